Source: an optimization exercise on an open RTL-to-GDS flow (aim: small area and few clock cycles per item). Production flows keep margins and buffers that such runs may drop. The RTL was checked by simulation tests, not by an equivalence proof against the original design. Runs are listed by start time; runs that overlapped did not see each other's results, and the first one shown may already differ from the original design. The series may have gaps, and a smaller design here may also do less where the tests do not look.

$ cat design/flow/design.v
module pipeline_division #(
  parameter int DIVINDED_WIDTH = 32,
  parameter int DIVISOR_WIDTH  = 32
)(
  input                           clk_i,
  input                           rst_i,
  input  [DIVINDED_WIDTH - 1 : 0] divinded_i,
  input  [DIVISOR_WIDTH - 1 : 0]  divisor_i,
  input                           valid_i,
  output                          ready_o,
  output [DIVINDED_WIDTH - 1 : 0] quotient_o,
  output [DIVISOR_WIDTH - 1 : 0]  reminder_o,
  output                          valid_o,
  input                           ready_i
);
localparam int STAGES_AMOUNT   = DIVINDED_WIDTH + 2;
localparam int SHIFT_REG_WIDTH = DIVINDED_WIDTH * 2;
logic       [STAGES_AMOUNT - 1 : 0][DIVINDED_WIDTH - 1 : 0] division_stages_rh;
logic       [STAGES_AMOUNT - 1 : 0][DIVINDED_WIDTH - 1 : 0] division_stages_rl;
logic       [STAGES_AMOUNT - 1 : 0][DIVINDED_WIDTH - 1 : 0] rh_comb;
logic       [STAGES_AMOUNT - 1 : 0]                         q;
logic       [STAGES_AMOUNT - 1 : 0][DIVISOR_WIDTH - 1 : 0]  divisor_lock;
logic       [STAGES_AMOUNT - 1 : 0]                         valid_d;
always_ff @( posedge clk_i, posedge rst_i )
  if( rst_i )
    valid_d <= STAGES_AMOUNT'( 0 );
  else
    if( ready_o )
      begin
        valid_d[0] <= valid_i;
        for( int i = 1; i < STAGES_AMOUNT; i++ )
          valid_d[i] <= valid_d[i - 1];
      end
always_comb
  for( int i = 0; i < STAGES_AMOUNT; i++ )
    begin
      q[i] = division_stages_rh[i] >= divisor_lock[i];
      rh_comb[i] = division_stages_rh[i];
      if( q[i] )
        rh_comb[i] = division_stages_rh[i] - divisor_lock[i];
    end
always_ff @( posedge clk_i, posedge rst_i )
  if( rst_i )
    divisor_lock <= ( STAGES_AMOUNT * DIVISOR_WIDTH )'( 0 );
  else
    if( ready_o )
      for( int i = 0; i < STAGES_AMOUNT; i++ )
        if( i == 0 )
          divisor_lock[i] <= divisor_i;
        else
          divisor_lock[i] <= divisor_lock[i - 1];
always_ff @( posedge clk_i, posedge rst_i )
  if( rst_i )
    begin
      division_stages_rh <= ( STAGES_AMOUNT * DIVINDED_WIDTH )'( 0 );
      division_stages_rl <= ( STAGES_AMOUNT * DIVINDED_WIDTH )'( 0 );
    end
  else
    if( ready_o )
      for( int i = 0; i < STAGES_AMOUNT; i++ )
        if( i == 0 )
          begin
            division_stages_rh[i] <= DIVINDED_WIDTH'( 0 );
            division_stages_rl[i] <= divinded_i;
          end
        else
          if( i == ( STAGES_AMOUNT - 1 ) )
            begin
              division_stages_rh[i] <= rh_comb[i - 1];
              division_stages_rl[i] <= { division_stages_rl[i - 1][DIVINDED_WIDTH - 2 : 0], q[i - 1] };
            end
          else
            begin
              division_stages_rh[i] <= { rh_comb[i - 1], division_stages_rl[i - 1][DIVINDED_WIDTH - 1] };
              division_stages_rl[i] <= { division_stages_rl[i - 1][DIVINDED_WIDTH - 2 : 0], q[i - 1] };
            end
assign quotient_o = division_stages_rl[STAGES_AMOUNT - 1];
assign reminder_o = division_stages_rh[STAGES_AMOUNT - 1];
assign ready_o    = !valid_d[STAGES_AMOUNT - 1] || ready_i;
assign valid_o    = valid_d[STAGES_AMOUNT - 1];
endmodule
$ cat design/flow/run.sh
#!/bin/bash
# synth_recipe.tcl (not shown) runs the flow's synth.tcl, then flattens the netlist and writes it again
# the make line also repeats each setting of config.mk as NAME=value (left out here)
make -C /OpenROAD-flow-scripts/flow DESIGN_CONFIG=/design/flow/config.mk WORK_HOME=/design/flow/orfs CLKGATE_MAP_FILE= SYNTH_SCRIPT=/design/flow/synth_recipe.tcl finish
$ cat design/flow/config.mk
export PLATFORM = sky130hd
export DESIGN_NAME = pipeline_division
export DESIGN_NICKNAME = pipeline_division
export VERILOG_FILES = /design/flow/design.v
export SDC_FILE = /design/flow/constraint.sdc
export NUM_CORES = 4
export LEC_CHECK = 0
export CAP_MARGIN = 20
export CORE_MARGIN = 2
export CORE_UTILIZATION = 45
export PLACE_DENSITY = 0.6
export SLEW_MARGIN = 20
$ cat design/flow/constraint.sdc
create_clock -name core_clock -period 5.0 [get_ports {clk_i}]
set_input_delay 1.0000 -clock core_clock [delete_from_list [all_inputs] [get_ports {clk_i}]]
set_output_delay 1.0000 -clock core_clock [all_outputs]
set_load 0.01 [all_outputs]
==> reports/metrics.csv, run 1 <==
stage,metric,value,unit
yosys,Syn. warnings,1,
final_layout,nets,21980,
route,metal1 wirelength,226700,µm
die,Chip Width,631.9,µm
die,I/O pin cnt,134,
route,first drt pass iteration count,8,
route,via count,140100,
clock_network,CTS Buf Count,366,
yosys,post-synthesis sequential element count,3202,
timing,# setup viols final,0,
final_layout,Filler Cells Inserted,38000,
yosys,Post-synth EDFFs,0,
route,DR WL/cell,17.31,µm
die,FP Rows,230,
place,RePlAce Congestion,0.8968,
clock_network,CTS tree,built,
die,full die area,399300,µm²
critical_path,critical path's most frequent cell,a211oi_1,
timing,relative max-transition margin,26.44,%
clock_network,H-tree levels,5,
global_routing,largest net degree at the start of global routing,204,
timing,max frequency,0.2357,GHz
clock_network,CTS sink count,3202,
final_layout,share of cells above drive strength 1,4.871,%
critical_path,"CP delay by family, top",compound AO/OA/AOI/OAI gates,
route,Met2 Wirelength,197000,µm
global_routing,first-pass GRT wire length,744000,µm
yosys,Synth Flop Type,dfrtp_1,
global_routing,All-Layer GR Usage,22.62,%
route,WL final,456400,µm
final_layout,most frequent cells in the layout,"nand2_1 (5484), dfrtp_1 (3202), o21ai_0 (1789), a21oi_1 (1567), nor2_1 (1472)",
clock_network,clock transition at the registers of the reported paths,0.06,ns
final_layout,sequential cell area,80130,µm²
die,Die H,631.9,µm
timing,Setup TNS Final,0,ns
worst_hold_path,Tightest Hold Check Type,reg -> reg,
route,metal3 WL,19900,µm
route,max layer used,met4,
yosys,Mapped Area,177400,µm²
timing,"Slew Viols, Final",0,
timing,RSZ-0062 raised after global routing,false,
clock_network,Root Driver,clkbuf_16,
run_status,status,finished clean,
clock_network,Hold Buf Count CTS,0,
clock_network,post_cts resized,0,
route,DRC viols,0,
critical_path,CP endpoint kind,flop,
global_routing,initial antenna violation count,7,
yosys,synthesized area per cell,8.402,µm²
critical_path,"Buf+Inv Stages, Crit Path",2,
critical_path,Setup CP Type,reg -> reg,
yosys,share of the synthesized area in the top cell type,45.17,%
clock_network,Post-CTS Setup Bufs,0,
critical_path,crit-path max cell delay,0.82,ns
yosys,post-synth cell types,96,
final_layout,multi-input logic area,88420,µm²
yosys,Mapped Cells,21110,
route,detail-routed via count per cell,5.313,
yosys,syn nets,22240,
yosys,Synth async-reset ratio,100.0,%
timing,Worst-Margin Slew,1.093,ns
place,HPWL after DPL,333700,µm
critical_path,Critical Path RT,5.85,ns
critical_path,critical path cell sequence,"inv_1, ha_1, fa_1, nor2b_1, o21ai_1, a21oi_1, o21a_1, a211oi_1, o21ai_1, a211oi_1, a211oi_1, o22ai_4, buf_4, mux2_2, o21ai_0",
die,initial core utilization,45.19,%
global_routing,vias in the first global route,134300,
global_routing,grt ovf,0,
clock_network,Max clock buf depth,4,
yosys,"area leader, netlist",dfrtp_1,
critical_path,Setup crit start kind,flop,
yosys,sequential share of the synthesized area,45.17,%
critical_path,critical path peak fanout,23,
timing,post-layout minimum cycle time,4.242,ns
route,antenna-violating nets left,0,
place,IO Port Bufs,133,
die,core area,392500,µm²
final_layout,area grow syn2layout,11.06,%
job,max_cap viols,0,
yosys,synth top area cells,"dfrtp_1 (45%), nand2_1 (12%), ha_1 (7.2%)",
critical_path,CP arrival,5.09,ns
clock_network,Clock Latency Late Sink,0.97,ns
timing,Final Skew,0.04121,ns
route,starting DRC count in detailed routing,9946,
timing,part of the cycle the worst path needs,84.84,%
final_layout,"most common cell after layout, fill and taps aside",nand2_1,
timing,final hold viol count,0,
critical_path,CP max stage cell,o22ai_4,
state kept, by name, indices dropped and copies added, names as in the netlist:
register and cells:
valid_d 34, division_stages_rl 1056, division_stages_rh 1056, divisor_lock 1056
worst register-to-register path, cell delays in order (launching register included):
cell      delay (ns)
dfrtp_1         0.35
inv_1           0.09
ha_1            0.19
fa_1            0.23
nor2b_1         0.06
o21ai_1         0.15
a21oi_1         0.13
o21a_1          0.26
a211oi_1        0.29
o21ai_1         0.23
a211oi_1        0.34
a211oi_1        0.14
o22ai_4         0.82
buf_4           0.38
mux2_2          0.36
o21ai_0         0.13
cell usage after synthesis (61+ instances only):
master    count
or3_1        61
a21o_1      562
nand3_1     197
o21bai_1    127
dfrtp_1    3202
o21ai_0    1789
clkbuf_1    815
buf_2        69
xor2_1      291
nor2_1     1474
a21oi_1    1569
mux2i_1     350
and3_1      107
o21a_1      173
a31oi_1     270
a211oi_1    103
nand2_1    5484
buf_1        66
nor3_1      233
nor2b_1     148
buf_4        71
inv_1      1312
nand4_1     157
xnor2_1     450
ha_1       1025
nand2b_1    116
o211ai_1     61
logic make-up after synthesis:
group	synth area share (%)
and+or+nand+nor	19.07
AOI/OAI and AO/OA	17.13
DFF	45.17
buffers and inverters	5.144
adders and majority gates	7.591
xor gates and xnor gates	3.658
muxes	2.235
per-stage QoR:
step | cell area (µm²) | instances | setup WS, ns | util [%] | hold slack, ns
final | 197000 | 26370 | 0.7580 | 50.19 | 0.4527
after global placement | 184500 | 25710 | 0.8089 | 46.99 | 0.4427
after global routing | 197000 | 26370 | 0.4509 | 50.19 | 0.4679
after floorplan | 177400 | 21110 | -40.58 | - | 0.4300
after CTS | 197000 | 26360 | 0.7734 | 50.19 | 0.4527
after detailed placement | 184500 | 25710 | 0.8060 | 46.99 | 0.4472
area by class of cell:
type                            count  area share, %
Sequential cell                  3202          40.67
Antenna cell                        5       0.006351
Multi-Input combinational cell  15580          44.88
Clock inverter                    142         0.9564
Inverter                         1313          2.507
Tap cell                         5220          3.315
Clock buffer                      516          5.416
Timing Repair Buffer              395          2.252
routing by layer:
| layer | GRT usage [%] | vias up |
|---|---|---|
| met5 | 0 | - |
| met4 | 6.201 | 0 |
| met3 | 2.427 | 650 |
| met2 | 34.44 | 2608 |
| met1 | 34.04 | 66260 |
| li1 | - | 70580 |
worst paths after layout:
kind	slack, ns	depth (start not counted)	end	start
setup / recovery	0.76	15	division_stages_rh[897]	division_stages_rh[864]
hold / removal	0.45	2	division_stages_rl[231]	division_stages_rl[198]
setup reg to reg	0.76	15	division_stages_rh[897]	division_stages_rh[864]
hold reg to reg	0.45	2	division_stages_rl[231]	division_stages_rl[198]
max in group asynchronous	2.94	5	divisor_lock[67]	rst_i
min in group asynchronous	0.61	2	division_stages_rl[1030]	rst_i
Testbench counts, summed over its fixed seeds: cycles 4,136, items 4,000.
Power of run 1 is not shown: the default activity estimate is doubtful for this run.
==> run 2: changes to the inputs <==
==> design/flow/design.v (replaced) <==
module pipeline_division #(
  parameter int DIVINDED_WIDTH = 32,
  parameter int DIVISOR_WIDTH  = 32
)(
  input                           clk_i,
  input                           rst_i,
  input  [DIVINDED_WIDTH - 1 : 0] divinded_i,
  input  [DIVISOR_WIDTH - 1 : 0]  divisor_i,
  input                           valid_i,
  output                          ready_o,
  output [DIVINDED_WIDTH - 1 : 0] quotient_o,
  output [DIVISOR_WIDTH - 1 : 0]  reminder_o,
  output                          valid_o,
  input                           ready_i
);
logic [2:0] rem_0;
logic [31:0] sh_0;
logic [31:0] dv_0;
logic [4:0] rem_1;
logic [31:0] sh_1;
logic [31:0] dv_1;
logic [6:0] rem_2;
logic [31:0] sh_2;
logic [31:0] dv_2;
logic [8:0] rem_3;
logic [31:0] sh_3;
logic [31:0] dv_3;
logic [10:0] rem_4;
logic [31:0] sh_4;
logic [31:0] dv_4;
logic [12:0] rem_5;
logic [31:0] sh_5;
logic [31:0] dv_5;
logic [14:0] rem_6;
logic [31:0] sh_6;
logic [31:0] dv_6;
logic [16:0] rem_7;
logic [31:0] sh_7;
logic [31:0] dv_7;
logic [18:0] rem_8;
logic [31:0] sh_8;
logic [31:0] dv_8;
logic [20:0] rem_9;
logic [31:0] sh_9;
logic [31:0] dv_9;
logic [22:0] rem_10;
logic [31:0] sh_10;
logic [31:0] dv_10;
logic [24:0] rem_11;
logic [31:0] sh_11;
logic [31:0] dv_11;
logic [26:0] rem_12;
logic [31:0] sh_12;
logic [31:0] dv_12;
logic [28:0] rem_13;
logic [31:0] sh_13;
logic [31:0] dv_13;
logic [30:0] rem_14;
logic [31:0] sh_14;
logic [31:0] dv_14;
logic [14:0] vld;
assign ready_o = !vld[14] || ready_i;
assign valid_o = vld[14];
always_ff @( posedge clk_i, posedge rst_i )
  if( rst_i )
    vld <= 15'( 0 );
  else
    if( ready_o )
      vld <= { vld[13:0], valid_i };
logic [0:0] x_s0_1;
assign x_s0_1 = divinded_i[31];
logic [1:0] d_s0_1;
assign d_s0_1 = { 1'b0, x_s0_1 } - { 1'b0, divisor_i[0:0] };
logic q_s0_1;
assign q_s0_1 = ( x_s0_1 >= divisor_i[0:0] ) && ( divisor_i[31:1] == 31'( 0 ) );
logic [0:0] r_s0_1;
assign r_s0_1 = q_s0_1 ? d_s0_1[0:0] : x_s0_1;
logic [31:0] s_s0_1;
assign s_s0_1 = { divinded_i[30:0], q_s0_1 };
logic [1:0] x_s0_2;
assign x_s0_2 = { r_s0_1, s_s0_1[31] };
logic [2:0] d_s0_2;
assign d_s0_2 = { 1'b0, x_s0_2 } - { 1'b0, divisor_i[1:0] };
logic q_s0_2;
assign q_s0_2 = ( x_s0_2 >= divisor_i[1:0] ) && ( divisor_i[31:2] == 30'( 0 ) );
logic [1:0] r_s0_2;
assign r_s0_2 = q_s0_2 ? d_s0_2[1:0] : x_s0_2;
logic [31:0] s_s0_2;
assign s_s0_2 = { s_s0_1[30:0], q_s0_2 };
logic [2:0] x_s0_3;
assign x_s0_3 = { r_s0_2, s_s0_2[31] };
logic [3:0] d_s0_3;
assign d_s0_3 = { 1'b0, x_s0_3 } - { 1'b0, divisor_i[2:0] };
logic q_s0_3;
assign q_s0_3 = ( x_s0_3 >= divisor_i[2:0] ) && ( divisor_i[31:3] == 29'( 0 ) );
logic [2:0] r_s0_3;
assign r_s0_3 = q_s0_3 ? d_s0_3[2:0] : x_s0_3;
logic [31:0] s_s0_3;
assign s_s0_3 = { s_s0_2[30:0], q_s0_3 };
always_ff @( posedge clk_i )
  if( ready_o )
    begin
      rem_0 <= r_s0_3;
      sh_0  <= s_s0_3;
      dv_0  <= divisor_i;
    end
logic [3:0] x_s1_4;
assign x_s1_4 = { rem_0, sh_0[31] };
logic [4:0] d_s1_4;
assign d_s1_4 = { 1'b0, x_s1_4 } - { 1'b0, dv_0[3:0] };
logic q_s1_4;
assign q_s1_4 = ( x_s1_4 >= dv_0[3:0] ) && ( dv_0[31:4] == 28'( 0 ) );
logic [3:0] r_s1_4;
assign r_s1_4 = q_s1_4 ? d_s1_4[3:0] : x_s1_4;
logic [31:0] s_s1_4;
assign s_s1_4 = { sh_0[30:0], q_s1_4 };
logic [4:0] x_s1_5;
assign x_s1_5 = { r_s1_4, s_s1_4[31] };
logic [5:0] d_s1_5;
assign d_s1_5 = { 1'b0, x_s1_5 } - { 1'b0, dv_0[4:0] };
logic q_s1_5;
assign q_s1_5 = ( x_s1_5 >= dv_0[4:0] ) && ( dv_0[31:5] == 27'( 0 ) );
logic [4:0] r_s1_5;
assign r_s1_5 = q_s1_5 ? d_s1_5[4:0] : x_s1_5;
logic [31:0] s_s1_5;
assign s_s1_5 = { s_s1_4[30:0], q_s1_5 };
always_ff @( posedge clk_i )
  if( ready_o )
    begin
      rem_1 <= r_s1_5;
      sh_1  <= s_s1_5;
      dv_1  <= dv_0;
    end
logic [5:0] x_s2_6;
assign x_s2_6 = { rem_1, sh_1[31] };
logic [6:0] d_s2_6;
assign d_s2_6 = { 1'b0, x_s2_6 } - { 1'b0, dv_1[5:0] };
logic q_s2_6;
assign q_s2_6 = ( x_s2_6 >= dv_1[5:0] ) && ( dv_1[31:6] == 26'( 0 ) );
logic [5:0] r_s2_6;
assign r_s2_6 = q_s2_6 ? d_s2_6[5:0] : x_s2_6;
logic [31:0] s_s2_6;
assign s_s2_6 = { sh_1[30:0], q_s2_6 };
logic [6:0] x_s2_7;
assign x_s2_7 = { r_s2_6, s_s2_6[31] };
logic [7:0] d_s2_7;
assign d_s2_7 = { 1'b0, x_s2_7 } - { 1'b0, dv_1[6:0] };
logic q_s2_7;
assign q_s2_7 = ( x_s2_7 >= dv_1[6:0] ) && ( dv_1[31:7] == 25'( 0 ) );
logic [6:0] r_s2_7;
assign r_s2_7 = q_s2_7 ? d_s2_7[6:0] : x_s2_7;
logic [31:0] s_s2_7;
assign s_s2_7 = { s_s2_6[30:0], q_s2_7 };
always_ff @( posedge clk_i )
  if( ready_o )
    begin
      rem_2 <= r_s2_7;
      sh_2  <= s_s2_7;
      dv_2  <= dv_1;
    end
logic [7:0] x_s3_8;
assign x_s3_8 = { rem_2, sh_2[31] };
logic [8:0] d_s3_8;
assign d_s3_8 = { 1'b0, x_s3_8 } - { 1'b0, dv_2[7:0] };
logic q_s3_8;
assign q_s3_8 = ( x_s3_8 >= dv_2[7:0] ) && ( dv_2[31:8] == 24'( 0 ) );
logic [7:0] r_s3_8;
assign r_s3_8 = q_s3_8 ? d_s3_8[7:0] : x_s3_8;
logic [31:0] s_s3_8;
assign s_s3_8 = { sh_2[30:0], q_s3_8 };
logic [8:0] x_s3_9;
assign x_s3_9 = { r_s3_8, s_s3_8[31] };
logic [9:0] d_s3_9;
assign d_s3_9 = { 1'b0, x_s3_9 } - { 1'b0, dv_2[8:0] };
logic q_s3_9;
assign q_s3_9 = ( x_s3_9 >= dv_2[8:0] ) && ( dv_2[31:9] == 23'( 0 ) );
logic [8:0] r_s3_9;
assign r_s3_9 = q_s3_9 ? d_s3_9[8:0] : x_s3_9;
logic [31:0] s_s3_9;
assign s_s3_9 = { s_s3_8[30:0], q_s3_9 };
always_ff @( posedge clk_i )
  if( ready_o )
    begin
      rem_3 <= r_s3_9;
      sh_3  <= s_s3_9;
      dv_3  <= dv_2;
    end
logic [9:0] x_s4_10;
assign x_s4_10 = { rem_3, sh_3[31] };
logic [10:0] d_s4_10;
assign d_s4_10 = { 1'b0, x_s4_10 } - { 1'b0, dv_3[9:0] };
logic q_s4_10;
assign q_s4_10 = ( x_s4_10 >= dv_3[9:0] ) && ( dv_3[31:10] == 22'( 0 ) );
logic [9:0] r_s4_10;
assign r_s4_10 = q_s4_10 ? d_s4_10[9:0] : x_s4_10;
logic [31:0] s_s4_10;
assign s_s4_10 = { sh_3[30:0], q_s4_10 };
logic [10:0] x_s4_11;
assign x_s4_11 = { r_s4_10, s_s4_10[31] };
logic [11:0] d_s4_11;
assign d_s4_11 = { 1'b0, x_s4_11 } - { 1'b0, dv_3[10:0] };
logic q_s4_11;
assign q_s4_11 = ( x_s4_11 >= dv_3[10:0] ) && ( dv_3[31:11] == 21'( 0 ) );
logic [10:0] r_s4_11;
assign r_s4_11 = q_s4_11 ? d_s4_11[10:0] : x_s4_11;
logic [31:0] s_s4_11;
assign s_s4_11 = { s_s4_10[30:0], q_s4_11 };
always_ff @( posedge clk_i )
  if( ready_o )
    begin
      rem_4 <= r_s4_11;
      sh_4  <= s_s4_11;
      dv_4  <= dv_3;
    end
logic [11:0] x_s5_12;
assign x_s5_12 = { rem_4, sh_4[31] };
logic [12:0] d_s5_12;
assign d_s5_12 = { 1'b0, x_s5_12 } - { 1'b0, dv_4[11:0] };
logic q_s5_12;
assign q_s5_12 = ( x_s5_12 >= dv_4[11:0] ) && ( dv_4[31:12] == 20'( 0 ) );
logic [11:0] r_s5_12;
assign r_s5_12 = q_s5_12 ? d_s5_12[11:0] : x_s5_12;
logic [31:0] s_s5_12;
assign s_s5_12 = { sh_4[30:0], q_s5_12 };
logic [12:0] x_s5_13;
assign x_s5_13 = { r_s5_12, s_s5_12[31] };
logic [13:0] d_s5_13;
assign d_s5_13 = { 1'b0, x_s5_13 } - { 1'b0, dv_4[12:0] };
logic q_s5_13;
assign q_s5_13 = ( x_s5_13 >= dv_4[12:0] ) && ( dv_4[31:13] == 19'( 0 ) );
logic [12:0] r_s5_13;
assign r_s5_13 = q_s5_13 ? d_s5_13[12:0] : x_s5_13;
logic [31:0] s_s5_13;
assign s_s5_13 = { s_s5_12[30:0], q_s5_13 };
always_ff @( posedge clk_i )
  if( ready_o )
    begin
      rem_5 <= r_s5_13;
      sh_5  <= s_s5_13;
      dv_5  <= dv_4;
    end
logic [13:0] x_s6_14;
assign x_s6_14 = { rem_5, sh_5[31] };
logic [14:0] d_s6_14;
assign d_s6_14 = { 1'b0, x_s6_14 } - { 1'b0, dv_5[13:0] };
logic q_s6_14;
assign q_s6_14 = ( x_s6_14 >= dv_5[13:0] ) && ( dv_5[31:14] == 18'( 0 ) );
logic [13:0] r_s6_14;
assign r_s6_14 = q_s6_14 ? d_s6_14[13:0] : x_s6_14;
logic [31:0] s_s6_14;
assign s_s6_14 = { sh_5[30:0], q_s6_14 };
logic [14:0] x_s6_15;
assign x_s6_15 = { r_s6_14, s_s6_14[31] };
logic [15:0] d_s6_15;
assign d_s6_15 = { 1'b0, x_s6_15 } - { 1'b0, dv_5[14:0] };
logic q_s6_15;
assign q_s6_15 = ( x_s6_15 >= dv_5[14:0] ) && ( dv_5[31:15] == 17'( 0 ) );
logic [14:0] r_s6_15;
assign r_s6_15 = q_s6_15 ? d_s6_15[14:0] : x_s6_15;
logic [31:0] s_s6_15;
assign s_s6_15 = { s_s6_14[30:0], q_s6_15 };
always_ff @( posedge clk_i )
  if( ready_o )
    begin
      rem_6 <= r_s6_15;
      sh_6  <= s_s6_15;
      dv_6  <= dv_5;
    end
logic [15:0] x_s7_16;
assign x_s7_16 = { rem_6, sh_6[31] };
logic [16:0] d_s7_16;
assign d_s7_16 = { 1'b0, x_s7_16 } - { 1'b0, dv_6[15:0] };
logic q_s7_16;
assign q_s7_16 = ( x_s7_16 >= dv_6[15:0] ) && ( dv_6[31:16] == 16'( 0 ) );
logic [15:0] r_s7_16;
assign r_s7_16 = q_s7_16 ? d_s7_16[15:0] : x_s7_16;
logic [31:0] s_s7_16;
assign s_s7_16 = { sh_6[30:0], q_s7_16 };
logic [16:0] x_s7_17;
assign x_s7_17 = { r_s7_16, s_s7_16[31] };
logic [17:0] d_s7_17;
assign d_s7_17 = { 1'b0, x_s7_17 } - { 1'b0, dv_6[16:0] };
logic q_s7_17;
assign q_s7_17 = ( x_s7_17 >= dv_6[16:0] ) && ( dv_6[31:17] == 15'( 0 ) );
logic [16:0] r_s7_17;
assign r_s7_17 = q_s7_17 ? d_s7_17[16:0] : x_s7_17;
logic [31:0] s_s7_17;
assign s_s7_17 = { s_s7_16[30:0], q_s7_17 };
always_ff @( posedge clk_i )
  if( ready_o )
    begin
      rem_7 <= r_s7_17;
      sh_7  <= s_s7_17;
      dv_7  <= dv_6;
    end
logic [17:0] x_s8_18;
assign x_s8_18 = { rem_7, sh_7[31] };
logic [18:0] d_s8_18;
assign d_s8_18 = { 1'b0, x_s8_18 } - { 1'b0, dv_7[17:0] };
logic q_s8_18;
assign q_s8_18 = ( x_s8_18 >= dv_7[17:0] ) && ( dv_7[31:18] == 14'( 0 ) );
logic [17:0] r_s8_18;
assign r_s8_18 = q_s8_18 ? d_s8_18[17:0] : x_s8_18;
logic [31:0] s_s8_18;
assign s_s8_18 = { sh_7[30:0], q_s8_18 };
logic [18:0] x_s8_19;
assign x_s8_19 = { r_s8_18, s_s8_18[31] };
logic [19:0] d_s8_19;
assign d_s8_19 = { 1'b0, x_s8_19 } - { 1'b0, dv_7[18:0] };
logic q_s8_19;
assign q_s8_19 = ( x_s8_19 >= dv_7[18:0] ) && ( dv_7[31:19] == 13'( 0 ) );
logic [18:0] r_s8_19;
assign r_s8_19 = q_s8_19 ? d_s8_19[18:0] : x_s8_19;
logic [31:0] s_s8_19;
assign s_s8_19 = { s_s8_18[30:0], q_s8_19 };
always_ff @( posedge clk_i )
  if( ready_o )
    begin
      rem_8 <= r_s8_19;
      sh_8  <= s_s8_19;
      dv_8  <= dv_7;
    end
logic [19:0] x_s9_20;
assign x_s9_20 = { rem_8, sh_8[31] };
logic [20:0] d_s9_20;
assign d_s9_20 = { 1'b0, x_s9_20 } - { 1'b0, dv_8[19:0] };
logic q_s9_20;
assign q_s9_20 = ( x_s9_20 >= dv_8[19:0] ) && ( dv_8[31:20] == 12'( 0 ) );
logic [19:0] r_s9_20;
assign r_s9_20 = q_s9_20 ? d_s9_20[19:0] : x_s9_20;
logic [31:0] s_s9_20;
assign s_s9_20 = { sh_8[30:0], q_s9_20 };
logic [20:0] x_s9_21;
assign x_s9_21 = { r_s9_20, s_s9_20[31] };
logic [21:0] d_s9_21;
assign d_s9_21 = { 1'b0, x_s9_21 } - { 1'b0, dv_8[20:0] };
logic q_s9_21;
assign q_s9_21 = ( x_s9_21 >= dv_8[20:0] ) && ( dv_8[31:21] == 11'( 0 ) );
logic [20:0] r_s9_21;
assign r_s9_21 = q_s9_21 ? d_s9_21[20:0] : x_s9_21;
logic [31:0] s_s9_21;
assign s_s9_21 = { s_s9_20[30:0], q_s9_21 };
always_ff @( posedge clk_i )
  if( ready_o )
    begin
      rem_9 <= r_s9_21;
      sh_9  <= s_s9_21;
      dv_9  <= dv_8;
    end
logic [21:0] x_s10_22;
assign x_s10_22 = { rem_9, sh_9[31] };
logic [22:0] d_s10_22;
assign d_s10_22 = { 1'b0, x_s10_22 } - { 1'b0, dv_9[21:0] };
logic q_s10_22;
assign q_s10_22 = ( x_s10_22 >= dv_9[21:0] ) && ( dv_9[31:22] == 10'( 0 ) );
logic [21:0] r_s10_22;
assign r_s10_22 = q_s10_22 ? d_s10_22[21:0] : x_s10_22;
logic [31:0] s_s10_22;
assign s_s10_22 = { sh_9[30:0], q_s10_22 };
logic [22:0] x_s10_23;
assign x_s10_23 = { r_s10_22, s_s10_22[31] };
logic [23:0] d_s10_23;
assign d_s10_23 = { 1'b0, x_s10_23 } - { 1'b0, dv_9[22:0] };
logic q_s10_23;
assign q_s10_23 = ( x_s10_23 >= dv_9[22:0] ) && ( dv_9[31:23] == 9'( 0 ) );
logic [22:0] r_s10_23;
assign r_s10_23 = q_s10_23 ? d_s10_23[22:0] : x_s10_23;
logic [31:0] s_s10_23;
assign s_s10_23 = { s_s10_22[30:0], q_s10_23 };
always_ff @( posedge clk_i )
  if( ready_o )
    begin
      rem_10 <= r_s10_23;
      sh_10  <= s_s10_23;
      dv_10  <= dv_9;
    end
logic [23:0] x_s11_24;
assign x_s11_24 = { rem_10, sh_10[31] };
logic [24:0] d_s11_24;
assign d_s11_24 = { 1'b0, x_s11_24 } - { 1'b0, dv_10[23:0] };
logic q_s11_24;
assign q_s11_24 = ( x_s11_24 >= dv_10[23:0] ) && ( dv_10[31:24] == 8'( 0 ) );
logic [23:0] r_s11_24;
assign r_s11_24 = q_s11_24 ? d_s11_24[23:0] : x_s11_24;
logic [31:0] s_s11_24;
assign s_s11_24 = { sh_10[30:0], q_s11_24 };
logic [24:0] x_s11_25;
assign x_s11_25 = { r_s11_24, s_s11_24[31] };
logic [25:0] d_s11_25;
assign d_s11_25 = { 1'b0, x_s11_25 } - { 1'b0, dv_10[24:0] };
logic q_s11_25;
assign q_s11_25 = ( x_s11_25 >= dv_10[24:0] ) && ( dv_10[31:25] == 7'( 0 ) );
logic [24:0] r_s11_25;
assign r_s11_25 = q_s11_25 ? d_s11_25[24:0] : x_s11_25;
logic [31:0] s_s11_25;
assign s_s11_25 = { s_s11_24[30:0], q_s11_25 };
always_ff @( posedge clk_i )
  if( ready_o )
    begin
      rem_11 <= r_s11_25;
      sh_11  <= s_s11_25;
      dv_11  <= dv_10;
    end
logic [25:0] x_s12_26;
assign x_s12_26 = { rem_11, sh_11[31] };
logic [26:0] d_s12_26;
assign d_s12_26 = { 1'b0, x_s12_26 } - { 1'b0, dv_11[25:0] };
logic q_s12_26;
assign q_s12_26 = ( x_s12_26 >= dv_11[25:0] ) && ( dv_11[31:26] == 6'( 0 ) );
logic [25:0] r_s12_26;
assign r_s12_26 = q_s12_26 ? d_s12_26[25:0] : x_s12_26;
logic [31:0] s_s12_26;
assign s_s12_26 = { sh_11[30:0], q_s12_26 };
logic [26:0] x_s12_27;
assign x_s12_27 = { r_s12_26, s_s12_26[31] };
logic [27:0] d_s12_27;
assign d_s12_27 = { 1'b0, x_s12_27 } - { 1'b0, dv_11[26:0] };
logic q_s12_27;
assign q_s12_27 = ( x_s12_27 >= dv_11[26:0] ) && ( dv_11[31:27] == 5'( 0 ) );
logic [26:0] r_s12_27;
assign r_s12_27 = q_s12_27 ? d_s12_27[26:0] : x_s12_27;
logic [31:0] s_s12_27;
assign s_s12_27 = { s_s12_26[30:0], q_s12_27 };
always_ff @( posedge clk_i )
  if( ready_o )
    begin
      rem_12 <= r_s12_27;
      sh_12  <= s_s12_27;
      dv_12  <= dv_11;
    end
logic [27:0] x_s13_28;
assign x_s13_28 = { rem_12, sh_12[31] };
logic [28:0] d_s13_28;
assign d_s13_28 = { 1'b0, x_s13_28 } - { 1'b0, dv_12[27:0] };
logic q_s13_28;
assign q_s13_28 = ( x_s13_28 >= dv_12[27:0] ) && ( dv_12[31:28] == 4'( 0 ) );
logic [27:0] r_s13_28;
assign r_s13_28 = q_s13_28 ? d_s13_28[27:0] : x_s13_28;
logic [31:0] s_s13_28;
assign s_s13_28 = { sh_12[30:0], q_s13_28 };
logic [28:0] x_s13_29;
assign x_s13_29 = { r_s13_28, s_s13_28[31] };
logic [29:0] d_s13_29;
assign d_s13_29 = { 1'b0, x_s13_29 } - { 1'b0, dv_12[28:0] };
logic q_s13_29;
assign q_s13_29 = ( x_s13_29 >= dv_12[28:0] ) && ( dv_12[31:29] == 3'( 0 ) );
logic [28:0] r_s13_29;
assign r_s13_29 = q_s13_29 ? d_s13_29[28:0] : x_s13_29;
logic [31:0] s_s13_29;
assign s_s13_29 = { s_s13_28[30:0], q_s13_29 };
always_ff @( posedge clk_i )
  if( ready_o )
    begin
      rem_13 <= r_s13_29;
      sh_13  <= s_s13_29;
      dv_13  <= dv_12;
    end
logic [29:0] x_s14_30;
assign x_s14_30 = { rem_13, sh_13[31] };
logic [30:0] d_s14_30;
assign d_s14_30 = { 1'b0, x_s14_30 } - { 1'b0, dv_13[29:0] };
logic q_s14_30;
assign q_s14_30 = ( x_s14_30 >= dv_13[29:0] ) && ( dv_13[31:30] == 2'( 0 ) );
logic [29:0] r_s14_30;
assign r_s14_30 = q_s14_30 ? d_s14_30[29:0] : x_s14_30;
logic [31:0] s_s14_30;
assign s_s14_30 = { sh_13[30:0], q_s14_30 };
logic [30:0] x_s14_31;
assign x_s14_31 = { r_s14_30, s_s14_30[31] };
logic [31:0] d_s14_31;
assign d_s14_31 = { 1'b0, x_s14_31 } - { 1'b0, dv_13[30:0] };
logic q_s14_31;
assign q_s14_31 = ( x_s14_31 >= dv_13[30:0] ) && ( dv_13[31:31] == 1'( 0 ) );
logic [30:0] r_s14_31;
assign r_s14_31 = q_s14_31 ? d_s14_31[30:0] : x_s14_31;
logic [31:0] s_s14_31;
assign s_s14_31 = { s_s14_30[30:0], q_s14_31 };
always_ff @( posedge clk_i )
  if( ready_o )
    begin
      rem_14 <= r_s14_31;
      sh_14  <= s_s14_31;
      dv_14  <= dv_13;
    end
logic [31:0] x_so_32;
assign x_so_32 = { rem_14, sh_14[31] };
logic [32:0] d_so_32;
assign d_so_32 = { 1'b0, x_so_32 } - { 1'b0, dv_14[31:0] };
logic q_so_32;
assign q_so_32 = ( x_so_32 >= dv_14[31:0] );
logic [31:0] r_so_32;
assign r_so_32 = q_so_32 ? d_so_32[31:0] : x_so_32;
logic [31:0] s_so_32;
assign s_so_32 = { sh_14[30:0], q_so_32 };
assign quotient_o = s_so_32;
assign reminder_o = r_so_32;
endmodule
--- a/design/flow/config.mk
+++ b/design/flow/config.mk
@@ -7,2 +7,3 @@
 export LEC_CHECK = 0
+export ABC_AREA = 1
 export CAP_MARGIN = 20
==> run 2 against run 1 <==
Compared with the run above:
- still clean
- register-to-register slack worse by 0.51 ns
- synthesized area shrank 56%
- fmax decreased by 11%
- via count decreased by 55%
- sequential share of layout area is 0.064 points higher
- setup slack worse by 0.55 ns
- core utilization up 2.5 points
==> reports/metrics.csv, run 2 <==
stage,metric,value,unit
critical_path,CP max stage cell,clkdlybuf4s50_1,
yosys,Mapped Cells,9111,
place,IO Port Bufs,133,
die,Die H,419.8,µm
route,detail-routed via count per cell,5.172,
global_routing,largest net degree at the start of global routing,182,
global_routing,first-pass GRT wire length,366300,µm
yosys,Synth async-reset ratio,1.220,%
route,starting DRC count in detailed routing,4896,
global_routing,All-Layer GR Usage,27.61,%
critical_path,Setup CP Type,reg -> out,
yosys,Synth Flop Type,edfxtp_1,
yosys,post-synthesis sequential element count,1230,
die,I/O pin cnt,134,
die,FP Rows,152,
final_layout,most frequent cells in the layout,"nand2_1 (2656), inv_1 (1262), edfxtp_1 (1215), nand3_1 (674), nor2_1 (600)",
final_layout,Filler Cells Inserted,16390,
die,initial core utilization,45.30,%
clock_network,CTS tree,built,
final_layout,nets,10440,
final_layout,share of cells above drive strength 1,8.916,%
timing,Final Skew,0.03994,ns
clock_network,H-tree levels,4,
global_routing,vias in the first global route,61820,
yosys,sequential share of the synthesized area,47.38,%
timing,final hold viol count,0,
critical_path,Critical Path RT,4.00,ns
final_layout,"most common cell after layout, fill and taps aside",nand2_1,
yosys,synthesized area per cell,8.539,µm²
yosys,synth cell count leaders,"nand2_1 (2661), inv_1 (1265), edfxtp_1 (1215), nand3_1 (674), nor2_1 (603)",
yosys,Post-synth EDFFs,1215,
die,core area,171700,µm²
route,WL final,244900,µm
place,HPWL after DPL,202900,µm
yosys,most common cell in the netlist,nand2_1,
clock_network,Root Driver,clkbuf_16,
clock_network,Hold Buf Count CTS,0,
timing,part of the cycle the worst path needs,95.79,%
critical_path,CP endpoint kind,output pin,
yosys,synth top area cells,"edfxtp_1 (47%), nand2_1 (13%), ha_1 (8.5%)",
timing,relative max-transition margin,31.55,%
timing,# setup viols final,0,
timing,Setup TNS Final,0,ns
die,Chip Width,419.8,µm
critical_path,CP arrival,3.79,ns
clock_network,Clock Latency Late Sink,0.81,ns
yosys,share of the synthesized area in the top cell type,46.90,%
timing,Worst-Margin Slew,1.027,ns
critical_path,critical path cell sequence,"inv_1, ha_1, a21oi_2, o21ai_0, a21oi_1, o21ai_0, nor2_1, nand2_4, clkinv_8, nand2_1, nand2_1, clkdlybuf4s50_1",
critical_path,crit-path max cell delay,0.64,ns
place,DP Area,85730,µm²
critical_path,critical path peak fanout,48,
yosys,Mapped Area,77800,µm²
critical_path,"CP delay by family, top",buffers and inverters,
critical_path,Setup crit start kind,flop,
clock_network,Max clock buf depth,3,
final_layout,area grow syn2layout,16.31,%
die,full die area,176200,µm²
place,RePlAce Congestion,0.9986,
run_status,status,finished clean,
route,first drt pass iteration count,6,
yosys,"area leader, netlist",edfxtp_1,
global_routing,initial antenna violation count,7,
worst_hold_path,Tightest Hold Check Type,reg -> reg,
yosys,Syn. warnings,1,
job,max_cap viols,0,
yosys,syn nets,9738,
clock_network,CTS sink count,1230,
route,via count,63320,
route,antenna-violating nets left,0,
critical_path,"Buf+Inv Stages, Crit Path",3,
route,DRC viols,0,
clock_network,clock transition at the registers of the reported paths,0.07,ns
timing,"Slew Viols, Final",0,
yosys,post-synth cell types,55,
final_layout,final core occ,52.69,%
clock_network,CTS Buf Count,136,
timing,post-layout minimum cycle time,4.790,ns
final_layout,final instance area,90490,µm²
route,DR WL/cell,20.00,µm
timing,max frequency,0.2088,GHz
global_routing,grt ovf,0,
==> run 2: logic make-up (layout without fill, tap and decap cells) <==
kind of cell / after synthesis / after routing / synth area share, %
xor+xnor: 315 / 315 / 3.546
simple gates: 4616 / 4616 / 25.68
buf+inv: 1405 / 2220 / 7.197
fa+ha+maj: 559 / 559 / 9.289
other cells: 0 / 7 / 0
compound gates: 975 / 975 / 6.753
mux: 11 / 11 / 0.1592
flops: 1230 / 1230 / 47.38
==> run 2: worst reg2reg max path, cell delays in order (launching register included) <==
cell,delay (ns)
edfxtp_1,0.60
inv_1,0.20
ha_1,0.34
nand2_1,0.07
buf_4,0.14
nor3_1,0.29
nand3_1,0.20
inv_1,0.09
nor2_1,0.06
nor2_4,0.13
buf_12,0.13
nand2_1,0.08
and2_1,0.16
ha_1,0.34
a21oi_1,0.28
o21ai_0,0.19
nand2_1,0.09
nand3_1,0.09
nor2_1,0.14
nand3_1,0.10
nand2_1,0.15
inv_2,0.06
buf_12,0.15
buf_4,0.15
nand2_1,0.07
nand2_2,0.16
==> run 2: final cells by class <==
cell class | count | area (µm²) | area share (%)
inverter | 1284 | 4845 | 5.354
clock inverter | 91 | 929.6 | 1.027
tap | 2310 | 2890 | 3.194
sequential | 1230 | 36860 | 40.73
multi-input combinational | 6476 | 35500 | 39.23
timing repair buffer | 685 | 5894 | 6.514
clock buffer | 160 | 3557 | 3.931
antenna | 7 | 17.52 | 0.01936
==> run 2: path summary, 6_finish.rpt <==
kind                       startpoint              to  slack (ns)  cells after the start
max in group asynchronous       rst_i          vld[5]        4.09                      2
max                         dv_14[25]  reminder_o[19]        0.21                     12
min in group asynchronous       rst_i          vld[0]        0.55                      2
min                          sh_7[23]        sh_8[25]        0.41                      0
min reg2reg                  sh_7[23]        sh_8[25]        0.41                      0
max reg2reg                 dv_11[25]      rem_12[24]        0.25                     25
==> run 2: routing by layer <==
metal / vias up / share of wire (%) / routed length [µm] / global-route usage [%]
met5: - / 0.0053 / 13 / 0
met1: 29690 / 44 / 108700 / 36.88
met3: 331 / 5.1 / 12560 / 3.482
met2: 1537 / 47 / 114100 / 45.97
met4: 2 / 3.9 / 9557 / 10.05
li1: 31760 / - / - / -
==> run 2: metrics by stage <==
stage | setup WS (ns) | cells | hold slack (ns)
finish | 0.2103 | 12240 | 0.4059
global route | -0.0002522 | 12240 | 0.4142
CTS | 0.006549 | 12220 | 0.4107
detailed placement | -0.03296 | 11970 | 0.4045
global placement | -0.1237 | 11970 | 0.4001
floorplan | -0.05792 | 9111 | 0.4003
==> run 2: what timing repair did <==
item,in CTS,in global routing
setup buffers,0,14
setup endpoints to repair,31,90
pin swaps,0,1
resized for setup,6,34
gates cloned,0,0
Testbench counts for the RTL of run 2, summed over its fixed seeds: cycles 4,060, items 4,000.
Power of run 2 is not shown: the default activity estimate is doubtful for this run.
==> run 3: too many edits to list; what changed since run 2 <==
design/flow/design.v: 497 -> 2511 lines; modules unchanged: 0
  pipeline_division: edited, 497 -> 2511 lines, shown in part
==> module pipeline_division, changes in run 3, first 77 of 2845 lines <==
@@ -15,3 +15,3 @@
 );
-logic [2:0] rem_0;
+logic [1:0] rem_0;
 logic [31:0] sh_0;
@@ -21,58 +21,49 @@
 logic [31:0] dv_1;
-logic [6:0] rem_2;
+logic [7:0] rem_2;
 logic [31:0] sh_2;
 logic [31:0] dv_2;
-logic [8:0] rem_3;
+logic [10:0] rem_3;
 logic [31:0] sh_3;
 logic [31:0] dv_3;
-logic [10:0] rem_4;
+logic [13:0] rem_4;
 logic [31:0] sh_4;
 logic [31:0] dv_4;
-logic [12:0] rem_5;
+logic [16:0] rem_5;
 logic [31:0] sh_5;
 logic [31:0] dv_5;
-logic [14:0] rem_6;
+logic [19:0] rem_6;
 logic [31:0] sh_6;
 logic [31:0] dv_6;
-logic [16:0] rem_7;
+logic [22:0] rem_7;
 logic [31:0] sh_7;
 logic [31:0] dv_7;
-logic [18:0] rem_8;
+logic [25:0] rem_8;
 logic [31:0] sh_8;
 logic [31:0] dv_8;
-logic [20:0] rem_9;
+logic [28:0] rem_9;
 logic [31:0] sh_9;
 logic [31:0] dv_9;
-logic [22:0] rem_10;
+logic [31:0] rem_10;
 logic [31:0] sh_10;
 logic [31:0] dv_10;
-logic [24:0] rem_11;
-logic [31:0] sh_11;
-logic [31:0] dv_11;
-logic [26:0] rem_12;
-logic [31:0] sh_12;
-logic [31:0] dv_12;
-logic [28:0] rem_13;
-logic [31:0] sh_13;
-logic [31:0] dv_13;
-logic [30:0] rem_14;
-logic [31:0] sh_14;
-logic [31:0] dv_14;
-logic [14:0] vld;
-assign ready_o = !vld[14] || ready_i;
-assign valid_o = vld[14];
+logic [10:0] vld;
+assign ready_o = !vld[10] || ready_i;
+assign valid_o = vld[10];
 always_ff @( posedge clk_i, posedge rst_i )
   if( rst_i )
-    vld <= 15'( 0 );
+    vld <= 11'( 0 );
   else
     if( ready_o )
-      vld <= { vld[13:0], valid_i };
+      vld <= { vld[9:0], valid_i };
 logic [0:0] x_s0_1;
 assign x_s0_1 = divinded_i[31];
-logic [1:0] d_s0_1;
-assign d_s0_1 = { 1'b0, x_s0_1 } - { 1'b0, divisor_i[0:0] };
+logic [0:0] g0_s0_1, e0_s0_1;
+assign g0_s0_1 = ~x_s0_1 & divisor_i[0:0];
+assign e0_s0_1 = ~x_s0_1 | divisor_i[0:0];
 logic q_s0_1;
==> run 3 against run 2 <==
Compared with the run above:
- critical endpoint is now rem_9[10]
- clock-buffer cell count down 43
- hold slack worse by 0.0042 ns
- setup slack worse by 0.25 ns
- fmax down 5.0%
- cell count down 3.1%
- now fails the layout checks on setup timing
- sequential share of layout area down 8.9 points
- largest cell class is now multi-input gates
- core utilization up 8.7 points
==> reports/metrics.csv, run 3 <==
stage,metric,value,unit
yosys,Syn. warnings,1,
yosys,post-synthesis sequential element count,870,
die,I/O pin cnt,134,
clock_network,Root Driver,clkbuf_16,
route,first drt pass iteration count,7,
critical_path,CP max stage cell,edfxtp_1,
clock_network,clock transition at the registers of the reported paths,0.06,ns
job,max_cap viols,0,
final_layout,nets,10080,
clock_network,Hold Buf Count CTS,0,
clock_network,CTS Buf Count,99,
critical_path,critical path startpoint,dv_8[17],
final_layout,Final Instance Count excl. Fillers,11860,
place,dpl cells,11410,
final_layout,share of cells above drive strength 1,25.03,%
critical_path,critical path's most frequent cell,nand2_2,
timing,worst setup margin,-0.04344,ns
clock_network,CTS sink count,870,
yosys,synthesized area per cell,7.157,µm²
global_routing,vias in the first global route,55320,
final_layout,most frequent cells in the layout,"nand2_1 (2849), buf_4 (1285), inv_1 (1011), nand3_1 (973), edfxtp_1 (859)",
timing,final hold slack,0.4017,ns
final_layout,sequential cell area,26070,µm²
yosys,share of the synthesized area in the top cell type,42.62,%
clock_network,H-tree levels,3,
final_layout,final core occ,61.35,%
place,HPWL after DPL,121500,µm
timing,relative max-transition margin,34.61,%
die,initial core utilization,45.35,%
final_layout,n_diodes,0,
timing,# setup viols final,14,
final_layout,Filler Cells Inserted,11710,
die,core area,133500,µm²
timing,post-layout minimum cycle time,5.043,ns
global_routing,grt ovf,0,
place,RePlAce Congestion,0.8894,
yosys,post-synth cell types,59,
timing,max frequency,0.1983,GHz
critical_path,r2r startpoint,dv_8[17],
timing,final hold viol count,0,
global_routing,initial antenna violation count,0,
global_routing,first-pass GRT wire length,251100,µm
timing,part of the cycle the worst path needs,100.9,%
route,antenna-violating nets left,0,
timing,"Slew Viols, Final",0,
critical_path,critical path peak fanout,8,
yosys,sequential share of the synthesized area,43.07,%
critical_path,flop-to-flop setup slack,-0.04,ns
run_status,layout check faults,setup timing,
critical_path,Critical Path RT,5.57,ns
critical_path,Setup CP Type,reg -> reg,
yosys,Post-synth EDFFs,859,
route,starting DRC count in detailed routing,2883,
yosys,syn nets,8525,
route,DRC viols,0,
worst_hold_path,Tightest Hold Check Type,reg -> reg,
critical_path,CP arrival,5.61,ns
run_status,status,finished with violations,
global_routing,largest net degree at the start of global routing,170,
die,full die area,137400,µm²
yosys,Mapped Area,60520,µm²
route,WL final,167000,µm
final_layout,area grow syn2layout,35.28,%
die,Die H,370.7,µm
timing,Final Skew,0.05859,ns
route,DR WL/cell,14.08,µm
critical_path,RR Endpoint,rem_9[10],
route,detail-routed via count per cell,5.026,
critical_path,Setup crit start kind,flop,
yosys,most common cell in the netlist,nand2_1,
timing,Worst-Margin Slew,0.9809,ns
timing,Setup TNS Final,-0.3292,ns
clock_network,Clock Latency Late Sink,0.74,ns
yosys,synth top area cells,"edfxtp_1 (43%), nand2_1 (20%), nand3_1 (9.0%)",
route,via count,59600,
final_layout,multi-input logic area,32340,µm²
timing,RSZ-0062 raised after global routing,true,
yosys,Synth async-reset ratio,1.264,%
place,IO Port Bufs,133,
critical_path,crit-path max cell delay,0.44,ns
clock_network,Max clock buf depth,3,
clock_network,CTS tree,built,
yosys,synth cell count leaders,"nand2_1 (3152), nand3_1 (1083), inv_1 (1039), edfxtp_1 (859), nor2_1 (647)",
yosys,Synth Flop Type,edfxtp_1,
yosys,"area leader, netlist",edfxtp_1,
critical_path,R2R depth,43,
yosys,Mapped Cells,8457,
global_routing,All-Layer GR Usage,21.91,%
final_layout,"most common cell after layout, fill and taps aside",nand2_1,
die,Chip Width,370.7,µm
critical_path,crit path to,rem_9[10],
critical_path,CP endpoint kind,flop,
die,FP Rows,134,
-- run 3: cell types whose count changed after synthesis, moves of 70 or more --
cell      before   now
a21oi_1      516   185
and2_1       220    16
edfxtp_1    1215   859
ha_1         528     0
inv_1       1265  1039
inv_2         14    84
nand2_1     2661  3152
nand3_1      674  1083
nand4_1      147   279
xnor2_1      159    20
-- run 3: layout make-up --
type | instances | area share, %
Sequential cell | 870 | 31.84
Timing Repair Buffer | 1559 | 16.63
Tap cell | 1768 | 2.702
Clock inverter | 61 | 0.9337
Multi-Input combinational cell | 6338 | 39.49
Clock buffer | 117 | 3.108
Inverter | 1146 | 5.291
-- run 3: how the worst min path moves through the flow --
| stage | slack (ns) | to | cells after the start | startpoint |
|---|---|---|---|---|
| after floorplan | 0.40 | sh_10[10] | 0 | sh_9[7] |
| after CTS | 0.40 | sh_1[30] | 0 | sh_0[27] |
| after detailed placement | 0.40 | sh_10[14] | 0 | sh_9[11] |
| final | 0.40 | sh_4[23] | 0 | sh_3[20] |
| after global placement | 0.40 | sh_3[11] | 0 | sh_2[8] |
| after global routing | 0.40 | sh_6[18] | 0 | sh_5[15] |
-- run 3: logic make-up (layout without fill, tap and decap cells) --
family	after synthesis	in the layout	share of synthesized area, %
and+or+nand+nor	5453	5467	38.85
buffers and inverters	1263	2883	8.563
DFF	870	870	43.07
AOI/OAI and AO/OA	655	655	6.353
xor gates and xnor gates	208	208	3.010
muxes	7	7	0.1302
adders and majority gates	1	1	0.01654
-- run 3: metal layers --
metal  up-vias  wire length (µm)  track usage [%]
li1      30930                 -                -
met1     27270             60210            22.39
met2       957             91570            43.71
met3       450              4377            2.465
met4         0             10830            10.28
met5         -                 0                0
-- run 3: timing repair --
| item | CTS | global route |
|---|---|---|
| endpoints found under the hold margin | 0 | 0 |
| cloned | 0 | 54 |
| setup buffers | 0 | 214 |
| gates resized for setup | 15 | 899 |
| setup endpoints to repair | 83 | 195 |
| pin swaps | 0 | 274 |
-- run 3: through the flow --
step	instance area, µm²	setup WS (ns)
floorplan	60540	0.6154
global placement	72600	-0.1397
detailed placement	72600	-0.1833
CTS	75970	0.0002442
global route	81870	-0.3049
finish	81870	-0.04344
-- run 3: worst max-delay path: cells and delay by family (launching register included) --
family	cells	cell delay [ns]
AO/OA/AOI/OAI	4	0.70
buffers and inverters	11	1.45
flip-flops	1	0.44
AND/OR/NAND/NOR	28	2.26
Testbench counts for the RTL of run 3, summed over its fixed seeds: cycles 4,044, items 4,000.
Power of run 3 is not shown: the default activity estimate is doubtful for this run.
==> run 4: too many edits to list; what changed since run 3 <==
design/flow/design.v: 2511 -> 2501 lines; modules unchanged: 0
  pipeline_division: edited, 2511 -> 2501 lines, shown in part
==> module pipeline_division, changes in run 4, first 71 of 3578 lines <==
@@ -15,44 +15,41 @@
 );
-logic [1:0] rem_0;
+logic [3:0] rem_0;
 logic [31:0] sh_0;
 logic [31:0] dv_0;
-logic [4:0] rem_1;
+logic [6:0] rem_1;
 logic [31:0] sh_1;
 logic [31:0] dv_1;
-logic [7:0] rem_2;
+logic [9:0] rem_2;
 logic [31:0] sh_2;
 logic [31:0] dv_2;
-logic [10:0] rem_3;
+logic [12:0] rem_3;
 logic [31:0] sh_3;
 logic [31:0] dv_3;
-logic [13:0] rem_4;
+logic [15:0] rem_4;
 logic [31:0] sh_4;
 logic [31:0] dv_4;
-logic [16:0] rem_5;
+logic [18:0] rem_5;
 logic [31:0] sh_5;
 logic [31:0] dv_5;
-logic [19:0] rem_6;
+logic [21:0] rem_6;
 logic [31:0] sh_6;
 logic [31:0] dv_6;
-logic [22:0] rem_7;
+logic [24:0] rem_7;
 logic [31:0] sh_7;
 logic [31:0] dv_7;
-logic [25:0] rem_8;
+logic [27:0] rem_8;
 logic [31:0] sh_8;
 logic [31:0] dv_8;
-logic [28:0] rem_9;
+logic [30:0] rem_9;
 logic [31:0] sh_9;
 logic [31:0] dv_9;
-logic [31:0] rem_10;
-logic [31:0] sh_10;
-logic [31:0] dv_10;
-logic [10:0] vld;
-assign ready_o = !vld[10] || ready_i;
-assign valid_o = vld[10];
+logic [9:0] vld;
+assign ready_o = !vld[9] || ready_i;
+assign valid_o = vld[9];
 always_ff @( posedge clk_i, posedge rst_i )
   if( rst_i )
-    vld <= 11'( 0 );
+    vld <= 10'( 0 );
   else
     if( ready_o )
-      vld <= { vld[9:0], valid_i };
+      vld <= { vld[8:0], valid_i };
 logic [0:0] x_s0_1;
@@ -84,2 +81,37 @@
 assign s_s0_2 = { s_s0_1[30:0], q_s0_2 };
+logic [2:0] x_s0_3;
+assign x_s0_3 = { r_s0_2, s_s0_2[31] };
+logic [2:0] g0_s0_3, e0_s0_3;
+assign g0_s0_3 = ~x_s0_3 & divisor_i[2:0];
+assign e0_s0_3 = ~x_s0_3 | divisor_i[2:0];
+logic g1_s0_3_1; assign g1_s0_3_1 = g0_s0_3[1] | ( e0_s0_3[1] & g0_s0_3[0] );
+logic e1_s0_3_1; assign e1_s0_3_1 = e0_s0_3[1] & e0_s0_3[0];
+logic g2_s0_3_2; assign g2_s0_3_2 = g0_s0_3[2] | ( e0_s0_3[2] & g1_s0_3_1 );
+logic q_s0_3;
==> run 4 against run 3 <==
Compared with the run above:
- still fails the layout checks on setup timing
- cell count down 1.2%
- clock skew down 0.024 ns
- register-to-register slack worse by 0.06 ns
- critical path type is now reg -> out
- largest cell class unchanged
- synthesized cell count down 1.5%
==> reports/metrics.csv, run 4 <==
stage,metric,value,unit
route,Met2 Wirelength,89850,µm
final_layout,share of cells above drive strength 1,27.37,%
yosys,Synth Area in Compound Gates,6.397,%
yosys,post-synthesis simple-gate area fraction,39.17,%
place,HPWL after DPL,118100,µm
global_routing,largest net degree at the start of global routing,147,
critical_path,CP max stage cell,edfxtp_1,
yosys,Synth async-reset ratio,1.212,%
critical_path,crit-path max cell delay,0.38,ns
route,DRC viols,0,
yosys,synthesized area per cell,7.115,µm²
yosys,Post-synth EDFFs,815,
route,antenna-violating nets left,0,
yosys,combinational family with the most area after synthesis,simple AND/OR/NAND/NOR gates,
critical_path,CP arrival,4.56,ns
yosys,sequential share of the synthesized area,41.71,%
global_routing,initial antenna violation count,0,
route,metal1 wirelength,58510,µm
final_layout,most frequent cells in the layout,"nand2_1 (2708), buf_4 (1293), inv_1 (1020), nand3_1 (928), edfxtp_1 (815)",
critical_path,Setup CP Type,reg -> out,
yosys,adder-cell share of the synthesized area,0,%
critical_path,Critical Path RT,4.00,ns
timing,final hold viol count,0,
clock_network,Max clock buf depth,3,
worst_hold_path,Tightest Hold Check Type,reg -> reg,
route,via count,58730,
critical_path,Setup crit start kind,flop,
critical_path,critical path peak fanout,8,
yosys,Synth Flop Type,edfxtp_1,
yosys,post-synth cell types,69,
clock_network,Hold Buf Count CTS,0,
yosys,syn nets,8400,
global_routing,vias in the first global route,54510,
yosys,Mapped Area,59280,µm²
route,metal3 WL,4250,µm
timing,RSZ-0062 raised after global routing,true,
clock_network,CTS tree,built,
critical_path,r2r startpoint,dv_8[0],
final_layout,area grow syn2layout,36.62,%
job,max_cap viols,0,
clock_network,Root Driver,clkbuf_16,
clock_network,clock transition at the registers of the reported paths,0.06,ns
run_status,layout check faults,setup timing,
clock_network,CTS Buf Count,95,
worst_hold_path,worst hold endpoint,sh_6[10],
yosys,synth top area cells,"edfxtp_1 (41%), nand2_1 (19%), nand3_1 (9.0%)",
critical_path,flop-to-flop setup slack,-0.10,ns
route,WL final,165100,µm
route,first drt pass iteration count,7,
yosys,share of the synthesized area in the top cell type,41.28,%
critical_path,CP endpoint kind,output pin,
place,IO Port Bufs,133,
route,starting DRC count in detailed routing,2333,
timing,max frequency,0.1799,GHz
critical_path,"CP delay by family, top",simple AND/OR/NAND/NOR gates,
timing,Final Skew,0.03500,ns
route,max layer used,met4,
yosys,Mapped Cells,8332,
yosys,Syn. warnings,1,
final_layout,nets,9952,
timing,post-layout minimum cycle time,5.560,ns
clock_network,Clock Latency Late Sink,0.73,ns
yosys,multiplexer area fraction after synthesis,0.1140,%
timing,Setup TNS Final,-15.92,ns
die,Chip Width,367.0,µm
critical_path,R2R depth,41,
timing,# setup viols final,57,
die,core area,131100,µm²
critical_path,RR Endpoint,rem_9[2],
critical_path,"Buf+Inv Stages, Crit Path",7,
route,DR WL/cell,14.09,µm
timing,"Slew Viols, Final",0,
worst_hold_path,hold_sp,sh_5[7],
yosys,post-synthesis sequential element count,825,
yosys,synth cell count leaders,"nand2_1 (3053), nand3_1 (1062), inv_1 (1060), edfxtp_1 (815), nor2_1 (612)",
die,I/O pin cnt,134,
clock_network,CTS sink count,825,
clock_network,H-tree levels,3,
final_layout,n_diodes,0,
yosys,Synth Area in XOR/XNOR,3.233,%
die,Die H,367.0,µm
global_routing,first-pass GRT wire length,247600,µm
timing,relative max-transition margin,39.53,%
final_layout,final core occ,61.76,%
route,detail-routed via count per cell,5.011,
yosys,"area leader, netlist",edfxtp_1,
timing,part of the cycle the worst path needs,111.2,%
die,FP Rows,133,
die,full die area,134700,µm²
final_layout,"most common cell after layout, fill and taps aside",nand2_1,
global_routing,grt ovf,0,
worst_hold_path,WHS Path Cells,0,
die,initial core utilization,45.21,%
yosys,most common cell in the netlist,nand2_1,
global_routing,All-Layer GR Usage,21.97,%
place,RePlAce Congestion,0.8828,
timing,worst setup margin,-0.5596,ns
run_status,status,finished with violations,
timing,Worst-Margin Slew,0.9070,ns
run 4: changes by cell type in the layout (fill, tap and decap cells not counted), moves of 22 or more:
cell             delta
nand3_1            -45
clkdlybuf4s50_1    -33
buf_2              +31
o21ai_0            -28
nand2_1           -141
edfxtp_1           -44
nand3_2            +28
inv_2              +22
nor2_1             -44
run 4: worst max path at each step:
| stage | start | end | slack [ns] | cells after the start |
|---|---|---|---|---|
| floorplan | dv_9[0] | reminder_o[13] | 0.07 | 27 |
| global placement | dv_9[0] | reminder_o[19] | -0.92 | 30 |
| detailed placement | dv_9[0] | reminder_o[19] | -1.05 | 30 |
| CTS | dv_9[0] | reminder_o[7] | -0.83 | 31 |
| global route | dv_9[0] | reminder_o[17] | -0.81 | 29 |
| finish | dv_9[0] | reminder_o[17] | -0.56 | 29 |
run 4: layout make-up:
class	instances	area (µm²)
clock buffers	110	2434
clock inverters	68	858.3
fillers	11550	50140
inverters	1180	4444
multi-input cells	6195	32510
flip-flops and latches	825	24720
well taps	1755	2196
repair buffers	1587	13820
run 4: metal layers:
layer	global-route usage [%]	vias up
met4	12.38	0
li1	-	30400
met5	0	-
met2	43.96	939
met3	2.253	475
met1	21.64	26910
run 4: metrics by stage:
step / hold WS (ns) / area (µm²) / setup slack, ns / instances
final: 0.4130 / 80990 / -0.5596 / 11720
after global routing: 0.4152 / 80990 / -0.8060 / 11720
after CTS: 0.4052 / 74710 / -0.8255 / 11440
after detailed placement: 0.4045 / 70970 / -1.049 / 11230
after global placement: 0.4002 / 70970 / -0.9153 / 11230
after floorplan: 0.4003 / 59300 / 0.07447 / 8332
run 4: logic make-up after synthesis:
kind of cell,after synthesis
AOI/OAI and AO/OA,638
muxes,6
DFF,825
buffers and inverters,1323
and+or+nand+nor,5322
xor gates and xnor gates,218
run 4: what timing repair did:
action | in CTS | in global routing
pin swaps | 17 | 395
gates cloned | 5 | 49
setup endpoints to repair | 120 | 210
resized for setup | 196 | 957
buffers inserted | 33 | 233
Testbench counts for the RTL of run 4, summed over its fixed seeds: cycles 4,040, items 4,000.
Power of run 4 is not shown: the default activity estimate is doubtful for this run.
## Run 5: large edit since run 4, in outline
design/flow/design.v: 2501 -> 2551 lines; modules unchanged: 0
  pipeline_division: edited, 2501 -> 2551 lines, shown in part
==> module pipeline_division, changes in run 5, first 79 of 4528 lines <==
@@ -15,41 +15,56 @@
 );
-logic [3:0] rem_0;
+logic [2:0] rem_0;
 logic [31:0] sh_0;
 logic [31:0] dv_0;
-logic [6:0] rem_1;
+logic [4:0] rem_1;
 logic [31:0] sh_1;
 logic [31:0] dv_1;
-logic [9:0] rem_2;
+logic [6:0] rem_2;
 logic [31:0] sh_2;
 logic [31:0] dv_2;
-logic [12:0] rem_3;
+logic [8:0] rem_3;
 logic [31:0] sh_3;
 logic [31:0] dv_3;
-logic [15:0] rem_4;
+logic [10:0] rem_4;
 logic [31:0] sh_4;
 logic [31:0] dv_4;
-logic [18:0] rem_5;
+logic [12:0] rem_5;
 logic [31:0] sh_5;
 logic [31:0] dv_5;
-logic [21:0] rem_6;
+logic [14:0] rem_6;
 logic [31:0] sh_6;
 logic [31:0] dv_6;
-logic [24:0] rem_7;
+logic [16:0] rem_7;
 logic [31:0] sh_7;
 logic [31:0] dv_7;
-logic [27:0] rem_8;
+logic [18:0] rem_8;
 logic [31:0] sh_8;
 logic [31:0] dv_8;
-logic [30:0] rem_9;
+logic [20:0] rem_9;
 logic [31:0] sh_9;
 logic [31:0] dv_9;
-logic [9:0] vld;
-assign ready_o = !vld[9] || ready_i;
-assign valid_o = vld[9];
+logic [22:0] rem_10;
+logic [31:0] sh_10;
+logic [31:0] dv_10;
+logic [24:0] rem_11;
+logic [31:0] sh_11;
+logic [31:0] dv_11;
+logic [26:0] rem_12;
+logic [31:0] sh_12;
+logic [31:0] dv_12;
+logic [28:0] rem_13;
+logic [31:0] sh_13;
+logic [31:0] dv_13;
+logic [30:0] rem_14;
+logic [31:0] sh_14;
+logic [31:0] dv_14;
+logic [14:0] vld;
+assign ready_o = !vld[14] || ready_i;
+assign valid_o = vld[14];
 always_ff @( posedge clk_i, posedge rst_i )
   if( rst_i )
-    vld <= 10'( 0 );
+    vld <= 15'( 0 );
   else
     if( ready_o )
-      vld <= { vld[8:0], valid_i };
+      vld <= { vld[13:0], valid_i };
 logic [0:0] x_s0_1;
@@ -97,21 +112,2 @@
 assign s_s0_3 = { s_s0_2[30:0], q_s0_3 };
-logic [3:0] x_s0_4;
-assign x_s0_4 = { r_s0_3, s_s0_3[31] };
-logic [3:0] g0_s0_4, e0_s0_4;
-assign g0_s0_4 = ~x_s0_4 & divisor_i[3:0];
-assign e0_s0_4 = ~x_s0_4 | divisor_i[3:0];
==> run 5 against run 4 <==
Compared with the run above:
- the run now finishes clean
- clock-buffer cell count is 55 higher
- via count is 6.8% lower
- critical path depth is 8 lower
- sequential share of layout area is 16 points higher
- first-iteration DRC count is 2.8% higher
- routed wire length is 8.0% lower
- synthesized area is 19% higher
- clock skew is 0.010 ns higher
- die area is 19% higher
==> reports/metrics.csv, run 5 <==
stage,metric,value,unit
route,starting DRC count in detailed routing,2399,
final_layout,"most common cell after layout, fill and taps aside",nand2_1,
critical_path,CP endpoint kind,output pin,
clock_network,H-tree levels,4,
yosys,sequential share of the synthesized area,52.12,%
route,DR WL/cell,14.02,µm
timing,max frequency,0.2053,GHz
place,IO Port Bufs,133,
yosys,Synth async-reset ratio,1.220,%
global_routing,largest net degree at the start of global routing,150,
final_layout,Filler Cells Inserted,14330,
route,DRC viols,0,
route,detail-routed via count per cell,5.050,
critical_path,Setup CP Type,reg -> out,
global_routing,initial antenna violation count,1,
route,antenna-violating nets left,0,
yosys,syn nets,8478,
clock_network,CTS Buf Count,140,
clock_network,Root Driver,clkbuf_16,
timing,relative max-transition margin,36.20,%
global_routing,GR peak layer,met2,
route,via count,54720,
yosys,Syn. warnings,1,
global_routing,vias in the first global route,53180,
timing,worst setup margin,0.1292,ns
die,FP Rows,145,
timing,Final Skew,0.04525,ns
final_layout,share of cells above drive strength 1,9.411,%
timing,"Slew Viols, Final",0,
global_routing,met1 Use GR,17.57,%
worst_hold_path,Tightest Hold Check Type,reg -> reg,
place,dpl ws,0.2708,ns
final_layout,nets,8736,
route,WL final,151900,µm
timing,RSZ-0062 raised after global routing,true,
die,I/O pin cnt,134,
critical_path,Critical Path RT,4.00,ns
clock_network,clock transition at the registers of the reported paths,0.06,ns
clock_network,Max clock buf depth,3,
clock_network,Clock Latency Late Sink,0.79,ns
job,max_cap viols,0,
yosys,share of the synthesized area in the top cell type,51.59,%
die,full die area,160300,µm²
yosys,"area leader, netlist",edfxtp_1,
global_routing,GRT met2 Usage,38.10,%
yosys,post-synthesis sequential element count,1230,
timing,Worst-Margin Slew,0.9570,ns
yosys,synth cell count leaders,"nand2_1 (2789), edfxtp_1 (1215), inv_1 (997), nand3_1 (799), nor2_1 (658)",
die,core area,156200,µm²
run_status,status,finished clean,
die,initial core utilization,45.27,%
critical_path,Setup crit start kind,flop,
route,first drt pass iteration count,6,
yosys,Synth Flop Type,edfxtp_1,
die,Die H,400.4,µm
global_routing,GR Util met3,2.552,%
yosys,Post-synth EDFFs,1215,
clock_network,CTS tree,built,
clock_network,CTS sink count,1230,
global_routing,All-Layer GR Usage,18.83,%
place,HPWL after DPL,116900,µm
timing,post-layout minimum cycle time,4.871,ns
die,Chip Width,400.4,µm
critical_path,CP arrival,3.87,ns
yosys,synth top area cells,"edfxtp_1 (52%), nand2_1 (15%), nand3_1 (5.7%)",
yosys,synthesized area per cell,8.409,µm²
yosys,Mapped Area,70720,µm²
timing,# setup viols final,0,
timing,final hold viol count,0,
yosys,Mapped Cells,8410,
yosys,most common cell in the netlist,nand2_1,
critical_path,critical path peak fanout,26,
place,RePlAce Congestion,0.8822,
global_routing,first-pass GRT wire length,248400,µm
final_layout,area grow syn2layout,12.38,%
timing,part of the cycle the worst path needs,97.42,%
yosys,post-synth cell types,64,
final_layout,most frequent cells in the layout,"nand2_1 (2784), edfxtp_1 (1215), inv_1 (995), nand3_1 (799), nor2_1 (657)",
clock_network,Hold Buf Count CTS,0,
global_routing,grt ovf,0,
==> run 5: cell type report <==
class / instances / area, µm² / area share, %
diodes: 1 / 2.502 / 0.003148
clock buffers: 165 / 3661 / 4.606
clock inverters: 86 / 1154 / 1.451
inverters: 1137 / 4300 / 5.411
multi-input cells: 5935 / 28700 / 36.11
flip-flops and latches: 1230 / 36860 / 46.38
well taps: 2058 / 2575 / 3.240
repair buffers: 224 / 2230 / 2.805
==> run 5: final timing paths <==
check	start	endpoint	slack, ns	depth (start not counted)
max	sh_14[31]	reminder_o[4]	0.13	21
min	sh_9[21]	sh_10[23]	0.39	0
max reg2reg	dv_11[13]	rem_12[8]	0.61	25
min reg2reg	sh_9[21]	sh_10[23]	0.39	0
max in group asynchronous	rst_i	vld[5]	4.06	2
min in group asynchronous	rst_i	vld[0]	0.58	2
==> run 5: worst max-delay path, cell delays in order (launching register included) <==
cell and delay [ns]:
edfxtp_1 0.39, inv_1 0.08, nand2_2 0.07, nor2_2 0.12
a21oi_2 0.06, nand2_1 0.06, o21ai_1 0.09, o21ai_1 0.13
nand2_1 0.10, o21ai_2 0.16, inv_1 0.09, o21ai_2 0.19
a21oi_2 0.10, inv_2 0.08, nand2_1 0.08, nand2_4 0.13
nand3_1 0.13, nand2_4 0.13, inv_8 0.09, o21ai_0 0.10
xor2_1 0.16, clkdlybuf4s50_1 0.54
==> run 5: metal layers <==
metal	part of all wire (%)	vias to the layer above	wire length, µm
met2	55	885	84150
li1	-	28360	-
met4	5.8	0	8850
met5	0	-	0
met3	2.8	393	4219
met1	36	25080	54710
==> run 5: cells by family after synthesis <==
kind of cell	after synthesis	share of synthesized area, %
buffers and inverters	1245	7.397
muxes	11	0.1752
xor gates and xnor gates	285	3.646
AOI/OAI and AO/OA	746	6.052
DFF	1230	52.12
adders and majority gates	2	0.02831
and+or+nand+nor	4891	30.58
==> run 5: per-stage QoR <==
step	util [%]	hold slack, ns	area, µm²	TNS (ns)	std cells
final	50.88	0.3905	79480	0	10840
after detailed placement	47.70	0.4045	74510	0	10580
after CTS	50.82	0.3888	79380	0	10830
after global placement	47.70	0.4006	74510	0	10580
after floorplan	-	0.4003	70770	-0.05792	8410
after global routing	50.88	0.3933	79480	-0.3574	10840
==> run 5: repair_timing <==
action / CTS / global route
resized for setup: 21 / 33
endpoints found under the setup margin: 33 / 40
pin swaps: 2 / 1
buffers inserted: 3 / 2
Testbench counts for the RTL of run 5, summed over its fixed seeds: cycles 4,060, items 4,000.
Power of run 5 is not shown: the default activity estimate is doubtful for this run.
## Run 6: large edit since run 5, in outline
design/flow/design.v: 2551 -> 2501 lines; modules unchanged: 0
  pipeline_division: edited, 2551 -> 2501 lines, shown in part
==> module pipeline_division, changes in run 6, first 79 of 4866 lines <==
@@ -15,56 +15,41 @@
 );
-logic [2:0] rem_0;
+logic [4:0] rem_0;
 logic [31:0] sh_0;
 logic [31:0] dv_0;
-logic [4:0] rem_1;
+logic [7:0] rem_1;
 logic [31:0] sh_1;
 logic [31:0] dv_1;
-logic [6:0] rem_2;
+logic [10:0] rem_2;
 logic [31:0] sh_2;
 logic [31:0] dv_2;
-logic [8:0] rem_3;
+logic [13:0] rem_3;
 logic [31:0] sh_3;
 logic [31:0] dv_3;
-logic [10:0] rem_4;
+logic [16:0] rem_4;
 logic [31:0] sh_4;
 logic [31:0] dv_4;
-logic [12:0] rem_5;
+logic [19:0] rem_5;
 logic [31:0] sh_5;
 logic [31:0] dv_5;
-logic [14:0] rem_6;
+logic [22:0] rem_6;
 logic [31:0] sh_6;
 logic [31:0] dv_6;
-logic [16:0] rem_7;
+logic [25:0] rem_7;
 logic [31:0] sh_7;
 logic [31:0] dv_7;
-logic [18:0] rem_8;
+logic [28:0] rem_8;
 logic [31:0] sh_8;
 logic [31:0] dv_8;
-logic [20:0] rem_9;
+logic [31:0] rem_9;
 logic [31:0] sh_9;
 logic [31:0] dv_9;
-logic [22:0] rem_10;
-logic [31:0] sh_10;
-logic [31:0] dv_10;
-logic [24:0] rem_11;
-logic [31:0] sh_11;
-logic [31:0] dv_11;
-logic [26:0] rem_12;
-logic [31:0] sh_12;
-logic [31:0] dv_12;
-logic [28:0] rem_13;
-logic [31:0] sh_13;
-logic [31:0] dv_13;
-logic [30:0] rem_14;
-logic [31:0] sh_14;
-logic [31:0] dv_14;
-logic [14:0] vld;
-assign ready_o = !vld[14] || ready_i;
-assign valid_o = vld[14];
+logic [9:0] vld;
+assign ready_o = !vld[9] || ready_i;
+assign valid_o = vld[9];
 always_ff @( posedge clk_i, posedge rst_i )
   if( rst_i )
-    vld <= 15'( 0 );
+    vld <= 10'( 0 );
   else
     if( ready_o )
-      vld <= { vld[13:0], valid_i };
+      vld <= { vld[8:0], valid_i };
 logic [0:0] x_s0_1;
@@ -112,2 +97,43 @@
 assign s_s0_3 = { s_s0_2[30:0], q_s0_3 };
+logic [3:0] x_s0_4;
+assign x_s0_4 = { r_s0_3, s_s0_3[31] };
+logic [3:0] g0_s0_4, e0_s0_4;
+assign g0_s0_4 = ~x_s0_4 & divisor_i[3:0];
+assign e0_s0_4 = ~x_s0_4 | divisor_i[3:0];
--- a/design/flow/config.mk
+++ b/design/flow/config.mk
@@ -10,4 +10,4 @@
 export CORE_MARGIN = 2
-export CORE_UTILIZATION = 45
-export PLACE_DENSITY = 0.6
+export CORE_UTILIZATION = 65
+export PLACE_DENSITY = 0.75
 export SLEW_MARGIN = 20
==> run 6 against run 5 <==
Compared with the run above:
- global-route usage increased by 14 points
- critical endpoint is now rem_7[14]
- now fails the layout checks on setup timing
- highest routed layer is now met5
- critical path type is now reg -> reg
- largest cell class is now multi-input gates
- critical path depth increased by 16
- sequential share of layout area decreased by 16 points
==> reports/metrics.csv, run 6 <==
stage,metric,value,unit
critical_path,CP endpoint kind,flop,
final_layout,final instance area,78830,µm²
yosys,synth cell count leaders,"nand2_1 (3177), nand3_1 (1124), inv_1 (1019), edfxtp_1 (793), nor2_1 (604)",
die,Chip Width,304.5,µm
route,DR WL/cell,18.79,µm
critical_path,critical path's most frequent cell,nand2_4,
clock_network,Root Driver,clkbuf_16,
yosys,syn nets,8467,
global_routing,All-Layer GR Usage,33.18,%
timing,"Slew Viols, Final",0,
clock_network,H-tree levels,3,
route,via count,67200,
yosys,Mapped Area,58680,µm²
critical_path,CP arrival,6.66,ns
route,WL final,208300,µm
global_routing,initial antenna violation count,3,
critical_path,CP max stage cell,edfxtp_1,
timing,part of the cycle the worst path needs,123.9,%
route,antenna-violating nets left,0,
die,I/O pin cnt,134,
place,DP Area,68710,µm²
critical_path,critical path peak fanout,7,
timing,post-layout minimum cycle time,6.195,ns
route,first drt pass iteration count,14,
worst_hold_path,Tightest Hold Check Type,reg -> reg,
yosys,post-synth cell types,65,
critical_path,Setup crit start kind,flop,
yosys,Syn. warnings,1,
critical_path,"Buf+Inv Stages, Crit Path",5,
yosys,synthesized area per cell,6.987,µm²
route,starting DRC count in detailed routing,7804,
place,HPWL after DPL,118800,µm
die,FP Rows,110,
timing,RSZ-0062 raised after global routing,true,
yosys,Synth async-reset ratio,1.245,%
run_status,status,finished with violations,
timing,# setup viols final,129,
clock_network,Max clock buf depth,3,
yosys,Mapped Cells,8399,
yosys,sequential share of the synthesized area,41.01,%
yosys,"area leader, netlist",edfxtp_1,
timing,worst setup margin,-1.195,ns
die,Die H,304.5,µm
global_routing,vias in the first global route,57380,
final_layout,area grow syn2layout,34.34,%
global_routing,largest net degree at the start of global routing,133,
yosys,share of the synthesized area in the top cell type,40.58,%
timing,relative max-transition margin,39.33,%
run_status,layout check faults,setup timing,
place,RePlAce Congestion,0.9169,
yosys,Post-synth EDFFs,793,
timing,final hold viol count,0,
final_layout,Filler Cells Inserted,4474,
job,max_cap viols,0,
clock_network,Hold Buf Count CTS,0,
yosys,synth top area cells,"edfxtp_1 (41%), nand2_1 (20%), nand3_1 (9.6%)",
die,full die area,92700,µm²
final_layout,share of cells above drive strength 1,26.19,%
clock_network,CTS Buf Count,86,
critical_path,Setup CP Type,reg -> reg,
clock_network,CTS sink count,803,
yosys,most common cell in the netlist,nand2_1,
global_routing,first-pass GRT wire length,257400,µm
place,IO Port Bufs,133,
route,DRC viols,0,
die,initial core utilization,65.39,%
final_layout,"most common cell after layout, fill and taps aside",nand2_1,
timing,max frequency,0.1614,GHz
final_layout,most frequent cells in the layout,"nand2_1 (2818), buf_4 (1171), inv_1 (982), nand3_1 (972), edfxtp_1 (793)",
timing,Final Skew,0.06618,ns
critical_path,Critical Path RT,5.46,ns
clock_network,clock transition at the registers of the reported paths,0.08,ns
clock_network,CTS tree,built,
clock_network,Clock Latency Late Sink,0.74,ns
timing,Worst-Margin Slew,0.9100,ns
route,detail-routed via count per cell,6.062,
yosys,post-synthesis sequential element count,803,
die,core area,89740,µm²
global_routing,grt ovf,0,
final_layout,nets,9906,
critical_path,"CP delay by family, top",simple AND/OR/NAND/NOR gates,
yosys,Synth Flop Type,edfxtp_1,
final_layout,n_diodes,0,
critical_path,crit-path max cell delay,0.56,ns
[run 6: cell types whose count changed after synthesis, moves of 22 or more]
cell,delta
a21oi_1,-25
edfxtp_1,-422
inv_1,+22
inv_2,-26
nand2_1,+388
nand2_2,-27
nand3_1,+325
nand4_1,+92
nor2_1,-54
o21ai_0,-68
xor2_1,-61
[run 6: area by class of cell]
| class | instances | area (µm²) | share of cell area, % |
|---|---|---|---|
| Clock buffer | 102 | 2222 | 2.819 |
| Clock inverter | 57 | 625.6 | 0.7936 |
| Inverter | 1151 | 4384 | 5.561 |
| Multi-Input combinational cell | 6340 | 33280 | 42.21 |
| Sequential cell | 803 | 24060 | 30.52 |
| Tap cell | 1176 | 1471 | 1.867 |
| Timing Repair Buffer | 1454 | 12770 | 16.20 |
| Timing Repair inverter | 2 | 17.52 | 0.02222 |
[run 6: cell families (layout without fill, tap and decap cells)]
kind of cell,Yosys count,count (layout),synth area share (%)
buf+inv,1266,2766,8.838
compound gates,624,624,6.215
xor+xnor,213,213,3.179
fa+ha+maj,1,1,0.01706
mux,6,6,0.1151
simple gates,5486,5496,40.63
flops,803,803,41.01
[run 6: path summary, 6_finish.rpt]
check                      startpoint   endpoint  slack [ns]  cells after the start
max                          dv_6[30]  rem_7[14]       -1.19                     37
min                          sh_5[19]   sh_6[22]        0.41                      0
max reg2reg                  dv_6[30]  rem_7[14]       -1.19                     37
min reg2reg                  sh_5[19]   sh_6[22]        0.41                      0
max in group asynchronous       rst_i     vld[8]        4.14                      2
min in group asynchronous       rst_i     vld[0]        0.57                      2
[run 6: through the flow]
| step | setup TNS, ns | setup WS (ns) | hold WS, ns | cells | util [%] |
|---|---|---|---|---|---|
| after global placement | -2.478 | -0.4623 | 0.4007 | 10600 | 76.56 |
| final | -71.62 | -1.195 | 0.4059 | 11090 | 87.85 |
| after floorplan | 0 | 0.6774 | 0.4003 | 8399 | - |
| after global routing | -109.33 | -1.653 | 0.4046 | 11090 | 87.85 |
| after CTS | 0 | 0.0007949 | 0.4132 | 10770 | 80.06 |
| after detailed placement | -5.622 | -0.5342 | 0.4045 | 10600 | 76.56 |
[run 6: what timing repair did]
action	4_1_cts	5_1_grt
endpoints found under the setup margin	144	194
buffers inserted	10	263
gates resized for setup	45	1084
pin swaps	10	401
cloned	1	52
[run 6: routing by layer]
metal	part of all wire [%]	track usage [%]
met3	9.0	4.214
met1	31	32.97
met4	11	20.95
met2	49	64.60
met5	0.032	0
[run 6: worst register-to-register path: cells and delay by family (launching register included)]
family / cells / cell delay [ns]
DFF: 1 / 0.56
and+or+nand+nor: 31 / 4.30
buffers and inverters: 5 / 0.86
AOI/OAI and AO/OA: 1 / 0.25
Testbench counts for the RTL of run 6, summed over its fixed seeds: cycles 4,040, items 4,000.
Power of run 6 is not shown: the default activity estimate is doubtful for this run.
==> run 7: changes to the inputs <==
==> design/flow/design.v: back to that of run 5 <==
--- a/design/flow/config.mk
+++ b/design/flow/config.mk
@@ -11,2 +11,4 @@
 export CORE_UTILIZATION = 65
+export CTS_BUF_LIST = sky130_fd_sc_hd__clkbuf_8
+export CTS_CLUSTER_SIZE = 20
 export PLACE_DENSITY = 0.75
==> run 7 against run 6 <==
Compared with the run above:
- now clean on timing, DRC and antenna
- cell count fell by 7.3%
- fmax rose by 27%
- design area shrank 1.4%
- first-iteration DRC count down 57%
- global-route usage decreased by 6.1 points
- synthesized area increased by 21%
- register-to-register slack improved by 1.7 ns
- flip-flop and latch count rose by 427
- sequential share of layout area rose by 17 points
- core utilization down 16 points
- clock-buffer cell count up 96
- critical path type is now reg -> out
- largest cell class is now registers
- highest routed layer is now met4
==> reports/metrics.csv, run 7 <==
stage,metric,value,unit
global_routing,first-pass GRT wire length,246900,µm
timing,Final Skew,0.05953,ns
die,FP Rows,121,
clock_network,CTS sink count,1230,
timing,worst setup margin,0.1242,ns
global_routing,largest net degree at the start of global routing,163,
timing,post-layout minimum cycle time,4.876,ns
yosys,Post-synth EDFFs,1215,
critical_path,CP max stage cell,clkdlybuf4s50_1,
final_layout,"most common cell after layout, fill and taps aside",nand2_1,
yosys,post-synth cell types,64,
route,starting DRC count in detailed routing,3345,
place,RePlAce Congestion,0.9314,
timing,relative max-transition margin,32.25,%
final_layout,share of cells above drive strength 1,9.716,%
yosys,multiplexer area fraction after synthesis,0.1751,%
yosys,combinational family with the most area after synthesis,simple AND/OR/NAND/NOR gates,
critical_path,r2r startpoint,dv_11[7],
critical_path,"CP delay by family, top",buffers and inverters,
yosys,Mapped Cells,8410,
clock_network,Clock Latency Late Sink,0.91,ns
yosys,Mapped Area,70720,µm²
critical_path,critical path peak fanout,26,
critical_path,CP endpoint kind,output pin,
worst_hold_path,WHS Path Cells,0,
clock_network,clock transition at the registers of the reported paths,0.06,ns
timing,Worst-Margin Slew,1.016,ns
yosys,Synth Area in Compound Gates,6.052,%
critical_path,Setup crit start kind,flop,
die,full die area,111500,µm²
yosys,Synth Area in XOR/XNOR,3.646,%
final_layout,nets,8774,
route,antenna-violating nets left,0,
timing,"Slew Viols, Final",0,
critical_path,critical path's most frequent cell,nand2_2,
final_layout,final core occ,71.71,%
final_layout,most frequent cells in the layout,"nand2_1 (2782), edfxtp_1 (1215), inv_1 (1045), nand3_1 (799), nor2_1 (657)",
yosys,sequential share of the synthesized area,52.12,%
yosys,Synth Flop Type,edfxtp_1,
timing,RSZ-0062 raised after global routing,true,
yosys,syn nets,8478,
yosys,Synth async-reset ratio,1.220,%
run_status,status,finished clean,
yosys,synth top area cells,"edfxtp_1 (52%), nand2_1 (15%), nand3_1 (5.7%)",
final_layout,Filler Cells Inserted,8041,
timing,max frequency,0.2051,GHz
global_routing,grt ovf,0,
critical_path,Critical Path RT,4.00,ns
critical_path,CP arrival,3.88,ns
route,DR WL/cell,14.60,µm
final_layout,area grow syn2layout,9.922,%
timing,# setup viols final,0,
timing,final hold viol count,0,
timing,Setup TNS Final,0,ns
global_routing,All-Layer GR Usage,27.12,%
clock_network,CTS tree,built,
die,Die H,333.9,µm
worst_hold_path,Tightest Hold Check Type,reg -> reg,
worst_hold_path,hold_sp,sh_8[19],
global_routing,initial antenna violation count,5,
critical_path,RR Endpoint,rem_12[8],
die,I/O pin cnt,134,
route,WL final,150100,µm
place,HPWL after DPL,115400,µm
clock_network,H-tree levels,4,
timing,part of the cycle the worst path needs,97.52,%
clock_network,Root Driver,clkbuf_8,
die,Chip Width,333.9,µm
route,DRC viols,0,
place,IO Port Bufs,133,
yosys,synthesized area per cell,8.409,µm²
yosys,synth cell count leaders,"nand2_1 (2789), edfxtp_1 (1215), inv_1 (997), nand3_1 (799), nor2_1 (658)",
job,max_cap viols,0,
clock_network,CTS Buf Count,194,
yosys,Syn. warnings,1,
critical_path,crit-path max cell delay,0.54,ns
yosys,adder-cell share of the synthesized area,0.02831,%
critical_path,R2R depth,25,
yosys,share of the synthesized area in the top cell type,51.59,%
yosys,most common cell in the netlist,nand2_1,
place,dpl ws,0.1280,ns
critical_path,"Buf+Inv Stages, Crit Path",5,
critical_path,flop-to-flop setup slack,0.53,ns
critical_path,Setup CP Type,reg -> out,
yosys,post-synthesis sequential element count,1230,
yosys,"area leader, netlist",edfxtp_1,
worst_hold_path,worst hold endpoint,sh_9[21],
die,initial core utilization,65.24,%
final_layout,multi-input logic area,28740,µm²
route,first drt pass iteration count,7,
final_layout,sequential cell area,36860,µm²
critical_path,critical path cell sequence,"inv_1, nand2_2, nand2_1, a21oi_2, nand2_1, o21ai_2, o21ai_2, nand2_2, o21ai_4, inv_2, o21ai_4, a21oi_2, inv_2, nand2_4, nand2_8, nand3_1, nand2_2, inv_8, nand3_1, xor2_1, clkdlybuf4s50_1",
route,via count,56040,
clock_network,Max clock buf depth,3,
die,core area,108400,µm²
route,detail-routed via count per cell,5.453,
yosys,post-synthesis simple-gate area fraction,30.58,%
global_routing,vias in the first global route,54330,
## run 7: through the flow
| step | cell area [µm²] | cells | hold slack [ns] |
|---|---|---|---|
| floorplan | 70770 | 8410 | 0.4003 |
| global placement | 73580 | 9916 | 0.4000 |
| detailed placement | 73600 | 9917 | 0.4045 |
| CTS | 77620 | 10270 | 0.3589 |
| global route | 77740 | 10280 | 0.3774 |
| finish | 77740 | 10280 | 0.3673 |
## run 7: how the worst max path moves through the flow
stage,start,end,depth (start not counted)
after floorplan,ready_i,ready_o,3
after global placement,sh_14[31],reminder_o[24],21
after detailed placement,sh_14[31],reminder_o[24],21
after CTS,sh_14[31],reminder_o[24],21
after global routing,dv_14[0],reminder_o[5],20
final,sh_14[31],reminder_o[5],21
## run 7: final cells by class
type,count,share of cell area [%]
Inverter,1137,5.532
Tap cell,1414,2.276
Clock buffer,198,3.505
Multi-Input combinational cell,5935,36.97
Clock inverter,154,1.611
Sequential cell,1230,47.42
Timing Repair Buffer,208,2.685
Antenna cell,1,0.003219
## run 7: metal layers
layer	GRT usage, %	routed length [µm]	vias up
met3	3.334	4808	457
met2	53.35	82490	1264
li1	-	-	28490
met5	0	0	-
met4	17.89	9633	0
met1	26.16	53160	25830
## run 7: kinds of logic after synthesis
kind of cell / after synthesis
adders and majority gates: 2
buffers and inverters: 1245
xor gates and xnor gates: 285
and+or+nand+nor: 4891
DFF: 1230
AOI/OAI and AO/OA: 746
muxes: 11
## run 7: worst reg2reg max path: cells and delay by family, from the launching register on
family	cells	cell delay, ns
flops	1	0.47
compound gates	1	0.10
buf+inv	3	0.66
xor+xnor	1	0.15
simple gates	20	2.83
## run 7: repair_timing
item                                    CTS  global route
buffers inserted                          2             4
hold buffers                              0             0
pin swaps                                 2             4
gates cloned                              0             1
endpoints found under the setup margin   33            48
resized for setup                        48            26
Testbench counts for the RTL of run 7, summed over its fixed seeds: cycles 4,060, items 4,000.
Power of run 7 is not shown: the default activity estimate is doubtful for this run.
## Run 8: large edit since run 7, in outline
design/flow/design.v: 2551 -> 2273 lines; modules unchanged: 0
  pipeline_division: edited, 2551 -> 2273 lines, shown in part
==> module pipeline_division, changes in run 8, first 72 of 3820 lines <==
@@ -15,45 +15,45 @@
 );
-logic [2:0] rem_0;
+logic [3:0] rem_0;
 logic [31:0] sh_0;
 logic [31:0] dv_0;
-logic [4:0] rem_1;
+logic [5:0] rem_1;
 logic [31:0] sh_1;
 logic [31:0] dv_1;
-logic [6:0] rem_2;
+logic [7:0] rem_2;
 logic [31:0] sh_2;
 logic [31:0] dv_2;
-logic [8:0] rem_3;
+logic [9:0] rem_3;
 logic [31:0] sh_3;
 logic [31:0] dv_3;
-logic [10:0] rem_4;
+logic [11:0] rem_4;
 logic [31:0] sh_4;
 logic [31:0] dv_4;
-logic [12:0] rem_5;
+logic [13:0] rem_5;
 logic [31:0] sh_5;
 logic [31:0] dv_5;
-logic [14:0] rem_6;
+logic [15:0] rem_6;
 logic [31:0] sh_6;
 logic [31:0] dv_6;
-logic [16:0] rem_7;
+logic [17:0] rem_7;
 logic [31:0] sh_7;
 logic [31:0] dv_7;
-logic [18:0] rem_8;
+logic [19:0] rem_8;
 logic [31:0] sh_8;
 logic [31:0] dv_8;
-logic [20:0] rem_9;
+logic [21:0] rem_9;
 logic [31:0] sh_9;
 logic [31:0] dv_9;
-logic [22:0] rem_10;
+logic [23:0] rem_10;
 logic [31:0] sh_10;
 logic [31:0] dv_10;
-logic [24:0] rem_11;
+logic [25:0] rem_11;
 logic [31:0] sh_11;
 logic [31:0] dv_11;
-logic [26:0] rem_12;
+logic [27:0] rem_12;
 logic [31:0] sh_12;
 logic [31:0] dv_12;
-logic [28:0] rem_13;
+logic [29:0] rem_13;
 logic [31:0] sh_13;
 logic [31:0] dv_13;
-logic [30:0] rem_14;
+logic [31:0] rem_14;
 logic [31:0] sh_14;
@@ -88,2 +88,3 @@
 logic g1_s0_2_1; assign g1_s0_2_1 = g0_s0_2[1] | ( e0_s0_2[1] & g0_s0_2[0] );
+logic e1_s0_2_1; assign e1_s0_2_1 = e0_s0_2[1] & e0_s0_2[0];
 logic q_s0_2;
@@ -103,5 +104,6 @@
 logic e1_s0_3_1; assign e1_s0_3_1 = e0_s0_3[1] & e0_s0_3[0];
-logic g2_s0_3_2; assign g2_s0_3_2 = g0_s0_3[2] | ( e0_s0_3[2] & g1_s0_3_1 );
+logic g4_s0_3_2; assign g4_s0_3_2 = g0_s0_3[2] | ( e0_s0_3[2] & g1_s0_3_1 );
+logic e4_s0_3_2; assign e4_s0_3_2 = e0_s0_3[2] & e1_s0_3_1;
 logic q_s0_3;
-assign q_s0_3 = !g2_s0_3_2 && ( divisor_i[31:3] == 29'( 0 ) );
--- a/design/flow/config.mk
+++ b/design/flow/config.mk
@@ -10,6 +10,4 @@
 export CORE_MARGIN = 2
-export CORE_UTILIZATION = 65
-export CTS_BUF_LIST = sky130_fd_sc_hd__clkbuf_8
-export CTS_CLUSTER_SIZE = 20
-export PLACE_DENSITY = 0.75
+export CORE_UTILIZATION = 45
+export PLACE_DENSITY = 0.6
 export SLEW_MARGIN = 20
==> run 8 against run 7 <==
Compared with the run above:
- still clean on timing, DRC and antenna
- synthesized cell count fell by 13%
- clock skew fell by 0.012 ns
- setup slack improved by 0.35 ns
- clock-buffer cell count fell by 32
- via count fell by 15%
- non-clock buffer count rose by 40
- cell count fell by 6.3%
- register-to-register slack got worse by 0.06 ns
- design area fell by 4.5%
- core utilization fell by 20 points
- die area rose by 33%
- critical endpoint is now rem_5[6]
==> reports/metrics.csv, run 8 <==
stage,metric,value,unit
yosys,Synth async-reset ratio,1.237,%
clock_network,Root Driver,clkbuf_16,
timing,"Slew Viols, Final",0,
route,starting DRC count in detailed routing,2276,
timing,relative max-transition margin,47.39,%
place,IO Port Bufs,133,
yosys,synth cell count leaders,"nand2_1 (2253), edfxtp_1 (1198), inv_1 (957), nand3_1 (660), nor2_1 (575)",
critical_path,CP arrival,5.06,ns
critical_path,Setup crit start kind,flop,
yosys,share of the synthesized area in the top cell type,55.07,%
timing,Final Skew,0.04750,ns
critical_path,Setup CP Type,reg -> reg,
worst_hold_path,Tightest Hold Check Type,reg -> reg,
yosys,most common cell in the netlist,nand2_1,
global_routing,vias in the first global route,46280,
final_layout,"most common cell after layout, fill and taps aside",nand2_1,
critical_path,critical path startpoint,dv_4[0],
final_layout,area grow syn2layout,13.65,%
critical_path,Critical Path RT,5.53,ns
clock_network,H-tree levels,4,
route,via count,47580,
clock_network,CTS sink count,1213,
timing,RSZ-0062 raised after global routing,true,
global_routing,GR Util met3,2.542,%
place,RePlAce Congestion,0.8920,
yosys,post-synthesis sequential element count,1213,
critical_path,critical path peak fanout,11,
route,first drt pass iteration count,8,
yosys,Synth Flop Type,edfxtp_1,
die,Chip Width,385.0,µm
timing,final hold viol count,0,
route,DRC viols,0,
yosys,synthesized area per cell,8.960,µm²
timing,post-layout minimum cycle time,4.527,ns
route,DR WL/cell,13.34,µm
yosys,Mapped Cells,7291,
place,HPWL after DPL,97640,µm
timing,max frequency,0.2209,GHz
route,WL final,128400,µm
clock_network,Max clock buf depth,3,
timing,part of the cycle the worst path needs,90.54,%
global_routing,largest net degree at the start of global routing,133,
route,detail-routed via count per cell,4.941,
global_routing,GR peak layer,met2,
critical_path,r2r startpoint,dv_4[0],
yosys,sequential share of the synthesized area,55.64,%
clock_network,CTS tree,built,
final_layout,share of cells above drive strength 1,7.146,%
die,Die H,385.0,µm
global_routing,GRT met2 Usage,34.40,%
die,core area,143800,µm²
critical_path,CP endpoint kind,flop,
yosys,syn nets,7359,
final_layout,final core occ,51.62,%
die,I/O pin cnt,134,
global_routing,first-pass GRT wire length,214300,µm
yosys,"area leader, netlist",edfxtp_1,
global_routing,initial antenna violation count,0,
job,max_cap viols,0,
final_layout,nets,7678,
global_routing,All-Layer GR Usage,17.52,%
worst_hold_path,hold_sp,sh_6[0],
yosys,synth top area cells,"edfxtp_1 (55%), nand2_1 (13%), xor2_1 (5.7%)",
die,FP Rows,139,
yosys,Syn. warnings,1,
die,full die area,148200,µm²
yosys,Mapped Area,65330,µm²
run_status,status,finished clean,
timing,Worst-Margin Slew,0.7892,ns
clock_network,clock transition at the registers of the reported paths,0.06,ns
global_routing,grt ovf,0,
clock_network,Clock Latency Late Sink,0.78,ns
global_routing,met1 Use GR,18.03,%
route,antenna-violating nets left,0,
timing,# setup viols final,0,
yosys,Post-synth EDFFs,1198,
final_layout,most frequent cells in the layout,"nand2_1 (2252), edfxtp_1 (1198), inv_1 (956), nand3_1 (660), nor2_1 (574)",
clock_network,Post-CTS Setup Bufs,0,
clock_network,CTS Buf Count,140,
yosys,post-synth cell types,66,
die,initial core utilization,45.42,%
run 8: cell types whose count changed after synthesis, sizes merged, moves of 39 or more:
cell and change:
nand2 -613, o21ai -60, a21oi -67, nor2 -134, nand4 -47, inv -146
nand3 -157, xor2 +169, buf -39
run 8: final cells by class:
cell class / instances / area [µm²]
tap: 1903 / 2381
sequential: 1213 / 36350
multi-input combinational: 5014 / 24710
inverter: 993 / 3742
clock inverter: 91 / 1057
antenna: 1 / 2.502
clock buffer: 166 / 3601
fill: 12880 / 69590
timing repair buffer: 248 / 2395
run 8: per-layer routing:
layer  wire length [µm]  share of wire, %  vias to the layer above
met5                  0                 0                        -
met4               5556               4.3                        0
met3               3510               2.7                      288
met2              69340                54                      643
met1              50020                39                    21850
li1                   -                 -                    24800
run 8: path summary, 6_finish.rpt:
| check | cells after the start | endpoint | slack [ns] |
|---|---|---|---|
| worst max-delay path | 27 | rem_5[6] | 0.47 |
| worst min-delay path | 0 | sh_7[2] | 0.40 |
| worst max register to register | 27 | rem_5[6] | 0.47 |
| worst min register to register | 0 | sh_7[2] | 0.40 |
| max in group asynchronous | 2 | vld[2] | 4.07 |
| min in group asynchronous | 2 | vld[0] | 0.56 |
run 8: worst max-delay path, cell delays in order, from the launching register on:
cell and delay, ns:
edfxtp_1 0.48, nand2_2 0.13, nand2_1 0.08, a21oi_2 0.17
a21oi_1 0.12, maj3_2 0.35, nand2_1 0.07, nand2_1 0.09
nand2_1 0.09, nand2_2 0.08, nand2_1 0.07, nand2_1 0.12
o21ai_1 0.22, nand2_1 0.11, nor2_2 0.29, nand2_1 0.09
nand2_1 0.13, nand2_1 0.08, nand3_1 0.11, nand2_1 0.12
nand3_1 0.10, nand2_1 0.15, nand2_1 0.09, nand2_1 0.10
nand3_1 0.09, nand3_1 0.35, o21ai_0 0.31, nand2_1 0.07
run 8: cell families after synthesis:
kind of cell	count (synthesis)	share of synthesized area [%]
compound gates	564	4.852
xor+xnor	486	6.573
fa+ha+maj	6	0.09768
buf+inv	1064	6.579
flops	1213	55.64
mux	11	0.1896
simple gates	3947	26.06
run 8: per-stage QoR:
stage | hold slack, ns | setup TNS, ns | setup slack [ns] | cell area, µm² | instances
6_report | 0.3961 | 0 | 0.4729 | 74240 | 9629
5_1_grt | 0.4025 | 0 | 0.00006972 | 74240 | 9628
4_1_cts | 0.3921 | 0 | 0.3665 | 74240 | 9628
3_5_place_dp | 0.4045 | 0 | 0.04677 | 69580 | 9371
3_3_place_gp | 0.4004 | -0.03624 | -0.03624 | 69580 | 9371
2_1_floorplan | 0.4003 | -0.01860 | -0.01860 | 65380 | 7291
run 8: what timing repair did:
item | in CTS | in global routing
endpoints found under the setup margin | 0 | 18
resized for setup | 0 | 3
hold buffers | 0 | 0
Testbench counts for the RTL of run 8, summed over its fixed seeds: cycles 4,060, items 4,000.
Power of run 8 is not shown: the default activity estimate is doubtful for this run.
==> run 9: changes to the inputs <==
--- a/design/flow/config.mk
+++ b/design/flow/config.mk
@@ -10,4 +10,6 @@
 export CORE_MARGIN = 2
-export CORE_UTILIZATION = 45
-export PLACE_DENSITY = 0.6
+export CORE_UTILIZATION = 65
+export CTS_BUF_LIST = sky130_fd_sc_hd__clkbuf_8
+export CTS_CLUSTER_SIZE = 20
+export PLACE_DENSITY = 0.75
 export SLEW_MARGIN = 20
==> run 9 against run 8 <==
Compared with the run above:
- fmax is essentially flat
- cell count is 5.7% lower
- clock skew decreased by 0.011 ns
- routed wire length is 1.6% lower
- via count is 1.5% higher
- non-clock buffer count shrank 41
- synthesized area stayed put
- synthesized cell count unchanged
- still clean
- highest routed layer unchanged
==> reports/metrics.csv, run 9 <==
stage,metric,value,unit
timing,part of the cycle the worst path needs,90.50,%
route,DRC viols,0,
yosys,Post-synth EDFFs,1198,
yosys,Synth Area in Compound Gates,4.852,%
critical_path,CP max stage cell,edfxtp_1,
worst_hold_path,WHS Path Cells,0,
yosys,synth cell count leaders,"nand2_1 (2253), edfxtp_1 (1198), inv_1 (957), nand3_1 (660), nor2_1 (575)",
route,DR WL/cell,13.93,µm
clock_network,CTS tree,built,
final_layout,"most common cell after layout, fill and taps aside",nand2_1,
die,core area,99860,µm²
yosys,multiplexer area fraction after synthesis,0.1896,%
final_layout,sequential cell area,36350,µm²
clock_network,CTS sink count,1213,
place,IO Port Bufs,133,
critical_path,Critical Path RT,5.63,ns
timing,relative max-transition margin,25.90,%
yosys,post-synthesis sequential element count,1213,
die,I/O pin cnt,134,
global_routing,grt ovf,0,
timing,"Slew Viols, Final",0,
final_layout,most frequent cells in the layout,"nand2_1 (2252), edfxtp_1 (1198), inv_1 (1020), nand3_1 (660), nor2_1 (574)",
route,antenna-violating nets left,0,
yosys,synth top area cells,"edfxtp_1 (55%), nand2_1 (13%), xor2_1 (5.7%)",
worst_hold_path,hold_sp,sh_12[3],
yosys,most common cell in the netlist,nand2_1,
die,initial core utilization,65.42,%
yosys,Syn. warnings,1,
route,detail-routed via count per cell,5.320,
timing,post-layout minimum cycle time,4.525,ns
critical_path,CP arrival,5.15,ns
route,starting DRC count in detailed routing,2601,
clock_network,H-tree levels,4,
yosys,Synth Area in XOR/XNOR,6.573,%
clock_network,Max clock buf depth,3,
clock_network,Post-CTS Setup Bufs,0,
critical_path,critical path startpoint,dv_4[0],
global_routing,All-Layer GR Usage,24.85,%
critical_path,crit-path max cell delay,0.49,ns
yosys,synthesized area per cell,8.960,µm²
timing,Final Skew,0.03622,ns
global_routing,first-pass GRT wire length,209300,µm
yosys,combinational family with the most area after synthesis,simple AND/OR/NAND/NOR gates,
clock_network,Root Driver,clkbuf_8,
clock_network,Clock Latency Late Sink,0.88,ns
timing,max frequency,0.2210,GHz
final_layout,multi-input logic area,24720,µm²
place,HPWL after DPL,94560,µm
critical_path,Setup CP Type,reg -> reg,
critical_path,R2R depth,27,
final_layout,Filler Cells Inserted,7244,
critical_path,flop-to-flop setup slack,0.48,ns
yosys,adder-cell share of the synthesized area,0.09768,%
yosys,Mapped Area,65330,µm²
worst_hold_path,Tightest Hold Check Type,reg -> reg,
critical_path,critical path peak fanout,11,
global_routing,initial antenna violation count,1,
job,max_cap viols,0,
run_status,status,finished clean,
route,first drt pass iteration count,6,
critical_path,RR Endpoint,rem_5[6],
timing,final hold slack,0.3928,ns
critical_path,critical path's most frequent cell,nand2_1,
final_layout,final core occ,72.37,%
die,full die area,103100,µm²
timing,Worst-Margin Slew,1.112,ns
critical_path,r2r startpoint,dv_4[0],
route,WL final,126400,µm
timing,final hold viol count,0,
yosys,sequential share of the synthesized area,55.64,%
place,RePlAce Congestion,0.8954,
final_layout,area grow syn2layout,10.62,%
yosys,Mapped Cells,7291,
final_layout,share of cells above drive strength 1,7.185,%
timing,# setup viols final,0,
clock_network,CTS Buf Count,193,
yosys,Synth async-reset ratio,1.237,%
yosys,"area leader, netlist",edfxtp_1,
global_routing,largest net degree at the start of global routing,178,
worst_hold_path,worst hold endpoint,sh_13[5],
yosys,syn nets,7359,
timing,RSZ-0062 raised after global routing,false,
die,Die H,321.0,µm
critical_path,Setup crit start kind,flop,
yosys,share of the synthesized area in the top cell type,55.07,%
yosys,Synth Flop Type,edfxtp_1,
clock_network,clock transition at the registers of the reported paths,0.06,ns
final_layout,nets,7690,
global_routing,vias in the first global route,46320,
timing,Setup TNS Final,0,ns
route,via count,48300,
yosys,post-synth cell types,66,
die,Chip Width,321.0,µm
yosys,post-synthesis simple-gate area fraction,26.06,%
die,FP Rows,116,
critical_path,CP endpoint kind,flop,
## run 9: cell counts after synthesis
No cell type changed its count.
## run 9: per-stage QoR
step	area [µm²]	worst slack, ns	std cells
final	72270	0.4751	9079
after global routing	72270	0.01452	9079
after CTS	72250	0.3405	9078
after detailed placement	68480	-0.1813	8725
after global placement	68480	-0.1618	8725
after floorplan	65380	-0.01860	7291
## run 9: worst max-delay path: cells and delay by family (launching register included)
family	cells	cell delay (ns)
adder cells (fa/ha/maj)	1	0.35
AND/OR/NAND/NOR	22	2.56
flip-flops	1	0.49
AO/OA/AOI/OAI	4	0.84
## run 9: kinds of logic after synthesis
group,count (synthesis)
adders and majority gates,6
xor gates and xnor gates,486
muxes,11
buffers and inverters,1064
DFF,1213
AOI/OAI and AO/OA,564
and+or+nand+nor,3947
## run 9: routing by layer
layer	global-route usage (%)	wire length (µm)	up-vias
met5	0	0	-
met4	14.15	6778	0
met3	3.960	4284	334
met2	47.70	67720	936
met1	25.34	47650	22170
li1	-	-	24860
## run 9: how the worst max path moves through the flow
stage	to	slack, ns	depth (start not counted)
after global routing	rem_14[30]	0.01	35
final	rem_5[6]	0.48	27
after floorplan	ready_o	-0.02	3
after CTS	rem_7[10]	0.34	30
after global placement	rem_0[0]	-0.16	25
after detailed placement	rem_0[0]	-0.18	25
## run 9: area by class of cell
class,instances,share of cell area [%]
Tap cell,1298,2.247
Clock buffer,199,3.790
Clock inverter,154,1.435
Multi-Input combinational cell,5014,34.21
Sequential cell,1213,50.30
Timing Repair Buffer,207,2.836
Inverter,993,5.179
Antenna cell,1,0.003463
## run 9: timing repair
item	in CTS	in global routing
setup endpoints to repair	0	17
hold buffers	0	0
resized for setup	0	7
hold endpoints to repair	0	0
Power of run 9 is not shown: the default activity estimate is doubtful for this run.
==> run 10: too many edits to list; what changed since run 9 <==
design/flow/design.v: 2273 -> 2299 lines; modules unchanged: 0
  pipeline_division: edited, 2273 -> 2174 lines, shown in part
  pipeline_division_steps_1_6: new, 125 lines
==> module pipeline_division, changes in run 10, first 76 of 4330 lines <==
@@ -15,122 +15,54 @@
 );
-logic [3:0] rem_0;
-logic [31:0] sh_0;
+logic [5:0] rem_0, rem_0_d;
+logic [31:0] sh_0, sh_0_d;
 logic [31:0] dv_0;
-logic [5:0] rem_1;
-logic [31:0] sh_1;
+logic [7:0] rem_1, rem_1_d;
+logic [31:0] sh_1, sh_1_d;
 logic [31:0] dv_1;
-logic [7:0] rem_2;
-logic [31:0] sh_2;
+logic [9:0] rem_2, rem_2_d;
+logic [31:0] sh_2, sh_2_d;
 logic [31:0] dv_2;
-logic [9:0] rem_3;
-logic [31:0] sh_3;
+logic [11:0] rem_3, rem_3_d;
+logic [31:0] sh_3, sh_3_d;
 logic [31:0] dv_3;
-logic [11:0] rem_4;
-logic [31:0] sh_4;
+logic [13:0] rem_4, rem_4_d;
+logic [31:0] sh_4, sh_4_d;
 logic [31:0] dv_4;
-logic [13:0] rem_5;
-logic [31:0] sh_5;
+logic [15:0] rem_5, rem_5_d;
+logic [31:0] sh_5, sh_5_d;
 logic [31:0] dv_5;
-logic [15:0] rem_6;
-logic [31:0] sh_6;
+logic [17:0] rem_6, rem_6_d;
+logic [31:0] sh_6, sh_6_d;
 logic [31:0] dv_6;
-logic [17:0] rem_7;
-logic [31:0] sh_7;
+logic [19:0] rem_7, rem_7_d;
+logic [31:0] sh_7, sh_7_d;
 logic [31:0] dv_7;
-logic [19:0] rem_8;
-logic [31:0] sh_8;
+logic [21:0] rem_8, rem_8_d;
+logic [31:0] sh_8, sh_8_d;
 logic [31:0] dv_8;
-logic [21:0] rem_9;
-logic [31:0] sh_9;
+logic [23:0] rem_9, rem_9_d;
+logic [31:0] sh_9, sh_9_d;
 logic [31:0] dv_9;
-logic [23:0] rem_10;
-logic [31:0] sh_10;
+logic [25:0] rem_10, rem_10_d;
+logic [31:0] sh_10, sh_10_d;
 logic [31:0] dv_10;
-logic [25:0] rem_11;
-logic [31:0] sh_11;
+logic [27:0] rem_11, rem_11_d;
+logic [31:0] sh_11, sh_11_d;
 logic [31:0] dv_11;
-logic [27:0] rem_12;
-logic [31:0] sh_12;
+logic [29:0] rem_12, rem_12_d;
+logic [31:0] sh_12, sh_12_d;
 logic [31:0] dv_12;
-logic [29:0] rem_13;
-logic [31:0] sh_13;
+logic [31:0] rem_13, rem_13_d;
+logic [31:0] sh_13, sh_13_d;
 logic [31:0] dv_13;
-logic [31:0] rem_14;
-logic [31:0] sh_14;
-logic [31:0] dv_14;
-logic [14:0] vld;
==> module pipeline_division_steps_1_6 as of run 10 <==
module pipeline_division_steps_1_6 (
  input  [31:0] sh_i,
  input  [31:0] dv_i,
  output [5:0] rem_o,
  output [31:0] sh_o
);
  logic [0:0] x_1;
  assign x_1 = sh_i[31];
  logic [0:0] g0_1, e0_1;
  assign g0_1 = ~x_1 & dv_i[0:0];
  assign e0_1 = ~x_1 | dv_i[0:0];
  logic q_1;
  assign q_1 = !g0_1[0] && ( dv_i[31:1] == 31'( 0 ) );
  logic [0:0] bw_1;
  assign bw_1 = { 1'b0 };
  logic [0:0] r_1;
  assign r_1 = x_1 ^ ( { 1{ q_1 } } & ( dv_i[0:0] ^ bw_1 ) );
  logic [31:0] s_1;
  assign s_1 = { sh_i[30:0], q_1 };
  logic [1:0] x_2;
  assign x_2 = { r_1, s_1[31] };
  logic [1:0] g0_2, e0_2;
  assign g0_2 = ~x_2 & dv_i[1:0];
  assign e0_2 = ~x_2 | dv_i[1:0];
  logic g1_2_1; assign g1_2_1 = g0_2[1] | ( e0_2[1] & g0_2[0] );
  logic e1_2_1; assign e1_2_1 = e0_2[1] & e0_2[0];
  logic q_2;
  assign q_2 = !g1_2_1 && ( dv_i[31:2] == 30'( 0 ) );
  logic [1:0] bw_2;
  assign bw_2 = { g0_2[0], 1'b0 };
  logic [1:0] r_2;
  assign r_2 = x_2 ^ ( { 2{ q_2 } } & ( dv_i[1:0] ^ bw_2 ) );
  logic [31:0] s_2;
  assign s_2 = { s_1[30:0], q_2 };
  logic [2:0] x_3;
  assign x_3 = { r_2, s_2[31] };
  logic [2:0] g0_3, e0_3;
  assign g0_3 = ~x_3 & dv_i[2:0];
  assign e0_3 = ~x_3 | dv_i[2:0];
  logic g1_3_1; assign g1_3_1 = g0_3[1] | ( e0_3[1] & g0_3[0] );
  logic e1_3_1; assign e1_3_1 = e0_3[1] & e0_3[0];
  logic g4_3_2; assign g4_3_2 = g0_3[2] | ( e0_3[2] & g1_3_1 );
  logic e4_3_2; assign e4_3_2 = e0_3[2] & e1_3_1;
  logic q_3;
  assign q_3 = !g4_3_2 && ( dv_i[31:3] == 29'( 0 ) );
  logic [2:0] bw_3;
  assign bw_3 = { g1_3_1, g0_3[0], 1'b0 };
  logic [2:0] r_3;
  assign r_3 = x_3 ^ ( { 3{ q_3 } } & ( dv_i[2:0] ^ bw_3 ) );
  logic [31:0] s_3;
  assign s_3 = { s_2[30:0], q_3 };
  logic [3:0] x_4;
  assign x_4 = { r_3, s_3[31] };
  logic [3:0] g0_4, e0_4;
  assign g0_4 = ~x_4 & dv_i[3:0];
  assign e0_4 = ~x_4 | dv_i[3:0];
  logic g1_4_1; assign g1_4_1 = g0_4[1] | ( e0_4[1] & g0_4[0] );
  logic e1_4_1; assign e1_4_1 = e0_4[1] & e0_4[0];
  logic g1_4_3; assign g1_4_3 = g0_4[3] | ( e0_4[3] & g0_4[2] );
  logic e1_4_3; assign e1_4_3 = e0_4[3] & e0_4[2];
  logic g2_4_3; assign g2_4_3 = g1_4_3 | ( e1_4_3 & g1_4_1 );
  logic e2_4_3; assign e2_4_3 = e1_4_3 & e1_4_1;
  logic g4_4_2; assign g4_4_2 = g0_4[2] | ( e0_4[2] & g1_4_1 );
  logic e4_4_2; assign e4_4_2 = e0_4[2] & e1_4_1;
  logic q_4;
  assign q_4 = !g2_4_3 && ( dv_i[31:4] == 28'( 0 ) );
  logic [3:0] bw_4;
  assign bw_4 = { g4_4_2, g1_4_1, g0_4[0], 1'b0 };
  logic [3:0] r_4;
  assign r_4 = x_4 ^ ( { 4{ q_4 } } & ( dv_i[3:0] ^ bw_4 ) );
  logic [31:0] s_4;
  assign s_4 = { s_3[30:0], q_4 };
  logic [4:0] x_5;
  assign x_5 = { r_4, s_4[31] };
  logic [4:0] g0_5, e0_5;
  assign g0_5 = ~x_5 & dv_i[4:0];
  assign e0_5 = ~x_5 | dv_i[4:0];
  logic g1_5_1; assign g1_5_1 = g0_5[1] | ( e0_5[1] & g0_5[0] );
  logic e1_5_1; assign e1_5_1 = e0_5[1] & e0_5[0];
  logic g1_5_3; assign g1_5_3 = g0_5[3] | ( e0_5[3] & g0_5[2] );
  logic e1_5_3; assign e1_5_3 = e0_5[3] & e0_5[2];
  logic g2_5_3; assign g2_5_3 = g1_5_3 | ( e1_5_3 & g1_5_1 );
  logic e2_5_3; assign e2_5_3 = e1_5_3 & e1_5_1;
  logic g6_5_2; assign g6_5_2 = g0_5[2] | ( e0_5[2] & g1_5_1 );
  logic e6_5_2; assign e6_5_2 = e0_5[2] & e1_5_1;
  logic g6_5_4; assign g6_5_4 = g0_5[4] | ( e0_5[4] & g2_5_3 );
  logic e6_5_4; assign e6_5_4 = e0_5[4] & e2_5_3;
  logic q_5;
  assign q_5 = !g6_5_4 && ( dv_i[31:5] == 27'( 0 ) );
  logic [4:0] bw_5;
  assign bw_5 = { g2_5_3, g6_5_2, g1_5_1, g0_5[0], 1'b0 };
  logic [4:0] r_5;
  assign r_5 = x_5 ^ ( { 5{ q_5 } } & ( dv_i[4:0] ^ bw_5 ) );
  logic [31:0] s_5;
  assign s_5 = { s_4[30:0], q_5 };
  logic [5:0] x_6;
  assign x_6 = { r_5, s_5[31] };
  logic [5:0] g0_6, e0_6;
  assign g0_6 = ~x_6 & dv_i[5:0];
  assign e0_6 = ~x_6 | dv_i[5:0];
  logic g1_6_1; assign g1_6_1 = g0_6[1] | ( e0_6[1] & g0_6[0] );
  logic e1_6_1; assign e1_6_1 = e0_6[1] & e0_6[0];
  logic g1_6_3; assign g1_6_3 = g0_6[3] | ( e0_6[3] & g0_6[2] );
  logic e1_6_3; assign e1_6_3 = e0_6[3] & e0_6[2];
  logic g1_6_5; assign g1_6_5 = g0_6[5] | ( e0_6[5] & g0_6[4] );
  logic e1_6_5; assign e1_6_5 = e0_6[5] & e0_6[4];
  logic g2_6_3; assign g2_6_3 = g1_6_3 | ( e1_6_3 & g1_6_1 );
  logic e2_6_3; assign e2_6_3 = e1_6_3 & e1_6_1;
  logic g5_6_5; assign g5_6_5 = g1_6_5 | ( e1_6_5 & g2_6_3 );
  logic e5_6_5; assign e5_6_5 = e1_6_5 & e2_6_3;
  logic g6_6_2; assign g6_6_2 = g0_6[2] | ( e0_6[2] & g1_6_1 );
  logic e6_6_2; assign e6_6_2 = e0_6[2] & e1_6_1;
  logic g6_6_4; assign g6_6_4 = g0_6[4] | ( e0_6[4] & g2_6_3 );
  logic e6_6_4; assign e6_6_4 = e0_6[4] & e2_6_3;
  logic q_6;
  assign q_6 = !g5_6_5 && ( dv_i[31:6] == 26'( 0 ) );
  logic [5:0] bw_6;
  assign bw_6 = { g6_6_4, g2_6_3, g6_6_2, g1_6_1, g0_6[0], 1'b0 };
  logic [5:0] r_6;
  assign r_6 = x_6 ^ ( { 6{ q_6 } } & ( dv_i[5:0] ^ bw_6 ) );
  logic [31:0] s_6;
  assign s_6 = { s_5[30:0], q_6 };
  assign rem_o = r_6;
  assign sh_o  = s_6;
endmodule
--- a/design/flow/config.mk
+++ b/design/flow/config.mk
@@ -15 +15,2 @@
 export SLEW_MARGIN = 20
+export SYNTH_HIERARCHICAL = 1
==> run 10 against run 9 <==
Compared with the run above:
- register-to-register slack worse by 0.097 ns
- die area down 1.6%
- design area fell by 2.3%
- hold slack better by 0.0081 ns
- synthesized cell count hardly changed
- global-route usage shrank 0.38 points
- clock-buffer cell count is 12 lower
- first-iteration DRC count shrank 4.1%
- flip-flop and latch count fell by 69
- core utilization decreased by 0.41 points
- non-clock buffer count grew 15
- sequential share of layout area decreased by 1.8 points
==> reports/metrics.csv, run 10 <==
stage,metric,value,unit
critical_path,CP endpoint kind,flop,
place,dpl ws,-0.2117,ns
yosys,Synth async-reset ratio,1.224,%
clock_network,Max clock buf depth,3,
die,initial core utilization,65.46,%
yosys,Syn. warnings,7,
global_routing,largest net degree at the start of global routing,189,
critical_path,CP max stage cell,edfxtp_1,
final_layout,Filler Cells Inserted,7255,
route,WL final,123500,µm
global_routing,All-Layer GR Usage,24.47,%
yosys,Mapped Area,64240,µm²
yosys,"area leader, netlist",edfxtp_1,
route,detail-routed via count per cell,5.316,
final_layout,final instance area,70610,µm²
worst_hold_path,hold_sp,sh_11[25],
timing,Worst-Margin Slew,1.027,ns
final_layout,share of cells above drive strength 1,9.177,%
die,I/O pin cnt,134,
critical_path,CP arrival,5.22,ns
yosys,post-synth cell types,74,
clock_network,Hold Buf Count CTS,0,
die,Die H,318.4,µm
clock_network,Post-CTS Setup Bufs,0,
critical_path,RR Endpoint,rem_13[29],
timing,final hold viol count,0,
worst_hold_path,WHS Path Cells,0,
yosys,sequential share of the synthesized area,53.37,%
clock_network,Clock Latency Late Sink,0.88,ns
final_layout,nets,7657,
route,starting DRC count in detailed routing,2495,
final_layout,final core occ,71.96,%
timing,# setup viols final,0,
critical_path,Critical Path RT,5.59,ns
worst_hold_path,Tightest Hold Check Type,reg -> reg,
clock_network,Root Driver,clkbuf_8,
timing,part of the cycle the worst path needs,92.44,%
timing,RSZ-0062 raised after global routing,false,
yosys,Synth Flop Type,edfxtp_1,
critical_path,critical path peak fanout,32,
yosys,Post-synth EDFFs,1130,
timing,"Slew Viols, Final",0,
die,Chip Width,318.4,µm
route,antenna-violating nets left,0,
yosys,most common cell in the netlist,nand2_1,
place,HPWL after DPL,93580,µm
place,DP Area,67110,µm²
final_layout,area grow syn2layout,9.919,%
place,IO Port Bufs,133,
job,max_cap viols,0,
critical_path,Setup crit start kind,flop,
timing,relative max-transition margin,31.55,%
timing,max frequency,0.2164,GHz
clock_network,CTS tree,built,
die,full die area,101400,µm²
final_layout,most frequent cells in the layout,"nand2_1 (2240), edfxtp_1 (1130), inv_1 (980), nand3_1 (682), nor2_1 (524)",
route,DRC viols,0,
critical_path,R2R depth,34,
yosys,post-synthesis sequential element count,1144,
yosys,synth cell count leaders,"nand2_1 (2241), edfxtp_1 (1130), inv_1 (919), nand3_1 (682), nor2_1 (524)",
global_routing,initial antenna violation count,1,
clock_network,H-tree levels,4,
route,first drt pass iteration count,6,
yosys,syn nets,7354,
run_status,status,finished clean,
final_layout,"most common cell after layout, fill and taps aside",nand2_1,
critical_path,r2r startpoint,dv_12[3],
yosys,synth top area cells,"edfxtp_1 (53%), nand2_1 (13%), xor2_1 (5.6%)",
die,FP Rows,115,
global_routing,vias in the first global route,46700,
critical_path,flop-to-flop setup slack,0.38,ns
route,DR WL/cell,13.68,µm
global_routing,first-pass GRT wire length,206000,µm
timing,Final Skew,0.04691,ns
yosys,Mapped Cells,7286,
timing,worst setup margin,0.3780,ns
route,via count,47980,
yosys,share of the synthesized area in the top cell type,52.82,%
critical_path,critical path's most frequent cell,nand2_1,
critical_path,crit-path max cell delay,0.46,ns
clock_network,clock transition at the registers of the reported paths,0.06,ns
worst_hold_path,worst hold endpoint,sh_12[27],
clock_network,CTS sink count,1144,
place,RePlAce Congestion,0.8533,
timing,post-layout minimum cycle time,4.622,ns
yosys,synthesized area per cell,8.817,µm²
clock_network,post_cts resized,0,
clock_network,CTS Buf Count,185,
die,core area,98130,µm²
global_routing,grt ovf,0,
critical_path,Setup CP Type,reg -> reg,
[run 10: worst max-delay path by stage]
stage	startpoint	to	slack, ns	cells past startpoint
after floorplan	ready_i	ready_o	0.02	3
after global placement	divisor_i[27]	rem_0[1]	-0.1	37
after detailed placement	divisor_i[30]	rem_0[3]	-0.21	35
after CTS	dv_12[2]	rem_13[4]	0.32	31
after global routing	dv_12[2]	rem_13[30]	0.01	34
final	dv_12[3]	rem_13[29]	0.38	34
[run 10: cell families (layout without fill, tap and decap cells)]
kind of cell               count (synthesis)  in the layout  synth area share (%)
xor gates and xnor gates                 469            469                 6.453
other                                      0              1                     0
and+or+nand+nor                         3996           3996                 27.52
AOI/OAI and AO/OA                        562            563                 5.169
muxes                                     10             10                0.1753
buffers and inverters                   1098           1548                 7.200
DFF                                     1144           1144                 53.37
adders and majority gates                  7              7                0.1207
[run 10: through the flow]
step                TNS [ns]  cells  hold slack, ns
CTS                        0   9023          0.3989
finish                     0   9025          0.4009
detailed placement    -1.256   8688          0.4045
global route               0   9025          0.4014
floorplan                  0   7286          0.4003
global placement     -0.5109   8688          0.4003
[run 10: cell type report]
type                    instances  area, µm²  share of cell area (%)
clock buffers                 187       2574                   3.645
diodes                          1      2.502                0.003544
inverters                     991       3739                   5.294
flip-flops and latches       1144      34280                   48.55
multi-input cells            5045      25380                   35.95
repair buffers                222       2112                   2.991
clock inverters               148      910.9                   1.290
well taps                    1287       1610                   2.280
[run 10: metal layers]
layer	part of all wire (%)	up-vias	global-route usage [%]
li1	-	24740	-
met1	37	22040	24.45
met2	54	881	47.72
met3	3.0	321	3.383
met4	5.8	0	14.41
met5	0	-	0
[run 10: worst max-delay path: cells and delay by family (launching register included)]
family	cells	cell delay, ns
buf+inv	2	0.18
compound gates	2	0.30
flops	1	0.46
simple gates	30	3.38
[run 10: Yosys stat by module, one instance, submodules excluded]
| module | flip-flops and latches | area (µm²) | times used |
|---|---|---|---|
| pipeline_division | 1144 | 62560 | 1 |
| pipeline_division_steps_1_6 | 0 | 1683 | 1 |
Testbench counts for the RTL of run 10, summed over its fixed seeds: cycles 4,056, items 4,000.
Power of run 10 is not shown: the default activity estimate is doubtful for this run.
==> run 11: changes to the inputs <==
==> design/flow/design.v: back to that of run 8 <==
--- a/design/flow/config.mk
+++ b/design/flow/config.mk
@@ -11,6 +11,5 @@
 export CORE_UTILIZATION = 65
-export CTS_BUF_LIST = sky130_fd_sc_hd__clkbuf_8
-export CTS_CLUSTER_SIZE = 20
+export CTS_BUF_LIST = sky130_fd_sc_hd__clkbuf_4
+export CTS_CLUSTER_SIZE = 16
 export PLACE_DENSITY = 0.75
 export SLEW_MARGIN = 20
-export SYNTH_HIERARCHICAL = 1
==> run 11 against run 10 <==
Compared with the run above:
- core utilization up 0.57 points
- first-iteration DRC count up 15%
- clock-buffer cell count up 259
- register-to-register slack hardly changed
- synthesized area rose by 1.7%
- flip-flop and latch count rose by 69
- synthesized cell count about the same
- via count up 2.0%
- sequential share of layout area up 1.6 points
- critical path depth shrank 5
- critical path type unchanged
- critical endpoint is now rem_9[13]
==> reports/metrics.csv, run 11 <==
stage,metric,value,unit
clock_network,CTS Buf Count,322,
critical_path,crit-path max cell delay,0.46,ns
die,Die H,321.0,µm
die,Chip Width,321.0,µm
global_routing,vias in the first global route,47270,
yosys,Mapped Area,65330,µm²
die,I/O pin cnt,134,
final_layout,share of cells above drive strength 1,9.802,%
critical_path,Setup crit start kind,flop,
timing,max frequency,0.2158,GHz
timing,# setup viols final,0,
run_status,status,finished clean,
worst_hold_path,Tightest Hold Check Type,in -> async,
route,first drt pass iteration count,6,
global_routing,largest net degree at the start of global routing,178,
clock_network,CTS sink count,1213,
final_layout,nets,7819,
critical_path,Setup CP Type,reg -> reg,
route,DR WL/cell,13.75,µm
yosys,sequential share of the synthesized area,55.64,%
critical_path,CP arrival,5.49,ns
critical_path,CP endpoint kind,flop,
final_layout,Final Instance Count excl. Fillers,9281,
clock_network,Clock Latency Late Sink,1.19,ns
die,full die area,103100,µm²
critical_path,critical path peak fanout,19,
route,metal3 WL,4103,µm
critical_path,Critical Path RT,5.86,ns
timing,part of the cycle the worst path needs,92.67,%
clock_network,H-tree levels,5,
critical_path,critical path's most frequent cell,nand2_1,
die,FP Rows,116,
place,IO Port Bufs,133,
route,Met2 Wirelength,68530,µm
route,via count,48920,
route,max layer used,met4,
place,DP Area,68480,µm²
clock_network,Post-CTS Setup Bufs,0,
global_routing,initial antenna violation count,2,
yosys,syn nets,7359,
yosys,synth top area cells,"edfxtp_1 (55%), nand2_1 (13%), xor2_1 (5.7%)",
yosys,synthesized area per cell,8.960,µm²
place,HPWL after DPL,94560,µm
timing,relative max-transition margin,28.55,%
final_layout,"most common cell after layout, fill and taps aside",nand2_1,
final_layout,most frequent cells in the layout,"nand2_1 (2252), edfxtp_1 (1198), inv_1 (956), nand3_1 (660), nor2_1 (574)",
final_layout,area grow syn2layout,10.87,%
route,antenna-violating nets left,0,
critical_path,CP max stage cell,edfxtp_1,
yosys,post-synthesis sequential element count,1213,
route,metal1 wirelength,47630,µm
place,dpl cells,8725,
route,detail-routed via count per cell,5.271,
route,DRC viols,0,
timing,post-layout minimum cycle time,4.633,ns
job,max_cap viols,0,
yosys,Synth async-reset ratio,1.237,%
yosys,Synth Flop Type,edfxtp_1,
final_layout,Filler Cells Inserted,7326,
yosys,post-synth cell types,66,
timing,RSZ-0062 raised after global routing,true,
route,WL final,127600,µm
timing,final hold viol count,0,
die,core area,99860,µm²
clock_network,clock transition at the registers of the reported paths,0.06,ns
global_routing,first-pass GRT wire length,211100,µm
final_layout,final instance area,72430,µm²
yosys,synth cell count leaders,"nand2_1 (2253), edfxtp_1 (1198), inv_1 (957), nand3_1 (660), nor2_1 (575)",
yosys,Mapped Cells,7291,
global_routing,All-Layer GR Usage,25.05,%
yosys,"area leader, netlist",edfxtp_1,
yosys,share of the synthesized area in the top cell type,55.07,%
timing,Final Skew,0.1005,ns
yosys,Syn. warnings,1,
die,initial core utilization,65.42,%
yosys,Post-synth EDFFs,1198,
timing,Worst-Margin Slew,1.072,ns
yosys,most common cell in the netlist,nand2_1,
clock_network,Max clock buf depth,4,
timing,"Slew Viols, Final",0,
place,RePlAce Congestion,0.8954,
clock_network,CTS tree,built,
global_routing,grt ovf,0,
route,starting DRC count in detailed routing,2865,
clock_network,Root Driver,clkbuf_4,
## run 11: cell families after synthesis
kind of cell	count (synthesis)	synth area share, %
and+or+nand+nor	3947	26.06
DFF	1213	55.64
buffers and inverters	1064	6.579
AOI/OAI and AO/OA	564	4.852
xor gates and xnor gates	486	6.573
muxes	11	0.1896
adders and majority gates	6	0.09768
## run 11: final timing paths
| check | from | to | slack (ns) | cells past startpoint |
|---|---|---|---|---|
| min in group core_clock | divinded_i[27] | sh_0[31] | 0.37 | 1 |
| worst max register to register | dv_8[3] | rem_9[13] | 0.37 | 29 |
| worst min register to register | sh_0[29] | sh_1[31] | 0.37 | 0 |
| worst max-delay path | dv_8[3] | rem_9[13] | 0.37 | 29 |
| worst min-delay path | rst_i | vld[6] | 0.16 | 2 |
| max in group asynchronous | rst_i | vld[11] | 4.41 | 2 |
## run 11: area by class of cell
| type | instances | area, µm² | area share, % |
|---|---|---|---|
| timing repair buffer | 207 | 2049 | 2.830 |
| inverter | 993 | 3742 | 5.167 |
| antenna | 5 | 12.51 | 0.01728 |
| sequential | 1213 | 36350 | 50.19 |
| clock inverter | 105 | 583.1 | 0.8050 |
| multi-input combinational | 5014 | 24720 | 34.13 |
| clock buffer | 446 | 3348 | 4.623 |
| tap | 1298 | 1624 | 2.242 |
## run 11: critical path: cells and delay by family, from the launching register on
| family | cells | cell delay [ns] |
|---|---|---|
| and+or+nand+nor | 18 | 1.92 |
| buffers and inverters | 4 | 0.52 |
| DFF | 1 | 0.46 |
| AOI/OAI and AO/OA | 7 | 1.38 |
## run 11: what timing repair did
action	in CTS	in global routing
hold buffers	0	0
endpoints found under the setup margin	0	14
resized for setup	0	5
## run 11: through the flow
stage | setup WS, ns | utilization [%] | hold WS [ns] | TNS, ns
after global placement | -0.1618 | 68.57 | 0.4003 | -0.5119
after floorplan | -0.01860 | - | 0.4003 | -0.01860
after global routing | -0.005805 | 72.52 | 0.1499 | -0.005805
after CTS | 0.3253 | 72.51 | 0.05575 | 0
after detailed placement | -0.1813 | 68.57 | 0.4045 | -0.5558
final | 0.3666 | 72.53 | 0.1621 | 0
## run 11: metal layers
| layer | track usage [%] | up-vias |
|---|---|---|
| met5 | 0 | - |
| met4 | 16.37 | 0 |
| met3 | 3.652 | 353 |
| met2 | 47.88 | 960 |
| met1 | 25.08 | 22320 |
| li1 | - | 25280 |
Testbench counts for the RTL of run 11, summed over its fixed seeds: cycles 4,060, items 4,000.
Power of run 11 is not shown: the default activity estimate is doubtful for this run.
--- run 12: outline of the changes from run 11 ---
design/flow/design.v: 2273 -> 2302 lines; modules unchanged: 0
  pipeline_division: edited, 2273 -> 1685 lines, shown in part
  pipeline_division_steps_1_6: new, 125 lines
  pipeline_division_steps_7_10: new, 152 lines, not shown
  pipeline_division_steps_11_13: new, 153 lines, not shown
  pipeline_division_steps_14_16: new, 187 lines, not shown
==> module pipeline_division, changes in run 12, first 76 of 3853 lines <==
@@ -15,122 +15,48 @@
 );
-logic [3:0] rem_0;
-logic [31:0] sh_0;
+logic [5:0] rem_0, rem_0_d;
+logic [31:0] sh_0, sh_0_d;
 logic [31:0] dv_0;
-logic [5:0] rem_1;
-logic [31:0] sh_1;
+logic [9:0] rem_1, rem_1_d;
+logic [31:0] sh_1, sh_1_d;
 logic [31:0] dv_1;
-logic [7:0] rem_2;
-logic [31:0] sh_2;
+logic [12:0] rem_2, rem_2_d;
+logic [31:0] sh_2, sh_2_d;
 logic [31:0] dv_2;
-logic [9:0] rem_3;
-logic [31:0] sh_3;
+logic [15:0] rem_3, rem_3_d;
+logic [31:0] sh_3, sh_3_d;
 logic [31:0] dv_3;
-logic [11:0] rem_4;
-logic [31:0] sh_4;
+logic [17:0] rem_4, rem_4_d;
+logic [31:0] sh_4, sh_4_d;
 logic [31:0] dv_4;
-logic [13:0] rem_5;
-logic [31:0] sh_5;
+logic [19:0] rem_5, rem_5_d;
+logic [31:0] sh_5, sh_5_d;
 logic [31:0] dv_5;
-logic [15:0] rem_6;
-logic [31:0] sh_6;
+logic [21:0] rem_6, rem_6_d;
+logic [31:0] sh_6, sh_6_d;
 logic [31:0] dv_6;
-logic [17:0] rem_7;
-logic [31:0] sh_7;
+logic [23:0] rem_7, rem_7_d;
+logic [31:0] sh_7, sh_7_d;
 logic [31:0] dv_7;
-logic [19:0] rem_8;
-logic [31:0] sh_8;
+logic [25:0] rem_8, rem_8_d;
+logic [31:0] sh_8, sh_8_d;
 logic [31:0] dv_8;
-logic [21:0] rem_9;
-logic [31:0] sh_9;
+logic [27:0] rem_9, rem_9_d;
+logic [31:0] sh_9, sh_9_d;
 logic [31:0] dv_9;
-logic [23:0] rem_10;
-logic [31:0] sh_10;
+logic [29:0] rem_10, rem_10_d;
+logic [31:0] sh_10, sh_10_d;
 logic [31:0] dv_10;
-logic [25:0] rem_11;
-logic [31:0] sh_11;
+logic [31:0] rem_11, rem_11_d;
+logic [31:0] sh_11, sh_11_d;
 logic [31:0] dv_11;
-logic [27:0] rem_12;
-logic [31:0] sh_12;
-logic [31:0] dv_12;
-logic [29:0] rem_13;
-logic [31:0] sh_13;
-logic [31:0] dv_13;
-logic [31:0] rem_14;
-logic [31:0] sh_14;
-logic [31:0] dv_14;
-logic [14:0] vld;
-assign ready_o = !vld[14] || ready_i;
-assign valid_o = vld[14];
+logic [11:0] vld;
+assign ready_o = !vld[11] || ready_i;
==> module pipeline_division_steps_1_6 as of run 12 <==
module pipeline_division_steps_1_6 (
  input  [31:0] sh_i,
  input  [31:0] dv_i,
  output [5:0] rem_o,
  output [31:0] sh_o
);
  logic [0:0] x_1;
  assign x_1 = sh_i[31];
  logic [0:0] g0_1, e0_1;
  assign g0_1 = ~x_1 & dv_i[0:0];
  assign e0_1 = ~x_1 | dv_i[0:0];
  logic q_1;
  assign q_1 = !g0_1[0] && ( dv_i[31:1] == 31'( 0 ) );
  logic [0:0] bw_1;
  assign bw_1 = { 1'b0 };
  logic [0:0] r_1;
  assign r_1 = x_1 ^ ( { 1{ q_1 } } & ( dv_i[0:0] ^ bw_1 ) );
  logic [31:0] s_1;
  assign s_1 = { sh_i[30:0], q_1 };
  logic [1:0] x_2;
  assign x_2 = { r_1, s_1[31] };
  logic [1:0] g0_2, e0_2;
  assign g0_2 = ~x_2 & dv_i[1:0];
  assign e0_2 = ~x_2 | dv_i[1:0];
  logic g1_2_1; assign g1_2_1 = g0_2[1] | ( e0_2[1] & g0_2[0] );
  logic e1_2_1; assign e1_2_1 = e0_2[1] & e0_2[0];
  logic q_2;
  assign q_2 = !g1_2_1 && ( dv_i[31:2] == 30'( 0 ) );
  logic [1:0] bw_2;
  assign bw_2 = { g0_2[0], 1'b0 };
  logic [1:0] r_2;
  assign r_2 = x_2 ^ ( { 2{ q_2 } } & ( dv_i[1:0] ^ bw_2 ) );
  logic [31:0] s_2;
  assign s_2 = { s_1[30:0], q_2 };
  logic [2:0] x_3;
  assign x_3 = { r_2, s_2[31] };
  logic [2:0] g0_3, e0_3;
  assign g0_3 = ~x_3 & dv_i[2:0];
  assign e0_3 = ~x_3 | dv_i[2:0];
  logic g1_3_1; assign g1_3_1 = g0_3[1] | ( e0_3[1] & g0_3[0] );
  logic e1_3_1; assign e1_3_1 = e0_3[1] & e0_3[0];
  logic g4_3_2; assign g4_3_2 = g0_3[2] | ( e0_3[2] & g1_3_1 );
  logic e4_3_2; assign e4_3_2 = e0_3[2] & e1_3_1;
  logic q_3;
  assign q_3 = !g4_3_2 && ( dv_i[31:3] == 29'( 0 ) );
  logic [2:0] bw_3;
  assign bw_3 = { g1_3_1, g0_3[0], 1'b0 };
  logic [2:0] r_3;
  assign r_3 = x_3 ^ ( { 3{ q_3 } } & ( dv_i[2:0] ^ bw_3 ) );
  logic [31:0] s_3;
  assign s_3 = { s_2[30:0], q_3 };
  logic [3:0] x_4;
  assign x_4 = { r_3, s_3[31] };
  logic [3:0] g0_4, e0_4;
  assign g0_4 = ~x_4 & dv_i[3:0];
  assign e0_4 = ~x_4 | dv_i[3:0];
  logic g1_4_1; assign g1_4_1 = g0_4[1] | ( e0_4[1] & g0_4[0] );
  logic e1_4_1; assign e1_4_1 = e0_4[1] & e0_4[0];
  logic g1_4_3; assign g1_4_3 = g0_4[3] | ( e0_4[3] & g0_4[2] );
  logic e1_4_3; assign e1_4_3 = e0_4[3] & e0_4[2];
  logic g2_4_3; assign g2_4_3 = g1_4_3 | ( e1_4_3 & g1_4_1 );
  logic e2_4_3; assign e2_4_3 = e1_4_3 & e1_4_1;
  logic g4_4_2; assign g4_4_2 = g0_4[2] | ( e0_4[2] & g1_4_1 );
  logic e4_4_2; assign e4_4_2 = e0_4[2] & e1_4_1;
  logic q_4;
  assign q_4 = !g2_4_3 && ( dv_i[31:4] == 28'( 0 ) );
  logic [3:0] bw_4;
  assign bw_4 = { g4_4_2, g1_4_1, g0_4[0], 1'b0 };
  logic [3:0] r_4;
  assign r_4 = x_4 ^ ( { 4{ q_4 } } & ( dv_i[3:0] ^ bw_4 ) );
  logic [31:0] s_4;
  assign s_4 = { s_3[30:0], q_4 };
  logic [4:0] x_5;
  assign x_5 = { r_4, s_4[31] };
  logic [4:0] g0_5, e0_5;
  assign g0_5 = ~x_5 & dv_i[4:0];
  assign e0_5 = ~x_5 | dv_i[4:0];
  logic g1_5_1; assign g1_5_1 = g0_5[1] | ( e0_5[1] & g0_5[0] );
  logic e1_5_1; assign e1_5_1 = e0_5[1] & e0_5[0];
  logic g1_5_3; assign g1_5_3 = g0_5[3] | ( e0_5[3] & g0_5[2] );
  logic e1_5_3; assign e1_5_3 = e0_5[3] & e0_5[2];
  logic g2_5_3; assign g2_5_3 = g1_5_3 | ( e1_5_3 & g1_5_1 );
  logic e2_5_3; assign e2_5_3 = e1_5_3 & e1_5_1;
  logic g6_5_2; assign g6_5_2 = g0_5[2] | ( e0_5[2] & g1_5_1 );
  logic e6_5_2; assign e6_5_2 = e0_5[2] & e1_5_1;
  logic g6_5_4; assign g6_5_4 = g0_5[4] | ( e0_5[4] & g2_5_3 );
  logic e6_5_4; assign e6_5_4 = e0_5[4] & e2_5_3;
  logic q_5;
  assign q_5 = !g6_5_4 && ( dv_i[31:5] == 27'( 0 ) );
  logic [4:0] bw_5;
  assign bw_5 = { g2_5_3, g6_5_2, g1_5_1, g0_5[0], 1'b0 };
  logic [4:0] r_5;
  assign r_5 = x_5 ^ ( { 5{ q_5 } } & ( dv_i[4:0] ^ bw_5 ) );
  logic [31:0] s_5;
  assign s_5 = { s_4[30:0], q_5 };
  logic [5:0] x_6;
  assign x_6 = { r_5, s_5[31] };
  logic [5:0] g0_6, e0_6;
  assign g0_6 = ~x_6 & dv_i[5:0];
  assign e0_6 = ~x_6 | dv_i[5:0];
  logic g1_6_1; assign g1_6_1 = g0_6[1] | ( e0_6[1] & g0_6[0] );
  logic e1_6_1; assign e1_6_1 = e0_6[1] & e0_6[0];
  logic g1_6_3; assign g1_6_3 = g0_6[3] | ( e0_6[3] & g0_6[2] );
  logic e1_6_3; assign e1_6_3 = e0_6[3] & e0_6[2];
  logic g1_6_5; assign g1_6_5 = g0_6[5] | ( e0_6[5] & g0_6[4] );
  logic e1_6_5; assign e1_6_5 = e0_6[5] & e0_6[4];
  logic g2_6_3; assign g2_6_3 = g1_6_3 | ( e1_6_3 & g1_6_1 );
  logic e2_6_3; assign e2_6_3 = e1_6_3 & e1_6_1;
  logic g5_6_5; assign g5_6_5 = g1_6_5 | ( e1_6_5 & g2_6_3 );
  logic e5_6_5; assign e5_6_5 = e1_6_5 & e2_6_3;
  logic g6_6_2; assign g6_6_2 = g0_6[2] | ( e0_6[2] & g1_6_1 );
  logic e6_6_2; assign e6_6_2 = e0_6[2] & e1_6_1;
  logic g6_6_4; assign g6_6_4 = g0_6[4] | ( e0_6[4] & g2_6_3 );
  logic e6_6_4; assign e6_6_4 = e0_6[4] & e2_6_3;
  logic q_6;
  assign q_6 = !g5_6_5 && ( dv_i[31:6] == 26'( 0 ) );
  logic [5:0] bw_6;
  assign bw_6 = { g6_6_4, g2_6_3, g6_6_2, g1_6_1, g0_6[0], 1'b0 };
  logic [5:0] r_6;
  assign r_6 = x_6 ^ ( { 6{ q_6 } } & ( dv_i[5:0] ^ bw_6 ) );
  logic [31:0] s_6;
  assign s_6 = { s_5[30:0], q_6 };
  assign rem_o = r_6;
  assign sh_o  = s_6;
endmodule
--- a/design/flow/config.mk
+++ b/design/flow/config.mk
@@ -11,5 +11,6 @@
 export CORE_UTILIZATION = 65
-export CTS_BUF_LIST = sky130_fd_sc_hd__clkbuf_4
-export CTS_CLUSTER_SIZE = 16
+export CTS_BUF_LIST = sky130_fd_sc_hd__clkbuf_8
+export CTS_CLUSTER_SIZE = 20
 export PLACE_DENSITY = 0.75
 export SLEW_MARGIN = 20
+export SYNTH_HIERARCHICAL = 1
==> run 12 against run 11 <==
Compared with the run above:
- still clean on timing, DRC and antenna
- synthesized cell count rose by 2.5%
- synthesized area fell by 5.4%
- hold slack improved by 0.24 ns
- flip-flop and latch count fell by 220
- non-clock buffer count rose by 81
- via count fell by 0.57%
==> reports/metrics.csv, run 12 <==
stage,metric,value,unit
route,detail-routed via count per cell,5.339,
timing,part of the cycle the worst path needs,92.94,%
route,DRC viols,0,
die,I/O pin cnt,134,
yosys,post-synth cell types,75,
critical_path,critical path peak fanout,17,
route,antenna-violating nets left,0,
route,via count,48640,
final_layout,area grow syn2layout,9.654,%
die,Die H,312.4,µm
final_layout,Final Instance Count excl. Fillers,9110,
critical_path,flop-to-flop setup slack,0.35,ns
timing,final hold slack,0.4070,ns
timing,post-layout minimum cycle time,4.647,ns
place,HPWL after DPL,98670,µm
yosys,Mapped Area,61820,µm²
final_layout,share of cells above drive strength 1,10.79,%
yosys,sequential share of the synthesized area,48.14,%
clock_network,Root Driver,clkbuf_8,
timing,final hold viol count,0,
final_layout,Filler Cells Inserted,7162,
clock_network,CTS Buf Count,162,
die,initial core utilization,65.36,%
final_layout,final instance area,67790,µm²
critical_path,Setup crit start kind,flop,
clock_network,Max clock buf depth,3,
final_layout,most frequent cells in the layout,"nand2_1 (2264), edfxtp_1 (981), inv_1 (980), nand3_1 (757), nor2_1 (535)",
die,core area,94590,µm²
critical_path,critical path's most frequent cell,nand2_1,
yosys,synthesized area per cell,8.272,µm²
global_routing,largest net degree at the start of global routing,154,
yosys,Post-synth EDFFs,981,
run_status,status,finished clean,
timing,Final Skew,0.02637,ns
timing,Worst-Margin Slew,0.8840,ns
place,RePlAce Congestion,0.9015,
timing,relative max-transition margin,41.07,%
worst_hold_path,Tightest Hold Check Type,reg -> reg,
critical_path,crit-path max cell delay,0.53,ns
critical_path,CP max stage cell,edfxtp_1,
final_layout,sequential cell area,29760,µm²
yosys,most common cell in the netlist,nand2_1,
final_layout,"most common cell after layout, fill and taps aside",nand2_1,
route,DR WL/cell,14.17,µm
clock_network,Hold Buf Count CTS,0,
yosys,"area leader, netlist",edfxtp_1,
final_layout,nets,7780,
global_routing,first-pass GRT wire length,212900,µm
place,IO Port Bufs,133,
route,WL final,129100,µm
yosys,Synth Flop Type,edfxtp_1,
global_routing,initial antenna violation count,1,
critical_path,"CP delay by family, top",simple AND/OR/NAND/NOR gates,
global_routing,vias in the first global route,45600,
clock_network,CTS tree,built,
die,full die area,97590,µm²
global_routing,All-Layer GR Usage,26.55,%
die,Chip Width,312.4,µm
timing,# setup viols final,0,
place,dpl cells,8783,
clock_network,Clock Latency Late Sink,0.86,ns
yosys,synth cell count leaders,"nand2_1 (2268), edfxtp_1 (981), inv_1 (950), nand3_1 (759), nor2_1 (542)",
global_routing,grt ovf,0,
yosys,syn nets,7542,
critical_path,CP endpoint kind,flop,
yosys,Syn. warnings,7,
critical_path,CP arrival,5.24,ns
job,max_cap viols,0,
timing,max frequency,0.2152,GHz
die,FP Rows,113,
clock_network,clock transition at the registers of the reported paths,0.06,ns
clock_network,H-tree levels,4,
route,first drt pass iteration count,6,
route,starting DRC count in detailed routing,3141,
final_layout,multi-input logic area,26600,µm²
clock_network,CTS sink count,993,
critical_path,Critical Path RT,5.60,ns
yosys,Synth async-reset ratio,1.208,%
place,DP Area,64230,µm²
yosys,share of the synthesized area in the top cell type,47.65,%
critical_path,"Buf+Inv Stages, Crit Path",3,
critical_path,Setup CP Type,reg -> reg,
yosys,Mapped Cells,7474,
yosys,post-synthesis sequential element count,993,
yosys,synth top area cells,"edfxtp_1 (48%), nand2_1 (14%), nand3_1 (6.1%)",
timing,"Slew Viols, Final",0,
## run 12: cell count changes in the layout (fill, tap and decap cells not counted), sizes merged, moves of 32 or more
| cell | previous run | this run |
|---|---|---|
| clkbuf | 446 | 167 |
| edfxtp | 1198 | 981 |
| nand4 | 176 | 236 |
| inv | 994 | 1074 |
| nor4 | 45 | 13 |
| nand2 | 2337 | 2432 |
| o21ai | 324 | 292 |
| nand3 | 672 | 813 |
| buf | 74 | 155 |
## run 12: worst paths after layout
check,startpoint,to,depth (start not counted)
worst max-delay path,dv_1[1],rem_2[1],34
worst min register to register,sh_2[27],sh_3[30],0
worst max register to register,dv_1[1],rem_2[1],34
min in group asynchronous,rst_i,vld[0],2
max in group asynchronous,rst_i,vld[3],2
worst min-delay path,sh_2[27],sh_3[30],0
## run 12: final cells by class
cell class | instances | area share [%]
Sequential cell | 993 | 43.90
Tap cell | 1265 | 2.335
Clock inverter | 129 | 1.353
Clock buffer | 167 | 3.391
Timing Repair Buffer | 288 | 3.981
Multi-Input combinational cell | 5224 | 39.23
Inverter | 1043 | 5.805
Antenna cell | 1 | 0.003691
## run 12: through the flow
step | TNS [ns] | setup WS [ns] | utilization [%]
floorplan | 0 | 0.3073 | -
global placement | 0 | 0.02246 | 67.91
detailed placement | -0.3412 | -0.07823 | 67.91
CTS | 0 | 0.1017 | 71.31
global route | -0.2585 | -0.03742 | 71.67
finish | 0 | 0.3531 | 71.67
## run 12: kinds of logic (layout without fill, tap and decap cells)
group	count (synthesis)	count (layout)	synth area share, %
and+or+nand+nor	4196	4199	30.70
buffers and inverters	1260	1627	9.095
DFF	993	993	48.14
AOI/OAI and AO/OA	557	557	5.333
xor gates and xnor gates	459	459	6.576
muxes	8	8	0.1457
adders and majority gates	1	1	0.01821
other	0	1	0
## run 12: modules after synthesis, one instance, submodules excluded
| module | cells | flops+latches | area [µm²] |
|---|---|---|---|
| pipeline_division_steps_7_10 | 505 | 0 | 2571 |
| pipeline_division_steps_11_13 | 495 | 0 | 2564 |
| pipeline_division_steps_14_16 | 588 | 0 | 3129 |
| pipeline_division_steps_1_6 | 319 | 0 | 1683 |
| pipeline_division | 5567 | 993 | 51870 |
## run 12: worst reg2reg max path, delay by kind of cell, from the launching register on
kind	cells	cell delay [ns]
buf+inv	3	0.57
flops	1	0.53
compound gates	1	0.29
xor+xnor	1	0.18
simple gates	29	2.84
## run 12: repair_timing
action,in CTS,in global routing
setup endpoints to repair,0,40
setup buffers,0,27
gates resized for setup,0,29
## run 12: layer usage
| layer | wire length, µm | share of wire (%) | global-route usage [%] |
|---|---|---|---|
| met5 | 0 | 0 | 0 |
| met4 | 5059 | 3.9 | 11.36 |
| met3 | 4941 | 3.8 | 3.869 |
| met2 | 66960 | 52 | 49.06 |
| met1 | 52120 | 40 | 30.55 |
Testbench counts for the RTL of run 12, summed over its fixed seeds: cycles 4,048, items 4,000.
Power of run 12 is not shown: the default activity estimate is doubtful for this run.
==> run 13: changes to the inputs <==
--- a/design/flow/config.mk
+++ b/design/flow/config.mk
@@ -10,6 +10,6 @@
 export CORE_MARGIN = 2
-export CORE_UTILIZATION = 65
+export CORE_UTILIZATION = 75
 export CTS_BUF_LIST = sky130_fd_sc_hd__clkbuf_8
 export CTS_CLUSTER_SIZE = 20
-export PLACE_DENSITY = 0.75
+export PLACE_DENSITY = 0.85
 export SLEW_MARGIN = 20
==> run 13 against run 12 <==
Compared with the run above:
- still clean on timing, DRC and antenna
- clock skew increased by 0.031 ns
- design area fell by 0.95%
- fmax decreased by 2.8%
- critical path type unchanged
- critical endpoint is now rem_3[14]
- largest cell class unchanged
==> reports/metrics.csv, run 13 <==
stage,metric,value,unit
die,FP Rows,105,
critical_path,CP arrival,5.36,ns
timing,post-layout minimum cycle time,4.783,ns
global_routing,largest net degree at the start of global routing,161,
route,detail-routed via count per cell,5.689,
die,I/O pin cnt,134,
global_routing,vias in the first global route,48650,
timing,Final Skew,0.05710,ns
yosys,Synth Area in XOR/XNOR,6.576,%
yosys,Synth Area in Compound Gates,5.333,%
clock_network,CTS tree,built,
timing,Setup TNS Final,0,ns
worst_hold_path,Tightest Hold Check Type,reg -> reg,
yosys,Syn. warnings,7,
route,DRC viols,0,
yosys,combinational family with the most area after synthesis,simple AND/OR/NAND/NOR gates,
place,dpl ws,-0.1238,ns
critical_path,R2R depth,40,
yosys,post-synth cell types,75,
timing,final hold viol count,0,
route,first drt pass iteration count,6,
timing,Worst-Margin Slew,0.8238,ns
final_layout,share of cells above drive strength 1,10.22,%
clock_network,H-tree levels,4,
yosys,Mapped Cells,7474,
route,starting DRC count in detailed routing,3688,
yosys,"area leader, netlist",edfxtp_1,
critical_path,Setup CP Type,reg -> reg,
timing,part of the cycle the worst path needs,95.66,%
final_layout,area grow syn2layout,8.610,%
timing,# setup viols final,0,
clock_network,Hold Buf Count CTS,0,
timing,worst setup margin,0.2171,ns
place,IO Port Bufs,133,
yosys,sequential share of the synthesized area,48.14,%
die,full die area,84740,µm²
die,initial core utilization,75.53,%
final_layout,final instance area,67140,µm²
timing,max frequency,0.2091,GHz
yosys,synth top area cells,"edfxtp_1 (48%), nand2_1 (14%), nand3_1 (6.1%)",
critical_path,crit-path max cell delay,0.52,ns
yosys,Post-synth EDFFs,981,
timing,relative max-transition margin,45.08,%
clock_network,Max clock buf depth,3,
yosys,syn nets,7542,
timing,"Slew Viols, Final",0,
critical_path,critical path peak fanout,18,
critical_path,CP max stage cell,edfxtp_1,
clock_network,CTS sink count,993,
job,max_cap viols,0,
worst_hold_path,WHS Path Cells,0,
final_layout,"most common cell after layout, fill and taps aside",nand2_1,
die,core area,81850,µm²
clock_network,CTS Buf Count,161,
critical_path,Critical Path RT,5.58,ns
global_routing,first-pass GRT wire length,223300,µm
yosys,post-synthesis simple-gate area fraction,30.70,%
yosys,most common cell in the netlist,nand2_1,
clock_network,Root Driver,clkbuf_8,
route,antenna-violating nets left,0,
final_layout,most frequent cells in the layout,"nand2_1 (2265), inv_1 (993), edfxtp_1 (981), nand3_1 (759), nor2_1 (538)",
place,HPWL after DPL,102500,µm
route,WL final,139100,µm
clock_network,Clock Latency Late Sink,0.88,ns
place,RePlAce Congestion,0.9276,
yosys,synth cell count leaders,"nand2_1 (2268), edfxtp_1 (981), inv_1 (950), nand3_1 (759), nor2_1 (542)",
global_routing,All-Layer GR Usage,32.24,%
critical_path,critical path's most frequent cell,nand2_1,
critical_path,CP endpoint kind,flop,
global_routing,initial antenna violation count,4,
place,DP Area,63710,µm²
yosys,synthesized area per cell,8.272,µm²
critical_path,flop-to-flop setup slack,0.22,ns
final_layout,nets,7753,
route,via count,50540,
die,Chip Width,291.1,µm
yosys,post-synthesis sequential element count,993,
route,DR WL/cell,15.65,µm
yosys,adder-cell share of the synthesized area,0.01821,%
yosys,share of the synthesized area in the top cell type,47.65,%
clock_network,clock transition at the registers of the reported paths,0.13,ns
yosys,Synth Flop Type,edfxtp_1,
yosys,Synth async-reset ratio,1.208,%
yosys,Mapped Area,61820,µm²
yosys,multiplexer area fraction after synthesis,0.1457,%
critical_path,Setup crit start kind,flop,
run_status,status,finished clean,
global_routing,grt ovf,0,
die,Die H,291.1,µm
## run 13: metal layers
metal	vias up	wire length [µm]	track usage [%]
met5	-	43	0
met2	1748	71790	59.69
met1	23350	51300	34.49
li1	24920	-	-
met4	6	8625	19.40
met3	521	7289	5.055
## run 13: layout make-up
type | instances | area [µm²]
clock inverter | 128 | 857.1
timing repair buffer | 263 | 2470
multi-input combinational | 5223 | 26550
clock buffer | 162 | 2230
inverter | 1043 | 3939
sequential | 993 | 29760
tap | 1070 | 1339
fill | 5173 | 14700
antenna | 2 | 5.005
## run 13: per-stage QoR
step	hold slack [ns]	util, %	cells
floorplan	0.4003	-	7474
global placement	0.4003	77.84	8558
detailed placement	0.4045	77.84	8558
CTS	0.3992	81.62	8848
global route	0.3793	82.03	8883
finish	0.3629	82.04	8884
## run 13: critical path: cells and delay by family, from the launching register on
| kind | cells | cell delay (ns) |
|---|---|---|
| simple gates | 34 | 3.40 |
| buf+inv | 5 | 0.41 |
| compound gates | 1 | 0.16 |
| flops | 1 | 0.52 |
## run 13: what timing repair did
item,in CTS,in global routing
resized for setup,0,18
endpoints found under the setup margin,0,45
setup buffers,0,32
## run 13: logic make-up (layout without fill, tap and decap cells)
kind of cell,count (synthesis),in the layout
other,0,2
DFF,993,993
buffers and inverters,1260,1596
xor gates and xnor gates,459,459
AOI/OAI and AO/OA,557,558
muxes,8,8
adders and majority gates,1,1
and+or+nand+nor,4196,4197
## run 13: path summary, 6_finish.rpt
check	endpoint	from
worst max-delay path	rem_3[14]	dv_2[2]
worst min-delay path	sh_1[26]	sh_0[22]
worst max register to register	rem_3[14]	dv_2[2]
worst min register to register	sh_1[26]	sh_0[22]
max in group asynchronous	vld[10]	rst_i
min in group asynchronous	vld[7]	rst_i
## run 13: modules after synthesis, one instance, submodules excluded
module	cell area (µm²)	flops+latches
pipeline_division_steps_11_13	2564	0
pipeline_division_steps_1_6	1683	0
pipeline_division	51870	993
pipeline_division_steps_14_16	3129	0
pipeline_division_steps_7_10	2571	0
Power of run 13 is not shown: the default activity estimate is doubtful for this run.
==> run 14: changes to the inputs <==
--- a/design/flow/config.mk
+++ b/design/flow/config.mk
@@ -10,6 +10,7 @@
 export CORE_MARGIN = 2
-export CORE_UTILIZATION = 75
+export CORE_UTILIZATION = 65
 export CTS_BUF_LIST = sky130_fd_sc_hd__clkbuf_8
 export CTS_CLUSTER_SIZE = 20
-export PLACE_DENSITY = 0.85
+export GPL_TIMING_DRIVEN = 0
+export PLACE_DENSITY = 0.75
 export SLEW_MARGIN = 20
==> run 14 against run 13 <==
Compared with the run above:
- still clean on timing, DRC and antenna
- first-iteration DRC count decreased by 18%
- die area up 15%
- via count fell by 2.2%
- flip-flop and latch count did not move
- setup slack worse by 0.023 ns
- cell count grew 3.6%
- core utilization decreased by 9.6 points
- register-to-register slack better by 0.02 ns
- critical endpoint is now ready_o
==> reports/metrics.csv, run 14 <==
stage,metric,value,unit
job,max_cap viols,0,
final_layout,nets,7874,
timing,Final Skew,0.04838,ns
yosys,"area leader, netlist",edfxtp_1,
critical_path,critical path peak fanout,90,
yosys,Synth Flop Type,edfxtp_1,
global_routing,first-pass GRT wire length,219600,µm
yosys,synth cell count leaders,"nand2_1 (2268), edfxtp_1 (981), inv_1 (950), nand3_1 (759), nor2_1 (542)",
die,initial core utilization,65.36,%
worst_hold_path,Tightest Hold Check Type,in -> reg,
global_routing,GR peak layer,met2,
clock_network,CTS sink count,993,
clock_network,Hold Buf Count CTS,0,
clock_network,Root Driver,clkbuf_8,
timing,"Slew Viols, Final",0,
timing,final hold viol count,0,
timing,Setup TNS Final,0,ns
route,DR WL/cell,14.75,µm
die,FP Rows,113,
clock_network,Clock Latency Late Sink,0.86,ns
clock_network,CTS Buf Count,164,
timing,Worst-Margin Slew,0.9290,ns
global_routing,largest net degree at the start of global routing,157,
yosys,Post-synth EDFFs,981,
timing,post-layout minimum cycle time,4.805,ns
global_routing,vias in the first global route,47100,
final_layout,Filler Cells Inserted,7223,
critical_path,Setup CP Type,in -> out,
critical_path,CP endpoint kind,output pin,
yosys,Mapped Cells,7474,
clock_network,clock transition at the registers of the reported paths,0.05,ns
clock_network,CTS tree,built,
global_routing,All-Layer GR Usage,27.62,%
global_routing,met1 Use GR,29.56,%
yosys,sequential share of the synthesized area,48.14,%
yosys,Syn. warnings,7,
run_status,status,finished clean,
final_layout,final core occ,72.47,%
yosys,synth top area cells,"edfxtp_1 (48%), nand2_1 (14%), nand3_1 (6.1%)",
timing,part of the cycle the worst path needs,96.11,%
die,Chip Width,312.4,µm
yosys,Mapped Area,61820,µm²
timing,# setup viols final,0,
route,starting DRC count in detailed routing,3012,
critical_path,Critical Path RT,4.00,ns
yosys,post-synth cell types,75,
route,WL final,135700,µm
die,core area,94590,µm²
route,first drt pass iteration count,6,
place,RePlAce Congestion,0.9101,
critical_path,Setup crit start kind,input pin,
final_layout,area grow syn2layout,10.88,%
global_routing,grt ovf,0,
yosys,syn nets,7542,
place,HPWL after DPL,104000,µm
route,via count,49440,
route,DRC viols,0,
yosys,post-synthesis sequential element count,993,
critical_path,CP arrival,3.81,ns
global_routing,GRT met2 Usage,51.34,%
global_routing,initial antenna violation count,1,
place,IO Port Bufs,107,
final_layout,most frequent cells in the layout,"nand2_1 (2255), inv_1 (995), edfxtp_1 (981), nand3_1 (745), nor2_1 (541)",
die,full die area,97590,µm²
final_layout,"most common cell after layout, fill and taps aside",nand2_1,
yosys,most common cell in the netlist,nand2_1,
die,Die H,312.4,µm
timing,relative max-transition margin,38.07,%
timing,max frequency,0.2081,GHz
timing,RSZ-0062 raised after global routing,true,
global_routing,GR Util met3,3.796,%
die,I/O pin cnt,134,
route,detail-routed via count per cell,5.371,
yosys,Synth async-reset ratio,1.208,%
route,antenna-violating nets left,0,
yosys,share of the synthesized area in the top cell type,47.65,%
timing,final hold slack,0.3216,ns
clock_network,Max clock buf depth,3,
final_layout,share of cells above drive strength 1,12.13,%
clock_network,H-tree levels,4,
yosys,synthesized area per cell,8.272,µm²
==> run 14: cell counts after synthesis <==
No cell type changed its count.
==> run 14: Yosys stat by module, one instance, submodules excluded <==
module,cells inside,times used,flops+latches
pipeline_division,5567,1,993
pipeline_division_steps_14_16,588,1,0
pipeline_division_steps_7_10,505,1,0
pipeline_division_steps_11_13,495,1,0
pipeline_division_steps_1_6,319,1,0
==> run 14: path summary, 6_finish.rpt <==
check | start | endpoint | slack (ns) | depth (start not counted)
min reg2reg | sh_9[17] | sh_10[19] | 0.40 | 0
max reg2reg | dv_0[6] | rem_1[1] | 0.24 | 37
max | ready_i | ready_o | 0.19 | 7
min in group asynchronous | rst_i | vld[7] | 0.46 | 2
min | divinded_i[19] | sh_0[25] | 0.32 | 1
max in group asynchronous | rst_i | vld[5] | 4.25 | 2
==> run 14: stage by stage <==
step / setup WS [ns] / cell area [µm²] / cells
6_report: 0.1946 / 68550 / 9204
5_1_grt: -0.09979 / 68550 / 9203
4_1_cts: 0.01744 / 67800 / 9152
3_5_place_dp: -0.3194 / 64700 / 8854
3_3_place_gp: -2.132 / 64500 / 8846
2_1_floorplan: 0.3073 / 61840 / 7474
==> run 14: cells by family after synthesis <==
logic type,count (synthesis),share of synthesized area [%]
simple gates,4196,30.70
buf+inv,1260,9.095
flops,993,48.14
compound gates,557,5.333
xor+xnor,459,6.576
mux,8,0.1457
fa+ha+maj,1,0.01821
==> run 14: critical path, stage by stage <==
cell	delay (ns)
clkdlybuf4s50_1	0.45
inv_1	0.04
nand2_1	0.32
clkbuf_16	0.38
buf_16	0.34
buf_16	0.38
clkdlybuf4s50_1	0.63
==> run 14: repair_timing <==
item / CTS / global route
gates resized for setup: 1 / 80
cloned: 1 / 6
pin swaps: 0 / 26
setup buffers: 0 / 44
setup endpoints to repair: 2 / 109
==> run 14: area by class of cell <==
type	count	area (µm²)	share of cell area, %
Timing Repair Buffer	165	1729	2.523
Tap cell	1265	1583	2.309
Inverter	1043	3955	5.770
Clock inverter	133	799.5	1.166
Sequential cell	993	29760	43.41
Buffer	217	1723	2.513
Multi-Input combinational cell	5222	26740	39.01
Clock buffer	164	2257	3.293
Antenna cell	2	5.005	0.007301
==> run 14: routing by layer <==
layer  routed length (µm)  vias to the layer above
met1                52200                    22680
met3                 5445                      416
li1                     -                    25150
met5                    0                        -
met4                 8240                        0
met2                69840                     1188
Power of run 14 is not shown: the default activity estimate is doubtful for this run.
==> run 15: changes to the inputs <==
--- a/design/flow/design.v
+++ b/design/flow/design.v
@@ -27,35 +27,32 @@
 logic [31:0] dv_3;
-logic [17:0] rem_4, rem_4_d;
+logic [18:0] rem_4, rem_4_d;
 logic [31:0] sh_4, sh_4_d;
 logic [31:0] dv_4;
-logic [19:0] rem_5, rem_5_d;
+logic [21:0] rem_5, rem_5_d;
 logic [31:0] sh_5, sh_5_d;
 logic [31:0] dv_5;
-logic [21:0] rem_6, rem_6_d;
+logic [23:0] rem_6, rem_6_d;
 logic [31:0] sh_6, sh_6_d;
 logic [31:0] dv_6;
-logic [23:0] rem_7, rem_7_d;
+logic [25:0] rem_7, rem_7_d;
 logic [31:0] sh_7, sh_7_d;
 logic [31:0] dv_7;
-logic [25:0] rem_8, rem_8_d;
+logic [27:0] rem_8, rem_8_d;
 logic [31:0] sh_8, sh_8_d;
 logic [31:0] dv_8;
-logic [27:0] rem_9, rem_9_d;
+logic [29:0] rem_9, rem_9_d;
 logic [31:0] sh_9, sh_9_d;
 logic [31:0] dv_9;
-logic [29:0] rem_10, rem_10_d;
+logic [31:0] rem_10, rem_10_d;
 logic [31:0] sh_10, sh_10_d;
 logic [31:0] dv_10;
-logic [31:0] rem_11, rem_11_d;
-logic [31:0] sh_11, sh_11_d;
-logic [31:0] dv_11;
-logic [11:0] vld;
-assign ready_o = !vld[11] || ready_i;
-assign valid_o = vld[11];
+logic [10:0] vld;
+assign ready_o = !vld[10] || ready_i;
+assign valid_o = vld[10];
 always_ff @( posedge clk_i, posedge rst_i )
   if( rst_i )
-    vld <= 12'( 0 );
+    vld <= 11'( 0 );
   else
     if( ready_o )
-      vld <= { vld[10:0], valid_i };
+      vld <= { vld[9:0], valid_i };
 pipeline_division_steps_1_6 u_steps_0 ( .sh_i( divinded_i ), .dv_i( divisor_i ), .rem_o( rem_0_d ), .sh_o( sh_0_d ) );
@@ -92,142 +89,3 @@
     end
-logic [16:0] x_17;
-assign x_17 = { rem_3, sh_3[31] };
-logic [16:0] g0_17, e0_17;
-assign g0_17 = ~x_17 & dv_3[16:0];
-assign e0_17 = ~x_17 | dv_3[16:0];
-logic g1_17_1; assign g1_17_1 = g0_17[1] | ( e0_17[1] & g0_17[0] );
-logic e1_17_1; assign e1_17_1 = e0_17[1] & e0_17[0];
-logic g1_17_3; assign g1_17_3 = g0_17[3] | ( e0_17[3] & g0_17[2] );
-logic e1_17_3; assign e1_17_3 = e0_17[3] & e0_17[2];
-logic g1_17_5; assign g1_17_5 = g0_17[5] | ( e0_17[5] & g0_17[4] );
-logic e1_17_5; assign e1_17_5 = e0_17[5] & e0_17[4];
-logic g1_17_7; assign g1_17_7 = g0_17[7] | ( e0_17[7] & g0_17[6] );
-logic e1_17_7; assign e1_17_7 = e0_17[7] & e0_17[6];
-logic g1_17_9; assign g1_17_9 = g0_17[9] | ( e0_17[9] & g0_17[8] );
-logic e1_17_9; assign e1_17_9 = e0_17[9] & e0_17[8];
-logic g1_17_11; assign g1_17_11 = g0_17[11] | ( e0_17[11] & g0_17[10] );
-logic e1_17_11; assign e1_17_11 = e0_17[11] & e0_17[10];
-logic g1_17_13; assign g1_17_13 = g0_17[13] | ( e0_17[13] & g0_17[12] );
-logic e1_17_13; assign e1_17_13 = e0_17[13] & e0_17[12];
-logic g1_17_15; assign g1_17_15 = g0_17[15] | ( e0_17[15] & g0_17[14] );
-logic e1_17_15; assign e1_17_15 = e0_17[15] & e0_17[14];
-logic g2_17_3; assign g2_17_3 = g1_17_3 | ( e1_17_3 & g1_17_1 );
-logic e2_17_3; assign e2_17_3 = e1_17_3 & e1_17_1;
-logic g2_17_7; assign g2_17_7 = g1_17_7 | ( e1_17_7 & g1_17_5 );
-logic e2_17_7; assign e2_17_7 = e1_17_7 & e1_17_5;
-logic g2_17_11; assign g2_17_11 = g1_17_11 | ( e1_17_11 & g1_17_9 );
-logic e2_17_11; assign e2_17_11 = e1_17_11 & e1_17_9;
-logic g2_17_15; assign g2_17_15 = g1_17_15 | ( e1_17_15 & g1_17_13 );
-logic e2_17_15; assign e2_17_15 = e1_17_15 & e1_17_13;
-logic g3_17_7; assign g3_17_7 = g2_17_7 | ( e2_17_7 & g2_17_3 );
-logic e3_17_7; assign e3_17_7 = e2_17_7 & e2_17_3;
-logic g3_17_15; assign g3_17_15 = g2_17_15 | ( e2_17_15 & g2_17_11 );
-logic e3_17_15; assign e3_17_15 = e2_17_15 & e2_17_11;
-logic g4_17_15; assign g4_17_15 = g3_17_15 | ( e3_17_15 & g3_17_7 );
-logic e4_17_15; assign e4_17_15 = e3_17_15 & e3_17_7;
-logic g8_17_11; assign g8_17_11 = g2_17_11 | ( e2_17_11 & g3_17_7 );
-logic e8_17_11; assign e8_17_11 = e2_17_11 & e3_17_7;
-logic g9_17_5; assign g9_17_5 = g1_17_5 | ( e1_17_5 & g2_17_3 );
-logic e9_17_5; assign e9_17_5 = e1_17_5 & e2_17_3;
-logic g9_17_9; assign g9_17_9 = g1_17_9 | ( e1_17_9 & g3_17_7 );
-logic e9_17_9; assign e9_17_9 = e1_17_9 & e3_17_7;
-logic g9_17_13; assign g9_17_13 = g1_17_13 | ( e1_17_13 & g8_17_11 );
-logic e9_17_13; assign e9_17_13 = e1_17_13 & e8_17_11;
-logic g10_17_2; assign g10_17_2 = g0_17[2] | ( e0_17[2] & g1_17_1 );
-logic e10_17_2; assign e10_17_2 = e0_17[2] & e1_17_1;
-logic g10_17_4; assign g10_17_4 = g0_17[4] | ( e0_17[4] & g2_17_3 );
-logic e10_17_4; assign e10_17_4 = e0_17[4] & e2_17_3;
-logic g10_17_6; assign g10_17_6 = g0_17[6] | ( e0_17[6] & g9_17_5 );
-logic e10_17_6; assign e10_17_6 = e0_17[6] & e9_17_5;
-logic g10_17_8; assign g10_17_8 = g0_17[8] | ( e0_17[8] & g3_17_7 );
-logic e10_17_8; assign e10_17_8 = e0_17[8] & e3_17_7;
-logic g10_17_10; assign g10_17_10 = g0_17[10] | ( e0_17[10] & g9_17_9 );
-logic e10_17_10; assign e10_17_10 = e0_17[10] & e9_17_9;
-logic g10_17_12; assign g10_17_12 = g0_17[12] | ( e0_17[12] & g8_17_11 );
-logic e10_17_12; assign e10_17_12 = e0_17[12] & e8_17_11;
-logic g10_17_14; assign g10_17_14 = g0_17[14] | ( e0_17[14] & g9_17_13 );
-logic e10_17_14; assign e10_17_14 = e0_17[14] & e9_17_13;
-logic g10_17_16; assign g10_17_16 = g0_17[16] | ( e0_17[16] & g4_17_15 );
-logic e10_17_16; assign e10_17_16 = e0_17[16] & e4_17_15;
-logic q_17;
-assign q_17 = !g10_17_16 && ( dv_3[31:17] == 15'( 0 ) );
-logic [16:0] bw_17;
-assign bw_17 = { g4_17_15, g10_17_14, g9_17_13, g10_17_12, g8_17_11, g10_17_10, g9_17_9, g10_17_8, g3_17_7, g10_17_6, g9_17_5, g10_17_4, g2_17_3, g10_17_2, g1_17_1, g0_17[0], 1'b0 };
-logic [16:0] r_17;
-assign r_17 = x_17 ^ ( { 17{ q_17 } } & ( dv_3[16:0] ^ bw_17 ) );
-logic [31:0] s_17;
-assign s_17 = { sh_3[30:0], q_17 };
-logic [17:0] x_18;
-assign x_18 = { r_17, s_17[31] };
-logic [17:0] g0_18, e0_18;
-assign g0_18 = ~x_18 & dv_3[17:0];
-assign e0_18 = ~x_18 | dv_3[17:0];
-logic g1_18_1; assign g1_18_1 = g0_18[1] | ( e0_18[1] & g0_18[0] );
-logic e1_18_1; assign e1_18_1 = e0_18[1] & e0_18[0];
-logic g1_18_3; assign g1_18_3 = g0_18[3] | ( e0_18[3] & g0_18[2] );
-logic e1_18_3; assign e1_18_3 = e0_18[3] & e0_18[2];
-logic g1_18_5; assign g1_18_5 = g0_18[5] | ( e0_18[5] & g0_18[4] );
-logic e1_18_5; assign e1_18_5 = e0_18[5] & e0_18[4];
-logic g1_18_7; assign g1_18_7 = g0_18[7] | ( e0_18[7] & g0_18[6] );
-logic e1_18_7; assign e1_18_7 = e0_18[7] & e0_18[6];
-logic g1_18_9; assign g1_18_9 = g0_18[9] | ( e0_18[9] & g0_18[8] );
-logic e1_18_9; assign e1_18_9 = e0_18[9] & e0_18[8];
-logic g1_18_11; assign g1_18_11 = g0_18[11] | ( e0_18[11] & g0_18[10] );
-logic e1_18_11; assign e1_18_11 = e0_18[11] & e0_18[10];
-logic g1_18_13; assign g1_18_13 = g0_18[13] | ( e0_18[13] & g0_18[12] );
-logic e1_18_13; assign e1_18_13 = e0_18[13] & e0_18[12];
-logic g1_18_15; assign g1_18_15 = g0_18[15] | ( e0_18[15] & g0_18[14] );
-logic e1_18_15; assign e1_18_15 = e0_18[15] & e0_18[14];
-logic g1_18_17; assign g1_18_17 = g0_18[17] | ( e0_18[17] & g0_18[16] );
-logic e1_18_17; assign e1_18_17 = e0_18[17] & e0_18[16];
-logic g2_18_3; assign g2_18_3 = g1_18_3 | ( e1_18_3 & g1_18_1 );
-logic e2_18_3; assign e2_18_3 = e1_18_3 & e1_18_1;
-logic g2_18_7; assign g2_18_7 = g1_18_7 | ( e1_18_7 & g1_18_5 );
-logic e2_18_7; assign e2_18_7 = e1_18_7 & e1_18_5;
-logic g2_18_11; assign g2_18_11 = g1_18_11 | ( e1_18_11 & g1_18_9 );
-logic e2_18_11; assign e2_18_11 = e1_18_11 & e1_18_9;
-logic g2_18_15; assign g2_18_15 = g1_18_15 | ( e1_18_15 & g1_18_13 );
-logic e2_18_15; assign e2_18_15 = e1_18_15 & e1_18_13;
-logic g3_18_7; assign g3_18_7 = g2_18_7 | ( e2_18_7 & g2_18_3 );
-logic e3_18_7; assign e3_18_7 = e2_18_7 & e2_18_3;
-logic g3_18_15; assign g3_18_15 = g2_18_15 | ( e2_18_15 & g2_18_11 );
-logic e3_18_15; assign e3_18_15 = e2_18_15 & e2_18_11;
-logic g4_18_15; assign g4_18_15 = g3_18_15 | ( e3_18_15 & g3_18_7 );
-logic e4_18_15; assign e4_18_15 = e3_18_15 & e3_18_7;
-logic g8_18_11; assign g8_18_11 = g2_18_11 | ( e2_18_11 & g3_18_7 );
-logic e8_18_11; assign e8_18_11 = e2_18_11 & e3_18_7;
-logic g9_18_5; assign g9_18_5 = g1_18_5 | ( e1_18_5 & g2_18_3 );
-logic e9_18_5; assign e9_18_5 = e1_18_5 & e2_18_3;
-logic g9_18_9; assign g9_18_9 = g1_18_9 | ( e1_18_9 & g3_18_7 );
-logic e9_18_9; assign e9_18_9 = e1_18_9 & e3_18_7;
-logic g9_18_13; assign g9_18_13 = g1_18_13 | ( e1_18_13 & g8_18_11 );
-logic e9_18_13; assign e9_18_13 = e1_18_13 & e8_18_11;
-logic g9_18_17; assign g9_18_17 = g1_18_17 | ( e1_18_17 & g4_18_15 );
-logic e9_18_17; assign e9_18_17 = e1_18_17 & e4_18_15;
-logic g10_18_2; assign g10_18_2 = g0_18[2] | ( e0_18[2] & g1_18_1 );
-logic e10_18_2; assign e10_18_2 = e0_18[2] & e1_18_1;
-logic g10_18_4; assign g10_18_4 = g0_18[4] | ( e0_18[4] & g2_18_3 );
-logic e10_18_4; assign e10_18_4 = e0_18[4] & e2_18_3;
-logic g10_18_6; assign g10_18_6 = g0_18[6] | ( e0_18[6] & g9_18_5 );
-logic e10_18_6; assign e10_18_6 = e0_18[6] & e9_18_5;
-logic g10_18_8; assign g10_18_8 = g0_18[8] | ( e0_18[8] & g3_18_7 );
-logic e10_18_8; assign e10_18_8 = e0_18[8] & e3_18_7;
-logic g10_18_10; assign g10_18_10 = g0_18[10] | ( e0_18[10] & g9_18_9 );
-logic e10_18_10; assign e10_18_10 = e0_18[10] & e9_18_9;
-logic g10_18_12; assign g10_18_12 = g0_18[12] | ( e0_18[12] & g8_18_11 );
-logic e10_18_12; assign e10_18_12 = e0_18[12] & e8_18_11;
-logic g10_18_14; assign g10_18_14 = g0_18[14] | ( e0_18[14] & g9_18_13 );
-logic e10_18_14; assign e10_18_14 = e0_18[14] & e9_18_13;
-logic g10_18_16; assign g10_18_16 = g0_18[16] | ( e0_18[16] & g4_18_15 );
-logic e10_18_16; assign e10_18_16 = e0_18[16] & e4_18_15;
-logic q_18;
-assign q_18 = !g9_18_17 && ( dv_3[31:18] == 14'( 0 ) );
-logic [17:0] bw_18;
-assign bw_18 = { g10_18_16, g4_18_15, g10_18_14, g9_18_13, g10_18_12, g8_18_11, g10_18_10, g9_18_9, g10_18_8, g3_18_7, g10_18_6, g9_18_5, g10_18_4, g2_18_3, g10_18_2, g1_18_1, g0_18[0], 1'b0 };
-logic [17:0] r_18;
-assign r_18 = x_18 ^ ( { 18{ q_18 } } & ( dv_3[17:0] ^ bw_18 ) );
-logic [31:0] s_18;
-assign s_18 = { s_17[30:0], q_18 };
-assign rem_4_d = r_18;
-assign sh_4_d = s_18;
+pipeline_division_steps_17_19 u_steps_4 ( .rem_i( rem_3 ), .sh_i( sh_3 ), .dv_i( dv_3 ), .rem_o( rem_4_d ), .sh_o( sh_4_d ) );
 always_ff @( posedge clk_i )
@@ -239,156 +97,3 @@
     end
-logic [18:0] x_19;
-assign x_19 = { rem_4, sh_4[31] };
-logic [18:0] g0_19, e0_19;
-assign g0_19 = ~x_19 & dv_4[18:0];
-assign e0_19 = ~x_19 | dv_4[18:0];
-logic g1_19_1; assign g1_19_1 = g0_19[1] | ( e0_19[1] & g0_19[0] );
-logic e1_19_1; assign e1_19_1 = e0_19[1] & e0_19[0];
-logic g1_19_3; assign g1_19_3 = g0_19[3] | ( e0_19[3] & g0_19[2] );
-logic e1_19_3; assign e1_19_3 = e0_19[3] & e0_19[2];
-logic g1_19_5; assign g1_19_5 = g0_19[5] | ( e0_19[5] & g0_19[4] );
-logic e1_19_5; assign e1_19_5 = e0_19[5] & e0_19[4];
-logic g1_19_7; assign g1_19_7 = g0_19[7] | ( e0_19[7] & g0_19[6] );
-logic e1_19_7; assign e1_19_7 = e0_19[7] & e0_19[6];
-logic g1_19_9; assign g1_19_9 = g0_19[9] | ( e0_19[9] & g0_19[8] );
-logic e1_19_9; assign e1_19_9 = e0_19[9] & e0_19[8];
-logic g1_19_11; assign g1_19_11 = g0_19[11] | ( e0_19[11] & g0_19[10] );
-logic e1_19_11; assign e1_19_11 = e0_19[11] & e0_19[10];
-logic g1_19_13; assign g1_19_13 = g0_19[13] | ( e0_19[13] & g0_19[12] );
-logic e1_19_13; assign e1_19_13 = e0_19[13] & e0_19[12];
-logic g1_19_15; assign g1_19_15 = g0_19[15] | ( e0_19[15] & g0_19[14] );
-logic e1_19_15; assign e1_19_15 = e0_19[15] & e0_19[14];
-logic g1_19_17; assign g1_19_17 = g0_19[17] | ( e0_19[17] & g0_19[16] );
-logic e1_19_17; assign e1_19_17 = e0_19[17] & e0_19[16];
-logic g2_19_3; assign g2_19_3 = g1_19_3 | ( e1_19_3 & g1_19_1 );
-logic e2_19_3; assign e2_19_3 = e1_19_3 & e1_19_1;
-logic g2_19_7; assign g2_19_7 = g1_19_7 | ( e1_19_7 & g1_19_5 );
-logic e2_19_7; assign e2_19_7 = e1_19_7 & e1_19_5;
-logic g2_19_11; assign g2_19_11 = g1_19_11 | ( e1_19_11 & g1_19_9 );
-logic e2_19_11; assign e2_19_11 = e1_19_11 & e1_19_9;
-logic g2_19_15; assign g2_19_15 = g1_19_15 | ( e1_19_15 & g1_19_13 );
-logic e2_19_15; assign e2_19_15 = e1_19_15 & e1_19_13;
-logic g3_19_7; assign g3_19_7 = g2_19_7 | ( e2_19_7 & g2_19_3 );
-logic e3_19_7; assign e3_19_7 = e2_19_7 & e2_19_3;
-logic g3_19_15; assign g3_19_15 = g2_19_15 | ( e2_19_15 & g2_19_11 );
-logic e3_19_15; assign e3_19_15 = e2_19_15 & e2_19_11;
-logic g4_19_15; assign g4_19_15 = g3_19_15 | ( e3_19_15 & g3_19_7 );
-logic e4_19_15; assign e4_19_15 = e3_19_15 & e3_19_7;
-logic g8_19_11; assign g8_19_11 = g2_19_11 | ( e2_19_11 & g3_19_7 );
-logic e8_19_11; assign e8_19_11 = e2_19_11 & e3_19_7;
-logic g9_19_5; assign g9_19_5 = g1_19_5 | ( e1_19_5 & g2_19_3 );
-logic e9_19_5; assign e9_19_5 = e1_19_5 & e2_19_3;
-logic g9_19_9; assign g9_19_9 = g1_19_9 | ( e1_19_9 & g3_19_7 );
-logic e9_19_9; assign e9_19_9 = e1_19_9 & e3_19_7;
-logic g9_19_13; assign g9_19_13 = g1_19_13 | ( e1_19_13 & g8_19_11 );
-logic e9_19_13; assign e9_19_13 = e1_19_13 & e8_19_11;
-logic g9_19_17; assign g9_19_17 = g1_19_17 | ( e1_19_17 & g4_19_15 );
-logic e9_19_17; assign e9_19_17 = e1_19_17 & e4_19_15;
-logic g10_19_2; assign g10_19_2 = g0_19[2] | ( e0_19[2] & g1_19_1 );
-logic e10_19_2; assign e10_19_2 = e0_19[2] & e1_19_1;
-logic g10_19_4; assign g10_19_4 = g0_19[4] | ( e0_19[4] & g2_19_3 );
-logic e10_19_4; assign e10_19_4 = e0_19[4] & e2_19_3;
-logic g10_19_6; assign g10_19_6 = g0_19[6] | ( e0_19[6] & g9_19_5 );
-logic e10_19_6; assign e10_19_6 = e0_19[6] & e9_19_5;
-logic g10_19_8; assign g10_19_8 = g0_19[8] | ( e0_19[8] & g3_19_7 );
-logic e10_19_8; assign e10_19_8 = e0_19[8] & e3_19_7;
-logic g10_19_10; assign g10_19_10 = g0_19[10] | ( e0_19[10] & g9_19_9 );
-logic e10_19_10; assign e10_19_10 = e0_19[10] & e9_19_9;
-logic g10_19_12; assign g10_19_12 = g0_19[12] | ( e0_19[12] & g8_19_11 );
-logic e10_19_12; assign e10_19_12 = e0_19[12] & e8_19_11;
-logic g10_19_14; assign g10_19_14 = g0_19[14] | ( e0_19[14] & g9_19_13 );
-logic e10_19_14; assign e10_19_14 = e0_19[14] & e9_19_13;
-logic g10_19_16; assign g10_19_16 = g0_19[16] | ( e0_19[16] & g4_19_15 );
-logic e10_19_16; assign e10_19_16 = e0_19[16] & e4_19_15;
-logic g10_19_18; assign g10_19_18 = g0_19[18] | ( e0_19[18] & g9_19_17 );
-logic e10_19_18; assign e10_19_18 = e0_19[18] & e9_19_17;
-logic q_19;
-assign q_19 = !g10_19_18 && ( dv_4[31:19] == 13'( 0 ) );
-logic [18:0] bw_19;
-assign bw_19 = { g9_19_17, g10_19_16, g4_19_15, g10_19_14, g9_19_13, g10_19_12, g8_19_11, g10_19_10, g9_19_9, g10_19_8, g3_19_7, g10_19_6, g9_19_5, g10_19_4, g2_19_3, g10_19_2, g1_19_1, g0_19[0], 1'b0 };
-logic [18:0] r_19;
-assign r_19 = x_19 ^ ( { 19{ q_19 } } & ( dv_4[18:0] ^ bw_19 ) );
-logic [31:0] s_19;
-assign s_19 = { sh_4[30:0], q_19 };
-logic [19:0] x_20;
-assign x_20 = { r_19, s_19[31] };
-logic [19:0] g0_20, e0_20;
-assign g0_20 = ~x_20 & dv_4[19:0];
-assign e0_20 = ~x_20 | dv_4[19:0];
-logic g1_20_1; assign g1_20_1 = g0_20[1] | ( e0_20[1] & g0_20[0] );
-logic e1_20_1; assign e1_20_1 = e0_20[1] & e0_20[0];
-logic g1_20_3; assign g1_20_3 = g0_20[3] | ( e0_20[3] & g0_20[2] );
-logic e1_20_3; assign e1_20_3 = e0_20[3] & e0_20[2];
-logic g1_20_5; assign g1_20_5 = g0_20[5] | ( e0_20[5] & g0_20[4] );
-logic e1_20_5; assign e1_20_5 = e0_20[5] & e0_20[4];
-logic g1_20_7; assign g1_20_7 = g0_20[7] | ( e0_20[7] & g0_20[6] );
-logic e1_20_7; assign e1_20_7 = e0_20[7] & e0_20[6];
-logic g1_20_9; assign g1_20_9 = g0_20[9] | ( e0_20[9] & g0_20[8] );
-logic e1_20_9; assign e1_20_9 = e0_20[9] & e0_20[8];
-logic g1_20_11; assign g1_20_11 = g0_20[11] | ( e0_20[11] & g0_20[10] );
-logic e1_20_11; assign e1_20_11 = e0_20[11] & e0_20[10];
-logic g1_20_13; assign g1_20_13 = g0_20[13] | ( e0_20[13] & g0_20[12] );
-logic e1_20_13; assign e1_20_13 = e0_20[13] & e0_20[12];
-logic g1_20_15; assign g1_20_15 = g0_20[15] | ( e0_20[15] & g0_20[14] );
-logic e1_20_15; assign e1_20_15 = e0_20[15] & e0_20[14];
-logic g1_20_17; assign g1_20_17 = g0_20[17] | ( e0_20[17] & g0_20[16] );
-logic e1_20_17; assign e1_20_17 = e0_20[17] & e0_20[16];
-logic g1_20_19; assign g1_20_19 = g0_20[19] | ( e0_20[19] & g0_20[18] );
-logic e1_20_19; assign e1_20_19 = e0_20[19] & e0_20[18];
-logic g2_20_3; assign g2_20_3 = g1_20_3 | ( e1_20_3 & g1_20_1 );
-logic e2_20_3; assign e2_20_3 = e1_20_3 & e1_20_1;
-logic g2_20_7; assign g2_20_7 = g1_20_7 | ( e1_20_7 & g1_20_5 );
-logic e2_20_7; assign e2_20_7 = e1_20_7 & e1_20_5;
-logic g2_20_11; assign g2_20_11 = g1_20_11 | ( e1_20_11 & g1_20_9 );
-logic e2_20_11; assign e2_20_11 = e1_20_11 & e1_20_9;
-logic g2_20_15; assign g2_20_15 = g1_20_15 | ( e1_20_15 & g1_20_13 );
-logic e2_20_15; assign e2_20_15 = e1_20_15 & e1_20_13;
-logic g2_20_19; assign g2_20_19 = g1_20_19 | ( e1_20_19 & g1_20_17 );
-logic e2_20_19; assign e2_20_19 = e1_20_19 & e1_20_17;
-logic g3_20_7; assign g3_20_7 = g2_20_7 | ( e2_20_7 & g2_20_3 );
-logic e3_20_7; assign e3_20_7 = e2_20_7 & e2_20_3;
-logic g3_20_15; assign g3_20_15 = g2_20_15 | ( e2_20_15 & g2_20_11 );
-logic e3_20_15; assign e3_20_15 = e2_20_15 & e2_20_11;
-logic g4_20_15; assign g4_20_15 = g3_20_15 | ( e3_20_15 & g3_20_7 );
-logic e4_20_15; assign e4_20_15 = e3_20_15 & e3_20_7;
-logic g8_20_11; assign g8_20_11 = g2_20_11 | ( e2_20_11 & g3_20_7 );
-logic e8_20_11; assign e8_20_11 = e2_20_11 & e3_20_7;
-logic g8_20_19; assign g8_20_19 = g2_20_19 | ( e2_20_19 & g4_20_15 );
-logic e8_20_19; assign e8_20_19 = e2_20_19 & e4_20_15;
-logic g9_20_5; assign g9_20_5 = g1_20_5 | ( e1_20_5 & g2_20_3 );
-logic e9_20_5; assign e9_20_5 = e1_20_5 & e2_20_3;
-logic g9_20_9; assign g9_20_9 = g1_20_9 | ( e1_20_9 & g3_20_7 );
-logic e9_20_9; assign e9_20_9 = e1_20_9 & e3_20_7;
-logic g9_20_13; assign g9_20_13 = g1_20_13 | ( e1_20_13 & g8_20_11 );
-logic e9_20_13; assign e9_20_13 = e1_20_13 & e8_20_11;
-logic g9_20_17; assign g9_20_17 = g1_20_17 | ( e1_20_17 & g4_20_15 );
-logic e9_20_17; assign e9_20_17 = e1_20_17 & e4_20_15;
-logic g10_20_2; assign g10_20_2 = g0_20[2] | ( e0_20[2] & g1_20_1 );
-logic e10_20_2; assign e10_20_2 = e0_20[2] & e1_20_1;
-logic g10_20_4; assign g10_20_4 = g0_20[4] | ( e0_20[4] & g2_20_3 );
-logic e10_20_4; assign e10_20_4 = e0_20[4] & e2_20_3;
-logic g10_20_6; assign g10_20_6 = g0_20[6] | ( e0_20[6] & g9_20_5 );
-logic e10_20_6; assign e10_20_6 = e0_20[6] & e9_20_5;
-logic g10_20_8; assign g10_20_8 = g0_20[8] | ( e0_20[8] & g3_20_7 );
-logic e10_20_8; assign e10_20_8 = e0_20[8] & e3_20_7;
-logic g10_20_10; assign g10_20_10 = g0_20[10] | ( e0_20[10] & g9_20_9 );
-logic e10_20_10; assign e10_20_10 = e0_20[10] & e9_20_9;
-logic g10_20_12; assign g10_20_12 = g0_20[12] | ( e0_20[12] & g8_20_11 );
-logic e10_20_12; assign e10_20_12 = e0_20[12] & e8_20_11;
-logic g10_20_14; assign g10_20_14 = g0_20[14] | ( e0_20[14] & g9_20_13 );
-logic e10_20_14; assign e10_20_14 = e0_20[14] & e9_20_13;
-logic g10_20_16; assign g10_20_16 = g0_20[16] | ( e0_20[16] & g4_20_15 );
-logic e10_20_16; assign e10_20_16 = e0_20[16] & e4_20_15;
-logic g10_20_18; assign g10_20_18 = g0_20[18] | ( e0_20[18] & g9_20_17 );
-logic e10_20_18; assign e10_20_18 = e0_20[18] & e9_20_17;
-logic q_20;
-assign q_20 = !g8_20_19 && ( dv_4[31:20] == 12'( 0 ) );
-logic [19:0] bw_20;
-assign bw_20 = { g10_20_18, g9_20_17, g10_20_16, g4_20_15, g10_20_14, g9_20_13, g10_20_12, g8_20_11, g10_20_10, g9_20_9, g10_20_8, g3_20_7, g10_20_6, g9_20_5, g10_20_4, g2_20_3, g10_20_2, g1_20_1, g0_20[0], 1'b0 };
-logic [19:0] r_20;
-assign r_20 = x_20 ^ ( { 20{ q_20 } } & ( dv_4[19:0] ^ bw_20 ) );
-logic [31:0] s_20;
-assign s_20 = { s_19[30:0], q_20 };
-assign rem_5_d = r_20;
-assign sh_5_d = s_20;
+pipeline_division_steps_20_22 u_steps_5 ( .rem_i( rem_4 ), .sh_i( sh_4 ), .dv_i( dv_4 ), .rem_o( rem_5_d ), .sh_o( sh_5_d ) );
 always_ff @( posedge clk_i )
@@ -400,182 +105,7 @@
     end
-logic [20:0] x_21;
-assign x_21 = { rem_5, sh_5[31] };
-logic [20:0] g0_21, e0_21;
-assign g0_21 = ~x_21 & dv_5[20:0];
-assign e0_21 = ~x_21 | dv_5[20:0];
-logic g1_21_1; assign g1_21_1 = g0_21[1] | ( e0_21[1] & g0_21[0] );
-logic e1_21_1; assign e1_21_1 = e0_21[1] & e0_21[0];
-logic g1_21_3; assign g1_21_3 = g0_21[3] | ( e0_21[3] & g0_21[2] );
-logic e1_21_3; assign e1_21_3 = e0_21[3] & e0_21[2];
-logic g1_21_5; assign g1_21_5 = g0_21[5] | ( e0_21[5] & g0_21[4] );
-logic e1_21_5; assign e1_21_5 = e0_21[5] & e0_21[4];
-logic g1_21_7; assign g1_21_7 = g0_21[7] | ( e0_21[7] & g0_21[6] );
-logic e1_21_7; assign e1_21_7 = e0_21[7] & e0_21[6];
-logic g1_21_9; assign g1_21_9 = g0_21[9] | ( e0_21[9] & g0_21[8] );
-logic e1_21_9; assign e1_21_9 = e0_21[9] & e0_21[8];
-logic g1_21_11; assign g1_21_11 = g0_21[11] | ( e0_21[11] & g0_21[10] );
-logic e1_21_11; assign e1_21_11 = e0_21[11] & e0_21[10];
-logic g1_21_13; assign g1_21_13 = g0_21[13] | ( e0_21[13] & g0_21[12] );
-logic e1_21_13; assign e1_21_13 = e0_21[13] & e0_21[12];
-logic g1_21_15; assign g1_21_15 = g0_21[15] | ( e0_21[15] & g0_21[14] );
-logic e1_21_15; assign e1_21_15 = e0_21[15] & e0_21[14];
-logic g1_21_17; assign g1_21_17 = g0_21[17] | ( e0_21[17] & g0_21[16] );
-logic e1_21_17; assign e1_21_17 = e0_21[17] & e0_21[16];
-logic g1_21_19; assign g1_21_19 = g0_21[19] | ( e0_21[19] & g0_21[18] );
-logic e1_21_19; assign e1_21_19 = e0_21[19] & e0_21[18];
-logic g2_21_3; assign g2_21_3 = g1_21_3 | ( e1_21_3 & g1_21_1 );
-logic e2_21_3; assign e2_21_3 = e1_21_3 & e1_21_1;
-logic g2_21_7; assign g2_21_7 = g1_21_7 | ( e1_21_7 & g1_21_5 );
-logic e2_21_7; assign e2_21_7 = e1_21_7 & e1_21_5;
-logic g2_21_11; assign g2_21_11 = g1_21_11 | ( e1_21_11 & g1_21_9 );
-logic e2_21_11; assign e2_21_11 = e1_21_11 & e1_21_9;
-logic g2_21_15; assign g2_21_15 = g1_21_15 | ( e1_21_15 & g1_21_13 );
-logic e2_21_15; assign e2_21_15 = e1_21_15 & e1_21_13;
-logic g2_21_19; assign g2_21_19 = g1_21_19 | ( e1_21_19 & g1_21_17 );
-logic e2_21_19; assign e2_21_19 = e1_21_19 & e1_21_17;
-logic g3_21_7; assign g3_21_7 = g2_21_7 | ( e2_21_7 & g2_21_3 );
-logic e3_21_7; assign e3_21_7 = e2_21_7 & e2_21_3;
-logic g3_21_15; assign g3_21_15 = g2_21_15 | ( e2_21_15 & g2_21_11 );
-logic e3_21_15; assign e3_21_15 = e2_21_15 & e2_21_11;
-logic g4_21_15; assign g4_21_15 = g3_21_15 | ( e3_21_15 & g3_21_7 );
-logic e4_21_15; assign e4_21_15 = e3_21_15 & e3_21_7;
-logic g8_21_11; assign g8_21_11 = g2_21_11 | ( e2_21_11 & g3_21_7 );
-logic e8_21_11; assign e8_21_11 = e2_21_11 & e3_21_7;
-logic g8_21_19; assign g8_21_19 = g2_21_19 | ( e2_21_19 & g4_21_15 );
-logic e8_21_19; assign e8_21_19 = e2_21_19 & e4_21_15;
-logic g9_21_5; assign g9_21_5 = g1_21_5 | ( e1_21_5 & g2_21_3 );
-logic e9_21_5; assign e9_21_5 = e1_21_5 & e2_21_3;
-logic g9_21_9; assign g9_21_9 = g1_21_9 | ( e1_21_9 & g3_21_7 );
-logic e9_21_9; assign e9_21_9 = e1_21_9 & e3_21_7;
-logic g9_21_13; assign g9_21_13 = g1_21_13 | ( e1_21_13 & g8_21_11 );
-logic e9_21_13; assign e9_21_13 = e1_21_13 & e8_21_11;
-logic g9_21_17; assign g9_21_17 = g1_21_17 | ( e1_21_17 & g4_21_15 );
-logic e9_21_17; assign e9_21_17 = e1_21_17 & e4_21_15;
-logic g10_21_2; assign g10_21_2 = g0_21[2] | ( e0_21[2] & g1_21_1 );
-logic e10_21_2; assign e10_21_2 = e0_21[2] & e1_21_1;
-logic g10_21_4; assign g10_21_4 = g0_21[4] | ( e0_21[4] & g2_21_3 );
-logic e10_21_4; assign e10_21_4 = e0_21[4] & e2_21_3;
-logic g10_21_6; assign g10_21_6 = g0_21[6] | ( e0_21[6] & g9_21_5 );
-logic e10_21_6; assign e10_21_6 = e0_21[6] & e9_21_5;
-logic g10_21_8; assign g10_21_8 = g0_21[8] | ( e0_21[8] & g3_21_7 );
-logic e10_21_8; assign e10_21_8 = e0_21[8] & e3_21_7;
-logic g10_21_10; assign g10_21_10 = g0_21[10] | ( e0_21[10] & g9_21_9 );
-logic e10_21_10; assign e10_21_10 = e0_21[10] & e9_21_9;
-logic g10_21_12; assign g10_21_12 = g0_21[12] | ( e0_21[12] & g8_21_11 );
-logic e10_21_12; assign e10_21_12 = e0_21[12] & e8_21_11;
-logic g10_21_14; assign g10_21_14 = g0_21[14] | ( e0_21[14] & g9_21_13 );
-logic e10_21_14; assign e10_21_14 = e0_21[14] & e9_21_13;
-logic g10_21_16; assign g10_21_16 = g0_21[16] | ( e0_21[16] & g4_21_15 );
-logic e10_21_16; assign e10_21_16 = e0_21[16] & e4_21_15;
-logic g10_21_18; assign g10_21_18 = g0_21[18] | ( e0_21[18] & g9_21_17 );
-logic e10_21_18; assign e10_21_18 = e0_21[18] & e9_21_17;
-logic g10_21_20; assign g10_21_20 = g0_21[20] | ( e0_21[20] & g8_21_19 );
-logic e10_21_20; assign e10_21_20 = e0_21[20] & e8_21_19;
-logic q_21;
-assign q_21 = !g10_21_20 && ( dv_5[31:21] == 11'( 0 ) );
-logic [20:0] bw_21;
-assign bw_21 = { g8_21_19, g10_21_18, g9_21_17, g10_21_16, g4_21_15, g10_21_14, g9_21_13, g10_21_12, g8_21_11, g10_21_10, g9_21_9, g10_21_8, g3_21_7, g10_21_6, g9_21_5, g10_21_4, g2_21_3, g10_21_2, g1_21_1, g0_21[0], 1'b0 };
-logic [20:0] r_21;
-assign r_21 = x_21 ^ ( { 21{ q_21 } } & ( dv_5[20:0] ^ bw_21 ) );
-logic [31:0] s_21;
-assign s_21 = { sh_5[30:0], q_21 };
-logic [21:0] x_22;
-assign x_22 = { r_21, s_21[31] };
-logic [21:0] g0_22, e0_22;
-assign g0_22 = ~x_22 & dv_5[21:0];
-assign e0_22 = ~x_22 | dv_5[21:0];
-logic g1_22_1; assign g1_22_1 = g0_22[1] | ( e0_22[1] & g0_22[0] );
-logic e1_22_1; assign e1_22_1 = e0_22[1] & e0_22[0];
-logic g1_22_3; assign g1_22_3 = g0_22[3] | ( e0_22[3] & g0_22[2] );
-logic e1_22_3; assign e1_22_3 = e0_22[3] & e0_22[2];
-logic g1_22_5; assign g1_22_5 = g0_22[5] | ( e0_22[5] & g0_22[4] );
-logic e1_22_5; assign e1_22_5 = e0_22[5] & e0_22[4];
-logic g1_22_7; assign g1_22_7 = g0_22[7] | ( e0_22[7] & g0_22[6] );
-logic e1_22_7; assign e1_22_7 = e0_22[7] & e0_22[6];
-logic g1_22_9; assign g1_22_9 = g0_22[9] | ( e0_22[9] & g0_22[8] );
-logic e1_22_9; assign e1_22_9 = e0_22[9] & e0_22[8];
-logic g1_22_11; assign g1_22_11 = g0_22[11] | ( e0_22[11] & g0_22[10] );
-logic e1_22_11; assign e1_22_11 = e0_22[11] & e0_22[10];
-logic g1_22_13; assign g1_22_13 = g0_22[13] | ( e0_22[13] & g0_22[12] );
-logic e1_22_13; assign e1_22_13 = e0_22[13] & e0_22[12];
-logic g1_22_15; assign g1_22_15 = g0_22[15] | ( e0_22[15] & g0_22[14] );
-logic e1_22_15; assign e1_22_15 = e0_22[15] & e0_22[14];
-logic g1_22_17; assign g1_22_17 = g0_22[17] | ( e0_22[17] & g0_22[16] );
-logic e1_22_17; assign e1_22_17 = e0_22[17] & e0_22[16];
-logic g1_22_19; assign g1_22_19 = g0_22[19] | ( e0_22[19] & g0_22[18] );
-logic e1_22_19; assign e1_22_19 = e0_22[19] & e0_22[18];
-logic g1_22_21; assign g1_22_21 = g0_22[21] | ( e0_22[21] & g0_22[20] );
-logic e1_22_21; assign e1_22_21 = e0_22[21] & e0_22[20];
-logic g2_22_3; assign g2_22_3 = g1_22_3 | ( e1_22_3 & g1_22_1 );
-logic e2_22_3; assign e2_22_3 = e1_22_3 & e1_22_1;
-logic g2_22_7; assign g2_22_7 = g1_22_7 | ( e1_22_7 & g1_22_5 );
-logic e2_22_7; assign e2_22_7 = e1_22_7 & e1_22_5;
-logic g2_22_11; assign g2_22_11 = g1_22_11 | ( e1_22_11 & g1_22_9 );
-logic e2_22_11; assign e2_22_11 = e1_22_11 & e1_22_9;
-logic g2_22_15; assign g2_22_15 = g1_22_15 | ( e1_22_15 & g1_22_13 );
-logic e2_22_15; assign e2_22_15 = e1_22_15 & e1_22_13;
-logic g2_22_19; assign g2_22_19 = g1_22_19 | ( e1_22_19 & g1_22_17 );
-logic e2_22_19; assign e2_22_19 = e1_22_19 & e1_22_17;
-logic g3_22_7; assign g3_22_7 = g2_22_7 | ( e2_22_7 & g2_22_3 );
-logic e3_22_7; assign e3_22_7 = e2_22_7 & e2_22_3;
-logic g3_22_15; assign g3_22_15 = g2_22_15 | ( e2_22_15 & g2_22_11 );
-logic e3_22_15; assign e3_22_15 = e2_22_15 & e2_22_11;
-logic g4_22_15; assign g4_22_15 = g3_22_15 | ( e3_22_15 & g3_22_7 );
-logic e4_22_15; assign e4_22_15 = e3_22_15 & e3_22_7;
-logic g8_22_11; assign g8_22_11 = g2_22_11 | ( e2_22_11 & g3_22_7 );
-logic e8_22_11; assign e8_22_11 = e2_22_11 & e3_22_7;
-logic g8_22_19; assign g8_22_19 = g2_22_19 | ( e2_22_19 & g4_22_15 );
-logic e8_22_19; assign e8_22_19 = e2_22_19 & e4_22_15;
-logic g9_22_5; assign g9_22_5 = g1_22_5 | ( e1_22_5 & g2_22_3 );
-logic e9_22_5; assign e9_22_5 = e1_22_5 & e2_22_3;
-logic g9_22_9; assign g9_22_9 = g1_22_9 | ( e1_22_9 & g3_22_7 );
-logic e9_22_9; assign e9_22_9 = e1_22_9 & e3_22_7;
-logic g9_22_13; assign g9_22_13 = g1_22_13 | ( e1_22_13 & g8_22_11 );
-logic e9_22_13; assign e9_22_13 = e1_22_13 & e8_22_11;
-logic g9_22_17; assign g9_22_17 = g1_22_17 | ( e1_22_17 & g4_22_15 );
-logic e9_22_17; assign e9_22_17 = e1_22_17 & e4_22_15;
-logic g9_22_21; assign g9_22_21 = g1_22_21 | ( e1_22_21 & g8_22_19 );
-logic e9_22_21; assign e9_22_21 = e1_22_21 & e8_22_19;
-logic g10_22_2; assign g10_22_2 = g0_22[2] | ( e0_22[2] & g1_22_1 );
-logic e10_22_2; assign e10_22_2 = e0_22[2] & e1_22_1;
-logic g10_22_4; assign g10_22_4 = g0_22[4] | ( e0_22[4] & g2_22_3 );
-logic e10_22_4; assign e10_22_4 = e0_22[4] & e2_22_3;
-logic g10_22_6; assign g10_22_6 = g0_22[6] | ( e0_22[6] & g9_22_5 );
-logic e10_22_6; assign e10_22_6 = e0_22[6] & e9_22_5;
-logic g10_22_8; assign g10_22_8 = g0_22[8] | ( e0_22[8] & g3_22_7 );
-logic e10_22_8; assign e10_22_8 = e0_22[8] & e3_22_7;
-logic g10_22_10; assign g10_22_10 = g0_22[10] | ( e0_22[10] & g9_22_9 );
-logic e10_22_10; assign e10_22_10 = e0_22[10] & e9_22_9;
-logic g10_22_12; assign g10_22_12 = g0_22[12] | ( e0_22[12] & g8_22_11 );
-logic e10_22_12; assign e10_22_12 = e0_22[12] & e8_22_11;
-logic g10_22_14; assign g10_22_14 = g0_22[14] | ( e0_22[14] & g9_22_13 );
-logic e10_22_14; assign e10_22_14 = e0_22[14] & e9_22_13;
-logic g10_22_16; assign g10_22_16 = g0_22[16] | ( e0_22[16] & g4_22_15 );
-logic e10_22_16; assign e10_22_16 = e0_22[16] & e4_22_15;
-logic g10_22_18; assign g10_22_18 = g0_22[18] | ( e0_22[18] & g9_22_17 );
-logic e10_22_18; assign e10_22_18 = e0_22[18] & e9_22_17;
-logic g10_22_20; assign g10_22_20 = g0_22[20] | ( e0_22[20] & g8_22_19 );
-logic e10_22_20; assign e10_22_20 = e0_22[20] & e8_22_19;
-logic q_22;
-assign q_22 = !g9_22_21 && ( dv_5[31:22] == 10'( 0 ) );
-logic [21:0] bw_22;
-assign bw_22 = { g10_22_20, g8_22_19, g10_22_18, g9_22_17, g10_22_16, g4_22_15, g10_22_14, g9_22_13, g10_22_12, g8_22_11, g10_22_10, g9_22_9, g10_22_8, g3_22_7, g10_22_6, g9_22_5, g10_22_4, g2_22_3, g10_22_2, g1_22_1, g0_22[0], 1'b0 };
-logic [21:0] r_22;
-assign r_22 = x_22 ^ ( { 22{ q_22 } } & ( dv_5[21:0] ^ bw_22 ) );
-logic [31:0] s_22;
-assign s_22 = { s_21[30:0], q_22 };
-assign rem_6_d = r_22;
-assign sh_6_d = s_22;
-always_ff @( posedge clk_i )
-  if( ready_o )
-    begin
-      rem_6 <= rem_6_d;
-      sh_6  <= sh_6_d;
-      dv_6  <= dv_5;
-    end
 logic [22:0] x_23;
-assign x_23 = { rem_6, sh_6[31] };
+assign x_23 = { rem_5, sh_5[31] };
 logic [22:0] g0_23, e0_23;
-assign g0_23 = ~x_23 & dv_6[22:0];
-assign e0_23 = ~x_23 | dv_6[22:0];
+assign g0_23 = ~x_23 & dv_5[22:0];
+assign e0_23 = ~x_23 | dv_5[22:0];
 logic g1_23_1; assign g1_23_1 = g0_23[1] | ( e0_23[1] & g0_23[0] );
@@ -655,3 +185,3 @@
 logic q_23;
-assign q_23 = !g10_23_22 && ( dv_6[31:23] == 9'( 0 ) );
+assign q_23 = !g10_23_22 && ( dv_5[31:23] == 9'( 0 ) );
 logic [22:0] bw_23;
@@ -659,5 +189,5 @@
 logic [22:0] r_23;
-assign r_23 = x_23 ^ ( { 23{ q_23 } } & ( dv_6[22:0] ^ bw_23 ) );
+assign r_23 = x_23 ^ ( { 23{ q_23 } } & ( dv_5[22:0] ^ bw_23 ) );
 logic [31:0] s_23;
-assign s_23 = { sh_6[30:0], q_23 };
+assign s_23 = { sh_5[30:0], q_23 };
 logic [23:0] x_24;
@@ -665,4 +195,4 @@
 logic [23:0] g0_24, e0_24;
-assign g0_24 = ~x_24 & dv_6[23:0];
-assign e0_24 = ~x_24 | dv_6[23:0];
+assign g0_24 = ~x_24 & dv_5[23:0];
+assign e0_24 = ~x_24 | dv_5[23:0];
 logic g1_24_1; assign g1_24_1 = g0_24[1] | ( e0_24[1] & g0_24[0] );
@@ -750,3 +280,3 @@
 logic q_24;
-assign q_24 = !g7_24_23 && ( dv_6[31:24] == 8'( 0 ) );
+assign q_24 = !g7_24_23 && ( dv_5[31:24] == 8'( 0 ) );
 logic [23:0] bw_24;
@@ -754,7 +284,7 @@
 logic [23:0] r_24;
-assign r_24 = x_24 ^ ( { 24{ q_24 } } & ( dv_6[23:0] ^ bw_24 ) );
+assign r_24 = x_24 ^ ( { 24{ q_24 } } & ( dv_5[23:0] ^ bw_24 ) );
 logic [31:0] s_24;
 assign s_24 = { s_23[30:0], q_24 };
-assign rem_7_d = r_24;
-assign sh_7_d = s_24;
+assign rem_6_d = r_24;
+assign sh_6_d = s_24;
 always_ff @( posedge clk_i )
@@ -762,11 +292,11 @@
     begin
-      rem_7 <= rem_7_d;
-      sh_7  <= sh_7_d;
-      dv_7  <= dv_6;
+      rem_6 <= rem_6_d;
+      sh_6  <= sh_6_d;
+      dv_6  <= dv_5;
     end
 logic [24:0] x_25;
-assign x_25 = { rem_7, sh_7[31] };
+assign x_25 = { rem_6, sh_6[31] };
 logic [24:0] g0_25, e0_25;
-assign g0_25 = ~x_25 & dv_7[24:0];
-assign e0_25 = ~x_25 | dv_7[24:0];
+assign g0_25 = ~x_25 & dv_6[24:0];
+assign e0_25 = ~x_25 | dv_6[24:0];
 logic g1_25_1; assign g1_25_1 = g0_25[1] | ( e0_25[1] & g0_25[0] );
@@ -856,3 +386,3 @@
 logic q_25;
-assign q_25 = !g10_25_24 && ( dv_7[31:25] == 7'( 0 ) );
+assign q_25 = !g10_25_24 && ( dv_6[31:25] == 7'( 0 ) );
 logic [24:0] bw_25;
@@ -860,5 +390,5 @@
 logic [24:0] r_25;
-assign r_25 = x_25 ^ ( { 25{ q_25 } } & ( dv_7[24:0] ^ bw_25 ) );
+assign r_25 = x_25 ^ ( { 25{ q_25 } } & ( dv_6[24:0] ^ bw_25 ) );
 logic [31:0] s_25;
-assign s_25 = { sh_7[30:0], q_25 };
+assign s_25 = { sh_6[30:0], q_25 };
 logic [25:0] x_26;
@@ -866,4 +396,4 @@
 logic [25:0] g0_26, e0_26;
-assign g0_26 = ~x_26 & dv_7[25:0];
-assign e0_26 = ~x_26 | dv_7[25:0];
+assign g0_26 = ~x_26 & dv_6[25:0];
+assign e0_26 = ~x_26 | dv_6[25:0];
 logic g1_26_1; assign g1_26_1 = g0_26[1] | ( e0_26[1] & g0_26[0] );
@@ -957,3 +487,3 @@
 logic q_26;
-assign q_26 = !g9_26_25 && ( dv_7[31:26] == 6'( 0 ) );
+assign q_26 = !g9_26_25 && ( dv_6[31:26] == 6'( 0 ) );
 logic [25:0] bw_26;
@@ -961,7 +491,7 @@
 logic [25:0] r_26;
-assign r_26 = x_26 ^ ( { 26{ q_26 } } & ( dv_7[25:0] ^ bw_26 ) );
+assign r_26 = x_26 ^ ( { 26{ q_26 } } & ( dv_6[25:0] ^ bw_26 ) );
 logic [31:0] s_26;
 assign s_26 = { s_25[30:0], q_26 };
-assign rem_8_d = r_26;
-assign sh_8_d = s_26;
+assign rem_7_d = r_26;
+assign sh_7_d = s_26;
 always_ff @( posedge clk_i )
@@ -969,11 +499,11 @@
     begin
-      rem_8 <= rem_8_d;
-      sh_8  <= sh_8_d;
-      dv_8  <= dv_7;
+      rem_7 <= rem_7_d;
+      sh_7  <= sh_7_d;
+      dv_7  <= dv_6;
     end
 logic [26:0] x_27;
-assign x_27 = { rem_8, sh_8[31] };
+assign x_27 = { rem_7, sh_7[31] };
 logic [26:0] g0_27, e0_27;
-assign g0_27 = ~x_27 & dv_8[26:0];
-assign e0_27 = ~x_27 | dv_8[26:0];
+assign g0_27 = ~x_27 & dv_7[26:0];
+assign e0_27 = ~x_27 | dv_7[26:0];
 logic g1_27_1; assign g1_27_1 = g0_27[1] | ( e0_27[1] & g0_27[0] );
@@ -1069,3 +599,3 @@
 logic q_27;
-assign q_27 = !g10_27_26 && ( dv_8[31:27] == 5'( 0 ) );
+assign q_27 = !g10_27_26 && ( dv_7[31:27] == 5'( 0 ) );
 logic [26:0] bw_27;
@@ -1073,5 +603,5 @@
 logic [26:0] r_27;
-assign r_27 = x_27 ^ ( { 27{ q_27 } } & ( dv_8[26:0] ^ bw_27 ) );
+assign r_27 = x_27 ^ ( { 27{ q_27 } } & ( dv_7[26:0] ^ bw_27 ) );
 logic [31:0] s_27;
-assign s_27 = { sh_8[30:0], q_27 };
+assign s_27 = { sh_7[30:0], q_27 };
 logic [27:0] x_28;
@@ -1079,4 +609,4 @@
 logic [27:0] g0_28, e0_28;
-assign g0_28 = ~x_28 & dv_8[27:0];
-assign e0_28 = ~x_28 | dv_8[27:0];
+assign g0_28 = ~x_28 & dv_7[27:0];
+assign e0_28 = ~x_28 | dv_7[27:0];
 logic g1_28_1; assign g1_28_1 = g0_28[1] | ( e0_28[1] & g0_28[0] );
@@ -1178,3 +708,3 @@
 logic q_28;
-assign q_28 = !g8_28_27 && ( dv_8[31:28] == 4'( 0 ) );
+assign q_28 = !g8_28_27 && ( dv_7[31:28] == 4'( 0 ) );
 logic [27:0] bw_28;
@@ -1182,7 +712,7 @@
 logic [27:0] r_28;
-assign r_28 = x_28 ^ ( { 28{ q_28 } } & ( dv_8[27:0] ^ bw_28 ) );
+assign r_28 = x_28 ^ ( { 28{ q_28 } } & ( dv_7[27:0] ^ bw_28 ) );
 logic [31:0] s_28;
 assign s_28 = { s_27[30:0], q_28 };
-assign rem_9_d = r_28;
-assign sh_9_d = s_28;
+assign rem_8_d = r_28;
+assign sh_8_d = s_28;
 always_ff @( posedge clk_i )
@@ -1190,11 +720,11 @@
     begin
-      rem_9 <= rem_9_d;
-      sh_9  <= sh_9_d;
-      dv_9  <= dv_8;
+      rem_8 <= rem_8_d;
+      sh_8  <= sh_8_d;
+      dv_8  <= dv_7;
     end
 logic [28:0] x_29;
-assign x_29 = { rem_9, sh_9[31] };
+assign x_29 = { rem_8, sh_8[31] };
 logic [28:0] g0_29, e0_29;
-assign g0_29 = ~x_29 & dv_9[28:0];
-assign e0_29 = ~x_29 | dv_9[28:0];
+assign g0_29 = ~x_29 & dv_8[28:0];
+assign e0_29 = ~x_29 | dv_8[28:0];
 logic g1_29_1; assign g1_29_1 = g0_29[1] | ( e0_29[1] & g0_29[0] );
@@ -1298,3 +828,3 @@
 logic q_29;
-assign q_29 = !g10_29_28 && ( dv_9[31:29] == 3'( 0 ) );
+assign q_29 = !g10_29_28 && ( dv_8[31:29] == 3'( 0 ) );
 logic [28:0] bw_29;
@@ -1302,5 +832,5 @@
 logic [28:0] r_29;
-assign r_29 = x_29 ^ ( { 29{ q_29 } } & ( dv_9[28:0] ^ bw_29 ) );
+assign r_29 = x_29 ^ ( { 29{ q_29 } } & ( dv_8[28:0] ^ bw_29 ) );
 logic [31:0] s_29;
-assign s_29 = { sh_9[30:0], q_29 };
+assign s_29 = { sh_8[30:0], q_29 };
 logic [29:0] x_30;
@@ -1308,4 +838,4 @@
 logic [29:0] g0_30, e0_30;
-assign g0_30 = ~x_30 & dv_9[29:0];
-assign e0_30 = ~x_30 | dv_9[29:0];
+assign g0_30 = ~x_30 & dv_8[29:0];
+assign e0_30 = ~x_30 | dv_8[29:0];
 logic g1_30_1; assign g1_30_1 = g0_30[1] | ( e0_30[1] & g0_30[0] );
@@ -1413,3 +943,3 @@
 logic q_30;
-assign q_30 = !g9_30_29 && ( dv_9[31:30] == 2'( 0 ) );
+assign q_30 = !g9_30_29 && ( dv_8[31:30] == 2'( 0 ) );
 logic [29:0] bw_30;
@@ -1417,7 +947,7 @@
 logic [29:0] r_30;
-assign r_30 = x_30 ^ ( { 30{ q_30 } } & ( dv_9[29:0] ^ bw_30 ) );
+assign r_30 = x_30 ^ ( { 30{ q_30 } } & ( dv_8[29:0] ^ bw_30 ) );
 logic [31:0] s_30;
 assign s_30 = { s_29[30:0], q_30 };
-assign rem_10_d = r_30;
-assign sh_10_d = s_30;
+assign rem_9_d = r_30;
+assign sh_9_d = s_30;
 always_ff @( posedge clk_i )
@@ -1425,11 +955,11 @@
     begin
-      rem_10 <= rem_10_d;
-      sh_10  <= sh_10_d;
-      dv_10  <= dv_9;
+      rem_9 <= rem_9_d;
+      sh_9  <= sh_9_d;
+      dv_9  <= dv_8;
     end
 logic [30:0] x_31;
-assign x_31 = { rem_10, sh_10[31] };
+assign x_31 = { rem_9, sh_9[31] };
 logic [30:0] g0_31, e0_31;
-assign g0_31 = ~x_31 & dv_10[30:0];
-assign e0_31 = ~x_31 | dv_10[30:0];
+assign g0_31 = ~x_31 & dv_9[30:0];
+assign e0_31 = ~x_31 | dv_9[30:0];
 logic g1_31_1; assign g1_31_1 = g0_31[1] | ( e0_31[1] & g0_31[0] );
@@ -1539,3 +1069,3 @@
 logic q_31;
-assign q_31 = !g10_31_30 && ( dv_10[31:31] == 1'( 0 ) );
+assign q_31 = !g10_31_30 && ( dv_9[31:31] == 1'( 0 ) );
 logic [30:0] bw_31;
@@ -1543,5 +1073,5 @@
 logic [30:0] r_31;
-assign r_31 = x_31 ^ ( { 31{ q_31 } } & ( dv_10[30:0] ^ bw_31 ) );
+assign r_31 = x_31 ^ ( { 31{ q_31 } } & ( dv_9[30:0] ^ bw_31 ) );
 logic [31:0] s_31;
-assign s_31 = { sh_10[30:0], q_31 };
+assign s_31 = { sh_9[30:0], q_31 };
 logic [31:0] x_32;
@@ -1549,4 +1079,4 @@
 logic [31:0] g0_32, e0_32;
-assign g0_32 = ~x_32 & dv_10[31:0];
-assign e0_32 = ~x_32 | dv_10[31:0];
+assign g0_32 = ~x_32 & dv_9[31:0];
+assign e0_32 = ~x_32 | dv_9[31:0];
 logic g1_32_1; assign g1_32_1 = g0_32[1] | ( e0_32[1] & g0_32[0] );
@@ -1670,7 +1200,7 @@
 logic [31:0] r_32;
-assign r_32 = x_32 ^ ( { 32{ q_32 } } & ( dv_10[31:0] ^ bw_32 ) );
+assign r_32 = x_32 ^ ( { 32{ q_32 } } & ( dv_9[31:0] ^ bw_32 ) );
 logic [31:0] s_32;
 assign s_32 = { s_31[30:0], q_32 };
-assign rem_11_d = r_32;
-assign sh_11_d = s_32;
+assign rem_10_d = r_32;
+assign sh_10_d = s_32;
 always_ff @( posedge clk_i )
@@ -1678,8 +1208,8 @@
     begin
-      rem_11 <= rem_11_d;
-      sh_11  <= sh_11_d;
-      dv_11  <= dv_10;
+      rem_10 <= rem_10_d;
+      sh_10  <= sh_10_d;
+      dv_10  <= dv_9;
     end
-assign quotient_o = sh_11;
-assign reminder_o = rem_11;
+assign quotient_o = sh_10;
+assign reminder_o = rem_10;
 endmodule
@@ -2302 +1832,477 @@
 endmodule
+module pipeline_division_steps_17_19 (
+  input  [15:0] rem_i,
+  input  [31:0] sh_i,
+  input  [31:0] dv_i,
+  output [18:0] rem_o,
+  output [31:0] sh_o
+);
+  logic [16:0] x_17;
+  assign x_17 = { rem_i, sh_i[31] };
+  logic [16:0] g0_17, e0_17;
+  assign g0_17 = ~x_17 & dv_i[16:0];
+  assign e0_17 = ~x_17 | dv_i[16:0];
+  logic g1_17_1; assign g1_17_1 = g0_17[1] | ( e0_17[1] & g0_17[0] );
+  logic e1_17_1; assign e1_17_1 = e0_17[1] & e0_17[0];
+  logic g1_17_3; assign g1_17_3 = g0_17[3] | ( e0_17[3] & g0_17[2] );
+  logic e1_17_3; assign e1_17_3 = e0_17[3] & e0_17[2];
+  logic g1_17_5; assign g1_17_5 = g0_17[5] | ( e0_17[5] & g0_17[4] );
+  logic e1_17_5; assign e1_17_5 = e0_17[5] & e0_17[4];
+  logic g1_17_7; assign g1_17_7 = g0_17[7] | ( e0_17[7] & g0_17[6] );
+  logic e1_17_7; assign e1_17_7 = e0_17[7] & e0_17[6];
+  logic g1_17_9; assign g1_17_9 = g0_17[9] | ( e0_17[9] & g0_17[8] );
+  logic e1_17_9; assign e1_17_9 = e0_17[9] & e0_17[8];
+  logic g1_17_11; assign g1_17_11 = g0_17[11] | ( e0_17[11] & g0_17[10] );
+  logic e1_17_11; assign e1_17_11 = e0_17[11] & e0_17[10];
+  logic g1_17_13; assign g1_17_13 = g0_17[13] | ( e0_17[13] & g0_17[12] );
+  logic e1_17_13; assign e1_17_13 = e0_17[13] & e0_17[12];
+  logic g1_17_15; assign g1_17_15 = g0_17[15] | ( e0_17[15] & g0_17[14] );
+  logic e1_17_15; assign e1_17_15 = e0_17[15] & e0_17[14];
+  logic g2_17_3; assign g2_17_3 = g1_17_3 | ( e1_17_3 & g1_17_1 );
+  logic e2_17_3; assign e2_17_3 = e1_17_3 & e1_17_1;
+  logic g2_17_7; assign g2_17_7 = g1_17_7 | ( e1_17_7 & g1_17_5 );
+  logic e2_17_7; assign e2_17_7 = e1_17_7 & e1_17_5;
+  logic g2_17_11; assign g2_17_11 = g1_17_11 | ( e1_17_11 & g1_17_9 );
+  logic e2_17_11; assign e2_17_11 = e1_17_11 & e1_17_9;
+  logic g2_17_15; assign g2_17_15 = g1_17_15 | ( e1_17_15 & g1_17_13 );
+  logic e2_17_15; assign e2_17_15 = e1_17_15 & e1_17_13;
+  logic g3_17_7; assign g3_17_7 = g2_17_7 | ( e2_17_7 & g2_17_3 );
+  logic e3_17_7; assign e3_17_7 = e2_17_7 & e2_17_3;
+  logic g3_17_15; assign g3_17_15 = g2_17_15 | ( e2_17_15 & g2_17_11 );
+  logic e3_17_15; assign e3_17_15 = e2_17_15 & e2_17_11;
+  logic g4_17_15; assign g4_17_15 = g3_17_15 | ( e3_17_15 & g3_17_7 );
+  logic e4_17_15; assign e4_17_15 = e3_17_15 & e3_17_7;
+  logic g8_17_11; assign g8_17_11 = g2_17_11 | ( e2_17_11 & g3_17_7 );
+  logic e8_17_11; assign e8_17_11 = e2_17_11 & e3_17_7;
+  logic g9_17_5; assign g9_17_5 = g1_17_5 | ( e1_17_5 & g2_17_3 );
+  logic e9_17_5; assign e9_17_5 = e1_17_5 & e2_17_3;
+  logic g9_17_9; assign g9_17_9 = g1_17_9 | ( e1_17_9 & g3_17_7 );
+  logic e9_17_9; assign e9_17_9 = e1_17_9 & e3_17_7;
+  logic g9_17_13; assign g9_17_13 = g1_17_13 | ( e1_17_13 & g8_17_11 );
+  logic e9_17_13; assign e9_17_13 = e1_17_13 & e8_17_11;
+  logic g10_17_2; assign g10_17_2 = g0_17[2] | ( e0_17[2] & g1_17_1 );
+  logic e10_17_2; assign e10_17_2 = e0_17[2] & e1_17_1;
+  logic g10_17_4; assign g10_17_4 = g0_17[4] | ( e0_17[4] & g2_17_3 );
+  logic e10_17_4; assign e10_17_4 = e0_17[4] & e2_17_3;
+  logic g10_17_6; assign g10_17_6 = g0_17[6] | ( e0_17[6] & g9_17_5 );
+  logic e10_17_6; assign e10_17_6 = e0_17[6] & e9_17_5;
+  logic g10_17_8; assign g10_17_8 = g0_17[8] | ( e0_17[8] & g3_17_7 );
+  logic e10_17_8; assign e10_17_8 = e0_17[8] & e3_17_7;
+  logic g10_17_10; assign g10_17_10 = g0_17[10] | ( e0_17[10] & g9_17_9 );
+  logic e10_17_10; assign e10_17_10 = e0_17[10] & e9_17_9;
+  logic g10_17_12; assign g10_17_12 = g0_17[12] | ( e0_17[12] & g8_17_11 );
+  logic e10_17_12; assign e10_17_12 = e0_17[12] & e8_17_11;
+  logic g10_17_14; assign g10_17_14 = g0_17[14] | ( e0_17[14] & g9_17_13 );
+  logic e10_17_14; assign e10_17_14 = e0_17[14] & e9_17_13;
+  logic g10_17_16; assign g10_17_16 = g0_17[16] | ( e0_17[16] & g4_17_15 );
+  logic e10_17_16; assign e10_17_16 = e0_17[16] & e4_17_15;
+  logic q_17;
+  assign q_17 = !g10_17_16 && ( dv_i[31:17] == 15'( 0 ) );
+  logic [16:0] bw_17;
+  assign bw_17 = { g4_17_15, g10_17_14, g9_17_13, g10_17_12, g8_17_11, g10_17_10, g9_17_9, g10_17_8, g3_17_7, g10_17_6, g9_17_5, g10_17_4, g2_17_3, g10_17_2, g1_17_1, g0_17[0], 1'b0 };
+  logic [16:0] r_17;
+  assign r_17 = x_17 ^ ( { 17{ q_17 } } & ( dv_i[16:0] ^ bw_17 ) );
+  logic [31:0] s_17;
+  assign s_17 = { sh_i[30:0], q_17 };
+  logic [17:0] x_18;
+  assign x_18 = { r_17, s_17[31] };
+  logic [17:0] g0_18, e0_18;
+  assign g0_18 = ~x_18 & dv_i[17:0];
+  assign e0_18 = ~x_18 | dv_i[17:0];
+  logic g1_18_1; assign g1_18_1 = g0_18[1] | ( e0_18[1] & g0_18[0] );
+  logic e1_18_1; assign e1_18_1 = e0_18[1] & e0_18[0];
+  logic g1_18_3; assign g1_18_3 = g0_18[3] | ( e0_18[3] & g0_18[2] );
+  logic e1_18_3; assign e1_18_3 = e0_18[3] & e0_18[2];
+  logic g1_18_5; assign g1_18_5 = g0_18[5] | ( e0_18[5] & g0_18[4] );
+  logic e1_18_5; assign e1_18_5 = e0_18[5] & e0_18[4];
+  logic g1_18_7; assign g1_18_7 = g0_18[7] | ( e0_18[7] & g0_18[6] );
+  logic e1_18_7; assign e1_18_7 = e0_18[7] & e0_18[6];
+  logic g1_18_9; assign g1_18_9 = g0_18[9] | ( e0_18[9] & g0_18[8] );
+  logic e1_18_9; assign e1_18_9 = e0_18[9] & e0_18[8];
+  logic g1_18_11; assign g1_18_11 = g0_18[11] | ( e0_18[11] & g0_18[10] );
+  logic e1_18_11; assign e1_18_11 = e0_18[11] & e0_18[10];
+  logic g1_18_13; assign g1_18_13 = g0_18[13] | ( e0_18[13] & g0_18[12] );
+  logic e1_18_13; assign e1_18_13 = e0_18[13] & e0_18[12];
+  logic g1_18_15; assign g1_18_15 = g0_18[15] | ( e0_18[15] & g0_18[14] );
+  logic e1_18_15; assign e1_18_15 = e0_18[15] & e0_18[14];
+  logic g1_18_17; assign g1_18_17 = g0_18[17] | ( e0_18[17] & g0_18[16] );
+  logic e1_18_17; assign e1_18_17 = e0_18[17] & e0_18[16];
+  logic g2_18_3; assign g2_18_3 = g1_18_3 | ( e1_18_3 & g1_18_1 );
+  logic e2_18_3; assign e2_18_3 = e1_18_3 & e1_18_1;
+  logic g2_18_7; assign g2_18_7 = g1_18_7 | ( e1_18_7 & g1_18_5 );
+  logic e2_18_7; assign e2_18_7 = e1_18_7 & e1_18_5;
+  logic g2_18_11; assign g2_18_11 = g1_18_11 | ( e1_18_11 & g1_18_9 );
+  logic e2_18_11; assign e2_18_11 = e1_18_11 & e1_18_9;
+  logic g2_18_15; assign g2_18_15 = g1_18_15 | ( e1_18_15 & g1_18_13 );
+  logic e2_18_15; assign e2_18_15 = e1_18_15 & e1_18_13;
+  logic g3_18_7; assign g3_18_7 = g2_18_7 | ( e2_18_7 & g2_18_3 );
+  logic e3_18_7; assign e3_18_7 = e2_18_7 & e2_18_3;
+  logic g3_18_15; assign g3_18_15 = g2_18_15 | ( e2_18_15 & g2_18_11 );
+  logic e3_18_15; assign e3_18_15 = e2_18_15 & e2_18_11;
+  logic g4_18_15; assign g4_18_15 = g3_18_15 | ( e3_18_15 & g3_18_7 );
+  logic e4_18_15; assign e4_18_15 = e3_18_15 & e3_18_7;
+  logic g8_18_11; assign g8_18_11 = g2_18_11 | ( e2_18_11 & g3_18_7 );
+  logic e8_18_11; assign e8_18_11 = e2_18_11 & e3_18_7;
+  logic g9_18_5; assign g9_18_5 = g1_18_5 | ( e1_18_5 & g2_18_3 );
+  logic e9_18_5; assign e9_18_5 = e1_18_5 & e2_18_3;
+  logic g9_18_9; assign g9_18_9 = g1_18_9 | ( e1_18_9 & g3_18_7 );
+  logic e9_18_9; assign e9_18_9 = e1_18_9 & e3_18_7;
+  logic g9_18_13; assign g9_18_13 = g1_18_13 | ( e1_18_13 & g8_18_11 );
+  logic e9_18_13; assign e9_18_13 = e1_18_13 & e8_18_11;
+  logic g9_18_17; assign g9_18_17 = g1_18_17 | ( e1_18_17 & g4_18_15 );
+  logic e9_18_17; assign e9_18_17 = e1_18_17 & e4_18_15;
+  logic g10_18_2; assign g10_18_2 = g0_18[2] | ( e0_18[2] & g1_18_1 );
+  logic e10_18_2; assign e10_18_2 = e0_18[2] & e1_18_1;
+  logic g10_18_4; assign g10_18_4 = g0_18[4] | ( e0_18[4] & g2_18_3 );
+  logic e10_18_4; assign e10_18_4 = e0_18[4] & e2_18_3;
+  logic g10_18_6; assign g10_18_6 = g0_18[6] | ( e0_18[6] & g9_18_5 );
+  logic e10_18_6; assign e10_18_6 = e0_18[6] & e9_18_5;
+  logic g10_18_8; assign g10_18_8 = g0_18[8] | ( e0_18[8] & g3_18_7 );
+  logic e10_18_8; assign e10_18_8 = e0_18[8] & e3_18_7;
+  logic g10_18_10; assign g10_18_10 = g0_18[10] | ( e0_18[10] & g9_18_9 );
+  logic e10_18_10; assign e10_18_10 = e0_18[10] & e9_18_9;
+  logic g10_18_12; assign g10_18_12 = g0_18[12] | ( e0_18[12] & g8_18_11 );
+  logic e10_18_12; assign e10_18_12 = e0_18[12] & e8_18_11;
+  logic g10_18_14; assign g10_18_14 = g0_18[14] | ( e0_18[14] & g9_18_13 );
+  logic e10_18_14; assign e10_18_14 = e0_18[14] & e9_18_13;
+  logic g10_18_16; assign g10_18_16 = g0_18[16] | ( e0_18[16] & g4_18_15 );
+  logic e10_18_16; assign e10_18_16 = e0_18[16] & e4_18_15;
+  logic q_18;
+  assign q_18 = !g9_18_17 && ( dv_i[31:18] == 14'( 0 ) );
+  logic [17:0] bw_18;
+  assign bw_18 = { g10_18_16, g4_18_15, g10_18_14, g9_18_13, g10_18_12, g8_18_11, g10_18_10, g9_18_9, g10_18_8, g3_18_7, g10_18_6, g9_18_5, g10_18_4, g2_18_3, g10_18_2, g1_18_1, g0_18[0], 1'b0 };
+  logic [17:0] r_18;
+  assign r_18 = x_18 ^ ( { 18{ q_18 } } & ( dv_i[17:0] ^ bw_18 ) );
+  logic [31:0] s_18;
+  assign s_18 = { s_17[30:0], q_18 };
+  logic [18:0] x_19;
+  assign x_19 = { r_18, s_18[31] };
+  logic [18:0] g0_19, e0_19;
+  assign g0_19 = ~x_19 & dv_i[18:0];
+  assign e0_19 = ~x_19 | dv_i[18:0];
+  logic g1_19_1; assign g1_19_1 = g0_19[1] | ( e0_19[1] & g0_19[0] );
+  logic e1_19_1; assign e1_19_1 = e0_19[1] & e0_19[0];
+  logic g1_19_3; assign g1_19_3 = g0_19[3] | ( e0_19[3] & g0_19[2] );
+  logic e1_19_3; assign e1_19_3 = e0_19[3] & e0_19[2];
+  logic g1_19_5; assign g1_19_5 = g0_19[5] | ( e0_19[5] & g0_19[4] );
+  logic e1_19_5; assign e1_19_5 = e0_19[5] & e0_19[4];
+  logic g1_19_7; assign g1_19_7 = g0_19[7] | ( e0_19[7] & g0_19[6] );
+  logic e1_19_7; assign e1_19_7 = e0_19[7] & e0_19[6];
+  logic g1_19_9; assign g1_19_9 = g0_19[9] | ( e0_19[9] & g0_19[8] );
+  logic e1_19_9; assign e1_19_9 = e0_19[9] & e0_19[8];
+  logic g1_19_11; assign g1_19_11 = g0_19[11] | ( e0_19[11] & g0_19[10] );
+  logic e1_19_11; assign e1_19_11 = e0_19[11] & e0_19[10];
+  logic g1_19_13; assign g1_19_13 = g0_19[13] | ( e0_19[13] & g0_19[12] );
+  logic e1_19_13; assign e1_19_13 = e0_19[13] & e0_19[12];
+  logic g1_19_15; assign g1_19_15 = g0_19[15] | ( e0_19[15] & g0_19[14] );
+  logic e1_19_15; assign e1_19_15 = e0_19[15] & e0_19[14];
+  logic g1_19_17; assign g1_19_17 = g0_19[17] | ( e0_19[17] & g0_19[16] );
+  logic e1_19_17; assign e1_19_17 = e0_19[17] & e0_19[16];
+  logic g2_19_3; assign g2_19_3 = g1_19_3 | ( e1_19_3 & g1_19_1 );
+  logic e2_19_3; assign e2_19_3 = e1_19_3 & e1_19_1;
+  logic g2_19_7; assign g2_19_7 = g1_19_7 | ( e1_19_7 & g1_19_5 );
+  logic e2_19_7; assign e2_19_7 = e1_19_7 & e1_19_5;
+  logic g2_19_11; assign g2_19_11 = g1_19_11 | ( e1_19_11 & g1_19_9 );
+  logic e2_19_11; assign e2_19_11 = e1_19_11 & e1_19_9;
+  logic g2_19_15; assign g2_19_15 = g1_19_15 | ( e1_19_15 & g1_19_13 );
+  logic e2_19_15; assign e2_19_15 = e1_19_15 & e1_19_13;
+  logic g3_19_7; assign g3_19_7 = g2_19_7 | ( e2_19_7 & g2_19_3 );
+  logic e3_19_7; assign e3_19_7 = e2_19_7 & e2_19_3;
+  logic g3_19_15; assign g3_19_15 = g2_19_15 | ( e2_19_15 & g2_19_11 );
+  logic e3_19_15; assign e3_19_15 = e2_19_15 & e2_19_11;
+  logic g4_19_15; assign g4_19_15 = g3_19_15 | ( e3_19_15 & g3_19_7 );
+  logic e4_19_15; assign e4_19_15 = e3_19_15 & e3_19_7;
+  logic g8_19_11; assign g8_19_11 = g2_19_11 | ( e2_19_11 & g3_19_7 );
+  logic e8_19_11; assign e8_19_11 = e2_19_11 & e3_19_7;
+  logic g9_19_5; assign g9_19_5 = g1_19_5 | ( e1_19_5 & g2_19_3 );
+  logic e9_19_5; assign e9_19_5 = e1_19_5 & e2_19_3;
+  logic g9_19_9; assign g9_19_9 = g1_19_9 | ( e1_19_9 & g3_19_7 );
+  logic e9_19_9; assign e9_19_9 = e1_19_9 & e3_19_7;
+  logic g9_19_13; assign g9_19_13 = g1_19_13 | ( e1_19_13 & g8_19_11 );
+  logic e9_19_13; assign e9_19_13 = e1_19_13 & e8_19_11;
+  logic g9_19_17; assign g9_19_17 = g1_19_17 | ( e1_19_17 & g4_19_15 );
+  logic e9_19_17; assign e9_19_17 = e1_19_17 & e4_19_15;
+  logic g10_19_2; assign g10_19_2 = g0_19[2] | ( e0_19[2] & g1_19_1 );
+  logic e10_19_2; assign e10_19_2 = e0_19[2] & e1_19_1;
+  logic g10_19_4; assign g10_19_4 = g0_19[4] | ( e0_19[4] & g2_19_3 );
+  logic e10_19_4; assign e10_19_4 = e0_19[4] & e2_19_3;
+  logic g10_19_6; assign g10_19_6 = g0_19[6] | ( e0_19[6] & g9_19_5 );
+  logic e10_19_6; assign e10_19_6 = e0_19[6] & e9_19_5;
+  logic g10_19_8; assign g10_19_8 = g0_19[8] | ( e0_19[8] & g3_19_7 );
+  logic e10_19_8; assign e10_19_8 = e0_19[8] & e3_19_7;
+  logic g10_19_10; assign g10_19_10 = g0_19[10] | ( e0_19[10] & g9_19_9 );
+  logic e10_19_10; assign e10_19_10 = e0_19[10] & e9_19_9;
+  logic g10_19_12; assign g10_19_12 = g0_19[12] | ( e0_19[12] & g8_19_11 );
+  logic e10_19_12; assign e10_19_12 = e0_19[12] & e8_19_11;
+  logic g10_19_14; assign g10_19_14 = g0_19[14] | ( e0_19[14] & g9_19_13 );
+  logic e10_19_14; assign e10_19_14 = e0_19[14] & e9_19_13;
+  logic g10_19_16; assign g10_19_16 = g0_19[16] | ( e0_19[16] & g4_19_15 );
+  logic e10_19_16; assign e10_19_16 = e0_19[16] & e4_19_15;
+  logic g10_19_18; assign g10_19_18 = g0_19[18] | ( e0_19[18] & g9_19_17 );
+  logic e10_19_18; assign e10_19_18 = e0_19[18] & e9_19_17;
+  logic q_19;
+  assign q_19 = !g10_19_18 && ( dv_i[31:19] == 13'( 0 ) );
+  logic [18:0] bw_19;
+  assign bw_19 = { g9_19_17, g10_19_16, g4_19_15, g10_19_14, g9_19_13, g10_19_12, g8_19_11, g10_19_10, g9_19_9, g10_19_8, g3_19_7, g10_19_6, g9_19_5, g10_19_4, g2_19_3, g10_19_2, g1_19_1, g0_19[0], 1'b0 };
+  logic [18:0] r_19;
+  assign r_19 = x_19 ^ ( { 19{ q_19 } } & ( dv_i[18:0] ^ bw_19 ) );
+  logic [31:0] s_19;
+  assign s_19 = { s_18[30:0], q_19 };
+  assign rem_o = r_19;
+  assign sh_o  = s_19;
+endmodule
+module pipeline_division_steps_20_22 (
+  input  [18:0] rem_i,
+  input  [31:0] sh_i,
+  input  [31:0] dv_i,
+  output [21:0] rem_o,
+  output [31:0] sh_o
+);
+  logic [19:0] x_20;
+  assign x_20 = { rem_i, sh_i[31] };
+  logic [19:0] g0_20, e0_20;
+  assign g0_20 = ~x_20 & dv_i[19:0];
+  assign e0_20 = ~x_20 | dv_i[19:0];
+  logic g1_20_1; assign g1_20_1 = g0_20[1] | ( e0_20[1] & g0_20[0] );
+  logic e1_20_1; assign e1_20_1 = e0_20[1] & e0_20[0];
+  logic g1_20_3; assign g1_20_3 = g0_20[3] | ( e0_20[3] & g0_20[2] );
+  logic e1_20_3; assign e1_20_3 = e0_20[3] & e0_20[2];
+  logic g1_20_5; assign g1_20_5 = g0_20[5] | ( e0_20[5] & g0_20[4] );
+  logic e1_20_5; assign e1_20_5 = e0_20[5] & e0_20[4];
+  logic g1_20_7; assign g1_20_7 = g0_20[7] | ( e0_20[7] & g0_20[6] );
+  logic e1_20_7; assign e1_20_7 = e0_20[7] & e0_20[6];
+  logic g1_20_9; assign g1_20_9 = g0_20[9] | ( e0_20[9] & g0_20[8] );
+  logic e1_20_9; assign e1_20_9 = e0_20[9] & e0_20[8];
+  logic g1_20_11; assign g1_20_11 = g0_20[11] | ( e0_20[11] & g0_20[10] );
+  logic e1_20_11; assign e1_20_11 = e0_20[11] & e0_20[10];
+  logic g1_20_13; assign g1_20_13 = g0_20[13] | ( e0_20[13] & g0_20[12] );
+  logic e1_20_13; assign e1_20_13 = e0_20[13] & e0_20[12];
+  logic g1_20_15; assign g1_20_15 = g0_20[15] | ( e0_20[15] & g0_20[14] );
+  logic e1_20_15; assign e1_20_15 = e0_20[15] & e0_20[14];
+  logic g1_20_17; assign g1_20_17 = g0_20[17] | ( e0_20[17] & g0_20[16] );
+  logic e1_20_17; assign e1_20_17 = e0_20[17] & e0_20[16];
+  logic g1_20_19; assign g1_20_19 = g0_20[19] | ( e0_20[19] & g0_20[18] );
+  logic e1_20_19; assign e1_20_19 = e0_20[19] & e0_20[18];
+  logic g2_20_3; assign g2_20_3 = g1_20_3 | ( e1_20_3 & g1_20_1 );
+  logic e2_20_3; assign e2_20_3 = e1_20_3 & e1_20_1;
+  logic g2_20_7; assign g2_20_7 = g1_20_7 | ( e1_20_7 & g1_20_5 );
+  logic e2_20_7; assign e2_20_7 = e1_20_7 & e1_20_5;
+  logic g2_20_11; assign g2_20_11 = g1_20_11 | ( e1_20_11 & g1_20_9 );
+  logic e2_20_11; assign e2_20_11 = e1_20_11 & e1_20_9;
+  logic g2_20_15; assign g2_20_15 = g1_20_15 | ( e1_20_15 & g1_20_13 );
+  logic e2_20_15; assign e2_20_15 = e1_20_15 & e1_20_13;
+  logic g2_20_19; assign g2_20_19 = g1_20_19 | ( e1_20_19 & g1_20_17 );
+  logic e2_20_19; assign e2_20_19 = e1_20_19 & e1_20_17;
+  logic g3_20_7; assign g3_20_7 = g2_20_7 | ( e2_20_7 & g2_20_3 );
+  logic e3_20_7; assign e3_20_7 = e2_20_7 & e2_20_3;
+  logic g3_20_15; assign g3_20_15 = g2_20_15 | ( e2_20_15 & g2_20_11 );
+  logic e3_20_15; assign e3_20_15 = e2_20_15 & e2_20_11;
+  logic g4_20_15; assign g4_20_15 = g3_20_15 | ( e3_20_15 & g3_20_7 );
+  logic e4_20_15; assign e4_20_15 = e3_20_15 & e3_20_7;
+  logic g8_20_11; assign g8_20_11 = g2_20_11 | ( e2_20_11 & g3_20_7 );
+  logic e8_20_11; assign e8_20_11 = e2_20_11 & e3_20_7;
+  logic g8_20_19; assign g8_20_19 = g2_20_19 | ( e2_20_19 & g4_20_15 );
+  logic e8_20_19; assign e8_20_19 = e2_20_19 & e4_20_15;
+  logic g9_20_5; assign g9_20_5 = g1_20_5 | ( e1_20_5 & g2_20_3 );
+  logic e9_20_5; assign e9_20_5 = e1_20_5 & e2_20_3;
+  logic g9_20_9; assign g9_20_9 = g1_20_9 | ( e1_20_9 & g3_20_7 );
+  logic e9_20_9; assign e9_20_9 = e1_20_9 & e3_20_7;
+  logic g9_20_13; assign g9_20_13 = g1_20_13 | ( e1_20_13 & g8_20_11 );
+  logic e9_20_13; assign e9_20_13 = e1_20_13 & e8_20_11;
+  logic g9_20_17; assign g9_20_17 = g1_20_17 | ( e1_20_17 & g4_20_15 );
+  logic e9_20_17; assign e9_20_17 = e1_20_17 & e4_20_15;
+  logic g10_20_2; assign g10_20_2 = g0_20[2] | ( e0_20[2] & g1_20_1 );
+  logic e10_20_2; assign e10_20_2 = e0_20[2] & e1_20_1;
+  logic g10_20_4; assign g10_20_4 = g0_20[4] | ( e0_20[4] & g2_20_3 );
+  logic e10_20_4; assign e10_20_4 = e0_20[4] & e2_20_3;
+  logic g10_20_6; assign g10_20_6 = g0_20[6] | ( e0_20[6] & g9_20_5 );
+  logic e10_20_6; assign e10_20_6 = e0_20[6] & e9_20_5;
+  logic g10_20_8; assign g10_20_8 = g0_20[8] | ( e0_20[8] & g3_20_7 );
+  logic e10_20_8; assign e10_20_8 = e0_20[8] & e3_20_7;
+  logic g10_20_10; assign g10_20_10 = g0_20[10] | ( e0_20[10] & g9_20_9 );
+  logic e10_20_10; assign e10_20_10 = e0_20[10] & e9_20_9;
+  logic g10_20_12; assign g10_20_12 = g0_20[12] | ( e0_20[12] & g8_20_11 );
+  logic e10_20_12; assign e10_20_12 = e0_20[12] & e8_20_11;
+  logic g10_20_14; assign g10_20_14 = g0_20[14] | ( e0_20[14] & g9_20_13 );
+  logic e10_20_14; assign e10_20_14 = e0_20[14] & e9_20_13;
+  logic g10_20_16; assign g10_20_16 = g0_20[16] | ( e0_20[16] & g4_20_15 );
+  logic e10_20_16; assign e10_20_16 = e0_20[16] & e4_20_15;
+  logic g10_20_18; assign g10_20_18 = g0_20[18] | ( e0_20[18] & g9_20_17 );
+  logic e10_20_18; assign e10_20_18 = e0_20[18] & e9_20_17;
+  logic q_20;
+  assign q_20 = !g8_20_19 && ( dv_i[31:20] == 12'( 0 ) );
+  logic [19:0] bw_20;
+  assign bw_20 = { g10_20_18, g9_20_17, g10_20_16, g4_20_15, g10_20_14, g9_20_13, g10_20_12, g8_20_11, g10_20_10, g9_20_9, g10_20_8, g3_20_7, g10_20_6, g9_20_5, g10_20_4, g2_20_3, g10_20_2, g1_20_1, g0_20[0], 1'b0 };
+  logic [19:0] r_20;
+  assign r_20 = x_20 ^ ( { 20{ q_20 } } & ( dv_i[19:0] ^ bw_20 ) );
+  logic [31:0] s_20;
+  assign s_20 = { sh_i[30:0], q_20 };
+  logic [20:0] x_21;
+  assign x_21 = { r_20, s_20[31] };
+  logic [20:0] g0_21, e0_21;
+  assign g0_21 = ~x_21 & dv_i[20:0];
+  assign e0_21 = ~x_21 | dv_i[20:0];
+  logic g1_21_1; assign g1_21_1 = g0_21[1] | ( e0_21[1] & g0_21[0] );
+  logic e1_21_1; assign e1_21_1 = e0_21[1] & e0_21[0];
+  logic g1_21_3; assign g1_21_3 = g0_21[3] | ( e0_21[3] & g0_21[2] );
+  logic e1_21_3; assign e1_21_3 = e0_21[3] & e0_21[2];
+  logic g1_21_5; assign g1_21_5 = g0_21[5] | ( e0_21[5] & g0_21[4] );
+  logic e1_21_5; assign e1_21_5 = e0_21[5] & e0_21[4];
+  logic g1_21_7; assign g1_21_7 = g0_21[7] | ( e0_21[7] & g0_21[6] );
+  logic e1_21_7; assign e1_21_7 = e0_21[7] & e0_21[6];
+  logic g1_21_9; assign g1_21_9 = g0_21[9] | ( e0_21[9] & g0_21[8] );
+  logic e1_21_9; assign e1_21_9 = e0_21[9] & e0_21[8];
+  logic g1_21_11; assign g1_21_11 = g0_21[11] | ( e0_21[11] & g0_21[10] );
+  logic e1_21_11; assign e1_21_11 = e0_21[11] & e0_21[10];
+  logic g1_21_13; assign g1_21_13 = g0_21[13] | ( e0_21[13] & g0_21[12] );
+  logic e1_21_13; assign e1_21_13 = e0_21[13] & e0_21[12];
+  logic g1_21_15; assign g1_21_15 = g0_21[15] | ( e0_21[15] & g0_21[14] );
+  logic e1_21_15; assign e1_21_15 = e0_21[15] & e0_21[14];
+  logic g1_21_17; assign g1_21_17 = g0_21[17] | ( e0_21[17] & g0_21[16] );
+  logic e1_21_17; assign e1_21_17 = e0_21[17] & e0_21[16];
+  logic g1_21_19; assign g1_21_19 = g0_21[19] | ( e0_21[19] & g0_21[18] );
+  logic e1_21_19; assign e1_21_19 = e0_21[19] & e0_21[18];
+  logic g2_21_3; assign g2_21_3 = g1_21_3 | ( e1_21_3 & g1_21_1 );
+  logic e2_21_3; assign e2_21_3 = e1_21_3 & e1_21_1;
+  logic g2_21_7; assign g2_21_7 = g1_21_7 | ( e1_21_7 & g1_21_5 );
+  logic e2_21_7; assign e2_21_7 = e1_21_7 & e1_21_5;
+  logic g2_21_11; assign g2_21_11 = g1_21_11 | ( e1_21_11 & g1_21_9 );
+  logic e2_21_11; assign e2_21_11 = e1_21_11 & e1_21_9;
+  logic g2_21_15; assign g2_21_15 = g1_21_15 | ( e1_21_15 & g1_21_13 );
+  logic e2_21_15; assign e2_21_15 = e1_21_15 & e1_21_13;
+  logic g2_21_19; assign g2_21_19 = g1_21_19 | ( e1_21_19 & g1_21_17 );
+  logic e2_21_19; assign e2_21_19 = e1_21_19 & e1_21_17;
+  logic g3_21_7; assign g3_21_7 = g2_21_7 | ( e2_21_7 & g2_21_3 );
+  logic e3_21_7; assign e3_21_7 = e2_21_7 & e2_21_3;
+  logic g3_21_15; assign g3_21_15 = g2_21_15 | ( e2_21_15 & g2_21_11 );
+  logic e3_21_15; assign e3_21_15 = e2_21_15 & e2_21_11;
+  logic g4_21_15; assign g4_21_15 = g3_21_15 | ( e3_21_15 & g3_21_7 );
+  logic e4_21_15; assign e4_21_15 = e3_21_15 & e3_21_7;
+  logic g8_21_11; assign g8_21_11 = g2_21_11 | ( e2_21_11 & g3_21_7 );
+  logic e8_21_11; assign e8_21_11 = e2_21_11 & e3_21_7;
+  logic g8_21_19; assign g8_21_19 = g2_21_19 | ( e2_21_19 & g4_21_15 );
+  logic e8_21_19; assign e8_21_19 = e2_21_19 & e4_21_15;
+  logic g9_21_5; assign g9_21_5 = g1_21_5 | ( e1_21_5 & g2_21_3 );
+  logic e9_21_5; assign e9_21_5 = e1_21_5 & e2_21_3;
+  logic g9_21_9; assign g9_21_9 = g1_21_9 | ( e1_21_9 & g3_21_7 );
+  logic e9_21_9; assign e9_21_9 = e1_21_9 & e3_21_7;
+  logic g9_21_13; assign g9_21_13 = g1_21_13 | ( e1_21_13 & g8_21_11 );
+  logic e9_21_13; assign e9_21_13 = e1_21_13 & e8_21_11;
+  logic g9_21_17; assign g9_21_17 = g1_21_17 | ( e1_21_17 & g4_21_15 );
+  logic e9_21_17; assign e9_21_17 = e1_21_17 & e4_21_15;
+  logic g10_21_2; assign g10_21_2 = g0_21[2] | ( e0_21[2] & g1_21_1 );
+  logic e10_21_2; assign e10_21_2 = e0_21[2] & e1_21_1;
+  logic g10_21_4; assign g10_21_4 = g0_21[4] | ( e0_21[4] & g2_21_3 );
+  logic e10_21_4; assign e10_21_4 = e0_21[4] & e2_21_3;
+  logic g10_21_6; assign g10_21_6 = g0_21[6] | ( e0_21[6] & g9_21_5 );
+  logic e10_21_6; assign e10_21_6 = e0_21[6] & e9_21_5;
+  logic g10_21_8; assign g10_21_8 = g0_21[8] | ( e0_21[8] & g3_21_7 );
+  logic e10_21_8; assign e10_21_8 = e0_21[8] & e3_21_7;
+  logic g10_21_10; assign g10_21_10 = g0_21[10] | ( e0_21[10] & g9_21_9 );
+  logic e10_21_10; assign e10_21_10 = e0_21[10] & e9_21_9;
+  logic g10_21_12; assign g10_21_12 = g0_21[12] | ( e0_21[12] & g8_21_11 );
+  logic e10_21_12; assign e10_21_12 = e0_21[12] & e8_21_11;
+  logic g10_21_14; assign g10_21_14 = g0_21[14] | ( e0_21[14] & g9_21_13 );
+  logic e10_21_14; assign e10_21_14 = e0_21[14] & e9_21_13;
+  logic g10_21_16; assign g10_21_16 = g0_21[16] | ( e0_21[16] & g4_21_15 );
+  logic e10_21_16; assign e10_21_16 = e0_21[16] & e4_21_15;
+  logic g10_21_18; assign g10_21_18 = g0_21[18] | ( e0_21[18] & g9_21_17 );
+  logic e10_21_18; assign e10_21_18 = e0_21[18] & e9_21_17;
+  logic g10_21_20; assign g10_21_20 = g0_21[20] | ( e0_21[20] & g8_21_19 );
+  logic e10_21_20; assign e10_21_20 = e0_21[20] & e8_21_19;
+  logic q_21;
+  assign q_21 = !g10_21_20 && ( dv_i[31:21] == 11'( 0 ) );
+  logic [20:0] bw_21;
+  assign bw_21 = { g8_21_19, g10_21_18, g9_21_17, g10_21_16, g4_21_15, g10_21_14, g9_21_13, g10_21_12, g8_21_11, g10_21_10, g9_21_9, g10_21_8, g3_21_7, g10_21_6, g9_21_5, g10_21_4, g2_21_3, g10_21_2, g1_21_1, g0_21[0], 1'b0 };
+  logic [20:0] r_21;
+  assign r_21 = x_21 ^ ( { 21{ q_21 } } & ( dv_i[20:0] ^ bw_21 ) );
+  logic [31:0] s_21;
+  assign s_21 = { s_20[30:0], q_21 };
+  logic [21:0] x_22;
+  assign x_22 = { r_21, s_21[31] };
+  logic [21:0] g0_22, e0_22;
+  assign g0_22 = ~x_22 & dv_i[21:0];
+  assign e0_22 = ~x_22 | dv_i[21:0];
+  logic g1_22_1; assign g1_22_1 = g0_22[1] | ( e0_22[1] & g0_22[0] );
+  logic e1_22_1; assign e1_22_1 = e0_22[1] & e0_22[0];
+  logic g1_22_3; assign g1_22_3 = g0_22[3] | ( e0_22[3] & g0_22[2] );
+  logic e1_22_3; assign e1_22_3 = e0_22[3] & e0_22[2];
+  logic g1_22_5; assign g1_22_5 = g0_22[5] | ( e0_22[5] & g0_22[4] );
+  logic e1_22_5; assign e1_22_5 = e0_22[5] & e0_22[4];
+  logic g1_22_7; assign g1_22_7 = g0_22[7] | ( e0_22[7] & g0_22[6] );
+  logic e1_22_7; assign e1_22_7 = e0_22[7] & e0_22[6];
+  logic g1_22_9; assign g1_22_9 = g0_22[9] | ( e0_22[9] & g0_22[8] );
+  logic e1_22_9; assign e1_22_9 = e0_22[9] & e0_22[8];
+  logic g1_22_11; assign g1_22_11 = g0_22[11] | ( e0_22[11] & g0_22[10] );
+  logic e1_22_11; assign e1_22_11 = e0_22[11] & e0_22[10];
+  logic g1_22_13; assign g1_22_13 = g0_22[13] | ( e0_22[13] & g0_22[12] );
+  logic e1_22_13; assign e1_22_13 = e0_22[13] & e0_22[12];
+  logic g1_22_15; assign g1_22_15 = g0_22[15] | ( e0_22[15] & g0_22[14] );
+  logic e1_22_15; assign e1_22_15 = e0_22[15] & e0_22[14];
+  logic g1_22_17; assign g1_22_17 = g0_22[17] | ( e0_22[17] & g0_22[16] );
+  logic e1_22_17; assign e1_22_17 = e0_22[17] & e0_22[16];
+  logic g1_22_19; assign g1_22_19 = g0_22[19] | ( e0_22[19] & g0_22[18] );
+  logic e1_22_19; assign e1_22_19 = e0_22[19] & e0_22[18];
+  logic g1_22_21; assign g1_22_21 = g0_22[21] | ( e0_22[21] & g0_22[20] );
+  logic e1_22_21; assign e1_22_21 = e0_22[21] & e0_22[20];
+  logic g2_22_3; assign g2_22_3 = g1_22_3 | ( e1_22_3 & g1_22_1 );
+  logic e2_22_3; assign e2_22_3 = e1_22_3 & e1_22_1;
+  logic g2_22_7; assign g2_22_7 = g1_22_7 | ( e1_22_7 & g1_22_5 );
+  logic e2_22_7; assign e2_22_7 = e1_22_7 & e1_22_5;
+  logic g2_22_11; assign g2_22_11 = g1_22_11 | ( e1_22_11 & g1_22_9 );
+  logic e2_22_11; assign e2_22_11 = e1_22_11 & e1_22_9;
+  logic g2_22_15; assign g2_22_15 = g1_22_15 | ( e1_22_15 & g1_22_13 );
+  logic e2_22_15; assign e2_22_15 = e1_22_15 & e1_22_13;
+  logic g2_22_19; assign g2_22_19 = g1_22_19 | ( e1_22_19 & g1_22_17 );
+  logic e2_22_19; assign e2_22_19 = e1_22_19 & e1_22_17;
+  logic g3_22_7; assign g3_22_7 = g2_22_7 | ( e2_22_7 & g2_22_3 );
+  logic e3_22_7; assign e3_22_7 = e2_22_7 & e2_22_3;
+  logic g3_22_15; assign g3_22_15 = g2_22_15 | ( e2_22_15 & g2_22_11 );
+  logic e3_22_15; assign e3_22_15 = e2_22_15 & e2_22_11;
+  logic g4_22_15; assign g4_22_15 = g3_22_15 | ( e3_22_15 & g3_22_7 );
+  logic e4_22_15; assign e4_22_15 = e3_22_15 & e3_22_7;
+  logic g8_22_11; assign g8_22_11 = g2_22_11 | ( e2_22_11 & g3_22_7 );
+  logic e8_22_11; assign e8_22_11 = e2_22_11 & e3_22_7;
+  logic g8_22_19; assign g8_22_19 = g2_22_19 | ( e2_22_19 & g4_22_15 );
+  logic e8_22_19; assign e8_22_19 = e2_22_19 & e4_22_15;
+  logic g9_22_5; assign g9_22_5 = g1_22_5 | ( e1_22_5 & g2_22_3 );
+  logic e9_22_5; assign e9_22_5 = e1_22_5 & e2_22_3;
+  logic g9_22_9; assign g9_22_9 = g1_22_9 | ( e1_22_9 & g3_22_7 );
+  logic e9_22_9; assign e9_22_9 = e1_22_9 & e3_22_7;
+  logic g9_22_13; assign g9_22_13 = g1_22_13 | ( e1_22_13 & g8_22_11 );
+  logic e9_22_13; assign e9_22_13 = e1_22_13 & e8_22_11;
+  logic g9_22_17; assign g9_22_17 = g1_22_17 | ( e1_22_17 & g4_22_15 );
+  logic e9_22_17; assign e9_22_17 = e1_22_17 & e4_22_15;
+  logic g9_22_21; assign g9_22_21 = g1_22_21 | ( e1_22_21 & g8_22_19 );
+  logic e9_22_21; assign e9_22_21 = e1_22_21 & e8_22_19;
+  logic g10_22_2; assign g10_22_2 = g0_22[2] | ( e0_22[2] & g1_22_1 );
+  logic e10_22_2; assign e10_22_2 = e0_22[2] & e1_22_1;
+  logic g10_22_4; assign g10_22_4 = g0_22[4] | ( e0_22[4] & g2_22_3 );
+  logic e10_22_4; assign e10_22_4 = e0_22[4] & e2_22_3;
+  logic g10_22_6; assign g10_22_6 = g0_22[6] | ( e0_22[6] & g9_22_5 );
+  logic e10_22_6; assign e10_22_6 = e0_22[6] & e9_22_5;
+  logic g10_22_8; assign g10_22_8 = g0_22[8] | ( e0_22[8] & g3_22_7 );
+  logic e10_22_8; assign e10_22_8 = e0_22[8] & e3_22_7;
+  logic g10_22_10; assign g10_22_10 = g0_22[10] | ( e0_22[10] & g9_22_9 );
+  logic e10_22_10; assign e10_22_10 = e0_22[10] & e9_22_9;
+  logic g10_22_12; assign g10_22_12 = g0_22[12] | ( e0_22[12] & g8_22_11 );
+  logic e10_22_12; assign e10_22_12 = e0_22[12] & e8_22_11;
+  logic g10_22_14; assign g10_22_14 = g0_22[14] | ( e0_22[14] & g9_22_13 );
+  logic e10_22_14; assign e10_22_14 = e0_22[14] & e9_22_13;
+  logic g10_22_16; assign g10_22_16 = g0_22[16] | ( e0_22[16] & g4_22_15 );
+  logic e10_22_16; assign e10_22_16 = e0_22[16] & e4_22_15;
+  logic g10_22_18; assign g10_22_18 = g0_22[18] | ( e0_22[18] & g9_22_17 );
+  logic e10_22_18; assign e10_22_18 = e0_22[18] & e9_22_17;
+  logic g10_22_20; assign g10_22_20 = g0_22[20] | ( e0_22[20] & g8_22_19 );
+  logic e10_22_20; assign e10_22_20 = e0_22[20] & e8_22_19;
+  logic q_22;
+  assign q_22 = !g9_22_21 && ( dv_i[31:22] == 10'( 0 ) );
+  logic [21:0] bw_22;
+  assign bw_22 = { g10_22_20, g8_22_19, g10_22_18, g9_22_17, g10_22_16, g4_22_15, g10_22_14, g9_22_13, g10_22_12, g8_22_11, g10_22_10, g9_22_9, g10_22_8, g3_22_7, g10_22_6, g9_22_5, g10_22_4, g2_22_3, g10_22_2, g1_22_1, g0_22[0], 1'b0 };
+  logic [21:0] r_22;
+  assign r_22 = x_22 ^ ( { 22{ q_22 } } & ( dv_i[21:0] ^ bw_22 ) );
+  logic [31:0] s_22;
+  assign s_22 = { s_21[30:0], q_22 };
+  assign rem_o = r_22;
+  assign sh_o  = s_22;
+endmodule
--- a/design/flow/config.mk
+++ b/design/flow/config.mk
@@ -13,3 +13,2 @@
 export CTS_CLUSTER_SIZE = 20
-export GPL_TIMING_DRIVEN = 0
 export PLACE_DENSITY = 0.75
==> run 15 against run 14 <==
Compared with the run above:
- the layout now fails its checks (setup timing)
- hold slack improved by 0.078 ns
- synthesized cell count increased by 2.8%
- critical path depth increased by 28
- synthesized area decreased by 1.7%
- design area increased by 0.14%
- critical endpoint is now rem_5[8]
- register-to-register slack got worse by 0.30 ns
- core utilization increased by 1.3 points
- global-route usage decreased by 0.37 points
- flip-flop and latch count decreased by 84
- routed wire length decreased by 0.38%
- sequential share of layout area decreased by 3.7 points
==> reports/metrics.csv, run 15 <==
stage,metric,value,unit
clock_network,CTS sink count,909,
timing,"Slew Viols, Final",0,
die,core area,93050,µm²
route,DRC viols,0,
critical_path,CP max stage cell,edfxtp_1,
place,HPWL after DPL,100600,µm
die,Chip Width,309.8,µm
clock_network,clock transition at the registers of the reported paths,0.06,ns
global_routing,grt ovf,0,
route,detail-routed via count per cell,5.362,
place,RePlAce Congestion,0.9004,
route,first drt pass iteration count,8,
timing,# setup viols final,9,
run_status,status,finished with violations,
die,initial core utilization,65.33,%
yosys,synthesized area per cell,7.915,µm²
clock_network,Clock Latency Late Sink,0.85,ns
yosys,Synth Flop Type,edfxtp_1,
timing,final hold viol count,0,
timing,Final Skew,0.03929,ns
yosys,Synth async-reset ratio,1.210,%
place,dpl cells,9072,
timing,relative max-transition margin,41.43,%
final_layout,"most common cell after layout, fill and taps aside",nand2_1,
critical_path,Critical Path RT,5.60,ns
yosys,Post-synth EDFFs,898,
route,starting DRC count in detailed routing,3314,
job,max_cap viols,0,
yosys,"area leader, netlist",edfxtp_1,
global_routing,largest net degree at the start of global routing,157,
worst_hold_path,Tightest Hold Check Type,reg -> reg,
timing,Setup TNS Final,-0.2761,ns
critical_path,critical path peak fanout,8,
global_routing,All-Layer GR Usage,27.25,%
final_layout,final core occ,73.78,%
global_routing,vias in the first global route,46890,
route,WL final,135200,µm
yosys,most common cell in the netlist,nand2_1,
clock_network,Max clock buf depth,3,
final_layout,most frequent cells in the layout,"nand2_1 (2425), inv_1 (936), edfxtp_1 (898), nand3_1 (816), nor2_1 (468)",
die,FP Rows,112,
yosys,synth top area cells,"edfxtp_1 (44%), nand2_1 (15%), nand3_1 (7.0%)",
critical_path,CP endpoint kind,flop,
critical_path,"CP delay by family, top",simple AND/OR/NAND/NOR gates,
die,Die H,309.8,µm
clock_network,Root Driver,clkbuf_8,
final_layout,nets,8123,
timing,max frequency,0.1974,GHz
critical_path,CP arrival,5.66,ns
place,IO Port Bufs,133,
yosys,sequential share of the synthesized area,44.81,%
yosys,Syn. warnings,7,
die,full die area,95980,µm²
timing,part of the cycle the worst path needs,101.3,%
final_layout,Final Instance Count excl. Fillers,9435,
critical_path,crit-path max cell delay,0.39,ns
place,dpl ws,-0.04865,ns
critical_path,critical path's most frequent cell,nand2_2,
yosys,Mapped Area,60790,µm²
yosys,post-synthesis sequential element count,909,
clock_network,CTS tree,built,
clock_network,CTS Buf Count,151,
global_routing,first-pass GRT wire length,214700,µm
clock_network,Hold Buf Count CTS,0,
final_layout,area grow syn2layout,12.93,%
yosys,syn nets,7748,
timing,Worst-Margin Slew,0.8775,ns
clock_network,H-tree levels,4,
yosys,synth cell count leaders,"nand2_1 (2486), inv_1 (903), edfxtp_1 (898), nand3_1 (856), nor2_1 (486)",
critical_path,Setup CP Type,reg -> reg,
yosys,share of the synthesized area in the top cell type,44.36,%
critical_path,"Buf+Inv Stages, Crit Path",6,
run_status,layout check faults,setup timing,
route,via count,50590,
timing,post-layout minimum cycle time,5.065,ns
yosys,post-synth cell types,73,
die,I/O pin cnt,134,
global_routing,initial antenna violation count,3,
critical_path,Setup crit start kind,flop,
yosys,Mapped Cells,7680,
route,DR WL/cell,14.33,µm
timing,worst setup margin,-0.06485,ns
final_layout,Filler Cells Inserted,7091,
route,antenna-violating nets left,0,
final_layout,share of cells above drive strength 1,15.68,%
timing,RSZ-0062 raised after global routing,true,
run 15: cell count changes in the layout (fill, tap and decap cells not counted), moves of 39 or more:
| cell | before | now |
|---|---|---|
| inv_1 | 995 | 936 |
| buf_4 | 183 | 330 |
| xor2_1 | 411 | 355 |
| edfxtp_1 | 981 | 898 |
| buf_6 | 44 | 3 |
| nand2_1 | 2255 | 2425 |
| nand3_1 | 745 | 816 |
| nand2_2 | 130 | 187 |
| o21ai_0 | 223 | 184 |
| nor2_1 | 541 | 468 |
| inv_2 | 71 | 122 |
run 15: worst paths after layout:
| path | start | slack [ns] | depth (start not counted) | to |
|---|---|---|---|---|
| max | dv_4[24] | -0.06 | 35 | rem_5[8] |
| min | sh_1[28] | 0.40 | 0 | sh_2[31] |
| max reg2reg | dv_4[24] | -0.06 | 35 | rem_5[8] |
| min reg2reg | sh_1[28] | 0.40 | 0 | sh_2[31] |
| max in group asynchronous | rst_i | 4.27 | 2 | vld[7] |
| min in group asynchronous | rst_i | 0.44 | 2 | vld[5] |
run 15: modules after synthesis, one instance, submodules excluded:
| module | cells inside | flip-flops and latches | copies in the design | cell area, µm² |
|---|---|---|---|---|
| pipeline_division_steps_20_22 | 875 | 0 | 1 | 4229 |
| pipeline_division_steps_14_16 | 588 | 0 | 1 | 3129 |
| pipeline_division_steps_7_10 | 505 | 0 | 1 | 2571 |
| pipeline_division_steps_1_6 | 319 | 0 | 1 | 1683 |
| pipeline_division_steps_11_13 | 495 | 0 | 1 | 2564 |
| pipeline_division | 4151 | 909 | 1 | 42820 |
| pipeline_division_steps_17_19 | 747 | 0 | 1 | 3786 |
run 15: cells by family (layout without fill, tap and decap cells):
logic type	count (synthesis)	after routing	share of synthesized area, %
AOI/OAI and AO/OA	491	492	4.790
xor gates and xnor gates	410	410	6.019
buffers and inverters	1338	1820	10.24
DFF	909	909	44.81
muxes	7	7	0.1297
other	0	5	0
and+or+nand+nor	4525	4538	34.00
run 15: area by class of cell:
class / count / area, µm² / area share (%)
Antenna cell: 5 / 12.51 / 0.01823
Clock inverter: 121 / 903.4 / 1.316
Timing Repair Buffer: 501 / 4558 / 6.640
Clock buffer: 153 / 2106 / 3.068
Inverter: 1045 / 3959 / 5.767
Sequential cell: 909 / 27240 / 39.68
Tap cell: 1254 / 1569 / 2.286
Multi-Input combinational cell: 5447 / 28300 / 41.22
run 15: layer usage:
layer	up-vias	routed length, µm	track usage (%)
met4	4	6624	13.43
met2	1181	69920	50.57
met5	-	25	0
met3	376	5480	4.105
met1	23230	53170	30.32
li1	25800	-	-
run 15: metrics by stage:
stage          area (µm²)  hold slack [ns]
5_1_grt             68650           0.4149
4_1_cts             67050           0.3705
6_report            68650           0.3996
3_5_place_dp        64030           0.4045
2_1_floorplan       60810           0.4003
3_3_place_gp        64030           0.4007
run 15: repair_timing:
| item | 4_1_cts | 5_1_grt |
|---|---|---|
| resized for setup | 1 | 207 |
| pin swaps | 0 | 73 |
| cloned | 0 | 18 |
| setup buffers | 0 | 66 |
| setup endpoints to repair | 11 | 90 |
run 15: worst reg2reg max path, delay by kind of cell (launching register included):
| family | cells | cell delay [ns] |
|---|---|---|
| AO/OA/AOI/OAI | 3 | 0.44 |
| XOR/XNOR | 1 | 0.16 |
| buffers and inverters | 6 | 0.88 |
| flip-flops | 1 | 0.39 |
| AND/OR/NAND/NOR | 25 | 2.95 |
Testbench counts for the RTL of run 15, summed over its fixed seeds: cycles 4,044, items 4,000.
Power of run 15 is not shown: the default activity estimate is doubtful for this run.
==> run 16: changes to the inputs <==
==> design/flow/design.v: back to that of run 12 <==
--- a/design/flow/config.mk
+++ b/design/flow/config.mk
@@ -12,3 +12,4 @@
 export CTS_BUF_LIST = sky130_fd_sc_hd__clkbuf_8
-export CTS_CLUSTER_SIZE = 20
+export CTS_CLUSTER_DIAMETER = 80
+export CTS_CLUSTER_SIZE = 16
 export PLACE_DENSITY = 0.75
==> run 16 against run 15 <==
Compared with the run above:
- the run now finishes clean
- clock skew is 0.0074 ns higher
- setup slack better by 0.36 ns
- routed wire length down 5.6%
- via count shrank 5.2%
- non-clock buffer count is 208 lower
- fmax rose by 7.7%
- flip-flop and latch count up 84
- global-route usage is 1.1 points lower
- core utilization down 4.1 points
- highest routed layer is now met4
==> reports/metrics.csv, run 16 <==
stage,metric,value,unit
place,dpl ws,-0.07823,ns
critical_path,critical path peak fanout,17,
yosys,synth top area cells,"edfxtp_1 (48%), nand2_1 (14%), nand3_1 (6.1%)",
critical_path,Setup CP Type,reg -> reg,
timing,max frequency,0.2126,GHz
worst_hold_path,worst hold endpoint,sh_8[6],
clock_network,clock transition at the registers of the reported paths,0.10,ns
job,max_cap viols,0,
yosys,post-synthesis sequential element count,993,
final_layout,share of cells above drive strength 1,9.434,%
place,dpl cells,8783,
critical_path,R2R depth,32,
clock_network,CTS tree,built,
route,via count,47970,
global_routing,initial antenna violation count,1,
yosys,share of the synthesized area in the top cell type,47.65,%
final_layout,area grow syn2layout,6.529,%
timing,part of the cycle the worst path needs,94.07,%
timing,final hold slack,0.3939,ns
global_routing,first-pass GRT wire length,210400,µm
critical_path,critical path's most frequent cell,nand2_1,
yosys,sequential share of the synthesized area,48.14,%
clock_network,CTS sink count,993,
critical_path,Critical Path RT,5.50,ns
timing,Setup TNS Final,0,ns
global_routing,All-Layer GR Usage,26.16,%
global_routing,grt ovf,0,
yosys,Mapped Cells,7474,
critical_path,CP max stage cell,edfxtp_1,
yosys,"area leader, netlist",edfxtp_1,
global_routing,vias in the first global route,44800,
critical_path,crit-path max cell delay,0.52,ns
clock_network,Max clock buf depth,3,
die,full die area,97590,µm²
route,antenna-violating nets left,0,
critical_path,CP arrival,5.21,ns
final_layout,nets,7698,
yosys,synthesized area per cell,8.272,µm²
clock_network,CTS Buf Count,74,
timing,post-layout minimum cycle time,4.703,ns
place,IO Port Bufs,133,
timing,worst setup margin,0.2966,ns
timing,"Slew Viols, Final",0,
die,FP Rows,113,
timing,# setup viols final,0,
route,DRC viols,0,
worst_hold_path,Tightest Hold Check Type,reg -> reg,
route,first drt pass iteration count,6,
route,starting DRC count in detailed routing,3041,
route,WL final,127600,µm
critical_path,r2r startpoint,dv_1[6],
timing,final hold viol count,0,
yosys,syn nets,7542,
global_routing,largest net degree at the start of global routing,154,
worst_hold_path,hold_sp,sh_7[4],
timing,Final Skew,0.04671,ns
yosys,post-synth cell types,75,
critical_path,Setup crit start kind,flop,
yosys,Synth async-reset ratio,1.208,%
timing,relative max-transition margin,41.67,%
timing,Worst-Margin Slew,0.8749,ns
clock_network,Root Driver,clkbuf_8,
yosys,Mapped Area,61820,µm²
yosys,Syn. warnings,7,
critical_path,CP endpoint kind,flop,
die,core area,94590,µm²
worst_hold_path,WHS Path Cells,0,
clock_network,H-tree levels,3,
yosys,synth cell count leaders,"nand2_1 (2268), edfxtp_1 (981), inv_1 (950), nand3_1 (759), nor2_1 (542)",
die,I/O pin cnt,134,
die,Chip Width,312.4,µm
place,RePlAce Congestion,0.9015,
place,HPWL after DPL,98670,µm
die,initial core utilization,65.36,%
critical_path,RR Endpoint,rem_2[1],
yosys,Synth Flop Type,edfxtp_1,
final_layout,Final Instance Count excl. Fillers,8920,
timing,RSZ-0062 raised after global routing,true,
clock_network,Clock Latency Late Sink,0.78,ns
yosys,most common cell in the netlist,nand2_1,
route,DR WL/cell,14.31,µm
run_status,status,finished clean,
critical_path,flop-to-flop setup slack,0.30,ns
route,detail-routed via count per cell,5.377,
yosys,Post-synth EDFFs,981,
final_layout,Filler Cells Inserted,7320,
final_layout,"most common cell after layout, fill and taps aside",nand2_1,
final_layout,most frequent cells in the layout,"nand2_1 (2264), edfxtp_1 (981), inv_1 (957), nand3_1 (757), nor2_1 (538)",
die,Die H,312.4,µm
==> run 16: changes by cell type after synthesis, sizes merged, moves of 6 or more <==
cell | previous run | this run
nand2 | 2684 | 2430
nand3 | 908 | 812
edfxtp | 898 | 981
buf | 283 | 205
xor2 | 365 | 419
nor2 | 532 | 579
nand4 | 272 | 236
o21ai | 264 | 292
a21oi | 147 | 161
o21bai | 24 | 31
clkinv | 17 | 11
or2 | 34 | 40
==> run 16: final cells by class <==
type                    count  area, µm²  share of cell area, %
flip-flops and latches    993      29760                  45.19
multi-input cells        5225      26610                  40.40
inverters                1043       3935                  5.975
repair buffers            293       2745                  4.168
well taps                1265       1583                  2.403
clock buffers              77       1060                  1.609
clock inverters            22      162.7                 0.2470
diodes                      2      5.005               0.007599
==> run 16: how the worst max path moves through the flow <==
stage	from	to	slack, ns
2_1_floorplan	ready_i	ready_o	0.31
3_3_place_gp	divisor_i[10]	rem_0[4]	0.02
3_5_place_dp	divisor_i[10]	rem_0[1]	-0.08
4_1_cts	dv_0[14]	rem_1[7]	0.12
5_1_grt	dv_1[6]	rem_2[1]	-0.04
6_report	dv_1[6]	rem_2[1]	0.30
==> run 16: critical path, delay by kind of cell, from the launching register on <==
kind / cells / cell delay (ns)
xor gates and xnor gates: 1 / 0.18
buffers and inverters: 3 / 0.58
and+or+nand+nor: 26 / 2.74
AOI/OAI and AO/OA: 2 / 0.41
DFF: 1 / 0.52
==> run 16: through the flow <==
step	area [µm²]	util, %
after detailed placement	64230	67.91
final	65860	69.63
after CTS	65460	69.20
after global placement	64230	67.91
after global routing	65860	69.62
after floorplan	61840	-
==> run 16: cell families after synthesis <==
family | synth area share, %
and+or+nand+nor | 30.70
buffers and inverters | 9.095
DFF | 48.14
AOI/OAI and AO/OA | 5.333
xor gates and xnor gates | 6.576
muxes | 0.1457
adders and majority gates | 0.01821
==> run 16: per-module statistics from Yosys, one instance, submodules excluded <==
module / copies in the design / flops+latches
pipeline_division_steps_11_13: 1 / 0
pipeline_division_steps_1_6: 1 / 0
pipeline_division: 1 / 993
pipeline_division_steps_7_10: 1 / 0
pipeline_division_steps_14_16: 1 / 0
==> run 16: what timing repair did <==
item                                    4_1_cts  5_1_grt
setup buffers                                 0       32
endpoints found under the setup margin        0       41
gates resized for setup                       0       27
hold buffers                                  0        0
==> run 16: layer usage <==
metal,up-vias,track usage [%],wire length [µm]
li1,24700,-,-
met1,22080,30.75,52240
met2,918,48.75,66050
met3,267,2.541,4529
met4,0,10.85,4824
met5,-,0,0
Testbench counts for the RTL of run 16, summed over its fixed seeds: cycles 4,048, items 4,000.
Power of run 16 is not shown: the default activity estimate is doubtful for this run.
==> run 17: changes to the inputs <==
--- a/design/flow/design.v
+++ b/design/flow/design.v
@@ -76,3 +76,147 @@
     end
-pipeline_division_steps_11_13 u_steps_2 ( .rem_i( rem_1 ), .sh_i( sh_1 ), .dv_i( dv_1 ), .rem_o( rem_2_d ), .sh_o( sh_2_d ) );
+logic [10:0] x_11;
+assign x_11 = { rem_1, sh_1[31] };
+logic [10:0] g0_11, e0_11;
+assign g0_11 = ~x_11 & dv_1[10:0];
+assign e0_11 = ~x_11 | dv_1[10:0];
+logic g1_11_1; assign g1_11_1 = g0_11[1] | ( e0_11[1] & g0_11[0] );
+logic e1_11_1; assign e1_11_1 = e0_11[1] & e0_11[0];
+logic g1_11_3; assign g1_11_3 = g0_11[3] | ( e0_11[3] & g0_11[2] );
+logic e1_11_3; assign e1_11_3 = e0_11[3] & e0_11[2];
+logic g1_11_5; assign g1_11_5 = g0_11[5] | ( e0_11[5] & g0_11[4] );
+logic e1_11_5; assign e1_11_5 = e0_11[5] & e0_11[4];
+logic g1_11_7; assign g1_11_7 = g0_11[7] | ( e0_11[7] & g0_11[6] );
+logic e1_11_7; assign e1_11_7 = e0_11[7] & e0_11[6];
+logic g1_11_9; assign g1_11_9 = g0_11[9] | ( e0_11[9] & g0_11[8] );
+logic e1_11_9; assign e1_11_9 = e0_11[9] & e0_11[8];
+logic g2_11_3; assign g2_11_3 = g1_11_3 | ( e1_11_3 & g1_11_1 );
+logic e2_11_3; assign e2_11_3 = e1_11_3 & e1_11_1;
+logic g2_11_7; assign g2_11_7 = g1_11_7 | ( e1_11_7 & g1_11_5 );
+logic e2_11_7; assign e2_11_7 = e1_11_7 & e1_11_5;
+logic g3_11_7; assign g3_11_7 = g2_11_7 | ( e2_11_7 & g2_11_3 );
+logic e3_11_7; assign e3_11_7 = e2_11_7 & e2_11_3;
+logic g7_11_5; assign g7_11_5 = g1_11_5 | ( e1_11_5 & g2_11_3 );
+logic e7_11_5; assign e7_11_5 = e1_11_5 & e2_11_3;
+logic g7_11_9; assign g7_11_9 = g1_11_9 | ( e1_11_9 & g3_11_7 );
+logic e7_11_9; assign e7_11_9 = e1_11_9 & e3_11_7;
+logic g8_11_2; assign g8_11_2 = g0_11[2] | ( e0_11[2] & g1_11_1 );
+logic e8_11_2; assign e8_11_2 = e0_11[2] & e1_11_1;
+logic g8_11_4; assign g8_11_4 = g0_11[4] | ( e0_11[4] & g2_11_3 );
+logic e8_11_4; assign e8_11_4 = e0_11[4] & e2_11_3;
+logic g8_11_6; assign g8_11_6 = g0_11[6] | ( e0_11[6] & g7_11_5 );
+logic e8_11_6; assign e8_11_6 = e0_11[6] & e7_11_5;
+logic g8_11_8; assign g8_11_8 = g0_11[8] | ( e0_11[8] & g3_11_7 );
+logic e8_11_8; assign e8_11_8 = e0_11[8] & e3_11_7;
+logic g8_11_10; assign g8_11_10 = g0_11[10] | ( e0_11[10] & g7_11_9 );
+logic e8_11_10; assign e8_11_10 = e0_11[10] & e7_11_9;
+logic q_11;
+assign q_11 = !g8_11_10 && ( dv_1[31:11] == 21'( 0 ) );
+logic [10:0] bw_11;
+assign bw_11 = { g7_11_9, g8_11_8, g3_11_7, g8_11_6, g7_11_5, g8_11_4, g2_11_3, g8_11_2, g1_11_1, g0_11[0], 1'b0 };
+logic [10:0] r_11;
+assign r_11 = x_11 ^ ( { 11{ q_11 } } & ( dv_1[10:0] ^ bw_11 ) );
+logic [31:0] s_11;
+assign s_11 = { sh_1[30:0], q_11 };
+logic [11:0] x_12;
+assign x_12 = { r_11, s_11[31] };
+logic [11:0] g0_12, e0_12;
+assign g0_12 = ~x_12 & dv_1[11:0];
+assign e0_12 = ~x_12 | dv_1[11:0];
+logic g1_12_1; assign g1_12_1 = g0_12[1] | ( e0_12[1] & g0_12[0] );
+logic e1_12_1; assign e1_12_1 = e0_12[1] & e0_12[0];
+logic g1_12_3; assign g1_12_3 = g0_12[3] | ( e0_12[3] & g0_12[2] );
+logic e1_12_3; assign e1_12_3 = e0_12[3] & e0_12[2];
+logic g1_12_5; assign g1_12_5 = g0_12[5] | ( e0_12[5] & g0_12[4] );
+logic e1_12_5; assign e1_12_5 = e0_12[5] & e0_12[4];
+logic g1_12_7; assign g1_12_7 = g0_12[7] | ( e0_12[7] & g0_12[6] );
+logic e1_12_7; assign e1_12_7 = e0_12[7] & e0_12[6];
+logic g1_12_9; assign g1_12_9 = g0_12[9] | ( e0_12[9] & g0_12[8] );
+logic e1_12_9; assign e1_12_9 = e0_12[9] & e0_12[8];
+logic g1_12_11; assign g1_12_11 = g0_12[11] | ( e0_12[11] & g0_12[10] );
+logic e1_12_11; assign e1_12_11 = e0_12[11] & e0_12[10];
+logic g2_12_3; assign g2_12_3 = g1_12_3 | ( e1_12_3 & g1_12_1 );
+logic e2_12_3; assign e2_12_3 = e1_12_3 & e1_12_1;
+logic g2_12_7; assign g2_12_7 = g1_12_7 | ( e1_12_7 & g1_12_5 );
+logic e2_12_7; assign e2_12_7 = e1_12_7 & e1_12_5;
+logic g2_12_11; assign g2_12_11 = g1_12_11 | ( e1_12_11 & g1_12_9 );
+logic e2_12_11; assign e2_12_11 = e1_12_11 & e1_12_9;
+logic g3_12_7; assign g3_12_7 = g2_12_7 | ( e2_12_7 & g2_12_3 );
+logic e3_12_7; assign e3_12_7 = e2_12_7 & e2_12_3;
+logic g6_12_11; assign g6_12_11 = g2_12_11 | ( e2_12_11 & g3_12_7 );
+logic e6_12_11; assign e6_12_11 = e2_12_11 & e3_12_7;
+logic g7_12_5; assign g7_12_5 = g1_12_5 | ( e1_12_5 & g2_12_3 );
+logic e7_12_5; assign e7_12_5 = e1_12_5 & e2_12_3;
+logic g7_12_9; assign g7_12_9 = g1_12_9 | ( e1_12_9 & g3_12_7 );
+logic e7_12_9; assign e7_12_9 = e1_12_9 & e3_12_7;
+logic g8_12_2; assign g8_12_2 = g0_12[2] | ( e0_12[2] & g1_12_1 );
+logic e8_12_2; assign e8_12_2 = e0_12[2] & e1_12_1;
+logic g8_12_4; assign g8_12_4 = g0_12[4] | ( e0_12[4] & g2_12_3 );
+logic e8_12_4; assign e8_12_4 = e0_12[4] & e2_12_3;
+logic g8_12_6; assign g8_12_6 = g0_12[6] | ( e0_12[6] & g7_12_5 );
+logic e8_12_6; assign e8_12_6 = e0_12[6] & e7_12_5;
+logic g8_12_8; assign g8_12_8 = g0_12[8] | ( e0_12[8] & g3_12_7 );
+logic e8_12_8; assign e8_12_8 = e0_12[8] & e3_12_7;
+logic g8_12_10; assign g8_12_10 = g0_12[10] | ( e0_12[10] & g7_12_9 );
+logic e8_12_10; assign e8_12_10 = e0_12[10] & e7_12_9;
+logic q_12;
+assign q_12 = !g6_12_11 && ( dv_1[31:12] == 20'( 0 ) );
+logic [11:0] bw_12;
+assign bw_12 = { g8_12_10, g7_12_9, g8_12_8, g3_12_7, g8_12_6, g7_12_5, g8_12_4, g2_12_3, g8_12_2, g1_12_1, g0_12[0], 1'b0 };
+logic [11:0] r_12;
+assign r_12 = x_12 ^ ( { 12{ q_12 } } & ( dv_1[11:0] ^ bw_12 ) );
+logic [31:0] s_12;
+assign s_12 = { s_11[30:0], q_12 };
+logic [12:0] x_13;
+assign x_13 = { r_12, s_12[31] };
+logic [12:0] g0_13, e0_13;
+assign g0_13 = ~x_13 & dv_1[12:0];
+assign e0_13 = ~x_13 | dv_1[12:0];
+logic g1_13_1; assign g1_13_1 = g0_13[1] | ( e0_13[1] & g0_13[0] );
+logic e1_13_1; assign e1_13_1 = e0_13[1] & e0_13[0];
+logic g1_13_3; assign g1_13_3 = g0_13[3] | ( e0_13[3] & g0_13[2] );
+logic e1_13_3; assign e1_13_3 = e0_13[3] & e0_13[2];
+logic g1_13_5; assign g1_13_5 = g0_13[5] | ( e0_13[5] & g0_13[4] );
+logic e1_13_5; assign e1_13_5 = e0_13[5] & e0_13[4];
+logic g1_13_7; assign g1_13_7 = g0_13[7] | ( e0_13[7] & g0_13[6] );
+logic e1_13_7; assign e1_13_7 = e0_13[7] & e0_13[6];
+logic g1_13_9; assign g1_13_9 = g0_13[9] | ( e0_13[9] & g0_13[8] );
+logic e1_13_9; assign e1_13_9 = e0_13[9] & e0_13[8];
+logic g1_13_11; assign g1_13_11 = g0_13[11] | ( e0_13[11] & g0_13[10] );
+logic e1_13_11; assign e1_13_11 = e0_13[11] & e0_13[10];
+logic g2_13_3; assign g2_13_3 = g1_13_3 | ( e1_13_3 & g1_13_1 );
+logic e2_13_3; assign e2_13_3 = e1_13_3 & e1_13_1;
+logic g2_13_7; assign g2_13_7 = g1_13_7 | ( e1_13_7 & g1_13_5 );
+logic e2_13_7; assign e2_13_7 = e1_13_7 & e1_13_5;
+logic g2_13_11; assign g2_13_11 = g1_13_11 | ( e1_13_11 & g1_13_9 );
+logic e2_13_11; assign e2_13_11 = e1_13_11 & e1_13_9;
+logic g3_13_7; assign g3_13_7 = g2_13_7 | ( e2_13_7 & g2_13_3 );
+logic e3_13_7; assign e3_13_7 = e2_13_7 & e2_13_3;
+logic g6_13_11; assign g6_13_11 = g2_13_11 | ( e2_13_11 & g3_13_7 );
+logic e6_13_11; assign e6_13_11 = e2_13_11 & e3_13_7;
+logic g7_13_5; assign g7_13_5 = g1_13_5 | ( e1_13_5 & g2_13_3 );
+logic e7_13_5; assign e7_13_5 = e1_13_5 & e2_13_3;
+logic g7_13_9; assign g7_13_9 = g1_13_9 | ( e1_13_9 & g3_13_7 );
+logic e7_13_9; assign e7_13_9 = e1_13_9 & e3_13_7;
+logic g8_13_2; assign g8_13_2 = g0_13[2] | ( e0_13[2] & g1_13_1 );
+logic e8_13_2; assign e8_13_2 = e0_13[2] & e1_13_1;
+logic g8_13_4; assign g8_13_4 = g0_13[4] | ( e0_13[4] & g2_13_3 );
+logic e8_13_4; assign e8_13_4 = e0_13[4] & e2_13_3;
+logic g8_13_6; assign g8_13_6 = g0_13[6] | ( e0_13[6] & g7_13_5 );
+logic e8_13_6; assign e8_13_6 = e0_13[6] & e7_13_5;
+logic g8_13_8; assign g8_13_8 = g0_13[8] | ( e0_13[8] & g3_13_7 );
+logic e8_13_8; assign e8_13_8 = e0_13[8] & e3_13_7;
+logic g8_13_10; assign g8_13_10 = g0_13[10] | ( e0_13[10] & g7_13_9 );
+logic e8_13_10; assign e8_13_10 = e0_13[10] & e7_13_9;
+logic g8_13_12; assign g8_13_12 = g0_13[12] | ( e0_13[12] & g6_13_11 );
+logic e8_13_12; assign e8_13_12 = e0_13[12] & e6_13_11;
+logic q_13;
+assign q_13 = !g8_13_12 && ( dv_1[31:13] == 19'( 0 ) );
+logic [12:0] bw_13;
+assign bw_13 = { g6_13_11, g8_13_10, g7_13_9, g8_13_8, g3_13_7, g8_13_6, g7_13_5, g8_13_4, g2_13_3, g8_13_2, g1_13_1, g0_13[0], 1'b0 };
+logic [12:0] r_13;
+assign r_13 = x_13 ^ ( { 13{ q_13 } } & ( dv_1[12:0] ^ bw_13 ) );
+logic [31:0] s_13;
+assign s_13 = { s_12[30:0], q_13 };
+assign rem_2_d = r_13;
+assign sh_2_d = s_13;
 always_ff @( posedge clk_i )
@@ -84,3 +228,181 @@
     end
-pipeline_division_steps_14_16 u_steps_3 ( .rem_i( rem_2 ), .sh_i( sh_2 ), .dv_i( dv_2 ), .rem_o( rem_3_d ), .sh_o( sh_3_d ) );
+logic [13:0] x_14;
+assign x_14 = { rem_2, sh_2[31] };
+logic [13:0] g0_14, e0_14;
+assign g0_14 = ~x_14 & dv_2[13:0];
+assign e0_14 = ~x_14 | dv_2[13:0];
+logic g1_14_1; assign g1_14_1 = g0_14[1] | ( e0_14[1] & g0_14[0] );
+logic e1_14_1; assign e1_14_1 = e0_14[1] & e0_14[0];
+logic g1_14_3; assign g1_14_3 = g0_14[3] | ( e0_14[3] & g0_14[2] );
+logic e1_14_3; assign e1_14_3 = e0_14[3] & e0_14[2];
+logic g1_14_5; assign g1_14_5 = g0_14[5] | ( e0_14[5] & g0_14[4] );
+logic e1_14_5; assign e1_14_5 = e0_14[5] & e0_14[4];
+logic g1_14_7; assign g1_14_7 = g0_14[7] | ( e0_14[7] & g0_14[6] );
+logic e1_14_7; assign e1_14_7 = e0_14[7] & e0_14[6];
+logic g1_14_9; assign g1_14_9 = g0_14[9] | ( e0_14[9] & g0_14[8] );
+logic e1_14_9; assign e1_14_9 = e0_14[9] & e0_14[8];
+logic g1_14_11; assign g1_14_11 = g0_14[11] | ( e0_14[11] & g0_14[10] );
+logic e1_14_11; assign e1_14_11 = e0_14[11] & e0_14[10];
+logic g1_14_13; assign g1_14_13 = g0_14[13] | ( e0_14[13] & g0_14[12] );
+logic e1_14_13; assign e1_14_13 = e0_14[13] & e0_14[12];
+logic g2_14_3; assign g2_14_3 = g1_14_3 | ( e1_14_3 & g1_14_1 );
+logic e2_14_3; assign e2_14_3 = e1_14_3 & e1_14_1;
+logic g2_14_7; assign g2_14_7 = g1_14_7 | ( e1_14_7 & g1_14_5 );
+logic e2_14_7; assign e2_14_7 = e1_14_7 & e1_14_5;
+logic g2_14_11; assign g2_14_11 = g1_14_11 | ( e1_14_11 & g1_14_9 );
+logic e2_14_11; assign e2_14_11 = e1_14_11 & e1_14_9;
+logic g3_14_7; assign g3_14_7 = g2_14_7 | ( e2_14_7 & g2_14_3 );
+logic e3_14_7; assign e3_14_7 = e2_14_7 & e2_14_3;
+logic g6_14_11; assign g6_14_11 = g2_14_11 | ( e2_14_11 & g3_14_7 );
+logic e6_14_11; assign e6_14_11 = e2_14_11 & e3_14_7;
+logic g7_14_5; assign g7_14_5 = g1_14_5 | ( e1_14_5 & g2_14_3 );
+logic e7_14_5; assign e7_14_5 = e1_14_5 & e2_14_3;
+logic g7_14_9; assign g7_14_9 = g1_14_9 | ( e1_14_9 & g3_14_7 );
+logic e7_14_9; assign e7_14_9 = e1_14_9 & e3_14_7;
+logic g7_14_13; assign g7_14_13 = g1_14_13 | ( e1_14_13 & g6_14_11 );
+logic e7_14_13; assign e7_14_13 = e1_14_13 & e6_14_11;
+logic g8_14_2; assign g8_14_2 = g0_14[2] | ( e0_14[2] & g1_14_1 );
+logic e8_14_2; assign e8_14_2 = e0_14[2] & e1_14_1;
+logic g8_14_4; assign g8_14_4 = g0_14[4] | ( e0_14[4] & g2_14_3 );
+logic e8_14_4; assign e8_14_4 = e0_14[4] & e2_14_3;
+logic g8_14_6; assign g8_14_6 = g0_14[6] | ( e0_14[6] & g7_14_5 );
+logic e8_14_6; assign e8_14_6 = e0_14[6] & e7_14_5;
+logic g8_14_8; assign g8_14_8 = g0_14[8] | ( e0_14[8] & g3_14_7 );
+logic e8_14_8; assign e8_14_8 = e0_14[8] & e3_14_7;
+logic g8_14_10; assign g8_14_10 = g0_14[10] | ( e0_14[10] & g7_14_9 );
+logic e8_14_10; assign e8_14_10 = e0_14[10] & e7_14_9;
+logic g8_14_12; assign g8_14_12 = g0_14[12] | ( e0_14[12] & g6_14_11 );
+logic e8_14_12; assign e8_14_12 = e0_14[12] & e6_14_11;
+logic q_14;
+assign q_14 = !g7_14_13 && ( dv_2[31:14] == 18'( 0 ) );
+logic [13:0] bw_14;
+assign bw_14 = { g8_14_12, g6_14_11, g8_14_10, g7_14_9, g8_14_8, g3_14_7, g8_14_6, g7_14_5, g8_14_4, g2_14_3, g8_14_2, g1_14_1, g0_14[0], 1'b0 };
+logic [13:0] r_14;
+assign r_14 = x_14 ^ ( { 14{ q_14 } } & ( dv_2[13:0] ^ bw_14 ) );
+logic [31:0] s_14;
+assign s_14 = { sh_2[30:0], q_14 };
+logic [14:0] x_15;
+assign x_15 = { r_14, s_14[31] };
+logic [14:0] g0_15, e0_15;
+assign g0_15 = ~x_15 & dv_2[14:0];
+assign e0_15 = ~x_15 | dv_2[14:0];
+logic g1_15_1; assign g1_15_1 = g0_15[1] | ( e0_15[1] & g0_15[0] );
+logic e1_15_1; assign e1_15_1 = e0_15[1] & e0_15[0];
+logic g1_15_3; assign g1_15_3 = g0_15[3] | ( e0_15[3] & g0_15[2] );
+logic e1_15_3; assign e1_15_3 = e0_15[3] & e0_15[2];
+logic g1_15_5; assign g1_15_5 = g0_15[5] | ( e0_15[5] & g0_15[4] );
+logic e1_15_5; assign e1_15_5 = e0_15[5] & e0_15[4];
+logic g1_15_7; assign g1_15_7 = g0_15[7] | ( e0_15[7] & g0_15[6] );
+logic e1_15_7; assign e1_15_7 = e0_15[7] & e0_15[6];
+logic g1_15_9; assign g1_15_9 = g0_15[9] | ( e0_15[9] & g0_15[8] );
+logic e1_15_9; assign e1_15_9 = e0_15[9] & e0_15[8];
+logic g1_15_11; assign g1_15_11 = g0_15[11] | ( e0_15[11] & g0_15[10] );
+logic e1_15_11; assign e1_15_11 = e0_15[11] & e0_15[10];
+logic g1_15_13; assign g1_15_13 = g0_15[13] | ( e0_15[13] & g0_15[12] );
+logic e1_15_13; assign e1_15_13 = e0_15[13] & e0_15[12];
+logic g2_15_3; assign g2_15_3 = g1_15_3 | ( e1_15_3 & g1_15_1 );
+logic e2_15_3; assign e2_15_3 = e1_15_3 & e1_15_1;
+logic g2_15_7; assign g2_15_7 = g1_15_7 | ( e1_15_7 & g1_15_5 );
+logic e2_15_7; assign e2_15_7 = e1_15_7 & e1_15_5;
+logic g2_15_11; assign g2_15_11 = g1_15_11 | ( e1_15_11 & g1_15_9 );
+logic e2_15_11; assign e2_15_11 = e1_15_11 & e1_15_9;
+logic g3_15_7; assign g3_15_7 = g2_15_7 | ( e2_15_7 & g2_15_3 );
+logic e3_15_7; assign e3_15_7 = e2_15_7 & e2_15_3;
+logic g6_15_11; assign g6_15_11 = g2_15_11 | ( e2_15_11 & g3_15_7 );
+logic e6_15_11; assign e6_15_11 = e2_15_11 & e3_15_7;
+logic g7_15_5; assign g7_15_5 = g1_15_5 | ( e1_15_5 & g2_15_3 );
+logic e7_15_5; assign e7_15_5 = e1_15_5 & e2_15_3;
+logic g7_15_9; assign g7_15_9 = g1_15_9 | ( e1_15_9 & g3_15_7 );
+logic e7_15_9; assign e7_15_9 = e1_15_9 & e3_15_7;
+logic g7_15_13; assign g7_15_13 = g1_15_13 | ( e1_15_13 & g6_15_11 );
+logic e7_15_13; assign e7_15_13 = e1_15_13 & e6_15_11;
+logic g8_15_2; assign g8_15_2 = g0_15[2] | ( e0_15[2] & g1_15_1 );
+logic e8_15_2; assign e8_15_2 = e0_15[2] & e1_15_1;
+logic g8_15_4; assign g8_15_4 = g0_15[4] | ( e0_15[4] & g2_15_3 );
+logic e8_15_4; assign e8_15_4 = e0_15[4] & e2_15_3;
+logic g8_15_6; assign g8_15_6 = g0_15[6] | ( e0_15[6] & g7_15_5 );
+logic e8_15_6; assign e8_15_6 = e0_15[6] & e7_15_5;
+logic g8_15_8; assign g8_15_8 = g0_15[8] | ( e0_15[8] & g3_15_7 );
+logic e8_15_8; assign e8_15_8 = e0_15[8] & e3_15_7;
+logic g8_15_10; assign g8_15_10 = g0_15[10] | ( e0_15[10] & g7_15_9 );
+logic e8_15_10; assign e8_15_10 = e0_15[10] & e7_15_9;
+logic g8_15_12; assign g8_15_12 = g0_15[12] | ( e0_15[12] & g6_15_11 );
+logic e8_15_12; assign e8_15_12 = e0_15[12] & e6_15_11;
+logic g8_15_14; assign g8_15_14 = g0_15[14] | ( e0_15[14] & g7_15_13 );
+logic e8_15_14; assign e8_15_14 = e0_15[14] & e7_15_13;
+logic q_15;
+assign q_15 = !g8_15_14 && ( dv_2[31:15] == 17'( 0 ) );
+logic [14:0] bw_15;
+assign bw_15 = { g7_15_13, g8_15_12, g6_15_11, g8_15_10, g7_15_9, g8_15_8, g3_15_7, g8_15_6, g7_15_5, g8_15_4, g2_15_3, g8_15_2, g1_15_1, g0_15[0], 1'b0 };
+logic [14:0] r_15;
+assign r_15 = x_15 ^ ( { 15{ q_15 } } & ( dv_2[14:0] ^ bw_15 ) );
+logic [31:0] s_15;
+assign s_15 = { s_14[30:0], q_15 };
+logic [15:0] x_16;
+assign x_16 = { r_15, s_15[31] };
+logic [15:0] g0_16, e0_16;
+assign g0_16 = ~x_16 & dv_2[15:0];
+assign e0_16 = ~x_16 | dv_2[15:0];
+logic g1_16_1; assign g1_16_1 = g0_16[1] | ( e0_16[1] & g0_16[0] );
+logic e1_16_1; assign e1_16_1 = e0_16[1] & e0_16[0];
+logic g1_16_3; assign g1_16_3 = g0_16[3] | ( e0_16[3] & g0_16[2] );
+logic e1_16_3; assign e1_16_3 = e0_16[3] & e0_16[2];
+logic g1_16_5; assign g1_16_5 = g0_16[5] | ( e0_16[5] & g0_16[4] );
+logic e1_16_5; assign e1_16_5 = e0_16[5] & e0_16[4];
+logic g1_16_7; assign g1_16_7 = g0_16[7] | ( e0_16[7] & g0_16[6] );
+logic e1_16_7; assign e1_16_7 = e0_16[7] & e0_16[6];
+logic g1_16_9; assign g1_16_9 = g0_16[9] | ( e0_16[9] & g0_16[8] );
+logic e1_16_9; assign e1_16_9 = e0_16[9] & e0_16[8];
+logic g1_16_11; assign g1_16_11 = g0_16[11] | ( e0_16[11] & g0_16[10] );
+logic e1_16_11; assign e1_16_11 = e0_16[11] & e0_16[10];
+logic g1_16_13; assign g1_16_13 = g0_16[13] | ( e0_16[13] & g0_16[12] );
+logic e1_16_13; assign e1_16_13 = e0_16[13] & e0_16[12];
+logic g1_16_15; assign g1_16_15 = g0_16[15] | ( e0_16[15] & g0_16[14] );
+logic e1_16_15; assign e1_16_15 = e0_16[15] & e0_16[14];
+logic g2_16_3; assign g2_16_3 = g1_16_3 | ( e1_16_3 & g1_16_1 );
+logic e2_16_3; assign e2_16_3 = e1_16_3 & e1_16_1;
+logic g2_16_7; assign g2_16_7 = g1_16_7 | ( e1_16_7 & g1_16_5 );
+logic e2_16_7; assign e2_16_7 = e1_16_7 & e1_16_5;
+logic g2_16_11; assign g2_16_11 = g1_16_11 | ( e1_16_11 & g1_16_9 );
+logic e2_16_11; assign e2_16_11 = e1_16_11 & e1_16_9;
+logic g2_16_15; assign g2_16_15 = g1_16_15 | ( e1_16_15 & g1_16_13 );
+logic e2_16_15; assign e2_16_15 = e1_16_15 & e1_16_13;
+logic g3_16_7; assign g3_16_7 = g2_16_7 | ( e2_16_7 & g2_16_3 );
+logic e3_16_7; assign e3_16_7 = e2_16_7 & e2_16_3;
+logic g3_16_15; assign g3_16_15 = g2_16_15 | ( e2_16_15 & g2_16_11 );
+logic e3_16_15; assign e3_16_15 = e2_16_15 & e2_16_11;
+logic g4_16_15; assign g4_16_15 = g3_16_15 | ( e3_16_15 & g3_16_7 );
+logic e4_16_15; assign e4_16_15 = e3_16_15 & e3_16_7;
+logic g6_16_11; assign g6_16_11 = g2_16_11 | ( e2_16_11 & g3_16_7 );
+logic e6_16_11; assign e6_16_11 = e2_16_11 & e3_16_7;
+logic g7_16_5; assign g7_16_5 = g1_16_5 | ( e1_16_5 & g2_16_3 );
+logic e7_16_5; assign e7_16_5 = e1_16_5 & e2_16_3;
+logic g7_16_9; assign g7_16_9 = g1_16_9 | ( e1_16_9 & g3_16_7 );
+logic e7_16_9; assign e7_16_9 = e1_16_9 & e3_16_7;
+logic g7_16_13; assign g7_16_13 = g1_16_13 | ( e1_16_13 & g6_16_11 );
+logic e7_16_13; assign e7_16_13 = e1_16_13 & e6_16_11;
+logic g8_16_2; assign g8_16_2 = g0_16[2] | ( e0_16[2] & g1_16_1 );
+logic e8_16_2; assign e8_16_2 = e0_16[2] & e1_16_1;
+logic g8_16_4; assign g8_16_4 = g0_16[4] | ( e0_16[4] & g2_16_3 );
+logic e8_16_4; assign e8_16_4 = e0_16[4] & e2_16_3;
+logic g8_16_6; assign g8_16_6 = g0_16[6] | ( e0_16[6] & g7_16_5 );
+logic e8_16_6; assign e8_16_6 = e0_16[6] & e7_16_5;
+logic g8_16_8; assign g8_16_8 = g0_16[8] | ( e0_16[8] & g3_16_7 );
+logic e8_16_8; assign e8_16_8 = e0_16[8] & e3_16_7;
+logic g8_16_10; assign g8_16_10 = g0_16[10] | ( e0_16[10] & g7_16_9 );
+logic e8_16_10; assign e8_16_10 = e0_16[10] & e7_16_9;
+logic g8_16_12; assign g8_16_12 = g0_16[12] | ( e0_16[12] & g6_16_11 );
+logic e8_16_12; assign e8_16_12 = e0_16[12] & e6_16_11;
+logic g8_16_14; assign g8_16_14 = g0_16[14] | ( e0_16[14] & g7_16_13 );
+logic e8_16_14; assign e8_16_14 = e0_16[14] & e7_16_13;
+logic q_16;
+assign q_16 = !g4_16_15 && ( dv_2[31:16] == 16'( 0 ) );
+logic [15:0] bw_16;
+assign bw_16 = { g8_16_14, g7_16_13, g8_16_12, g6_16_11, g8_16_10, g7_16_9, g8_16_8, g3_16_7, g8_16_6, g7_16_5, g8_16_4, g2_16_3, g8_16_2, g1_16_1, g0_16[0], 1'b0 };
+logic [15:0] r_16;
+assign r_16 = x_16 ^ ( { 16{ q_16 } } & ( dv_2[15:0] ^ bw_16 ) );
+logic [31:0] s_16;
+assign s_16 = { s_15[30:0], q_16 };
+assign rem_3_d = r_16;
+assign sh_3_d = s_16;
 always_ff @( posedge clk_i )
@@ -1962,341 +2284 @@
 endmodule
-module pipeline_division_steps_11_13 (
-  input  [9:0] rem_i,
-  input  [31:0] sh_i,
-  input  [31:0] dv_i,
-  output [12:0] rem_o,
-  output [31:0] sh_o
-);
-  logic [10:0] x_11;
-  assign x_11 = { rem_i, sh_i[31] };
-  logic [10:0] g0_11, e0_11;
-  assign g0_11 = ~x_11 & dv_i[10:0];
-  assign e0_11 = ~x_11 | dv_i[10:0];
-  logic g1_11_1; assign g1_11_1 = g0_11[1] | ( e0_11[1] & g0_11[0] );
-  logic e1_11_1; assign e1_11_1 = e0_11[1] & e0_11[0];
-  logic g1_11_3; assign g1_11_3 = g0_11[3] | ( e0_11[3] & g0_11[2] );
-  logic e1_11_3; assign e1_11_3 = e0_11[3] & e0_11[2];
-  logic g1_11_5; assign g1_11_5 = g0_11[5] | ( e0_11[5] & g0_11[4] );
-  logic e1_11_5; assign e1_11_5 = e0_11[5] & e0_11[4];
-  logic g1_11_7; assign g1_11_7 = g0_11[7] | ( e0_11[7] & g0_11[6] );
-  logic e1_11_7; assign e1_11_7 = e0_11[7] & e0_11[6];
-  logic g1_11_9; assign g1_11_9 = g0_11[9] | ( e0_11[9] & g0_11[8] );
-  logic e1_11_9; assign e1_11_9 = e0_11[9] & e0_11[8];
-  logic g2_11_3; assign g2_11_3 = g1_11_3 | ( e1_11_3 & g1_11_1 );
-  logic e2_11_3; assign e2_11_3 = e1_11_3 & e1_11_1;
-  logic g2_11_7; assign g2_11_7 = g1_11_7 | ( e1_11_7 & g1_11_5 );
-  logic e2_11_7; assign e2_11_7 = e1_11_7 & e1_11_5;
-  logic g3_11_7; assign g3_11_7 = g2_11_7 | ( e2_11_7 & g2_11_3 );
-  logic e3_11_7; assign e3_11_7 = e2_11_7 & e2_11_3;
-  logic g7_11_5; assign g7_11_5 = g1_11_5 | ( e1_11_5 & g2_11_3 );
-  logic e7_11_5; assign e7_11_5 = e1_11_5 & e2_11_3;
-  logic g7_11_9; assign g7_11_9 = g1_11_9 | ( e1_11_9 & g3_11_7 );
-  logic e7_11_9; assign e7_11_9 = e1_11_9 & e3_11_7;
-  logic g8_11_2; assign g8_11_2 = g0_11[2] | ( e0_11[2] & g1_11_1 );
-  logic e8_11_2; assign e8_11_2 = e0_11[2] & e1_11_1;
-  logic g8_11_4; assign g8_11_4 = g0_11[4] | ( e0_11[4] & g2_11_3 );
-  logic e8_11_4; assign e8_11_4 = e0_11[4] & e2_11_3;
-  logic g8_11_6; assign g8_11_6 = g0_11[6] | ( e0_11[6] & g7_11_5 );
-  logic e8_11_6; assign e8_11_6 = e0_11[6] & e7_11_5;
-  logic g8_11_8; assign g8_11_8 = g0_11[8] | ( e0_11[8] & g3_11_7 );
-  logic e8_11_8; assign e8_11_8 = e0_11[8] & e3_11_7;
-  logic g8_11_10; assign g8_11_10 = g0_11[10] | ( e0_11[10] & g7_11_9 );
-  logic e8_11_10; assign e8_11_10 = e0_11[10] & e7_11_9;
-  logic q_11;
-  assign q_11 = !g8_11_10 && ( dv_i[31:11] == 21'( 0 ) );
-  logic [10:0] bw_11;
-  assign bw_11 = { g7_11_9, g8_11_8, g3_11_7, g8_11_6, g7_11_5, g8_11_4, g2_11_3, g8_11_2, g1_11_1, g0_11[0], 1'b0 };
-  logic [10:0] r_11;
-  assign r_11 = x_11 ^ ( { 11{ q_11 } } & ( dv_i[10:0] ^ bw_11 ) );
-  logic [31:0] s_11;
-  assign s_11 = { sh_i[30:0], q_11 };
-  logic [11:0] x_12;
-  assign x_12 = { r_11, s_11[31] };
-  logic [11:0] g0_12, e0_12;
-  assign g0_12 = ~x_12 & dv_i[11:0];
-  assign e0_12 = ~x_12 | dv_i[11:0];
-  logic g1_12_1; assign g1_12_1 = g0_12[1] | ( e0_12[1] & g0_12[0] );
-  logic e1_12_1; assign e1_12_1 = e0_12[1] & e0_12[0];
-  logic g1_12_3; assign g1_12_3 = g0_12[3] | ( e0_12[3] & g0_12[2] );
-  logic e1_12_3; assign e1_12_3 = e0_12[3] & e0_12[2];
-  logic g1_12_5; assign g1_12_5 = g0_12[5] | ( e0_12[5] & g0_12[4] );
-  logic e1_12_5; assign e1_12_5 = e0_12[5] & e0_12[4];
-  logic g1_12_7; assign g1_12_7 = g0_12[7] | ( e0_12[7] & g0_12[6] );
-  logic e1_12_7; assign e1_12_7 = e0_12[7] & e0_12[6];
-  logic g1_12_9; assign g1_12_9 = g0_12[9] | ( e0_12[9] & g0_12[8] );
-  logic e1_12_9; assign e1_12_9 = e0_12[9] & e0_12[8];
-  logic g1_12_11; assign g1_12_11 = g0_12[11] | ( e0_12[11] & g0_12[10] );
-  logic e1_12_11; assign e1_12_11 = e0_12[11] & e0_12[10];
-  logic g2_12_3; assign g2_12_3 = g1_12_3 | ( e1_12_3 & g1_12_1 );
-  logic e2_12_3; assign e2_12_3 = e1_12_3 & e1_12_1;
-  logic g2_12_7; assign g2_12_7 = g1_12_7 | ( e1_12_7 & g1_12_5 );
-  logic e2_12_7; assign e2_12_7 = e1_12_7 & e1_12_5;
-  logic g2_12_11; assign g2_12_11 = g1_12_11 | ( e1_12_11 & g1_12_9 );
-  logic e2_12_11; assign e2_12_11 = e1_12_11 & e1_12_9;
-  logic g3_12_7; assign g3_12_7 = g2_12_7 | ( e2_12_7 & g2_12_3 );
-  logic e3_12_7; assign e3_12_7 = e2_12_7 & e2_12_3;
-  logic g6_12_11; assign g6_12_11 = g2_12_11 | ( e2_12_11 & g3_12_7 );
-  logic e6_12_11; assign e6_12_11 = e2_12_11 & e3_12_7;
-  logic g7_12_5; assign g7_12_5 = g1_12_5 | ( e1_12_5 & g2_12_3 );
-  logic e7_12_5; assign e7_12_5 = e1_12_5 & e2_12_3;
-  logic g7_12_9; assign g7_12_9 = g1_12_9 | ( e1_12_9 & g3_12_7 );
-  logic e7_12_9; assign e7_12_9 = e1_12_9 & e3_12_7;
-  logic g8_12_2; assign g8_12_2 = g0_12[2] | ( e0_12[2] & g1_12_1 );
-  logic e8_12_2; assign e8_12_2 = e0_12[2] & e1_12_1;
-  logic g8_12_4; assign g8_12_4 = g0_12[4] | ( e0_12[4] & g2_12_3 );
-  logic e8_12_4; assign e8_12_4 = e0_12[4] & e2_12_3;
-  logic g8_12_6; assign g8_12_6 = g0_12[6] | ( e0_12[6] & g7_12_5 );
-  logic e8_12_6; assign e8_12_6 = e0_12[6] & e7_12_5;
-  logic g8_12_8; assign g8_12_8 = g0_12[8] | ( e0_12[8] & g3_12_7 );
-  logic e8_12_8; assign e8_12_8 = e0_12[8] & e3_12_7;
-  logic g8_12_10; assign g8_12_10 = g0_12[10] | ( e0_12[10] & g7_12_9 );
-  logic e8_12_10; assign e8_12_10 = e0_12[10] & e7_12_9;
-  logic q_12;
-  assign q_12 = !g6_12_11 && ( dv_i[31:12] == 20'( 0 ) );
-  logic [11:0] bw_12;
-  assign bw_12 = { g8_12_10, g7_12_9, g8_12_8, g3_12_7, g8_12_6, g7_12_5, g8_12_4, g2_12_3, g8_12_2, g1_12_1, g0_12[0], 1'b0 };
-  logic [11:0] r_12;
-  assign r_12 = x_12 ^ ( { 12{ q_12 } } & ( dv_i[11:0] ^ bw_12 ) );
-  logic [31:0] s_12;
-  assign s_12 = { s_11[30:0], q_12 };
-  logic [12:0] x_13;
-  assign x_13 = { r_12, s_12[31] };
-  logic [12:0] g0_13, e0_13;
-  assign g0_13 = ~x_13 & dv_i[12:0];
-  assign e0_13 = ~x_13 | dv_i[12:0];
-  logic g1_13_1; assign g1_13_1 = g0_13[1] | ( e0_13[1] & g0_13[0] );
-  logic e1_13_1; assign e1_13_1 = e0_13[1] & e0_13[0];
-  logic g1_13_3; assign g1_13_3 = g0_13[3] | ( e0_13[3] & g0_13[2] );
-  logic e1_13_3; assign e1_13_3 = e0_13[3] & e0_13[2];
-  logic g1_13_5; assign g1_13_5 = g0_13[5] | ( e0_13[5] & g0_13[4] );
-  logic e1_13_5; assign e1_13_5 = e0_13[5] & e0_13[4];
-  logic g1_13_7; assign g1_13_7 = g0_13[7] | ( e0_13[7] & g0_13[6] );
-  logic e1_13_7; assign e1_13_7 = e0_13[7] & e0_13[6];
-  logic g1_13_9; assign g1_13_9 = g0_13[9] | ( e0_13[9] & g0_13[8] );
-  logic e1_13_9; assign e1_13_9 = e0_13[9] & e0_13[8];
-  logic g1_13_11; assign g1_13_11 = g0_13[11] | ( e0_13[11] & g0_13[10] );
-  logic e1_13_11; assign e1_13_11 = e0_13[11] & e0_13[10];
-  logic g2_13_3; assign g2_13_3 = g1_13_3 | ( e1_13_3 & g1_13_1 );
-  logic e2_13_3; assign e2_13_3 = e1_13_3 & e1_13_1;
-  logic g2_13_7; assign g2_13_7 = g1_13_7 | ( e1_13_7 & g1_13_5 );
-  logic e2_13_7; assign e2_13_7 = e1_13_7 & e1_13_5;
-  logic g2_13_11; assign g2_13_11 = g1_13_11 | ( e1_13_11 & g1_13_9 );
-  logic e2_13_11; assign e2_13_11 = e1_13_11 & e1_13_9;
-  logic g3_13_7; assign g3_13_7 = g2_13_7 | ( e2_13_7 & g2_13_3 );
-  logic e3_13_7; assign e3_13_7 = e2_13_7 & e2_13_3;
-  logic g6_13_11; assign g6_13_11 = g2_13_11 | ( e2_13_11 & g3_13_7 );
-  logic e6_13_11; assign e6_13_11 = e2_13_11 & e3_13_7;
-  logic g7_13_5; assign g7_13_5 = g1_13_5 | ( e1_13_5 & g2_13_3 );
-  logic e7_13_5; assign e7_13_5 = e1_13_5 & e2_13_3;
-  logic g7_13_9; assign g7_13_9 = g1_13_9 | ( e1_13_9 & g3_13_7 );
-  logic e7_13_9; assign e7_13_9 = e1_13_9 & e3_13_7;
-  logic g8_13_2; assign g8_13_2 = g0_13[2] | ( e0_13[2] & g1_13_1 );
-  logic e8_13_2; assign e8_13_2 = e0_13[2] & e1_13_1;
-  logic g8_13_4; assign g8_13_4 = g0_13[4] | ( e0_13[4] & g2_13_3 );
-  logic e8_13_4; assign e8_13_4 = e0_13[4] & e2_13_3;
-  logic g8_13_6; assign g8_13_6 = g0_13[6] | ( e0_13[6] & g7_13_5 );
-  logic e8_13_6; assign e8_13_6 = e0_13[6] & e7_13_5;
-  logic g8_13_8; assign g8_13_8 = g0_13[8] | ( e0_13[8] & g3_13_7 );
-  logic e8_13_8; assign e8_13_8 = e0_13[8] & e3_13_7;
-  logic g8_13_10; assign g8_13_10 = g0_13[10] | ( e0_13[10] & g7_13_9 );
-  logic e8_13_10; assign e8_13_10 = e0_13[10] & e7_13_9;
-  logic g8_13_12; assign g8_13_12 = g0_13[12] | ( e0_13[12] & g6_13_11 );
-  logic e8_13_12; assign e8_13_12 = e0_13[12] & e6_13_11;
-  logic q_13;
-  assign q_13 = !g8_13_12 && ( dv_i[31:13] == 19'( 0 ) );
-  logic [12:0] bw_13;
-  assign bw_13 = { g6_13_11, g8_13_10, g7_13_9, g8_13_8, g3_13_7, g8_13_6, g7_13_5, g8_13_4, g2_13_3, g8_13_2, g1_13_1, g0_13[0], 1'b0 };
-  logic [12:0] r_13;
-  assign r_13 = x_13 ^ ( { 13{ q_13 } } & ( dv_i[12:0] ^ bw_13 ) );
-  logic [31:0] s_13;
-  assign s_13 = { s_12[30:0], q_13 };
-  assign rem_o = r_13;
-  assign sh_o  = s_13;
-endmodule
-module pipeline_division_steps_14_16 (
-  input  [12:0] rem_i,
-  input  [31:0] sh_i,
-  input  [31:0] dv_i,
-  output [15:0] rem_o,
-  output [31:0] sh_o
-);
-  logic [13:0] x_14;
-  assign x_14 = { rem_i, sh_i[31] };
-  logic [13:0] g0_14, e0_14;
-  assign g0_14 = ~x_14 & dv_i[13:0];
-  assign e0_14 = ~x_14 | dv_i[13:0];
-  logic g1_14_1; assign g1_14_1 = g0_14[1] | ( e0_14[1] & g0_14[0] );
-  logic e1_14_1; assign e1_14_1 = e0_14[1] & e0_14[0];
-  logic g1_14_3; assign g1_14_3 = g0_14[3] | ( e0_14[3] & g0_14[2] );
-  logic e1_14_3; assign e1_14_3 = e0_14[3] & e0_14[2];
-  logic g1_14_5; assign g1_14_5 = g0_14[5] | ( e0_14[5] & g0_14[4] );
-  logic e1_14_5; assign e1_14_5 = e0_14[5] & e0_14[4];
-  logic g1_14_7; assign g1_14_7 = g0_14[7] | ( e0_14[7] & g0_14[6] );
-  logic e1_14_7; assign e1_14_7 = e0_14[7] & e0_14[6];
-  logic g1_14_9; assign g1_14_9 = g0_14[9] | ( e0_14[9] & g0_14[8] );
-  logic e1_14_9; assign e1_14_9 = e0_14[9] & e0_14[8];
-  logic g1_14_11; assign g1_14_11 = g0_14[11] | ( e0_14[11] & g0_14[10] );
-  logic e1_14_11; assign e1_14_11 = e0_14[11] & e0_14[10];
-  logic g1_14_13; assign g1_14_13 = g0_14[13] | ( e0_14[13] & g0_14[12] );
-  logic e1_14_13; assign e1_14_13 = e0_14[13] & e0_14[12];
-  logic g2_14_3; assign g2_14_3 = g1_14_3 | ( e1_14_3 & g1_14_1 );
-  logic e2_14_3; assign e2_14_3 = e1_14_3 & e1_14_1;
-  logic g2_14_7; assign g2_14_7 = g1_14_7 | ( e1_14_7 & g1_14_5 );
-  logic e2_14_7; assign e2_14_7 = e1_14_7 & e1_14_5;
-  logic g2_14_11; assign g2_14_11 = g1_14_11 | ( e1_14_11 & g1_14_9 );
-  logic e2_14_11; assign e2_14_11 = e1_14_11 & e1_14_9;
-  logic g3_14_7; assign g3_14_7 = g2_14_7 | ( e2_14_7 & g2_14_3 );
-  logic e3_14_7; assign e3_14_7 = e2_14_7 & e2_14_3;
-  logic g6_14_11; assign g6_14_11 = g2_14_11 | ( e2_14_11 & g3_14_7 );
-  logic e6_14_11; assign e6_14_11 = e2_14_11 & e3_14_7;
-  logic g7_14_5; assign g7_14_5 = g1_14_5 | ( e1_14_5 & g2_14_3 );
-  logic e7_14_5; assign e7_14_5 = e1_14_5 & e2_14_3;
-  logic g7_14_9; assign g7_14_9 = g1_14_9 | ( e1_14_9 & g3_14_7 );
-  logic e7_14_9; assign e7_14_9 = e1_14_9 & e3_14_7;
-  logic g7_14_13; assign g7_14_13 = g1_14_13 | ( e1_14_13 & g6_14_11 );
-  logic e7_14_13; assign e7_14_13 = e1_14_13 & e6_14_11;
-  logic g8_14_2; assign g8_14_2 = g0_14[2] | ( e0_14[2] & g1_14_1 );
-  logic e8_14_2; assign e8_14_2 = e0_14[2] & e1_14_1;
-  logic g8_14_4; assign g8_14_4 = g0_14[4] | ( e0_14[4] & g2_14_3 );
-  logic e8_14_4; assign e8_14_4 = e0_14[4] & e2_14_3;
-  logic g8_14_6; assign g8_14_6 = g0_14[6] | ( e0_14[6] & g7_14_5 );
-  logic e8_14_6; assign e8_14_6 = e0_14[6] & e7_14_5;
-  logic g8_14_8; assign g8_14_8 = g0_14[8] | ( e0_14[8] & g3_14_7 );
-  logic e8_14_8; assign e8_14_8 = e0_14[8] & e3_14_7;
-  logic g8_14_10; assign g8_14_10 = g0_14[10] | ( e0_14[10] & g7_14_9 );
-  logic e8_14_10; assign e8_14_10 = e0_14[10] & e7_14_9;
-  logic g8_14_12; assign g8_14_12 = g0_14[12] | ( e0_14[12] & g6_14_11 );
-  logic e8_14_12; assign e8_14_12 = e0_14[12] & e6_14_11;
-  logic q_14;
-  assign q_14 = !g7_14_13 && ( dv_i[31:14] == 18'( 0 ) );
-  logic [13:0] bw_14;
-  assign bw_14 = { g8_14_12, g6_14_11, g8_14_10, g7_14_9, g8_14_8, g3_14_7, g8_14_6, g7_14_5, g8_14_4, g2_14_3, g8_14_2, g1_14_1, g0_14[0], 1'b0 };
-  logic [13:0] r_14;
-  assign r_14 = x_14 ^ ( { 14{ q_14 } } & ( dv_i[13:0] ^ bw_14 ) );
-  logic [31:0] s_14;
-  assign s_14 = { sh_i[30:0], q_14 };
-  logic [14:0] x_15;
-  assign x_15 = { r_14, s_14[31] };
-  logic [14:0] g0_15, e0_15;
-  assign g0_15 = ~x_15 & dv_i[14:0];
-  assign e0_15 = ~x_15 | dv_i[14:0];
-  logic g1_15_1; assign g1_15_1 = g0_15[1] | ( e0_15[1] & g0_15[0] );
-  logic e1_15_1; assign e1_15_1 = e0_15[1] & e0_15[0];
-  logic g1_15_3; assign g1_15_3 = g0_15[3] | ( e0_15[3] & g0_15[2] );
-  logic e1_15_3; assign e1_15_3 = e0_15[3] & e0_15[2];
-  logic g1_15_5; assign g1_15_5 = g0_15[5] | ( e0_15[5] & g0_15[4] );
-  logic e1_15_5; assign e1_15_5 = e0_15[5] & e0_15[4];
-  logic g1_15_7; assign g1_15_7 = g0_15[7] | ( e0_15[7] & g0_15[6] );
-  logic e1_15_7; assign e1_15_7 = e0_15[7] & e0_15[6];
-  logic g1_15_9; assign g1_15_9 = g0_15[9] | ( e0_15[9] & g0_15[8] );
-  logic e1_15_9; assign e1_15_9 = e0_15[9] & e0_15[8];
-  logic g1_15_11; assign g1_15_11 = g0_15[11] | ( e0_15[11] & g0_15[10] );
-  logic e1_15_11; assign e1_15_11 = e0_15[11] & e0_15[10];
-  logic g1_15_13; assign g1_15_13 = g0_15[13] | ( e0_15[13] & g0_15[12] );
-  logic e1_15_13; assign e1_15_13 = e0_15[13] & e0_15[12];
-  logic g2_15_3; assign g2_15_3 = g1_15_3 | ( e1_15_3 & g1_15_1 );
-  logic e2_15_3; assign e2_15_3 = e1_15_3 & e1_15_1;
-  logic g2_15_7; assign g2_15_7 = g1_15_7 | ( e1_15_7 & g1_15_5 );
-  logic e2_15_7; assign e2_15_7 = e1_15_7 & e1_15_5;
-  logic g2_15_11; assign g2_15_11 = g1_15_11 | ( e1_15_11 & g1_15_9 );
-  logic e2_15_11; assign e2_15_11 = e1_15_11 & e1_15_9;
-  logic g3_15_7; assign g3_15_7 = g2_15_7 | ( e2_15_7 & g2_15_3 );
-  logic e3_15_7; assign e3_15_7 = e2_15_7 & e2_15_3;
-  logic g6_15_11; assign g6_15_11 = g2_15_11 | ( e2_15_11 & g3_15_7 );
-  logic e6_15_11; assign e6_15_11 = e2_15_11 & e3_15_7;
-  logic g7_15_5; assign g7_15_5 = g1_15_5 | ( e1_15_5 & g2_15_3 );
-  logic e7_15_5; assign e7_15_5 = e1_15_5 & e2_15_3;
-  logic g7_15_9; assign g7_15_9 = g1_15_9 | ( e1_15_9 & g3_15_7 );
-  logic e7_15_9; assign e7_15_9 = e1_15_9 & e3_15_7;
-  logic g7_15_13; assign g7_15_13 = g1_15_13 | ( e1_15_13 & g6_15_11 );
-  logic e7_15_13; assign e7_15_13 = e1_15_13 & e6_15_11;
-  logic g8_15_2; assign g8_15_2 = g0_15[2] | ( e0_15[2] & g1_15_1 );
-  logic e8_15_2; assign e8_15_2 = e0_15[2] & e1_15_1;
-  logic g8_15_4; assign g8_15_4 = g0_15[4] | ( e0_15[4] & g2_15_3 );
-  logic e8_15_4; assign e8_15_4 = e0_15[4] & e2_15_3;
-  logic g8_15_6; assign g8_15_6 = g0_15[6] | ( e0_15[6] & g7_15_5 );
-  logic e8_15_6; assign e8_15_6 = e0_15[6] & e7_15_5;
-  logic g8_15_8; assign g8_15_8 = g0_15[8] | ( e0_15[8] & g3_15_7 );
-  logic e8_15_8; assign e8_15_8 = e0_15[8] & e3_15_7;
-  logic g8_15_10; assign g8_15_10 = g0_15[10] | ( e0_15[10] & g7_15_9 );
-  logic e8_15_10; assign e8_15_10 = e0_15[10] & e7_15_9;
-  logic g8_15_12; assign g8_15_12 = g0_15[12] | ( e0_15[12] & g6_15_11 );
-  logic e8_15_12; assign e8_15_12 = e0_15[12] & e6_15_11;
-  logic g8_15_14; assign g8_15_14 = g0_15[14] | ( e0_15[14] & g7_15_13 );
-  logic e8_15_14; assign e8_15_14 = e0_15[14] & e7_15_13;
-  logic q_15;
-  assign q_15 = !g8_15_14 && ( dv_i[31:15] == 17'( 0 ) );
-  logic [14:0] bw_15;
-  assign bw_15 = { g7_15_13, g8_15_12, g6_15_11, g8_15_10, g7_15_9, g8_15_8, g3_15_7, g8_15_6, g7_15_5, g8_15_4, g2_15_3, g8_15_2, g1_15_1, g0_15[0], 1'b0 };
-  logic [14:0] r_15;
-  assign r_15 = x_15 ^ ( { 15{ q_15 } } & ( dv_i[14:0] ^ bw_15 ) );
-  logic [31:0] s_15;
-  assign s_15 = { s_14[30:0], q_15 };
-  logic [15:0] x_16;
-  assign x_16 = { r_15, s_15[31] };
-  logic [15:0] g0_16, e0_16;
-  assign g0_16 = ~x_16 & dv_i[15:0];
-  assign e0_16 = ~x_16 | dv_i[15:0];
-  logic g1_16_1; assign g1_16_1 = g0_16[1] | ( e0_16[1] & g0_16[0] );
-  logic e1_16_1; assign e1_16_1 = e0_16[1] & e0_16[0];
-  logic g1_16_3; assign g1_16_3 = g0_16[3] | ( e0_16[3] & g0_16[2] );
-  logic e1_16_3; assign e1_16_3 = e0_16[3] & e0_16[2];
-  logic g1_16_5; assign g1_16_5 = g0_16[5] | ( e0_16[5] & g0_16[4] );
-  logic e1_16_5; assign e1_16_5 = e0_16[5] & e0_16[4];
-  logic g1_16_7; assign g1_16_7 = g0_16[7] | ( e0_16[7] & g0_16[6] );
-  logic e1_16_7; assign e1_16_7 = e0_16[7] & e0_16[6];
-  logic g1_16_9; assign g1_16_9 = g0_16[9] | ( e0_16[9] & g0_16[8] );
-  logic e1_16_9; assign e1_16_9 = e0_16[9] & e0_16[8];
-  logic g1_16_11; assign g1_16_11 = g0_16[11] | ( e0_16[11] & g0_16[10] );
-  logic e1_16_11; assign e1_16_11 = e0_16[11] & e0_16[10];
-  logic g1_16_13; assign g1_16_13 = g0_16[13] | ( e0_16[13] & g0_16[12] );
-  logic e1_16_13; assign e1_16_13 = e0_16[13] & e0_16[12];
-  logic g1_16_15; assign g1_16_15 = g0_16[15] | ( e0_16[15] & g0_16[14] );
-  logic e1_16_15; assign e1_16_15 = e0_16[15] & e0_16[14];
-  logic g2_16_3; assign g2_16_3 = g1_16_3 | ( e1_16_3 & g1_16_1 );
-  logic e2_16_3; assign e2_16_3 = e1_16_3 & e1_16_1;
-  logic g2_16_7; assign g2_16_7 = g1_16_7 | ( e1_16_7 & g1_16_5 );
-  logic e2_16_7; assign e2_16_7 = e1_16_7 & e1_16_5;
-  logic g2_16_11; assign g2_16_11 = g1_16_11 | ( e1_16_11 & g1_16_9 );
-  logic e2_16_11; assign e2_16_11 = e1_16_11 & e1_16_9;
-  logic g2_16_15; assign g2_16_15 = g1_16_15 | ( e1_16_15 & g1_16_13 );
-  logic e2_16_15; assign e2_16_15 = e1_16_15 & e1_16_13;
-  logic g3_16_7; assign g3_16_7 = g2_16_7 | ( e2_16_7 & g2_16_3 );
-  logic e3_16_7; assign e3_16_7 = e2_16_7 & e2_16_3;
-  logic g3_16_15; assign g3_16_15 = g2_16_15 | ( e2_16_15 & g2_16_11 );
-  logic e3_16_15; assign e3_16_15 = e2_16_15 & e2_16_11;
-  logic g4_16_15; assign g4_16_15 = g3_16_15 | ( e3_16_15 & g3_16_7 );
-  logic e4_16_15; assign e4_16_15 = e3_16_15 & e3_16_7;
-  logic g6_16_11; assign g6_16_11 = g2_16_11 | ( e2_16_11 & g3_16_7 );
-  logic e6_16_11; assign e6_16_11 = e2_16_11 & e3_16_7;
-  logic g7_16_5; assign g7_16_5 = g1_16_5 | ( e1_16_5 & g2_16_3 );
-  logic e7_16_5; assign e7_16_5 = e1_16_5 & e2_16_3;
-  logic g7_16_9; assign g7_16_9 = g1_16_9 | ( e1_16_9 & g3_16_7 );
-  logic e7_16_9; assign e7_16_9 = e1_16_9 & e3_16_7;
-  logic g7_16_13; assign g7_16_13 = g1_16_13 | ( e1_16_13 & g6_16_11 );
-  logic e7_16_13; assign e7_16_13 = e1_16_13 & e6_16_11;
-  logic g8_16_2; assign g8_16_2 = g0_16[2] | ( e0_16[2] & g1_16_1 );
-  logic e8_16_2; assign e8_16_2 = e0_16[2] & e1_16_1;
-  logic g8_16_4; assign g8_16_4 = g0_16[4] | ( e0_16[4] & g2_16_3 );
-  logic e8_16_4; assign e8_16_4 = e0_16[4] & e2_16_3;
-  logic g8_16_6; assign g8_16_6 = g0_16[6] | ( e0_16[6] & g7_16_5 );
-  logic e8_16_6; assign e8_16_6 = e0_16[6] & e7_16_5;
-  logic g8_16_8; assign g8_16_8 = g0_16[8] | ( e0_16[8] & g3_16_7 );
-  logic e8_16_8; assign e8_16_8 = e0_16[8] & e3_16_7;
-  logic g8_16_10; assign g8_16_10 = g0_16[10] | ( e0_16[10] & g7_16_9 );
-  logic e8_16_10; assign e8_16_10 = e0_16[10] & e7_16_9;
-  logic g8_16_12; assign g8_16_12 = g0_16[12] | ( e0_16[12] & g6_16_11 );
-  logic e8_16_12; assign e8_16_12 = e0_16[12] & e6_16_11;
-  logic g8_16_14; assign g8_16_14 = g0_16[14] | ( e0_16[14] & g7_16_13 );
-  logic e8_16_14; assign e8_16_14 = e0_16[14] & e7_16_13;
-  logic q_16;
-  assign q_16 = !g4_16_15 && ( dv_i[31:16] == 16'( 0 ) );
-  logic [15:0] bw_16;
-  assign bw_16 = { g8_16_14, g7_16_13, g8_16_12, g6_16_11, g8_16_10, g7_16_9, g8_16_8, g3_16_7, g8_16_6, g7_16_5, g8_16_4, g2_16_3, g8_16_2, g1_16_1, g0_16[0], 1'b0 };
-  logic [15:0] r_16;
-  assign r_16 = x_16 ^ ( { 16{ q_16 } } & ( dv_i[15:0] ^ bw_16 ) );
-  logic [31:0] s_16;
-  assign s_16 = { s_15[30:0], q_16 };
-  assign rem_o = r_16;
-  assign sh_o  = s_16;
-endmodule
--- a/design/flow/config.mk
+++ b/design/flow/config.mk
@@ -12,4 +12,3 @@
 export CTS_BUF_LIST = sky130_fd_sc_hd__clkbuf_8
-export CTS_CLUSTER_DIAMETER = 80
-export CTS_CLUSTER_SIZE = 16
+export CTS_CLUSTER_SIZE = 20
 export PLACE_DENSITY = 0.75
==> run 17 against run 16 <==
Compared with the run above:
- design area is 3.0% higher
- highest routed layer unchanged
- hold slack worse by 0.0069 ns
- synthesized area is 2.2% lower
- register-to-register slack worse by 0.12 ns
- fmax is 2.6% lower
- global-route usage is 0.38 points higher
- routed wire length is 0.29% higher
- largest cell class unchanged
- cell count is 1.2% higher
- sequential share of layout area is 1.3 points lower
- core utilization is 4.1 points higher
- die area is 2.1% lower
- synthesized cell count is 2.5% lower
==> reports/metrics.csv, run 17 <==
stage,metric,value,unit
timing,Setup TNS Final,0,ns
worst_hold_path,hold_sp,sh_6[25],
die,FP Rows,111,
timing,Worst-Margin Slew,0.9251,ns
route,DR WL/cell,14.18,µm
final_layout,final core occ,73.76,%
die,full die area,95520,µm²
clock_network,clock transition at the registers of the reported paths,0.06,ns
clock_network,Max clock buf depth,3,
timing,relative max-transition margin,38.32,%
yosys,most common cell in the netlist,nand2_1,
worst_hold_path,worst hold endpoint,sh_7[27],
global_routing,initial antenna violation count,1,
final_layout,Final Instance Count excl. Fillers,9028,
global_routing,vias in the first global route,45310,
yosys,synthesized area per cell,8.302,µm²
route,starting DRC count in detailed routing,2954,
critical_path,CP arrival,5.40,ns
critical_path,critical path peak fanout,9,
final_layout,area grow syn2layout,12.11,%
place,dpl cells,8693,
yosys,synth cell count leaders,"nand2_1 (2260), edfxtp_1 (981), inv_1 (940), nand3_1 (764), nor2_1 (546)",
timing,RSZ-0062 raised after global routing,true,
clock_network,CTS tree,built,
yosys,post-synthesis sequential element count,993,
final_layout,nets,7722,
die,I/O pin cnt,134,
critical_path,r2r startpoint,sh_9[31],
timing,part of the cycle the worst path needs,96.55,%
final_layout,share of cells above drive strength 1,11.53,%
yosys,synth top area cells,"edfxtp_1 (49%), nand2_1 (14%), nand3_1 (6.3%)",
critical_path,crit-path max cell delay,0.48,ns
die,core area,91940,µm²
timing,max frequency,0.2071,GHz
place,HPWL after DPL,97010,µm
yosys,Mapped Area,60490,µm²
place,dpl ws,-0.1642,ns
route,DRC viols,0,
yosys,syn nets,7354,
clock_network,H-tree levels,4,
timing,Final Skew,0.05085,ns
job,max_cap viols,0,
yosys,Post-synth EDFFs,981,
die,Die H,309.1,µm
route,antenna-violating nets left,0,
die,Chip Width,309.1,µm
yosys,Synth async-reset ratio,1.208,%
critical_path,Setup crit start kind,flop,
clock_network,Root Driver,clkbuf_8,
critical_path,RR Endpoint,rem_10[4],
route,WL final,128000,µm
route,detail-routed via count per cell,5.312,
route,first drt pass iteration count,8,
timing,worst setup margin,0.1724,ns
clock_network,Clock Latency Late Sink,0.85,ns
critical_path,R2R depth,35,
yosys,Mapped Cells,7286,
critical_path,CP max stage cell,edfxtp_1,
yosys,Syn. warnings,7,
worst_hold_path,WHS Path Cells,0,
final_layout,most frequent cells in the layout,"nand2_1 (2245), edfxtp_1 (981), inv_1 (979), nand3_1 (760), nor2_1 (539)",
timing,"Slew Viols, Final",0,
timing,post-layout minimum cycle time,4.828,ns
global_routing,All-Layer GR Usage,26.54,%
critical_path,Setup CP Type,reg -> reg,
yosys,"area leader, netlist",edfxtp_1,
yosys,share of the synthesized area in the top cell type,48.70,%
critical_path,flop-to-flop setup slack,0.17,ns
yosys,Synth Flop Type,edfxtp_1,
critical_path,critical path's most frequent cell,nand2_1,
die,initial core utilization,65.79,%
final_layout,Filler Cells Inserted,6747,
place,IO Port Bufs,133,
global_routing,grt ovf,0,
timing,# setup viols final,0,
route,via count,47960,
run_status,status,finished clean,
global_routing,first-pass GRT wire length,207100,µm
worst_hold_path,Tightest Hold Check Type,reg -> reg,
yosys,post-synth cell types,75,
yosys,sequential share of the synthesized area,49.20,%
final_layout,"most common cell after layout, fill and taps aside",nand2_1,
clock_network,Hold Buf Count CTS,0,
timing,final hold viol count,0,
clock_network,CTS sink count,993,
critical_path,CP endpoint kind,flop,
global_routing,largest net degree at the start of global routing,171,
clock_network,CTS Buf Count,161,
critical_path,Critical Path RT,5.57,ns
place,RePlAce Congestion,0.8886,
## run 17: modules after synthesis, one instance, submodules excluded
| module | cells inside | times used | flops+latches | area, µm² |
|---|---|---|---|---|
| pipeline_division_steps_7_10 | 505 | 1 | 0 | 2571 |
| pipeline_division | 6462 | 1 | 993 | 56240 |
| pipeline_division_steps_1_6 | 319 | 1 | 0 | 1683 |
## run 17: area by class of cell
type | count | area (µm²) | share of cell area [%]
antenna | 2 | 5.005 | 0.007380
clock buffer | 168 | 2312 | 3.410
clock inverter | 124 | 824.5 | 1.216
inverter | 1012 | 3826 | 5.642
multi-input combinational | 5133 | 26120 | 38.51
sequential | 993 | 29760 | 43.88
tap | 1243 | 1555 | 2.293
timing repair buffer | 353 | 3416 | 5.037
## run 17: layer usage
layer	up-vias	wire length, µm	global-route usage, %
met1	21900	48240	27.91
met3	382	4608	3.672
met4	0	7510	14.47
met2	1023	67660	50.71
met5	-	0	0
li1	24660	-	-
## run 17: metrics by stage
step / area [µm²] / hold WS [ns]
6_report: 67820 / 0.3870
5_1_grt: 67810 / 0.3961
4_1_cts: 67000 / 0.3908
3_5_place_dp: 63870 / 0.4045
3_3_place_gp: 63870 / 0.4003
2_1_floorplan: 60510 / 0.4003
## run 17: repair_timing
action / 4_1_cts / 5_1_grt
setup buffers: 0 / 34
endpoints found under the setup margin: 0 / 169
resized for setup: 0 / 80
## run 17: cell families after synthesis
group | after synthesis | share of synthesized area [%]
AO/OA/AOI/OAI | 512 | 5.014
XOR/XNOR | 478 | 6.958
adder cells (fa/ha/maj) | 7 | 0.1282
buffers and inverters | 1162 | 8.226
flip-flops | 993 | 49.20
multiplexers | 8 | 0.1489
AND/OR/NAND/NOR | 4126 | 30.33
## run 17: how the worst max path moves through the flow
stage,from,to,depth (start not counted),slack (ns)
2_1_floorplan,ready_i,ready_o,3,0.31
3_3_place_gp,divisor_i[9],rem_0[2],38,-0.07
3_5_place_dp,divisor_i[9],rem_0[2],40,-0.16
4_1_cts,dv_0[9],rem_1[2],36,0.07
5_1_grt,sh_9[31],rem_10[24],35,-0.09
6_report,sh_9[31],rem_10[4],35,0.17
## run 17: critical path, delay by kind of cell, from the launching register on
kind	cells	cell delay (ns)
flip-flops	1	0.48
buffers and inverters	5	0.67
AO/OA/AOI/OAI	5	0.86
AND/OR/NAND/NOR	23	1.98
XOR/XNOR	1	0.17
adder cells (fa/ha/maj)	1	0.36
Testbench counts for the RTL of run 17, summed over its fixed seeds: cycles 4,048, items 4,000.
Power of run 17 is not shown: the default activity estimate is doubtful for this run.
==> run 18: changes to the inputs <==
--- a/design/flow/config.mk
+++ b/design/flow/config.mk
@@ -12,3 +12,4 @@
 export CTS_BUF_LIST = sky130_fd_sc_hd__clkbuf_8
-export CTS_CLUSTER_SIZE = 20
+export CTS_CLUSTER_DIAMETER = 80
+export CTS_CLUSTER_SIZE = 16
 export PLACE_DENSITY = 0.75
==> run 18 against run 17 <==
Compared with the run above:
- still clean on timing, DRC and antenna
- routed wire length decreased by 1.8%
- sequential share of layout area increased by 1.2 points
- clock-buffer cell count decreased by 93
- synthesized area unchanged
- non-clock buffer count increased by 7
- cell count decreased by 2.0%
- fmax decreased by 0.51%
- first-iteration DRC count decreased by 5.8%
- synthesized cell count unchanged
- setup slack got worse by 0.025 ns
- clock skew about the same
- core utilization decreased by 2.0 points
- critical path type unchanged
- critical endpoint unchanged
==> reports/metrics.csv, run 18 <==
stage,metric,value,unit
run_status,status,finished clean,
timing,relative max-transition margin,41.09,%
clock_network,Root Driver,clkbuf_8,
global_routing,GR peak layer,met2,
yosys,Synth Flop Type,edfxtp_1,
route,DRC viols,0,
die,Die H,309.1,µm
final_layout,Filler Cells Inserted,6977,
yosys,Post-synth EDFFs,981,
timing,Setup TNS Final,0,ns
global_routing,largest net degree at the start of global routing,171,
yosys,Synth async-reset ratio,1.208,%
die,FP Rows,111,
critical_path,Setup crit start kind,flop,
clock_network,Clock Latency Late Sink,0.76,ns
final_layout,area grow syn2layout,9.112,%
final_layout,nets,7644,
place,HPWL after DPL,97010,µm
clock_network,Max clock buf depth,3,
timing,part of the cycle the worst path needs,97.04,%
clock_network,CTS Buf Count,75,
worst_hold_path,Tightest Hold Check Type,reg -> reg,
global_routing,met1 Use GR,28.01,%
critical_path,CP arrival,5.36,ns
route,DR WL/cell,14.21,µm
timing,"Slew Viols, Final",0,
yosys,most common cell in the netlist,nand2_1,
yosys,post-synthesis sequential element count,993,
die,Chip Width,309.1,µm
job,max_cap viols,0,
final_layout,share of cells above drive strength 1,10.27,%
route,starting DRC count in detailed routing,2782,
yosys,syn nets,7354,
clock_network,H-tree levels,3,
timing,Worst-Margin Slew,0.8763,ns
die,initial core utilization,65.79,%
die,I/O pin cnt,134,
yosys,share of the synthesized area in the top cell type,48.70,%
final_layout,final core occ,71.79,%
timing,final hold viol count,0,
timing,post-layout minimum cycle time,4.852,ns
global_routing,GRT met2 Usage,50.55,%
yosys,synth top area cells,"edfxtp_1 (49%), nand2_1 (14%), nand3_1 (6.3%)",
final_layout,most frequent cells in the layout,"nand2_1 (2243), edfxtp_1 (981), inv_1 (944), nand3_1 (762), nor2_1 (541)",
critical_path,critical path's most frequent cell,nand2_2,
die,core area,91940,µm²
global_routing,vias in the first global route,44410,
place,RePlAce Congestion,0.8886,
yosys,Mapped Cells,7286,
route,WL final,125700,µm
critical_path,Critical Path RT,5.51,ns
critical_path,CP endpoint kind,flop,
route,detail-routed via count per cell,5.330,
final_layout,Final Instance Count excl. Fillers,8848,
global_routing,grt ovf,0,
clock_network,CTS tree,built,
critical_path,critical path peak fanout,9,
yosys,Syn. warnings,7,
yosys,post-synth cell types,75,
route,first drt pass iteration count,8,
yosys,sequential share of the synthesized area,49.20,%
clock_network,CTS sink count,993,
place,IO Port Bufs,133,
route,antenna-violating nets left,0,
critical_path,CP max stage cell,edfxtp_1,
yosys,"area leader, netlist",edfxtp_1,
timing,Final Skew,0.05084,ns
route,via count,47160,
global_routing,GR Util met3,2.699,%
yosys,Mapped Area,60490,µm²
global_routing,initial antenna violation count,2,
timing,max frequency,0.2061,GHz
timing,# setup viols final,0,
yosys,synth cell count leaders,"nand2_1 (2260), edfxtp_1 (981), inv_1 (940), nand3_1 (764), nor2_1 (546)",
global_routing,All-Layer GR Usage,26.01,%
global_routing,first-pass GRT wire length,203900,µm
place,dpl cells,8693,
final_layout,"most common cell after layout, fill and taps aside",nand2_1,
die,full die area,95520,µm²
critical_path,crit-path max cell delay,0.50,ns
clock_network,clock transition at the registers of the reported paths,0.10,ns
critical_path,Setup CP Type,reg -> reg,
yosys,synthesized area per cell,8.302,µm²
[run 18: cell counts after synthesis]
No cell type changed its count.
[run 18: per-module statistics from Yosys (local to each module, per instance)]
| module | cell area (µm²) | flops+latches |
|---|---|---|
| pipeline_division_steps_7_10 | 2571 | 0 |
| pipeline_division_steps_1_6 | 1683 | 0 |
| pipeline_division | 56240 | 993 |
[run 18: routing by layer]
metal	up-vias	wire, µm	share of wire, %
met5	-	0	0
met4	0	6665	5.3
met3	299	3557	2.8
met2	813	67040	53
met1	21660	48460	39
li1	24400	-	-
[run 18: critical path, delay by kind of cell, from the launching register on]
family          cells  cell delay, ns
fa+ha+maj           1            0.36
buf+inv             6            0.86
xor+xnor            2            0.38
flops               1            0.50
compound gates      5            0.84
simple gates       19            1.63
[run 18: path summary, 6_finish.rpt]
path / from / endpoint / slack [ns] / cells after the start
worst min-delay path: sh_10[5] / sh_11[7] / 0.40 / 0
worst max-delay path: sh_9[31] / rem_10[4] / 0.15 / 33
worst min register to register: sh_10[5] / sh_11[7] / 0.40 / 0
min in group asynchronous: rst_i / vld[9] / 0.55 / 2
max in group asynchronous: rst_i / vld[8] / 4.13 / 2
worst max register to register: sh_9[31] / rem_10[4] / 0.15 / 33
[run 18: final cells by class]
cell class	count	area [µm²]	share of cell area (%)
Sequential cell	993	29760	45.09
Multi-Input combinational cell	5134	26120	39.57
Inverter	1012	3825	5.795
Timing Repair Buffer	360	3455	5.234
Tap cell	1243	1555	2.356
Clock buffer	75	1032	1.564
Clock inverter	27	250.2	0.3791
Antenna cell	4	10.01	0.01517
[run 18: timing repair]
action,in CTS,in global routing
hold buffers,0,0
resized for setup,0,81
buffers inserted,0,41
endpoints found under the setup margin,0,168
[run 18: stage by stage]
step | hold slack (ns) | area [µm²] | worst slack (ns)
final | 0.4009 | 66000 | 0.1478
after global routing | 0.4102 | 66000 | -0.08314
after CTS | 0.3941 | 65150 | 0.09174
after detailed placement | 0.4045 | 63870 | -0.1642
after global placement | 0.4003 | 63870 | -0.07498
after floorplan | 0.4003 | 60510 | 0.3073
[run 18: kinds of logic (layout without fill, tap and decap cells)]
family | Yosys count | in the layout | share of synthesized area (%)
simple gates | 4126 | 4129 | 30.33
compound gates | 512 | 512 | 5.014
fa+ha+maj | 7 | 7 | 0.1282
buf+inv | 1162 | 1474 | 8.226
flops | 993 | 993 | 49.20
xor+xnor | 478 | 478 | 6.958
other cells | 0 | 4 | 0
mux | 8 | 8 | 0.1489
Power of run 18 is not shown: the default activity estimate is doubtful for this run.
==> run 19: changes to the inputs <==
==> design/flow/design.v: back to that of run 12 <==
--- a/design/flow/config.mk
+++ b/design/flow/config.mk
@@ -10,3 +10,3 @@
 export CORE_MARGIN = 2
-export CORE_UTILIZATION = 65
+export CORE_UTILIZATION = 70
 export CTS_BUF_LIST = sky130_fd_sc_hd__clkbuf_8
@@ -14,3 +14,3 @@
 export CTS_CLUSTER_SIZE = 16
-export PLACE_DENSITY = 0.75
+export PLACE_DENSITY = 0.8
 export SLEW_MARGIN = 20
==> run 19 against run 18 <==
Compared with the run above:
- highest routed layer unchanged
- fmax increased by 4.0%
- critical endpoint is now rem_3[11]
- cell count decreased by 0.50%
- flip-flop and latch count unchanged
- synthesized area increased by 2.2%
- sequential share of layout area increased by 0.20 points
- still clean on timing, DRC and antenna
==> reports/metrics.csv, run 19 <==
stage,metric,value,unit
yosys,synthesized area per cell,8.272,µm²
critical_path,Setup crit start kind,flop,
yosys,Mapped Area,61820,µm²
worst_hold_path,Tightest Hold Check Type,reg -> reg,
die,FP Rows,108,
die,full die area,90710,µm²
yosys,synth top area cells,"edfxtp_1 (48%), nand2_1 (14%), nand3_1 (6.1%)",
critical_path,r2r startpoint,dv_2[28],
yosys,Synth Flop Type,edfxtp_1,
clock_network,Max clock buf depth,3,
place,HPWL after DPL,102900,µm
yosys,most common cell in the netlist,nand2_1,
place,DP Area,64030,µm²
global_routing,All-Layer GR Usage,29.48,%
worst_hold_path,hold_sp,sh_6[22],
run_status,status,finished clean,
route,WL final,133600,µm
global_routing,initial antenna violation count,2,
die,initial core utilization,70.93,%
yosys,synth cell count leaders,"nand2_1 (2268), edfxtp_1 (981), inv_1 (950), nand3_1 (759), nor2_1 (542)",
global_routing,grt ovf,0,
clock_network,CTS sink count,993,
timing,"Slew Viols, Final",0,
critical_path,"Buf+Inv Stages, Crit Path",3,
final_layout,area grow syn2layout,6.290,%
yosys,share of the synthesized area in the top cell type,47.65,%
final_layout,final instance area,65710,µm²
timing,Worst-Margin Slew,0.9583,ns
timing,Final Skew,0.05925,ns
critical_path,Setup CP Type,reg -> reg,
timing,max frequency,0.2142,GHz
final_layout,"most common cell after layout, fill and taps aside",nand2_1,
route,detail-routed via count per cell,5.564,
route,antenna-violating nets left,0,
route,via count,48980,
clock_network,Clock Latency Late Sink,0.79,ns
global_routing,largest net degree at the start of global routing,178,
yosys,sequential share of the synthesized area,48.14,%
route,DR WL/cell,15.18,µm
place,IO Port Bufs,133,
timing,part of the cycle the worst path needs,93.36,%
critical_path,CP max stage cell,nor4_2,
clock_network,CTS tree,built,
timing,post-layout minimum cycle time,4.668,ns
timing,final hold slack,0.4047,ns
yosys,post-synthesis sequential element count,993,
route,DRC viols,0,
die,I/O pin cnt,134,
route,starting DRC count in detailed routing,3425,
yosys,Post-synth EDFFs,981,
critical_path,critical path peak fanout,18,
timing,final hold viol count,0,
die,Chip Width,301.2,µm
critical_path,critical path startpoint,dv_2[28],
yosys,Mapped Cells,7474,
final_layout,share of cells above drive strength 1,9.375,%
place,RePlAce Congestion,0.9200,
clock_network,Root Driver,clkbuf_8,
critical_path,CP arrival,5.18,ns
final_layout,nets,7694,
global_routing,vias in the first global route,46180,
yosys,Syn. warnings,7,
yosys,Synth async-reset ratio,1.208,%
timing,# setup viols final,0,
job,max_cap viols,0,
yosys,"area leader, netlist",edfxtp_1,
final_layout,most frequent cells in the layout,"nand2_1 (2264), edfxtp_1 (981), inv_1 (959), nand3_1 (756), nor2_1 (539)",
yosys,post-synth cell types,75,
clock_network,CTS Buf Count,73,
critical_path,Critical Path RT,5.51,ns
global_routing,first-pass GRT wire length,218200,µm
critical_path,crit-path max cell delay,0.47,ns
final_layout,Filler Cells Inserted,6417,
die,core area,87160,µm²
clock_network,clock transition at the registers of the reported paths,0.10,ns
yosys,syn nets,7542,
clock_network,H-tree levels,3,
route,first drt pass iteration count,10,
critical_path,critical path's most frequent cell,nand2_1,
die,Die H,301.2,µm
critical_path,CP endpoint kind,flop,
critical_path,"CP delay by family, top",simple AND/OR/NAND/NOR gates,
timing,relative max-transition margin,36.11,%
run 19: layout make-up:
type | instances | area [µm²] | area share, %
clock buffers | 75 | 1032 | 1.571
clock inverters | 22 | 195.2 | 0.2970
well taps | 1155 | 1445 | 2.199
multi-input cells | 5225 | 26620 | 40.51
inverters | 1043 | 3939 | 5.994
repair buffers | 290 | 2716 | 4.134
diodes | 1 | 2.502 | 0.003808
flip-flops and latches | 993 | 29760 | 45.29
run 19: routing by layer:
layer | vias to the layer above | share of wire [%] | GRT usage [%]
li1 | 24670 | - | -
met1 | 22710 | 40 | 35.09
met2 | 1277 | 51 | 53.30
met3 | 326 | 4.7 | 3.242
met4 | 0 | 4.6 | 13.98
met5 | - | 0 | 0
run 19: kinds of logic after synthesis:
| family | synth area share, % |
|---|---|
| AND/OR/NAND/NOR | 30.70 |
| XOR/XNOR | 6.576 |
| multiplexers | 0.1457 |
| AO/OA/AOI/OAI | 5.333 |
| buffers and inverters | 9.095 |
| adder cells (fa/ha/maj) | 0.01821 |
| flip-flops | 48.14 |
run 19: Yosys stat by module (local to each module, per instance):
module                         cells  cell area, µm²  flops+latches
pipeline_division_steps_14_16    588            3129              0
pipeline_division_steps_11_13    495            2564              0
pipeline_division_steps_7_10     505            2571              0
pipeline_division               5567           51870            993
pipeline_division_steps_1_6      319            1683              0
run 19: final timing paths:
check / to / slack [ns] / cells past startpoint
setup / recovery: rem_3[11] / 0.33 / 31
hold / removal: sh_7[24] / 0.40 / 0
setup reg to reg: rem_3[11] / 0.33 / 31
hold reg to reg: sh_7[24] / 0.40 / 0
max in group asynchronous: vld[6] / 4.13 / 2
min in group asynchronous: vld[9] / 0.56 / 2
run 19: repair_timing:
action / in CTS / in global routing
setup buffers: 0 / 33
endpoints found under the setup margin: 0 / 81
resized for setup: 0 / 37
hold buffers: 0 / 0
run 19: through the flow:
stage          util (%)  instances  setup slack [ns]  setup TNS, ns
2_1_floorplan         -       7474            0.3073              0
3_3_place_gp      73.47       8668          -0.07765        -0.4242
3_5_place_dp      73.47       8668           -0.1535        -0.8446
4_1_cts           74.88       8765           0.06112              0
5_1_grt           75.39       8804          -0.02961        -0.1466
6_report          75.39       8804            0.3322              0
Testbench counts for the RTL of run 19, summed over its fixed seeds: cycles 4,048, items 4,000.
Power of run 19 is not shown: the default activity estimate is doubtful for this run.
==> run 20: changes to the inputs <==
==> design/flow/design.v: back to that of run 8 <==
--- a/design/flow/config.mk
+++ b/design/flow/config.mk
@@ -10,3 +10,3 @@
 export CORE_MARGIN = 2
-export CORE_UTILIZATION = 70
+export CORE_UTILIZATION = 65
 export CTS_BUF_LIST = sky130_fd_sc_hd__clkbuf_8
@@ -14,4 +14,3 @@
 export CTS_CLUSTER_SIZE = 16
-export PLACE_DENSITY = 0.8
+export PLACE_DENSITY = 0.75
 export SLEW_MARGIN = 20
-export SYNTH_HIERARCHICAL = 1
==> run 20 against run 19 <==
Compared with the run above:
- die area increased by 14%
- clock-buffer cell count is 13 higher
- cell count increased by 0.56%
- synthesized cell count is 2.4% lower
- sequential share of layout area is 6.6 points higher
- flip-flop and latch count up 220
- fmax grew 2.9%
- still clean
- global-route usage down 5.3 points
- clock skew fell by 0.0014 ns
- synthesized area up 5.7%
- hold slack lost 0.015 ns
- first-iteration DRC count fell by 21%
==> reports/metrics.csv, run 20 <==
stage,metric,value,unit
yosys,Syn. warnings,1,
clock_network,Post-CTS Setup Bufs,0,
critical_path,CP max stage cell,edfxtp_1,
route,first drt pass iteration count,5,
yosys,synth cell count leaders,"nand2_1 (2253), edfxtp_1 (1198), inv_1 (957), nand3_1 (660), nor2_1 (575)",
global_routing,initial antenna violation count,1,
timing,# setup viols final,0,
global_routing,first-pass GRT wire length,204600,µm
clock_network,CTS sink count,1213,
clock_network,H-tree levels,3,
timing,relative max-transition margin,32.23,%
die,Die H,321.0,µm
clock_network,CTS tree,built,
die,I/O pin cnt,134,
yosys,share of the synthesized area in the top cell type,55.07,%
critical_path,Setup CP Type,reg -> reg,
die,Chip Width,321.0,µm
final_layout,nets,7585,
critical_path,crit-path max cell delay,0.50,ns
place,HPWL after DPL,94560,µm
critical_path,critical path cell sequence,"nand2_1, nand2_1, a21oi_1, a21oi_1, maj3_2, a21oi_2, o21ai_2, nand3_1, nand2_1, a21boi_2, buf_4, nand4_1, nand2_1, nand2_1, nand2_1, inv_1, nand2_1, nand3_1, nand2_1, nand2_1, nand3_1, clkinv_1, nand4_1, nand2_1",
global_routing,grt ovf,0,
route,DRC viols,0,
clock_network,Root Driver,clkbuf_8,
timing,Worst-Margin Slew,1.017,ns
timing,post-layout minimum cycle time,4.535,ns
final_layout,share of cells above drive strength 1,5.494,%
clock_network,clock transition at the registers of the reported paths,0.09,ns
global_routing,vias in the first global route,44860,
run_status,status,finished clean,
route,via count,47340,
final_layout,"most common cell after layout, fill and taps aside",nand2_1,
yosys,synth top area cells,"edfxtp_1 (55%), nand2_1 (13%), xor2_1 (5.7%)",
timing,final hold viol count,0,
final_layout,final instance area,70010,µm²
critical_path,Critical Path RT,5.54,ns
yosys,Synth Flop Type,edfxtp_1,
critical_path,"CP delay by family, top",simple AND/OR/NAND/NOR gates,
global_routing,largest net degree at the start of global routing,178,
route,detail-routed via count per cell,5.347,
route,WL final,123600,µm
critical_path,critical path's most frequent cell,nand2_1,
place,RePlAce Congestion,0.8954,
critical_path,"Buf+Inv Stages, Crit Path",3,
clock_network,CTS Buf Count,88,
place,IO Port Bufs,133,
timing,part of the cycle the worst path needs,90.71,%
yosys,post-synth cell types,66,
die,full die area,103100,µm²
critical_path,Setup crit start kind,flop,
yosys,synthesized area per cell,8.960,µm²
route,antenna-violating nets left,0,
yosys,syn nets,7359,
timing,max frequency,0.2205,GHz
global_routing,All-Layer GR Usage,24.19,%
worst_hold_path,Tightest Hold Check Type,reg -> reg,
timing,"Slew Viols, Final",0,
timing,RSZ-0062 raised after global routing,false,
timing,Final Skew,0.05788,ns
critical_path,flop-to-flop setup slack,0.46,ns
yosys,post-synthesis sequential element count,1213,
clock_network,Clock Latency Late Sink,0.82,ns
yosys,sequential share of the synthesized area,55.64,%
yosys,"area leader, netlist",edfxtp_1,
route,DR WL/cell,13.97,µm
critical_path,CP arrival,5.07,ns
job,max_cap viols,0,
clock_network,Max clock buf depth,3,
yosys,most common cell in the netlist,nand2_1,
die,FP Rows,116,
yosys,Synth async-reset ratio,1.237,%
yosys,Post-synth EDFFs,1198,
final_layout,area grow syn2layout,7.173,%
die,initial core utilization,65.42,%
critical_path,critical path peak fanout,13,
route,starting DRC count in detailed routing,2712,
die,core area,99860,µm²
critical_path,CP endpoint kind,flop,
place,DP Area,68480,µm²
final_layout,most frequent cells in the layout,"nand2_1 (2252), edfxtp_1 (1198), inv_1 (977), nand3_1 (660), nor2_1 (574)",
yosys,Mapped Cells,7291,
yosys,Mapped Area,65330,µm²
## run 20: metal layers
| metal | GRT usage (%) | vias up | routed length [µm] |
|---|---|---|---|
| met1 | 25.20 | 21690 | 46910 |
| met3 | 2.840 | 313 | 3597 |
| met5 | 0 | - | 0 |
| met4 | 13.74 | 0 | 7401 |
| met2 | 46.65 | 822 | 65740 |
| li1 | - | 24520 | - |
## run 20: cell type report
type / count / area, µm²
diodes: 1 / 2.502
inverters: 993 / 3742
multi-input cells: 5014 / 24720
repair buffers: 207 / 2053
fillers: 7481 / 29840
clock buffers: 88 / 1211
well taps: 1298 / 1624
clock inverters: 39 / 306.5
flip-flops and latches: 1213 / 36350
## run 20: per-stage QoR
step           cells  util, %  setup TNS [ns]  worst slack [ns]  hold slack (ns)
6_report        8853    70.11               0            0.4647           0.3896
4_1_cts         8852    70.09               0            0.3350           0.3911
3_3_place_gp    8725    68.57         -0.5119           -0.1618           0.4003
2_1_floorplan   7291        -        -0.01860          -0.01860           0.4003
5_1_grt         8853    70.11               0           0.04258           0.4077
3_5_place_dp    8725    68.57         -0.5558           -0.1813           0.4045
## run 20: cells by family (layout without fill, tap and decap cells)
family,count (synthesis),in the layout,synth area share (%)
buffers and inverters,1064,1327,6.579
and+or+nand+nor,3947,3947,26.06
muxes,11,11,0.1896
AOI/OAI and AO/OA,564,564,4.852
DFF,1213,1213,55.64
adders and majority gates,6,6,0.09768
xor gates and xnor gates,486,486,6.573
other,0,1,0
## run 20: worst paths after layout
kind,from,endpoint,cells past startpoint
setup / recovery,dv_3[0],rem_4[7],24
hold / removal,sh_3[5],sh_4[7],0
setup reg to reg,dv_3[0],rem_4[7],24
hold reg to reg,sh_3[5],sh_4[7],0
max in group asynchronous,rst_i,vld[12],2
min in group asynchronous,rst_i,vld[2],2
## run 20: timing repair
item,4_1_cts,5_1_grt
endpoints found under the setup margin,0,22
hold buffers,0,0
gates resized for setup,0,8
hold endpoints to repair,0,0
Testbench counts for the RTL of run 20, summed over its fixed seeds: cycles 4,060, items 4,000.
Power of run 20 is not shown: the default activity estimate is doubtful for this run.
## Run 21: large edit since run 20, in outline
design/flow/design.v: 2273 -> 2383 lines; modules unchanged: 0
  pipeline_division: edited, 2273 -> 1382 lines, not shown
  pipeline_division_steps_1_7: new, 158 lines
  pipeline_division_steps_8_11: new, 246 lines, not shown
  pipeline_division_steps_12_14: new, 165 lines, not shown
  pipeline_division_steps_15_17: new, 199 lines, not shown
  pipeline_division_steps_18_20: new, 233 lines, not shown
==> module pipeline_division_steps_1_7 as of run 21 <==
module pipeline_division_steps_1_7 (
  input  [31:0] sh_i,
  input  [31:0] dv_i,
  output [6:0] rem_o,
  output [31:0] sh_o
);
  logic big;
  assign big = dv_i[31:7] != 25'( 0 );
  logic [31:0] dvl;
  assign dvl = { 25'( 0 ), dv_i[6:0] };
  logic [0:0] x_1;
  assign x_1 = sh_i[31];
  logic [0:0] g0_1, e0_1;
  assign g0_1 = ~x_1 & dvl[0:0];
  assign e0_1 = ~x_1 | dvl[0:0];
  logic q_1;
  assign q_1 = !g0_1[0] && ( dvl[31:1] == 31'( 0 ) );
  logic [0:0] bw_1;
  assign bw_1 = { 1'b0 };
  logic [0:0] r_1;
  assign r_1 = x_1 ^ ( { 1{ q_1 } } & ( dvl[0:0] ^ bw_1 ) );
  logic [31:0] s_1;
  assign s_1 = { sh_i[30:0], q_1 };
  logic [1:0] x_2;
  assign x_2 = { r_1, s_1[31] };
  logic [1:0] g0_2, e0_2;
  assign g0_2 = ~x_2 & dvl[1:0];
  assign e0_2 = ~x_2 | dvl[1:0];
  logic g1_2_1; assign g1_2_1 = g0_2[1] | ( e0_2[1] & g0_2[0] );
  logic e1_2_1; assign e1_2_1 = e0_2[1] & e0_2[0];
  logic q_2;
  assign q_2 = !g1_2_1 && ( dvl[31:2] == 30'( 0 ) );
  logic [1:0] bw_2;
  assign bw_2 = { g0_2[0], 1'b0 };
  logic [1:0] r_2;
  assign r_2 = x_2 ^ ( { 2{ q_2 } } & ( dvl[1:0] ^ bw_2 ) );
  logic [31:0] s_2;
  assign s_2 = { s_1[30:0], q_2 };
  logic [2:0] x_3;
  assign x_3 = { r_2, s_2[31] };
  logic [2:0] g0_3, e0_3;
  assign g0_3 = ~x_3 & dvl[2:0];
  assign e0_3 = ~x_3 | dvl[2:0];
  logic g1_3_1; assign g1_3_1 = g0_3[1] | ( e0_3[1] & g0_3[0] );
  logic e1_3_1; assign e1_3_1 = e0_3[1] & e0_3[0];
  logic g4_3_2; assign g4_3_2 = g0_3[2] | ( e0_3[2] & g1_3_1 );
  logic e4_3_2; assign e4_3_2 = e0_3[2] & e1_3_1;
  logic q_3;
  assign q_3 = !g4_3_2 && ( dvl[31:3] == 29'( 0 ) );
  logic [2:0] bw_3;
  assign bw_3 = { g1_3_1, g0_3[0], 1'b0 };
  logic [2:0] r_3;
  assign r_3 = x_3 ^ ( { 3{ q_3 } } & ( dvl[2:0] ^ bw_3 ) );
  logic [31:0] s_3;
  assign s_3 = { s_2[30:0], q_3 };
  logic [3:0] x_4;
  assign x_4 = { r_3, s_3[31] };
  logic [3:0] g0_4, e0_4;
  assign g0_4 = ~x_4 & dvl[3:0];
  assign e0_4 = ~x_4 | dvl[3:0];
  logic g1_4_1; assign g1_4_1 = g0_4[1] | ( e0_4[1] & g0_4[0] );
  logic e1_4_1; assign e1_4_1 = e0_4[1] & e0_4[0];
  logic g1_4_3; assign g1_4_3 = g0_4[3] | ( e0_4[3] & g0_4[2] );
  logic e1_4_3; assign e1_4_3 = e0_4[3] & e0_4[2];
  logic g2_4_3; assign g2_4_3 = g1_4_3 | ( e1_4_3 & g1_4_1 );
  logic e2_4_3; assign e2_4_3 = e1_4_3 & e1_4_1;
  logic g4_4_2; assign g4_4_2 = g0_4[2] | ( e0_4[2] & g1_4_1 );
  logic e4_4_2; assign e4_4_2 = e0_4[2] & e1_4_1;
  logic q_4;
  assign q_4 = !g2_4_3 && ( dvl[31:4] == 28'( 0 ) );
  logic [3:0] bw_4;
  assign bw_4 = { g4_4_2, g1_4_1, g0_4[0], 1'b0 };
  logic [3:0] r_4;
  assign r_4 = x_4 ^ ( { 4{ q_4 } } & ( dvl[3:0] ^ bw_4 ) );
  logic [31:0] s_4;
  assign s_4 = { s_3[30:0], q_4 };
  logic [4:0] x_5;
  assign x_5 = { r_4, s_4[31] };
  logic [4:0] g0_5, e0_5;
  assign g0_5 = ~x_5 & dvl[4:0];
  assign e0_5 = ~x_5 | dvl[4:0];
  logic g1_5_1; assign g1_5_1 = g0_5[1] | ( e0_5[1] & g0_5[0] );
  logic e1_5_1; assign e1_5_1 = e0_5[1] & e0_5[0];
  logic g1_5_3; assign g1_5_3 = g0_5[3] | ( e0_5[3] & g0_5[2] );
  logic e1_5_3; assign e1_5_3 = e0_5[3] & e0_5[2];
  logic g2_5_3; assign g2_5_3 = g1_5_3 | ( e1_5_3 & g1_5_1 );
  logic e2_5_3; assign e2_5_3 = e1_5_3 & e1_5_1;
  logic g6_5_2; assign g6_5_2 = g0_5[2] | ( e0_5[2] & g1_5_1 );
  logic e6_5_2; assign e6_5_2 = e0_5[2] & e1_5_1;
  logic g6_5_4; assign g6_5_4 = g0_5[4] | ( e0_5[4] & g2_5_3 );
  logic e6_5_4; assign e6_5_4 = e0_5[4] & e2_5_3;
  logic q_5;
  assign q_5 = !g6_5_4 && ( dvl[31:5] == 27'( 0 ) );
  logic [4:0] bw_5;
  assign bw_5 = { g2_5_3, g6_5_2, g1_5_1, g0_5[0], 1'b0 };
  logic [4:0] r_5;
  assign r_5 = x_5 ^ ( { 5{ q_5 } } & ( dvl[4:0] ^ bw_5 ) );
  logic [31:0] s_5;
  assign s_5 = { s_4[30:0], q_5 };
  logic [5:0] x_6;
  assign x_6 = { r_5, s_5[31] };
  logic [5:0] g0_6, e0_6;
  assign g0_6 = ~x_6 & dvl[5:0];
  assign e0_6 = ~x_6 | dvl[5:0];
  logic g1_6_1; assign g1_6_1 = g0_6[1] | ( e0_6[1] & g0_6[0] );
  logic e1_6_1; assign e1_6_1 = e0_6[1] & e0_6[0];
  logic g1_6_3; assign g1_6_3 = g0_6[3] | ( e0_6[3] & g0_6[2] );
  logic e1_6_3; assign e1_6_3 = e0_6[3] & e0_6[2];
  logic g1_6_5; assign g1_6_5 = g0_6[5] | ( e0_6[5] & g0_6[4] );
  logic e1_6_5; assign e1_6_5 = e0_6[5] & e0_6[4];
  logic g2_6_3; assign g2_6_3 = g1_6_3 | ( e1_6_3 & g1_6_1 );
  logic e2_6_3; assign e2_6_3 = e1_6_3 & e1_6_1;
  logic g5_6_5; assign g5_6_5 = g1_6_5 | ( e1_6_5 & g2_6_3 );
  logic e5_6_5; assign e5_6_5 = e1_6_5 & e2_6_3;
  logic g6_6_2; assign g6_6_2 = g0_6[2] | ( e0_6[2] & g1_6_1 );
  logic e6_6_2; assign e6_6_2 = e0_6[2] & e1_6_1;
  logic g6_6_4; assign g6_6_4 = g0_6[4] | ( e0_6[4] & g2_6_3 );
  logic e6_6_4; assign e6_6_4 = e0_6[4] & e2_6_3;
  logic q_6;
  assign q_6 = !g5_6_5 && ( dvl[31:6] == 26'( 0 ) );
  logic [5:0] bw_6;
  assign bw_6 = { g6_6_4, g2_6_3, g6_6_2, g1_6_1, g0_6[0], 1'b0 };
  logic [5:0] r_6;
  assign r_6 = x_6 ^ ( { 6{ q_6 } } & ( dvl[5:0] ^ bw_6 ) );
  logic [31:0] s_6;
  assign s_6 = { s_5[30:0], q_6 };
  logic [6:0] x_7;
  assign x_7 = { r_6, s_6[31] };
  logic [6:0] g0_7, e0_7;
  assign g0_7 = ~x_7 & dvl[6:0];
  assign e0_7 = ~x_7 | dvl[6:0];
  logic g1_7_1; assign g1_7_1 = g0_7[1] | ( e0_7[1] & g0_7[0] );
  logic e1_7_1; assign e1_7_1 = e0_7[1] & e0_7[0];
  logic g1_7_3; assign g1_7_3 = g0_7[3] | ( e0_7[3] & g0_7[2] );
  logic e1_7_3; assign e1_7_3 = e0_7[3] & e0_7[2];
  logic g1_7_5; assign g1_7_5 = g0_7[5] | ( e0_7[5] & g0_7[4] );
  logic e1_7_5; assign e1_7_5 = e0_7[5] & e0_7[4];
  logic g2_7_3; assign g2_7_3 = g1_7_3 | ( e1_7_3 & g1_7_1 );
  logic e2_7_3; assign e2_7_3 = e1_7_3 & e1_7_1;
  logic g5_7_5; assign g5_7_5 = g1_7_5 | ( e1_7_5 & g2_7_3 );
  logic e5_7_5; assign e5_7_5 = e1_7_5 & e2_7_3;
  logic g6_7_2; assign g6_7_2 = g0_7[2] | ( e0_7[2] & g1_7_1 );
  logic e6_7_2; assign e6_7_2 = e0_7[2] & e1_7_1;
  logic g6_7_4; assign g6_7_4 = g0_7[4] | ( e0_7[4] & g2_7_3 );
  logic e6_7_4; assign e6_7_4 = e0_7[4] & e2_7_3;
  logic g6_7_6; assign g6_7_6 = g0_7[6] | ( e0_7[6] & g5_7_5 );
  logic e6_7_6; assign e6_7_6 = e0_7[6] & e5_7_5;
  logic q_7;
  assign q_7 = !g6_7_6 && ( dvl[31:7] == 25'( 0 ) );
  logic [6:0] bw_7;
  assign bw_7 = { g5_7_5, g6_7_4, g2_7_3, g6_7_2, g1_7_1, g0_7[0], 1'b0 };
  logic [6:0] r_7;
  assign r_7 = x_7 ^ ( { 7{ q_7 } } & ( dvl[6:0] ^ bw_7 ) );
  logic [31:0] s_7;
  assign s_7 = { s_6[30:0], q_7 };
  assign rem_o = big ? sh_i[31:25] : r_7;
  assign sh_o  = big ? { sh_i[24:0], 7'( 0 ) } : s_7;
endmodule
--- a/design/flow/config.mk
+++ b/design/flow/config.mk
@@ -16 +16,2 @@
 export SLEW_MARGIN = 20
+export SYNTH_HIERARCHICAL = 1
==> run 21 against run 20 <==
Compared with the run above:
- still clean on timing, DRC and antenna
- synthesized cell count grew 5.1%
- non-clock buffer count grew 173
- die area shrank 7.0%
- cell count grew 3.5%
- register-to-register slack lost 0.21 ns
- hold slack gained 0.023 ns
- critical endpoint is now rem_1[6]
==> reports/metrics.csv, run 21 <==
stage,metric,value,unit
run_status,status,finished clean,
route,DRC viols,0,
die,initial core utilization,65.29,%
timing,post-layout minimum cycle time,4.748,ns
critical_path,Setup crit start kind,flop,
yosys,Synth Area in Compound Gates,4.940,%
final_layout,Filler Cells Inserted,7376,
clock_network,Hold Buf Count CTS,0,
job,max_cap viols,0,
yosys,multiplexer area fraction after synthesis,0.1299,%
die,I/O pin cnt,134,
yosys,synth cell count leaders,"nand2_1 (2533), edfxtp_1 (903), inv_1 (857), nand3_1 (853), nor2_1 (500)",
critical_path,CP endpoint kind,flop,
die,Die H,309.5,µm
yosys,combinational family with the most area after synthesis,simple AND/OR/NAND/NOR gates,
final_layout,"most common cell after layout, fill and taps aside",nand2_1,
yosys,Mapped Area,60660,µm²
global_routing,largest net degree at the start of global routing,187,
place,HPWL after DPL,98040,µm
yosys,adder-cell share of the synthesized area,0,%
clock_network,Max clock buf depth,3,
die,Chip Width,309.5,µm
timing,relative max-transition margin,34.07,%
yosys,share of the synthesized area in the top cell type,44.70,%
clock_network,Root Driver,clkbuf_8,
yosys,Mapped Cells,7664,
yosys,post-synthesis sequential element count,914,
final_layout,nets,7938,
timing,part of the cycle the worst path needs,94.97,%
timing,Worst-Margin Slew,0.9890,ns
yosys,Synth async-reset ratio,1.204,%
final_layout,final core occ,70.60,%
clock_network,Clock Latency Late Sink,0.76,ns
clock_network,CTS sink count,914,
yosys,"area leader, netlist",edfxtp_1,
yosys,sequential share of the synthesized area,45.15,%
final_layout,multi-input logic area,28010,µm²
global_routing,initial antenna violation count,1,
final_layout,final instance area,65600,µm²
critical_path,critical path peak fanout,11,
critical_path,flop-to-flop setup slack,0.25,ns
route,WL final,127000,µm
clock_network,CTS tree,built,
route,via count,49010,
clock_network,CTS Buf Count,72,
global_routing,vias in the first global route,45430,
final_layout,most frequent cells in the layout,"nand2_1 (2504), edfxtp_1 (903), inv_1 (865), nand3_1 (830), nor2_1 (482)",
timing,"Slew Viols, Final",0,
route,starting DRC count in detailed routing,2856,
timing,max frequency,0.2106,GHz
timing,final hold viol count,0,
yosys,Syn. warnings,7,
timing,# setup viols final,0,
die,FP Rows,112,
critical_path,crit-path max cell delay,0.48,ns
route,detail-routed via count per cell,5.351,
timing,Final Skew,0.05246,ns
critical_path,CP max stage cell,edfxtp_1,
route,DR WL/cell,13.87,µm
yosys,Post-synth EDFFs,903,
final_layout,sequential cell area,27390,µm²
global_routing,grt ovf,0,
route,first drt pass iteration count,6,
die,core area,92910,µm²
yosys,synthesized area per cell,7.915,µm²
critical_path,Critical Path RT,5.49,ns
final_layout,share of cells above drive strength 1,12.64,%
yosys,post-synthesis simple-gate area fraction,34.39,%
global_routing,All-Layer GR Usage,26.27,%
critical_path,CP arrival,5.24,ns
critical_path,critical path's most frequent cell,nand2_1,
place,IO Port Bufs,133,
yosys,Synth Flop Type,edfxtp_1,
yosys,syn nets,7732,
timing,final hold slack,0.4123,ns
clock_network,clock transition at the registers of the reported paths,0.12,ns
yosys,most common cell in the netlist,nand2_1,
global_routing,first-pass GRT wire length,207900,µm
worst_hold_path,Tightest Hold Check Type,reg -> reg,
route,antenna-violating nets left,0,
place,RePlAce Congestion,0.9317,
place,DP Area,63110,µm²
clock_network,H-tree levels,3,
critical_path,Setup CP Type,reg -> reg,
yosys,post-synth cell types,76,
die,full die area,95790,µm²
yosys,Synth Area in XOR/XNOR,5.903,%
final_layout,area grow syn2layout,8.137,%
yosys,synth top area cells,"edfxtp_1 (45%), nand2_1 (16%), nand3_1 (7.0%)",
-- run 21: cell count changes after synthesis, moves of 29 or more --
cell | before | now
nand4_1 | 170 | 217
nor2_1 | 575 | 500
inv_2 | 32 | 125
inv_1 | 957 | 857
xor2_1 | 424 | 338
edfxtp_1 | 1198 | 903
nor2_2 | 4 | 44
o21ai_0 | 275 | 203
nand2_2 | 69 | 151
buf_4 | 14 | 174
nor4_1 | 44 | 15
nand3_2 | 12 | 76
nand2_1 | 2253 | 2533
nand3_1 | 660 | 853
-- run 21: area by class of cell --
cell class | count | area share (%)
clock buffer | 73 | 1.532
antenna | 3 | 0.01144
sequential | 914 | 41.76
clock inverter | 33 | 0.4749
tap | 1254 | 2.392
timing repair buffer | 380 | 5.331
timing repair inverter | 1 | 0.007630
multi-input combinational | 5502 | 42.70
inverter | 999 | 5.791
-- run 21: logic make-up after synthesis --
| logic type | Yosys count |
|---|---|
| buffers and inverters | 1252 |
| AO/OA/AOI/OAI | 509 |
| AND/OR/NAND/NOR | 4583 |
| XOR/XNOR | 399 |
| multiplexers | 7 |
| flip-flops | 914 |
-- run 21: routing by layer --
layer	wire length [µm]	share of wire [%]	GRT usage [%]
met1	50070	39	28.92
met2	67000	53	50.40
met3	4080	3.2	2.596
met4	5903	4.6	12.36
met5	0	0	0
-- run 21: worst paths after layout --
path                          start        to  cells past startpoint
max                        dv_0[18]  rem_1[6]                     36
min                         sh_9[4]  sh_10[6]                      0
max reg2reg                dv_0[18]  rem_1[6]                     36
min reg2reg                 sh_9[4]  sh_10[6]                      0
max in group asynchronous     rst_i    vld[7]                      2
min in group asynchronous     rst_i    vld[4]                      2
-- run 21: worst max-delay path, delay by kind of cell, from the launching register on --
kind | cells | cell delay [ns]
AND/OR/NAND/NOR | 29 | 3.09
flip-flops | 1 | 0.48
AO/OA/AOI/OAI | 2 | 0.37
buffers and inverters | 5 | 0.55
-- run 21: Yosys stat by module (local to each module, per instance) --
module | flops+latches | copies in the design
pipeline_division_steps_12_14 | 0 | 1
pipeline_division | 914 | 1
pipeline_division_steps_15_17 | 0 | 1
pipeline_division_steps_18_20 | 0 | 1
pipeline_division_steps_1_7 | 0 | 1
pipeline_division_steps_8_11 | 0 | 1
-- run 21: through the flow --
step                      setup slack, ns  cells  setup TNS, ns
after floorplan                    0.3185   7664              0
after global placement            -0.5046   8972         -3.704
after detailed placement          -0.5937   8972         -4.396
after CTS                          0.1409   9078              0
after global routing             -0.07573   9159         -1.017
final                              0.2515   9159              0
-- run 21: what timing repair did --
action	4_1_cts	5_1_grt
resized for setup	0	150
setup endpoints to repair	0	117
setup buffers	0	71
Testbench counts for the RTL of run 21, summed over its fixed seeds: cycles 4,044, items 4,000.
Power of run 21 is not shown: the default activity estimate is doubtful for this run.
==> run 22: changes to the inputs <==
--- a/design/flow/design.v
+++ b/design/flow/design.v
@@ -2164,62 +2164,122 @@
   logic e1_18_1; assign e1_18_1 = e0_18[1] & e0_18[0];
+  logic g1_18_2; assign g1_18_2 = g0_18[2] | ( e0_18[2] & g0_18[1] );
+  logic e1_18_2; assign e1_18_2 = e0_18[2] & e0_18[1];
   logic g1_18_3; assign g1_18_3 = g0_18[3] | ( e0_18[3] & g0_18[2] );
   logic e1_18_3; assign e1_18_3 = e0_18[3] & e0_18[2];
+  logic g1_18_4; assign g1_18_4 = g0_18[4] | ( e0_18[4] & g0_18[3] );
+  logic e1_18_4; assign e1_18_4 = e0_18[4] & e0_18[3];
   logic g1_18_5; assign g1_18_5 = g0_18[5] | ( e0_18[5] & g0_18[4] );
   logic e1_18_5; assign e1_18_5 = e0_18[5] & e0_18[4];
+  logic g1_18_6; assign g1_18_6 = g0_18[6] | ( e0_18[6] & g0_18[5] );
+  logic e1_18_6; assign e1_18_6 = e0_18[6] & e0_18[5];
   logic g1_18_7; assign g1_18_7 = g0_18[7] | ( e0_18[7] & g0_18[6] );
   logic e1_18_7; assign e1_18_7 = e0_18[7] & e0_18[6];
+  logic g1_18_8; assign g1_18_8 = g0_18[8] | ( e0_18[8] & g0_18[7] );
+  logic e1_18_8; assign e1_18_8 = e0_18[8] & e0_18[7];
   logic g1_18_9; assign g1_18_9 = g0_18[9] | ( e0_18[9] & g0_18[8] );
   logic e1_18_9; assign e1_18_9 = e0_18[9] & e0_18[8];
+  logic g1_18_10; assign g1_18_10 = g0_18[10] | ( e0_18[10] & g0_18[9] );
+  logic e1_18_10; assign e1_18_10 = e0_18[10] & e0_18[9];
   logic g1_18_11; assign g1_18_11 = g0_18[11] | ( e0_18[11] & g0_18[10] );
   logic e1_18_11; assign e1_18_11 = e0_18[11] & e0_18[10];
+  logic g1_18_12; assign g1_18_12 = g0_18[12] | ( e0_18[12] & g0_18[11] );
+  logic e1_18_12; assign e1_18_12 = e0_18[12] & e0_18[11];
   logic g1_18_13; assign g1_18_13 = g0_18[13] | ( e0_18[13] & g0_18[12] );
   logic e1_18_13; assign e1_18_13 = e0_18[13] & e0_18[12];
+  logic g1_18_14; assign g1_18_14 = g0_18[14] | ( e0_18[14] & g0_18[13] );
+  logic e1_18_14; assign e1_18_14 = e0_18[14] & e0_18[13];
   logic g1_18_15; assign g1_18_15 = g0_18[15] | ( e0_18[15] & g0_18[14] );
   logic e1_18_15; assign e1_18_15 = e0_18[15] & e0_18[14];
+  logic g1_18_16; assign g1_18_16 = g0_18[16] | ( e0_18[16] & g0_18[15] );
+  logic e1_18_16; assign e1_18_16 = e0_18[16] & e0_18[15];
   logic g1_18_17; assign g1_18_17 = g0_18[17] | ( e0_18[17] & g0_18[16] );
   logic e1_18_17; assign e1_18_17 = e0_18[17] & e0_18[16];
+  logic g2_18_2; assign g2_18_2 = g1_18_2 | ( e1_18_2 & g0_18[0] );
+  logic e2_18_2; assign e2_18_2 = e1_18_2 & e0_18[0];
   logic g2_18_3; assign g2_18_3 = g1_18_3 | ( e1_18_3 & g1_18_1 );
   logic e2_18_3; assign e2_18_3 = e1_18_3 & e1_18_1;
+  logic g2_18_4; assign g2_18_4 = g1_18_4 | ( e1_18_4 & g1_18_2 );
+  logic e2_18_4; assign e2_18_4 = e1_18_4 & e1_18_2;
+  logic g2_18_5; assign g2_18_5 = g1_18_5 | ( e1_18_5 & g1_18_3 );
+  logic e2_18_5; assign e2_18_5 = e1_18_5 & e1_18_3;
+  logic g2_18_6; assign g2_18_6 = g1_18_6 | ( e1_18_6 & g1_18_4 );
+  logic e2_18_6; assign e2_18_6 = e1_18_6 & e1_18_4;
   logic g2_18_7; assign g2_18_7 = g1_18_7 | ( e1_18_7 & g1_18_5 );
   logic e2_18_7; assign e2_18_7 = e1_18_7 & e1_18_5;
+  logic g2_18_8; assign g2_18_8 = g1_18_8 | ( e1_18_8 & g1_18_6 );
+  logic e2_18_8; assign e2_18_8 = e1_18_8 & e1_18_6;
+  logic g2_18_9; assign g2_18_9 = g1_18_9 | ( e1_18_9 & g1_18_7 );
+  logic e2_18_9; assign e2_18_9 = e1_18_9 & e1_18_7;
+  logic g2_18_10; assign g2_18_10 = g1_18_10 | ( e1_18_10 & g1_18_8 );
+  logic e2_18_10; assign e2_18_10 = e1_18_10 & e1_18_8;
   logic g2_18_11; assign g2_18_11 = g1_18_11 | ( e1_18_11 & g1_18_9 );
   logic e2_18_11; assign e2_18_11 = e1_18_11 & e1_18_9;
+  logic g2_18_12; assign g2_18_12 = g1_18_12 | ( e1_18_12 & g1_18_10 );
+  logic e2_18_12; assign e2_18_12 = e1_18_12 & e1_18_10;
+  logic g2_18_13; assign g2_18_13 = g1_18_13 | ( e1_18_13 & g1_18_11 );
+  logic e2_18_13; assign e2_18_13 = e1_18_13 & e1_18_11;
+  logic g2_18_14; assign g2_18_14 = g1_18_14 | ( e1_18_14 & g1_18_12 );
+  logic e2_18_14; assign e2_18_14 = e1_18_14 & e1_18_12;
   logic g2_18_15; assign g2_18_15 = g1_18_15 | ( e1_18_15 & g1_18_13 );
   logic e2_18_15; assign e2_18_15 = e1_18_15 & e1_18_13;
+  logic g2_18_16; assign g2_18_16 = g1_18_16 | ( e1_18_16 & g1_18_14 );
+  logic e2_18_16; assign e2_18_16 = e1_18_16 & e1_18_14;
+  logic g2_18_17; assign g2_18_17 = g1_18_17 | ( e1_18_17 & g1_18_15 );
+  logic e2_18_17; assign e2_18_17 = e1_18_17 & e1_18_15;
+  logic g3_18_4; assign g3_18_4 = g2_18_4 | ( e2_18_4 & g0_18[0] );
+  logic e3_18_4; assign e3_18_4 = e2_18_4 & e0_18[0];
+  logic g3_18_5; assign g3_18_5 = g2_18_5 | ( e2_18_5 & g1_18_1 );
+  logic e3_18_5; assign e3_18_5 = e2_18_5 & e1_18_1;
+  logic g3_18_6; assign g3_18_6 = g2_18_6 | ( e2_18_6 & g2_18_2 );
+  logic e3_18_6; assign e3_18_6 = e2_18_6 & e2_18_2;
   logic g3_18_7; assign g3_18_7 = g2_18_7 | ( e2_18_7 & g2_18_3 );
   logic e3_18_7; assign e3_18_7 = e2_18_7 & e2_18_3;
+  logic g3_18_8; assign g3_18_8 = g2_18_8 | ( e2_18_8 & g2_18_4 );
+  logic e3_18_8; assign e3_18_8 = e2_18_8 & e2_18_4;
+  logic g3_18_9; assign g3_18_9 = g2_18_9 | ( e2_18_9 & g2_18_5 );
+  logic e3_18_9; assign e3_18_9 = e2_18_9 & e2_18_5;
+  logic g3_18_10; assign g3_18_10 = g2_18_10 | ( e2_18_10 & g2_18_6 );
+  logic e3_18_10; assign e3_18_10 = e2_18_10 & e2_18_6;
+  logic g3_18_11; assign g3_18_11 = g2_18_11 | ( e2_18_11 & g2_18_7 );
+  logic e3_18_11; assign e3_18_11 = e2_18_11 & e2_18_7;
+  logic g3_18_12; assign g3_18_12 = g2_18_12 | ( e2_18_12 & g2_18_8 );
+  logic e3_18_12; assign e3_18_12 = e2_18_12 & e2_18_8;
+  logic g3_18_13; assign g3_18_13 = g2_18_13 | ( e2_18_13 & g2_18_9 );
+  logic e3_18_13; assign e3_18_13 = e2_18_13 & e2_18_9;
+  logic g3_18_14; assign g3_18_14 = g2_18_14 | ( e2_18_14 & g2_18_10 );
+  logic e3_18_14; assign e3_18_14 = e2_18_14 & e2_18_10;
   logic g3_18_15; assign g3_18_15 = g2_18_15 | ( e2_18_15 & g2_18_11 );
   logic e3_18_15; assign e3_18_15 = e2_18_15 & e2_18_11;
+  logic g3_18_16; assign g3_18_16 = g2_18_16 | ( e2_18_16 & g2_18_12 );
+  logic e3_18_16; assign e3_18_16 = e2_18_16 & e2_18_12;
+  logic g3_18_17; assign g3_18_17 = g2_18_17 | ( e2_18_17 & g2_18_13 );
+  logic e3_18_17; assign e3_18_17 = e2_18_17 & e2_18_13;
+  logic g4_18_8; assign g4_18_8 = g3_18_8 | ( e3_18_8 & g0_18[0] );
+  logic e4_18_8; assign e4_18_8 = e3_18_8 & e0_18[0];
+  logic g4_18_9; assign g4_18_9 = g3_18_9 | ( e3_18_9 & g1_18_1 );
+  logic e4_18_9; assign e4_18_9 = e3_18_9 & e1_18_1;
+  logic g4_18_10; assign g4_18_10 = g3_18_10 | ( e3_18_10 & g2_18_2 );
+  logic e4_18_10; assign e4_18_10 = e3_18_10 & e2_18_2;
+  logic g4_18_11; assign g4_18_11 = g3_18_11 | ( e3_18_11 & g2_18_3 );
+  logic e4_18_11; assign e4_18_11 = e3_18_11 & e2_18_3;
+  logic g4_18_12; assign g4_18_12 = g3_18_12 | ( e3_18_12 & g3_18_4 );
+  logic e4_18_12; assign e4_18_12 = e3_18_12 & e3_18_4;
+  logic g4_18_13; assign g4_18_13 = g3_18_13 | ( e3_18_13 & g3_18_5 );
+  logic e4_18_13; assign e4_18_13 = e3_18_13 & e3_18_5;
+  logic g4_18_14; assign g4_18_14 = g3_18_14 | ( e3_18_14 & g3_18_6 );
+  logic e4_18_14; assign e4_18_14 = e3_18_14 & e3_18_6;
   logic g4_18_15; assign g4_18_15 = g3_18_15 | ( e3_18_15 & g3_18_7 );
   logic e4_18_15; assign e4_18_15 = e3_18_15 & e3_18_7;
-  logic g8_18_11; assign g8_18_11 = g2_18_11 | ( e2_18_11 & g3_18_7 );
-  logic e8_18_11; assign e8_18_11 = e2_18_11 & e3_18_7;
-  logic g9_18_5; assign g9_18_5 = g1_18_5 | ( e1_18_5 & g2_18_3 );
-  logic e9_18_5; assign e9_18_5 = e1_18_5 & e2_18_3;
-  logic g9_18_9; assign g9_18_9 = g1_18_9 | ( e1_18_9 & g3_18_7 );
-  logic e9_18_9; assign e9_18_9 = e1_18_9 & e3_18_7;
-  logic g9_18_13; assign g9_18_13 = g1_18_13 | ( e1_18_13 & g8_18_11 );
-  logic e9_18_13; assign e9_18_13 = e1_18_13 & e8_18_11;
-  logic g9_18_17; assign g9_18_17 = g1_18_17 | ( e1_18_17 & g4_18_15 );
-  logic e9_18_17; assign e9_18_17 = e1_18_17 & e4_18_15;
-  logic g10_18_2; assign g10_18_2 = g0_18[2] | ( e0_18[2] & g1_18_1 );
-  logic e10_18_2; assign e10_18_2 = e0_18[2] & e1_18_1;
-  logic g10_18_4; assign g10_18_4 = g0_18[4] | ( e0_18[4] & g2_18_3 );
-  logic e10_18_4; assign e10_18_4 = e0_18[4] & e2_18_3;
-  logic g10_18_6; assign g10_18_6 = g0_18[6] | ( e0_18[6] & g9_18_5 );
-  logic e10_18_6; assign e10_18_6 = e0_18[6] & e9_18_5;
-  logic g10_18_8; assign g10_18_8 = g0_18[8] | ( e0_18[8] & g3_18_7 );
-  logic e10_18_8; assign e10_18_8 = e0_18[8] & e3_18_7;
-  logic g10_18_10; assign g10_18_10 = g0_18[10] | ( e0_18[10] & g9_18_9 );
-  logic e10_18_10; assign e10_18_10 = e0_18[10] & e9_18_9;
-  logic g10_18_12; assign g10_18_12 = g0_18[12] | ( e0_18[12] & g8_18_11 );
-  logic e10_18_12; assign e10_18_12 = e0_18[12] & e8_18_11;
-  logic g10_18_14; assign g10_18_14 = g0_18[14] | ( e0_18[14] & g9_18_13 );
-  logic e10_18_14; assign e10_18_14 = e0_18[14] & e9_18_13;
-  logic g10_18_16; assign g10_18_16 = g0_18[16] | ( e0_18[16] & g4_18_15 );
-  logic e10_18_16; assign e10_18_16 = e0_18[16] & e4_18_15;
+  logic g4_18_16; assign g4_18_16 = g3_18_16 | ( e3_18_16 & g3_18_8 );
+  logic e4_18_16; assign e4_18_16 = e3_18_16 & e3_18_8;
+  logic g4_18_17; assign g4_18_17 = g3_18_17 | ( e3_18_17 & g3_18_9 );
+  logic e4_18_17; assign e4_18_17 = e3_18_17 & e3_18_9;
+  logic g5_18_16; assign g5_18_16 = g4_18_16 | ( e4_18_16 & g0_18[0] );
+  logic e5_18_16; assign e5_18_16 = e4_18_16 & e0_18[0];
+  logic g5_18_17; assign g5_18_17 = g4_18_17 | ( e4_18_17 & g1_18_1 );
+  logic e5_18_17; assign e5_18_17 = e4_18_17 & e1_18_1;
   logic q_18;
-  assign q_18 = !g9_18_17 && ( dv_i[31:18] == 14'( 0 ) );
+  assign q_18 = !g5_18_17 && ( dv_i[31:18] == 14'( 0 ) );
   logic [17:0] bw_18;
-  assign bw_18 = { g10_18_16, g4_18_15, g10_18_14, g9_18_13, g10_18_12, g8_18_11, g10_18_10, g9_18_9, g10_18_8, g3_18_7, g10_18_6, g9_18_5, g10_18_4, g2_18_3, g10_18_2, g1_18_1, g0_18[0], 1'b0 };
+  assign bw_18 = { g5_18_16, g4_18_15, g4_18_14, g4_18_13, g4_18_12, g4_18_11, g4_18_10, g4_18_9, g4_18_8, g3_18_7, g3_18_6, g3_18_5, g3_18_4, g2_18_3, g2_18_2, g1_18_1, g0_18[0], 1'b0 };
   logic [17:0] r_18;
@@ -2235,64 +2295,132 @@
   logic e1_19_1; assign e1_19_1 = e0_19[1] & e0_19[0];
+  logic g1_19_2; assign g1_19_2 = g0_19[2] | ( e0_19[2] & g0_19[1] );
+  logic e1_19_2; assign e1_19_2 = e0_19[2] & e0_19[1];
   logic g1_19_3; assign g1_19_3 = g0_19[3] | ( e0_19[3] & g0_19[2] );
   logic e1_19_3; assign e1_19_3 = e0_19[3] & e0_19[2];
+  logic g1_19_4; assign g1_19_4 = g0_19[4] | ( e0_19[4] & g0_19[3] );
+  logic e1_19_4; assign e1_19_4 = e0_19[4] & e0_19[3];
   logic g1_19_5; assign g1_19_5 = g0_19[5] | ( e0_19[5] & g0_19[4] );
   logic e1_19_5; assign e1_19_5 = e0_19[5] & e0_19[4];
+  logic g1_19_6; assign g1_19_6 = g0_19[6] | ( e0_19[6] & g0_19[5] );
+  logic e1_19_6; assign e1_19_6 = e0_19[6] & e0_19[5];
   logic g1_19_7; assign g1_19_7 = g0_19[7] | ( e0_19[7] & g0_19[6] );
   logic e1_19_7; assign e1_19_7 = e0_19[7] & e0_19[6];
+  logic g1_19_8; assign g1_19_8 = g0_19[8] | ( e0_19[8] & g0_19[7] );
+  logic e1_19_8; assign e1_19_8 = e0_19[8] & e0_19[7];
   logic g1_19_9; assign g1_19_9 = g0_19[9] | ( e0_19[9] & g0_19[8] );
   logic e1_19_9; assign e1_19_9 = e0_19[9] & e0_19[8];
+  logic g1_19_10; assign g1_19_10 = g0_19[10] | ( e0_19[10] & g0_19[9] );
+  logic e1_19_10; assign e1_19_10 = e0_19[10] & e0_19[9];
   logic g1_19_11; assign g1_19_11 = g0_19[11] | ( e0_19[11] & g0_19[10] );
   logic e1_19_11; assign e1_19_11 = e0_19[11] & e0_19[10];
+  logic g1_19_12; assign g1_19_12 = g0_19[12] | ( e0_19[12] & g0_19[11] );
+  logic e1_19_12; assign e1_19_12 = e0_19[12] & e0_19[11];
   logic g1_19_13; assign g1_19_13 = g0_19[13] | ( e0_19[13] & g0_19[12] );
   logic e1_19_13; assign e1_19_13 = e0_19[13] & e0_19[12];
+  logic g1_19_14; assign g1_19_14 = g0_19[14] | ( e0_19[14] & g0_19[13] );
+  logic e1_19_14; assign e1_19_14 = e0_19[14] & e0_19[13];
   logic g1_19_15; assign g1_19_15 = g0_19[15] | ( e0_19[15] & g0_19[14] );
   logic e1_19_15; assign e1_19_15 = e0_19[15] & e0_19[14];
+  logic g1_19_16; assign g1_19_16 = g0_19[16] | ( e0_19[16] & g0_19[15] );
+  logic e1_19_16; assign e1_19_16 = e0_19[16] & e0_19[15];
   logic g1_19_17; assign g1_19_17 = g0_19[17] | ( e0_19[17] & g0_19[16] );
   logic e1_19_17; assign e1_19_17 = e0_19[17] & e0_19[16];
+  logic g1_19_18; assign g1_19_18 = g0_19[18] | ( e0_19[18] & g0_19[17] );
+  logic e1_19_18; assign e1_19_18 = e0_19[18] & e0_19[17];
+  logic g2_19_2; assign g2_19_2 = g1_19_2 | ( e1_19_2 & g0_19[0] );
+  logic e2_19_2; assign e2_19_2 = e1_19_2 & e0_19[0];
   logic g2_19_3; assign g2_19_3 = g1_19_3 | ( e1_19_3 & g1_19_1 );
   logic e2_19_3; assign e2_19_3 = e1_19_3 & e1_19_1;
+  logic g2_19_4; assign g2_19_4 = g1_19_4 | ( e1_19_4 & g1_19_2 );
+  logic e2_19_4; assign e2_19_4 = e1_19_4 & e1_19_2;
+  logic g2_19_5; assign g2_19_5 = g1_19_5 | ( e1_19_5 & g1_19_3 );
+  logic e2_19_5; assign e2_19_5 = e1_19_5 & e1_19_3;
+  logic g2_19_6; assign g2_19_6 = g1_19_6 | ( e1_19_6 & g1_19_4 );
+  logic e2_19_6; assign e2_19_6 = e1_19_6 & e1_19_4;
   logic g2_19_7; assign g2_19_7 = g1_19_7 | ( e1_19_7 & g1_19_5 );
   logic e2_19_7; assign e2_19_7 = e1_19_7 & e1_19_5;
+  logic g2_19_8; assign g2_19_8 = g1_19_8 | ( e1_19_8 & g1_19_6 );
+  logic e2_19_8; assign e2_19_8 = e1_19_8 & e1_19_6;
+  logic g2_19_9; assign g2_19_9 = g1_19_9 | ( e1_19_9 & g1_19_7 );
+  logic e2_19_9; assign e2_19_9 = e1_19_9 & e1_19_7;
+  logic g2_19_10; assign g2_19_10 = g1_19_10 | ( e1_19_10 & g1_19_8 );
+  logic e2_19_10; assign e2_19_10 = e1_19_10 & e1_19_8;
   logic g2_19_11; assign g2_19_11 = g1_19_11 | ( e1_19_11 & g1_19_9 );
   logic e2_19_11; assign e2_19_11 = e1_19_11 & e1_19_9;
+  logic g2_19_12; assign g2_19_12 = g1_19_12 | ( e1_19_12 & g1_19_10 );
+  logic e2_19_12; assign e2_19_12 = e1_19_12 & e1_19_10;
+  logic g2_19_13; assign g2_19_13 = g1_19_13 | ( e1_19_13 & g1_19_11 );
+  logic e2_19_13; assign e2_19_13 = e1_19_13 & e1_19_11;
+  logic g2_19_14; assign g2_19_14 = g1_19_14 | ( e1_19_14 & g1_19_12 );
+  logic e2_19_14; assign e2_19_14 = e1_19_14 & e1_19_12;
   logic g2_19_15; assign g2_19_15 = g1_19_15 | ( e1_19_15 & g1_19_13 );
   logic e2_19_15; assign e2_19_15 = e1_19_15 & e1_19_13;
+  logic g2_19_16; assign g2_19_16 = g1_19_16 | ( e1_19_16 & g1_19_14 );
+  logic e2_19_16; assign e2_19_16 = e1_19_16 & e1_19_14;
+  logic g2_19_17; assign g2_19_17 = g1_19_17 | ( e1_19_17 & g1_19_15 );
+  logic e2_19_17; assign e2_19_17 = e1_19_17 & e1_19_15;
+  logic g2_19_18; assign g2_19_18 = g1_19_18 | ( e1_19_18 & g1_19_16 );
+  logic e2_19_18; assign e2_19_18 = e1_19_18 & e1_19_16;
+  logic g3_19_4; assign g3_19_4 = g2_19_4 | ( e2_19_4 & g0_19[0] );
+  logic e3_19_4; assign e3_19_4 = e2_19_4 & e0_19[0];
+  logic g3_19_5; assign g3_19_5 = g2_19_5 | ( e2_19_5 & g1_19_1 );
+  logic e3_19_5; assign e3_19_5 = e2_19_5 & e1_19_1;
+  logic g3_19_6; assign g3_19_6 = g2_19_6 | ( e2_19_6 & g2_19_2 );
+  logic e3_19_6; assign e3_19_6 = e2_19_6 & e2_19_2;
   logic g3_19_7; assign g3_19_7 = g2_19_7 | ( e2_19_7 & g2_19_3 );
   logic e3_19_7; assign e3_19_7 = e2_19_7 & e2_19_3;
+  logic g3_19_8; assign g3_19_8 = g2_19_8 | ( e2_19_8 & g2_19_4 );
+  logic e3_19_8; assign e3_19_8 = e2_19_8 & e2_19_4;
+  logic g3_19_9; assign g3_19_9 = g2_19_9 | ( e2_19_9 & g2_19_5 );
+  logic e3_19_9; assign e3_19_9 = e2_19_9 & e2_19_5;
+  logic g3_19_10; assign g3_19_10 = g2_19_10 | ( e2_19_10 & g2_19_6 );
+  logic e3_19_10; assign e3_19_10 = e2_19_10 & e2_19_6;
+  logic g3_19_11; assign g3_19_11 = g2_19_11 | ( e2_19_11 & g2_19_7 );
+  logic e3_19_11; assign e3_19_11 = e2_19_11 & e2_19_7;
+  logic g3_19_12; assign g3_19_12 = g2_19_12 | ( e2_19_12 & g2_19_8 );
+  logic e3_19_12; assign e3_19_12 = e2_19_12 & e2_19_8;
+  logic g3_19_13; assign g3_19_13 = g2_19_13 | ( e2_19_13 & g2_19_9 );
+  logic e3_19_13; assign e3_19_13 = e2_19_13 & e2_19_9;
+  logic g3_19_14; assign g3_19_14 = g2_19_14 | ( e2_19_14 & g2_19_10 );
+  logic e3_19_14; assign e3_19_14 = e2_19_14 & e2_19_10;
   logic g3_19_15; assign g3_19_15 = g2_19_15 | ( e2_19_15 & g2_19_11 );
   logic e3_19_15; assign e3_19_15 = e2_19_15 & e2_19_11;
+  logic g3_19_16; assign g3_19_16 = g2_19_16 | ( e2_19_16 & g2_19_12 );
+  logic e3_19_16; assign e3_19_16 = e2_19_16 & e2_19_12;
+  logic g3_19_17; assign g3_19_17 = g2_19_17 | ( e2_19_17 & g2_19_13 );
+  logic e3_19_17; assign e3_19_17 = e2_19_17 & e2_19_13;
+  logic g3_19_18; assign g3_19_18 = g2_19_18 | ( e2_19_18 & g2_19_14 );
+  logic e3_19_18; assign e3_19_18 = e2_19_18 & e2_19_14;
+  logic g4_19_8; assign g4_19_8 = g3_19_8 | ( e3_19_8 & g0_19[0] );
+  logic e4_19_8; assign e4_19_8 = e3_19_8 & e0_19[0];
+  logic g4_19_9; assign g4_19_9 = g3_19_9 | ( e3_19_9 & g1_19_1 );
+  logic e4_19_9; assign e4_19_9 = e3_19_9 & e1_19_1;
+  logic g4_19_10; assign g4_19_10 = g3_19_10 | ( e3_19_10 & g2_19_2 );
+  logic e4_19_10; assign e4_19_10 = e3_19_10 & e2_19_2;
+  logic g4_19_11; assign g4_19_11 = g3_19_11 | ( e3_19_11 & g2_19_3 );
+  logic e4_19_11; assign e4_19_11 = e3_19_11 & e2_19_3;
+  logic g4_19_12; assign g4_19_12 = g3_19_12 | ( e3_19_12 & g3_19_4 );
+  logic e4_19_12; assign e4_19_12 = e3_19_12 & e3_19_4;
+  logic g4_19_13; assign g4_19_13 = g3_19_13 | ( e3_19_13 & g3_19_5 );
+  logic e4_19_13; assign e4_19_13 = e3_19_13 & e3_19_5;
+  logic g4_19_14; assign g4_19_14 = g3_19_14 | ( e3_19_14 & g3_19_6 );
+  logic e4_19_14; assign e4_19_14 = e3_19_14 & e3_19_6;
   logic g4_19_15; assign g4_19_15 = g3_19_15 | ( e3_19_15 & g3_19_7 );
   logic e4_19_15; assign e4_19_15 = e3_19_15 & e3_19_7;
-  logic g8_19_11; assign g8_19_11 = g2_19_11 | ( e2_19_11 & g3_19_7 );
-  logic e8_19_11; assign e8_19_11 = e2_19_11 & e3_19_7;
-  logic g9_19_5; assign g9_19_5 = g1_19_5 | ( e1_19_5 & g2_19_3 );
-  logic e9_19_5; assign e9_19_5 = e1_19_5 & e2_19_3;
-  logic g9_19_9; assign g9_19_9 = g1_19_9 | ( e1_19_9 & g3_19_7 );
-  logic e9_19_9; assign e9_19_9 = e1_19_9 & e3_19_7;
-  logic g9_19_13; assign g9_19_13 = g1_19_13 | ( e1_19_13 & g8_19_11 );
-  logic e9_19_13; assign e9_19_13 = e1_19_13 & e8_19_11;
-  logic g9_19_17; assign g9_19_17 = g1_19_17 | ( e1_19_17 & g4_19_15 );
-  logic e9_19_17; assign e9_19_17 = e1_19_17 & e4_19_15;
-  logic g10_19_2; assign g10_19_2 = g0_19[2] | ( e0_19[2] & g1_19_1 );
-  logic e10_19_2; assign e10_19_2 = e0_19[2] & e1_19_1;
-  logic g10_19_4; assign g10_19_4 = g0_19[4] | ( e0_19[4] & g2_19_3 );
-  logic e10_19_4; assign e10_19_4 = e0_19[4] & e2_19_3;
-  logic g10_19_6; assign g10_19_6 = g0_19[6] | ( e0_19[6] & g9_19_5 );
-  logic e10_19_6; assign e10_19_6 = e0_19[6] & e9_19_5;
-  logic g10_19_8; assign g10_19_8 = g0_19[8] | ( e0_19[8] & g3_19_7 );
-  logic e10_19_8; assign e10_19_8 = e0_19[8] & e3_19_7;
-  logic g10_19_10; assign g10_19_10 = g0_19[10] | ( e0_19[10] & g9_19_9 );
-  logic e10_19_10; assign e10_19_10 = e0_19[10] & e9_19_9;
-  logic g10_19_12; assign g10_19_12 = g0_19[12] | ( e0_19[12] & g8_19_11 );
-  logic e10_19_12; assign e10_19_12 = e0_19[12] & e8_19_11;
-  logic g10_19_14; assign g10_19_14 = g0_19[14] | ( e0_19[14] & g9_19_13 );
-  logic e10_19_14; assign e10_19_14 = e0_19[14] & e9_19_13;
-  logic g10_19_16; assign g10_19_16 = g0_19[16] | ( e0_19[16] & g4_19_15 );
-  logic e10_19_16; assign e10_19_16 = e0_19[16] & e4_19_15;
-  logic g10_19_18; assign g10_19_18 = g0_19[18] | ( e0_19[18] & g9_19_17 );
-  logic e10_19_18; assign e10_19_18 = e0_19[18] & e9_19_17;
+  logic g4_19_16; assign g4_19_16 = g3_19_16 | ( e3_19_16 & g3_19_8 );
+  logic e4_19_16; assign e4_19_16 = e3_19_16 & e3_19_8;
+  logic g4_19_17; assign g4_19_17 = g3_19_17 | ( e3_19_17 & g3_19_9 );
+  logic e4_19_17; assign e4_19_17 = e3_19_17 & e3_19_9;
+  logic g4_19_18; assign g4_19_18 = g3_19_18 | ( e3_19_18 & g3_19_10 );
+  logic e4_19_18; assign e4_19_18 = e3_19_18 & e3_19_10;
+  logic g5_19_16; assign g5_19_16 = g4_19_16 | ( e4_19_16 & g0_19[0] );
+  logic e5_19_16; assign e5_19_16 = e4_19_16 & e0_19[0];
+  logic g5_19_17; assign g5_19_17 = g4_19_17 | ( e4_19_17 & g1_19_1 );
+  logic e5_19_17; assign e5_19_17 = e4_19_17 & e1_19_1;
+  logic g5_19_18; assign g5_19_18 = g4_19_18 | ( e4_19_18 & g2_19_2 );
+  logic e5_19_18; assign e5_19_18 = e4_19_18 & e2_19_2;
   logic q_19;
-  assign q_19 = !g10_19_18 && ( dv_i[31:19] == 13'( 0 ) );
+  assign q_19 = !g5_19_18 && ( dv_i[31:19] == 13'( 0 ) );
   logic [18:0] bw_19;
-  assign bw_19 = { g9_19_17, g10_19_16, g4_19_15, g10_19_14, g9_19_13, g10_19_12, g8_19_11, g10_19_10, g9_19_9, g10_19_8, g3_19_7, g10_19_6, g9_19_5, g10_19_4, g2_19_3, g10_19_2, g1_19_1, g0_19[0], 1'b0 };
+  assign bw_19 = { g5_19_17, g5_19_16, g4_19_15, g4_19_14, g4_19_13, g4_19_12, g4_19_11, g4_19_10, g4_19_9, g4_19_8, g3_19_7, g3_19_6, g3_19_5, g3_19_4, g2_19_3, g2_19_2, g1_19_1, g0_19[0], 1'b0 };
   logic [18:0] r_19;
@@ -2308,70 +2436,142 @@
   logic e1_20_1; assign e1_20_1 = e0_20[1] & e0_20[0];
+  logic g1_20_2; assign g1_20_2 = g0_20[2] | ( e0_20[2] & g0_20[1] );
+  logic e1_20_2; assign e1_20_2 = e0_20[2] & e0_20[1];
   logic g1_20_3; assign g1_20_3 = g0_20[3] | ( e0_20[3] & g0_20[2] );
   logic e1_20_3; assign e1_20_3 = e0_20[3] & e0_20[2];
+  logic g1_20_4; assign g1_20_4 = g0_20[4] | ( e0_20[4] & g0_20[3] );
+  logic e1_20_4; assign e1_20_4 = e0_20[4] & e0_20[3];
   logic g1_20_5; assign g1_20_5 = g0_20[5] | ( e0_20[5] & g0_20[4] );
   logic e1_20_5; assign e1_20_5 = e0_20[5] & e0_20[4];
+  logic g1_20_6; assign g1_20_6 = g0_20[6] | ( e0_20[6] & g0_20[5] );
+  logic e1_20_6; assign e1_20_6 = e0_20[6] & e0_20[5];
   logic g1_20_7; assign g1_20_7 = g0_20[7] | ( e0_20[7] & g0_20[6] );
   logic e1_20_7; assign e1_20_7 = e0_20[7] & e0_20[6];
+  logic g1_20_8; assign g1_20_8 = g0_20[8] | ( e0_20[8] & g0_20[7] );
+  logic e1_20_8; assign e1_20_8 = e0_20[8] & e0_20[7];
   logic g1_20_9; assign g1_20_9 = g0_20[9] | ( e0_20[9] & g0_20[8] );
   logic e1_20_9; assign e1_20_9 = e0_20[9] & e0_20[8];
+  logic g1_20_10; assign g1_20_10 = g0_20[10] | ( e0_20[10] & g0_20[9] );
+  logic e1_20_10; assign e1_20_10 = e0_20[10] & e0_20[9];
   logic g1_20_11; assign g1_20_11 = g0_20[11] | ( e0_20[11] & g0_20[10] );
   logic e1_20_11; assign e1_20_11 = e0_20[11] & e0_20[10];
+  logic g1_20_12; assign g1_20_12 = g0_20[12] | ( e0_20[12] & g0_20[11] );
+  logic e1_20_12; assign e1_20_12 = e0_20[12] & e0_20[11];
   logic g1_20_13; assign g1_20_13 = g0_20[13] | ( e0_20[13] & g0_20[12] );
   logic e1_20_13; assign e1_20_13 = e0_20[13] & e0_20[12];
+  logic g1_20_14; assign g1_20_14 = g0_20[14] | ( e0_20[14] & g0_20[13] );
+  logic e1_20_14; assign e1_20_14 = e0_20[14] & e0_20[13];
   logic g1_20_15; assign g1_20_15 = g0_20[15] | ( e0_20[15] & g0_20[14] );
   logic e1_20_15; assign e1_20_15 = e0_20[15] & e0_20[14];
+  logic g1_20_16; assign g1_20_16 = g0_20[16] | ( e0_20[16] & g0_20[15] );
+  logic e1_20_16; assign e1_20_16 = e0_20[16] & e0_20[15];
   logic g1_20_17; assign g1_20_17 = g0_20[17] | ( e0_20[17] & g0_20[16] );
   logic e1_20_17; assign e1_20_17 = e0_20[17] & e0_20[16];
+  logic g1_20_18; assign g1_20_18 = g0_20[18] | ( e0_20[18] & g0_20[17] );
+  logic e1_20_18; assign e1_20_18 = e0_20[18] & e0_20[17];
   logic g1_20_19; assign g1_20_19 = g0_20[19] | ( e0_20[19] & g0_20[18] );
   logic e1_20_19; assign e1_20_19 = e0_20[19] & e0_20[18];
+  logic g2_20_2; assign g2_20_2 = g1_20_2 | ( e1_20_2 & g0_20[0] );
+  logic e2_20_2; assign e2_20_2 = e1_20_2 & e0_20[0];
   logic g2_20_3; assign g2_20_3 = g1_20_3 | ( e1_20_3 & g1_20_1 );
   logic e2_20_3; assign e2_20_3 = e1_20_3 & e1_20_1;
+  logic g2_20_4; assign g2_20_4 = g1_20_4 | ( e1_20_4 & g1_20_2 );
+  logic e2_20_4; assign e2_20_4 = e1_20_4 & e1_20_2;
+  logic g2_20_5; assign g2_20_5 = g1_20_5 | ( e1_20_5 & g1_20_3 );
+  logic e2_20_5; assign e2_20_5 = e1_20_5 & e1_20_3;
+  logic g2_20_6; assign g2_20_6 = g1_20_6 | ( e1_20_6 & g1_20_4 );
+  logic e2_20_6; assign e2_20_6 = e1_20_6 & e1_20_4;
   logic g2_20_7; assign g2_20_7 = g1_20_7 | ( e1_20_7 & g1_20_5 );
   logic e2_20_7; assign e2_20_7 = e1_20_7 & e1_20_5;
+  logic g2_20_8; assign g2_20_8 = g1_20_8 | ( e1_20_8 & g1_20_6 );
+  logic e2_20_8; assign e2_20_8 = e1_20_8 & e1_20_6;
+  logic g2_20_9; assign g2_20_9 = g1_20_9 | ( e1_20_9 & g1_20_7 );
+  logic e2_20_9; assign e2_20_9 = e1_20_9 & e1_20_7;
+  logic g2_20_10; assign g2_20_10 = g1_20_10 | ( e1_20_10 & g1_20_8 );
+  logic e2_20_10; assign e2_20_10 = e1_20_10 & e1_20_8;
   logic g2_20_11; assign g2_20_11 = g1_20_11 | ( e1_20_11 & g1_20_9 );
   logic e2_20_11; assign e2_20_11 = e1_20_11 & e1_20_9;
+  logic g2_20_12; assign g2_20_12 = g1_20_12 | ( e1_20_12 & g1_20_10 );
+  logic e2_20_12; assign e2_20_12 = e1_20_12 & e1_20_10;
+  logic g2_20_13; assign g2_20_13 = g1_20_13 | ( e1_20_13 & g1_20_11 );
+  logic e2_20_13; assign e2_20_13 = e1_20_13 & e1_20_11;
+  logic g2_20_14; assign g2_20_14 = g1_20_14 | ( e1_20_14 & g1_20_12 );
+  logic e2_20_14; assign e2_20_14 = e1_20_14 & e1_20_12;
   logic g2_20_15; assign g2_20_15 = g1_20_15 | ( e1_20_15 & g1_20_13 );
   logic e2_20_15; assign e2_20_15 = e1_20_15 & e1_20_13;
+  logic g2_20_16; assign g2_20_16 = g1_20_16 | ( e1_20_16 & g1_20_14 );
+  logic e2_20_16; assign e2_20_16 = e1_20_16 & e1_20_14;
+  logic g2_20_17; assign g2_20_17 = g1_20_17 | ( e1_20_17 & g1_20_15 );
+  logic e2_20_17; assign e2_20_17 = e1_20_17 & e1_20_15;
+  logic g2_20_18; assign g2_20_18 = g1_20_18 | ( e1_20_18 & g1_20_16 );
+  logic e2_20_18; assign e2_20_18 = e1_20_18 & e1_20_16;
   logic g2_20_19; assign g2_20_19 = g1_20_19 | ( e1_20_19 & g1_20_17 );
   logic e2_20_19; assign e2_20_19 = e1_20_19 & e1_20_17;
+  logic g3_20_4; assign g3_20_4 = g2_20_4 | ( e2_20_4 & g0_20[0] );
+  logic e3_20_4; assign e3_20_4 = e2_20_4 & e0_20[0];
+  logic g3_20_5; assign g3_20_5 = g2_20_5 | ( e2_20_5 & g1_20_1 );
+  logic e3_20_5; assign e3_20_5 = e2_20_5 & e1_20_1;
+  logic g3_20_6; assign g3_20_6 = g2_20_6 | ( e2_20_6 & g2_20_2 );
+  logic e3_20_6; assign e3_20_6 = e2_20_6 & e2_20_2;
   logic g3_20_7; assign g3_20_7 = g2_20_7 | ( e2_20_7 & g2_20_3 );
   logic e3_20_7; assign e3_20_7 = e2_20_7 & e2_20_3;
+  logic g3_20_8; assign g3_20_8 = g2_20_8 | ( e2_20_8 & g2_20_4 );
+  logic e3_20_8; assign e3_20_8 = e2_20_8 & e2_20_4;
+  logic g3_20_9; assign g3_20_9 = g2_20_9 | ( e2_20_9 & g2_20_5 );
+  logic e3_20_9; assign e3_20_9 = e2_20_9 & e2_20_5;
+  logic g3_20_10; assign g3_20_10 = g2_20_10 | ( e2_20_10 & g2_20_6 );
+  logic e3_20_10; assign e3_20_10 = e2_20_10 & e2_20_6;
+  logic g3_20_11; assign g3_20_11 = g2_20_11 | ( e2_20_11 & g2_20_7 );
+  logic e3_20_11; assign e3_20_11 = e2_20_11 & e2_20_7;
+  logic g3_20_12; assign g3_20_12 = g2_20_12 | ( e2_20_12 & g2_20_8 );
+  logic e3_20_12; assign e3_20_12 = e2_20_12 & e2_20_8;
+  logic g3_20_13; assign g3_20_13 = g2_20_13 | ( e2_20_13 & g2_20_9 );
+  logic e3_20_13; assign e3_20_13 = e2_20_13 & e2_20_9;
+  logic g3_20_14; assign g3_20_14 = g2_20_14 | ( e2_20_14 & g2_20_10 );
+  logic e3_20_14; assign e3_20_14 = e2_20_14 & e2_20_10;
   logic g3_20_15; assign g3_20_15 = g2_20_15 | ( e2_20_15 & g2_20_11 );
   logic e3_20_15; assign e3_20_15 = e2_20_15 & e2_20_11;
+  logic g3_20_16; assign g3_20_16 = g2_20_16 | ( e2_20_16 & g2_20_12 );
+  logic e3_20_16; assign e3_20_16 = e2_20_16 & e2_20_12;
+  logic g3_20_17; assign g3_20_17 = g2_20_17 | ( e2_20_17 & g2_20_13 );
+  logic e3_20_17; assign e3_20_17 = e2_20_17 & e2_20_13;
+  logic g3_20_18; assign g3_20_18 = g2_20_18 | ( e2_20_18 & g2_20_14 );
+  logic e3_20_18; assign e3_20_18 = e2_20_18 & e2_20_14;
+  logic g3_20_19; assign g3_20_19 = g2_20_19 | ( e2_20_19 & g2_20_15 );
+  logic e3_20_19; assign e3_20_19 = e2_20_19 & e2_20_15;
+  logic g4_20_8; assign g4_20_8 = g3_20_8 | ( e3_20_8 & g0_20[0] );
+  logic e4_20_8; assign e4_20_8 = e3_20_8 & e0_20[0];
+  logic g4_20_9; assign g4_20_9 = g3_20_9 | ( e3_20_9 & g1_20_1 );
+  logic e4_20_9; assign e4_20_9 = e3_20_9 & e1_20_1;
+  logic g4_20_10; assign g4_20_10 = g3_20_10 | ( e3_20_10 & g2_20_2 );
+  logic e4_20_10; assign e4_20_10 = e3_20_10 & e2_20_2;
+  logic g4_20_11; assign g4_20_11 = g3_20_11 | ( e3_20_11 & g2_20_3 );
+  logic e4_20_11; assign e4_20_11 = e3_20_11 & e2_20_3;
+  logic g4_20_12; assign g4_20_12 = g3_20_12 | ( e3_20_12 & g3_20_4 );
+  logic e4_20_12; assign e4_20_12 = e3_20_12 & e3_20_4;
+  logic g4_20_13; assign g4_20_13 = g3_20_13 | ( e3_20_13 & g3_20_5 );
+  logic e4_20_13; assign e4_20_13 = e3_20_13 & e3_20_5;
+  logic g4_20_14; assign g4_20_14 = g3_20_14 | ( e3_20_14 & g3_20_6 );
+  logic e4_20_14; assign e4_20_14 = e3_20_14 & e3_20_6;
   logic g4_20_15; assign g4_20_15 = g3_20_15 | ( e3_20_15 & g3_20_7 );
   logic e4_20_15; assign e4_20_15 = e3_20_15 & e3_20_7;
-  logic g8_20_11; assign g8_20_11 = g2_20_11 | ( e2_20_11 & g3_20_7 );
-  logic e8_20_11; assign e8_20_11 = e2_20_11 & e3_20_7;
-  logic g8_20_19; assign g8_20_19 = g2_20_19 | ( e2_20_19 & g4_20_15 );
-  logic e8_20_19; assign e8_20_19 = e2_20_19 & e4_20_15;
-  logic g9_20_5; assign g9_20_5 = g1_20_5 | ( e1_20_5 & g2_20_3 );
-  logic e9_20_5; assign e9_20_5 = e1_20_5 & e2_20_3;
-  logic g9_20_9; assign g9_20_9 = g1_20_9 | ( e1_20_9 & g3_20_7 );
-  logic e9_20_9; assign e9_20_9 = e1_20_9 & e3_20_7;
-  logic g9_20_13; assign g9_20_13 = g1_20_13 | ( e1_20_13 & g8_20_11 );
-  logic e9_20_13; assign e9_20_13 = e1_20_13 & e8_20_11;
-  logic g9_20_17; assign g9_20_17 = g1_20_17 | ( e1_20_17 & g4_20_15 );
-  logic e9_20_17; assign e9_20_17 = e1_20_17 & e4_20_15;
-  logic g10_20_2; assign g10_20_2 = g0_20[2] | ( e0_20[2] & g1_20_1 );
-  logic e10_20_2; assign e10_20_2 = e0_20[2] & e1_20_1;
-  logic g10_20_4; assign g10_20_4 = g0_20[4] | ( e0_20[4] & g2_20_3 );
-  logic e10_20_4; assign e10_20_4 = e0_20[4] & e2_20_3;
-  logic g10_20_6; assign g10_20_6 = g0_20[6] | ( e0_20[6] & g9_20_5 );
-  logic e10_20_6; assign e10_20_6 = e0_20[6] & e9_20_5;
-  logic g10_20_8; assign g10_20_8 = g0_20[8] | ( e0_20[8] & g3_20_7 );
-  logic e10_20_8; assign e10_20_8 = e0_20[8] & e3_20_7;
-  logic g10_20_10; assign g10_20_10 = g0_20[10] | ( e0_20[10] & g9_20_9 );
-  logic e10_20_10; assign e10_20_10 = e0_20[10] & e9_20_9;
-  logic g10_20_12; assign g10_20_12 = g0_20[12] | ( e0_20[12] & g8_20_11 );
-  logic e10_20_12; assign e10_20_12 = e0_20[12] & e8_20_11;
-  logic g10_20_14; assign g10_20_14 = g0_20[14] | ( e0_20[14] & g9_20_13 );
-  logic e10_20_14; assign e10_20_14 = e0_20[14] & e9_20_13;
-  logic g10_20_16; assign g10_20_16 = g0_20[16] | ( e0_20[16] & g4_20_15 );
-  logic e10_20_16; assign e10_20_16 = e0_20[16] & e4_20_15;
-  logic g10_20_18; assign g10_20_18 = g0_20[18] | ( e0_20[18] & g9_20_17 );
-  logic e10_20_18; assign e10_20_18 = e0_20[18] & e9_20_17;
+  logic g4_20_16; assign g4_20_16 = g3_20_16 | ( e3_20_16 & g3_20_8 );
+  logic e4_20_16; assign e4_20_16 = e3_20_16 & e3_20_8;
+  logic g4_20_17; assign g4_20_17 = g3_20_17 | ( e3_20_17 & g3_20_9 );
+  logic e4_20_17; assign e4_20_17 = e3_20_17 & e3_20_9;
+  logic g4_20_18; assign g4_20_18 = g3_20_18 | ( e3_20_18 & g3_20_10 );
+  logic e4_20_18; assign e4_20_18 = e3_20_18 & e3_20_10;
+  logic g4_20_19; assign g4_20_19 = g3_20_19 | ( e3_20_19 & g3_20_11 );
+  logic e4_20_19; assign e4_20_19 = e3_20_19 & e3_20_11;
+  logic g5_20_16; assign g5_20_16 = g4_20_16 | ( e4_20_16 & g0_20[0] );
+  logic e5_20_16; assign e5_20_16 = e4_20_16 & e0_20[0];
+  logic g5_20_17; assign g5_20_17 = g4_20_17 | ( e4_20_17 & g1_20_1 );
+  logic e5_20_17; assign e5_20_17 = e4_20_17 & e1_20_1;
+  logic g5_20_18; assign g5_20_18 = g4_20_18 | ( e4_20_18 & g2_20_2 );
+  logic e5_20_18; assign e5_20_18 = e4_20_18 & e2_20_2;
+  logic g5_20_19; assign g5_20_19 = g4_20_19 | ( e4_20_19 & g2_20_3 );
+  logic e5_20_19; assign e5_20_19 = e4_20_19 & e2_20_3;
   logic q_20;
-  assign q_20 = !g8_20_19 && ( dv_i[31:20] == 12'( 0 ) );
+  assign q_20 = !g5_20_19 && ( dv_i[31:20] == 12'( 0 ) );
   logic [19:0] bw_20;
-  assign bw_20 = { g10_20_18, g9_20_17, g10_20_16, g4_20_15, g10_20_14, g9_20_13, g10_20_12, g8_20_11, g10_20_10, g9_20_9, g10_20_8, g3_20_7, g10_20_6, g9_20_5, g10_20_4, g2_20_3, g10_20_2, g1_20_1, g0_20[0], 1'b0 };
+  assign bw_20 = { g5_20_18, g5_20_17, g5_20_16, g4_20_15, g4_20_14, g4_20_13, g4_20_12, g4_20_11, g4_20_10, g4_20_9, g4_20_8, g3_20_7, g3_20_6, g3_20_5, g3_20_4, g2_20_3, g2_20_2, g1_20_1, g0_20[0], 1'b0 };
   logic [19:0] r_20;
==> run 22 against run 21 <==
Compared with the run above:
- setup slack better by 0.021 ns
- fmax is 0.44% higher
- highest routed layer is now met5
- synthesized cell count is 4.6% higher
- critical path depth is 2 higher
- critical path type unchanged
- largest cell class unchanged
- critical endpoint is now rem_3[11]
- design area is 1.9% higher
- global-route usage is 2.2 points higher
==> reports/metrics.csv, run 22 <==
stage,metric,value,unit
run_status,status,finished clean,
yosys,Mapped Area,62030,µm²
route,DR WL/cell,14.85,µm
yosys,synth cell count leaders,"nand2_1 (2694), nand3_1 (911), edfxtp_1 (903), inv_1 (898), nor2_1 (541)",
final_layout,most frequent cells in the layout,"nand2_1 (2673), edfxtp_1 (903), inv_1 (901), nand3_1 (895), nor2_1 (529)",
route,antenna-violating nets left,0,
die,I/O pin cnt,134,
place,HPWL after DPL,110800,µm
final_layout,share of cells above drive strength 1,12.20,%
yosys,share of the synthesized area in the top cell type,43.71,%
yosys,synthesized area per cell,7.736,µm²
global_routing,grt ovf,0,
yosys,Synth Flop Type,edfxtp_1,
critical_path,r2r startpoint,dv_2[4],
global_routing,first-pass GRT wire length,229100,µm
yosys,Syn. warnings,7,
yosys,Synth Area in XOR/XNOR,5.420,%
critical_path,Setup CP Type,reg -> reg,
place,RePlAce Congestion,0.9464,
critical_path,critical path's most frequent cell,nand2_1,
critical_path,flop-to-flop setup slack,0.27,ns
yosys,post-synthesis sequential element count,914,
yosys,post-synthesis simple-gate area fraction,35.74,%
yosys,Post-synth EDFFs,903,
route,WL final,141300,µm
clock_network,CTS sink count,914,
timing,post-layout minimum cycle time,4.728,ns
critical_path,crit-path max cell delay,0.52,ns
critical_path,Critical Path RT,5.51,ns
timing,max frequency,0.2115,GHz
global_routing,All-Layer GR Usage,28.44,%
yosys,"area leader, netlist",edfxtp_1,
yosys,sequential share of the synthesized area,44.15,%
global_routing,vias in the first global route,49350,
timing,relative max-transition margin,41.73,%
yosys,Synth async-reset ratio,1.204,%
timing,part of the cycle the worst path needs,94.56,%
worst_hold_path,Tightest Hold Check Type,reg -> reg,
timing,"Slew Viols, Final",0,
timing,final hold viol count,0,
global_routing,largest net degree at the start of global routing,161,
yosys,Mapped Cells,8019,
critical_path,CP max stage cell,edfxtp_1,
worst_hold_path,hold_sp,sh_5[23],
final_layout,nets,8290,
route,detail-routed via count per cell,5.450,
yosys,most common cell in the netlist,nand2_1,
yosys,post-synth cell types,72,
final_layout,area grow syn2layout,7.743,%
worst_hold_path,WHS Path Cells,0,
critical_path,CP endpoint kind,flop,
critical_path,Setup crit start kind,flop,
critical_path,CP arrival,5.24,ns
route,starting DRC count in detailed routing,3456,
final_layout,sequential cell area,27390,µm²
yosys,Synth Area in Compound Gates,4.960,%
clock_network,CTS Buf Count,73,
final_layout,"most common cell after layout, fill and taps aside",nand2_1,
final_layout,Filler Cells Inserted,7624,
yosys,multiplexer area fraction after synthesis,0.1271,%
critical_path,RR Endpoint,rem_3[11],
yosys,synth top area cells,"edfxtp_1 (44%), nand2_1 (16%), nand3_1 (7.3%)",
place,IO Port Bufs,133,
die,Chip Width,312.9,µm
route,first drt pass iteration count,6,
yosys,syn nets,8087,
die,core area,94730,µm²
clock_network,Clock Latency Late Sink,0.77,ns
critical_path,R2R depth,38,
die,FP Rows,113,
clock_network,Max clock buf depth,3,
worst_hold_path,worst hold endpoint,sh_6[25],
yosys,adder-cell share of the synthesized area,0,%
die,Die H,312.9,µm
clock_network,clock transition at the registers of the reported paths,0.10,ns
route,via count,51850,
timing,final hold slack,0.4101,ns
route,DRC viols,0,
critical_path,critical path peak fanout,10,
yosys,combinational family with the most area after synthesis,simple AND/OR/NAND/NOR gates,
job,max_cap viols,0,
die,initial core utilization,65.49,%
die,full die area,97930,µm²
clock_network,Hold Buf Count CTS,0,
timing,# setup viols final,0,
timing,Final Skew,0.04615,ns
timing,Worst-Margin Slew,0.8740,ns
global_routing,initial antenna violation count,2,
clock_network,CTS tree,built,
final_layout,multi-input logic area,29110,µm²
clock_network,Root Driver,clkbuf_8,
clock_network,H-tree levels,3,
-- run 22: cell count changes after synthesis, moves of 5 or more --
cell	before	now
nor2_1	500	541
nand3_1	853	911
and2_1	16	22
a21oi_1	121	130
o21ai_0	203	209
nand2_2	151	171
nand2_1	2533	2694
xnor2_1	51	44
nand2_4	42	33
inv_2	125	140
xor2_1	338	325
o21ai_1	69	74
nand4_1	217	243
inv_1	857	898
-- run 22: critical path: cells and delay by family (launching register included) --
kind / cells / cell delay, ns
buffers and inverters: 7 / 0.91
AO/OA/AOI/OAI: 1 / 0.09
AND/OR/NAND/NOR: 30 / 2.95
flip-flops: 1 / 0.52
-- run 22: repair_timing --
action                                  CTS  global route
gates resized for setup                   0           126
hold endpoints to repair                  0             0
setup buffers                             0            55
endpoints found under the setup margin    0           110
-- run 22: cells by family (layout without fill, tap and decap cells) --
group	Yosys count	count (layout)
and+or+nand+nor	4888	4891
buffers and inverters	1306	1532
DFF	914	914
AOI/OAI and AO/OA	527	527
xor gates and xnor gates	377	377
muxes	7	7
other	0	2
-- run 22: cell type report --
type                    count  area share (%)
diodes                      2        0.007488
clock buffers              73           1.503
clock inverters            28          0.4025
inverters                1052           5.968
multi-input cells        5802           43.56
flip-flops and latches    914           40.98
well taps                1265           2.368
repair buffers            379           5.212
-- run 22: per-module statistics from Yosys (local to each module, per instance) --
module                         cells  area, µm²  times used  flip-flops and latches
pipeline_division               4675      45670           1                     914
pipeline_division_steps_12_14    551       2776           1                       0
pipeline_division_steps_15_17    687       3338           1                       0
pipeline_division_steps_18_20   1098       5228           1                       0
pipeline_division_steps_1_7      348       1901           1                       0
pipeline_division_steps_8_11     660       3120           1                       0
-- run 22: metrics by stage --
step | std cells | cell area [µm²] | util [%] | TNS [ns] | worst slack (ns)
floorplan | 8019 | 62060 | - | 0 | 0.3185
global placement | 9351 | 64580 | 68.17 | -3.722 | -0.5385
detailed placement | 9351 | 64580 | 68.17 | -4.985 | -0.6704
CTS | 9452 | 65850 | 69.52 | 0 | 0.1584
global route | 9515 | 66840 | 70.56 | -0.4465 | -0.08034
finish | 9515 | 66840 | 70.56 | 0 | 0.2722
-- run 22: per-layer routing --
metal / GRT usage (%) / vias up / share of wire, %
li1: - / 26550 / -
met5: 0 / - / 0.0092
met3: 3.010 / 386 / 3.4
met2: 54.33 / 1088 / 53
met1: 29.98 / 23830 / 38
met4: 16.83 / 2 / 6.2
-- run 22: worst max-delay path by stage --
stage | start | slack [ns] | cells past startpoint | end
after global placement | divisor_i[1] | -0.54 | 35 | rem_0[0]
after global routing | sh_2[31] | -0.08 | 40 | rem_3[15]
after CTS | divisor_i[1] | 0.16 | 35 | rem_0[0]
after detailed placement | divisor_i[1] | -0.67 | 35 | rem_0[0]
final | dv_2[4] | 0.27 | 38 | rem_3[11]
after floorplan | divisor_i[4] | 0.32 | 41 | rem_0[6]
Testbench counts for the RTL of run 22, summed over its fixed seeds: cycles 4,044, items 4,000.
Power of run 22 is not shown: the default activity estimate is doubtful for this run.

-- separate check: timing with driven ports --
The flow's constraints put no driver on any port. The routed layouts listed below were extracted and timed again, unchanged, in two steps. Step 1 sets driving cells, clkbuf_16 on the clock port and buf_2 on the other inputs (assumed; they add their load-dependent delay and slew). Step 2, shift: input delay + t, output delay - t, t = (earliest + latest rising clock arrival at the registers) / 2. This alone moves slack from input paths to output paths. Slacks: ideal / step 1 / step 2; pairs: ideal / step 1.
run | t, ns | setup WS [ns] | worst hold slack (ns) | latest minus earliest clock arrival (ns) | cell pins on the clock port's net
run 1 | 1.043 | 0.758 / 0.758 / 0.758 | 0.453 / 0.453 / 0.453 | 0.064 / 0.064 | 1
run 2 | 0.885 | 0.210 / 0.121 / 0.124 | 0.406 / 0.406 / 0.406 | 0.044 / 0.044 | 1
run 3 | 0.793 | -0.043 / -0.043 / -0.043 | 0.402 / 0.402 / 0.402 | 0.060 / 0.060 | 1
run 4 | 0.794 | -0.560 / -0.638 / -0.100 | 0.413 / 0.413 / 0.413 | 0.050 / 0.050 | 1
run 5 | 0.852 | 0.129 / 0.049 / 0.612 | 0.390 / 0.390 / 0.390 | 0.046 / 0.046 | 1
run 6 | 0.786 | -1.195 / -1.195 / -1.195 | 0.406 / 0.406 / 0.406 | 0.067 / 0.067 | 1
run 7 | 0.951 | 0.124 / 0.052 / 0.531 | 0.367 / 0.367 / 0.367 | 0.061 / 0.061 | 1
run 8 | 0.835 | 0.473 / 0.473 / 0.132 | 0.396 / 0.396 / 0.396 | 0.059 / 0.060 | 1
run 9 | 0.940 | 0.475 / 0.475 / -0.187 | 0.393 / 0.393 / 0.393 | 0.043 / 0.043 | 1
run 10 | 0.923 | 0.378 / 0.378 / -0.196 | 0.401 / 0.401 / 0.401 | 0.048 / 0.049 | 1
run 11 | 1.203 | 0.367 / 0.367 / -0.067 | 0.162 / 0.108 / 0.370 | 0.151 / 0.151 | 1
run 12 | 0.919 | 0.353 / 0.353 / -0.088 | 0.407 / 0.392 / 0.407 | 0.029 / 0.029 | 1
run 13 | 0.907 | 0.217 / 0.217 / -0.172 | 0.363 / 0.363 / 0.363 | 0.076 / 0.077 | 1
run 14 | 0.907 | 0.195 / 0.165 / -0.430 | 0.322 / 0.276 / 0.400 | 0.050 / 0.050 | 1
run 15 | 0.909 | -0.065 / -0.065 / -0.069 | 0.400 / 0.388 / 0.400 | 0.045 / 0.045 | 1
run 16 | 0.827 | 0.297 / 0.297 / -0.039 | 0.394 / 0.394 / 0.394 | 0.048 / 0.048 | 1
run 17 | 0.892 | 0.172 / 0.172 / -0.101 | 0.387 / 0.387 / 0.387 | 0.053 / 0.052 | 1
run 18 | 0.796 | 0.148 / 0.148 / -0.099 | 0.401 / 0.401 / 0.401 | 0.054 / 0.054 | 1
run 19 | 0.824 | 0.332 / 0.332 / -0.173 | 0.405 / 0.405 / 0.405 | 0.063 / 0.064 | 1
run 20 | 0.862 | 0.465 / 0.465 / -0.171 | 0.390 / 0.390 / 0.390 | 0.058 / 0.058 | 1
run 21 | 0.802 | 0.252 / 0.252 / -0.469 | 0.412 / 0.412 / 0.412 | 0.053 / 0.052 | 1
run 22 | 0.818 | 0.272 / 0.272 / -0.259 | 0.410 / 0.410 / 0.410 | 0.048 / 0.047 | 1
With both steps, setup timing fails in 13 of these runs, where it was met with ideal ports. For run 21, which loses most, drivers alone change the setup slack by 0.000 ns; drivers and shift together by -0.721 ns.
